Source: an optimization exercise on an open RTL-to-GDS flow (aim: small area). Production flows keep margins and buffers that such runs may drop.
At most, simulation tests tie the RTL to the original design; equivalence was not proved.
Order is by start time. A run may have started before the one above it ended, and the first run may already hold edits.
The series may have gaps, and a smaller design here may also do less where the tests do not look.
For runs 1 to 3, 6 and 7, only the layout was checked, not whether the RTL still works.
Power is estimated from default activity; no workload was simulated.

==> design/flow/design.v <==
`default_nettype none
module prt_scaler_krnl_mac
(
    input wire  [7:0] S0_IN, input wire [7:0] S1_IN, input wire [7:0] S2_IN, input wire [7:0] S3_IN,
    input wire  [7:0] C0_IN, input wire [7:0] C1_IN, input wire [7:0] C2_IN, input wire [7:0] C3_IN,
    output wire [15:0] CS_OUT
);
wire t_w1 = ~(S0_IN[0] & C0_IN[0]);
wire t_w2 = ~(S0_IN[0] & C0_IN[1]);
wire t_w3 = ~(S0_IN[0] & C0_IN[2]);
wire t_w4 = ~(S0_IN[0] & C0_IN[3]);
wire t_w5 = ~(S0_IN[0] & C0_IN[4]);
wire t_w6 = ~(S0_IN[0] & C0_IN[5]);
wire t_w7 = ~(S0_IN[0] & C0_IN[6]);
wire t_w8 = ~(S0_IN[0] & C0_IN[7]);
wire t_w9 = ~(S0_IN[1] & C0_IN[0]);
wire t_w10 = ~(S0_IN[1] & C0_IN[1]);
wire t_w11 = ~(S0_IN[1] & C0_IN[2]);
wire t_w12 = ~(S0_IN[1] & C0_IN[3]);
wire t_w13 = ~(S0_IN[1] & C0_IN[4]);
wire t_w14 = ~(S0_IN[1] & C0_IN[5]);
wire t_w15 = ~(S0_IN[1] & C0_IN[6]);
wire t_w16 = ~(S0_IN[1] & C0_IN[7]);
wire t_w17 = ~(S0_IN[2] & C0_IN[0]);
wire t_w18 = ~(S0_IN[2] & C0_IN[1]);
wire t_w19 = ~(S0_IN[2] & C0_IN[2]);
wire t_w20 = ~(S0_IN[2] & C0_IN[3]);
wire t_w21 = ~(S0_IN[2] & C0_IN[4]);
wire t_w22 = ~(S0_IN[2] & C0_IN[5]);
wire t_w23 = ~(S0_IN[2] & C0_IN[6]);
wire t_w24 = ~(S0_IN[2] & C0_IN[7]);
wire t_w25 = ~(S0_IN[3] & C0_IN[0]);
wire t_w26 = ~(S0_IN[3] & C0_IN[1]);
wire t_w27 = ~(S0_IN[3] & C0_IN[2]);
wire t_w28 = ~(S0_IN[3] & C0_IN[3]);
wire t_w29 = ~(S0_IN[3] & C0_IN[4]);
wire t_w30 = ~(S0_IN[3] & C0_IN[5]);
wire t_w31 = ~(S0_IN[3] & C0_IN[6]);
wire t_w32 = ~(S0_IN[3] & C0_IN[7]);
wire t_w33 = ~(S0_IN[4] & C0_IN[0]);
wire t_w34 = ~(S0_IN[4] & C0_IN[1]);
wire t_w35 = ~(S0_IN[4] & C0_IN[2]);
wire t_w36 = ~(S0_IN[4] & C0_IN[3]);
wire t_w37 = ~(S0_IN[4] & C0_IN[4]);
wire t_w38 = ~(S0_IN[4] & C0_IN[5]);
wire t_w39 = ~(S0_IN[4] & C0_IN[6]);
wire t_w40 = ~(S0_IN[4] & C0_IN[7]);
wire t_w41 = ~(S0_IN[5] & C0_IN[0]);
wire t_w42 = ~(S0_IN[5] & C0_IN[1]);
wire t_w43 = ~(S0_IN[5] & C0_IN[2]);
wire t_w44 = ~(S0_IN[5] & C0_IN[3]);
wire t_w45 = ~(S0_IN[5] & C0_IN[4]);
wire t_w46 = ~(S0_IN[5] & C0_IN[5]);
wire t_w47 = ~(S0_IN[5] & C0_IN[6]);
wire t_w48 = ~(S0_IN[5] & C0_IN[7]);
wire t_w49 = ~(S0_IN[6] & C0_IN[0]);
wire t_w50 = ~(S0_IN[6] & C0_IN[1]);
wire t_w51 = ~(S0_IN[6] & C0_IN[2]);
wire t_w52 = ~(S0_IN[6] & C0_IN[3]);
wire t_w53 = ~(S0_IN[6] & C0_IN[4]);
wire t_w54 = ~(S0_IN[6] & C0_IN[5]);
wire t_w55 = ~(S0_IN[6] & C0_IN[6]);
wire t_w56 = ~(S0_IN[6] & C0_IN[7]);
wire t_w57 = ~(S0_IN[7] & C0_IN[0]);
wire t_w58 = ~(S0_IN[7] & C0_IN[1]);
wire t_w59 = ~(S0_IN[7] & C0_IN[2]);
wire t_w60 = ~(S0_IN[7] & C0_IN[3]);
wire t_w61 = ~(S0_IN[7] & C0_IN[4]);
wire t_w62 = ~(S0_IN[7] & C0_IN[5]);
wire t_w63 = ~(S0_IN[7] & C0_IN[6]);
wire t_w64 = ~(S0_IN[7] & C0_IN[7]);
wire t_w65 = t_w2|t_w9;
wire t_w66, t_w67; prt_scaler_fa t_fa1 (.a(t_w10), .b(t_w17), .c(t_w3), .s(t_w66), .co(t_w67));
wire t_w68 = t_w65|t_w66;
wire t_w69, t_w70; prt_scaler_fa t_fa2 (.a(t_w11), .b(t_w18), .c(t_w25), .s(t_w69), .co(t_w70));
wire t_w71, t_w72; prt_scaler_fa t_fa3 (.a(t_w4), .b(t_w67), .c(t_w69), .s(t_w71), .co(t_w72));
wire t_w73 = t_w68|t_w71;
wire t_w74, t_w75; prt_scaler_fa t_fa4 (.a(t_w12), .b(t_w19), .c(t_w26), .s(t_w74), .co(t_w75));
wire t_w76, t_w77; prt_scaler_fa t_fa5 (.a(t_w33), .b(t_w5), .c(t_w70), .s(t_w76), .co(t_w77));
wire t_w78, t_w79; prt_scaler_fa t_fa6 (.a(t_w74), .b(t_w72), .c(t_w76), .s(t_w78), .co(t_w79));
wire t_w80 = t_w73|t_w78;
wire t_w81, t_w82; prt_scaler_fa t_fa7 (.a(t_w13), .b(t_w20), .c(t_w27), .s(t_w81), .co(t_w82));
wire t_w83, t_w84; prt_scaler_fa t_fa8 (.a(t_w34), .b(t_w41), .c(t_w6), .s(t_w83), .co(t_w84));
wire t_w85, t_w86; prt_scaler_fa t_fa9 (.a(t_w75), .b(t_w81), .c(t_w83), .s(t_w85), .co(t_w86));
wire t_w87, t_w88; prt_scaler_fa t_fa10 (.a(t_w77), .b(t_w85), .c(t_w79), .s(t_w87), .co(t_w88));
wire t_w89 = t_w80|t_w87;
wire t_w90, t_w91; prt_scaler_fa t_fa11 (.a(t_w14), .b(t_w21), .c(t_w28), .s(t_w90), .co(t_w91));
wire t_w92, t_w93; prt_scaler_fa t_fa12 (.a(t_w35), .b(t_w42), .c(t_w49), .s(t_w92), .co(t_w93));
wire t_w94, t_w95; prt_scaler_fa t_fa13 (.a(t_w7), .b(t_w82), .c(t_w84), .s(t_w94), .co(t_w95));
wire t_w96, t_w97; prt_scaler_fa t_fa14 (.a(t_w90), .b(t_w92), .c(t_w86), .s(t_w96), .co(t_w97));
wire t_w98, t_w99; prt_scaler_fa t_fa15 (.a(t_w94), .b(t_w96), .c(t_w88), .s(t_w98), .co(t_w99));
wire t_w100 = t_w89|t_w98;
wire t_w101, t_w102; prt_scaler_fa t_fa16 (.a(t_w15), .b(t_w22), .c(t_w29), .s(t_w101), .co(t_w102));
wire t_w103, t_w104; prt_scaler_fa t_fa17 (.a(t_w36), .b(t_w43), .c(t_w50), .s(t_w103), .co(t_w104));
wire t_w105, t_w106; prt_scaler_fa t_fa18 (.a(t_w57), .b(t_w8), .c(t_w101), .s(t_w105), .co(t_w106));
wire t_w107, t_w108; prt_scaler_fa t_fa19 (.a(t_w103), .b(t_w91), .c(t_w93), .s(t_w107), .co(t_w108));
wire t_w109, t_w110; prt_scaler_fa t_fa20 (.a(t_w105), .b(t_w107), .c(t_w95), .s(t_w109), .co(t_w110));
wire t_w111, t_w112; prt_scaler_fa t_fa21 (.a(t_w109), .b(t_w97), .c(t_w99), .s(t_w111), .co(t_w112));
wire t_w113 = t_w100|t_w111;
wire t_w114 = ~(S1_IN[0] & C1_IN[0]);
wire t_w115 = ~(S1_IN[0] & C1_IN[1]);
wire t_w116 = ~(S1_IN[0] & C1_IN[2]);
wire t_w117 = ~(S1_IN[0] & C1_IN[3]);
wire t_w118 = ~(S1_IN[0] & C1_IN[4]);
wire t_w119 = ~(S1_IN[0] & C1_IN[5]);
wire t_w120 = ~(S1_IN[0] & C1_IN[6]);
wire t_w121 = ~(S1_IN[0] & C1_IN[7]);
wire t_w122 = ~(S1_IN[1] & C1_IN[0]);
wire t_w123 = ~(S1_IN[1] & C1_IN[1]);
wire t_w124 = ~(S1_IN[1] & C1_IN[2]);
wire t_w125 = ~(S1_IN[1] & C1_IN[3]);
wire t_w126 = ~(S1_IN[1] & C1_IN[4]);
wire t_w127 = ~(S1_IN[1] & C1_IN[5]);
wire t_w128 = ~(S1_IN[1] & C1_IN[6]);
wire t_w129 = ~(S1_IN[1] & C1_IN[7]);
wire t_w130 = ~(S1_IN[2] & C1_IN[0]);
wire t_w131 = ~(S1_IN[2] & C1_IN[1]);
wire t_w132 = ~(S1_IN[2] & C1_IN[2]);
wire t_w133 = ~(S1_IN[2] & C1_IN[3]);
wire t_w134 = ~(S1_IN[2] & C1_IN[4]);
wire t_w135 = ~(S1_IN[2] & C1_IN[5]);
wire t_w136 = ~(S1_IN[2] & C1_IN[6]);
wire t_w137 = ~(S1_IN[2] & C1_IN[7]);
wire t_w138 = ~(S1_IN[3] & C1_IN[0]);
wire t_w139 = ~(S1_IN[3] & C1_IN[1]);
wire t_w140 = ~(S1_IN[3] & C1_IN[2]);
wire t_w141 = ~(S1_IN[3] & C1_IN[3]);
wire t_w142 = ~(S1_IN[3] & C1_IN[4]);
wire t_w143 = ~(S1_IN[3] & C1_IN[5]);
wire t_w144 = ~(S1_IN[3] & C1_IN[6]);
wire t_w145 = ~(S1_IN[3] & C1_IN[7]);
wire t_w146 = ~(S1_IN[4] & C1_IN[0]);
wire t_w147 = ~(S1_IN[4] & C1_IN[1]);
wire t_w148 = ~(S1_IN[4] & C1_IN[2]);
wire t_w149 = ~(S1_IN[4] & C1_IN[3]);
wire t_w150 = ~(S1_IN[4] & C1_IN[4]);
wire t_w151 = ~(S1_IN[4] & C1_IN[5]);
wire t_w152 = ~(S1_IN[4] & C1_IN[6]);
wire t_w153 = ~(S1_IN[4] & C1_IN[7]);
wire t_w154 = ~(S1_IN[5] & C1_IN[0]);
wire t_w155 = ~(S1_IN[5] & C1_IN[1]);
wire t_w156 = ~(S1_IN[5] & C1_IN[2]);
wire t_w157 = ~(S1_IN[5] & C1_IN[3]);
wire t_w158 = ~(S1_IN[5] & C1_IN[4]);
wire t_w159 = ~(S1_IN[5] & C1_IN[5]);
wire t_w160 = ~(S1_IN[5] & C1_IN[6]);
wire t_w161 = ~(S1_IN[5] & C1_IN[7]);
wire t_w162 = ~(S1_IN[6] & C1_IN[0]);
wire t_w163 = ~(S1_IN[6] & C1_IN[1]);
wire t_w164 = ~(S1_IN[6] & C1_IN[2]);
wire t_w165 = ~(S1_IN[6] & C1_IN[3]);
wire t_w166 = ~(S1_IN[6] & C1_IN[4]);
wire t_w167 = ~(S1_IN[6] & C1_IN[5]);
wire t_w168 = ~(S1_IN[6] & C1_IN[6]);
wire t_w169 = ~(S1_IN[6] & C1_IN[7]);
wire t_w170 = ~(S1_IN[7] & C1_IN[0]);
wire t_w171 = ~(S1_IN[7] & C1_IN[1]);
wire t_w172 = ~(S1_IN[7] & C1_IN[2]);
wire t_w173 = ~(S1_IN[7] & C1_IN[3]);
wire t_w174 = ~(S1_IN[7] & C1_IN[4]);
wire t_w175 = ~(S1_IN[7] & C1_IN[5]);
wire t_w176 = ~(S1_IN[7] & C1_IN[6]);
wire t_w177 = ~(S1_IN[7] & C1_IN[7]);
wire t_w178 = t_w115|t_w122;
wire t_w179, t_w180; prt_scaler_fa t_fa22 (.a(t_w116), .b(t_w123), .c(t_w130), .s(t_w179), .co(t_w180));
wire t_w181 = t_w178|t_w179;
wire t_w182, t_w183; prt_scaler_fa t_fa23 (.a(t_w117), .b(t_w124), .c(t_w131), .s(t_w182), .co(t_w183));
wire t_w184, t_w185; prt_scaler_fa t_fa24 (.a(t_w138), .b(t_w180), .c(t_w182), .s(t_w184), .co(t_w185));
wire t_w186 = t_w181|t_w184;
wire t_w187, t_w188; prt_scaler_fa t_fa25 (.a(t_w118), .b(t_w125), .c(t_w132), .s(t_w187), .co(t_w188));
wire t_w189, t_w190; prt_scaler_fa t_fa26 (.a(t_w139), .b(t_w146), .c(t_w183), .s(t_w189), .co(t_w190));
wire t_w191, t_w192; prt_scaler_fa t_fa27 (.a(t_w187), .b(t_w185), .c(t_w189), .s(t_w191), .co(t_w192));
wire t_w193 = t_w186|t_w191;
wire t_w194, t_w195; prt_scaler_fa t_fa28 (.a(t_w119), .b(t_w126), .c(t_w133), .s(t_w194), .co(t_w195));
wire t_w196, t_w197; prt_scaler_fa t_fa29 (.a(t_w140), .b(t_w147), .c(t_w154), .s(t_w196), .co(t_w197));
wire t_w198, t_w199; prt_scaler_fa t_fa30 (.a(t_w188), .b(t_w194), .c(t_w196), .s(t_w198), .co(t_w199));
wire t_w200, t_w201; prt_scaler_fa t_fa31 (.a(t_w190), .b(t_w198), .c(t_w192), .s(t_w200), .co(t_w201));
wire t_w202 = t_w193|t_w200;
wire t_w203, t_w204; prt_scaler_fa t_fa32 (.a(t_w120), .b(t_w127), .c(t_w134), .s(t_w203), .co(t_w204));
wire t_w205, t_w206; prt_scaler_fa t_fa33 (.a(t_w141), .b(t_w148), .c(t_w155), .s(t_w205), .co(t_w206));
wire t_w207, t_w208; prt_scaler_fa t_fa34 (.a(t_w162), .b(t_w195), .c(t_w197), .s(t_w207), .co(t_w208));
wire t_w209, t_w210; prt_scaler_fa t_fa35 (.a(t_w203), .b(t_w205), .c(t_w199), .s(t_w209), .co(t_w210));
wire t_w211, t_w212; prt_scaler_fa t_fa36 (.a(t_w207), .b(t_w209), .c(t_w201), .s(t_w211), .co(t_w212));
wire t_w213 = t_w202|t_w211;
wire t_w214, t_w215; prt_scaler_fa t_fa37 (.a(t_w121), .b(t_w128), .c(t_w135), .s(t_w214), .co(t_w215));
wire t_w216, t_w217; prt_scaler_fa t_fa38 (.a(t_w142), .b(t_w149), .c(t_w156), .s(t_w216), .co(t_w217));
wire t_w218, t_w219; prt_scaler_fa t_fa39 (.a(t_w163), .b(t_w170), .c(t_w204), .s(t_w218), .co(t_w219));
wire t_w220, t_w221; prt_scaler_fa t_fa40 (.a(t_w206), .b(t_w214), .c(t_w216), .s(t_w220), .co(t_w221));
wire t_w222, t_w223; prt_scaler_fa t_fa41 (.a(t_w208), .b(t_w218), .c(t_w220), .s(t_w222), .co(t_w223));
wire t_w224, t_w225; prt_scaler_fa t_fa42 (.a(t_w210), .b(t_w222), .c(t_w212), .s(t_w224), .co(t_w225));
wire t_w226 = t_w213|t_w224;
wire t_w227 = ~(S2_IN[0] & C2_IN[0]);
wire t_w228 = ~(S2_IN[0] & C2_IN[1]);
wire t_w229 = ~(S2_IN[0] & C2_IN[2]);
wire t_w230 = ~(S2_IN[0] & C2_IN[3]);
wire t_w231 = ~(S2_IN[0] & C2_IN[4]);
wire t_w232 = ~(S2_IN[0] & C2_IN[5]);
wire t_w233 = ~(S2_IN[0] & C2_IN[6]);
wire t_w234 = ~(S2_IN[0] & C2_IN[7]);
wire t_w235 = ~(S2_IN[1] & C2_IN[0]);
wire t_w236 = ~(S2_IN[1] & C2_IN[1]);
wire t_w237 = ~(S2_IN[1] & C2_IN[2]);
wire t_w238 = ~(S2_IN[1] & C2_IN[3]);
wire t_w239 = ~(S2_IN[1] & C2_IN[4]);
wire t_w240 = ~(S2_IN[1] & C2_IN[5]);
wire t_w241 = ~(S2_IN[1] & C2_IN[6]);
wire t_w242 = ~(S2_IN[1] & C2_IN[7]);
wire t_w243 = ~(S2_IN[2] & C2_IN[0]);
wire t_w244 = ~(S2_IN[2] & C2_IN[1]);
wire t_w245 = ~(S2_IN[2] & C2_IN[2]);
wire t_w246 = ~(S2_IN[2] & C2_IN[3]);
wire t_w247 = ~(S2_IN[2] & C2_IN[4]);
wire t_w248 = ~(S2_IN[2] & C2_IN[5]);
wire t_w249 = ~(S2_IN[2] & C2_IN[6]);
wire t_w250 = ~(S2_IN[2] & C2_IN[7]);
wire t_w251 = ~(S2_IN[3] & C2_IN[0]);
wire t_w252 = ~(S2_IN[3] & C2_IN[1]);
wire t_w253 = ~(S2_IN[3] & C2_IN[2]);
wire t_w254 = ~(S2_IN[3] & C2_IN[3]);
wire t_w255 = ~(S2_IN[3] & C2_IN[4]);
wire t_w256 = ~(S2_IN[3] & C2_IN[5]);
wire t_w257 = ~(S2_IN[3] & C2_IN[6]);
wire t_w258 = ~(S2_IN[3] & C2_IN[7]);
wire t_w259 = ~(S2_IN[4] & C2_IN[0]);
wire t_w260 = ~(S2_IN[4] & C2_IN[1]);
wire t_w261 = ~(S2_IN[4] & C2_IN[2]);
wire t_w262 = ~(S2_IN[4] & C2_IN[3]);
wire t_w263 = ~(S2_IN[4] & C2_IN[4]);
wire t_w264 = ~(S2_IN[4] & C2_IN[5]);
wire t_w265 = ~(S2_IN[4] & C2_IN[6]);
wire t_w266 = ~(S2_IN[4] & C2_IN[7]);
wire t_w267 = ~(S2_IN[5] & C2_IN[0]);
wire t_w268 = ~(S2_IN[5] & C2_IN[1]);
wire t_w269 = ~(S2_IN[5] & C2_IN[2]);
wire t_w270 = ~(S2_IN[5] & C2_IN[3]);
wire t_w271 = ~(S2_IN[5] & C2_IN[4]);
wire t_w272 = ~(S2_IN[5] & C2_IN[5]);
wire t_w273 = ~(S2_IN[5] & C2_IN[6]);
wire t_w274 = ~(S2_IN[5] & C2_IN[7]);
wire t_w275 = ~(S2_IN[6] & C2_IN[0]);
wire t_w276 = ~(S2_IN[6] & C2_IN[1]);
wire t_w277 = ~(S2_IN[6] & C2_IN[2]);
wire t_w278 = ~(S2_IN[6] & C2_IN[3]);
wire t_w279 = ~(S2_IN[6] & C2_IN[4]);
wire t_w280 = ~(S2_IN[6] & C2_IN[5]);
wire t_w281 = ~(S2_IN[6] & C2_IN[6]);
wire t_w282 = ~(S2_IN[6] & C2_IN[7]);
wire t_w283 = ~(S2_IN[7] & C2_IN[0]);
wire t_w284 = ~(S2_IN[7] & C2_IN[1]);
wire t_w285 = ~(S2_IN[7] & C2_IN[2]);
wire t_w286 = ~(S2_IN[7] & C2_IN[3]);
wire t_w287 = ~(S2_IN[7] & C2_IN[4]);
wire t_w288 = ~(S2_IN[7] & C2_IN[5]);
wire t_w289 = ~(S2_IN[7] & C2_IN[6]);
wire t_w290 = ~(S2_IN[7] & C2_IN[7]);
wire t_w291 = t_w228|t_w235;
wire t_w292, t_w293; prt_scaler_fa t_fa43 (.a(t_w229), .b(t_w236), .c(t_w243), .s(t_w292), .co(t_w293));
wire t_w294 = t_w291|t_w292;
wire t_w295, t_w296; prt_scaler_fa t_fa44 (.a(t_w230), .b(t_w237), .c(t_w244), .s(t_w295), .co(t_w296));
wire t_w297, t_w298; prt_scaler_fa t_fa45 (.a(t_w251), .b(t_w293), .c(t_w295), .s(t_w297), .co(t_w298));
wire t_w299 = t_w294|t_w297;
wire t_w300, t_w301; prt_scaler_fa t_fa46 (.a(t_w231), .b(t_w238), .c(t_w245), .s(t_w300), .co(t_w301));
wire t_w302, t_w303; prt_scaler_fa t_fa47 (.a(t_w252), .b(t_w259), .c(t_w296), .s(t_w302), .co(t_w303));
wire t_w304, t_w305; prt_scaler_fa t_fa48 (.a(t_w300), .b(t_w298), .c(t_w302), .s(t_w304), .co(t_w305));
wire t_w306 = t_w299|t_w304;
wire t_w307, t_w308; prt_scaler_fa t_fa49 (.a(t_w232), .b(t_w239), .c(t_w246), .s(t_w307), .co(t_w308));
wire t_w309, t_w310; prt_scaler_fa t_fa50 (.a(t_w253), .b(t_w260), .c(t_w267), .s(t_w309), .co(t_w310));
wire t_w311, t_w312; prt_scaler_fa t_fa51 (.a(t_w301), .b(t_w307), .c(t_w309), .s(t_w311), .co(t_w312));
wire t_w313, t_w314; prt_scaler_fa t_fa52 (.a(t_w303), .b(t_w311), .c(t_w305), .s(t_w313), .co(t_w314));
wire t_w315 = t_w306|t_w313;
wire t_w316, t_w317; prt_scaler_fa t_fa53 (.a(t_w233), .b(t_w240), .c(t_w247), .s(t_w316), .co(t_w317));
wire t_w318, t_w319; prt_scaler_fa t_fa54 (.a(t_w254), .b(t_w261), .c(t_w268), .s(t_w318), .co(t_w319));
wire t_w320, t_w321; prt_scaler_fa t_fa55 (.a(t_w275), .b(t_w308), .c(t_w310), .s(t_w320), .co(t_w321));
wire t_w322, t_w323; prt_scaler_fa t_fa56 (.a(t_w316), .b(t_w318), .c(t_w312), .s(t_w322), .co(t_w323));
wire t_w324, t_w325; prt_scaler_fa t_fa57 (.a(t_w320), .b(t_w322), .c(t_w314), .s(t_w324), .co(t_w325));
wire t_w326 = t_w315|t_w324;
wire t_w327, t_w328; prt_scaler_fa t_fa58 (.a(t_w234), .b(t_w241), .c(t_w248), .s(t_w327), .co(t_w328));
wire t_w329, t_w330; prt_scaler_fa t_fa59 (.a(t_w255), .b(t_w262), .c(t_w269), .s(t_w329), .co(t_w330));
wire t_w331, t_w332; prt_scaler_fa t_fa60 (.a(t_w276), .b(t_w283), .c(t_w317), .s(t_w331), .co(t_w332));
wire t_w333, t_w334; prt_scaler_fa t_fa61 (.a(t_w319), .b(t_w327), .c(t_w329), .s(t_w333), .co(t_w334));
wire t_w335, t_w336; prt_scaler_fa t_fa62 (.a(t_w321), .b(t_w331), .c(t_w333), .s(t_w335), .co(t_w336));
wire t_w337, t_w338; prt_scaler_fa t_fa63 (.a(t_w323), .b(t_w335), .c(t_w325), .s(t_w337), .co(t_w338));
wire t_w339 = t_w326|t_w337;
wire t_w340 = ~(S3_IN[0] & C3_IN[0]);
wire t_w341 = ~(S3_IN[0] & C3_IN[1]);
wire t_w342 = ~(S3_IN[0] & C3_IN[2]);
wire t_w343 = ~(S3_IN[0] & C3_IN[3]);
wire t_w344 = ~(S3_IN[0] & C3_IN[4]);
wire t_w345 = ~(S3_IN[0] & C3_IN[5]);
wire t_w346 = ~(S3_IN[0] & C3_IN[6]);
wire t_w347 = ~(S3_IN[0] & C3_IN[7]);
wire t_w348 = ~(S3_IN[1] & C3_IN[0]);
wire t_w349 = ~(S3_IN[1] & C3_IN[1]);
wire t_w350 = ~(S3_IN[1] & C3_IN[2]);
wire t_w351 = ~(S3_IN[1] & C3_IN[3]);
wire t_w352 = ~(S3_IN[1] & C3_IN[4]);
wire t_w353 = ~(S3_IN[1] & C3_IN[5]);
wire t_w354 = ~(S3_IN[1] & C3_IN[6]);
wire t_w355 = ~(S3_IN[1] & C3_IN[7]);
wire t_w356 = ~(S3_IN[2] & C3_IN[0]);
wire t_w357 = ~(S3_IN[2] & C3_IN[1]);
wire t_w358 = ~(S3_IN[2] & C3_IN[2]);
wire t_w359 = ~(S3_IN[2] & C3_IN[3]);
wire t_w360 = ~(S3_IN[2] & C3_IN[4]);
wire t_w361 = ~(S3_IN[2] & C3_IN[5]);
wire t_w362 = ~(S3_IN[2] & C3_IN[6]);
wire t_w363 = ~(S3_IN[2] & C3_IN[7]);
wire t_w364 = ~(S3_IN[3] & C3_IN[0]);
wire t_w365 = ~(S3_IN[3] & C3_IN[1]);
wire t_w366 = ~(S3_IN[3] & C3_IN[2]);
wire t_w367 = ~(S3_IN[3] & C3_IN[3]);
wire t_w368 = ~(S3_IN[3] & C3_IN[4]);
wire t_w369 = ~(S3_IN[3] & C3_IN[5]);
wire t_w370 = ~(S3_IN[3] & C3_IN[6]);
wire t_w371 = ~(S3_IN[3] & C3_IN[7]);
wire t_w372 = ~(S3_IN[4] & C3_IN[0]);
wire t_w373 = ~(S3_IN[4] & C3_IN[1]);
wire t_w374 = ~(S3_IN[4] & C3_IN[2]);
wire t_w375 = ~(S3_IN[4] & C3_IN[3]);
wire t_w376 = ~(S3_IN[4] & C3_IN[4]);
wire t_w377 = ~(S3_IN[4] & C3_IN[5]);
wire t_w378 = ~(S3_IN[4] & C3_IN[6]);
wire t_w379 = ~(S3_IN[4] & C3_IN[7]);
wire t_w380 = ~(S3_IN[5] & C3_IN[0]);
wire t_w381 = ~(S3_IN[5] & C3_IN[1]);
wire t_w382 = ~(S3_IN[5] & C3_IN[2]);
wire t_w383 = ~(S3_IN[5] & C3_IN[3]);
wire t_w384 = ~(S3_IN[5] & C3_IN[4]);
wire t_w385 = ~(S3_IN[5] & C3_IN[5]);
wire t_w386 = ~(S3_IN[5] & C3_IN[6]);
wire t_w387 = ~(S3_IN[5] & C3_IN[7]);
wire t_w388 = ~(S3_IN[6] & C3_IN[0]);
wire t_w389 = ~(S3_IN[6] & C3_IN[1]);
wire t_w390 = ~(S3_IN[6] & C3_IN[2]);
wire t_w391 = ~(S3_IN[6] & C3_IN[3]);
wire t_w392 = ~(S3_IN[6] & C3_IN[4]);
wire t_w393 = ~(S3_IN[6] & C3_IN[5]);
wire t_w394 = ~(S3_IN[6] & C3_IN[6]);
wire t_w395 = ~(S3_IN[6] & C3_IN[7]);
wire t_w396 = ~(S3_IN[7] & C3_IN[0]);
wire t_w397 = ~(S3_IN[7] & C3_IN[1]);
wire t_w398 = ~(S3_IN[7] & C3_IN[2]);
wire t_w399 = ~(S3_IN[7] & C3_IN[3]);
wire t_w400 = ~(S3_IN[7] & C3_IN[4]);
wire t_w401 = ~(S3_IN[7] & C3_IN[5]);
wire t_w402 = ~(S3_IN[7] & C3_IN[6]);
wire t_w403 = ~(S3_IN[7] & C3_IN[7]);
wire t_w404 = t_w341|t_w348;
wire t_w405, t_w406; prt_scaler_fa t_fa64 (.a(t_w342), .b(t_w349), .c(t_w356), .s(t_w405), .co(t_w406));
wire t_w407 = t_w404|t_w405;
wire t_w408, t_w409; prt_scaler_fa t_fa65 (.a(t_w343), .b(t_w350), .c(t_w357), .s(t_w408), .co(t_w409));
wire t_w410, t_w411; prt_scaler_fa t_fa66 (.a(t_w364), .b(t_w406), .c(t_w408), .s(t_w410), .co(t_w411));
wire t_w412 = t_w407|t_w410;
wire t_w413, t_w414; prt_scaler_fa t_fa67 (.a(t_w344), .b(t_w351), .c(t_w358), .s(t_w413), .co(t_w414));
wire t_w415, t_w416; prt_scaler_fa t_fa68 (.a(t_w365), .b(t_w372), .c(t_w409), .s(t_w415), .co(t_w416));
wire t_w417, t_w418; prt_scaler_fa t_fa69 (.a(t_w413), .b(t_w411), .c(t_w415), .s(t_w417), .co(t_w418));
wire t_w419 = t_w412|t_w417;
wire t_w420, t_w421; prt_scaler_fa t_fa70 (.a(t_w345), .b(t_w352), .c(t_w359), .s(t_w420), .co(t_w421));
wire t_w422, t_w423; prt_scaler_fa t_fa71 (.a(t_w366), .b(t_w373), .c(t_w380), .s(t_w422), .co(t_w423));
wire t_w424, t_w425; prt_scaler_fa t_fa72 (.a(t_w414), .b(t_w420), .c(t_w422), .s(t_w424), .co(t_w425));
wire t_w426, t_w427; prt_scaler_fa t_fa73 (.a(t_w416), .b(t_w424), .c(t_w418), .s(t_w426), .co(t_w427));
wire t_w428 = t_w419|t_w426;
wire t_w429, t_w430; prt_scaler_fa t_fa74 (.a(t_w346), .b(t_w353), .c(t_w360), .s(t_w429), .co(t_w430));
wire t_w431, t_w432; prt_scaler_fa t_fa75 (.a(t_w367), .b(t_w374), .c(t_w381), .s(t_w431), .co(t_w432));
wire t_w433, t_w434; prt_scaler_fa t_fa76 (.a(t_w388), .b(t_w421), .c(t_w423), .s(t_w433), .co(t_w434));
wire t_w435, t_w436; prt_scaler_fa t_fa77 (.a(t_w429), .b(t_w431), .c(t_w425), .s(t_w435), .co(t_w436));
wire t_w437, t_w438; prt_scaler_fa t_fa78 (.a(t_w433), .b(t_w435), .c(t_w427), .s(t_w437), .co(t_w438));
wire t_w439 = t_w428|t_w437;
wire t_w440, t_w441; prt_scaler_fa t_fa79 (.a(t_w347), .b(t_w354), .c(t_w361), .s(t_w440), .co(t_w441));
wire t_w442, t_w443; prt_scaler_fa t_fa80 (.a(t_w368), .b(t_w375), .c(t_w382), .s(t_w442), .co(t_w443));
wire t_w444, t_w445; prt_scaler_fa t_fa81 (.a(t_w389), .b(t_w396), .c(t_w430), .s(t_w444), .co(t_w445));
wire t_w446, t_w447; prt_scaler_fa t_fa82 (.a(t_w432), .b(t_w440), .c(t_w442), .s(t_w446), .co(t_w447));
wire t_w448, t_w449; prt_scaler_fa t_fa83 (.a(t_w434), .b(t_w444), .c(t_w446), .s(t_w448), .co(t_w449));
wire t_w450, t_w451; prt_scaler_fa t_fa84 (.a(t_w436), .b(t_w448), .c(t_w438), .s(t_w450), .co(t_w451));
wire t_w452 = t_w439|t_w450;
wire t_w453, t_w454; prt_scaler_fa t_fa85 (.a(t_w129), .b(t_w136), .c(t_w143), .s(t_w453), .co(t_w454));
wire t_w455, t_w456; prt_scaler_fa t_fa86 (.a(t_w150), .b(t_w157), .c(t_w16), .s(t_w455), .co(t_w456));
wire t_w457, t_w458; prt_scaler_fa t_fa87 (.a(t_w164), .b(t_w171), .c(t_w23), .s(t_w457), .co(t_w458));
wire t_w459, t_w460; prt_scaler_fa t_fa88 (.a(t_w242), .b(t_w249), .c(t_w256), .s(t_w459), .co(t_w460));
wire t_w461, t_w462; prt_scaler_fa t_fa89 (.a(t_w263), .b(t_w270), .c(t_w277), .s(t_w461), .co(t_w462));
wire t_w463, t_w464; prt_scaler_fa t_fa90 (.a(t_w284), .b(t_w30), .c(t_w355), .s(t_w463), .co(t_w464));
wire t_w465, t_w466; prt_scaler_fa t_fa91 (.a(t_w362), .b(t_w369), .c(t_w37), .s(t_w465), .co(t_w466));
wire t_w467, t_w468; prt_scaler_fa t_fa92 (.a(t_w376), .b(t_w383), .c(t_w390), .s(t_w467), .co(t_w468));
wire t_w469, t_w470; prt_scaler_fa t_fa93 (.a(t_w397), .b(t_w44), .c(t_w51), .s(t_w469), .co(t_w470));
wire t_w471, t_w472; prt_scaler_fa t_fa94 (.a(t_w58), .b(t_w102), .c(t_w104), .s(t_w471), .co(t_w472));
wire t_w473, t_w474; prt_scaler_fa t_fa95 (.a(t_w215), .b(t_w217), .c(t_w328), .s(t_w473), .co(t_w474));
wire t_w475, t_w476; prt_scaler_fa t_fa96 (.a(t_w330), .b(t_w441), .c(t_w443), .s(t_w475), .co(t_w476));
wire t_w477, t_w478; prt_scaler_fa t_fa97 (.a(t_w453), .b(t_w455), .c(t_w457), .s(t_w477), .co(t_w478));
wire t_w479, t_w480; prt_scaler_fa t_fa98 (.a(t_w459), .b(t_w461), .c(t_w463), .s(t_w479), .co(t_w480));
wire t_w481, t_w482; prt_scaler_fa t_fa99 (.a(t_w465), .b(t_w467), .c(t_w469), .s(t_w481), .co(t_w482));
wire t_w483, t_w484; prt_scaler_fa t_fa100 (.a(t_w106), .b(t_w108), .c(t_w219), .s(t_w483), .co(t_w484));
wire t_w485, t_w486; prt_scaler_fa t_fa101 (.a(t_w221), .b(t_w332), .c(t_w334), .s(t_w485), .co(t_w486));
wire t_w487, t_w488; prt_scaler_fa t_fa102 (.a(t_w445), .b(t_w447), .c(t_w471), .s(t_w487), .co(t_w488));
wire t_w489, t_w490; prt_scaler_fa t_fa103 (.a(t_w473), .b(t_w475), .c(t_w477), .s(t_w489), .co(t_w490));
wire t_w491, t_w492; prt_scaler_fa t_fa104 (.a(t_w479), .b(t_w481), .c(t_w110), .s(t_w491), .co(t_w492));
wire t_w493, t_w494; prt_scaler_fa t_fa105 (.a(t_w223), .b(t_w336), .c(t_w449), .s(t_w493), .co(t_w494));
wire t_w495, t_w496; prt_scaler_fa t_fa106 (.a(t_w483), .b(t_w485), .c(t_w487), .s(t_w495), .co(t_w496));
wire t_w497, t_w498; prt_scaler_fa t_fa107 (.a(t_w489), .b(t_w491), .c(t_w493), .s(t_w497), .co(t_w498));
wire t_w499, t_w500; prt_scaler_fa t_fa108 (.a(t_w495), .b(t_w497), .c(t_w112), .s(t_w499), .co(t_w500));
wire t_w501, t_w502; prt_scaler_fa t_fa109 (.a(t_w225), .b(t_w338), .c(t_w451), .s(t_w501), .co(t_w502));
wire t_w503, t_w504; prt_scaler_fa t_fa110 (.a(t_w113), .b(t_w226), .c(t_w339), .s(t_w503), .co(t_w504));
wire t_w505, t_w506; prt_scaler_fa t_fa111 (.a(t_w452), .b(t_w499), .c(t_w501), .s(t_w505), .co(t_w506));
wire t_w507, t_w508; prt_scaler_fa t_fa112 (.a(t_w137), .b(t_w144), .c(t_w151), .s(t_w507), .co(t_w508));
wire t_w509, t_w510; prt_scaler_fa t_fa113 (.a(t_w158), .b(t_w165), .c(t_w172), .s(t_w509), .co(t_w510));
wire t_w511, t_w512; prt_scaler_fa t_fa114 (.a(t_w24), .b(t_w250), .c(t_w257), .s(t_w511), .co(t_w512));
wire t_w513, t_w514; prt_scaler_fa t_fa115 (.a(t_w264), .b(t_w271), .c(t_w278), .s(t_w513), .co(t_w514));
wire t_w515, t_w516; prt_scaler_fa t_fa116 (.a(t_w285), .b(t_w31), .c(t_w363), .s(t_w515), .co(t_w516));
wire t_w517, t_w518; prt_scaler_fa t_fa117 (.a(t_w370), .b(t_w377), .c(t_w38), .s(t_w517), .co(t_w518));
wire t_w519, t_w520; prt_scaler_fa t_fa118 (.a(t_w384), .b(t_w391), .c(t_w398), .s(t_w519), .co(t_w520));
wire t_w521, t_w522; prt_scaler_fa t_fa119 (.a(t_w45), .b(t_w52), .c(t_w59), .s(t_w521), .co(t_w522));
wire t_w523, t_w524; prt_scaler_fa t_fa120 (.a(t_w454), .b(t_w456), .c(t_w458), .s(t_w523), .co(t_w524));
wire t_w525, t_w526; prt_scaler_fa t_fa121 (.a(t_w460), .b(t_w462), .c(t_w464), .s(t_w525), .co(t_w526));
wire t_w527, t_w528; prt_scaler_fa t_fa122 (.a(t_w466), .b(t_w468), .c(t_w470), .s(t_w527), .co(t_w528));
wire t_w529, t_w530; prt_scaler_fa t_fa123 (.a(t_w507), .b(t_w509), .c(t_w511), .s(t_w529), .co(t_w530));
wire t_w531, t_w532; prt_scaler_fa t_fa124 (.a(t_w513), .b(t_w515), .c(t_w517), .s(t_w531), .co(t_w532));
wire t_w533, t_w534; prt_scaler_fa t_fa125 (.a(t_w519), .b(t_w521), .c(t_w472), .s(t_w533), .co(t_w534));
wire t_w535, t_w536; prt_scaler_fa t_fa126 (.a(t_w474), .b(t_w476), .c(t_w478), .s(t_w535), .co(t_w536));
wire t_w537, t_w538; prt_scaler_fa t_fa127 (.a(t_w480), .b(t_w482), .c(t_w523), .s(t_w537), .co(t_w538));
wire t_w539, t_w540; prt_scaler_fa t_fa128 (.a(t_w525), .b(t_w527), .c(t_w529), .s(t_w539), .co(t_w540));
wire t_w541, t_w542; prt_scaler_fa t_fa129 (.a(t_w531), .b(t_w484), .c(t_w486), .s(t_w541), .co(t_w542));
wire t_w543, t_w544; prt_scaler_fa t_fa130 (.a(t_w488), .b(t_w490), .c(t_w533), .s(t_w543), .co(t_w544));
wire t_w545, t_w546; prt_scaler_fa t_fa131 (.a(t_w535), .b(t_w537), .c(t_w539), .s(t_w545), .co(t_w546));
wire t_w547, t_w548; prt_scaler_fa t_fa132 (.a(t_w492), .b(t_w494), .c(t_w496), .s(t_w547), .co(t_w548));
wire t_w549, t_w550; prt_scaler_fa t_fa133 (.a(t_w541), .b(t_w543), .c(t_w545), .s(t_w549), .co(t_w550));
wire t_w551, t_w552; prt_scaler_fa t_fa134 (.a(t_w498), .b(t_w547), .c(t_w549), .s(t_w551), .co(t_w552));
wire t_w553, t_w554; prt_scaler_fa t_fa135 (.a(t_w551), .b(t_w500), .c(t_w502), .s(t_w553), .co(t_w554));
wire t_w555, t_w556; prt_scaler_fa t_fa136 (.a(t_w504), .b(t_w506), .c(t_w553), .s(t_w555), .co(t_w556));
wire t_w557, t_w558; prt_scaler_fa t_fa137 (.a(t_w145), .b(t_w152), .c(t_w159), .s(t_w557), .co(t_w558));
wire t_w559, t_w560; prt_scaler_fa t_fa138 (.a(t_w166), .b(t_w173), .c(t_w258), .s(t_w559), .co(t_w560));
wire t_w561, t_w562; prt_scaler_fa t_fa139 (.a(t_w265), .b(t_w272), .c(t_w279), .s(t_w561), .co(t_w562));
wire t_w563, t_w564; prt_scaler_fa t_fa140 (.a(t_w286), .b(t_w32), .c(t_w371), .s(t_w563), .co(t_w564));
wire t_w565, t_w566; prt_scaler_fa t_fa141 (.a(t_w378), .b(t_w385), .c(t_w39), .s(t_w565), .co(t_w566));
wire t_w567, t_w568; prt_scaler_fa t_fa142 (.a(t_w392), .b(t_w399), .c(t_w46), .s(t_w567), .co(t_w568));
wire t_w569, t_w570; prt_scaler_fa t_fa143 (.a(t_w53), .b(t_w60), .c(t_w508), .s(t_w569), .co(t_w570));
wire t_w571, t_w572; prt_scaler_fa t_fa144 (.a(t_w510), .b(t_w512), .c(t_w514), .s(t_w571), .co(t_w572));
wire t_w573, t_w574; prt_scaler_fa t_fa145 (.a(t_w516), .b(t_w518), .c(t_w520), .s(t_w573), .co(t_w574));
wire t_w575, t_w576; prt_scaler_fa t_fa146 (.a(t_w522), .b(t_w557), .c(t_w559), .s(t_w575), .co(t_w576));
wire t_w577, t_w578; prt_scaler_fa t_fa147 (.a(t_w561), .b(t_w563), .c(t_w565), .s(t_w577), .co(t_w578));
wire t_w579, t_w580; prt_scaler_fa t_fa148 (.a(t_w567), .b(t_w524), .c(t_w526), .s(t_w579), .co(t_w580));
wire t_w581, t_w582; prt_scaler_fa t_fa149 (.a(t_w528), .b(t_w530), .c(t_w532), .s(t_w581), .co(t_w582));
wire t_w583, t_w584; prt_scaler_fa t_fa150 (.a(t_w569), .b(t_w571), .c(t_w573), .s(t_w583), .co(t_w584));
wire t_w585, t_w586; prt_scaler_fa t_fa151 (.a(t_w575), .b(t_w577), .c(t_w534), .s(t_w585), .co(t_w586));
wire t_w587, t_w588; prt_scaler_fa t_fa152 (.a(t_w536), .b(t_w538), .c(t_w540), .s(t_w587), .co(t_w588));
wire t_w589, t_w590; prt_scaler_fa t_fa153 (.a(t_w579), .b(t_w581), .c(t_w583), .s(t_w589), .co(t_w590));
wire t_w591, t_w592; prt_scaler_fa t_fa154 (.a(t_w542), .b(t_w544), .c(t_w546), .s(t_w591), .co(t_w592));
wire t_w593, t_w594; prt_scaler_fa t_fa155 (.a(t_w585), .b(t_w587), .c(t_w589), .s(t_w593), .co(t_w594));
wire t_w595, t_w596; prt_scaler_fa t_fa156 (.a(t_w548), .b(t_w550), .c(t_w591), .s(t_w595), .co(t_w596));
wire t_w597, t_w598; prt_scaler_fa t_fa157 (.a(t_w593), .b(t_w552), .c(t_w595), .s(t_w597), .co(t_w598));
wire t_w599, t_w600; prt_scaler_fa t_fa158 (.a(t_w597), .b(t_w554), .c(t_w556), .s(t_w599), .co(t_w600));
wire t_w601, t_w602; prt_scaler_fa t_fa159 (.a(t_w153), .b(t_w160), .c(t_w167), .s(t_w601), .co(t_w602));
wire t_w603, t_w604; prt_scaler_fa t_fa160 (.a(t_w174), .b(t_w266), .c(t_w273), .s(t_w603), .co(t_w604));
wire t_w605, t_w606; prt_scaler_fa t_fa161 (.a(t_w280), .b(t_w287), .c(t_w379), .s(t_w605), .co(t_w606));
wire t_w607, t_w608; prt_scaler_fa t_fa162 (.a(t_w386), .b(t_w393), .c(t_w40), .s(t_w607), .co(t_w608));
wire t_w609, t_w610; prt_scaler_fa t_fa163 (.a(t_w400), .b(t_w47), .c(t_w54), .s(t_w609), .co(t_w610));
wire t_w611, t_w612; prt_scaler_fa t_fa164 (.a(t_w61), .b(t_w558), .c(t_w560), .s(t_w611), .co(t_w612));
wire t_w613, t_w614; prt_scaler_fa t_fa165 (.a(t_w562), .b(t_w564), .c(t_w566), .s(t_w613), .co(t_w614));
wire t_w615, t_w616; prt_scaler_fa t_fa166 (.a(t_w568), .b(t_w601), .c(t_w603), .s(t_w615), .co(t_w616));
wire t_w617, t_w618; prt_scaler_fa t_fa167 (.a(t_w605), .b(t_w607), .c(t_w609), .s(t_w617), .co(t_w618));
wire t_w619, t_w620; prt_scaler_fa t_fa168 (.a(t_w570), .b(t_w572), .c(t_w574), .s(t_w619), .co(t_w620));
wire t_w621, t_w622; prt_scaler_fa t_fa169 (.a(t_w576), .b(t_w578), .c(t_w611), .s(t_w621), .co(t_w622));
wire t_w623, t_w624; prt_scaler_fa t_fa170 (.a(t_w613), .b(t_w615), .c(t_w617), .s(t_w623), .co(t_w624));
wire t_w625, t_w626; prt_scaler_fa t_fa171 (.a(t_w580), .b(t_w582), .c(t_w584), .s(t_w625), .co(t_w626));
wire t_w627, t_w628; prt_scaler_fa t_fa172 (.a(t_w619), .b(t_w621), .c(t_w623), .s(t_w627), .co(t_w628));
wire t_w629, t_w630; prt_scaler_fa t_fa173 (.a(t_w586), .b(t_w588), .c(t_w590), .s(t_w629), .co(t_w630));
wire t_w631, t_w632; prt_scaler_fa t_fa174 (.a(t_w625), .b(t_w627), .c(t_w592), .s(t_w631), .co(t_w632));
wire t_w633, t_w634; prt_scaler_fa t_fa175 (.a(t_w594), .b(t_w629), .c(t_w596), .s(t_w633), .co(t_w634));
wire t_w635, t_w636; prt_scaler_fa t_fa176 (.a(t_w631), .b(t_w598), .c(t_w633), .s(t_w635), .co(t_w636));
wire t_w637, t_w638; prt_scaler_fa t_fa177 (.a(t_w161), .b(t_w168), .c(t_w175), .s(t_w637), .co(t_w638));
wire t_w639, t_w640; prt_scaler_fa t_fa178 (.a(t_w274), .b(t_w281), .c(t_w288), .s(t_w639), .co(t_w640));
wire t_w641, t_w642; prt_scaler_fa t_fa179 (.a(t_w387), .b(t_w394), .c(t_w401), .s(t_w641), .co(t_w642));
wire t_w643, t_w644; prt_scaler_fa t_fa180 (.a(t_w48), .b(t_w55), .c(t_w62), .s(t_w643), .co(t_w644));
wire t_w645, t_w646; prt_scaler_fa t_fa181 (.a(t_w602), .b(t_w604), .c(t_w606), .s(t_w645), .co(t_w646));
wire t_w647, t_w648; prt_scaler_fa t_fa182 (.a(t_w608), .b(t_w610), .c(t_w637), .s(t_w647), .co(t_w648));
wire t_w649, t_w650; prt_scaler_fa t_fa183 (.a(t_w639), .b(t_w641), .c(t_w643), .s(t_w649), .co(t_w650));
wire t_w651, t_w652; prt_scaler_fa t_fa184 (.a(t_w612), .b(t_w614), .c(t_w616), .s(t_w651), .co(t_w652));
wire t_w653, t_w654; prt_scaler_fa t_fa185 (.a(t_w618), .b(t_w645), .c(t_w647), .s(t_w653), .co(t_w654));
wire t_w655, t_w656; prt_scaler_fa t_fa186 (.a(t_w649), .b(t_w620), .c(t_w622), .s(t_w655), .co(t_w656));
wire t_w657, t_w658; prt_scaler_fa t_fa187 (.a(t_w624), .b(t_w651), .c(t_w653), .s(t_w657), .co(t_w658));
wire t_w659, t_w660; prt_scaler_fa t_fa188 (.a(t_w626), .b(t_w628), .c(t_w655), .s(t_w659), .co(t_w660));
wire t_w661, t_w662; prt_scaler_fa t_fa189 (.a(t_w657), .b(t_w630), .c(t_w659), .s(t_w661), .co(t_w662));
wire t_w663, t_w664; prt_scaler_fa t_fa190 (.a(t_w632), .b(t_w661), .c(t_w634), .s(t_w663), .co(t_w664));
wire t_w665, t_w666; prt_scaler_fa t_fa191 (.a(t_w169), .b(t_w176), .c(t_w282), .s(t_w665), .co(t_w666));
wire t_w667, t_w668; prt_scaler_fa t_fa192 (.a(t_w289), .b(t_w395), .c(t_w402), .s(t_w667), .co(t_w668));
wire t_w669, t_w670; prt_scaler_fa t_fa193 (.a(t_w56), .b(t_w63), .c(t_w638), .s(t_w669), .co(t_w670));
wire t_w671, t_w672; prt_scaler_fa t_fa194 (.a(t_w640), .b(t_w642), .c(t_w644), .s(t_w671), .co(t_w672));
wire t_w673, t_w674; prt_scaler_fa t_fa195 (.a(t_w665), .b(t_w667), .c(t_w646), .s(t_w673), .co(t_w674));
wire t_w675, t_w676; prt_scaler_fa t_fa196 (.a(t_w648), .b(t_w650), .c(t_w669), .s(t_w675), .co(t_w676));
wire t_w677, t_w678; prt_scaler_fa t_fa197 (.a(t_w671), .b(t_w652), .c(t_w654), .s(t_w677), .co(t_w678));
wire t_w679, t_w680; prt_scaler_fa t_fa198 (.a(t_w673), .b(t_w675), .c(t_w656), .s(t_w679), .co(t_w680));
wire t_w681, t_w682; prt_scaler_fa t_fa199 (.a(t_w658), .b(t_w677), .c(t_w660), .s(t_w681), .co(t_w682));
wire t_w683, t_w684; prt_scaler_fa t_fa200 (.a(t_w679), .b(t_w662), .c(t_w681), .s(t_w683), .co(t_w684));
wire t_w685, t_w686; prt_scaler_fa t_fa201 (.a(t_w177), .b(t_w290), .c(t_w403), .s(t_w685), .co(t_w686));
wire t_w687, t_w688; prt_scaler_fa t_fa202 (.a(t_w64), .b(t_w666), .c(t_w668), .s(t_w687), .co(t_w688));
wire t_w689, t_w690; prt_scaler_fa t_fa203 (.a(t_w685), .b(t_w670), .c(t_w672), .s(t_w689), .co(t_w690));
wire t_w691, t_w692; prt_scaler_fa t_fa204 (.a(t_w687), .b(t_w674), .c(t_w676), .s(t_w691), .co(t_w692));
wire t_w693, t_w694; prt_scaler_fa t_fa205 (.a(t_w689), .b(t_w678), .c(t_w691), .s(t_w693), .co(t_w694));
wire t_w695, t_w696; prt_scaler_fa t_fa206 (.a(t_w680), .b(t_w693), .c(t_w682), .s(t_w695), .co(t_w696));
wire t_w697, t_w698; prt_scaler_fa t_fa207 (.a(t_w686), .b(t_w688), .c(t_w690), .s(t_w697), .co(t_w698));
wire t_w699, t_w700; prt_scaler_fa t_fa208 (.a(t_w692), .b(t_w697), .c(t_w694), .s(t_w699), .co(t_w700));
assign CS_OUT = {t_w700, t_w698, t_w696, t_w699, t_w695, t_w684, t_w664, t_w683, t_w663, t_w636, t_w600, t_w635, t_w599, t_w555, t_w505, t_w503};
endmodule
module prt_scaler_fa(input wire a, input wire b, input wire c, output wire s, output wire co);
assign s = a ^ b ^ c;
assign co = (a & b) | (a & c) | (b & c);
endmodule
`default_nettype wire
`default_nettype none
module prt_scaler_engine
#(
    parameter                               P_PPC = 4,           
    parameter                               P_BPC = 8            
)
(
    input wire                              RST_IN,
    input wire                              CLK_IN,
    input wire                              CTL_RUN_IN,
    input wire                              CTL_FS_IN,
    input wire [3:0]                        CTL_MODE_IN,
    input wire [15:0]                       CTL_HWIDTH_IN,
    input wire [15:0]                       CTL_VHEIGHT_IN,
    input wire                              LBF_RDY_IN,
    input wire                              SLW_RDY_IN,
    output wire                             SLW_LRST_OUT,
    output wire                             SLW_LNXT_OUT,
    output wire [1:0]                       SLW_STEP_OUT,
    input wire [(3*5*P_BPC)-1:0]            SLW_DAT0_IN,
    input wire [(3*5*P_BPC)-1:0]            SLW_DAT1_IN,
    output wire [(3*P_PPC*P_BPC)-1:0]       VID_DAT_OUT,
    output wire                             VID_DE_OUT
);
localparam [2:0] SM_IDLE = 3'd0, SM_S0 = 3'd1, SM_S1 = 3'd2, SM_S2 = 3'd3,
                 SM_S3 = 3'd4, SM_S4 = 3'd5, SM_S5 = 3'd6;
logic        clk_ctl_run;
logic        clk_ctl_fs;
logic [3:0]  clk_ctl_mode;
logic [1:0]  clk_agnt_ratio;
logic        clk_lbf_rdy;
logic        clk_slw_rdy;
logic        clk_slw_run;
logic        clk_slw_run_del;
logic [15:0] clk_agnt_hcnt;
logic [15:0] clk_agnt_vcnt;
logic        clk_agnt_hlast;
logic        clk_agnt_vlast;
logic [2:0]  clk_agnt_blk_idx;
logic [2:0]  clk_agnt_row_idx;
logic        clk_slw_lnxt_pre;
logic [3:0]  clk_agnt_cnt;
logic [2:0]  clk_agnt_sm_cur;
logic [1:0]  clk_slw_step;
logic [6:0]  clk_krnl_de;
logic [4:0]  clk_vid_de;
logic [2:0]  agnt_sm_nxt;
logic        slw_run_set;
logic        slw_lrst;
logic        slw_lnxt;
logic        agnt_cnt_ld;
wire         agnt_cnt_end = (clk_agnt_cnt == 4'd0);
wire         mode5 = (clk_ctl_mode == 4'd5);
wire         mode6 = (clk_ctl_mode == 4'd6);
wire         mode7 = (clk_ctl_mode == 4'd7);
wire         mode8 = (clk_ctl_mode == 4'd8);
    always_ff @ (posedge RST_IN, posedge CLK_IN)
    begin
        if (RST_IN)
            clk_ctl_run <= 0;
        else
            clk_ctl_run <= CTL_RUN_IN;
    end
    always_ff @ (posedge CLK_IN)
    begin
        clk_ctl_fs   <= CTL_FS_IN;
        clk_ctl_mode <= CTL_MODE_IN;
        clk_lbf_rdy  <= LBF_RDY_IN;
        clk_slw_rdy  <= SLW_RDY_IN;
    end
    always_ff @ (posedge CLK_IN)
    begin
        case (clk_ctl_mode)
            4'd6 : clk_agnt_ratio <= 2'd1;
            4'd7 : clk_agnt_ratio <= 2'd2;
            4'd8 : clk_agnt_ratio <= 2'd3;
            default : clk_agnt_ratio <= 2'd0;
        endcase
    end
    always_ff @ (posedge CLK_IN)
    begin
        if (clk_ctl_run)
        begin
            if (clk_ctl_fs || clk_agnt_hlast)
                clk_slw_run <= 0;
            else if (slw_run_set)
                clk_slw_run <= 1;
            clk_slw_run_del <= clk_slw_run;
        end
        else
        begin
            clk_slw_run <= 0;
            clk_slw_run_del <= 0;
        end
    end
wire [15:0] agnt_hcnt_nxt = clk_slw_run ? (clk_agnt_hcnt + 16'd1) : 16'd0;
wire [15:0] agnt_vcnt_nxt = !clk_ctl_run ? 16'd0 :
                            clk_ctl_fs ? 16'd0 :
                            slw_lrst ? (clk_agnt_vcnt + 16'd1) : clk_agnt_vcnt;
    always_ff @ (posedge CLK_IN)
    begin
        clk_agnt_hcnt  <= agnt_hcnt_nxt;
        clk_agnt_vcnt  <= agnt_vcnt_nxt;
        clk_agnt_hlast <= ({16'd0, agnt_hcnt_nxt} == ({18'd0, CTL_HWIDTH_IN[15:2]} - 32'd1));
        clk_agnt_vlast <= ({16'd0, agnt_vcnt_nxt} == ({16'd0, CTL_VHEIGHT_IN} - 32'd1));
    end
    always_ff @ (posedge CLK_IN)
    begin
        if (clk_slw_run)
        begin
            if (clk_ctl_fs || slw_lrst)
                clk_agnt_blk_idx <= 0;
            else if (mode5 && (clk_agnt_blk_idx == 3'd3))
                clk_agnt_blk_idx <= 3'd1;
            else if (mode6 && (clk_agnt_blk_idx == 3'd2))
                clk_agnt_blk_idx <= 3'd1;
            else if (mode7 && (clk_agnt_blk_idx == 3'd3))
                clk_agnt_blk_idx <= 3'd1;
            else if (mode8 && (clk_agnt_blk_idx == 3'd2))
                clk_agnt_blk_idx <= 3'd1;
            else
                clk_agnt_blk_idx <= clk_agnt_blk_idx + 3'd1;
        end
        else
            clk_agnt_blk_idx <= 0;
    end
    always_ff @ (posedge CLK_IN)
    begin
        if (clk_ctl_run)
        begin
            if (clk_ctl_fs)
                clk_agnt_row_idx <= 0;
            else if (slw_lrst)
            begin
                if (mode5 && (clk_agnt_row_idx == 3'd3))
                    clk_agnt_row_idx <= 3'd1;
                else if (mode6 && (clk_agnt_row_idx == 3'd2))
                    clk_agnt_row_idx <= 3'd1;
                else if (mode7 && (clk_agnt_row_idx == 3'd3))
                    clk_agnt_row_idx <= 3'd1;
                else if (mode8 && (clk_agnt_row_idx == 3'd4))
                    clk_agnt_row_idx <= 3'd1;
                else
                    clk_agnt_row_idx <= clk_agnt_row_idx + 3'd1;
            end
        end
        else
            clk_agnt_row_idx <= 0;
    end
    always_ff @ (posedge CLK_IN)
    begin
        clk_slw_lnxt_pre <=
            (mode5 && ((clk_agnt_row_idx == 3'd1) || (clk_agnt_row_idx == 3'd3))) ||
            (mode6 && (clk_agnt_row_idx == 3'd2)) ||
            (mode7 && (clk_agnt_row_idx == 3'd3)) ||
            (mode8 && ((clk_agnt_row_idx == 3'd1) || (clk_agnt_row_idx == 3'd2) || (clk_agnt_row_idx == 3'd4)));
    end
    always_ff @ (posedge CLK_IN)
    begin
        if (agnt_cnt_ld)
            clk_agnt_cnt <= 4'hf;
        else if (!agnt_cnt_end)
            clk_agnt_cnt <= clk_agnt_cnt - 4'd1;
    end
    always_ff @ (posedge CLK_IN)
    begin
        if (clk_ctl_run && !clk_ctl_fs)
            clk_agnt_sm_cur <= agnt_sm_nxt;
        else
            clk_agnt_sm_cur <= SM_IDLE;
    end
    always_comb
    begin
        slw_run_set = 0;
        slw_lrst = 0;
        slw_lnxt = 0;
        agnt_cnt_ld = 0;
        agnt_sm_nxt = clk_agnt_sm_cur;
        case (clk_agnt_sm_cur)
            SM_IDLE :
                if (clk_lbf_rdy && clk_slw_rdy)
                begin
                    slw_run_set = 1;
                    agnt_sm_nxt = SM_S0;
                end
            SM_S0 :
                if (clk_agnt_hlast)
                begin
                    if (clk_agnt_vlast)
                        agnt_sm_nxt = SM_S5;
                    else
                    begin
                        agnt_cnt_ld = 1;
                        agnt_sm_nxt = SM_S1;
                    end
                end
            SM_S1 :
                if (agnt_cnt_end)
                begin
                    slw_lnxt = clk_slw_lnxt_pre;
                    agnt_cnt_ld = 1;
                    agnt_sm_nxt = SM_S2;
                end
            SM_S2 :
                if (agnt_cnt_end)
                begin
                    agnt_cnt_ld = 1;
                    agnt_sm_nxt = SM_S3;
                end
            SM_S3 :
                if (agnt_cnt_end)
                begin
                    slw_lrst = 1;
                    agnt_cnt_ld = 1;
                    agnt_sm_nxt = SM_S4;
                end
            SM_S4 :
                if (agnt_cnt_end)
                    agnt_sm_nxt = SM_IDLE;
            SM_S5 : ;
            default :
                agnt_sm_nxt = SM_IDLE;
        endcase
    end
    always_ff @ (posedge CLK_IN)
    begin
        clk_slw_step <= 2'd0;
        if (mode5)
        begin
            case (clk_agnt_blk_idx)
                3'd0 : clk_slw_step <= 2'd2;
                3'd1 : clk_slw_step <= 2'd3;
                3'd2 : clk_slw_step <= 2'd2;
                3'd3 : clk_slw_step <= 2'd3;
                default : ;
            endcase
        end
        else if (mode6)
        begin
            case (clk_agnt_blk_idx)
                3'd0 : clk_slw_step <= 2'd1;
                3'd1 : clk_slw_step <= 2'd2;
                3'd2 : clk_slw_step <= 2'd2;
                default : ;
            endcase
        end
        else if (mode7)
        begin
            case (clk_agnt_blk_idx)
                3'd0 : clk_slw_step <= 2'd1;
                3'd1 : clk_slw_step <= 2'd1;
                3'd2 : clk_slw_step <= 2'd1;
                3'd3 : clk_slw_step <= 2'd2;
                default : ;
            endcase
        end
        else if (mode8)
        begin
            case (clk_agnt_blk_idx)
                3'd0 : clk_slw_step <= 2'd2;
                3'd1 : clk_slw_step <= 2'd3;
                3'd2 : clk_slw_step <= 2'd3;
                default : ;
            endcase
        end
    end
    always_ff @ (posedge CLK_IN)
    begin
        if (clk_ctl_run)
            clk_krnl_de <= {clk_krnl_de[5:0], clk_slw_run};
        else
            clk_krnl_de <= 0;
        clk_vid_de <= {clk_vid_de[3:0], clk_krnl_de[6]};
    end
    assign SLW_LRST_OUT = slw_lrst;
    assign SLW_LNXT_OUT = slw_lnxt;
    assign SLW_STEP_OUT = clk_slw_run_del ? clk_slw_step : 2'd0;
    assign VID_DE_OUT   = clk_vid_de[4];
logic [7:0] clk_lut_sel [1:8];
    always_ff @ (posedge CLK_IN)
    begin
        clk_lut_sel[1] <= {clk_agnt_ratio, clk_agnt_row_idx, clk_agnt_blk_idx};
        for (int i = 2; i <= 8; i++)
            clk_lut_sel[i] <= clk_lut_sel[i-1];
    end
logic [7:0] dec_c00;
logic [7:0] dec_c01;
logic [7:0] dec_c02;
logic [7:0] dec_c03;
logic [7:0] dec_c10;
logic [0:0] dec_m10;
logic [7:0] dec_c11;
logic [7:0] dec_c12;
logic [0:0] dec_m12;
logic [7:0] dec_c13;
logic [7:0] dec_c20;
logic [0:0] dec_m20;
logic [7:0] dec_c21;
logic [0:0] dec_m21;
logic [7:0] dec_c22;
logic [0:0] dec_m22;
logic [7:0] dec_c23;
logic [0:0] dec_m23;
logic [7:0] dec_c30;
logic [1:0] dec_m30;
logic [7:0] dec_c31;
logic [0:0] dec_m31;
logic [7:0] dec_c32;
logic [1:0] dec_m32;
logic [7:0] dec_c33;
logic [0:0] dec_m33;
logic [7:0] clk_c00;
logic [7:0] clk_c01;
logic [7:0] clk_c02;
logic [7:0] clk_c03;
logic [7:0] clk_c10;
logic [0:0] clk_m10;
logic [7:0] clk_c11;
logic [7:0] clk_c12;
logic [0:0] clk_m12;
logic [7:0] clk_c13;
logic [7:0] clk_c20;
logic [0:0] clk_m20;
logic [7:0] clk_c21;
logic [0:0] clk_m21;
logic [7:0] clk_c22;
logic [0:0] clk_m22;
logic [7:0] clk_c23;
logic [0:0] clk_m23;
logic [7:0] clk_c30;
logic [1:0] clk_m30;
logic [7:0] clk_c31;
logic [0:0] clk_m31;
logic [7:0] clk_c32;
logic [1:0] clk_m32;
logic [7:0] clk_c33;
logic [0:0] clk_m33;
wire [9:0] dec_idx = {clk_lut_sel[8], clk_lut_sel[6][7:6]};
    always_comb
    begin
        dec_c00 = 8'd0;
        case (dec_idx)
            10'd0 : dec_c00 = 8'd255;
            10'd1 : dec_c00 = 8'd114;
            10'd2 : dec_c00 = 8'd255;
            10'd3 : dec_c00 = 8'd255;
            10'd4 : dec_c00 = 8'd128;
            10'd5 : dec_c00 = 8'd64;
            10'd6 : dec_c00 = 8'd201;
            10'd7 : dec_c00 = 8'd77;
            10'd8 : dec_c00 = 8'd237;
            10'd10 : dec_c00 = 8'd194;
            10'd11 : dec_c00 = 8'd140;
            10'd12 : dec_c00 = 8'd18;
            10'd14 : dec_c00 = 8'd61;
            10'd15 : dec_c00 = 8'd115;
            10'd32 : dec_c00 = 8'd128;
            10'd33 : dec_c00 = 8'd64;
            10'd34 : dec_c00 = 8'd201;
            10'd35 : dec_c00 = 8'd77;
            10'd36 : dec_c00 = 8'd64;
            10'd38 : dec_c00 = 8'd219;
            10'd39 : dec_c00 = 8'd209;
            10'd40 : dec_c00 = 8'd97;
            10'd42 : dec_c00 = 8'd59;
            10'd43 : dec_c00 = 8'd112;
            10'd44 : dec_c00 = 8'd31;
            10'd46 : dec_c00 = 8'd23;
            10'd47 : dec_c00 = 8'd48;
            10'd64 : dec_c00 = 8'd237;
            10'd66 : dec_c00 = 8'd194;
            10'd67 : dec_c00 = 8'd140;
            10'd68 : dec_c00 = 8'd97;
            10'd70 : dec_c00 = 8'd59;
            10'd71 : dec_c00 = 8'd112;
            10'd72 : dec_c00 = 8'd122;
            10'd75 : dec_c00 = 8'd79;
            10'd76 : dec_c00 = 8'd63;
            10'd79 : dec_c00 = 8'd77;
            10'd96 : dec_c00 = 8'd18;
            10'd98 : dec_c00 = 8'd61;
            10'd99 : dec_c00 = 8'd115;
            10'd100 : dec_c00 = 8'd31;
            10'd102 : dec_c00 = 8'd23;
            10'd103 : dec_c00 = 8'd48;
            10'd104 : dec_c00 = 8'd63;
            10'd107 : dec_c00 = 8'd13;
            10'd108 : dec_c00 = 8'd7;
            10'd111 : dec_c00 = 8'd117;
            10'd256 : dec_c00 = 8'd255;
            10'd257 : dec_c00 = 8'd114;
            10'd258 : dec_c00 = 8'd255;
            10'd259 : dec_c00 = 8'd255;
            10'd260 : dec_c00 = 8'd128;
            10'd261 : dec_c00 = 8'd64;
            10'd262 : dec_c00 = 8'd201;
            10'd263 : dec_c00 = 8'd77;
            10'd264 : dec_c00 = 8'd128;
            10'd265 : dec_c00 = 8'd64;
            10'd266 : dec_c00 = 8'd201;
            10'd267 : dec_c00 = 8'd77;
            10'd288 : dec_c00 = 8'd255;
            10'd289 : dec_c00 = 8'd114;
            10'd290 : dec_c00 = 8'd255;
            10'd291 : dec_c00 = 8'd255;
            10'd292 : dec_c00 = 8'd128;
            10'd293 : dec_c00 = 8'd64;
            10'd294 : dec_c00 = 8'd201;
            10'd295 : dec_c00 = 8'd77;
            10'd296 : dec_c00 = 8'd128;
            10'd297 : dec_c00 = 8'd64;
            10'd298 : dec_c00 = 8'd201;
            10'd299 : dec_c00 = 8'd77;
            10'd320 : dec_c00 = 8'd128;
            10'd321 : dec_c00 = 8'd64;
            10'd322 : dec_c00 = 8'd201;
            10'd323 : dec_c00 = 8'd77;
            10'd324 : dec_c00 = 8'd127;
            10'd325 : dec_c00 = 8'd13;
            10'd326 : dec_c00 = 8'd51;
            10'd327 : dec_c00 = 8'd178;
            10'd328 : dec_c00 = 8'd127;
            10'd329 : dec_c00 = 8'd13;
            10'd330 : dec_c00 = 8'd51;
            10'd331 : dec_c00 = 8'd178;
            10'd512 : dec_c00 = 8'd255;
            10'd513 : dec_c00 = 8'd114;
            10'd514 : dec_c00 = 8'd255;
            10'd515 : dec_c00 = 8'd255;
            10'd516 : dec_c00 = 8'd255;
            10'd517 : dec_c00 = 8'd114;
            10'd518 : dec_c00 = 8'd255;
            10'd519 : dec_c00 = 8'd255;
            10'd520 : dec_c00 = 8'd128;
            10'd521 : dec_c00 = 8'd64;
            10'd522 : dec_c00 = 8'd201;
            10'd523 : dec_c00 = 8'd77;
            10'd524 : dec_c00 = 8'd127;
            10'd525 : dec_c00 = 8'd13;
            10'd526 : dec_c00 = 8'd51;
            10'd527 : dec_c00 = 8'd178;
            10'd544 : dec_c00 = 8'd255;
            10'd545 : dec_c00 = 8'd114;
            10'd546 : dec_c00 = 8'd255;
            10'd547 : dec_c00 = 8'd255;
            10'd548 : dec_c00 = 8'd255;
            10'd549 : dec_c00 = 8'd114;
            10'd550 : dec_c00 = 8'd255;
            10'd551 : dec_c00 = 8'd255;
            10'd552 : dec_c00 = 8'd128;
            10'd553 : dec_c00 = 8'd64;
            10'd554 : dec_c00 = 8'd201;
            10'd555 : dec_c00 = 8'd77;
            10'd556 : dec_c00 = 8'd127;
            10'd557 : dec_c00 = 8'd13;
            10'd558 : dec_c00 = 8'd51;
            10'd559 : dec_c00 = 8'd178;
            10'd576 : dec_c00 = 8'd237;
            10'd578 : dec_c00 = 8'd194;
            10'd579 : dec_c00 = 8'd140;
            10'd580 : dec_c00 = 8'd64;
            10'd582 : dec_c00 = 8'd219;
            10'd583 : dec_c00 = 8'd209;
            10'd584 : dec_c00 = 8'd64;
            10'd586 : dec_c00 = 8'd104;
            10'd587 : dec_c00 = 8'd11;
            10'd588 : dec_c00 = 8'd63;
            10'd590 : dec_c00 = 8'd69;
            10'd591 : dec_c00 = 8'd66;
            10'd608 : dec_c00 = 8'd18;
            10'd610 : dec_c00 = 8'd61;
            10'd611 : dec_c00 = 8'd115;
            10'd612 : dec_c00 = 8'd64;
            10'd614 : dec_c00 = 8'd36;
            10'd615 : dec_c00 = 8'd46;
            10'd616 : dec_c00 = 8'd97;
            10'd618 : dec_c00 = 8'd59;
            10'd619 : dec_c00 = 8'd112;
            10'd620 : dec_c00 = 8'd31;
            10'd622 : dec_c00 = 8'd23;
            10'd623 : dec_c00 = 8'd48;
            10'd768 : dec_c00 = 8'd255;
            10'd769 : dec_c00 = 8'd114;
            10'd770 : dec_c00 = 8'd255;
            10'd771 : dec_c00 = 8'd255;
            10'd800 : dec_c00 = 8'd128;
            10'd801 : dec_c00 = 8'd64;
            10'd802 : dec_c00 = 8'd201;
            10'd803 : dec_c00 = 8'd77;
            10'd807 : dec_c00 = 8'd8;
            10'd811 : dec_c00 = 8'd8;
            10'd835 : dec_c00 = 8'd148;
            10'd839 : dec_c00 = 8'd28;
            10'd843 : dec_c00 = 8'd28;
            10'd867 : dec_c00 = 8'd240;
            10'd871 : dec_c00 = 8'd56;
            10'd875 : dec_c00 = 8'd56;
            10'd899 : dec_c00 = 8'd3;
            10'd903 : dec_c00 = 8'd4;
            10'd907 : dec_c00 = 8'd4;
            default : ;
        endcase
    end
    always_comb
    begin
        dec_c01 = 8'd0;
        case (dec_idx)
            10'd4 : dec_c01 = 8'd127;
            10'd5 : dec_c01 = 8'd13;
            10'd6 : dec_c01 = 8'd51;
            10'd7 : dec_c01 = 8'd178;
            10'd8 : dec_c01 = 8'd18;
            10'd10 : dec_c01 = 8'd61;
            10'd11 : dec_c01 = 8'd115;
            10'd12 : dec_c01 = 8'd237;
            10'd14 : dec_c01 = 8'd194;
            10'd15 : dec_c01 = 8'd140;
            10'd36 : dec_c01 = 8'd64;
            10'd38 : dec_c01 = 8'd36;
            10'd39 : dec_c01 = 8'd46;
            10'd40 : dec_c01 = 8'd31;
            10'd42 : dec_c01 = 8'd23;
            10'd43 : dec_c01 = 8'd48;
            10'd44 : dec_c01 = 8'd97;
            10'd46 : dec_c01 = 8'd59;
            10'd47 : dec_c01 = 8'd112;
            10'd68 : dec_c01 = 8'd97;
            10'd71 : dec_c01 = 8'd36;
            10'd72 : dec_c01 = 8'd63;
            10'd75 : dec_c01 = 8'd77;
            10'd76 : dec_c01 = 8'd122;
            10'd79 : dec_c01 = 8'd79;
            10'd100 : dec_c01 = 8'd30;
            10'd103 : dec_c01 = 8'd92;
            10'd104 : dec_c01 = 8'd7;
            10'd107 : dec_c01 = 8'd117;
            10'd108 : dec_c01 = 8'd63;
            10'd111 : dec_c01 = 8'd13;
            10'd260 : dec_c01 = 8'd255;
            10'd261 : dec_c01 = 8'd114;
            10'd262 : dec_c01 = 8'd255;
            10'd263 : dec_c01 = 8'd255;
            10'd264 : dec_c01 = 8'd255;
            10'd265 : dec_c01 = 8'd114;
            10'd266 : dec_c01 = 8'd255;
            10'd267 : dec_c01 = 8'd255;
            10'd292 : dec_c01 = 8'd255;
            10'd293 : dec_c01 = 8'd114;
            10'd294 : dec_c01 = 8'd255;
            10'd295 : dec_c01 = 8'd255;
            10'd296 : dec_c01 = 8'd255;
            10'd297 : dec_c01 = 8'd114;
            10'd298 : dec_c01 = 8'd255;
            10'd299 : dec_c01 = 8'd255;
            10'd324 : dec_c01 = 8'd128;
            10'd325 : dec_c01 = 8'd64;
            10'd326 : dec_c01 = 8'd201;
            10'd327 : dec_c01 = 8'd77;
            10'd328 : dec_c01 = 8'd128;
            10'd329 : dec_c01 = 8'd64;
            10'd330 : dec_c01 = 8'd201;
            10'd331 : dec_c01 = 8'd77;
            10'd520 : dec_c01 = 8'd127;
            10'd521 : dec_c01 = 8'd13;
            10'd522 : dec_c01 = 8'd51;
            10'd523 : dec_c01 = 8'd178;
            10'd524 : dec_c01 = 8'd128;
            10'd525 : dec_c01 = 8'd64;
            10'd526 : dec_c01 = 8'd201;
            10'd527 : dec_c01 = 8'd77;
            10'd552 : dec_c01 = 8'd127;
            10'd553 : dec_c01 = 8'd13;
            10'd554 : dec_c01 = 8'd51;
            10'd555 : dec_c01 = 8'd178;
            10'd556 : dec_c01 = 8'd128;
            10'd557 : dec_c01 = 8'd64;
            10'd558 : dec_c01 = 8'd201;
            10'd559 : dec_c01 = 8'd77;
            10'd584 : dec_c01 = 8'd63;
            10'd586 : dec_c01 = 8'd69;
            10'd587 : dec_c01 = 8'd66;
            10'd588 : dec_c01 = 8'd64;
            10'd590 : dec_c01 = 8'd104;
            10'd591 : dec_c01 = 8'd11;
            10'd616 : dec_c01 = 8'd31;
            10'd618 : dec_c01 = 8'd23;
            10'd619 : dec_c01 = 8'd48;
            10'd620 : dec_c01 = 8'd97;
            10'd622 : dec_c01 = 8'd59;
            10'd623 : dec_c01 = 8'd112;
            10'd772 : dec_c01 = 8'd255;
            10'd773 : dec_c01 = 8'd114;
            10'd774 : dec_c01 = 8'd255;
            10'd775 : dec_c01 = 8'd255;
            10'd776 : dec_c01 = 8'd255;
            10'd777 : dec_c01 = 8'd114;
            10'd778 : dec_c01 = 8'd255;
            10'd779 : dec_c01 = 8'd255;
            10'd807 : dec_c01 = 8'd87;
            10'd811 : dec_c01 = 8'd87;
            10'd839 : dec_c01 = 8'd107;
            10'd843 : dec_c01 = 8'd107;
            10'd871 : dec_c01 = 8'd122;
            10'd875 : dec_c01 = 8'd122;
            10'd903 : dec_c01 = 8'd63;
            10'd907 : dec_c01 = 8'd63;
            default : ;
        endcase
    end
    always_comb
    begin
        dec_c02 = 8'd0;
        case (dec_idx)
            10'd32 : dec_c02 = 8'd127;
            10'd33 : dec_c02 = 8'd13;
            10'd34 : dec_c02 = 8'd51;
            10'd35 : dec_c02 = 8'd178;
            10'd36 : dec_c02 = 8'd64;
            10'd38 : dec_c02 = 8'd104;
            10'd39 : dec_c02 = 8'd11;
            10'd40 : dec_c02 = 8'd97;
            10'd43 : dec_c02 = 8'd36;
            10'd44 : dec_c02 = 8'd30;
            10'd47 : dec_c02 = 8'd92;
            10'd64 : dec_c02 = 8'd18;
            10'd66 : dec_c02 = 8'd61;
            10'd67 : dec_c02 = 8'd115;
            10'd68 : dec_c02 = 8'd31;
            10'd70 : dec_c02 = 8'd23;
            10'd71 : dec_c02 = 8'd48;
            10'd72 : dec_c02 = 8'd63;
            10'd75 : dec_c02 = 8'd13;
            10'd76 : dec_c02 = 8'd7;
            10'd79 : dec_c02 = 8'd117;
            10'd96 : dec_c02 = 8'd237;
            10'd98 : dec_c02 = 8'd194;
            10'd99 : dec_c02 = 8'd140;
            10'd100 : dec_c02 = 8'd97;
            10'd102 : dec_c02 = 8'd59;
            10'd103 : dec_c02 = 8'd112;
            10'd104 : dec_c02 = 8'd122;
            10'd107 : dec_c02 = 8'd79;
            10'd108 : dec_c02 = 8'd63;
            10'd111 : dec_c02 = 8'd77;
            10'd288 : dec_c02 = 8'd128;
            10'd289 : dec_c02 = 8'd64;
            10'd290 : dec_c02 = 8'd201;
            10'd291 : dec_c02 = 8'd77;
            10'd292 : dec_c02 = 8'd127;
            10'd293 : dec_c02 = 8'd13;
            10'd294 : dec_c02 = 8'd51;
            10'd295 : dec_c02 = 8'd178;
            10'd296 : dec_c02 = 8'd127;
            10'd297 : dec_c02 = 8'd13;
            10'd298 : dec_c02 = 8'd51;
            10'd299 : dec_c02 = 8'd178;
            10'd320 : dec_c02 = 8'd255;
            10'd321 : dec_c02 = 8'd114;
            10'd322 : dec_c02 = 8'd255;
            10'd323 : dec_c02 = 8'd255;
            10'd324 : dec_c02 = 8'd128;
            10'd325 : dec_c02 = 8'd64;
            10'd326 : dec_c02 = 8'd201;
            10'd327 : dec_c02 = 8'd77;
            10'd328 : dec_c02 = 8'd128;
            10'd329 : dec_c02 = 8'd64;
            10'd330 : dec_c02 = 8'd201;
            10'd331 : dec_c02 = 8'd77;
            10'd576 : dec_c02 = 8'd18;
            10'd578 : dec_c02 = 8'd61;
            10'd579 : dec_c02 = 8'd115;
            10'd580 : dec_c02 = 8'd64;
            10'd582 : dec_c02 = 8'd36;
            10'd583 : dec_c02 = 8'd46;
            10'd584 : dec_c02 = 8'd97;
            10'd586 : dec_c02 = 8'd59;
            10'd587 : dec_c02 = 8'd112;
            10'd588 : dec_c02 = 8'd31;
            10'd590 : dec_c02 = 8'd23;
            10'd591 : dec_c02 = 8'd48;
            10'd608 : dec_c02 = 8'd237;
            10'd610 : dec_c02 = 8'd194;
            10'd611 : dec_c02 = 8'd140;
            10'd612 : dec_c02 = 8'd64;
            10'd614 : dec_c02 = 8'd219;
            10'd615 : dec_c02 = 8'd209;
            10'd616 : dec_c02 = 8'd64;
            10'd618 : dec_c02 = 8'd104;
            10'd619 : dec_c02 = 8'd11;
            10'd620 : dec_c02 = 8'd63;
            10'd622 : dec_c02 = 8'd69;
            10'd623 : dec_c02 = 8'd66;
            10'd800 : dec_c02 = 8'd127;
            10'd801 : dec_c02 = 8'd13;
            10'd802 : dec_c02 = 8'd51;
            10'd803 : dec_c02 = 8'd178;
            10'd807 : dec_c02 = 8'd40;
            10'd811 : dec_c02 = 8'd40;
            10'd835 : dec_c02 = 8'd107;
            10'd839 : dec_c02 = 8'd20;
            10'd843 : dec_c02 = 8'd20;
            10'd867 : dec_c02 = 8'd15;
            10'd871 : dec_c02 = 8'd6;
            10'd875 : dec_c02 = 8'd6;
            10'd899 : dec_c02 = 8'd252;
            10'd903 : dec_c02 = 8'd63;
            10'd907 : dec_c02 = 8'd63;
            default : ;
        endcase
    end
    always_comb
    begin
        dec_c03 = 8'd0;
        case (dec_idx)
            10'd36 : dec_c03 = 8'd63;
            10'd38 : dec_c03 = 8'd69;
            10'd39 : dec_c03 = 8'd66;
            10'd40 : dec_c03 = 8'd30;
            10'd43 : dec_c03 = 8'd92;
            10'd44 : dec_c03 = 8'd97;
            10'd47 : dec_c03 = 8'd36;
            10'd68 : dec_c03 = 8'd30;
            10'd71 : dec_c03 = 8'd92;
            10'd72 : dec_c03 = 8'd7;
            10'd75 : dec_c03 = 8'd117;
            10'd76 : dec_c03 = 8'd63;
            10'd79 : dec_c03 = 8'd13;
            10'd100 : dec_c03 = 8'd97;
            10'd103 : dec_c03 = 8'd36;
            10'd104 : dec_c03 = 8'd63;
            10'd107 : dec_c03 = 8'd77;
            10'd108 : dec_c03 = 8'd122;
            10'd111 : dec_c03 = 8'd79;
            10'd292 : dec_c03 = 8'd128;
            10'd293 : dec_c03 = 8'd64;
            10'd294 : dec_c03 = 8'd201;
            10'd295 : dec_c03 = 8'd77;
            10'd296 : dec_c03 = 8'd128;
            10'd297 : dec_c03 = 8'd64;
            10'd298 : dec_c03 = 8'd201;
            10'd299 : dec_c03 = 8'd77;
            10'd324 : dec_c03 = 8'd255;
            10'd325 : dec_c03 = 8'd114;
            10'd326 : dec_c03 = 8'd255;
            10'd327 : dec_c03 = 8'd255;
            10'd328 : dec_c03 = 8'd255;
            10'd329 : dec_c03 = 8'd114;
            10'd330 : dec_c03 = 8'd255;
            10'd331 : dec_c03 = 8'd255;
            10'd584 : dec_c03 = 8'd31;
            10'd586 : dec_c03 = 8'd23;
            10'd587 : dec_c03 = 8'd48;
            10'd588 : dec_c03 = 8'd97;
            10'd590 : dec_c03 = 8'd59;
            10'd591 : dec_c03 = 8'd112;
            10'd616 : dec_c03 = 8'd63;
            10'd618 : dec_c03 = 8'd69;
            10'd619 : dec_c03 = 8'd66;
            10'd620 : dec_c03 = 8'd64;
            10'd622 : dec_c03 = 8'd104;
            10'd623 : dec_c03 = 8'd11;
            10'd807 : dec_c03 = 8'd120;
            10'd811 : dec_c03 = 8'd120;
            10'd839 : dec_c03 = 8'd100;
            10'd843 : dec_c03 = 8'd100;
            10'd871 : dec_c03 = 8'd71;
            10'd875 : dec_c03 = 8'd71;
            10'd903 : dec_c03 = 8'd125;
            10'd907 : dec_c03 = 8'd125;
            default : ;
        endcase
    end
    always_comb
    begin
        dec_c10 = 8'd0;
        dec_m10 = 1'd0;
        case (dec_idx)
            10'd0 : dec_c10 = 8'd128;
            10'd1 : dec_c10 = 8'd64;
            10'd2 : dec_c10 = 8'd201;
            10'd3 : dec_c10 = 8'd77;
            10'd4 : begin dec_c10 = 8'd18; dec_m10 = 1'd1; end
            10'd6 : begin dec_c10 = 8'd61; dec_m10 = 1'd1; end
            10'd7 : begin dec_c10 = 8'd115; dec_m10 = 1'd1; end
            10'd8 : dec_c10 = 8'd18;
            10'd10 : dec_c10 = 8'd61;
            10'd11 : dec_c10 = 8'd115;
            10'd12 : begin dec_c10 = 8'd127; dec_m10 = 1'd1; end
            10'd13 : begin dec_c10 = 8'd13; dec_m10 = 1'd1; end
            10'd14 : begin dec_c10 = 8'd51; dec_m10 = 1'd1; end
            10'd15 : begin dec_c10 = 8'd178; dec_m10 = 1'd1; end
            10'd32 : dec_c10 = 8'd64;
            10'd34 : dec_c10 = 8'd219;
            10'd35 : dec_c10 = 8'd209;
            10'd36 : begin dec_c10 = 8'd31; dec_m10 = 1'd1; end
            10'd38 : begin dec_c10 = 8'd23; dec_m10 = 1'd1; end
            10'd39 : begin dec_c10 = 8'd48; dec_m10 = 1'd1; end
            10'd40 : dec_c10 = 8'd31;
            10'd42 : dec_c10 = 8'd23;
            10'd43 : dec_c10 = 8'd48;
            10'd44 : begin dec_c10 = 8'd64; dec_m10 = 1'd1; end
            10'd46 : begin dec_c10 = 8'd36; dec_m10 = 1'd1; end
            10'd47 : begin dec_c10 = 8'd46; dec_m10 = 1'd1; end
            10'd64 : dec_c10 = 8'd97;
            10'd66 : dec_c10 = 8'd59;
            10'd67 : dec_c10 = 8'd112;
            10'd68 : begin dec_c10 = 8'd63; dec_m10 = 1'd1; end
            10'd71 : begin dec_c10 = 8'd77; dec_m10 = 1'd1; end
            10'd72 : dec_c10 = 8'd63;
            10'd75 : dec_c10 = 8'd77;
            10'd76 : begin dec_c10 = 8'd97; dec_m10 = 1'd1; end
            10'd79 : begin dec_c10 = 8'd36; dec_m10 = 1'd1; end
            10'd96 : dec_c10 = 8'd31;
            10'd98 : dec_c10 = 8'd23;
            10'd99 : dec_c10 = 8'd48;
            10'd100 : begin dec_c10 = 8'd7; dec_m10 = 1'd1; end
            10'd103 : begin dec_c10 = 8'd117; dec_m10 = 1'd1; end
            10'd104 : dec_c10 = 8'd7;
            10'd107 : dec_c10 = 8'd117;
            10'd108 : begin dec_c10 = 8'd30; dec_m10 = 1'd1; end
            10'd111 : begin dec_c10 = 8'd92; dec_m10 = 1'd1; end
            10'd256 : dec_c10 = 8'd255;
            10'd257 : dec_c10 = 8'd114;
            10'd258 : dec_c10 = 8'd255;
            10'd259 : dec_c10 = 8'd255;
            10'd260 : begin dec_c10 = 8'd128; dec_m10 = 1'd1; end
            10'd261 : begin dec_c10 = 8'd64; dec_m10 = 1'd1; end
            10'd262 : begin dec_c10 = 8'd201; dec_m10 = 1'd1; end
            10'd263 : begin dec_c10 = 8'd77; dec_m10 = 1'd1; end
            10'd264 : begin dec_c10 = 8'd128; dec_m10 = 1'd1; end
            10'd265 : begin dec_c10 = 8'd64; dec_m10 = 1'd1; end
            10'd266 : begin dec_c10 = 8'd201; dec_m10 = 1'd1; end
            10'd267 : begin dec_c10 = 8'd77; dec_m10 = 1'd1; end
            10'd288 : dec_c10 = 8'd255;
            10'd289 : dec_c10 = 8'd114;
            10'd290 : dec_c10 = 8'd255;
            10'd291 : dec_c10 = 8'd255;
            10'd292 : begin dec_c10 = 8'd128; dec_m10 = 1'd1; end
            10'd293 : begin dec_c10 = 8'd64; dec_m10 = 1'd1; end
            10'd294 : begin dec_c10 = 8'd201; dec_m10 = 1'd1; end
            10'd295 : begin dec_c10 = 8'd77; dec_m10 = 1'd1; end
            10'd296 : begin dec_c10 = 8'd128; dec_m10 = 1'd1; end
            10'd297 : begin dec_c10 = 8'd64; dec_m10 = 1'd1; end
            10'd298 : begin dec_c10 = 8'd201; dec_m10 = 1'd1; end
            10'd299 : begin dec_c10 = 8'd77; dec_m10 = 1'd1; end
            10'd320 : dec_c10 = 8'd128;
            10'd321 : dec_c10 = 8'd64;
            10'd322 : dec_c10 = 8'd201;
            10'd323 : dec_c10 = 8'd77;
            10'd324 : begin dec_c10 = 8'd127; dec_m10 = 1'd1; end
            10'd325 : begin dec_c10 = 8'd13; dec_m10 = 1'd1; end
            10'd326 : begin dec_c10 = 8'd51; dec_m10 = 1'd1; end
            10'd327 : begin dec_c10 = 8'd178; dec_m10 = 1'd1; end
            10'd328 : begin dec_c10 = 8'd127; dec_m10 = 1'd1; end
            10'd329 : begin dec_c10 = 8'd13; dec_m10 = 1'd1; end
            10'd330 : begin dec_c10 = 8'd51; dec_m10 = 1'd1; end
            10'd331 : begin dec_c10 = 8'd178; dec_m10 = 1'd1; end
            10'd512 : dec_c10 = 8'd255;
            10'd513 : dec_c10 = 8'd114;
            10'd514 : dec_c10 = 8'd255;
            10'd515 : dec_c10 = 8'd255;
            10'd516 : dec_c10 = 8'd128;
            10'd517 : dec_c10 = 8'd64;
            10'd518 : dec_c10 = 8'd201;
            10'd519 : dec_c10 = 8'd77;
            10'd520 : dec_c10 = 8'd127;
            10'd521 : dec_c10 = 8'd13;
            10'd522 : dec_c10 = 8'd51;
            10'd523 : dec_c10 = 8'd178;
            10'd544 : dec_c10 = 8'd255;
            10'd545 : dec_c10 = 8'd114;
            10'd546 : dec_c10 = 8'd255;
            10'd547 : dec_c10 = 8'd255;
            10'd548 : dec_c10 = 8'd128;
            10'd549 : dec_c10 = 8'd64;
            10'd550 : dec_c10 = 8'd201;
            10'd551 : dec_c10 = 8'd77;
            10'd552 : dec_c10 = 8'd127;
            10'd553 : dec_c10 = 8'd13;
            10'd554 : dec_c10 = 8'd51;
            10'd555 : dec_c10 = 8'd178;
            10'd576 : dec_c10 = 8'd64;
            10'd578 : dec_c10 = 8'd219;
            10'd579 : dec_c10 = 8'd209;
            10'd580 : dec_c10 = 8'd64;
            10'd582 : dec_c10 = 8'd104;
            10'd583 : dec_c10 = 8'd11;
            10'd584 : dec_c10 = 8'd63;
            10'd586 : dec_c10 = 8'd69;
            10'd587 : dec_c10 = 8'd66;
            10'd608 : dec_c10 = 8'd64;
            10'd610 : dec_c10 = 8'd36;
            10'd611 : dec_c10 = 8'd46;
            10'd612 : dec_c10 = 8'd97;
            10'd614 : dec_c10 = 8'd59;
            10'd615 : dec_c10 = 8'd112;
            10'd616 : dec_c10 = 8'd31;
            10'd618 : dec_c10 = 8'd23;
            10'd619 : dec_c10 = 8'd48;
            10'd768 : dec_c10 = 8'd128;
            10'd769 : dec_c10 = 8'd64;
            10'd770 : dec_c10 = 8'd201;
            10'd771 : dec_c10 = 8'd77;
            10'd772 : begin dec_c10 = 8'd127; dec_m10 = 1'd1; end
            10'd773 : begin dec_c10 = 8'd13; dec_m10 = 1'd1; end
            10'd774 : begin dec_c10 = 8'd51; dec_m10 = 1'd1; end
            10'd775 : begin dec_c10 = 8'd178; dec_m10 = 1'd1; end
            10'd776 : begin dec_c10 = 8'd127; dec_m10 = 1'd1; end
            10'd777 : begin dec_c10 = 8'd13; dec_m10 = 1'd1; end
            10'd778 : begin dec_c10 = 8'd51; dec_m10 = 1'd1; end
            10'd779 : begin dec_c10 = 8'd178; dec_m10 = 1'd1; end
            10'd800 : dec_c10 = 8'd64;
            10'd802 : dec_c10 = 8'd104;
            10'd803 : dec_c10 = 8'd11;
            10'd804 : begin dec_c10 = 8'd63; dec_m10 = 1'd1; end
            10'd806 : begin dec_c10 = 8'd69; dec_m10 = 1'd1; end
            10'd807 : begin dec_c10 = 8'd66; dec_m10 = 1'd1; end
            10'd808 : begin dec_c10 = 8'd63; dec_m10 = 1'd1; end
            10'd810 : begin dec_c10 = 8'd69; dec_m10 = 1'd1; end
            10'd811 : begin dec_c10 = 8'd66; dec_m10 = 1'd1; end
            10'd835 : dec_c10 = 8'd38;
            10'd839 : begin dec_c10 = 8'd84; dec_m10 = 1'd1; end
            10'd843 : begin dec_c10 = 8'd84; dec_m10 = 1'd1; end
            10'd867 : dec_c10 = 8'd79;
            10'd871 : begin dec_c10 = 8'd115; dec_m10 = 1'd1; end
            10'd875 : begin dec_c10 = 8'd115; dec_m10 = 1'd1; end
            10'd899 : dec_c10 = 8'd8;
            10'd903 : begin dec_c10 = 8'd40; dec_m10 = 1'd1; end
            10'd907 : begin dec_c10 = 8'd40; dec_m10 = 1'd1; end
            default : ;
        endcase
    end
    always_comb
    begin
        dec_c11 = 8'd0;
        case (dec_idx)
            10'd0 : dec_c11 = 8'd127;
            10'd1 : dec_c11 = 8'd13;
            10'd2 : dec_c11 = 8'd51;
            10'd3 : dec_c11 = 8'd178;
            10'd4 : dec_c11 = 8'd237;
            10'd6 : dec_c11 = 8'd194;
            10'd7 : dec_c11 = 8'd140;
            10'd8 : dec_c11 = 8'd237;
            10'd10 : dec_c11 = 8'd194;
            10'd11 : dec_c11 = 8'd140;
            10'd12 : dec_c11 = 8'd128;
            10'd13 : dec_c11 = 8'd64;
            10'd14 : dec_c11 = 8'd201;
            10'd15 : dec_c11 = 8'd77;
            10'd32 : dec_c11 = 8'd64;
            10'd34 : dec_c11 = 8'd36;
            10'd35 : dec_c11 = 8'd46;
            10'd36 : dec_c11 = 8'd97;
            10'd38 : dec_c11 = 8'd59;
            10'd39 : dec_c11 = 8'd112;
            10'd40 : dec_c11 = 8'd97;
            10'd42 : dec_c11 = 8'd59;
            10'd43 : dec_c11 = 8'd112;
            10'd44 : dec_c11 = 8'd64;
            10'd46 : dec_c11 = 8'd219;
            10'd47 : dec_c11 = 8'd209;
            10'd64 : dec_c11 = 8'd97;
            10'd67 : dec_c11 = 8'd36;
            10'd68 : dec_c11 = 8'd122;
            10'd71 : dec_c11 = 8'd79;
            10'd72 : dec_c11 = 8'd122;
            10'd75 : dec_c11 = 8'd79;
            10'd76 : dec_c11 = 8'd97;
            10'd78 : dec_c11 = 8'd59;
            10'd79 : dec_c11 = 8'd112;
            10'd96 : dec_c11 = 8'd30;
            10'd99 : dec_c11 = 8'd92;
            10'd100 : dec_c11 = 8'd63;
            10'd103 : dec_c11 = 8'd77;
            10'd104 : dec_c11 = 8'd63;
            10'd107 : dec_c11 = 8'd13;
            10'd108 : dec_c11 = 8'd31;
            10'd110 : dec_c11 = 8'd23;
            10'd111 : dec_c11 = 8'd48;
            10'd256 : dec_c11 = 8'd128;
            10'd257 : dec_c11 = 8'd64;
            10'd258 : dec_c11 = 8'd201;
            10'd259 : dec_c11 = 8'd77;
            10'd260 : dec_c11 = 8'd255;
            10'd261 : dec_c11 = 8'd114;
            10'd262 : dec_c11 = 8'd255;
            10'd263 : dec_c11 = 8'd255;
            10'd264 : dec_c11 = 8'd255;
            10'd265 : dec_c11 = 8'd114;
            10'd266 : dec_c11 = 8'd255;
            10'd267 : dec_c11 = 8'd255;
            10'd288 : dec_c11 = 8'd128;
            10'd289 : dec_c11 = 8'd64;
            10'd290 : dec_c11 = 8'd201;
            10'd291 : dec_c11 = 8'd77;
            10'd292 : dec_c11 = 8'd255;
            10'd293 : dec_c11 = 8'd114;
            10'd294 : dec_c11 = 8'd255;
            10'd295 : dec_c11 = 8'd255;
            10'd296 : dec_c11 = 8'd255;
            10'd297 : dec_c11 = 8'd114;
            10'd298 : dec_c11 = 8'd255;
            10'd299 : dec_c11 = 8'd255;
            10'd320 : dec_c11 = 8'd127;
            10'd321 : dec_c11 = 8'd13;
            10'd322 : dec_c11 = 8'd51;
            10'd323 : dec_c11 = 8'd178;
            10'd324 : dec_c11 = 8'd128;
            10'd325 : dec_c11 = 8'd64;
            10'd326 : dec_c11 = 8'd201;
            10'd327 : dec_c11 = 8'd77;
            10'd328 : dec_c11 = 8'd128;
            10'd329 : dec_c11 = 8'd64;
            10'd330 : dec_c11 = 8'd201;
            10'd331 : dec_c11 = 8'd77;
            10'd516 : dec_c11 = 8'd127;
            10'd517 : dec_c11 = 8'd13;
            10'd518 : dec_c11 = 8'd51;
            10'd519 : dec_c11 = 8'd178;
            10'd520 : dec_c11 = 8'd128;
            10'd521 : dec_c11 = 8'd64;
            10'd522 : dec_c11 = 8'd201;
            10'd523 : dec_c11 = 8'd77;
            10'd524 : dec_c11 = 8'd255;
            10'd525 : dec_c11 = 8'd114;
            10'd526 : dec_c11 = 8'd255;
            10'd527 : dec_c11 = 8'd255;
            10'd548 : dec_c11 = 8'd127;
            10'd549 : dec_c11 = 8'd13;
            10'd550 : dec_c11 = 8'd51;
            10'd551 : dec_c11 = 8'd178;
            10'd552 : dec_c11 = 8'd128;
            10'd553 : dec_c11 = 8'd64;
            10'd554 : dec_c11 = 8'd201;
            10'd555 : dec_c11 = 8'd77;
            10'd556 : dec_c11 = 8'd255;
            10'd557 : dec_c11 = 8'd114;
            10'd558 : dec_c11 = 8'd255;
            10'd559 : dec_c11 = 8'd255;
            10'd580 : dec_c11 = 8'd63;
            10'd582 : dec_c11 = 8'd69;
            10'd583 : dec_c11 = 8'd66;
            10'd584 : dec_c11 = 8'd64;
            10'd586 : dec_c11 = 8'd104;
            10'd587 : dec_c11 = 8'd11;
            10'd588 : dec_c11 = 8'd64;
            10'd590 : dec_c11 = 8'd219;
            10'd591 : dec_c11 = 8'd209;
            10'd612 : dec_c11 = 8'd31;
            10'd614 : dec_c11 = 8'd23;
            10'd615 : dec_c11 = 8'd48;
            10'd616 : dec_c11 = 8'd97;
            10'd618 : dec_c11 = 8'd59;
            10'd619 : dec_c11 = 8'd112;
            10'd620 : dec_c11 = 8'd64;
            10'd622 : dec_c11 = 8'd36;
            10'd623 : dec_c11 = 8'd46;
            10'd768 : dec_c11 = 8'd127;
            10'd769 : dec_c11 = 8'd13;
            10'd770 : dec_c11 = 8'd51;
            10'd771 : dec_c11 = 8'd178;
            10'd772 : dec_c11 = 8'd128;
            10'd773 : dec_c11 = 8'd64;
            10'd774 : dec_c11 = 8'd201;
            10'd775 : dec_c11 = 8'd77;
            10'd776 : dec_c11 = 8'd128;
            10'd777 : dec_c11 = 8'd64;
            10'd778 : dec_c11 = 8'd201;
            10'd779 : dec_c11 = 8'd77;
            10'd800 : dec_c11 = 8'd63;
            10'd802 : dec_c11 = 8'd69;
            10'd803 : dec_c11 = 8'd66;
            10'd804 : dec_c11 = 8'd64;
            10'd806 : dec_c11 = 8'd104;
            10'd807 : dec_c11 = 8'd11;
            10'd808 : dec_c11 = 8'd64;
            10'd810 : dec_c11 = 8'd104;
            10'd811 : dec_c11 = 8'd11;
            10'd835 : dec_c11 = 8'd84;
            10'd839 : dec_c11 = 8'd38;
            10'd843 : dec_c11 = 8'd38;
            10'd867 : dec_c11 = 8'd115;
            10'd871 : dec_c11 = 8'd79;
            10'd875 : dec_c11 = 8'd79;
            10'd899 : dec_c11 = 8'd40;
            10'd903 : dec_c11 = 8'd8;
            10'd907 : dec_c11 = 8'd8;
            default : ;
        endcase
    end
    always_comb
    begin
        dec_c12 = 8'd0;
        dec_m12 = 1'd0;
        case (dec_idx)
            10'd32 : dec_c12 = 8'd64;
            10'd34 : dec_c12 = 8'd104;
            10'd35 : dec_c12 = 8'd11;
            10'd36 : begin dec_c12 = 8'd30; dec_m12 = 1'd1; end
            10'd39 : begin dec_c12 = 8'd92; dec_m12 = 1'd1; end
            10'd40 : dec_c12 = 8'd30;
            10'd43 : dec_c12 = 8'd92;
            10'd44 : begin dec_c12 = 8'd63; dec_m12 = 1'd1; end
            10'd46 : begin dec_c12 = 8'd69; dec_m12 = 1'd1; end
            10'd47 : begin dec_c12 = 8'd66; dec_m12 = 1'd1; end
            10'd64 : dec_c12 = 8'd31;
            10'd66 : dec_c12 = 8'd23;
            10'd67 : dec_c12 = 8'd48;
            10'd68 : begin dec_c12 = 8'd7; dec_m12 = 1'd1; end
            10'd71 : begin dec_c12 = 8'd117; dec_m12 = 1'd1; end
            10'd72 : dec_c12 = 8'd7;
            10'd75 : dec_c12 = 8'd117;
            10'd76 : begin dec_c12 = 8'd30; dec_m12 = 1'd1; end
            10'd79 : begin dec_c12 = 8'd92; dec_m12 = 1'd1; end
            10'd96 : dec_c12 = 8'd97;
            10'd98 : dec_c12 = 8'd59;
            10'd99 : dec_c12 = 8'd112;
            10'd100 : begin dec_c12 = 8'd63; dec_m12 = 1'd1; end
            10'd103 : begin dec_c12 = 8'd13; dec_m12 = 1'd1; end
            10'd104 : dec_c12 = 8'd63;
            10'd107 : dec_c12 = 8'd77;
            10'd108 : begin dec_c12 = 8'd97; dec_m12 = 1'd1; end
            10'd111 : begin dec_c12 = 8'd36; dec_m12 = 1'd1; end
            10'd288 : dec_c12 = 8'd128;
            10'd289 : dec_c12 = 8'd64;
            10'd290 : dec_c12 = 8'd201;
            10'd291 : dec_c12 = 8'd77;
            10'd292 : begin dec_c12 = 8'd127; dec_m12 = 1'd1; end
            10'd293 : begin dec_c12 = 8'd13; dec_m12 = 1'd1; end
            10'd294 : begin dec_c12 = 8'd51; dec_m12 = 1'd1; end
            10'd295 : begin dec_c12 = 8'd178; dec_m12 = 1'd1; end
            10'd296 : begin dec_c12 = 8'd127; dec_m12 = 1'd1; end
            10'd297 : begin dec_c12 = 8'd13; dec_m12 = 1'd1; end
            10'd298 : begin dec_c12 = 8'd51; dec_m12 = 1'd1; end
            10'd299 : begin dec_c12 = 8'd178; dec_m12 = 1'd1; end
            10'd320 : dec_c12 = 8'd255;
            10'd321 : dec_c12 = 8'd114;
            10'd322 : dec_c12 = 8'd255;
            10'd323 : dec_c12 = 8'd255;
            10'd324 : begin dec_c12 = 8'd128; dec_m12 = 1'd1; end
            10'd325 : begin dec_c12 = 8'd64; dec_m12 = 1'd1; end
            10'd326 : begin dec_c12 = 8'd201; dec_m12 = 1'd1; end
            10'd327 : begin dec_c12 = 8'd77; dec_m12 = 1'd1; end
            10'd328 : begin dec_c12 = 8'd128; dec_m12 = 1'd1; end
            10'd329 : begin dec_c12 = 8'd64; dec_m12 = 1'd1; end
            10'd330 : begin dec_c12 = 8'd201; dec_m12 = 1'd1; end
            10'd331 : begin dec_c12 = 8'd77; dec_m12 = 1'd1; end
            10'd576 : dec_c12 = 8'd64;
            10'd578 : dec_c12 = 8'd36;
            10'd579 : dec_c12 = 8'd46;
            10'd580 : dec_c12 = 8'd97;
            10'd582 : dec_c12 = 8'd59;
            10'd583 : dec_c12 = 8'd112;
            10'd584 : dec_c12 = 8'd31;
            10'd586 : dec_c12 = 8'd23;
            10'd587 : dec_c12 = 8'd48;
            10'd608 : dec_c12 = 8'd64;
            10'd610 : dec_c12 = 8'd219;
            10'd611 : dec_c12 = 8'd209;
            10'd612 : dec_c12 = 8'd64;
            10'd614 : dec_c12 = 8'd104;
            10'd615 : dec_c12 = 8'd11;
            10'd616 : dec_c12 = 8'd63;
            10'd618 : dec_c12 = 8'd69;
            10'd619 : dec_c12 = 8'd66;
            10'd800 : dec_c12 = 8'd63;
            10'd802 : dec_c12 = 8'd69;
            10'd803 : dec_c12 = 8'd66;
            10'd804 : begin dec_c12 = 8'd97; dec_m12 = 1'd1; end
            10'd806 : begin dec_c12 = 8'd59; dec_m12 = 1'd1; end
            10'd807 : begin dec_c12 = 8'd112; dec_m12 = 1'd1; end
            10'd808 : begin dec_c12 = 8'd97; dec_m12 = 1'd1; end
            10'd810 : begin dec_c12 = 8'd59; dec_m12 = 1'd1; end
            10'd811 : begin dec_c12 = 8'd112; dec_m12 = 1'd1; end
            10'd835 : dec_c12 = 8'd51;
            10'd839 : begin dec_c12 = 8'd82; dec_m12 = 1'd1; end
            10'd843 : begin dec_c12 = 8'd82; dec_m12 = 1'd1; end
            10'd867 : dec_c12 = 8'd13;
            10'd871 : begin dec_c12 = 8'd48; dec_m12 = 1'd1; end
            10'd875 : begin dec_c12 = 8'd48; dec_m12 = 1'd1; end
            10'd899 : dec_c12 = 8'd87;
            10'd903 : begin dec_c12 = 8'd120; dec_m12 = 1'd1; end
            10'd907 : begin dec_c12 = 8'd120; dec_m12 = 1'd1; end
            default : ;
        endcase
    end
    always_comb
    begin
        dec_c13 = 8'd0;
        case (dec_idx)
            10'd32 : dec_c13 = 8'd63;
            10'd34 : dec_c13 = 8'd69;
            10'd35 : dec_c13 = 8'd66;
            10'd36 : dec_c13 = 8'd97;
            10'd39 : dec_c13 = 8'd36;
            10'd40 : dec_c13 = 8'd97;
            10'd43 : dec_c13 = 8'd36;
            10'd44 : dec_c13 = 8'd64;
            10'd46 : dec_c13 = 8'd104;
            10'd47 : dec_c13 = 8'd11;
            10'd64 : dec_c13 = 8'd30;
            10'd67 : dec_c13 = 8'd92;
            10'd68 : dec_c13 = 8'd63;
            10'd71 : dec_c13 = 8'd13;
            10'd72 : dec_c13 = 8'd63;
            10'd75 : dec_c13 = 8'd13;
            10'd76 : dec_c13 = 8'd31;
            10'd78 : dec_c13 = 8'd23;
            10'd79 : dec_c13 = 8'd48;
            10'd96 : dec_c13 = 8'd97;
            10'd99 : dec_c13 = 8'd36;
            10'd100 : dec_c13 = 8'd122;
            10'd103 : dec_c13 = 8'd79;
            10'd104 : dec_c13 = 8'd122;
            10'd107 : dec_c13 = 8'd79;
            10'd108 : dec_c13 = 8'd97;
            10'd110 : dec_c13 = 8'd59;
            10'd111 : dec_c13 = 8'd112;
            10'd288 : dec_c13 = 8'd127;
            10'd289 : dec_c13 = 8'd13;
            10'd290 : dec_c13 = 8'd51;
            10'd291 : dec_c13 = 8'd178;
            10'd292 : dec_c13 = 8'd128;
            10'd293 : dec_c13 = 8'd64;
            10'd294 : dec_c13 = 8'd201;
            10'd295 : dec_c13 = 8'd77;
            10'd296 : dec_c13 = 8'd128;
            10'd297 : dec_c13 = 8'd64;
            10'd298 : dec_c13 = 8'd201;
            10'd299 : dec_c13 = 8'd77;
            10'd320 : dec_c13 = 8'd128;
            10'd321 : dec_c13 = 8'd64;
            10'd322 : dec_c13 = 8'd201;
            10'd323 : dec_c13 = 8'd77;
            10'd324 : dec_c13 = 8'd255;
            10'd325 : dec_c13 = 8'd114;
            10'd326 : dec_c13 = 8'd255;
            10'd327 : dec_c13 = 8'd255;
            10'd328 : dec_c13 = 8'd255;
            10'd329 : dec_c13 = 8'd114;
            10'd330 : dec_c13 = 8'd255;
            10'd331 : dec_c13 = 8'd255;
            10'd580 : dec_c13 = 8'd31;
            10'd582 : dec_c13 = 8'd23;
            10'd583 : dec_c13 = 8'd48;
            10'd584 : dec_c13 = 8'd97;
            10'd586 : dec_c13 = 8'd59;
            10'd587 : dec_c13 = 8'd112;
            10'd588 : dec_c13 = 8'd64;
            10'd590 : dec_c13 = 8'd36;
            10'd591 : dec_c13 = 8'd46;
            10'd612 : dec_c13 = 8'd63;
            10'd614 : dec_c13 = 8'd69;
            10'd615 : dec_c13 = 8'd66;
            10'd616 : dec_c13 = 8'd64;
            10'd618 : dec_c13 = 8'd104;
            10'd619 : dec_c13 = 8'd11;
            10'd620 : dec_c13 = 8'd64;
            10'd622 : dec_c13 = 8'd219;
            10'd623 : dec_c13 = 8'd209;
            10'd800 : dec_c13 = 8'd97;
            10'd802 : dec_c13 = 8'd59;
            10'd803 : dec_c13 = 8'd112;
            10'd804 : dec_c13 = 8'd63;
            10'd806 : dec_c13 = 8'd69;
            10'd807 : dec_c13 = 8'd66;
            10'd808 : dec_c13 = 8'd63;
            10'd810 : dec_c13 = 8'd69;
            10'd811 : dec_c13 = 8'd66;
            10'd835 : dec_c13 = 8'd82;
            10'd839 : dec_c13 = 8'd51;
            10'd843 : dec_c13 = 8'd51;
            10'd867 : dec_c13 = 8'd48;
            10'd871 : dec_c13 = 8'd13;
            10'd875 : dec_c13 = 8'd13;
            10'd899 : dec_c13 = 8'd120;
            10'd903 : dec_c13 = 8'd87;
            10'd907 : dec_c13 = 8'd87;
            default : ;
        endcase
    end
    always_comb
    begin
        dec_c20 = 8'd0;
        dec_m20 = 1'd0;
        case (dec_idx)
            10'd0 : begin dec_c20 = 8'd18; dec_m20 = 1'd1; end
            10'd2 : begin dec_c20 = 8'd61; dec_m20 = 1'd1; end
            10'd3 : begin dec_c20 = 8'd115; dec_m20 = 1'd1; end
            10'd4 : begin dec_c20 = 8'd237; dec_m20 = 1'd1; end
            10'd6 : begin dec_c20 = 8'd194; dec_m20 = 1'd1; end
            10'd7 : begin dec_c20 = 8'd140; dec_m20 = 1'd1; end
            10'd8 : begin dec_c20 = 8'd127; dec_m20 = 1'd1; end
            10'd9 : begin dec_c20 = 8'd13; dec_m20 = 1'd1; end
            10'd10 : begin dec_c20 = 8'd51; dec_m20 = 1'd1; end
            10'd11 : begin dec_c20 = 8'd178; dec_m20 = 1'd1; end
            10'd12 : begin dec_c20 = 8'd237; dec_m20 = 1'd1; end
            10'd14 : begin dec_c20 = 8'd194; dec_m20 = 1'd1; end
            10'd15 : begin dec_c20 = 8'd140; dec_m20 = 1'd1; end
            10'd32 : begin dec_c20 = 8'd31; dec_m20 = 1'd1; end
            10'd34 : begin dec_c20 = 8'd23; dec_m20 = 1'd1; end
            10'd35 : begin dec_c20 = 8'd48; dec_m20 = 1'd1; end
            10'd36 : begin dec_c20 = 8'd97; dec_m20 = 1'd1; end
            10'd38 : begin dec_c20 = 8'd59; dec_m20 = 1'd1; end
            10'd39 : begin dec_c20 = 8'd112; dec_m20 = 1'd1; end
            10'd40 : begin dec_c20 = 8'd64; dec_m20 = 1'd1; end
            10'd42 : begin dec_c20 = 8'd36; dec_m20 = 1'd1; end
            10'd43 : begin dec_c20 = 8'd46; dec_m20 = 1'd1; end
            10'd44 : begin dec_c20 = 8'd97; dec_m20 = 1'd1; end
            10'd46 : begin dec_c20 = 8'd59; dec_m20 = 1'd1; end
            10'd47 : begin dec_c20 = 8'd112; dec_m20 = 1'd1; end
            10'd64 : begin dec_c20 = 8'd63; dec_m20 = 1'd1; end
            10'd67 : begin dec_c20 = 8'd77; dec_m20 = 1'd1; end
            10'd68 : begin dec_c20 = 8'd122; dec_m20 = 1'd1; end
            10'd71 : begin dec_c20 = 8'd79; dec_m20 = 1'd1; end
            10'd72 : begin dec_c20 = 8'd97; dec_m20 = 1'd1; end
            10'd75 : begin dec_c20 = 8'd36; dec_m20 = 1'd1; end
            10'd76 : begin dec_c20 = 8'd122; dec_m20 = 1'd1; end
            10'd79 : begin dec_c20 = 8'd79; dec_m20 = 1'd1; end
            10'd96 : begin dec_c20 = 8'd7; dec_m20 = 1'd1; end
            10'd99 : begin dec_c20 = 8'd117; dec_m20 = 1'd1; end
            10'd100 : begin dec_c20 = 8'd63; dec_m20 = 1'd1; end
            10'd103 : begin dec_c20 = 8'd13; dec_m20 = 1'd1; end
            10'd104 : begin dec_c20 = 8'd30; dec_m20 = 1'd1; end
            10'd107 : begin dec_c20 = 8'd92; dec_m20 = 1'd1; end
            10'd108 : begin dec_c20 = 8'd63; dec_m20 = 1'd1; end
            10'd111 : begin dec_c20 = 8'd13; dec_m20 = 1'd1; end
            10'd256 : dec_c20 = 8'd128;
            10'd257 : dec_c20 = 8'd64;
            10'd258 : dec_c20 = 8'd201;
            10'd259 : dec_c20 = 8'd77;
            10'd260 : begin dec_c20 = 8'd255; dec_m20 = 1'd1; end
            10'd261 : begin dec_c20 = 8'd114; dec_m20 = 1'd1; end
            10'd262 : begin dec_c20 = 8'd255; dec_m20 = 1'd1; end
            10'd263 : begin dec_c20 = 8'd255; dec_m20 = 1'd1; end
            10'd264 : begin dec_c20 = 8'd255; dec_m20 = 1'd1; end
            10'd265 : begin dec_c20 = 8'd114; dec_m20 = 1'd1; end
            10'd266 : begin dec_c20 = 8'd255; dec_m20 = 1'd1; end
            10'd267 : begin dec_c20 = 8'd255; dec_m20 = 1'd1; end
            10'd288 : dec_c20 = 8'd128;
            10'd289 : dec_c20 = 8'd64;
            10'd290 : dec_c20 = 8'd201;
            10'd291 : dec_c20 = 8'd77;
            10'd292 : begin dec_c20 = 8'd255; dec_m20 = 1'd1; end
            10'd293 : begin dec_c20 = 8'd114; dec_m20 = 1'd1; end
            10'd294 : begin dec_c20 = 8'd255; dec_m20 = 1'd1; end
            10'd295 : begin dec_c20 = 8'd255; dec_m20 = 1'd1; end
            10'd296 : begin dec_c20 = 8'd255; dec_m20 = 1'd1; end
            10'd297 : begin dec_c20 = 8'd114; dec_m20 = 1'd1; end
            10'd298 : begin dec_c20 = 8'd255; dec_m20 = 1'd1; end
            10'd299 : begin dec_c20 = 8'd255; dec_m20 = 1'd1; end
            10'd320 : dec_c20 = 8'd127;
            10'd321 : dec_c20 = 8'd13;
            10'd322 : dec_c20 = 8'd51;
            10'd323 : dec_c20 = 8'd178;
            10'd324 : begin dec_c20 = 8'd128; dec_m20 = 1'd1; end
            10'd325 : begin dec_c20 = 8'd64; dec_m20 = 1'd1; end
            10'd326 : begin dec_c20 = 8'd201; dec_m20 = 1'd1; end
            10'd327 : begin dec_c20 = 8'd77; dec_m20 = 1'd1; end
            10'd328 : begin dec_c20 = 8'd128; dec_m20 = 1'd1; end
            10'd329 : begin dec_c20 = 8'd64; dec_m20 = 1'd1; end
            10'd330 : begin dec_c20 = 8'd201; dec_m20 = 1'd1; end
            10'd331 : begin dec_c20 = 8'd77; dec_m20 = 1'd1; end
            10'd512 : dec_c20 = 8'd128;
            10'd513 : dec_c20 = 8'd64;
            10'd514 : dec_c20 = 8'd201;
            10'd515 : dec_c20 = 8'd77;
            10'd516 : dec_c20 = 8'd127;
            10'd517 : dec_c20 = 8'd13;
            10'd518 : dec_c20 = 8'd51;
            10'd519 : dec_c20 = 8'd178;
            10'd524 : begin dec_c20 = 8'd127; dec_m20 = 1'd1; end
            10'd525 : begin dec_c20 = 8'd13; dec_m20 = 1'd1; end
            10'd526 : begin dec_c20 = 8'd51; dec_m20 = 1'd1; end
            10'd527 : begin dec_c20 = 8'd178; dec_m20 = 1'd1; end
            10'd544 : dec_c20 = 8'd128;
            10'd545 : dec_c20 = 8'd64;
            10'd546 : dec_c20 = 8'd201;
            10'd547 : dec_c20 = 8'd77;
            10'd548 : dec_c20 = 8'd127;
            10'd549 : dec_c20 = 8'd13;
            10'd550 : dec_c20 = 8'd51;
            10'd551 : dec_c20 = 8'd178;
            10'd556 : begin dec_c20 = 8'd127; dec_m20 = 1'd1; end
            10'd557 : begin dec_c20 = 8'd13; dec_m20 = 1'd1; end
            10'd558 : begin dec_c20 = 8'd51; dec_m20 = 1'd1; end
            10'd559 : begin dec_c20 = 8'd178; dec_m20 = 1'd1; end
            10'd576 : dec_c20 = 8'd64;
            10'd578 : dec_c20 = 8'd104;
            10'd579 : dec_c20 = 8'd11;
            10'd580 : dec_c20 = 8'd63;
            10'd582 : dec_c20 = 8'd69;
            10'd583 : dec_c20 = 8'd66;
            10'd588 : begin dec_c20 = 8'd63; dec_m20 = 1'd1; end
            10'd590 : begin dec_c20 = 8'd69; dec_m20 = 1'd1; end
            10'd591 : begin dec_c20 = 8'd66; dec_m20 = 1'd1; end
            10'd608 : dec_c20 = 8'd63;
            10'd610 : dec_c20 = 8'd69;
            10'd611 : dec_c20 = 8'd66;
            10'd612 : dec_c20 = 8'd31;
            10'd614 : dec_c20 = 8'd23;
            10'd615 : dec_c20 = 8'd48;
            10'd620 : begin dec_c20 = 8'd31; dec_m20 = 1'd1; end
            10'd622 : begin dec_c20 = 8'd23; dec_m20 = 1'd1; end
            10'd623 : begin dec_c20 = 8'd48; dec_m20 = 1'd1; end
            10'd768 : begin dec_c20 = 8'd237; dec_m20 = 1'd1; end
            10'd770 : begin dec_c20 = 8'd194; dec_m20 = 1'd1; end
            10'd771 : begin dec_c20 = 8'd140; dec_m20 = 1'd1; end
            10'd772 : begin dec_c20 = 8'd127; dec_m20 = 1'd1; end
            10'd773 : begin dec_c20 = 8'd13; dec_m20 = 1'd1; end
            10'd774 : begin dec_c20 = 8'd51; dec_m20 = 1'd1; end
            10'd775 : begin dec_c20 = 8'd178; dec_m20 = 1'd1; end
            10'd776 : begin dec_c20 = 8'd127; dec_m20 = 1'd1; end
            10'd777 : begin dec_c20 = 8'd13; dec_m20 = 1'd1; end
            10'd778 : begin dec_c20 = 8'd51; dec_m20 = 1'd1; end
            10'd779 : begin dec_c20 = 8'd178; dec_m20 = 1'd1; end
            10'd800 : begin dec_c20 = 8'd97; dec_m20 = 1'd1; end
            10'd803 : begin dec_c20 = 8'd36; dec_m20 = 1'd1; end
            10'd804 : begin dec_c20 = 8'd31; dec_m20 = 1'd1; end
            10'd806 : begin dec_c20 = 8'd23; dec_m20 = 1'd1; end
            10'd807 : begin dec_c20 = 8'd48; dec_m20 = 1'd1; end
            10'd808 : begin dec_c20 = 8'd31; dec_m20 = 1'd1; end
            10'd810 : begin dec_c20 = 8'd23; dec_m20 = 1'd1; end
            10'd811 : begin dec_c20 = 8'd48; dec_m20 = 1'd1; end
            10'd835 : begin dec_c20 = 8'd61; dec_m20 = 1'd1; end
            10'd839 : begin dec_c20 = 8'd84; dec_m20 = 1'd1; end
            10'd843 : begin dec_c20 = 8'd84; dec_m20 = 1'd1; end
            10'd867 : begin dec_c20 = 8'd92; dec_m20 = 1'd1; end
            10'd871 : begin dec_c20 = 8'd102; dec_m20 = 1'd1; end
            10'd875 : begin dec_c20 = 8'd102; dec_m20 = 1'd1; end
            10'd899 : begin dec_c20 = 8'd20; dec_m20 = 1'd1; end
            10'd903 : begin dec_c20 = 8'd28; dec_m20 = 1'd1; end
            10'd907 : begin dec_c20 = 8'd28; dec_m20 = 1'd1; end
            default : ;
        endcase
    end
    always_comb
    begin
        dec_c21 = 8'd0;
        dec_m21 = 1'd0;
        case (dec_idx)
            10'd0 : dec_c21 = 8'd237;
            10'd2 : dec_c21 = 8'd194;
            10'd3 : dec_c21 = 8'd140;
            10'd4 : dec_c21 = 8'd18;
            10'd6 : dec_c21 = 8'd61;
            10'd7 : dec_c21 = 8'd115;
            10'd8 : dec_c21 = 8'd128;
            10'd9 : dec_c21 = 8'd64;
            10'd10 : dec_c21 = 8'd201;
            10'd11 : dec_c21 = 8'd77;
            10'd12 : begin dec_c21 = 8'd18; dec_m21 = 1'd1; end
            10'd14 : begin dec_c21 = 8'd61; dec_m21 = 1'd1; end
            10'd15 : begin dec_c21 = 8'd115; dec_m21 = 1'd1; end
            10'd32 : dec_c21 = 8'd97;
            10'd34 : dec_c21 = 8'd59;
            10'd35 : dec_c21 = 8'd112;
            10'd36 : dec_c21 = 8'd31;
            10'd38 : dec_c21 = 8'd23;
            10'd39 : dec_c21 = 8'd48;
            10'd40 : dec_c21 = 8'd64;
            10'd42 : dec_c21 = 8'd219;
            10'd43 : dec_c21 = 8'd209;
            10'd44 : begin dec_c21 = 8'd31; dec_m21 = 1'd1; end
            10'd46 : begin dec_c21 = 8'd23; dec_m21 = 1'd1; end
            10'd47 : begin dec_c21 = 8'd48; dec_m21 = 1'd1; end
            10'd64 : dec_c21 = 8'd122;
            10'd67 : dec_c21 = 8'd79;
            10'd68 : dec_c21 = 8'd63;
            10'd71 : dec_c21 = 8'd77;
            10'd72 : dec_c21 = 8'd97;
            10'd74 : dec_c21 = 8'd59;
            10'd75 : dec_c21 = 8'd112;
            10'd76 : begin dec_c21 = 8'd63; dec_m21 = 1'd1; end
            10'd79 : begin dec_c21 = 8'd77; dec_m21 = 1'd1; end
            10'd96 : dec_c21 = 8'd63;
            10'd99 : dec_c21 = 8'd13;
            10'd100 : dec_c21 = 8'd7;
            10'd103 : dec_c21 = 8'd117;
            10'd104 : dec_c21 = 8'd31;
            10'd106 : dec_c21 = 8'd23;
            10'd107 : dec_c21 = 8'd48;
            10'd108 : begin dec_c21 = 8'd7; dec_m21 = 1'd1; end
            10'd111 : begin dec_c21 = 8'd117; dec_m21 = 1'd1; end
            10'd256 : dec_c21 = 8'd255;
            10'd257 : dec_c21 = 8'd114;
            10'd258 : dec_c21 = 8'd255;
            10'd259 : dec_c21 = 8'd255;
            10'd260 : dec_c21 = 8'd128;
            10'd261 : dec_c21 = 8'd64;
            10'd262 : dec_c21 = 8'd201;
            10'd263 : dec_c21 = 8'd77;
            10'd264 : dec_c21 = 8'd128;
            10'd265 : dec_c21 = 8'd64;
            10'd266 : dec_c21 = 8'd201;
            10'd267 : dec_c21 = 8'd77;
            10'd288 : dec_c21 = 8'd255;
            10'd289 : dec_c21 = 8'd114;
            10'd290 : dec_c21 = 8'd255;
            10'd291 : dec_c21 = 8'd255;
            10'd292 : dec_c21 = 8'd128;
            10'd293 : dec_c21 = 8'd64;
            10'd294 : dec_c21 = 8'd201;
            10'd295 : dec_c21 = 8'd77;
            10'd296 : dec_c21 = 8'd128;
            10'd297 : dec_c21 = 8'd64;
            10'd298 : dec_c21 = 8'd201;
            10'd299 : dec_c21 = 8'd77;
            10'd320 : dec_c21 = 8'd128;
            10'd321 : dec_c21 = 8'd64;
            10'd322 : dec_c21 = 8'd201;
            10'd323 : dec_c21 = 8'd77;
            10'd324 : dec_c21 = 8'd127;
            10'd325 : dec_c21 = 8'd13;
            10'd326 : dec_c21 = 8'd51;
            10'd327 : dec_c21 = 8'd178;
            10'd328 : dec_c21 = 8'd127;
            10'd329 : dec_c21 = 8'd13;
            10'd330 : dec_c21 = 8'd51;
            10'd331 : dec_c21 = 8'd178;
            10'd512 : dec_c21 = 8'd127;
            10'd513 : dec_c21 = 8'd13;
            10'd514 : dec_c21 = 8'd51;
            10'd515 : dec_c21 = 8'd178;
            10'd516 : dec_c21 = 8'd128;
            10'd517 : dec_c21 = 8'd64;
            10'd518 : dec_c21 = 8'd201;
            10'd519 : dec_c21 = 8'd77;
            10'd520 : dec_c21 = 8'd255;
            10'd521 : dec_c21 = 8'd114;
            10'd522 : dec_c21 = 8'd255;
            10'd523 : dec_c21 = 8'd255;
            10'd524 : dec_c21 = 8'd128;
            10'd525 : dec_c21 = 8'd64;
            10'd526 : dec_c21 = 8'd201;
            10'd527 : dec_c21 = 8'd77;
            10'd544 : dec_c21 = 8'd127;
            10'd545 : dec_c21 = 8'd13;
            10'd546 : dec_c21 = 8'd51;
            10'd547 : dec_c21 = 8'd178;
            10'd548 : dec_c21 = 8'd128;
            10'd549 : dec_c21 = 8'd64;
            10'd550 : dec_c21 = 8'd201;
            10'd551 : dec_c21 = 8'd77;
            10'd552 : dec_c21 = 8'd255;
            10'd553 : dec_c21 = 8'd114;
            10'd554 : dec_c21 = 8'd255;
            10'd555 : dec_c21 = 8'd255;
            10'd556 : dec_c21 = 8'd128;
            10'd557 : dec_c21 = 8'd64;
            10'd558 : dec_c21 = 8'd201;
            10'd559 : dec_c21 = 8'd77;
            10'd576 : dec_c21 = 8'd63;
            10'd578 : dec_c21 = 8'd69;
            10'd579 : dec_c21 = 8'd66;
            10'd580 : dec_c21 = 8'd64;
            10'd582 : dec_c21 = 8'd104;
            10'd583 : dec_c21 = 8'd11;
            10'd584 : dec_c21 = 8'd64;
            10'd586 : dec_c21 = 8'd219;
            10'd587 : dec_c21 = 8'd209;
            10'd588 : dec_c21 = 8'd64;
            10'd590 : dec_c21 = 8'd104;
            10'd591 : dec_c21 = 8'd11;
            10'd608 : dec_c21 = 8'd31;
            10'd610 : dec_c21 = 8'd23;
            10'd611 : dec_c21 = 8'd48;
            10'd612 : dec_c21 = 8'd97;
            10'd614 : dec_c21 = 8'd59;
            10'd615 : dec_c21 = 8'd112;
            10'd616 : dec_c21 = 8'd64;
            10'd618 : dec_c21 = 8'd36;
            10'd619 : dec_c21 = 8'd46;
            10'd620 : dec_c21 = 8'd97;
            10'd622 : dec_c21 = 8'd59;
            10'd623 : dec_c21 = 8'd112;
            10'd768 : dec_c21 = 8'd127;
            10'd769 : dec_c21 = 8'd13;
            10'd770 : dec_c21 = 8'd51;
            10'd771 : dec_c21 = 8'd178;
            10'd772 : begin dec_c21 = 8'd237; dec_m21 = 1'd1; end
            10'd774 : begin dec_c21 = 8'd194; dec_m21 = 1'd1; end
            10'd775 : begin dec_c21 = 8'd140; dec_m21 = 1'd1; end
            10'd776 : begin dec_c21 = 8'd237; dec_m21 = 1'd1; end
            10'd778 : begin dec_c21 = 8'd194; dec_m21 = 1'd1; end
            10'd779 : begin dec_c21 = 8'd140; dec_m21 = 1'd1; end
            10'd800 : dec_c21 = 8'd31;
            10'd802 : dec_c21 = 8'd23;
            10'd803 : dec_c21 = 8'd48;
            10'd804 : begin dec_c21 = 8'd97; dec_m21 = 1'd1; end
            10'd807 : begin dec_c21 = 8'd36; dec_m21 = 1'd1; end
            10'd808 : begin dec_c21 = 8'd97; dec_m21 = 1'd1; end
            10'd811 : begin dec_c21 = 8'd36; dec_m21 = 1'd1; end
            10'd835 : dec_c21 = 8'd84;
            10'd839 : begin dec_c21 = 8'd61; dec_m21 = 1'd1; end
            10'd843 : begin dec_c21 = 8'd61; dec_m21 = 1'd1; end
            10'd867 : dec_c21 = 8'd102;
            10'd871 : begin dec_c21 = 8'd92; dec_m21 = 1'd1; end
            10'd875 : begin dec_c21 = 8'd92; dec_m21 = 1'd1; end
            10'd899 : dec_c21 = 8'd28;
            10'd903 : begin dec_c21 = 8'd20; dec_m21 = 1'd1; end
            10'd907 : begin dec_c21 = 8'd20; dec_m21 = 1'd1; end
            default : ;
        endcase
    end
    always_comb
    begin
        dec_c22 = 8'd0;
        dec_m22 = 1'd0;
        case (dec_idx)
            10'd32 : begin dec_c22 = 8'd30; dec_m22 = 1'd1; end
            10'd35 : begin dec_c22 = 8'd92; dec_m22 = 1'd1; end
            10'd36 : begin dec_c22 = 8'd97; dec_m22 = 1'd1; end
            10'd39 : begin dec_c22 = 8'd36; dec_m22 = 1'd1; end
            10'd40 : begin dec_c22 = 8'd63; dec_m22 = 1'd1; end
            10'd42 : begin dec_c22 = 8'd69; dec_m22 = 1'd1; end
            10'd43 : begin dec_c22 = 8'd66; dec_m22 = 1'd1; end
            10'd44 : begin dec_c22 = 8'd97; dec_m22 = 1'd1; end
            10'd47 : begin dec_c22 = 8'd36; dec_m22 = 1'd1; end
            10'd64 : begin dec_c22 = 8'd7; dec_m22 = 1'd1; end
            10'd67 : begin dec_c22 = 8'd117; dec_m22 = 1'd1; end
            10'd68 : begin dec_c22 = 8'd63; dec_m22 = 1'd1; end
            10'd71 : begin dec_c22 = 8'd13; dec_m22 = 1'd1; end
            10'd72 : begin dec_c22 = 8'd30; dec_m22 = 1'd1; end
            10'd75 : begin dec_c22 = 8'd92; dec_m22 = 1'd1; end
            10'd76 : begin dec_c22 = 8'd63; dec_m22 = 1'd1; end
            10'd79 : begin dec_c22 = 8'd13; dec_m22 = 1'd1; end
            10'd96 : begin dec_c22 = 8'd63; dec_m22 = 1'd1; end
            10'd99 : begin dec_c22 = 8'd77; dec_m22 = 1'd1; end
            10'd100 : begin dec_c22 = 8'd122; dec_m22 = 1'd1; end
            10'd103 : begin dec_c22 = 8'd79; dec_m22 = 1'd1; end
            10'd104 : begin dec_c22 = 8'd97; dec_m22 = 1'd1; end
            10'd107 : begin dec_c22 = 8'd36; dec_m22 = 1'd1; end
            10'd108 : begin dec_c22 = 8'd122; dec_m22 = 1'd1; end
            10'd111 : begin dec_c22 = 8'd79; dec_m22 = 1'd1; end
            10'd288 : dec_c22 = 8'd127;
            10'd289 : dec_c22 = 8'd13;
            10'd290 : dec_c22 = 8'd51;
            10'd291 : dec_c22 = 8'd178;
            10'd292 : begin dec_c22 = 8'd128; dec_m22 = 1'd1; end
            10'd293 : begin dec_c22 = 8'd64; dec_m22 = 1'd1; end
            10'd294 : begin dec_c22 = 8'd201; dec_m22 = 1'd1; end
            10'd295 : begin dec_c22 = 8'd77; dec_m22 = 1'd1; end
            10'd296 : begin dec_c22 = 8'd128; dec_m22 = 1'd1; end
            10'd297 : begin dec_c22 = 8'd64; dec_m22 = 1'd1; end
            10'd298 : begin dec_c22 = 8'd201; dec_m22 = 1'd1; end
            10'd299 : begin dec_c22 = 8'd77; dec_m22 = 1'd1; end
            10'd320 : dec_c22 = 8'd128;
            10'd321 : dec_c22 = 8'd64;
            10'd322 : dec_c22 = 8'd201;
            10'd323 : dec_c22 = 8'd77;
            10'd324 : begin dec_c22 = 8'd255; dec_m22 = 1'd1; end
            10'd325 : begin dec_c22 = 8'd114; dec_m22 = 1'd1; end
            10'd326 : begin dec_c22 = 8'd255; dec_m22 = 1'd1; end
            10'd327 : begin dec_c22 = 8'd255; dec_m22 = 1'd1; end
            10'd328 : begin dec_c22 = 8'd255; dec_m22 = 1'd1; end
            10'd329 : begin dec_c22 = 8'd114; dec_m22 = 1'd1; end
            10'd330 : begin dec_c22 = 8'd255; dec_m22 = 1'd1; end
            10'd331 : begin dec_c22 = 8'd255; dec_m22 = 1'd1; end
            10'd576 : dec_c22 = 8'd97;
            10'd578 : dec_c22 = 8'd59;
            10'd579 : dec_c22 = 8'd112;
            10'd580 : dec_c22 = 8'd31;
            10'd582 : dec_c22 = 8'd23;
            10'd583 : dec_c22 = 8'd48;
            10'd588 : begin dec_c22 = 8'd31; dec_m22 = 1'd1; end
            10'd590 : begin dec_c22 = 8'd23; dec_m22 = 1'd1; end
            10'd591 : begin dec_c22 = 8'd48; dec_m22 = 1'd1; end
            10'd608 : dec_c22 = 8'd64;
            10'd610 : dec_c22 = 8'd104;
            10'd611 : dec_c22 = 8'd11;
            10'd612 : dec_c22 = 8'd63;
            10'd614 : dec_c22 = 8'd69;
            10'd615 : dec_c22 = 8'd66;
            10'd620 : begin dec_c22 = 8'd63; dec_m22 = 1'd1; end
            10'd622 : begin dec_c22 = 8'd69; dec_m22 = 1'd1; end
            10'd623 : begin dec_c22 = 8'd66; dec_m22 = 1'd1; end
            10'd800 : begin dec_c22 = 8'd122; dec_m22 = 1'd1; end
            10'd803 : begin dec_c22 = 8'd79; dec_m22 = 1'd1; end
            10'd804 : begin dec_c22 = 8'd30; dec_m22 = 1'd1; end
            10'd807 : begin dec_c22 = 8'd92; dec_m22 = 1'd1; end
            10'd808 : begin dec_c22 = 8'd30; dec_m22 = 1'd1; end
            10'd811 : begin dec_c22 = 8'd92; dec_m22 = 1'd1; end
            10'd835 : begin dec_c22 = 8'd49; dec_m22 = 1'd1; end
            10'd839 : begin dec_c22 = 8'd61; dec_m22 = 1'd1; end
            10'd843 : begin dec_c22 = 8'd61; dec_m22 = 1'd1; end
            10'd867 : begin dec_c22 = 8'd25; dec_m22 = 1'd1; end
            10'd871 : begin dec_c22 = 8'd36; dec_m22 = 1'd1; end
            10'd875 : begin dec_c22 = 8'd36; dec_m22 = 1'd1; end
            10'd899 : begin dec_c22 = 8'd100; dec_m22 = 1'd1; end
            10'd903 : begin dec_c22 = 8'd107; dec_m22 = 1'd1; end
            10'd907 : begin dec_c22 = 8'd107; dec_m22 = 1'd1; end
            default : ;
        endcase
    end
    always_comb
    begin
        dec_c23 = 8'd0;
        dec_m23 = 1'd0;
        case (dec_idx)
            10'd32 : dec_c23 = 8'd97;
            10'd35 : dec_c23 = 8'd36;
            10'd36 : dec_c23 = 8'd30;
            10'd39 : dec_c23 = 8'd92;
            10'd40 : dec_c23 = 8'd64;
            10'd42 : dec_c23 = 8'd104;
            10'd43 : dec_c23 = 8'd11;
            10'd44 : begin dec_c23 = 8'd30; dec_m23 = 1'd1; end
            10'd47 : begin dec_c23 = 8'd92; dec_m23 = 1'd1; end
            10'd64 : dec_c23 = 8'd63;
            10'd67 : dec_c23 = 8'd13;
            10'd68 : dec_c23 = 8'd7;
            10'd71 : dec_c23 = 8'd117;
            10'd72 : dec_c23 = 8'd31;
            10'd74 : dec_c23 = 8'd23;
            10'd75 : dec_c23 = 8'd48;
            10'd76 : begin dec_c23 = 8'd7; dec_m23 = 1'd1; end
            10'd79 : begin dec_c23 = 8'd117; dec_m23 = 1'd1; end
            10'd96 : dec_c23 = 8'd122;
            10'd99 : dec_c23 = 8'd79;
            10'd100 : dec_c23 = 8'd63;
            10'd103 : dec_c23 = 8'd77;
            10'd104 : dec_c23 = 8'd97;
            10'd106 : dec_c23 = 8'd59;
            10'd107 : dec_c23 = 8'd112;
            10'd108 : begin dec_c23 = 8'd63; dec_m23 = 1'd1; end
            10'd111 : begin dec_c23 = 8'd77; dec_m23 = 1'd1; end
            10'd288 : dec_c23 = 8'd128;
            10'd289 : dec_c23 = 8'd64;
            10'd290 : dec_c23 = 8'd201;
            10'd291 : dec_c23 = 8'd77;
            10'd292 : dec_c23 = 8'd127;
            10'd293 : dec_c23 = 8'd13;
            10'd294 : dec_c23 = 8'd51;
            10'd295 : dec_c23 = 8'd178;
            10'd296 : dec_c23 = 8'd127;
            10'd297 : dec_c23 = 8'd13;
            10'd298 : dec_c23 = 8'd51;
            10'd299 : dec_c23 = 8'd178;
            10'd320 : dec_c23 = 8'd255;
            10'd321 : dec_c23 = 8'd114;
            10'd322 : dec_c23 = 8'd255;
            10'd323 : dec_c23 = 8'd255;
            10'd324 : dec_c23 = 8'd128;
            10'd325 : dec_c23 = 8'd64;
            10'd326 : dec_c23 = 8'd201;
            10'd327 : dec_c23 = 8'd77;
            10'd328 : dec_c23 = 8'd128;
            10'd329 : dec_c23 = 8'd64;
            10'd330 : dec_c23 = 8'd201;
            10'd331 : dec_c23 = 8'd77;
            10'd576 : dec_c23 = 8'd31;
            10'd578 : dec_c23 = 8'd23;
            10'd579 : dec_c23 = 8'd48;
            10'd580 : dec_c23 = 8'd97;
            10'd582 : dec_c23 = 8'd59;
            10'd583 : dec_c23 = 8'd112;
            10'd584 : dec_c23 = 8'd64;
            10'd586 : dec_c23 = 8'd36;
            10'd587 : dec_c23 = 8'd46;
            10'd588 : dec_c23 = 8'd97;
            10'd590 : dec_c23 = 8'd59;
            10'd591 : dec_c23 = 8'd112;
            10'd608 : dec_c23 = 8'd97;
            10'd610 : dec_c23 = 8'd59;
            10'd611 : dec_c23 = 8'd112;
            10'd612 : dec_c23 = 8'd64;
            10'd614 : dec_c23 = 8'd104;
            10'd615 : dec_c23 = 8'd11;
            10'd616 : dec_c23 = 8'd64;
            10'd618 : dec_c23 = 8'd219;
            10'd619 : dec_c23 = 8'd209;
            10'd620 : dec_c23 = 8'd64;
            10'd622 : dec_c23 = 8'd104;
            10'd623 : dec_c23 = 8'd11;
            10'd800 : dec_c23 = 8'd30;
            10'd803 : dec_c23 = 8'd92;
            10'd804 : begin dec_c23 = 8'd122; dec_m23 = 1'd1; end
            10'd807 : begin dec_c23 = 8'd79; dec_m23 = 1'd1; end
            10'd808 : begin dec_c23 = 8'd122; dec_m23 = 1'd1; end
            10'd811 : begin dec_c23 = 8'd79; dec_m23 = 1'd1; end
            10'd835 : dec_c23 = 8'd61;
            10'd839 : begin dec_c23 = 8'd49; dec_m23 = 1'd1; end
            10'd843 : begin dec_c23 = 8'd49; dec_m23 = 1'd1; end
            10'd867 : dec_c23 = 8'd36;
            10'd871 : begin dec_c23 = 8'd25; dec_m23 = 1'd1; end
            10'd875 : begin dec_c23 = 8'd25; dec_m23 = 1'd1; end
            10'd899 : dec_c23 = 8'd107;
            10'd903 : begin dec_c23 = 8'd100; dec_m23 = 1'd1; end
            10'd907 : begin dec_c23 = 8'd100; dec_m23 = 1'd1; end
            default : ;
        endcase
    end
    always_comb
    begin
        dec_c30 = 8'd0;
        dec_m30 = 2'd0;
        case (dec_idx)
            10'd0 : begin dec_c30 = 8'd237; dec_m30 = 2'd1; end
            10'd2 : begin dec_c30 = 8'd194; dec_m30 = 2'd1; end
            10'd3 : begin dec_c30 = 8'd140; dec_m30 = 2'd1; end
            10'd4 : begin dec_c30 = 8'd128; dec_m30 = 2'd1; end
            10'd5 : begin dec_c30 = 8'd64; dec_m30 = 2'd1; end
            10'd6 : begin dec_c30 = 8'd201; dec_m30 = 2'd1; end
            10'd7 : begin dec_c30 = 8'd77; dec_m30 = 2'd1; end
            10'd8 : begin dec_c30 = 8'd237; dec_m30 = 2'd1; end
            10'd10 : begin dec_c30 = 8'd194; dec_m30 = 2'd1; end
            10'd11 : begin dec_c30 = 8'd140; dec_m30 = 2'd1; end
            10'd12 : begin dec_c30 = 8'd18; dec_m30 = 2'd1; end
            10'd14 : begin dec_c30 = 8'd61; dec_m30 = 2'd1; end
            10'd15 : begin dec_c30 = 8'd115; dec_m30 = 2'd1; end
            10'd32 : begin dec_c30 = 8'd97; dec_m30 = 2'd1; end
            10'd34 : begin dec_c30 = 8'd59; dec_m30 = 2'd1; end
            10'd35 : begin dec_c30 = 8'd112; dec_m30 = 2'd1; end
            10'd36 : begin dec_c30 = 8'd64; dec_m30 = 2'd1; end
            10'd38 : begin dec_c30 = 8'd219; dec_m30 = 2'd1; end
            10'd39 : begin dec_c30 = 8'd209; dec_m30 = 2'd1; end
            10'd40 : begin dec_c30 = 8'd97; dec_m30 = 2'd1; end
            10'd42 : begin dec_c30 = 8'd59; dec_m30 = 2'd1; end
            10'd43 : begin dec_c30 = 8'd112; dec_m30 = 2'd1; end
            10'd44 : begin dec_c30 = 8'd31; dec_m30 = 2'd1; end
            10'd46 : begin dec_c30 = 8'd23; dec_m30 = 2'd1; end
            10'd47 : begin dec_c30 = 8'd48; dec_m30 = 2'd1; end
            10'd64 : begin dec_c30 = 8'd122; dec_m30 = 2'd1; end
            10'd67 : begin dec_c30 = 8'd79; dec_m30 = 2'd1; end
            10'd68 : begin dec_c30 = 8'd97; dec_m30 = 2'd1; end
            10'd70 : begin dec_c30 = 8'd59; dec_m30 = 2'd1; end
            10'd71 : begin dec_c30 = 8'd112; dec_m30 = 2'd1; end
            10'd72 : begin dec_c30 = 8'd122; dec_m30 = 2'd1; end
            10'd75 : begin dec_c30 = 8'd79; dec_m30 = 2'd1; end
            10'd76 : begin dec_c30 = 8'd63; dec_m30 = 2'd1; end
            10'd79 : begin dec_c30 = 8'd77; dec_m30 = 2'd1; end
            10'd96 : begin dec_c30 = 8'd63; dec_m30 = 2'd1; end
            10'd99 : begin dec_c30 = 8'd13; dec_m30 = 2'd1; end
            10'd100 : begin dec_c30 = 8'd31; dec_m30 = 2'd1; end
            10'd102 : begin dec_c30 = 8'd23; dec_m30 = 2'd1; end
            10'd103 : begin dec_c30 = 8'd48; dec_m30 = 2'd1; end
            10'd104 : begin dec_c30 = 8'd63; dec_m30 = 2'd1; end
            10'd107 : begin dec_c30 = 8'd13; dec_m30 = 2'd1; end
            10'd108 : begin dec_c30 = 8'd7; dec_m30 = 2'd1; end
            10'd111 : begin dec_c30 = 8'd117; dec_m30 = 2'd1; end
            10'd256 : begin dec_c30 = 8'd128; dec_m30 = 2'd1; end
            10'd257 : begin dec_c30 = 8'd64; dec_m30 = 2'd1; end
            10'd258 : begin dec_c30 = 8'd201; dec_m30 = 2'd1; end
            10'd259 : begin dec_c30 = 8'd77; dec_m30 = 2'd1; end
            10'd260 : begin dec_c30 = 8'd255; dec_m30 = 2'd1; end
            10'd261 : begin dec_c30 = 8'd114; dec_m30 = 2'd1; end
            10'd262 : begin dec_c30 = 8'd255; dec_m30 = 2'd1; end
            10'd263 : begin dec_c30 = 8'd255; dec_m30 = 2'd1; end
            10'd264 : begin dec_c30 = 8'd255; dec_m30 = 2'd1; end
            10'd265 : begin dec_c30 = 8'd114; dec_m30 = 2'd1; end
            10'd266 : begin dec_c30 = 8'd255; dec_m30 = 2'd1; end
            10'd267 : begin dec_c30 = 8'd255; dec_m30 = 2'd1; end
            10'd288 : begin dec_c30 = 8'd128; dec_m30 = 2'd1; end
            10'd289 : begin dec_c30 = 8'd64; dec_m30 = 2'd1; end
            10'd290 : begin dec_c30 = 8'd201; dec_m30 = 2'd1; end
            10'd291 : begin dec_c30 = 8'd77; dec_m30 = 2'd1; end
            10'd292 : begin dec_c30 = 8'd255; dec_m30 = 2'd1; end
            10'd293 : begin dec_c30 = 8'd114; dec_m30 = 2'd1; end
            10'd294 : begin dec_c30 = 8'd255; dec_m30 = 2'd1; end
            10'd295 : begin dec_c30 = 8'd255; dec_m30 = 2'd1; end
            10'd296 : begin dec_c30 = 8'd255; dec_m30 = 2'd1; end
            10'd297 : begin dec_c30 = 8'd114; dec_m30 = 2'd1; end
            10'd298 : begin dec_c30 = 8'd255; dec_m30 = 2'd1; end
            10'd299 : begin dec_c30 = 8'd255; dec_m30 = 2'd1; end
            10'd320 : begin dec_c30 = 8'd127; dec_m30 = 2'd1; end
            10'd321 : begin dec_c30 = 8'd13; dec_m30 = 2'd1; end
            10'd322 : begin dec_c30 = 8'd51; dec_m30 = 2'd1; end
            10'd323 : begin dec_c30 = 8'd178; dec_m30 = 2'd1; end
            10'd324 : begin dec_c30 = 8'd128; dec_m30 = 2'd1; end
            10'd325 : begin dec_c30 = 8'd64; dec_m30 = 2'd1; end
            10'd326 : begin dec_c30 = 8'd201; dec_m30 = 2'd1; end
            10'd327 : begin dec_c30 = 8'd77; dec_m30 = 2'd1; end
            10'd328 : begin dec_c30 = 8'd128; dec_m30 = 2'd1; end
            10'd329 : begin dec_c30 = 8'd64; dec_m30 = 2'd1; end
            10'd330 : begin dec_c30 = 8'd201; dec_m30 = 2'd1; end
            10'd331 : begin dec_c30 = 8'd77; dec_m30 = 2'd1; end
            10'd512 : dec_c30 = 8'd127;
            10'd513 : dec_c30 = 8'd13;
            10'd514 : dec_c30 = 8'd51;
            10'd515 : dec_c30 = 8'd178;
            10'd520 : begin dec_c30 = 8'd127; dec_m30 = 2'd1; end
            10'd521 : begin dec_c30 = 8'd13; dec_m30 = 2'd1; end
            10'd522 : begin dec_c30 = 8'd51; dec_m30 = 2'd1; end
            10'd523 : begin dec_c30 = 8'd178; dec_m30 = 2'd1; end
            10'd524 : begin dec_c30 = 8'd128; dec_m30 = 2'd1; end
            10'd525 : begin dec_c30 = 8'd64; dec_m30 = 2'd1; end
            10'd526 : begin dec_c30 = 8'd201; dec_m30 = 2'd1; end
            10'd527 : begin dec_c30 = 8'd77; dec_m30 = 2'd1; end
            10'd544 : dec_c30 = 8'd127;
            10'd545 : dec_c30 = 8'd13;
            10'd546 : dec_c30 = 8'd51;
            10'd547 : dec_c30 = 8'd178;
            10'd552 : begin dec_c30 = 8'd127; dec_m30 = 2'd1; end
            10'd553 : begin dec_c30 = 8'd13; dec_m30 = 2'd1; end
            10'd554 : begin dec_c30 = 8'd51; dec_m30 = 2'd1; end
            10'd555 : begin dec_c30 = 8'd178; dec_m30 = 2'd1; end
            10'd556 : begin dec_c30 = 8'd128; dec_m30 = 2'd1; end
            10'd557 : begin dec_c30 = 8'd64; dec_m30 = 2'd1; end
            10'd558 : begin dec_c30 = 8'd201; dec_m30 = 2'd1; end
            10'd559 : begin dec_c30 = 8'd77; dec_m30 = 2'd1; end
            10'd576 : dec_c30 = 8'd63;
            10'd578 : dec_c30 = 8'd69;
            10'd579 : dec_c30 = 8'd66;
            10'd584 : begin dec_c30 = 8'd63; dec_m30 = 2'd1; end
            10'd586 : begin dec_c30 = 8'd69; dec_m30 = 2'd1; end
            10'd587 : begin dec_c30 = 8'd66; dec_m30 = 2'd1; end
            10'd588 : begin dec_c30 = 8'd64; dec_m30 = 2'd1; end
            10'd590 : begin dec_c30 = 8'd104; dec_m30 = 2'd1; end
            10'd591 : begin dec_c30 = 8'd11; dec_m30 = 2'd1; end
            10'd608 : dec_c30 = 8'd31;
            10'd610 : dec_c30 = 8'd23;
            10'd611 : dec_c30 = 8'd48;
            10'd616 : begin dec_c30 = 8'd31; dec_m30 = 2'd1; end
            10'd618 : begin dec_c30 = 8'd23; dec_m30 = 2'd1; end
            10'd619 : begin dec_c30 = 8'd48; dec_m30 = 2'd1; end
            10'd620 : begin dec_c30 = 8'd97; dec_m30 = 2'd1; end
            10'd622 : begin dec_c30 = 8'd59; dec_m30 = 2'd1; end
            10'd623 : begin dec_c30 = 8'd112; dec_m30 = 2'd1; end
            10'd768 : begin dec_c30 = 8'd64; dec_m30 = 2'd1; end
            10'd770 : begin dec_c30 = 8'd219; dec_m30 = 2'd1; end
            10'd771 : begin dec_c30 = 8'd209; dec_m30 = 2'd1; end
            10'd772 : begin dec_c30 = 8'd64; dec_m30 = 2'd2; end
            10'd774 : begin dec_c30 = 8'd36; dec_m30 = 2'd2; end
            10'd775 : begin dec_c30 = 8'd46; dec_m30 = 2'd2; end
            10'd776 : begin dec_c30 = 8'd64; dec_m30 = 2'd2; end
            10'd778 : begin dec_c30 = 8'd36; dec_m30 = 2'd2; end
            10'd779 : begin dec_c30 = 8'd46; dec_m30 = 2'd2; end
            10'd800 : begin dec_c30 = 8'd63; dec_m30 = 2'd1; end
            10'd803 : begin dec_c30 = 8'd77; dec_m30 = 2'd1; end
            10'd804 : begin dec_c30 = 8'd63; dec_m30 = 2'd2; end
            10'd807 : begin dec_c30 = 8'd13; dec_m30 = 2'd2; end
            10'd808 : begin dec_c30 = 8'd63; dec_m30 = 2'd2; end
            10'd811 : begin dec_c30 = 8'd13; dec_m30 = 2'd2; end
            10'd835 : begin dec_c30 = 8'd102; dec_m30 = 2'd1; end
            10'd839 : begin dec_c30 = 8'd36; dec_m30 = 2'd2; end
            10'd843 : begin dec_c30 = 8'd36; dec_m30 = 2'd2; end
            10'd867 : begin dec_c30 = 8'd122; dec_m30 = 2'd1; end
            10'd871 : begin dec_c30 = 8'd63; dec_m30 = 2'd2; end
            10'd875 : begin dec_c30 = 8'd63; dec_m30 = 2'd2; end
            10'd899 : begin dec_c30 = 8'd56; dec_m30 = 2'd1; end
            10'd903 : begin dec_c30 = 8'd5; dec_m30 = 2'd2; end
            10'd907 : begin dec_c30 = 8'd5; dec_m30 = 2'd2; end
            default : ;
        endcase
    end
    always_comb
    begin
        dec_c31 = 8'd0;
        dec_m31 = 1'd0;
        case (dec_idx)
            10'd0 : dec_c31 = 8'd18;
            10'd2 : dec_c31 = 8'd61;
            10'd3 : dec_c31 = 8'd115;
            10'd4 : begin dec_c31 = 8'd127; dec_m31 = 1'd1; end
            10'd5 : begin dec_c31 = 8'd13; dec_m31 = 1'd1; end
            10'd6 : begin dec_c31 = 8'd51; dec_m31 = 1'd1; end
            10'd7 : begin dec_c31 = 8'd178; dec_m31 = 1'd1; end
            10'd8 : begin dec_c31 = 8'd18; dec_m31 = 1'd1; end
            10'd10 : begin dec_c31 = 8'd61; dec_m31 = 1'd1; end
            10'd11 : begin dec_c31 = 8'd115; dec_m31 = 1'd1; end
            10'd12 : begin dec_c31 = 8'd237; dec_m31 = 1'd1; end
            10'd14 : begin dec_c31 = 8'd194; dec_m31 = 1'd1; end
            10'd15 : begin dec_c31 = 8'd140; dec_m31 = 1'd1; end
            10'd32 : dec_c31 = 8'd31;
            10'd34 : dec_c31 = 8'd23;
            10'd35 : dec_c31 = 8'd48;
            10'd36 : begin dec_c31 = 8'd64; dec_m31 = 1'd1; end
            10'd38 : begin dec_c31 = 8'd36; dec_m31 = 1'd1; end
            10'd39 : begin dec_c31 = 8'd46; dec_m31 = 1'd1; end
            10'd40 : begin dec_c31 = 8'd31; dec_m31 = 1'd1; end
            10'd42 : begin dec_c31 = 8'd23; dec_m31 = 1'd1; end
            10'd43 : begin dec_c31 = 8'd48; dec_m31 = 1'd1; end
            10'd44 : begin dec_c31 = 8'd97; dec_m31 = 1'd1; end
            10'd46 : begin dec_c31 = 8'd59; dec_m31 = 1'd1; end
            10'd47 : begin dec_c31 = 8'd112; dec_m31 = 1'd1; end
            10'd64 : dec_c31 = 8'd63;
            10'd67 : dec_c31 = 8'd77;
            10'd68 : begin dec_c31 = 8'd97; dec_m31 = 1'd1; end
            10'd71 : begin dec_c31 = 8'd36; dec_m31 = 1'd1; end
            10'd72 : begin dec_c31 = 8'd63; dec_m31 = 1'd1; end
            10'd75 : begin dec_c31 = 8'd77; dec_m31 = 1'd1; end
            10'd76 : begin dec_c31 = 8'd122; dec_m31 = 1'd1; end
            10'd79 : begin dec_c31 = 8'd79; dec_m31 = 1'd1; end
            10'd96 : dec_c31 = 8'd7;
            10'd99 : dec_c31 = 8'd117;
            10'd100 : begin dec_c31 = 8'd30; dec_m31 = 1'd1; end
            10'd103 : begin dec_c31 = 8'd92; dec_m31 = 1'd1; end
            10'd104 : begin dec_c31 = 8'd7; dec_m31 = 1'd1; end
            10'd107 : begin dec_c31 = 8'd117; dec_m31 = 1'd1; end
            10'd108 : begin dec_c31 = 8'd63; dec_m31 = 1'd1; end
            10'd111 : begin dec_c31 = 8'd13; dec_m31 = 1'd1; end
            10'd256 : dec_c31 = 8'd255;
            10'd257 : dec_c31 = 8'd114;
            10'd258 : dec_c31 = 8'd255;
            10'd259 : dec_c31 = 8'd255;
            10'd260 : begin dec_c31 = 8'd128; dec_m31 = 1'd1; end
            10'd261 : begin dec_c31 = 8'd64; dec_m31 = 1'd1; end
            10'd262 : begin dec_c31 = 8'd201; dec_m31 = 1'd1; end
            10'd263 : begin dec_c31 = 8'd77; dec_m31 = 1'd1; end
            10'd264 : begin dec_c31 = 8'd128; dec_m31 = 1'd1; end
            10'd265 : begin dec_c31 = 8'd64; dec_m31 = 1'd1; end
            10'd266 : begin dec_c31 = 8'd201; dec_m31 = 1'd1; end
            10'd267 : begin dec_c31 = 8'd77; dec_m31 = 1'd1; end
            10'd288 : dec_c31 = 8'd255;
            10'd289 : dec_c31 = 8'd114;
            10'd290 : dec_c31 = 8'd255;
            10'd291 : dec_c31 = 8'd255;
            10'd292 : begin dec_c31 = 8'd128; dec_m31 = 1'd1; end
            10'd293 : begin dec_c31 = 8'd64; dec_m31 = 1'd1; end
            10'd294 : begin dec_c31 = 8'd201; dec_m31 = 1'd1; end
            10'd295 : begin dec_c31 = 8'd77; dec_m31 = 1'd1; end
            10'd296 : begin dec_c31 = 8'd128; dec_m31 = 1'd1; end
            10'd297 : begin dec_c31 = 8'd64; dec_m31 = 1'd1; end
            10'd298 : begin dec_c31 = 8'd201; dec_m31 = 1'd1; end
            10'd299 : begin dec_c31 = 8'd77; dec_m31 = 1'd1; end
            10'd320 : dec_c31 = 8'd128;
            10'd321 : dec_c31 = 8'd64;
            10'd322 : dec_c31 = 8'd201;
            10'd323 : dec_c31 = 8'd77;
            10'd324 : begin dec_c31 = 8'd127; dec_m31 = 1'd1; end
            10'd325 : begin dec_c31 = 8'd13; dec_m31 = 1'd1; end
            10'd326 : begin dec_c31 = 8'd51; dec_m31 = 1'd1; end
            10'd327 : begin dec_c31 = 8'd178; dec_m31 = 1'd1; end
            10'd328 : begin dec_c31 = 8'd127; dec_m31 = 1'd1; end
            10'd329 : begin dec_c31 = 8'd13; dec_m31 = 1'd1; end
            10'd330 : begin dec_c31 = 8'd51; dec_m31 = 1'd1; end
            10'd331 : begin dec_c31 = 8'd178; dec_m31 = 1'd1; end
            10'd512 : dec_c31 = 8'd128;
            10'd513 : dec_c31 = 8'd64;
            10'd514 : dec_c31 = 8'd201;
            10'd515 : dec_c31 = 8'd77;
            10'd516 : dec_c31 = 8'd255;
            10'd517 : dec_c31 = 8'd114;
            10'd518 : dec_c31 = 8'd255;
            10'd519 : dec_c31 = 8'd255;
            10'd520 : dec_c31 = 8'd128;
            10'd521 : dec_c31 = 8'd64;
            10'd522 : dec_c31 = 8'd201;
            10'd523 : dec_c31 = 8'd77;
            10'd524 : dec_c31 = 8'd127;
            10'd525 : dec_c31 = 8'd13;
            10'd526 : dec_c31 = 8'd51;
            10'd527 : dec_c31 = 8'd178;
            10'd544 : dec_c31 = 8'd128;
            10'd545 : dec_c31 = 8'd64;
            10'd546 : dec_c31 = 8'd201;
            10'd547 : dec_c31 = 8'd77;
            10'd548 : dec_c31 = 8'd255;
            10'd549 : dec_c31 = 8'd114;
            10'd550 : dec_c31 = 8'd255;
            10'd551 : dec_c31 = 8'd255;
            10'd552 : dec_c31 = 8'd128;
            10'd553 : dec_c31 = 8'd64;
            10'd554 : dec_c31 = 8'd201;
            10'd555 : dec_c31 = 8'd77;
            10'd556 : dec_c31 = 8'd127;
            10'd557 : dec_c31 = 8'd13;
            10'd558 : dec_c31 = 8'd51;
            10'd559 : dec_c31 = 8'd178;
            10'd576 : dec_c31 = 8'd64;
            10'd578 : dec_c31 = 8'd104;
            10'd579 : dec_c31 = 8'd11;
            10'd580 : dec_c31 = 8'd64;
            10'd582 : dec_c31 = 8'd219;
            10'd583 : dec_c31 = 8'd209;
            10'd584 : dec_c31 = 8'd64;
            10'd586 : dec_c31 = 8'd104;
            10'd587 : dec_c31 = 8'd11;
            10'd588 : dec_c31 = 8'd63;
            10'd590 : dec_c31 = 8'd69;
            10'd591 : dec_c31 = 8'd66;
            10'd608 : dec_c31 = 8'd97;
            10'd610 : dec_c31 = 8'd59;
            10'd611 : dec_c31 = 8'd112;
            10'd612 : dec_c31 = 8'd64;
            10'd614 : dec_c31 = 8'd36;
            10'd615 : dec_c31 = 8'd46;
            10'd616 : dec_c31 = 8'd97;
            10'd618 : dec_c31 = 8'd59;
            10'd619 : dec_c31 = 8'd112;
            10'd620 : dec_c31 = 8'd31;
            10'd622 : dec_c31 = 8'd23;
            10'd623 : dec_c31 = 8'd48;
            10'd768 : begin dec_c31 = 8'd64; dec_m31 = 1'd1; end
            10'd770 : begin dec_c31 = 8'd36; dec_m31 = 1'd1; end
            10'd771 : begin dec_c31 = 8'd46; dec_m31 = 1'd1; end
            10'd772 : begin dec_c31 = 8'd64; dec_m31 = 1'd1; end
            10'd774 : begin dec_c31 = 8'd219; dec_m31 = 1'd1; end
            10'd775 : begin dec_c31 = 8'd209; dec_m31 = 1'd1; end
            10'd776 : begin dec_c31 = 8'd64; dec_m31 = 1'd1; end
            10'd778 : begin dec_c31 = 8'd219; dec_m31 = 1'd1; end
            10'd779 : begin dec_c31 = 8'd209; dec_m31 = 1'd1; end
            10'd800 : begin dec_c31 = 8'd63; dec_m31 = 1'd1; end
            10'd803 : begin dec_c31 = 8'd13; dec_m31 = 1'd1; end
            10'd804 : begin dec_c31 = 8'd63; dec_m31 = 1'd1; end
            10'd807 : begin dec_c31 = 8'd77; dec_m31 = 1'd1; end
            10'd808 : begin dec_c31 = 8'd63; dec_m31 = 1'd1; end
            10'd811 : begin dec_c31 = 8'd77; dec_m31 = 1'd1; end
            10'd835 : begin dec_c31 = 8'd36; dec_m31 = 1'd1; end
            10'd839 : begin dec_c31 = 8'd102; dec_m31 = 1'd1; end
            10'd843 : begin dec_c31 = 8'd102; dec_m31 = 1'd1; end
            10'd867 : begin dec_c31 = 8'd63; dec_m31 = 1'd1; end
            10'd871 : begin dec_c31 = 8'd122; dec_m31 = 1'd1; end
            10'd875 : begin dec_c31 = 8'd122; dec_m31 = 1'd1; end
            10'd899 : begin dec_c31 = 8'd5; dec_m31 = 1'd1; end
            10'd903 : begin dec_c31 = 8'd56; dec_m31 = 1'd1; end
            10'd907 : begin dec_c31 = 8'd56; dec_m31 = 1'd1; end
            default : ;
        endcase
    end
    always_comb
    begin
        dec_c32 = 8'd0;
        dec_m32 = 2'd0;
        case (dec_idx)
            10'd32 : begin dec_c32 = 8'd97; dec_m32 = 2'd1; end
            10'd35 : begin dec_c32 = 8'd36; dec_m32 = 2'd1; end
            10'd36 : begin dec_c32 = 8'd64; dec_m32 = 2'd1; end
            10'd38 : begin dec_c32 = 8'd104; dec_m32 = 2'd1; end
            10'd39 : begin dec_c32 = 8'd11; dec_m32 = 2'd1; end
            10'd40 : begin dec_c32 = 8'd97; dec_m32 = 2'd1; end
            10'd43 : begin dec_c32 = 8'd36; dec_m32 = 2'd1; end
            10'd44 : begin dec_c32 = 8'd30; dec_m32 = 2'd1; end
            10'd47 : begin dec_c32 = 8'd92; dec_m32 = 2'd1; end
            10'd64 : begin dec_c32 = 8'd63; dec_m32 = 2'd1; end
            10'd67 : begin dec_c32 = 8'd13; dec_m32 = 2'd1; end
            10'd68 : begin dec_c32 = 8'd31; dec_m32 = 2'd1; end
            10'd70 : begin dec_c32 = 8'd23; dec_m32 = 2'd1; end
            10'd71 : begin dec_c32 = 8'd48; dec_m32 = 2'd1; end
            10'd72 : begin dec_c32 = 8'd63; dec_m32 = 2'd1; end
            10'd75 : begin dec_c32 = 8'd13; dec_m32 = 2'd1; end
            10'd76 : begin dec_c32 = 8'd7; dec_m32 = 2'd1; end
            10'd79 : begin dec_c32 = 8'd117; dec_m32 = 2'd1; end
            10'd96 : begin dec_c32 = 8'd122; dec_m32 = 2'd1; end
            10'd99 : begin dec_c32 = 8'd79; dec_m32 = 2'd1; end
            10'd100 : begin dec_c32 = 8'd97; dec_m32 = 2'd1; end
            10'd102 : begin dec_c32 = 8'd59; dec_m32 = 2'd1; end
            10'd103 : begin dec_c32 = 8'd112; dec_m32 = 2'd1; end
            10'd104 : begin dec_c32 = 8'd122; dec_m32 = 2'd1; end
            10'd107 : begin dec_c32 = 8'd79; dec_m32 = 2'd1; end
            10'd108 : begin dec_c32 = 8'd63; dec_m32 = 2'd1; end
            10'd111 : begin dec_c32 = 8'd77; dec_m32 = 2'd1; end
            10'd288 : begin dec_c32 = 8'd127; dec_m32 = 2'd1; end
            10'd289 : begin dec_c32 = 8'd13; dec_m32 = 2'd1; end
            10'd290 : begin dec_c32 = 8'd51; dec_m32 = 2'd1; end
            10'd291 : begin dec_c32 = 8'd178; dec_m32 = 2'd1; end
            10'd292 : begin dec_c32 = 8'd128; dec_m32 = 2'd1; end
            10'd293 : begin dec_c32 = 8'd64; dec_m32 = 2'd1; end
            10'd294 : begin dec_c32 = 8'd201; dec_m32 = 2'd1; end
            10'd295 : begin dec_c32 = 8'd77; dec_m32 = 2'd1; end
            10'd296 : begin dec_c32 = 8'd128; dec_m32 = 2'd1; end
            10'd297 : begin dec_c32 = 8'd64; dec_m32 = 2'd1; end
            10'd298 : begin dec_c32 = 8'd201; dec_m32 = 2'd1; end
            10'd299 : begin dec_c32 = 8'd77; dec_m32 = 2'd1; end
            10'd320 : begin dec_c32 = 8'd128; dec_m32 = 2'd1; end
            10'd321 : begin dec_c32 = 8'd64; dec_m32 = 2'd1; end
            10'd322 : begin dec_c32 = 8'd201; dec_m32 = 2'd1; end
            10'd323 : begin dec_c32 = 8'd77; dec_m32 = 2'd1; end
            10'd324 : begin dec_c32 = 8'd255; dec_m32 = 2'd1; end
            10'd325 : begin dec_c32 = 8'd114; dec_m32 = 2'd1; end
            10'd326 : begin dec_c32 = 8'd255; dec_m32 = 2'd1; end
            10'd327 : begin dec_c32 = 8'd255; dec_m32 = 2'd1; end
            10'd328 : begin dec_c32 = 8'd255; dec_m32 = 2'd1; end
            10'd329 : begin dec_c32 = 8'd114; dec_m32 = 2'd1; end
            10'd330 : begin dec_c32 = 8'd255; dec_m32 = 2'd1; end
            10'd331 : begin dec_c32 = 8'd255; dec_m32 = 2'd1; end
            10'd576 : dec_c32 = 8'd31;
            10'd578 : dec_c32 = 8'd23;
            10'd579 : dec_c32 = 8'd48;
            10'd584 : begin dec_c32 = 8'd31; dec_m32 = 2'd1; end
            10'd586 : begin dec_c32 = 8'd23; dec_m32 = 2'd1; end
            10'd587 : begin dec_c32 = 8'd48; dec_m32 = 2'd1; end
            10'd588 : begin dec_c32 = 8'd97; dec_m32 = 2'd1; end
            10'd590 : begin dec_c32 = 8'd59; dec_m32 = 2'd1; end
            10'd591 : begin dec_c32 = 8'd112; dec_m32 = 2'd1; end
            10'd608 : dec_c32 = 8'd63;
            10'd610 : dec_c32 = 8'd69;
            10'd611 : dec_c32 = 8'd66;
            10'd616 : begin dec_c32 = 8'd63; dec_m32 = 2'd1; end
            10'd618 : begin dec_c32 = 8'd69; dec_m32 = 2'd1; end
            10'd619 : begin dec_c32 = 8'd66; dec_m32 = 2'd1; end
            10'd620 : begin dec_c32 = 8'd64; dec_m32 = 2'd1; end
            10'd622 : begin dec_c32 = 8'd104; dec_m32 = 2'd1; end
            10'd623 : begin dec_c32 = 8'd11; dec_m32 = 2'd1; end
            10'd800 : begin dec_c32 = 8'd7; dec_m32 = 2'd1; end
            10'd803 : begin dec_c32 = 8'd117; dec_m32 = 2'd1; end
            10'd807 : begin dec_c32 = 8'd48; dec_m32 = 2'd2; end
            10'd811 : begin dec_c32 = 8'd48; dec_m32 = 2'd2; end
            10'd835 : begin dec_c32 = 8'd92; dec_m32 = 2'd1; end
            10'd839 : begin dec_c32 = 8'd25; dec_m32 = 2'd2; end
            10'd843 : begin dec_c32 = 8'd25; dec_m32 = 2'd2; end
            10'd867 : begin dec_c32 = 8'd63; dec_m32 = 2'd1; end
            10'd871 : begin dec_c32 = 8'd7; dec_m32 = 2'd2; end
            10'd875 : begin dec_c32 = 8'd7; dec_m32 = 2'd2; end
            10'd899 : begin dec_c32 = 8'd122; dec_m32 = 2'd1; end
            10'd903 : begin dec_c32 = 8'd72; dec_m32 = 2'd2; end
            10'd907 : begin dec_c32 = 8'd72; dec_m32 = 2'd2; end
            default : ;
        endcase
    end
    always_comb
    begin
        dec_c33 = 8'd0;
        dec_m33 = 1'd0;
        case (dec_idx)
            10'd32 : dec_c33 = 8'd30;
            10'd35 : dec_c33 = 8'd92;
            10'd36 : begin dec_c33 = 8'd63; dec_m33 = 1'd1; end
            10'd38 : begin dec_c33 = 8'd69; dec_m33 = 1'd1; end
            10'd39 : begin dec_c33 = 8'd66; dec_m33 = 1'd1; end
            10'd40 : begin dec_c33 = 8'd30; dec_m33 = 1'd1; end
            10'd43 : begin dec_c33 = 8'd92; dec_m33 = 1'd1; end
            10'd44 : begin dec_c33 = 8'd97; dec_m33 = 1'd1; end
            10'd47 : begin dec_c33 = 8'd36; dec_m33 = 1'd1; end
            10'd64 : dec_c33 = 8'd7;
            10'd67 : dec_c33 = 8'd117;
            10'd68 : begin dec_c33 = 8'd30; dec_m33 = 1'd1; end
            10'd71 : begin dec_c33 = 8'd92; dec_m33 = 1'd1; end
            10'd72 : begin dec_c33 = 8'd7; dec_m33 = 1'd1; end
            10'd75 : begin dec_c33 = 8'd117; dec_m33 = 1'd1; end
            10'd76 : begin dec_c33 = 8'd63; dec_m33 = 1'd1; end
            10'd79 : begin dec_c33 = 8'd13; dec_m33 = 1'd1; end
            10'd96 : dec_c33 = 8'd63;
            10'd99 : dec_c33 = 8'd77;
            10'd100 : begin dec_c33 = 8'd97; dec_m33 = 1'd1; end
            10'd103 : begin dec_c33 = 8'd36; dec_m33 = 1'd1; end
            10'd104 : begin dec_c33 = 8'd63; dec_m33 = 1'd1; end
            10'd107 : begin dec_c33 = 8'd77; dec_m33 = 1'd1; end
            10'd108 : begin dec_c33 = 8'd122; dec_m33 = 1'd1; end
            10'd111 : begin dec_c33 = 8'd79; dec_m33 = 1'd1; end
            10'd288 : dec_c33 = 8'd128;
            10'd289 : dec_c33 = 8'd64;
            10'd290 : dec_c33 = 8'd201;
            10'd291 : dec_c33 = 8'd77;
            10'd292 : begin dec_c33 = 8'd127; dec_m33 = 1'd1; end
            10'd293 : begin dec_c33 = 8'd13; dec_m33 = 1'd1; end
            10'd294 : begin dec_c33 = 8'd51; dec_m33 = 1'd1; end
            10'd295 : begin dec_c33 = 8'd178; dec_m33 = 1'd1; end
            10'd296 : begin dec_c33 = 8'd127; dec_m33 = 1'd1; end
            10'd297 : begin dec_c33 = 8'd13; dec_m33 = 1'd1; end
            10'd298 : begin dec_c33 = 8'd51; dec_m33 = 1'd1; end
            10'd299 : begin dec_c33 = 8'd178; dec_m33 = 1'd1; end
            10'd320 : dec_c33 = 8'd255;
            10'd321 : dec_c33 = 8'd114;
            10'd322 : dec_c33 = 8'd255;
            10'd323 : dec_c33 = 8'd255;
            10'd324 : begin dec_c33 = 8'd128; dec_m33 = 1'd1; end
            10'd325 : begin dec_c33 = 8'd64; dec_m33 = 1'd1; end
            10'd326 : begin dec_c33 = 8'd201; dec_m33 = 1'd1; end
            10'd327 : begin dec_c33 = 8'd77; dec_m33 = 1'd1; end
            10'd328 : begin dec_c33 = 8'd128; dec_m33 = 1'd1; end
            10'd329 : begin dec_c33 = 8'd64; dec_m33 = 1'd1; end
            10'd330 : begin dec_c33 = 8'd201; dec_m33 = 1'd1; end
            10'd331 : begin dec_c33 = 8'd77; dec_m33 = 1'd1; end
            10'd576 : dec_c33 = 8'd97;
            10'd578 : dec_c33 = 8'd59;
            10'd579 : dec_c33 = 8'd112;
            10'd580 : dec_c33 = 8'd64;
            10'd582 : dec_c33 = 8'd36;
            10'd583 : dec_c33 = 8'd46;
            10'd584 : dec_c33 = 8'd97;
            10'd586 : dec_c33 = 8'd59;
            10'd587 : dec_c33 = 8'd112;
            10'd588 : dec_c33 = 8'd31;
            10'd590 : dec_c33 = 8'd23;
            10'd591 : dec_c33 = 8'd48;
            10'd608 : dec_c33 = 8'd64;
            10'd610 : dec_c33 = 8'd104;
            10'd611 : dec_c33 = 8'd11;
            10'd612 : dec_c33 = 8'd64;
            10'd614 : dec_c33 = 8'd219;
            10'd615 : dec_c33 = 8'd209;
            10'd616 : dec_c33 = 8'd64;
            10'd618 : dec_c33 = 8'd104;
            10'd619 : dec_c33 = 8'd11;
            10'd620 : dec_c33 = 8'd63;
            10'd622 : dec_c33 = 8'd69;
            10'd623 : dec_c33 = 8'd66;
            10'd803 : begin dec_c33 = 8'd48; dec_m33 = 1'd1; end
            10'd804 : begin dec_c33 = 8'd7; dec_m33 = 1'd1; end
            10'd807 : begin dec_c33 = 8'd117; dec_m33 = 1'd1; end
            10'd808 : begin dec_c33 = 8'd7; dec_m33 = 1'd1; end
            10'd811 : begin dec_c33 = 8'd117; dec_m33 = 1'd1; end
            10'd835 : begin dec_c33 = 8'd25; dec_m33 = 1'd1; end
            10'd839 : begin dec_c33 = 8'd92; dec_m33 = 1'd1; end
            10'd843 : begin dec_c33 = 8'd92; dec_m33 = 1'd1; end
            10'd867 : begin dec_c33 = 8'd7; dec_m33 = 1'd1; end
            10'd871 : begin dec_c33 = 8'd63; dec_m33 = 1'd1; end
            10'd875 : begin dec_c33 = 8'd63; dec_m33 = 1'd1; end
            10'd899 : begin dec_c33 = 8'd72; dec_m33 = 1'd1; end
            10'd903 : begin dec_c33 = 8'd122; dec_m33 = 1'd1; end
            10'd907 : begin dec_c33 = 8'd122; dec_m33 = 1'd1; end
            default : ;
        endcase
    end
    always_ff @ (posedge CLK_IN)
    begin
        clk_c00 <= dec_c00;
        clk_c01 <= dec_c01;
        clk_c02 <= dec_c02;
        clk_c03 <= dec_c03;
        clk_c10 <= dec_c10;
        clk_m10 <= dec_m10;
        clk_c11 <= dec_c11;
        clk_c12 <= dec_c12;
        clk_m12 <= dec_m12;
        clk_c13 <= dec_c13;
        clk_c20 <= dec_c20;
        clk_m20 <= dec_m20;
        clk_c21 <= dec_c21;
        clk_m21 <= dec_m21;
        clk_c22 <= dec_c22;
        clk_m22 <= dec_m22;
        clk_c23 <= dec_c23;
        clk_m23 <= dec_m23;
        clk_c30 <= dec_c30;
        clk_m30 <= dec_m30;
        clk_c31 <= dec_c31;
        clk_m31 <= dec_m31;
        clk_c32 <= dec_c32;
        clk_m32 <= dec_m32;
        clk_c33 <= dec_c33;
        clk_m33 <= dec_m33;
    end
logic [119:0] clk_slw_dat0;
logic [119:0] clk_slw_dat1;
    always_ff @ (posedge CLK_IN)
    begin
        clk_slw_dat0 <= SLW_DAT0_IN;
        clk_slw_dat1 <= SLW_DAT1_IN;
    end
wire [7:0] k00_s0 = clk_slw_dat0[0 +: 8];
wire [7:0] k00_s1 = clk_slw_dat0[8 +: 8];
wire [7:0] k00_s2 = clk_slw_dat1[0 +: 8];
wire [7:0] k00_s3 = clk_slw_dat1[8 +: 8];
wire [15:0] k00_cs;
prt_scaler_krnl_mac MAC_k00 (.S0_IN(k00_s0), .S1_IN(k00_s1), .S2_IN(k00_s2), .S3_IN(k00_s3), .C0_IN(clk_c00), .C1_IN(clk_c01), .C2_IN(clk_c02), .C3_IN(clk_c03), .CS_OUT(k00_cs));
logic [15:0] clk_k00_cs;
always_ff @ (posedge CLK_IN) clk_k00_cs <= k00_cs;
wire [9:0] k00_sa = ({9'd0, ~clk_k00_cs[0]} << 0) | ({9'd0, ~clk_k00_cs[2]} << 1) | ({9'd0, ~clk_k00_cs[3]} << 2) | ({9'd0, ~clk_k00_cs[4]} << 3) | ({9'd0, ~clk_k00_cs[6]} << 4) | ({9'd0, ~clk_k00_cs[8]} << 5) | ({9'd0, ~clk_k00_cs[10]} << 6) | ({9'd0, ~clk_k00_cs[12]} << 7) | ({9'd0, ~clk_k00_cs[14]} << 8);
wire [9:0] k00_sb = ({9'd0, ~clk_k00_cs[1]} << 0) | ({9'd0, ~clk_k00_cs[5]} << 3) | ({9'd0, ~clk_k00_cs[7]} << 4) | ({9'd0, ~clk_k00_cs[9]} << 5) | ({9'd0, ~clk_k00_cs[11]} << 6) | ({9'd0, ~clk_k00_cs[13]} << 7) | ({9'd0, ~clk_k00_cs[15]} << 8);
wire [9:0] k00_sum = k00_sa + k00_sb;
logic [7:0] clk_k00_p [0:2];
always_ff @ (posedge CLK_IN) begin clk_k00_p[0] <= (k00_sum[9] | k00_sum[8]) ? 8'hff : k00_sum[7:0]; clk_k00_p[1] <= clk_k00_p[0]; clk_k00_p[2] <= clk_k00_p[1]; end
wire [7:0] k01_s0 = clk_m10[0] ? clk_slw_dat0[16 +: 8] : clk_slw_dat0[0 +: 8];
wire [7:0] k01_s1 = clk_slw_dat0[8 +: 8];
wire [7:0] k01_s2 = clk_m12[0] ? clk_slw_dat1[16 +: 8] : clk_slw_dat1[0 +: 8];
wire [7:0] k01_s3 = clk_slw_dat1[8 +: 8];
wire [15:0] k01_cs;
prt_scaler_krnl_mac MAC_k01 (.S0_IN(k01_s0), .S1_IN(k01_s1), .S2_IN(k01_s2), .S3_IN(k01_s3), .C0_IN(clk_c10), .C1_IN(clk_c11), .C2_IN(clk_c12), .C3_IN(clk_c13), .CS_OUT(k01_cs));
logic [15:0] clk_k01_cs;
always_ff @ (posedge CLK_IN) clk_k01_cs <= k01_cs;
wire [9:0] k01_sa = ({9'd0, ~clk_k01_cs[0]} << 0) | ({9'd0, ~clk_k01_cs[2]} << 1) | ({9'd0, ~clk_k01_cs[3]} << 2) | ({9'd0, ~clk_k01_cs[4]} << 3) | ({9'd0, ~clk_k01_cs[6]} << 4) | ({9'd0, ~clk_k01_cs[8]} << 5) | ({9'd0, ~clk_k01_cs[10]} << 6) | ({9'd0, ~clk_k01_cs[12]} << 7) | ({9'd0, ~clk_k01_cs[14]} << 8);
wire [9:0] k01_sb = ({9'd0, ~clk_k01_cs[1]} << 0) | ({9'd0, ~clk_k01_cs[5]} << 3) | ({9'd0, ~clk_k01_cs[7]} << 4) | ({9'd0, ~clk_k01_cs[9]} << 5) | ({9'd0, ~clk_k01_cs[11]} << 6) | ({9'd0, ~clk_k01_cs[13]} << 7) | ({9'd0, ~clk_k01_cs[15]} << 8);
wire [9:0] k01_sum = k01_sa + k01_sb;
logic [7:0] clk_k01_p [0:2];
always_ff @ (posedge CLK_IN) begin clk_k01_p[0] <= (k01_sum[9] | k01_sum[8]) ? 8'hff : k01_sum[7:0]; clk_k01_p[1] <= clk_k01_p[0]; clk_k01_p[2] <= clk_k01_p[1]; end
wire [7:0] k02_s0 = clk_m20[0] ? clk_slw_dat0[16 +: 8] : clk_slw_dat0[0 +: 8];
wire [7:0] k02_s1 = clk_m21[0] ? clk_slw_dat0[24 +: 8] : clk_slw_dat0[8 +: 8];
wire [7:0] k02_s2 = clk_m22[0] ? clk_slw_dat1[16 +: 8] : clk_slw_dat1[0 +: 8];
wire [7:0] k02_s3 = clk_m23[0] ? clk_slw_dat1[24 +: 8] : clk_slw_dat1[8 +: 8];
wire [15:0] k02_cs;
prt_scaler_krnl_mac MAC_k02 (.S0_IN(k02_s0), .S1_IN(k02_s1), .S2_IN(k02_s2), .S3_IN(k02_s3), .C0_IN(clk_c20), .C1_IN(clk_c21), .C2_IN(clk_c22), .C3_IN(clk_c23), .CS_OUT(k02_cs));
logic [15:0] clk_k02_cs;
always_ff @ (posedge CLK_IN) clk_k02_cs <= k02_cs;
wire [9:0] k02_sa = ({9'd0, ~clk_k02_cs[0]} << 0) | ({9'd0, ~clk_k02_cs[2]} << 1) | ({9'd0, ~clk_k02_cs[3]} << 2) | ({9'd0, ~clk_k02_cs[4]} << 3) | ({9'd0, ~clk_k02_cs[6]} << 4) | ({9'd0, ~clk_k02_cs[8]} << 5) | ({9'd0, ~clk_k02_cs[10]} << 6) | ({9'd0, ~clk_k02_cs[12]} << 7) | ({9'd0, ~clk_k02_cs[14]} << 8);
wire [9:0] k02_sb = ({9'd0, ~clk_k02_cs[1]} << 0) | ({9'd0, ~clk_k02_cs[5]} << 3) | ({9'd0, ~clk_k02_cs[7]} << 4) | ({9'd0, ~clk_k02_cs[9]} << 5) | ({9'd0, ~clk_k02_cs[11]} << 6) | ({9'd0, ~clk_k02_cs[13]} << 7) | ({9'd0, ~clk_k02_cs[15]} << 8);
wire [9:0] k02_sum = k02_sa + k02_sb;
logic [7:0] clk_k02_p [0:2];
always_ff @ (posedge CLK_IN) begin clk_k02_p[0] <= (k02_sum[9] | k02_sum[8]) ? 8'hff : k02_sum[7:0]; clk_k02_p[1] <= clk_k02_p[0]; clk_k02_p[2] <= clk_k02_p[1]; end
wire [7:0] k03_s0 = clk_m30[1] ? clk_slw_dat0[32 +: 8] : clk_m30[0] ? clk_slw_dat0[16 +: 8] : clk_slw_dat0[0 +: 8];
wire [7:0] k03_s1 = clk_m31[0] ? clk_slw_dat0[24 +: 8] : clk_slw_dat0[8 +: 8];
wire [7:0] k03_s2 = clk_m32[1] ? clk_slw_dat1[32 +: 8] : clk_m32[0] ? clk_slw_dat1[16 +: 8] : clk_slw_dat1[0 +: 8];
wire [7:0] k03_s3 = clk_m33[0] ? clk_slw_dat1[24 +: 8] : clk_slw_dat1[8 +: 8];
wire [15:0] k03_cs;
prt_scaler_krnl_mac MAC_k03 (.S0_IN(k03_s0), .S1_IN(k03_s1), .S2_IN(k03_s2), .S3_IN(k03_s3), .C0_IN(clk_c30), .C1_IN(clk_c31), .C2_IN(clk_c32), .C3_IN(clk_c33), .CS_OUT(k03_cs));
logic [15:0] clk_k03_cs;
always_ff @ (posedge CLK_IN) clk_k03_cs <= k03_cs;
wire [9:0] k03_sa = ({9'd0, ~clk_k03_cs[0]} << 0) | ({9'd0, ~clk_k03_cs[2]} << 1) | ({9'd0, ~clk_k03_cs[3]} << 2) | ({9'd0, ~clk_k03_cs[4]} << 3) | ({9'd0, ~clk_k03_cs[6]} << 4) | ({9'd0, ~clk_k03_cs[8]} << 5) | ({9'd0, ~clk_k03_cs[10]} << 6) | ({9'd0, ~clk_k03_cs[12]} << 7) | ({9'd0, ~clk_k03_cs[14]} << 8);
wire [9:0] k03_sb = ({9'd0, ~clk_k03_cs[1]} << 0) | ({9'd0, ~clk_k03_cs[5]} << 3) | ({9'd0, ~clk_k03_cs[7]} << 4) | ({9'd0, ~clk_k03_cs[9]} << 5) | ({9'd0, ~clk_k03_cs[11]} << 6) | ({9'd0, ~clk_k03_cs[13]} << 7) | ({9'd0, ~clk_k03_cs[15]} << 8);
wire [9:0] k03_sum = k03_sa + k03_sb;
logic [7:0] clk_k03_p [0:2];
always_ff @ (posedge CLK_IN) begin clk_k03_p[0] <= (k03_sum[9] | k03_sum[8]) ? 8'hff : k03_sum[7:0]; clk_k03_p[1] <= clk_k03_p[0]; clk_k03_p[2] <= clk_k03_p[1]; end
wire [7:0] k10_s0 = clk_slw_dat0[40 +: 8];
wire [7:0] k10_s1 = clk_slw_dat0[48 +: 8];
wire [7:0] k10_s2 = clk_slw_dat1[40 +: 8];
wire [7:0] k10_s3 = clk_slw_dat1[48 +: 8];
wire [15:0] k10_cs;
prt_scaler_krnl_mac MAC_k10 (.S0_IN(k10_s0), .S1_IN(k10_s1), .S2_IN(k10_s2), .S3_IN(k10_s3), .C0_IN(clk_c00), .C1_IN(clk_c01), .C2_IN(clk_c02), .C3_IN(clk_c03), .CS_OUT(k10_cs));
logic [15:0] clk_k10_cs;
always_ff @ (posedge CLK_IN) clk_k10_cs <= k10_cs;
wire [9:0] k10_sa = ({9'd0, ~clk_k10_cs[0]} << 0) | ({9'd0, ~clk_k10_cs[2]} << 1) | ({9'd0, ~clk_k10_cs[3]} << 2) | ({9'd0, ~clk_k10_cs[4]} << 3) | ({9'd0, ~clk_k10_cs[6]} << 4) | ({9'd0, ~clk_k10_cs[8]} << 5) | ({9'd0, ~clk_k10_cs[10]} << 6) | ({9'd0, ~clk_k10_cs[12]} << 7) | ({9'd0, ~clk_k10_cs[14]} << 8);
wire [9:0] k10_sb = ({9'd0, ~clk_k10_cs[1]} << 0) | ({9'd0, ~clk_k10_cs[5]} << 3) | ({9'd0, ~clk_k10_cs[7]} << 4) | ({9'd0, ~clk_k10_cs[9]} << 5) | ({9'd0, ~clk_k10_cs[11]} << 6) | ({9'd0, ~clk_k10_cs[13]} << 7) | ({9'd0, ~clk_k10_cs[15]} << 8);
wire [9:0] k10_sum = k10_sa + k10_sb;
logic [7:0] clk_k10_p [0:2];
always_ff @ (posedge CLK_IN) begin clk_k10_p[0] <= (k10_sum[9] | k10_sum[8]) ? 8'hff : k10_sum[7:0]; clk_k10_p[1] <= clk_k10_p[0]; clk_k10_p[2] <= clk_k10_p[1]; end
wire [7:0] k11_s0 = clk_m10[0] ? clk_slw_dat0[56 +: 8] : clk_slw_dat0[40 +: 8];
wire [7:0] k11_s1 = clk_slw_dat0[48 +: 8];
wire [7:0] k11_s2 = clk_m12[0] ? clk_slw_dat1[56 +: 8] : clk_slw_dat1[40 +: 8];
wire [7:0] k11_s3 = clk_slw_dat1[48 +: 8];
wire [15:0] k11_cs;
prt_scaler_krnl_mac MAC_k11 (.S0_IN(k11_s0), .S1_IN(k11_s1), .S2_IN(k11_s2), .S3_IN(k11_s3), .C0_IN(clk_c10), .C1_IN(clk_c11), .C2_IN(clk_c12), .C3_IN(clk_c13), .CS_OUT(k11_cs));
logic [15:0] clk_k11_cs;
always_ff @ (posedge CLK_IN) clk_k11_cs <= k11_cs;
wire [9:0] k11_sa = ({9'd0, ~clk_k11_cs[0]} << 0) | ({9'd0, ~clk_k11_cs[2]} << 1) | ({9'd0, ~clk_k11_cs[3]} << 2) | ({9'd0, ~clk_k11_cs[4]} << 3) | ({9'd0, ~clk_k11_cs[6]} << 4) | ({9'd0, ~clk_k11_cs[8]} << 5) | ({9'd0, ~clk_k11_cs[10]} << 6) | ({9'd0, ~clk_k11_cs[12]} << 7) | ({9'd0, ~clk_k11_cs[14]} << 8);
wire [9:0] k11_sb = ({9'd0, ~clk_k11_cs[1]} << 0) | ({9'd0, ~clk_k11_cs[5]} << 3) | ({9'd0, ~clk_k11_cs[7]} << 4) | ({9'd0, ~clk_k11_cs[9]} << 5) | ({9'd0, ~clk_k11_cs[11]} << 6) | ({9'd0, ~clk_k11_cs[13]} << 7) | ({9'd0, ~clk_k11_cs[15]} << 8);
wire [9:0] k11_sum = k11_sa + k11_sb;
logic [7:0] clk_k11_p [0:2];
always_ff @ (posedge CLK_IN) begin clk_k11_p[0] <= (k11_sum[9] | k11_sum[8]) ? 8'hff : k11_sum[7:0]; clk_k11_p[1] <= clk_k11_p[0]; clk_k11_p[2] <= clk_k11_p[1]; end
wire [7:0] k12_s0 = clk_m20[0] ? clk_slw_dat0[56 +: 8] : clk_slw_dat0[40 +: 8];
wire [7:0] k12_s1 = clk_m21[0] ? clk_slw_dat0[64 +: 8] : clk_slw_dat0[48 +: 8];
wire [7:0] k12_s2 = clk_m22[0] ? clk_slw_dat1[56 +: 8] : clk_slw_dat1[40 +: 8];
wire [7:0] k12_s3 = clk_m23[0] ? clk_slw_dat1[64 +: 8] : clk_slw_dat1[48 +: 8];
wire [15:0] k12_cs;
prt_scaler_krnl_mac MAC_k12 (.S0_IN(k12_s0), .S1_IN(k12_s1), .S2_IN(k12_s2), .S3_IN(k12_s3), .C0_IN(clk_c20), .C1_IN(clk_c21), .C2_IN(clk_c22), .C3_IN(clk_c23), .CS_OUT(k12_cs));
logic [15:0] clk_k12_cs;
always_ff @ (posedge CLK_IN) clk_k12_cs <= k12_cs;
wire [9:0] k12_sa = ({9'd0, ~clk_k12_cs[0]} << 0) | ({9'd0, ~clk_k12_cs[2]} << 1) | ({9'd0, ~clk_k12_cs[3]} << 2) | ({9'd0, ~clk_k12_cs[4]} << 3) | ({9'd0, ~clk_k12_cs[6]} << 4) | ({9'd0, ~clk_k12_cs[8]} << 5) | ({9'd0, ~clk_k12_cs[10]} << 6) | ({9'd0, ~clk_k12_cs[12]} << 7) | ({9'd0, ~clk_k12_cs[14]} << 8);
wire [9:0] k12_sb = ({9'd0, ~clk_k12_cs[1]} << 0) | ({9'd0, ~clk_k12_cs[5]} << 3) | ({9'd0, ~clk_k12_cs[7]} << 4) | ({9'd0, ~clk_k12_cs[9]} << 5) | ({9'd0, ~clk_k12_cs[11]} << 6) | ({9'd0, ~clk_k12_cs[13]} << 7) | ({9'd0, ~clk_k12_cs[15]} << 8);
wire [9:0] k12_sum = k12_sa + k12_sb;
logic [7:0] clk_k12_p [0:2];
always_ff @ (posedge CLK_IN) begin clk_k12_p[0] <= (k12_sum[9] | k12_sum[8]) ? 8'hff : k12_sum[7:0]; clk_k12_p[1] <= clk_k12_p[0]; clk_k12_p[2] <= clk_k12_p[1]; end
wire [7:0] k13_s0 = clk_m30[1] ? clk_slw_dat0[72 +: 8] : clk_m30[0] ? clk_slw_dat0[56 +: 8] : clk_slw_dat0[40 +: 8];
wire [7:0] k13_s1 = clk_m31[0] ? clk_slw_dat0[64 +: 8] : clk_slw_dat0[48 +: 8];
wire [7:0] k13_s2 = clk_m32[1] ? clk_slw_dat1[72 +: 8] : clk_m32[0] ? clk_slw_dat1[56 +: 8] : clk_slw_dat1[40 +: 8];
wire [7:0] k13_s3 = clk_m33[0] ? clk_slw_dat1[64 +: 8] : clk_slw_dat1[48 +: 8];
wire [15:0] k13_cs;
prt_scaler_krnl_mac MAC_k13 (.S0_IN(k13_s0), .S1_IN(k13_s1), .S2_IN(k13_s2), .S3_IN(k13_s3), .C0_IN(clk_c30), .C1_IN(clk_c31), .C2_IN(clk_c32), .C3_IN(clk_c33), .CS_OUT(k13_cs));
logic [15:0] clk_k13_cs;
always_ff @ (posedge CLK_IN) clk_k13_cs <= k13_cs;
wire [9:0] k13_sa = ({9'd0, ~clk_k13_cs[0]} << 0) | ({9'd0, ~clk_k13_cs[2]} << 1) | ({9'd0, ~clk_k13_cs[3]} << 2) | ({9'd0, ~clk_k13_cs[4]} << 3) | ({9'd0, ~clk_k13_cs[6]} << 4) | ({9'd0, ~clk_k13_cs[8]} << 5) | ({9'd0, ~clk_k13_cs[10]} << 6) | ({9'd0, ~clk_k13_cs[12]} << 7) | ({9'd0, ~clk_k13_cs[14]} << 8);
wire [9:0] k13_sb = ({9'd0, ~clk_k13_cs[1]} << 0) | ({9'd0, ~clk_k13_cs[5]} << 3) | ({9'd0, ~clk_k13_cs[7]} << 4) | ({9'd0, ~clk_k13_cs[9]} << 5) | ({9'd0, ~clk_k13_cs[11]} << 6) | ({9'd0, ~clk_k13_cs[13]} << 7) | ({9'd0, ~clk_k13_cs[15]} << 8);
wire [9:0] k13_sum = k13_sa + k13_sb;
logic [7:0] clk_k13_p [0:2];
always_ff @ (posedge CLK_IN) begin clk_k13_p[0] <= (k13_sum[9] | k13_sum[8]) ? 8'hff : k13_sum[7:0]; clk_k13_p[1] <= clk_k13_p[0]; clk_k13_p[2] <= clk_k13_p[1]; end
wire [7:0] k20_s0 = clk_slw_dat0[80 +: 8];
wire [7:0] k20_s1 = clk_slw_dat0[88 +: 8];
wire [7:0] k20_s2 = clk_slw_dat1[80 +: 8];
wire [7:0] k20_s3 = clk_slw_dat1[88 +: 8];
wire [15:0] k20_cs;
prt_scaler_krnl_mac MAC_k20 (.S0_IN(k20_s0), .S1_IN(k20_s1), .S2_IN(k20_s2), .S3_IN(k20_s3), .C0_IN(clk_c00), .C1_IN(clk_c01), .C2_IN(clk_c02), .C3_IN(clk_c03), .CS_OUT(k20_cs));
logic [15:0] clk_k20_cs;
always_ff @ (posedge CLK_IN) clk_k20_cs <= k20_cs;
wire [9:0] k20_sa = ({9'd0, ~clk_k20_cs[0]} << 0) | ({9'd0, ~clk_k20_cs[2]} << 1) | ({9'd0, ~clk_k20_cs[3]} << 2) | ({9'd0, ~clk_k20_cs[4]} << 3) | ({9'd0, ~clk_k20_cs[6]} << 4) | ({9'd0, ~clk_k20_cs[8]} << 5) | ({9'd0, ~clk_k20_cs[10]} << 6) | ({9'd0, ~clk_k20_cs[12]} << 7) | ({9'd0, ~clk_k20_cs[14]} << 8);
wire [9:0] k20_sb = ({9'd0, ~clk_k20_cs[1]} << 0) | ({9'd0, ~clk_k20_cs[5]} << 3) | ({9'd0, ~clk_k20_cs[7]} << 4) | ({9'd0, ~clk_k20_cs[9]} << 5) | ({9'd0, ~clk_k20_cs[11]} << 6) | ({9'd0, ~clk_k20_cs[13]} << 7) | ({9'd0, ~clk_k20_cs[15]} << 8);
wire [9:0] k20_sum = k20_sa + k20_sb;
logic [7:0] clk_k20_p [0:2];
always_ff @ (posedge CLK_IN) begin clk_k20_p[0] <= (k20_sum[9] | k20_sum[8]) ? 8'hff : k20_sum[7:0]; clk_k20_p[1] <= clk_k20_p[0]; clk_k20_p[2] <= clk_k20_p[1]; end
wire [7:0] k21_s0 = clk_m10[0] ? clk_slw_dat0[96 +: 8] : clk_slw_dat0[80 +: 8];
wire [7:0] k21_s1 = clk_slw_dat0[88 +: 8];
wire [7:0] k21_s2 = clk_m12[0] ? clk_slw_dat1[96 +: 8] : clk_slw_dat1[80 +: 8];
wire [7:0] k21_s3 = clk_slw_dat1[88 +: 8];
wire [15:0] k21_cs;
prt_scaler_krnl_mac MAC_k21 (.S0_IN(k21_s0), .S1_IN(k21_s1), .S2_IN(k21_s2), .S3_IN(k21_s3), .C0_IN(clk_c10), .C1_IN(clk_c11), .C2_IN(clk_c12), .C3_IN(clk_c13), .CS_OUT(k21_cs));
logic [15:0] clk_k21_cs;
always_ff @ (posedge CLK_IN) clk_k21_cs <= k21_cs;
wire [9:0] k21_sa = ({9'd0, ~clk_k21_cs[0]} << 0) | ({9'd0, ~clk_k21_cs[2]} << 1) | ({9'd0, ~clk_k21_cs[3]} << 2) | ({9'd0, ~clk_k21_cs[4]} << 3) | ({9'd0, ~clk_k21_cs[6]} << 4) | ({9'd0, ~clk_k21_cs[8]} << 5) | ({9'd0, ~clk_k21_cs[10]} << 6) | ({9'd0, ~clk_k21_cs[12]} << 7) | ({9'd0, ~clk_k21_cs[14]} << 8);
wire [9:0] k21_sb = ({9'd0, ~clk_k21_cs[1]} << 0) | ({9'd0, ~clk_k21_cs[5]} << 3) | ({9'd0, ~clk_k21_cs[7]} << 4) | ({9'd0, ~clk_k21_cs[9]} << 5) | ({9'd0, ~clk_k21_cs[11]} << 6) | ({9'd0, ~clk_k21_cs[13]} << 7) | ({9'd0, ~clk_k21_cs[15]} << 8);
wire [9:0] k21_sum = k21_sa + k21_sb;
logic [7:0] clk_k21_p [0:2];
always_ff @ (posedge CLK_IN) begin clk_k21_p[0] <= (k21_sum[9] | k21_sum[8]) ? 8'hff : k21_sum[7:0]; clk_k21_p[1] <= clk_k21_p[0]; clk_k21_p[2] <= clk_k21_p[1]; end
wire [7:0] k22_s0 = clk_m20[0] ? clk_slw_dat0[96 +: 8] : clk_slw_dat0[80 +: 8];
wire [7:0] k22_s1 = clk_m21[0] ? clk_slw_dat0[104 +: 8] : clk_slw_dat0[88 +: 8];
wire [7:0] k22_s2 = clk_m22[0] ? clk_slw_dat1[96 +: 8] : clk_slw_dat1[80 +: 8];
wire [7:0] k22_s3 = clk_m23[0] ? clk_slw_dat1[104 +: 8] : clk_slw_dat1[88 +: 8];
wire [15:0] k22_cs;
prt_scaler_krnl_mac MAC_k22 (.S0_IN(k22_s0), .S1_IN(k22_s1), .S2_IN(k22_s2), .S3_IN(k22_s3), .C0_IN(clk_c20), .C1_IN(clk_c21), .C2_IN(clk_c22), .C3_IN(clk_c23), .CS_OUT(k22_cs));
logic [15:0] clk_k22_cs;
always_ff @ (posedge CLK_IN) clk_k22_cs <= k22_cs;
wire [9:0] k22_sa = ({9'd0, ~clk_k22_cs[0]} << 0) | ({9'd0, ~clk_k22_cs[2]} << 1) | ({9'd0, ~clk_k22_cs[3]} << 2) | ({9'd0, ~clk_k22_cs[4]} << 3) | ({9'd0, ~clk_k22_cs[6]} << 4) | ({9'd0, ~clk_k22_cs[8]} << 5) | ({9'd0, ~clk_k22_cs[10]} << 6) | ({9'd0, ~clk_k22_cs[12]} << 7) | ({9'd0, ~clk_k22_cs[14]} << 8);
wire [9:0] k22_sb = ({9'd0, ~clk_k22_cs[1]} << 0) | ({9'd0, ~clk_k22_cs[5]} << 3) | ({9'd0, ~clk_k22_cs[7]} << 4) | ({9'd0, ~clk_k22_cs[9]} << 5) | ({9'd0, ~clk_k22_cs[11]} << 6) | ({9'd0, ~clk_k22_cs[13]} << 7) | ({9'd0, ~clk_k22_cs[15]} << 8);
wire [9:0] k22_sum = k22_sa + k22_sb;
logic [7:0] clk_k22_p [0:2];
always_ff @ (posedge CLK_IN) begin clk_k22_p[0] <= (k22_sum[9] | k22_sum[8]) ? 8'hff : k22_sum[7:0]; clk_k22_p[1] <= clk_k22_p[0]; clk_k22_p[2] <= clk_k22_p[1]; end
wire [7:0] k23_s0 = clk_m30[1] ? clk_slw_dat0[112 +: 8] : clk_m30[0] ? clk_slw_dat0[96 +: 8] : clk_slw_dat0[80 +: 8];
wire [7:0] k23_s1 = clk_m31[0] ? clk_slw_dat0[104 +: 8] : clk_slw_dat0[88 +: 8];
wire [7:0] k23_s2 = clk_m32[1] ? clk_slw_dat1[112 +: 8] : clk_m32[0] ? clk_slw_dat1[96 +: 8] : clk_slw_dat1[80 +: 8];
wire [7:0] k23_s3 = clk_m33[0] ? clk_slw_dat1[104 +: 8] : clk_slw_dat1[88 +: 8];
wire [15:0] k23_cs;
prt_scaler_krnl_mac MAC_k23 (.S0_IN(k23_s0), .S1_IN(k23_s1), .S2_IN(k23_s2), .S3_IN(k23_s3), .C0_IN(clk_c30), .C1_IN(clk_c31), .C2_IN(clk_c32), .C3_IN(clk_c33), .CS_OUT(k23_cs));
logic [15:0] clk_k23_cs;
always_ff @ (posedge CLK_IN) clk_k23_cs <= k23_cs;
wire [9:0] k23_sa = ({9'd0, ~clk_k23_cs[0]} << 0) | ({9'd0, ~clk_k23_cs[2]} << 1) | ({9'd0, ~clk_k23_cs[3]} << 2) | ({9'd0, ~clk_k23_cs[4]} << 3) | ({9'd0, ~clk_k23_cs[6]} << 4) | ({9'd0, ~clk_k23_cs[8]} << 5) | ({9'd0, ~clk_k23_cs[10]} << 6) | ({9'd0, ~clk_k23_cs[12]} << 7) | ({9'd0, ~clk_k23_cs[14]} << 8);
wire [9:0] k23_sb = ({9'd0, ~clk_k23_cs[1]} << 0) | ({9'd0, ~clk_k23_cs[5]} << 3) | ({9'd0, ~clk_k23_cs[7]} << 4) | ({9'd0, ~clk_k23_cs[9]} << 5) | ({9'd0, ~clk_k23_cs[11]} << 6) | ({9'd0, ~clk_k23_cs[13]} << 7) | ({9'd0, ~clk_k23_cs[15]} << 8);
wire [9:0] k23_sum = k23_sa + k23_sb;
logic [7:0] clk_k23_p [0:2];
always_ff @ (posedge CLK_IN) begin clk_k23_p[0] <= (k23_sum[9] | k23_sum[8]) ? 8'hff : k23_sum[7:0]; clk_k23_p[1] <= clk_k23_p[0]; clk_k23_p[2] <= clk_k23_p[1]; end
assign VID_DAT_OUT = {clk_k23_p[2], clk_k22_p[2], clk_k21_p[2], clk_k20_p[2], clk_k13_p[2], clk_k12_p[2], clk_k11_p[2], clk_k10_p[2], clk_k03_p[2], clk_k02_p[2], clk_k01_p[2], clk_k00_p[2]};
endmodule
`default_nettype wire
==> design/flow/run.sh <==
#!/bin/bash
# synth_recipe.tcl (not shown) runs the flow's synth.tcl, then flattens the netlist and writes it again
# the make line also repeats each setting of config.mk as NAME=value (left out here)
make -C /OpenROAD-flow-scripts/flow DESIGN_CONFIG=/design/flow/config.mk WORK_HOME=/design/flow/orfs CLKGATE_MAP_FILE= SYNTH_SCRIPT=/design/flow/synth_recipe.tcl finish
==> design/flow/config.mk <==
export PLATFORM = sky130hd
export DESIGN_NAME = prt_scaler_engine
export DESIGN_NICKNAME = prt_scaler_engine
export VERILOG_FILES = /design/flow/design.v
export SDC_FILE = /design/flow/constraint.sdc
export NUM_CORES = 8
export LEC_CHECK = 0
export CAP_MARGIN = 40
export CORE_MARGIN = 2
export CORE_UTILIZATION = 30
export PLACE_DENSITY = 0.4
export SLEW_MARGIN = 40
export SYNTH_HIERARCHICAL = 1
export SYNTH_MEMORY_MAX_BITS = 65536
==> design/flow/constraint.sdc <==
create_clock -name core_clock -period 5.0 [get_ports {CLK_IN}]
set_input_delay 1.0000 -clock core_clock [delete_from_list [all_inputs] [get_ports {CLK_IN}]]
set_output_delay 1.0000 -clock core_clock [all_outputs]
set_load 0.01 [all_outputs]
==> qor.yml, run 1 <==
most-common-layout-cells: "nand2_1 (3210), fa_1 (2025), buf_4 (1463)"
grt.total_usage: 0.3328
relSlewSlack: 0.3437
cpPeakStageDelay_ps: 550
ios: 383
crit_top_cell: "fa_1"
syn_inst: 10380
ff2ff_setup_slack_ps: -690
grt_max_degree: 30
die_h_microns: 593.7
grt_pass1_vias: 95730
worstPathArrival_ps: 6520
insertion_delay_ps: 940
synth_top_area_frac: 0.4789
yosysUniqueCellTypes: 87
multi_input_area_sq_um: 81420
path_clk_slew_ps: 60
synth_nets: 13270
rsz0062_at_grt: "yes"
wire_per_inst_microns: 35.60
via_per_inst: 5.300
drive_gt1_frac: 0.2727
p_comb_frac: 0.562
grt_pass1_wl_mm: 803.9
timing.fmax_mhz: 175.8
vias: 87610
finish.instance_area_sq_um: 136700
dp_hpwl_mm: 490.4
postSynth.asyncResetShare: 0.001003
fillers: 33860
critPathLaunchType: "flip-flop"
ys_warn_count: 20
p_int_mw: 28.35
core_sq_um: 346200
min_path_type: "primary input to asynchronous set/reset pin"
synthFlopType: "dfxtp_1"
buffer_ports.inserted: 380
r2r-start: "clk_m30[0]"
dp.cells: 16120
finalNonFillerCells: 16530
avgSynthCellArea_sq_um: 10.06
gp_congestion: 1.059
fin_ws_ps: -689.9
die_x_microns: 593.7
reg2reg_depth: 15
crit_family: "adder cells"
cp.required_ps: 5830
finalCriticalPeriod_ps: 5690
antenna_found_initial: 60
place_area_sq_um: 128300
crit_type: "flip-flop to flip-flop"
layout_commonest_cell: "nand2_1"
maxCapViolCount: 0
ant_nets: 0
die_area_sq_um: 352500
start_util: 0.3014
cts_root_buf: "clkbuf_16"
report.final.hold_viol_count: 0
rows: 216
drc_errors: 0
fin_worst_skew_ps: 75.45
tritoncts: "built"
fin_util: 0.3947
cp_slowest_cell: "fa_1"
synth_sequential_area_ratio: 0.1913
fin_crit_sh: 1.138
status: "complete, but fails checks"
ys_ff_latch: 997
r2r_end: "clk_k23_cs[3]"
swShare: 0.4025
area_growth_pct: 30.97
so_faults: "setup timing"
pwr-share-clk: 0.201
crit_buf_inv: 3
power.net_switching_mw: 19.10
clockBufferDepth: 4
fin_nets: 14690
drt_first_pass_iters: 6
setup_viol_count_final: 42
seq_area_sq_um: 20150
grt_overflow: 0
end_kind: "flip-flop"
p_leak_nw: 45.24
synth.area.top_cells: "fa_1 (48%), dfxtp_1 (19%), nand2_1 (12%)"
cts_buffers: 124
pre_cts_ws_ps: -901.0
synth_edf_count: 0
cts_max_level: 3
crit_fanout: 8
power.density_nw_per_um2: 347.2
irDropWorstVdd_uv: 567.8
path_cells: "buf_12 > buf_6 > mux2i_1 > o21ai_2 > buf_6 > nand2_4 > fa_1 > fa_1 > fa_1 > fa_1 > fa_2 > fa_2 > fa_1 > fa_2 > fa_2"
seq_power_share: 0.236
synth_area_sq_um: 104300
tightest_slew_ps: 980.9
drt-total-wl_mm: 588.5
final_max_slew_viol_count: 0
synth_top_area_cell: "fa_1"
clkSinkCount: 997
drt_iter0_markers: 8432
-- Yosys stat by module, one instance, submodules excluded --
module	times used	flip-flops and latches	area (sq um)
prt_scaler_engine	1	997	37670
prt_scaler_krnl_mac	12	0	1391
prt_scaler_fa	2496	0	20.02
-- power by group through the flow --
stage                     combinational, mW  clock, mW  sequential (mW)
after floorplan                        21.8          0             11.2
after global placement                 26.0          0             11.4
after detailed placement               26.0          0             11.4
after CTS                              26.8       9.84             11.3
after global routing                   30.0       10.1             11.4
final                                  26.7       9.56             11.2
-- layout make-up --
cell class | instances | share of cell area
diodes | 44 | 0.0008057
flip-flops and latches | 997 | 0.1474
clock inverters | 70 | 0.006217
multi-input cells | 8102 | 0.5958
clock buffers | 161 | 0.02534
inverters | 251 | 0.006894
repair buffers | 2325 | 0.1756
well taps | 4578 | 0.04192
-- metal layers --
layer / track usage / vias up / wire length [microns]
met5: 0 / - / 149
met4: 0.2237 / 22 / 49240
met3: 0.06836 / 1314 / 43300
met2: 0.5102 / 4455 / 258300
met1: 0.4239 / 46240 / 237500
li1: - / 35570 / -
-- cells in the mapped netlist, types with 13 or more instances --
cell type  number
a22oi_1        13
buf_1          15
ha_1          113
a31oi_1        13
nor4bb_1       16
buf_4         196
inv_1         251
mux2i_1        49
a21oi_1       134
or3_1          27
dfxtp_1       996
and3_1         40
xor2_1         45
or4_1          35
clkbuf_1      794
nor4b_2        96
o2111ai_1      23
nor2_1        301
nand2b_1       65
o21ai_0       236
mux2_2        192
nand2_1      3328
nor4_1         88
fa_1         2496
a211oi_1       23
nor3_1        125
buf_2          19
o21a_1         26
o211ai_1       13
nand4_1       175
xnor2_1        51
o22ai_1        34
nand3_1       138
and2_1         22
-- worst max-delay path by stage --
stage	to	start	cells after the start
finish	clk_k23_cs[3]	clk_m30[0]	15
global route	clk_k13_cs[3]	clk_m32[0]	16
CTS	clk_k23_cs[3]	clk_m32[0]	15
detailed placement	clk_k03_cs[3]	clk_m32[0]	15
global placement	clk_k03_cs[3]	clk_m32[0]	15
floorplan	clk_k23_cs[3]	clk_m31	15
-- through the flow --
| stage | hold slack [ps] | setup TNS [ps] | power [mW] |
|---|---|---|---|
| 4_1_cts | 184.5 | -14730 | 47.88 |
| 6_report | 220.9 | -14630 | 47.45 |
| 2_1_floorplan | 309.6 | -6593 | 33.03 |
| 3_3_place_gp | 309.9 | -31150 | 37.35 |
| 5_1_grt | 199.5 | -18590 | 51.53 |
| 3_5_place_dp | 312.1 | -30550 | 37.40 |
-- logic make-up after synthesis --
logic type	count (synthesis)	share of synthesized area
flip-flops	997	0.1913
AO/OA/AOI/OAI	594	0.03446
buffers and inverters	1277	0.05336
AND/OR/NAND/NOR	4561	0.1946
multiplexers	241	0.02542
adder cells (fa/ha/maj)	2609	0.4925
XOR/XNOR	97	0.008322
-- registers in the layout, summed over array words and instances (netlist names), 24 cells and up --
register	cells
clk_lut_sel	64
clk_k10_p	24
clk_k22_p	24
clk_slw_dat0	120
clk_k21_p	24
clk_k23_p	24
clk_k00_p	24
clk_k01_p	24
clk_k12_p	24
clk_k20_p	24
clk_k02_p	24
clk_k03_p	24
clk_slw_dat1	120
clk_k11_p	24
clk_k13_p	24
-- what timing repair did --
action	CTS	global route
setup buffers	73	50
gates cloned	10	4
pin swaps	87	131
endpoints found under the setup margin	96	83
hold buffers	0	0
gates resized for setup	485	329
==> run 2: too many edits to list; what changed since run 1 <==
design/flow/design.v: 2998 -> 3012 lines; modules unchanged: 1
  prt_scaler_krnl_mac: edited, 500 -> 474 lines, not shown
  prt_scaler_engine: edited, 2490 -> 2530 lines, shown in part
==> module prt_scaler_engine, changes in run 2, first 79 of 380 lines <==
@@ -289,24 +289,54 @@
 logic [7:0] dec_c10;
 logic [0:0] dec_m10;
+logic [0:0] clk_m10_0;
+logic [0:0] clk_m10_1;
+logic [0:0] clk_m10_2;
 logic [7:0] dec_c11;
 logic [7:0] dec_c12;
 logic [0:0] dec_m12;
+logic [0:0] clk_m12_0;
+logic [0:0] clk_m12_1;
+logic [0:0] clk_m12_2;
 logic [7:0] dec_c13;
 logic [7:0] dec_c20;
 logic [0:0] dec_m20;
+logic [0:0] clk_m20_0;
+logic [0:0] clk_m20_1;
+logic [0:0] clk_m20_2;
 logic [7:0] dec_c21;
 logic [0:0] dec_m21;
+logic [0:0] clk_m21_0;
+logic [0:0] clk_m21_1;
+logic [0:0] clk_m21_2;
 logic [7:0] dec_c22;
 logic [0:0] dec_m22;
+logic [0:0] clk_m22_0;
+logic [0:0] clk_m22_1;
+logic [0:0] clk_m22_2;
 logic [7:0] dec_c23;
 logic [0:0] dec_m23;
+logic [0:0] clk_m23_0;
+logic [0:0] clk_m23_1;
+logic [0:0] clk_m23_2;
 logic [7:0] dec_c30;
 logic [1:0] dec_m30;
+logic [1:0] clk_m30_0;
+logic [1:0] clk_m30_1;
+logic [1:0] clk_m30_2;
 logic [7:0] dec_c31;
 logic [0:0] dec_m31;
+logic [0:0] clk_m31_0;
+logic [0:0] clk_m31_1;
+logic [0:0] clk_m31_2;
 logic [7:0] dec_c32;
 logic [1:0] dec_m32;
+logic [1:0] clk_m32_0;
+logic [1:0] clk_m32_1;
+logic [1:0] clk_m32_2;
 logic [7:0] dec_c33;
 logic [0:0] dec_m33;
+logic [0:0] clk_m33_0;
+logic [0:0] clk_m33_1;
+logic [0:0] clk_m33_2;
 logic [7:0] clk_c00;
 logic [7:0] clk_c01;
@@ -314,25 +344,15 @@
 logic [7:0] clk_c03;
 logic [7:0] clk_c10;
-logic [0:0] clk_m10;
 logic [7:0] clk_c11;
 logic [7:0] clk_c12;
-logic [0:0] clk_m12;
 logic [7:0] clk_c13;
 logic [7:0] clk_c20;
-logic [0:0] clk_m20;
 logic [7:0] clk_c21;
-logic [0:0] clk_m21;
 logic [7:0] clk_c22;
-logic [0:0] clk_m22;
 logic [7:0] clk_c23;
-logic [0:0] clk_m23;
 logic [7:0] clk_c30;
-logic [1:0] clk_m30;
 logic [7:0] clk_c31;
-logic [0:0] clk_m31;
 logic [7:0] clk_c32;
-logic [1:0] clk_m32;
 logic [7:0] clk_c33;
-logic [0:0] clk_m33;
==> run 2 against run 1 <==
Compared with the run above: the layout still fails its checks (setup timing); clock power rose by 9.8%; clock skew up 13 ps; sequential share of layout area increased by 1.3 points; non-clock buffer count fell by 640; die area rose by 5.5%; fmax up 13%; utilization shrank 2.9 points; cell count is 1.0% higher; count of clock-buffer cells in the layout is 17 higher; register-to-register slack gained 650 ps; setup slack improved by 650 ps; power shrank 2.3%; critical endpoint is now clk_k23_cs[7]; largest power group unchanged.
==> qor.yml, run 2 <==
status: "complete, but fails checks"
so_faults: "setup timing"
path_cells: "buf_16 > buf_6 > mux2i_1 > buf_4 > o21ai_1 > buf_4 > buf_4 > nand2_2 > fa_1 > fa_1 > fa_1 > fa_1 > fa_1 > fa_2 > inv_2 > ha_4 > inv_1"
ff2ff_setup_slack_ps: -40  # +650 ps
p_leak_nw: 44.91  # -0.74%
synth_sequential_area_ratio: 0.1944  # +0.003092
drive_gt1_frac: 0.1762  # -0.09652
synthFlopType: "dfxtp_1"
synth.most_common_cell: "nand2_1"
fin_ws_ps: -35.15  # +654.8 ps
crit_top_cell: "fa_1"
gp_congestion: 1.048  # -1.0%
cts_max_level: 4  # +1
finish.instance_area_sq_um: 133700  # -2.2%
wire_per_inst_microns: 33.83  # -5.0%
timing.fmax_mhz: 198.6  # +13%
finalCriticalPeriod_ps: 5035  # -654.8 ps
grt_max_degree: 31  # +3.3%
ys_warn_count: 20  # unchanged
swShare: 0.4020  # -0.0005045
power.net_switching_mw: 18.64  # -2.4%
place_area_sq_um: 127500  # -0.62%
antenna_found_initial: 65  # +8.3%
synth_area_sq_um: 110100  # +5.5%
grt_pass1_vias: 96440  # +0.75%
final_max_slew_viol_count: 0  # unchanged
p_int_mw: 27.74  # -2.2%
start_util: 0.3012  # about the same
tritoncts: "built"
critPathCapture: "clk_k23_cs[7]"
rsz0062_at_grt: "yes"
via_per_inst: 5.302  # about the same
critPathLaunchType: "flip-flop"
yosysUniqueCellTypes: 89  # +2.3%
area_growth_pct: 21.41
die_x_microns: 609.8  # +2.7%
buffer_ports.inserted: 380  # unchanged
relSlewSlack: 0.3657  # +0.02207
rows: 222  # +2.8%
setup_viol_count_final: 4  # -90%
maxCapViolCount: 0  # unchanged
synth_nets: 14090  # +6.2%
report.final.hold_viol_count: 0  # unchanged
crit_fanout: 5  # -3
synth_common_cells: "nand2_1 (3330), fa_1 (2472), dfxtp_1 (1068), clkbuf_1 (765), inv_1 (419)"
finalNonFillerCells: 16700  # +1.0%
drt_iter0_markers: 8533  # +1.2%
largestRegisters: "clk_slw_dat0 x120, clk_slw_dat1 x120, clk_lut_sel x64"
layout_commonest_cell: "nand2_1"
irDropWorstVdd_uv: 323.5  # -43%
path_clk_slew_ps: 60  # about the same
clockBufferDepth: 4  # unchanged
cp_slowest_cell: "fa_2"
worstPathArrival_ps: 5810  # -710 ps
reg2reg_depth: 17  # +2
postSynth.asyncResetShare: 0.0009355  # -0.00006756
die_h_microns: 609.8  # +2.7%
synth_edf_count: 0  # unchanged
pwr-share-clk: 0.227  # +0.026
tns_ps: -64.41  # +14570 ps
fin_worst_skew_ps: 88.93  # +13.49 ps
grt_overflow: 0  # unchanged
fin_hold_ws_ps: 259.9  # +38.97 ps
drt_first_pass_iters: 7  # +1
end_kind: "flip-flop"
fin_nets: 14820  # +0.87%
drt-total-wl_mm: 564.9  # -4.0%
cts_buffers: 143  # +15%
crit_type: "flip-flop to flip-flop"
cp.required_ps: 5770  # -60 ps
r2r-start: "clk_m32_0[0]"
fillers: 36480  # +7.7%
synth.area.top_cells: "fa_1 (45%), dfxtp_1 (19%), nand2_1 (11%)"
power.density_nw_per_um2: 347.0  # about the same
most-common-layout-cells: "nand2_1 (3312), fa_1 (2367), dfxtp_1 (1052)"
p_comb_frac: 0.520  # -0.042
synth_top_area_cell: "fa_1"
ant_nets: 0  # unchanged
r2r_end: "clk_k23_cs[7]"
grt_pass1_wl_mm: 783.2  # -2.6%
avgSynthCellArea_sq_um: 9.988  # -0.67%
ios: 383  # unchanged
syn_inst: 11020  # +6.2%
multi_input_area_sq_um: 82920  # +1.9%
die_area_sq_um: 371800  # +5.5%
tightest_slew_ps: 947.9  # -32.99 ps
insertion_delay_ps: 920  # -20 ps
dp.cells: 16380  # +1.6%
cts_root_buf: "clkbuf_16"
drc_errors: 0  # unchanged
grt.total_usage: 0.3036  # -0.02925
crit_start: "clk_m32_0[0]"
cpPeakStageDelay_ps: 560  # about the same
clkSinkCount: 1069  # +7.2%
core_sq_um: 365500  # +5.6%
dp_hpwl_mm: 466.5  # -4.9%
synth_top_area_frac: 0.4495  # -0.02939
ys_ff_latch: 1069  # +7.2%
seq_power_share: 0.252  # +0.016
fin_crit_sh: 1.007  # -0.1310
seq_area_sq_um: 21440  # +6.4%
min_path_type: "primary input to asynchronous set/reset pin"
vias: 88540  # +1.1%
==> run 2: Yosys stat by module, one instance, submodules excluded <==
module               times used  flip-flops and latches  cell area (sq um)  cells
prt_scaler_fa              2424                       0              20.02      1
prt_scaler_krnl_mac          12                       0               1491    344
prt_scaler_engine             1                    1069              43670   4470
==> run 2: logic make-up (layout without fill, tap and decap cells) <==
kind of cell / count (synthesis) / count (layout) / synth area share
AO/OA/AOI/OAI: 657 / 657 / 0.03745
XOR/XNOR: 121 / 121 / 0.009626
adder cells (fa/ha/maj): 2788 / 2788 / 0.4854
buffers and inverters: 1522 / 2356 / 0.06171
flip-flops: 1069 / 1069 / 0.1944
multiplexers: 249 / 249 / 0.02483
other: 0 / 28 / 0
AND/OR/NAND/NOR: 4616 / 4616 / 0.1865
==> run 2: how the worst min path moves through the flow <==
stage | slack (ps) | to
finish | 260 | clk_ctl_run
floorplan | 310 | clk_k00_p[1][0]
global placement | 310 | clk_k11_p[1][4]
detailed placement | 310 | clk_k03_p[1][2]
global route | 220 | clk_ctl_run
CTS | 190 | clk_ctl_run
==> run 2: layer usage <==
metal | vias up | part of all wire | track usage
met5 | - | 0.00022 | 0
li1 | 36120 | - | -
met3 | 1073 | 0.083 | 0.06569
met1 | 46950 | 0.42 | 0.4032
met4 | 20 | 0.070 | 0.1739
met2 | 4374 | 0.43 | 0.4569
==> run 2: worst max-delay path, delay by kind of cell, from the launching register on <==
kind | cells | cell delay, ps
fa+ha+maj | 7 | 3250
buf+inv | 7 | 890
flops | 1 | 470
mux | 1 | 180
compound gates | 1 | 70
simple gates | 1 | 70
==> run 2: through the flow <==
stage / power (mW) / setup slack (ps) / util
3_3_place_gp: 35.75 / -886.8 / 0.3486
6_report: 46.38 / -35.15 / 0.3657
4_1_cts: 47.04 / -60.30 / 0.3632
2_1_floorplan: 31.36 / 36.93 / -
5_1_grt: 50.62 / -100.1 / 0.3655
3_5_place_dp: 35.77 / -602.8 / 0.3489
==> run 2: timing repair <==
| action | in CTS | in global routing |
|---|---|---|
| hold buffers | 0 | 0 |
| gates resized for setup | 105 | 176 |
| cloned | 4 | 2 |
| buffers inserted | 12 | 25 |
| setup endpoints to repair | 47 | 48 |
| pin swaps | 6 | 46 |
==> run 2: layout make-up <==
| type | count | share of cell area |
|---|---|---|
| Timing Repair Buffer | 1685 | 0.1265 |
| Clock inverter | 73 | 0.006450 |
| Antenna cell | 28 | 0.0005242 |
| Sequential cell | 1069 | 0.1604 |
| Tap cell | 4816 | 0.04508 |
| Multi-Input combinational cell | 8431 | 0.6204 |
| Clock buffer | 178 | 0.02882 |
| Inverter | 420 | 0.01179 |
==> run 2: power groups by stage <==
stage	combinational, mW	clock, mW	sequential (mW)
2_1_floorplan	19.6	0	11.8
3_3_place_gp	23.9	0	11.9
3_5_place_dp	23.9	0	11.9
4_1_cts	24.3	10.9	11.8
5_1_grt	27.5	11.3	11.9
6_report	24.1	10.5	11.7
==> run 3: changes to the inputs <==
--- a/design/flow/config.mk
+++ b/design/flow/config.mk
@@ -6,9 +6,9 @@
 export NUM_CORES = 8
 export LEC_CHECK = 0
-export CAP_MARGIN = 40
+export CAP_MARGIN = 20
 export CORE_MARGIN = 2
-export CORE_UTILIZATION = 30
-export PLACE_DENSITY = 0.4
-export SLEW_MARGIN = 40
+export CORE_UTILIZATION = 50
+export PLACE_DENSITY = 0.6
+export SLEW_MARGIN = 20
 export SYNTH_HIERARCHICAL = 1
 export SYNTH_MEMORY_MAX_BITS = 65536
==> run 3 against run 2 <==
Compared with the run above: the layout still fails its checks (setup timing); global-route usage grew 14 points; die area down 40%; synthesized cell count unchanged; clock skew is 22 ps lower; area after synthesis is the same; critical path depth down 9; combinational power is 3% lower; wire length down 14%; worst hold slack better by 47 ps; first-iteration DRC count increased by 25%; sequential power about the same; critical path type unchanged; critical endpoint is now clk_c10[0]; largest cell class unchanged.
==> qor.yml, run 3 <==
layout_commonest_cell: "nand2_1"
irDropWorstVdd_uv: 440.8  # +36%
p_total_mw: 44.17  # -4.8%
setup_viol_count_final: 1  # -3
die_h_microns: 473.2  # -22%
fin_ws_ps: -29.87  # +5.284 ps
report.final.hold_viol_count: 0  # unchanged
maxCapViolCount: 0  # unchanged
synth_top_area_frac: 0.4495  # unchanged
ys_ff_latch: 1069  # unchanged
syn_inst: 11020  # unchanged
grt.total_usage: 0.4394  # +0.1359
so_faults: "setup timing"
r2r-start: "clk_lut_sel[8][5]"
synth.most_common_cell: "nand2_1"
fin_worst_skew_ps: 67.32  # -21.61 ps
synthFlopType: "dfxtp_1"
clkSinkCount: 1069  # unchanged
fillers: 18840  # -48%
synth_top_area_cell: "fa_1"
vias: 89890  # +1.5%
avgSynthCellArea_sq_um: 9.988  # unchanged
drive_gt1_frac: 0.1387  # -0.03754
dp_hpwl_mm: 391.1  # -16%
grt_max_degree: 31  # unchanged
postSynth.asyncResetShare: 0.0009355  # unchanged
via_per_inst: 6.258  # +18%
fin_crit_sh: 1.006  # -0.001057
drt-total-wl_mm: 486.5  # -14%
final_max_slew_viol_count: 0  # unchanged
grt_pass1_vias: 96200  # -0.25%
place_area_sq_um: 121300  # -4.9%
grt_overflow: 0  # unchanged
crit_type: "flip-flop to flip-flop"
finish.instance_area_sq_um: 126000  # -5.7%
status: "complete, but fails checks"
die_area_sq_um: 224000  # -40%
end_kind: "flip-flop"
fin_util: 0.5745  # +0.2088
clockBufferDepth: 3  # -1
yosysUniqueCellTypes: 89  # unchanged
crit_fanout: 17  # +12
gp_congestion: 1.216  # +16%
path_clk_slew_ps: 80  # +20 ps
core_sq_um: 219300  # -40%
synth_common_cells: "nand2_1 (3330), fa_1 (2472), dfxtp_1 (1068), clkbuf_1 (765), inv_1 (419)"
tns_ps: -29.87  # +34.55 ps
crit_start: "clk_lut_sel[8][5]"
drt_iter0_markers: 10700  # +25%
antenna_found_initial: 40  # -38%
cts_root_buf: "clkbuf_16"
tritoncts: "built"
timing.fmax_mhz: 198.8  # +0.10%
cts_hold_buf: 0  # unchanged
cp.required_ps: 5640  # -130 ps
grt_pass1_wl_mm: 690.4  # -12%
relSlewSlack: 0.09421  # -0.2715
power.density_nw_per_um2: 350.6  # +1.0%
buffer_ports.inserted: 380  # unchanged
ys_warn_count: 20  # unchanged
worstPathArrival_ps: 5670  # -140 ps
ant_nets: 0  # unchanged
most-common-layout-cells: "nand2_1 (3327), fa_1 (2437), dfxtp_1 (1058)"
synth_area_sq_um: 110100  # unchanged
finalCriticalPeriod_ps: 5030  # -5.284 ps
wire_per_inst_microns: 33.87  # +0.13%
area_growth_pct: 14.43
min_path_type: "flip-flop to flip-flop"
insertion_delay_ps: 850  # -70 ps
ios: 383  # unchanged
rows: 172  # -23%
drt_first_pass_iters: 10  # +3
rsz0062_at_grt: "yes"
synth.area.top_cells: "fa_1 (45%), dfxtp_1 (19%), nand2_1 (11%)"
synth_nets: 14090  # unchanged
synth_sequential_area_ratio: 0.1944  # unchanged
fin_nets: 14440  # -2.6%
die_x_microns: 473.2  # -22%
critPathLaunchType: "flip-flop"
largestRegisters: "clk_slw_dat0 x120, clk_slw_dat1 x120, clk_lut_sel x64"
pre_cts_ws_ps: -494.6  # +108.2 ps
cts_max_level: 3  # -1
worstHoldStart: "clk_k21_p[0][7]"
tightest_slew_ps: 1354  # +405.8 ps
fin_hold_ws_ps: 307.0  # +47.07 ps
p_leak_nw: 42.24  # -5.9%
drc_errors: 0  # unchanged
cts_buffers: 118  # -17%
start_util: 0.5020  # +0.2009
synth_edf_count: 0  # unchanged
finalNonFillerCells: 14370  # -14%
dp.cells: 14110  # -14%
## run 3: timing repair
item	in CTS	in global routing
hold endpoints to repair	0	0
gates resized for setup	17	107
endpoints found under the setup margin	23	37
gates cloned	0	1
setup buffers	5	9
pin swaps	1	5
## run 3: kinds of logic after synthesis
group | synth area share
flip-flops | 0.1944
adder cells (fa/ha/maj) | 0.4854
XOR/XNOR | 0.009626
AO/OA/AOI/OAI | 0.03745
AND/OR/NAND/NOR | 0.1865
multiplexers | 0.02483
buffers and inverters | 0.06171
## run 3: per-layer routing
| layer | GRT usage | vias to the layer above | wire, microns | share of wire |
|---|---|---|---|---|
| li1 | - | 35350 | - | - |
| met1 | 0.5426 | 45710 | 172000 | 0.35 |
| met2 | 0.6231 | 6896 | 198700 | 0.41 |
| met3 | 0.1798 | 1896 | 68850 | 0.14 |
| met4 | 0.3111 | 40 | 46390 | 0.095 |
| met5 | 0 | - | 574 | 0.0012 |
## run 3: where the power goes
group	internal, mW	switching [mW]	total (mW)
Combinational	10.4	13.0	23.4
Sequential	10.9	0.712	11.6
Clock	5.09	4.05	9.15
Total	26.4	17.8	44.2
## run 3: worst paths after layout
path | to | slack [ps] | depth (start not counted)
max | clk_c10[0] | -30 | 8
min | clk_k21_p[1][7] | 310 | 0
max reg2reg | clk_c10[0] | -30 | 8
min reg2reg | clk_k21_p[1][7] | 310 | 0
max in group asynchronous | clk_ctl_run | 4580 | 2
min in group asynchronous | clk_ctl_run | 330 | 2
## run 3: layout make-up
class / count / area [sq um] / area share
Antenna cell: 20 / 50.05 / 0.0003973
Clock buffer: 145 / 3224 / 0.02559
Clock inverter: 77 / 897.1 / 0.007121
Inverter: 420 / 1577 / 0.01251
Multi-Input combinational cell: 8431 / 82350 / 0.6537
Sequential cell: 1069 / 21420 / 0.1700
Tap cell: 2871 / 3592 / 0.02851
Timing Repair Buffer: 1332 / 12870 / 0.1021
## run 3: critical path, cell delays in order (launching register included)
cell      delay [ps]
dfxtp_1          820
or3_1            580
nor2_1           350
a22oi_1          970
nand3_1          210
a311oi_2         530
nand3_1          200
or4_1            570
or4_1            620
## run 3: Yosys stat by module (local to each module, per instance)
module               area (sq um)  cells  copies in the design
prt_scaler_fa               20.02      1                  2424
prt_scaler_krnl_mac          1491    344                    12
prt_scaler_engine           43670   4470                     1
==> run 4: too many edits to list; what changed since run 3 <==
design/flow/design.v: 3012 -> 4694 lines; modules unchanged: 2
  prt_scaler_coef: new, 3324 lines, shown in part
  prt_scaler_krnl: new, 37 lines
  prt_scaler_engine: edited, 2530 -> 847 lines, not shown
  code outside the modules changed too, not shown
==> module prt_scaler_coef as of run 4, first 115 of 3324 lines <==
module prt_scaler_coef(SEL_IN, COEF_OUT);
  input [9:0] SEL_IN;
  wire [9:0] SEL_IN;
  output [127:0] COEF_OUT;
  wire [127:0] COEF_OUT;
  wire _0000_;
  wire _0001_;
  wire _0002_;
  wire _0003_;
  wire _0004_;
  wire _0005_;
  wire _0006_;
  wire _0007_;
  wire _0008_;
  wire _0009_;
  wire _0010_;
  wire _0011_;
  wire _0012_;
  wire _0013_;
  wire _0014_;
  wire _0015_;
  wire _0016_;
  wire _0017_;
  wire _0018_;
  wire _0019_;
  wire _0020_;
  wire _0021_;
  wire _0022_;
  wire _0023_;
  wire _0024_;
  wire _0025_;
  wire _0026_;
  wire _0027_;
  wire _0028_;
  wire _0029_;
  wire _0030_;
  wire _0031_;
  wire _0032_;
  wire _0033_;
  wire _0034_;
  wire _0035_;
  wire _0036_;
  wire _0037_;
  wire _0038_;
  wire _0039_;
  wire _0040_;
  wire _0041_;
  wire _0042_;
  wire _0043_;
  wire _0044_;
  wire _0045_;
  wire _0046_;
  wire _0047_;
  wire _0048_;
  wire _0049_;
  wire _0050_;
  wire _0051_;
  wire _0052_;
  wire _0053_;
  wire _0054_;
  wire _0055_;
  wire _0056_;
  wire _0057_;
  wire _0058_;
  wire _0059_;
  wire _0060_;
  wire _0061_;
  wire _0062_;
  wire _0063_;
  wire _0064_;
  wire _0065_;
  wire _0066_;
  wire _0067_;
  wire _0068_;
  wire _0069_;
  wire _0070_;
  wire _0071_;
  wire _0072_;
  wire _0073_;
  wire _0074_;
  wire _0075_;
  wire _0076_;
  wire _0077_;
  wire _0078_;
  wire _0079_;
  wire _0080_;
  wire _0081_;
  wire _0082_;
  wire _0083_;
  wire _0084_;
  wire _0085_;
  wire _0086_;
  wire _0087_;
  wire _0088_;
  wire _0089_;
  wire _0090_;
  wire _0091_;
  wire _0092_;
  wire _0093_;
  wire _0094_;
  wire _0095_;
  wire _0096_;
  wire _0097_;
  wire _0098_;
  wire _0099_;
  wire _0100_;
  wire _0101_;
  wire _0102_;
  wire _0103_;
  wire _0104_;
  wire _0105_;
  wire _0106_;
  wire _0107_;
  wire _0108_;
  wire _0109_;
==> module prt_scaler_krnl as of run 4 <==
module prt_scaler_krnl
(
    input wire  [21:0] CS_IN,
    output wire [7:0] PIX_OUT
);
wire a_w1, a_w2; prt_scaler_fa a_fa1 (.a(CS_IN[0]), .b(CS_IN[1]), .c(CS_IN[18]), .s(a_w1), .co(a_w2));
wire a_w3, a_w4; prt_scaler_fa a_fa2 (.a(CS_IN[19]), .b(CS_IN[20]), .c(CS_IN[21]), .s(a_w3), .co(a_w4));
wire a_w5 = ~(a_w1 ^ a_w3);
wire a_w6 = a_w1 | a_w3;
wire a_w7, a_w8; prt_scaler_fa a_fa3 (.a(CS_IN[2]), .b(CS_IN[3]), .c(a_w2), .s(a_w7), .co(a_w8));
wire a_w9, a_w10; prt_scaler_fa a_fa4 (.a(a_w4), .b(a_w6), .c(a_w7), .s(a_w9), .co(a_w10));
wire a_w11, a_w12; prt_scaler_fa a_fa5 (.a(CS_IN[4]), .b(CS_IN[5]), .c(a_w8), .s(a_w11), .co(a_w12));
wire a_w13 = ~(a_w10 ^ a_w11);
wire a_w14 = a_w10 | a_w11;
wire a_w15, a_w16; prt_scaler_fa a_fa6 (.a(CS_IN[6]), .b(CS_IN[7]), .c(a_w12), .s(a_w15), .co(a_w16));
wire a_w17 = ~(a_w14 ^ a_w15);
wire a_w18 = a_w14 | a_w15;
wire a_w19, a_w20; prt_scaler_fa a_fa7 (.a(CS_IN[8]), .b(CS_IN[9]), .c(a_w16), .s(a_w19), .co(a_w20));
wire a_w21 = ~(a_w18 ^ a_w19);
wire a_w22 = a_w18 | a_w19;
wire a_w23, a_w24; prt_scaler_fa a_fa8 (.a(CS_IN[10]), .b(CS_IN[11]), .c(a_w20), .s(a_w23), .co(a_w24));
wire a_w25 = ~(a_w22 ^ a_w23);
wire a_w26 = a_w22 | a_w23;
wire a_w27, a_w28; prt_scaler_fa a_fa9 (.a(CS_IN[12]), .b(CS_IN[13]), .c(a_w24), .s(a_w27), .co(a_w28));
wire a_w29 = ~(a_w26 ^ a_w27);
wire a_w30 = a_w26 | a_w27;
wire a_w31, a_w32; prt_scaler_fa a_fa10 (.a(CS_IN[14]), .b(CS_IN[15]), .c(a_w28), .s(a_w31), .co(a_w32));
wire a_w33 = ~(a_w30 ^ a_w31);
wire a_w34 = a_w30 | a_w31;
wire a_w35, a_w36; prt_scaler_fa a_fa11 (.a(CS_IN[16]), .b(CS_IN[17]), .c(a_w32), .s(a_w35), .co(a_w36));
wire a_w37 = ~(a_w34 ^ a_w35);
wire a_w38 = a_w34 | a_w35;
wire a_w39 = ~(a_w36 ^ a_w38);
wire a_w40 = a_w36 | a_w38;
wire [9:0] nsum = {a_w39, a_w37, a_w33, a_w29, a_w25, a_w21, a_w17, a_w13, a_w9, a_w5};
assign PIX_OUT = ~(nsum[7:0] & {8{nsum[9] & nsum[8]}});
endmodule
--- a/design/flow/config.mk
+++ b/design/flow/config.mk
@@ -9,4 +9,5 @@
 export CORE_MARGIN = 2
 export CORE_UTILIZATION = 50
+export GPL_TIMING_DRIVEN = 0
 export PLACE_DENSITY = 0.6
 export SLEW_MARGIN = 20
==> run 4 against run 3 <==
Compared with the run above: the layout still fails its checks (setup timing); wire length grew 3.1%; cell count is 3.9% lower; critical path depth stayed put; first-iteration DRC count down 7.2%; global-route usage increased by 2.7 points; worst hold slack got worse by 25 ps; sequential power is 6% higher; sequential share of layout area is 0.66 points higher; power grew 8.3%; clock power is 2% lower; largest power group unchanged.
==> qor.yml, run 4 <==
path_depth: 8  # unchanged
timing.fmax_mhz: 191.2  # -3.8%
hold_depth: 0  # unchanged
p_leak_nw: 38.11  # -9.8%
ant_nets: 0  # unchanged
cts_max_level: 3  # unchanged
buffer_ports.inserted: 378  # -0.53%
crit_buf_inv: 5  # +5
yosysUniqueCellTypes: 88  # -1.1%
largest_reg_flops: 128
drt_iter0_markers: 9936  # -7.2%
avgSynthCellArea_sq_um: 10.40  # +4.1%
grt_overflow: 0  # unchanged
fin_ws_ps: -231.3  # -201.4 ps
min_path_type: "flip-flop to flip-flop"
worstHoldEndpoint: "clk_k01_p[2][0]"
report.final.hold_viol_count: 0  # unchanged
grt.total_usage: 0.4661  # +0.02666
grt_max_degree: 22  # -29%
drt-total-wl_mm: 501.8  # +3.1%
synthFlopType: "dfxtp_1"
r2r_end: "clk_coef[53]"
seq_area_sq_um: 21640  # +1.0%
grt_pass1_wl_mm: 695.7  # +0.77%
ff2ff_setup_slack_ps: -230  # -200 ps
antenna_found_initial: 90  # +130%
layout_commonest_cell: "nand2_1"
ys_ff_latch: 1069  # unchanged
cp.required_ps: 5630  # about the same
maxCapViolCount: 0  # unchanged
r2r-start: "clk_lut_sel[8][1]"
synth_top_area_frac: 0.4803  # +0.03084
finalCriticalPeriod_ps: 5231  # +201.4 ps
finalNonFillerCells: 13800  # -3.9%
relSlewSlack: 0.1330  # +0.03875
postSynth.asyncResetShare: 0.0009355  # unchanged
multi_input_area_sq_um: 81020  # -1.6%
crit_fanout: 10  # -7
power.density_nw_per_um2: 390.4  # +11%
fillers: 17450  # -7.4%
synth.area.top_cells: "fa_1 (48%), dfxtp_1 (20%), nand2_1 (11%)"
end_kind: "flip-flop"
grt_pass1_vias: 92720  # -3.6%
largest_register: "clk_coef"
start_util: 0.5028  # +0.0007443
path_cells: "clkbuf_2 > clkbuf_1 > buf_6 > clkbuf_1 > clkbuf_1 > o22ai_1 > a211oi_1 > nand4_1"
worstHoldStart: "clk_k01_p[1][0]"
tritoncts: "built"
core_sq_um: 211900  # -3.4%
via_per_inst: 6.251  # -0.11%
synth_nets: 13230  # -6.1%
ios: 383  # unchanged
drive_gt1_frac: 0.1635  # +0.02483
rows: 169  # -1.7%
area_growth_pct: 15.00
synth_sequential_area_ratio: 0.2009  # +0.006511
synth_top_area_cell: "fa_1"
drt_first_pass_iters: 12  # +2
crit_family: "buffers and inverters"
insertion_delay_ps: 850  # about the same
dp_hpwl_mm: 407.9  # +4.3%
fin_crit_sh: 1.046  # +0.04028
synth_common_cells: "nand2_1 (3201), fa_1 (2556), dfxtp_1 (1068), clkbuf_1 (809), inv_1 (270)"
worstPathArrival_ps: 5870  # +200 ps
critPathLaunchType: "flip-flop"
drc_errors: 0  # unchanged
pre_cts_ws_ps: -2056  # -1561 ps
clockBufferDepth: 3  # unchanged
dp.cells: 13480  # -4.4%
crit_type: "flip-flop to flip-flop"
status: "complete, but fails checks"
crit_top_cell: "clkbuf_1"
irDropWorstVdd_uv: 602.1  # +37%
synth_edf_count: 0  # unchanged
p_total_mw: 47.82  # +8.3%
clkSinkCount: 1069  # unchanged
cts_root_buf: "clkbuf_16"
cpPeakStageDelay_ps: 930  # -40 ps
fin_util: 0.5782  # +0.003718
tightest_slew_ps: 1287  # -66.73 ps
reg2reg_depth: 8  # unchanged
fin_worst_skew_ps: 58.90  # -8.420 ps
vias: 86270  # -4.0%
so_faults: "setup timing"
gp_congestion: 1.128  # -7.2%
largestRegisters: "clk_coef x128, clk_slw_dat0 x96, clk_slw_dat1 x96"
final_max_slew_viol_count: 0  # unchanged
cp_slowest_cell: "clkbuf_1"
cts_buffers: 115  # -2.5%
ys_warn_count: 20  # unchanged
setup_viol_count_final: 39  # +38
syn_inst: 10240  # -7.1%
die_area_sq_um: 216800  # -3.2%
cts_hold_buf: 0  # unchanged
path_clk_slew_ps: 60  # -20 ps
rsz0062_at_grt: "yes"
fin_nets: 13750  # -4.8%
synth_area_sq_um: 106500  # -3.2%
die_x_microns: 465.6  # -1.6%
most-common-layout-cells: "nand2_1 (3150), fa_1 (2359), dfxtp_1 (939)"
die_h_microns: 465.6  # -1.6%
synth.most_common_cell: "nand2_1"
wire_per_inst_microns: 36.36  # +7.4%
[run 4: cell types whose count changed after synthesis, sizes merged, moves of 67 or more]
cell and change:
fa +84, ha -164, inv -149, nand2 -129, nor2 -145, nor4 -67
o21ai -93, or3 +78
[run 4: through the flow]
stage | area (sq um) | hold WS, ps | setup TNS (ps)
3_3_place_gp | 113900 | 309.6 | -508150
5_1_grt | 122400 | 290.4 | -778.4
2_1_floorplan | 106500 | 309.6 | 0
6_report | 122500 | 282.3 | -2688
4_1_cts | 120900 | 260.6 | -131.1
3_5_place_dp | 114700 | 312.1 | -321600
[run 4: worst max-delay path by stage]
stage / from / to / slack (ps)
after floorplan: clk_m12 / clk_k01_cs[9] / 50
after global placement: clk_lut_sel[6][6] / clk_coef[22] / -4050
after detailed placement: clk_lut_sel[6][7] / clk_coef[22] / -2060
after CTS: clk_m23 / clk_k02_cs[5] / -70
after global routing: clk_m20 / clk_k02_cs[5] / -100
final: clk_lut_sel[8][1] / clk_coef[53] / -230
[run 4: area by class of cell]
cell class / instances / share of cell area
Sequential cell: 1069 / 0.1766
Inverter: 273 / 0.008457
Clock inverter: 59 / 0.005791
Tap cell: 2821 / 0.02881
Antenna cell: 117 / 0.002390
Multi-Input combinational cell: 7798 / 0.6614
Clock buffer: 158 / 0.02661
Buffer: 923 / 0.04239
Timing Repair Buffer: 583 / 0.04750
[run 4: what timing repair did]
item | 4_1_cts | 5_1_grt
gates resized for setup | 551 | 550
cloned | 5 | 4
setup endpoints to repair | 417 | 198
setup buffers | 116 | 40
pin swaps | 25 | 65
[run 4: modules after synthesis (local to each module, per instance)]
module,flops+latches,cells inside
prt_scaler_coef,0,1274
prt_scaler_engine,1069,1950
prt_scaler_fa,0,1
prt_scaler_krnl,0,28
prt_scaler_krnl_mac,0,344
[run 4: report_power, final]
| part | switching, mW | internal (mW) |
|---|---|---|
| Combinational | 12.8 | 13.7 |
| Clock | 4.02 | 4.99 |
| Sequential | 1.34 | 11.0 |
[run 4: cell families (layout without fill, tap and decap cells)]
logic type,Yosys count,count (layout),share of synthesized area
AOI/OAI and AO/OA,514,514,0.03131
adders and majority gates,2708,2708,0.4982
and+or+nand+nor,4248,4248,0.1789
buffers and inverters,1377,1996,0.05821
muxes,262,262,0.02699
other,0,117,0
xor gates and xnor gates,66,66,0.005426
DFF,1069,1069,0.2009
[run 4: routing by layer]
| layer | GRT usage | up-vias | share of wire |
|---|---|---|---|
| met2 | 0.6706 | 6571 | 0.42 |
| met3 | 0.1762 | 1802 | 0.13 |
| met1 | 0.5637 | 44630 | 0.35 |
| li1 | - | 33240 | - |
| met5 | 0 | - | 0.00089 |
| met4 | 0.3648 | 32 | 0.099 |
==> run 5: changes to the inputs <==
--- a/design/flow/config.mk
+++ b/design/flow/config.mk
@@ -9,5 +9,4 @@
 export CORE_MARGIN = 2
 export CORE_UTILIZATION = 50
-export GPL_TIMING_DRIVEN = 0
 export PLACE_DENSITY = 0.6
 export SLEW_MARGIN = 20
==> run 5 against run 4 <==
Compared with the run above: now clean on timing, DRC and antenna; sequential power about the same; critical endpoint is now clk_k02_cs[9]; synthesized cell count unchanged; critical path depth up 2; flip-flop and latch count unchanged; setup slack better by 270 ps; largest power group unchanged; combinational power down about 20%; cell area down 1.4%; die area unchanged.
==> qor.yml, run 5 <==
status: "finished clean"
insertion_delay_ps: 830  # -20 ps
layout_commonest_cell: "nand2_1"
fin_worst_skew_ps: 75.34  # +16.44 ps
setup_viol_count_final: 0  # -100%
via_per_inst: 6.190  # -0.97%
cts_max_level: 3  # unchanged
grt_pass1_vias: 90090  # -2.8%
irDropWorstVdd_uv: 589.0  # -2.2%
synth_adder_area_share: 0.4982  # unchanged
crit_top_cell: "fa_1"
path_cells: "mux2_2 > nand2_1 > fa_1 > fa_1 > fa_1 > fa_1 > fa_1 > fa_1 > fa_1 > fa_1"
crit_start: "clk_slw_dat0[29]"
finalCriticalPeriod_ps: 4960  # -270.8 ps
largest_register: "clk_coef"
synth.most_common_cell: "nand2_1"
die_x_microns: 465.6  # unchanged
start_util: 0.5028  # unchanged
largestRegisters: "clk_coef x128, clk_slw_dat0 x96, clk_slw_dat1 x96"
reg2reg_depth: 10  # +2
seq_area_sq_um: 21430  # -0.95%
critPathLaunchType: "flip-flop"
multi_input_area_sq_um: 79500  # -1.9%
drc_errors: 0  # unchanged
ys_ff_latch: 1069  # unchanged
grt_max_degree: 55  # +150%
timing.fmax_mhz: 201.6  # +5.5%
most-common-layout-cells: "nand2_1 (3201), fa_1 (2533), dfxtp_1 (1050)"
core_sq_um: 211900  # unchanged
die_h_microns: 465.6  # unchanged
r2r-start: "clk_slw_dat0[29]"
crit_fanout: 5  # -5
dp.cells: 13090  # -2.9%
pre_cts_ws_ps: -143.0  # +1913 ps
clkSinkCount: 1069  # unchanged
synth.area.top_cells: "fa_1 (48%), dfxtp_1 (20%), nand2_1 (11%)"
power.density_nw_per_um2: 349.9  # -10%
maxCapViolCount: 0  # unchanged
largest_reg_flops: 128  # unchanged
place_area_sq_um: 115900  # +1.1%
end_kind: "flip-flop"
tns_ps: 0  # +2688 ps
ys_warn_count: 20  # unchanged
synth_edf_count: 0  # unchanged
report.final.hold_viol_count: 0  # unchanged
yosys.area_share.simple: 0.1789  # unchanged
cts_hold_buf: 0  # unchanged
hold_depth: 0  # unchanged
worstPathArrival_ps: 5600  # -270 ps
relSlewSlack: 0.1232  # -0.009750
fin_ws_ps: 39.55  # +270.8 ps
cpPeakStageDelay_ps: 610  # -320 ps
wire_per_inst_microns: 34.51  # -5.1%
finish.instance_area_sq_um: 120800  # -1.4%
synth_compound_area_frac: 0.03131  # unchanged
p_leak_nw: 37.78  # -0.86%
synth_nets: 13230  # unchanged
cts_buffers: 114  # -0.87%
grt_pass1_wl_mm: 655.3  # -5.8%
area_growth_pct: 13.39
clockBufferDepth: 3  # unchanged
avgSynthCellArea_sq_um: 10.40  # unchanged
tritoncts: "built"
synth_common_cells: "nand2_1 (3201), fa_1 (2556), dfxtp_1 (1068), clkbuf_1 (809), inv_1 (270)"
final_max_slew_viol_count: 0  # unchanged
cp.required_ps: 5640  # about the same
fin_crit_sh: 0.9921  # -0.05416
min_path_type: "flip-flop to flip-flop"
drive_gt1_frac: 0.1303  # -0.03323
path_clk_slew_ps: 70  # about the same
cts_root_buf: "clkbuf_16"
synth_top_area_frac: 0.4803  # unchanged
fin_nets: 13380  # -2.7%
crit_type: "flip-flop to flip-flop"
synth_top_area_cell: "fa_1"
rows: 169  # unchanged
syn_inst: 10240  # unchanged
grt.total_usage: 0.4335  # -0.03262
antenna_found_initial: 74  # -18%
cts_setup_buffers: 0  # -100%
worstHoldStart: "clk_k11_p[1][7]"
synthFlopType: "dfxtp_1"
ios: 383  # unchanged
synth_xor_area_frac: 0.005426  # unchanged
drt_first_pass_iters: 8  # -4
finalNonFillerCells: 13380  # -3.0%
drt-total-wl_mm: 461.9  # -8.0%
grt_overflow: 0  # unchanged
cp_slowest_cell: "dfxtp_1"
fillers: 18140  # +3.9%
yosysUniqueCellTypes: 88  # unchanged
gp_congestion: 1.104  # -2.1%
fin_util: 0.5701  # -0.008067
vias: 82850  # -4.0%
synth_sequential_area_ratio: 0.2009  # unchanged
drt_iter0_markers: 9996  # +0.60%
synth_area_sq_um: 106500  # unchanged
rsz0062_at_grt: "yes"
postSynth.asyncResetShare: 0.0009355  # unchanged
ant_nets: 0  # unchanged
dp_hpwl_mm: 369.2  # -9.5%
die_area_sq_um: 216800  # unchanged
tightest_slew_ps: 1279  # -8.352 ps
synth_top_family_by_area: "adder cells"
muxShareOfSynthArea: 0.02699  # unchanged
buffer_ports.inserted: 380  # +0.53%
-- run 5: cells by family (layout without fill, tap and decap cells) --
logic type / after synthesis / count (layout)
AND/OR/NAND/NOR: 4248 / 4248
XOR/XNOR: 66 / 66
multiplexers: 262 / 262
flip-flops: 1069 / 1069
buffers and inverters: 1377 / 1620
AO/OA/AOI/OAI: 514 / 514
adder cells (fa/ha/maj): 2708 / 2708
other: 0 / 75
-- run 5: metal layers --
metal,track usage,part of all wire,vias to the layer above
met5,0.004172,0.00072,-
li1,-,-,32390
met4,0.3326,0.098,34
met1,0.5387,0.36,42650
met2,0.6054,0.41,6215
met3,0.1700,0.14,1560
-- run 5: power breakdown --
| part | internal [mW] | switching, mW |
|---|---|---|
| logic | 9.55 | 11.5 |
| registers | 11.0 | 1.06 |
| clock network | 5.22 | 3.97 |
| total | 25.7 | 16.5 |
-- run 5: timing repair --
item / in CTS / in global routing
hold endpoints to repair: 0 / 0
setup endpoints to repair: 48 / 122
cloned: 0 / 2
pin swaps: 0 / 1
resized for setup: 15 / 95
-- run 5: per-stage QoR --
stage               total power, mW  hold slack [ps]
finish                        42.27            304.0
floorplan                     30.16            309.6
CTS                           42.47            267.7
global route                  45.89            293.4
detailed placement            33.10            312.1
global placement              32.48            309.8
-- run 5: final cells by class --
type,count,share of cell area
inverter,273,0.008483
clock inverter,70,0.008142
tap,2821,0.02922
sequential,1069,0.1774
clock buffer,142,0.02598
multi-input combinational,7798,0.6582
timing repair buffer,1135,0.09102
antenna,75,0.001554
-- run 5: worst max-delay path, delay by kind of cell, from the launching register on --
| family | cells | cell delay [ps] |
|---|---|---|
| flops | 1 | 610 |
| mux | 1 | 460 |
| fa+ha+maj | 8 | 3560 |
| simple gates | 1 | 120 |
-- run 5: worst paths after layout --
path / endpoint / slack [ps]
max: clk_k02_cs[9] / 40
min: clk_k11_p[2][7] / 300
max reg2reg: clk_k02_cs[9] / 40
min reg2reg: clk_k11_p[2][7] / 300
max in group asynchronous: clk_ctl_run / 4580
min in group asynchronous: clk_ctl_run / 330
-- run 5: modules after synthesis, one instance, submodules excluded --
module / cells / times used
prt_scaler_krnl_mac: 344 / 12
prt_scaler_engine: 1950 / 1
prt_scaler_krnl: 28 / 12
prt_scaler_coef: 1274 / 1
prt_scaler_fa: 1 / 2556
==> run 6: changes to the inputs <==
--- a/design/flow/design.v
+++ b/design/flow/design.v
@@ -3330,5 +3330,5 @@
     input wire  [7:0] S0_IN, input wire [7:0] S1_IN, input wire [7:0] S2_IN, input wire [7:0] S3_IN,
     input wire  [7:0] C0_IN, input wire [7:0] C1_IN, input wire [7:0] C2_IN, input wire [7:0] C3_IN,
-    output wire [21:0] CS_OUT
+    output wire [17:0] CS_OUT
 );
 wire t_w1 = ~(S0_IN[0] & C0_IN[0]);
@@ -3701,102 +3701,106 @@
 wire t_w475, t_w476; prt_scaler_fa t_fa108 (.a(t_w471), .b(t_w473), .c(t_w106), .s(t_w475), .co(t_w476));
 wire t_w477, t_w478; prt_scaler_fa t_fa109 (.a(t_w213), .b(t_w320), .c(t_w427), .s(t_w477), .co(t_w478));
-wire t_w479, t_w480; prt_scaler_fa t_fa110 (.a(t_w131), .b(t_w138), .c(t_w145), .s(t_w479), .co(t_w480));
-wire t_w481, t_w482; prt_scaler_fa t_fa111 (.a(t_w152), .b(t_w159), .c(t_w166), .s(t_w481), .co(t_w482));
-wire t_w483, t_w484; prt_scaler_fa t_fa112 (.a(t_w238), .b(t_w24), .c(t_w245), .s(t_w483), .co(t_w484));
-wire t_w485, t_w486; prt_scaler_fa t_fa113 (.a(t_w252), .b(t_w259), .c(t_w266), .s(t_w485), .co(t_w486));
-wire t_w487, t_w488; prt_scaler_fa t_fa114 (.a(t_w273), .b(t_w31), .c(t_w345), .s(t_w487), .co(t_w488));
-wire t_w489, t_w490; prt_scaler_fa t_fa115 (.a(t_w352), .b(t_w359), .c(t_w366), .s(t_w489), .co(t_w490));
-wire t_w491, t_w492; prt_scaler_fa t_fa116 (.a(t_w373), .b(t_w38), .c(t_w380), .s(t_w491), .co(t_w492));
-wire t_w493, t_w494; prt_scaler_fa t_fa117 (.a(t_w45), .b(t_w52), .c(t_w59), .s(t_w493), .co(t_w494));
-wire t_w495, t_w496; prt_scaler_fa t_fa118 (.a(t_w430), .b(t_w432), .c(t_w434), .s(t_w495), .co(t_w496));
-wire t_w497, t_w498; prt_scaler_fa t_fa119 (.a(t_w436), .b(t_w438), .c(t_w440), .s(t_w497), .co(t_w498));
-wire t_w499, t_w500; prt_scaler_fa t_fa120 (.a(t_w442), .b(t_w444), .c(t_w446), .s(t_w499), .co(t_w500));
-wire t_w501, t_w502; prt_scaler_fa t_fa121 (.a(t_w479), .b(t_w481), .c(t_w483), .s(t_w501), .co(t_w502));
-wire t_w503, t_w504; prt_scaler_fa t_fa122 (.a(t_w485), .b(t_w487), .c(t_w489), .s(t_w503), .co(t_w504));
-wire t_w505, t_w506; prt_scaler_fa t_fa123 (.a(t_w491), .b(t_w493), .c(t_w448), .s(t_w505), .co(t_w506));
-wire t_w507, t_w508; prt_scaler_fa t_fa124 (.a(t_w450), .b(t_w452), .c(t_w454), .s(t_w507), .co(t_w508));
-wire t_w509, t_w510; prt_scaler_fa t_fa125 (.a(t_w456), .b(t_w458), .c(t_w495), .s(t_w509), .co(t_w510));
-wire t_w511, t_w512; prt_scaler_fa t_fa126 (.a(t_w497), .b(t_w499), .c(t_w501), .s(t_w511), .co(t_w512));
-wire t_w513, t_w514; prt_scaler_fa t_fa127 (.a(t_w503), .b(t_w460), .c(t_w505), .s(t_w513), .co(t_w514));
-wire t_w515, t_w516; prt_scaler_fa t_fa128 (.a(t_w462), .b(t_w464), .c(t_w507), .s(t_w515), .co(t_w516));
-wire t_w517, t_w518; prt_scaler_fa t_fa129 (.a(t_w466), .b(t_w509), .c(t_w511), .s(t_w517), .co(t_w518));
-wire t_w519, t_w520; prt_scaler_fa t_fa130 (.a(t_w468), .b(t_w513), .c(t_w470), .s(t_w519), .co(t_w520));
-wire t_w521, t_w522; prt_scaler_fa t_fa131 (.a(t_w472), .b(t_w515), .c(t_w517), .s(t_w521), .co(t_w522));
-wire t_w523, t_w524; prt_scaler_fa t_fa132 (.a(t_w519), .b(t_w474), .c(t_w521), .s(t_w523), .co(t_w524));
-wire t_w525 = ~(t_w523 ^ t_w476);
-wire t_w526 = t_w523 | t_w476;
-wire t_w527, t_w528; prt_scaler_fa t_fa133 (.a(t_w139), .b(t_w146), .c(t_w153), .s(t_w527), .co(t_w528));
-wire t_w529, t_w530; prt_scaler_fa t_fa134 (.a(t_w160), .b(t_w167), .c(t_w246), .s(t_w529), .co(t_w530));
-wire t_w531, t_w532; prt_scaler_fa t_fa135 (.a(t_w253), .b(t_w260), .c(t_w267), .s(t_w531), .co(t_w532));
-wire t_w533, t_w534; prt_scaler_fa t_fa136 (.a(t_w274), .b(t_w32), .c(t_w353), .s(t_w533), .co(t_w534));
-wire t_w535, t_w536; prt_scaler_fa t_fa137 (.a(t_w360), .b(t_w367), .c(t_w374), .s(t_w535), .co(t_w536));
-wire t_w537, t_w538; prt_scaler_fa t_fa138 (.a(t_w381), .b(t_w39), .c(t_w46), .s(t_w537), .co(t_w538));
-wire t_w539, t_w540; prt_scaler_fa t_fa139 (.a(t_w53), .b(t_w60), .c(t_w480), .s(t_w539), .co(t_w540));
-wire t_w541, t_w542; prt_scaler_fa t_fa140 (.a(t_w482), .b(t_w484), .c(t_w486), .s(t_w541), .co(t_w542));
-wire t_w543, t_w544; prt_scaler_fa t_fa141 (.a(t_w488), .b(t_w490), .c(t_w492), .s(t_w543), .co(t_w544));
-wire t_w545, t_w546; prt_scaler_fa t_fa142 (.a(t_w494), .b(t_w527), .c(t_w529), .s(t_w545), .co(t_w546));
-wire t_w547, t_w548; prt_scaler_fa t_fa143 (.a(t_w531), .b(t_w533), .c(t_w535), .s(t_w547), .co(t_w548));
-wire t_w549, t_w550; prt_scaler_fa t_fa144 (.a(t_w537), .b(t_w496), .c(t_w498), .s(t_w549), .co(t_w550));
-wire t_w551, t_w552; prt_scaler_fa t_fa145 (.a(t_w500), .b(t_w539), .c(t_w502), .s(t_w551), .co(t_w552));
-wire t_w553, t_w554; prt_scaler_fa t_fa146 (.a(t_w504), .b(t_w541), .c(t_w543), .s(t_w553), .co(t_w554));
-wire t_w555, t_w556; prt_scaler_fa t_fa147 (.a(t_w545), .b(t_w547), .c(t_w506), .s(t_w555), .co(t_w556));
-wire t_w557, t_w558; prt_scaler_fa t_fa148 (.a(t_w508), .b(t_w510), .c(t_w549), .s(t_w557), .co(t_w558));
-wire t_w559, t_w560; prt_scaler_fa t_fa149 (.a(t_w551), .b(t_w512), .c(t_w553), .s(t_w559), .co(t_w560));
-wire t_w561, t_w562; prt_scaler_fa t_fa150 (.a(t_w514), .b(t_w555), .c(t_w516), .s(t_w561), .co(t_w562));
-wire t_w563, t_w564; prt_scaler_fa t_fa151 (.a(t_w557), .b(t_w518), .c(t_w559), .s(t_w563), .co(t_w564));
-wire t_w565, t_w566; prt_scaler_fa t_fa152 (.a(t_w561), .b(t_w520), .c(t_w522), .s(t_w565), .co(t_w566));
-wire t_w567, t_w568; prt_scaler_fa t_fa153 (.a(t_w563), .b(t_w524), .c(t_w565), .s(t_w567), .co(t_w568));
-wire t_w569, t_w570; prt_scaler_fa t_fa154 (.a(t_w147), .b(t_w154), .c(t_w161), .s(t_w569), .co(t_w570));
-wire t_w571, t_w572; prt_scaler_fa t_fa155 (.a(t_w168), .b(t_w254), .c(t_w261), .s(t_w571), .co(t_w572));
-wire t_w573, t_w574; prt_scaler_fa t_fa156 (.a(t_w268), .b(t_w275), .c(t_w361), .s(t_w573), .co(t_w574));
-wire t_w575, t_w576; prt_scaler_fa t_fa157 (.a(t_w368), .b(t_w375), .c(t_w382), .s(t_w575), .co(t_w576));
-wire t_w577, t_w578; prt_scaler_fa t_fa158 (.a(t_w40), .b(t_w47), .c(t_w54), .s(t_w577), .co(t_w578));
-wire t_w579, t_w580; prt_scaler_fa t_fa159 (.a(t_w61), .b(t_w528), .c(t_w530), .s(t_w579), .co(t_w580));
-wire t_w581, t_w582; prt_scaler_fa t_fa160 (.a(t_w532), .b(t_w534), .c(t_w536), .s(t_w581), .co(t_w582));
-wire t_w583, t_w584; prt_scaler_fa t_fa161 (.a(t_w538), .b(t_w569), .c(t_w571), .s(t_w583), .co(t_w584));
-wire t_w585, t_w586; prt_scaler_fa t_fa162 (.a(t_w573), .b(t_w575), .c(t_w577), .s(t_w585), .co(t_w586));
-wire t_w587, t_w588; prt_scaler_fa t_fa163 (.a(t_w540), .b(t_w542), .c(t_w544), .s(t_w587), .co(t_w588));
-wire t_w589, t_w590; prt_scaler_fa t_fa164 (.a(t_w546), .b(t_w548), .c(t_w579), .s(t_w589), .co(t_w590));
-wire t_w591, t_w592; prt_scaler_fa t_fa165 (.a(t_w581), .b(t_w583), .c(t_w585), .s(t_w591), .co(t_w592));
-wire t_w593, t_w594; prt_scaler_fa t_fa166 (.a(t_w550), .b(t_w552), .c(t_w554), .s(t_w593), .co(t_w594));
-wire t_w595, t_w596; prt_scaler_fa t_fa167 (.a(t_w587), .b(t_w589), .c(t_w591), .s(t_w595), .co(t_w596));
-wire t_w597, t_w598; prt_scaler_fa t_fa168 (.a(t_w556), .b(t_w558), .c(t_w560), .s(t_w597), .co(t_w598));
-wire t_w599, t_w600; prt_scaler_fa t_fa169 (.a(t_w593), .b(t_w595), .c(t_w562), .s(t_w599), .co(t_w600));
-wire t_w601, t_w602; prt_scaler_fa t_fa170 (.a(t_w597), .b(t_w564), .c(t_w599), .s(t_w601), .co(t_w602));
-wire t_w603 = ~(t_w566 ^ t_w601);
-wire t_w604 = t_w566 | t_w601;
-wire t_w605, t_w606; prt_scaler_fa t_fa171 (.a(t_w155), .b(t_w162), .c(t_w169), .s(t_w605), .co(t_w606));
-wire t_w607, t_w608; prt_scaler_fa t_fa172 (.a(t_w262), .b(t_w269), .c(t_w276), .s(t_w607), .co(t_w608));
-wire t_w609, t_w610; prt_scaler_fa t_fa173 (.a(t_w369), .b(t_w376), .c(t_w383), .s(t_w609), .co(t_w610));
-wire t_w611, t_w612; prt_scaler_fa t_fa174 (.a(t_w48), .b(t_w55), .c(t_w62), .s(t_w611), .co(t_w612));
-wire t_w613, t_w614; prt_scaler_fa t_fa175 (.a(t_w570), .b(t_w572), .c(t_w574), .s(t_w613), .co(t_w614));
-wire t_w615, t_w616; prt_scaler_fa t_fa176 (.a(t_w576), .b(t_w578), .c(t_w605), .s(t_w615), .co(t_w616));
-wire t_w617, t_w618; prt_scaler_fa t_fa177 (.a(t_w607), .b(t_w609), .c(t_w611), .s(t_w617), .co(t_w618));
-wire t_w619, t_w620; prt_scaler_fa t_fa178 (.a(t_w580), .b(t_w582), .c(t_w584), .s(t_w619), .co(t_w620));
-wire t_w621, t_w622; prt_scaler_fa t_fa179 (.a(t_w586), .b(t_w613), .c(t_w615), .s(t_w621), .co(t_w622));
-wire t_w623, t_w624; prt_scaler_fa t_fa180 (.a(t_w617), .b(t_w588), .c(t_w590), .s(t_w623), .co(t_w624));
-wire t_w625, t_w626; prt_scaler_fa t_fa181 (.a(t_w619), .b(t_w592), .c(t_w621), .s(t_w625), .co(t_w626));
-wire t_w627, t_w628; prt_scaler_fa t_fa182 (.a(t_w594), .b(t_w623), .c(t_w596), .s(t_w627), .co(t_w628));
-wire t_w629, t_w630; prt_scaler_fa t_fa183 (.a(t_w625), .b(t_w598), .c(t_w627), .s(t_w629), .co(t_w630));
-wire t_w631, t_w632; prt_scaler_fa t_fa184 (.a(t_w600), .b(t_w629), .c(t_w602), .s(t_w631), .co(t_w632));
-wire t_w633, t_w634; prt_scaler_fa t_fa185 (.a(t_w163), .b(t_w170), .c(t_w270), .s(t_w633), .co(t_w634));
-wire t_w635, t_w636; prt_scaler_fa t_fa186 (.a(t_w277), .b(t_w377), .c(t_w384), .s(t_w635), .co(t_w636));
-wire t_w637, t_w638; prt_scaler_fa t_fa187 (.a(t_w56), .b(t_w63), .c(t_w606), .s(t_w637), .co(t_w638));
-wire t_w639, t_w640; prt_scaler_fa t_fa188 (.a(t_w608), .b(t_w610), .c(t_w612), .s(t_w639), .co(t_w640));
-wire t_w641, t_w642; prt_scaler_fa t_fa189 (.a(t_w633), .b(t_w635), .c(t_w614), .s(t_w641), .co(t_w642));
-wire t_w643, t_w644; prt_scaler_fa t_fa190 (.a(t_w637), .b(t_w616), .c(t_w618), .s(t_w643), .co(t_w644));
-wire t_w645, t_w646; prt_scaler_fa t_fa191 (.a(t_w639), .b(t_w641), .c(t_w620), .s(t_w645), .co(t_w646));
-wire t_w647, t_w648; prt_scaler_fa t_fa192 (.a(t_w622), .b(t_w643), .c(t_w624), .s(t_w647), .co(t_w648));
-wire t_w649, t_w650; prt_scaler_fa t_fa193 (.a(t_w645), .b(t_w626), .c(t_w647), .s(t_w649), .co(t_w650));
-wire t_w651, t_w652; prt_scaler_fa t_fa194 (.a(t_w628), .b(t_w649), .c(t_w630), .s(t_w651), .co(t_w652));
-wire t_w653, t_w654; prt_scaler_fa t_fa195 (.a(t_w171), .b(t_w278), .c(t_w385), .s(t_w653), .co(t_w654));
-wire t_w655, t_w656; prt_scaler_fa t_fa196 (.a(t_w64), .b(t_w634), .c(t_w636), .s(t_w655), .co(t_w656));
-wire t_w657, t_w658; prt_scaler_fa t_fa197 (.a(t_w653), .b(t_w638), .c(t_w640), .s(t_w657), .co(t_w658));
-wire t_w659, t_w660; prt_scaler_fa t_fa198 (.a(t_w655), .b(t_w642), .c(t_w644), .s(t_w659), .co(t_w660));
-wire t_w661, t_w662; prt_scaler_fa t_fa199 (.a(t_w657), .b(t_w646), .c(t_w659), .s(t_w661), .co(t_w662));
-wire t_w663, t_w664; prt_scaler_fa t_fa200 (.a(t_w648), .b(t_w661), .c(t_w650), .s(t_w663), .co(t_w664));
-wire t_w665, t_w666; prt_scaler_fa t_fa201 (.a(t_w654), .b(t_w656), .c(t_w658), .s(t_w665), .co(t_w666));
-wire t_w667, t_w668; prt_scaler_fa t_fa202 (.a(t_w665), .b(t_w660), .c(t_w662), .s(t_w667), .co(t_w668));
-assign CS_OUT = {t_w428, t_w321, t_w214, t_w107, t_w668, t_w666, t_w664, t_w667, t_w652, t_w663, t_w632, t_w651, t_w631, t_w604, t_w603, t_w568, t_w567, t_w526, t_w525, t_w478, t_w477, t_w475};
+wire t_w479, t_w480; prt_scaler_fa t_fa110 (.a(t_w475), .b(t_w477), .c(t_w107), .s(t_w479), .co(t_w480));
+wire t_w481, t_w482; prt_scaler_fa t_fa111 (.a(t_w214), .b(t_w321), .c(t_w428), .s(t_w481), .co(t_w482));
+wire t_w483, t_w484; prt_scaler_fa t_fa112 (.a(t_w131), .b(t_w138), .c(t_w145), .s(t_w483), .co(t_w484));
+wire t_w485, t_w486; prt_scaler_fa t_fa113 (.a(t_w152), .b(t_w159), .c(t_w166), .s(t_w485), .co(t_w486));
+wire t_w487, t_w488; prt_scaler_fa t_fa114 (.a(t_w238), .b(t_w24), .c(t_w245), .s(t_w487), .co(t_w488));
+wire t_w489, t_w490; prt_scaler_fa t_fa115 (.a(t_w252), .b(t_w259), .c(t_w266), .s(t_w489), .co(t_w490));
+wire t_w491, t_w492; prt_scaler_fa t_fa116 (.a(t_w273), .b(t_w31), .c(t_w345), .s(t_w491), .co(t_w492));
+wire t_w493, t_w494; prt_scaler_fa t_fa117 (.a(t_w352), .b(t_w359), .c(t_w366), .s(t_w493), .co(t_w494));
+wire t_w495, t_w496; prt_scaler_fa t_fa118 (.a(t_w373), .b(t_w38), .c(t_w380), .s(t_w495), .co(t_w496));
+wire t_w497, t_w498; prt_scaler_fa t_fa119 (.a(t_w45), .b(t_w52), .c(t_w59), .s(t_w497), .co(t_w498));
+wire t_w499, t_w500; prt_scaler_fa t_fa120 (.a(t_w430), .b(t_w432), .c(t_w434), .s(t_w499), .co(t_w500));
+wire t_w501, t_w502; prt_scaler_fa t_fa121 (.a(t_w436), .b(t_w438), .c(t_w440), .s(t_w501), .co(t_w502));
+wire t_w503, t_w504; prt_scaler_fa t_fa122 (.a(t_w442), .b(t_w444), .c(t_w446), .s(t_w503), .co(t_w504));
+wire t_w505, t_w506; prt_scaler_fa t_fa123 (.a(t_w483), .b(t_w485), .c(t_w487), .s(t_w505), .co(t_w506));
+wire t_w507, t_w508; prt_scaler_fa t_fa124 (.a(t_w489), .b(t_w491), .c(t_w493), .s(t_w507), .co(t_w508));
+wire t_w509, t_w510; prt_scaler_fa t_fa125 (.a(t_w495), .b(t_w497), .c(t_w448), .s(t_w509), .co(t_w510));
+wire t_w511, t_w512; prt_scaler_fa t_fa126 (.a(t_w450), .b(t_w452), .c(t_w454), .s(t_w511), .co(t_w512));
+wire t_w513, t_w514; prt_scaler_fa t_fa127 (.a(t_w456), .b(t_w458), .c(t_w499), .s(t_w513), .co(t_w514));
+wire t_w515, t_w516; prt_scaler_fa t_fa128 (.a(t_w501), .b(t_w503), .c(t_w505), .s(t_w515), .co(t_w516));
+wire t_w517, t_w518; prt_scaler_fa t_fa129 (.a(t_w507), .b(t_w460), .c(t_w509), .s(t_w517), .co(t_w518));
+wire t_w519, t_w520; prt_scaler_fa t_fa130 (.a(t_w462), .b(t_w464), .c(t_w511), .s(t_w519), .co(t_w520));
+wire t_w521, t_w522; prt_scaler_fa t_fa131 (.a(t_w466), .b(t_w513), .c(t_w515), .s(t_w521), .co(t_w522));
+wire t_w523, t_w524; prt_scaler_fa t_fa132 (.a(t_w468), .b(t_w517), .c(t_w470), .s(t_w523), .co(t_w524));
+wire t_w525, t_w526; prt_scaler_fa t_fa133 (.a(t_w472), .b(t_w519), .c(t_w521), .s(t_w525), .co(t_w526));
+wire t_w527, t_w528; prt_scaler_fa t_fa134 (.a(t_w523), .b(t_w474), .c(t_w525), .s(t_w527), .co(t_w528));
+wire t_w529, t_w530; prt_scaler_fa t_fa135 (.a(t_w527), .b(t_w476), .c(t_w478), .s(t_w529), .co(t_w530));
+wire t_w531 = ~(t_w529 ^ t_w480);
+wire t_w532 = t_w529 | t_w480;
+wire t_w533, t_w534; prt_scaler_fa t_fa136 (.a(t_w139), .b(t_w146), .c(t_w153), .s(t_w533), .co(t_w534));
+wire t_w535, t_w536; prt_scaler_fa t_fa137 (.a(t_w160), .b(t_w167), .c(t_w246), .s(t_w535), .co(t_w536));
+wire t_w537, t_w538; prt_scaler_fa t_fa138 (.a(t_w253), .b(t_w260), .c(t_w267), .s(t_w537), .co(t_w538));
+wire t_w539, t_w540; prt_scaler_fa t_fa139 (.a(t_w274), .b(t_w32), .c(t_w353), .s(t_w539), .co(t_w540));
+wire t_w541, t_w542; prt_scaler_fa t_fa140 (.a(t_w360), .b(t_w367), .c(t_w374), .s(t_w541), .co(t_w542));
+wire t_w543, t_w544; prt_scaler_fa t_fa141 (.a(t_w381), .b(t_w39), .c(t_w46), .s(t_w543), .co(t_w544));
+wire t_w545, t_w546; prt_scaler_fa t_fa142 (.a(t_w53), .b(t_w60), .c(t_w484), .s(t_w545), .co(t_w546));
+wire t_w547, t_w548; prt_scaler_fa t_fa143 (.a(t_w486), .b(t_w488), .c(t_w490), .s(t_w547), .co(t_w548));
+wire t_w549, t_w550; prt_scaler_fa t_fa144 (.a(t_w492), .b(t_w494), .c(t_w496), .s(t_w549), .co(t_w550));
+wire t_w551, t_w552; prt_scaler_fa t_fa145 (.a(t_w498), .b(t_w533), .c(t_w535), .s(t_w551), .co(t_w552));
+wire t_w553, t_w554; prt_scaler_fa t_fa146 (.a(t_w537), .b(t_w539), .c(t_w541), .s(t_w553), .co(t_w554));
+wire t_w555, t_w556; prt_scaler_fa t_fa147 (.a(t_w543), .b(t_w500), .c(t_w502), .s(t_w555), .co(t_w556));
+wire t_w557, t_w558; prt_scaler_fa t_fa148 (.a(t_w504), .b(t_w545), .c(t_w506), .s(t_w557), .co(t_w558));
+wire t_w559, t_w560; prt_scaler_fa t_fa149 (.a(t_w508), .b(t_w547), .c(t_w549), .s(t_w559), .co(t_w560));
+wire t_w561, t_w562; prt_scaler_fa t_fa150 (.a(t_w551), .b(t_w553), .c(t_w510), .s(t_w561), .co(t_w562));
+wire t_w563, t_w564; prt_scaler_fa t_fa151 (.a(t_w512), .b(t_w514), .c(t_w555), .s(t_w563), .co(t_w564));
+wire t_w565, t_w566; prt_scaler_fa t_fa152 (.a(t_w557), .b(t_w516), .c(t_w559), .s(t_w565), .co(t_w566));
+wire t_w567, t_w568; prt_scaler_fa t_fa153 (.a(t_w518), .b(t_w561), .c(t_w520), .s(t_w567), .co(t_w568));
+wire t_w569, t_w570; prt_scaler_fa t_fa154 (.a(t_w563), .b(t_w522), .c(t_w565), .s(t_w569), .co(t_w570));
+wire t_w571, t_w572; prt_scaler_fa t_fa155 (.a(t_w567), .b(t_w524), .c(t_w526), .s(t_w571), .co(t_w572));
+wire t_w573, t_w574; prt_scaler_fa t_fa156 (.a(t_w569), .b(t_w528), .c(t_w571), .s(t_w573), .co(t_w574));
+wire t_w575 = ~(t_w573 ^ t_w530);
+wire t_w576 = t_w573 | t_w530;
+wire t_w577, t_w578; prt_scaler_fa t_fa157 (.a(t_w147), .b(t_w154), .c(t_w161), .s(t_w577), .co(t_w578));
+wire t_w579, t_w580; prt_scaler_fa t_fa158 (.a(t_w168), .b(t_w254), .c(t_w261), .s(t_w579), .co(t_w580));
+wire t_w581, t_w582; prt_scaler_fa t_fa159 (.a(t_w268), .b(t_w275), .c(t_w361), .s(t_w581), .co(t_w582));
+wire t_w583, t_w584; prt_scaler_fa t_fa160 (.a(t_w368), .b(t_w375), .c(t_w382), .s(t_w583), .co(t_w584));
+wire t_w585, t_w586; prt_scaler_fa t_fa161 (.a(t_w40), .b(t_w47), .c(t_w54), .s(t_w585), .co(t_w586));
+wire t_w587, t_w588; prt_scaler_fa t_fa162 (.a(t_w61), .b(t_w534), .c(t_w536), .s(t_w587), .co(t_w588));
+wire t_w589, t_w590; prt_scaler_fa t_fa163 (.a(t_w538), .b(t_w540), .c(t_w542), .s(t_w589), .co(t_w590));
+wire t_w591, t_w592; prt_scaler_fa t_fa164 (.a(t_w544), .b(t_w577), .c(t_w579), .s(t_w591), .co(t_w592));
+wire t_w593, t_w594; prt_scaler_fa t_fa165 (.a(t_w581), .b(t_w583), .c(t_w585), .s(t_w593), .co(t_w594));
+wire t_w595, t_w596; prt_scaler_fa t_fa166 (.a(t_w546), .b(t_w548), .c(t_w550), .s(t_w595), .co(t_w596));
+wire t_w597, t_w598; prt_scaler_fa t_fa167 (.a(t_w552), .b(t_w554), .c(t_w587), .s(t_w597), .co(t_w598));
+wire t_w599, t_w600; prt_scaler_fa t_fa168 (.a(t_w589), .b(t_w591), .c(t_w593), .s(t_w599), .co(t_w600));
+wire t_w601, t_w602; prt_scaler_fa t_fa169 (.a(t_w556), .b(t_w558), .c(t_w560), .s(t_w601), .co(t_w602));
+wire t_w603, t_w604; prt_scaler_fa t_fa170 (.a(t_w595), .b(t_w597), .c(t_w599), .s(t_w603), .co(t_w604));
+wire t_w605, t_w606; prt_scaler_fa t_fa171 (.a(t_w562), .b(t_w564), .c(t_w566), .s(t_w605), .co(t_w606));
+wire t_w607, t_w608; prt_scaler_fa t_fa172 (.a(t_w601), .b(t_w603), .c(t_w568), .s(t_w607), .co(t_w608));
+wire t_w609, t_w610; prt_scaler_fa t_fa173 (.a(t_w605), .b(t_w570), .c(t_w607), .s(t_w609), .co(t_w610));
+wire t_w611, t_w612; prt_scaler_fa t_fa174 (.a(t_w572), .b(t_w609), .c(t_w574), .s(t_w611), .co(t_w612));
+wire t_w613, t_w614; prt_scaler_fa t_fa175 (.a(t_w155), .b(t_w162), .c(t_w169), .s(t_w613), .co(t_w614));
+wire t_w615, t_w616; prt_scaler_fa t_fa176 (.a(t_w262), .b(t_w269), .c(t_w276), .s(t_w615), .co(t_w616));
+wire t_w617, t_w618; prt_scaler_fa t_fa177 (.a(t_w369), .b(t_w376), .c(t_w383), .s(t_w617), .co(t_w618));
+wire t_w619, t_w620; prt_scaler_fa t_fa178 (.a(t_w48), .b(t_w55), .c(t_w62), .s(t_w619), .co(t_w620));
+wire t_w621, t_w622; prt_scaler_fa t_fa179 (.a(t_w578), .b(t_w580), .c(t_w582), .s(t_w621), .co(t_w622));
+wire t_w623, t_w624; prt_scaler_fa t_fa180 (.a(t_w584), .b(t_w586), .c(t_w613), .s(t_w623), .co(t_w624));
+wire t_w625, t_w626; prt_scaler_fa t_fa181 (.a(t_w615), .b(t_w617), .c(t_w619), .s(t_w625), .co(t_w626));
+wire t_w627, t_w628; prt_scaler_fa t_fa182 (.a(t_w588), .b(t_w590), .c(t_w592), .s(t_w627), .co(t_w628));
+wire t_w629, t_w630; prt_scaler_fa t_fa183 (.a(t_w594), .b(t_w621), .c(t_w623), .s(t_w629), .co(t_w630));
+wire t_w631, t_w632; prt_scaler_fa t_fa184 (.a(t_w625), .b(t_w596), .c(t_w598), .s(t_w631), .co(t_w632));
+wire t_w633, t_w634; prt_scaler_fa t_fa185 (.a(t_w627), .b(t_w600), .c(t_w629), .s(t_w633), .co(t_w634));
+wire t_w635, t_w636; prt_scaler_fa t_fa186 (.a(t_w602), .b(t_w631), .c(t_w604), .s(t_w635), .co(t_w636));
+wire t_w637, t_w638; prt_scaler_fa t_fa187 (.a(t_w633), .b(t_w606), .c(t_w635), .s(t_w637), .co(t_w638));
+wire t_w639, t_w640; prt_scaler_fa t_fa188 (.a(t_w608), .b(t_w637), .c(t_w610), .s(t_w639), .co(t_w640));
+wire t_w641, t_w642; prt_scaler_fa t_fa189 (.a(t_w163), .b(t_w170), .c(t_w270), .s(t_w641), .co(t_w642));
+wire t_w643, t_w644; prt_scaler_fa t_fa190 (.a(t_w277), .b(t_w377), .c(t_w384), .s(t_w643), .co(t_w644));
+wire t_w645, t_w646; prt_scaler_fa t_fa191 (.a(t_w56), .b(t_w63), .c(t_w614), .s(t_w645), .co(t_w646));
+wire t_w647, t_w648; prt_scaler_fa t_fa192 (.a(t_w616), .b(t_w618), .c(t_w620), .s(t_w647), .co(t_w648));
+wire t_w649, t_w650; prt_scaler_fa t_fa193 (.a(t_w641), .b(t_w643), .c(t_w622), .s(t_w649), .co(t_w650));
+wire t_w651, t_w652; prt_scaler_fa t_fa194 (.a(t_w645), .b(t_w624), .c(t_w626), .s(t_w651), .co(t_w652));
+wire t_w653, t_w654; prt_scaler_fa t_fa195 (.a(t_w647), .b(t_w649), .c(t_w628), .s(t_w653), .co(t_w654));
+wire t_w655, t_w656; prt_scaler_fa t_fa196 (.a(t_w630), .b(t_w651), .c(t_w632), .s(t_w655), .co(t_w656));
+wire t_w657, t_w658; prt_scaler_fa t_fa197 (.a(t_w653), .b(t_w634), .c(t_w655), .s(t_w657), .co(t_w658));
+wire t_w659, t_w660; prt_scaler_fa t_fa198 (.a(t_w636), .b(t_w657), .c(t_w638), .s(t_w659), .co(t_w660));
+wire t_w661, t_w662; prt_scaler_fa t_fa199 (.a(t_w171), .b(t_w278), .c(t_w385), .s(t_w661), .co(t_w662));
+wire t_w663, t_w664; prt_scaler_fa t_fa200 (.a(t_w64), .b(t_w642), .c(t_w644), .s(t_w663), .co(t_w664));
+wire t_w665, t_w666; prt_scaler_fa t_fa201 (.a(t_w661), .b(t_w646), .c(t_w648), .s(t_w665), .co(t_w666));
+wire t_w667, t_w668; prt_scaler_fa t_fa202 (.a(t_w663), .b(t_w650), .c(t_w652), .s(t_w667), .co(t_w668));
+wire t_w669, t_w670; prt_scaler_fa t_fa203 (.a(t_w665), .b(t_w654), .c(t_w667), .s(t_w669), .co(t_w670));
+wire t_w671, t_w672; prt_scaler_fa t_fa204 (.a(t_w656), .b(t_w669), .c(t_w658), .s(t_w671), .co(t_w672));
+wire t_w673, t_w674; prt_scaler_fa t_fa205 (.a(t_w662), .b(t_w664), .c(t_w666), .s(t_w673), .co(t_w674));
+wire t_w675, t_w676; prt_scaler_fa t_fa206 (.a(t_w673), .b(t_w668), .c(t_w670), .s(t_w675), .co(t_w676));
+assign CS_OUT = {t_w676, t_w674, t_w672, t_w675, t_w660, t_w671, t_w640, t_w659, t_w612, t_w639, t_w576, t_w611, t_w532, t_w575, t_w531, t_w482, t_w481, t_w479};
 endmodule
 module prt_scaler_fa(input wire a, input wire b, input wire c, output wire s, output wire co);
@@ -3808,37 +3812,18 @@
 module prt_scaler_krnl
 (
-    input wire  [21:0] CS_IN,
+    input wire  [17:0] CS_IN,
     output wire [7:0] PIX_OUT
 );
-wire a_w1, a_w2; prt_scaler_fa a_fa1 (.a(CS_IN[0]), .b(CS_IN[1]), .c(CS_IN[18]), .s(a_w1), .co(a_w2));
-wire a_w3, a_w4; prt_scaler_fa a_fa2 (.a(CS_IN[19]), .b(CS_IN[20]), .c(CS_IN[21]), .s(a_w3), .co(a_w4));
-wire a_w5 = ~(a_w1 ^ a_w3);
-wire a_w6 = a_w1 | a_w3;
-wire a_w7, a_w8; prt_scaler_fa a_fa3 (.a(CS_IN[2]), .b(CS_IN[3]), .c(a_w2), .s(a_w7), .co(a_w8));
-wire a_w9, a_w10; prt_scaler_fa a_fa4 (.a(a_w4), .b(a_w6), .c(a_w7), .s(a_w9), .co(a_w10));
-wire a_w11, a_w12; prt_scaler_fa a_fa5 (.a(CS_IN[4]), .b(CS_IN[5]), .c(a_w8), .s(a_w11), .co(a_w12));
-wire a_w13 = ~(a_w10 ^ a_w11);
-wire a_w14 = a_w10 | a_w11;
-wire a_w15, a_w16; prt_scaler_fa a_fa6 (.a(CS_IN[6]), .b(CS_IN[7]), .c(a_w12), .s(a_w15), .co(a_w16));
-wire a_w17 = ~(a_w14 ^ a_w15);
-wire a_w18 = a_w14 | a_w15;
-wire a_w19, a_w20; prt_scaler_fa a_fa7 (.a(CS_IN[8]), .b(CS_IN[9]), .c(a_w16), .s(a_w19), .co(a_w20));
-wire a_w21 = ~(a_w18 ^ a_w19);
-wire a_w22 = a_w18 | a_w19;
-wire a_w23, a_w24; prt_scaler_fa a_fa8 (.a(CS_IN[10]), .b(CS_IN[11]), .c(a_w20), .s(a_w23), .co(a_w24));
-wire a_w25 = ~(a_w22 ^ a_w23);
-wire a_w26 = a_w22 | a_w23;
-wire a_w27, a_w28; prt_scaler_fa a_fa9 (.a(CS_IN[12]), .b(CS_IN[13]), .c(a_w24), .s(a_w27), .co(a_w28));
-wire a_w29 = ~(a_w26 ^ a_w27);
-wire a_w30 = a_w26 | a_w27;
-wire a_w31, a_w32; prt_scaler_fa a_fa10 (.a(CS_IN[14]), .b(CS_IN[15]), .c(a_w28), .s(a_w31), .co(a_w32));
-wire a_w33 = ~(a_w30 ^ a_w31);
-wire a_w34 = a_w30 | a_w31;
-wire a_w35, a_w36; prt_scaler_fa a_fa11 (.a(CS_IN[16]), .b(CS_IN[17]), .c(a_w32), .s(a_w35), .co(a_w36));
-wire a_w37 = ~(a_w34 ^ a_w35);
-wire a_w38 = a_w34 | a_w35;
-wire a_w39 = ~(a_w36 ^ a_w38);
-wire a_w40 = a_w36 | a_w38;
-wire [9:0] nsum = {a_w39, a_w37, a_w33, a_w29, a_w25, a_w21, a_w17, a_w13, a_w9, a_w5};
+wire a_w1 = ~(CS_IN[0] ^ CS_IN[1]);
+wire a_w2 = CS_IN[0] | CS_IN[1];
+wire a_w3, a_w4; prt_scaler_fa a_fa1 (.a(CS_IN[2]), .b(CS_IN[3]), .c(a_w2), .s(a_w3), .co(a_w4));
+wire a_w5, a_w6; prt_scaler_fa a_fa2 (.a(CS_IN[4]), .b(CS_IN[5]), .c(a_w4), .s(a_w5), .co(a_w6));
+wire a_w7, a_w8; prt_scaler_fa a_fa3 (.a(CS_IN[6]), .b(CS_IN[7]), .c(a_w6), .s(a_w7), .co(a_w8));
+wire a_w9, a_w10; prt_scaler_fa a_fa4 (.a(CS_IN[8]), .b(CS_IN[9]), .c(a_w8), .s(a_w9), .co(a_w10));
+wire a_w11, a_w12; prt_scaler_fa a_fa5 (.a(CS_IN[10]), .b(CS_IN[11]), .c(a_w10), .s(a_w11), .co(a_w12));
+wire a_w13, a_w14; prt_scaler_fa a_fa6 (.a(CS_IN[12]), .b(CS_IN[13]), .c(a_w12), .s(a_w13), .co(a_w14));
+wire a_w15, a_w16; prt_scaler_fa a_fa7 (.a(CS_IN[14]), .b(CS_IN[15]), .c(a_w14), .s(a_w15), .co(a_w16));
+wire a_w17, a_w18; prt_scaler_fa a_fa8 (.a(CS_IN[16]), .b(CS_IN[17]), .c(a_w16), .s(a_w17), .co(a_w18));
+wire [9:0] nsum = {a_w18, a_w17, a_w15, a_w13, a_w11, a_w9, a_w7, a_w5, a_w3, a_w1};
 assign PIX_OUT = ~(nsum[7:0] & {8{nsum[9] & nsum[8]}});
 endmodule
@@ -4134,5 +4119,5 @@
     begin
         dec_m10 = 1'd0;
-        case (clk_lut_sel[8])
+        case (clk_lut_sel[7])
             8'd1 : dec_m10 = 1'd1;
             8'd3 : dec_m10 = 1'd1;
@@ -4168,5 +4153,5 @@
     begin
         dec_m12 = 1'd0;
-        case (clk_lut_sel[8])
+        case (clk_lut_sel[7])
             8'd9 : dec_m12 = 1'd1;
             8'd11 : dec_m12 = 1'd1;
@@ -4196,5 +4181,5 @@
     begin
         dec_m20 = 1'd0;
-        case (clk_lut_sel[8])
+        case (clk_lut_sel[7])
             8'd0 : dec_m20 = 1'd1;
             8'd1 : dec_m20 = 1'd1;
@@ -4247,5 +4232,5 @@
     begin
         dec_m21 = 1'd0;
-        case (clk_lut_sel[8])
+        case (clk_lut_sel[7])
             8'd3 : dec_m21 = 1'd1;
             8'd11 : dec_m21 = 1'd1;
@@ -4271,5 +4256,5 @@
     begin
         dec_m22 = 1'd0;
-        case (clk_lut_sel[8])
+        case (clk_lut_sel[7])
             8'd8 : dec_m22 = 1'd1;
             8'd9 : dec_m22 = 1'd1;
@@ -4311,5 +4296,5 @@
     begin
         dec_m23 = 1'd0;
-        case (clk_lut_sel[8])
+        case (clk_lut_sel[7])
             8'd11 : dec_m23 = 1'd1;
             8'd19 : dec_m23 = 1'd1;
@@ -4390,5 +4375,5 @@
     begin
         dec_m31 = 1'd0;
-        case (clk_lut_sel[8])
+        case (clk_lut_sel[7])
             8'd1 : dec_m31 = 1'd1;
             8'd2 : dec_m31 = 1'd1;
@@ -4477,5 +4462,5 @@
     begin
         dec_m33 = 1'd0;
-        case (clk_lut_sel[8])
+        case (clk_lut_sel[7])
             8'd9 : dec_m33 = 1'd1;
             8'd10 : dec_m33 = 1'd1;
@@ -4534,15 +4519,31 @@
         clk_slw_dat1 <= SLW_DAT1_IN;
     end
+logic [7:0] clk_pm10_0;
+always_ff @ (posedge CLK_IN) clk_pm10_0 <= clk_m10[0] ? SLW_DAT0_IN[16 +: 8] : SLW_DAT0_IN[0 +: 8];
+logic [7:0] clk_pm12_0;
+always_ff @ (posedge CLK_IN) clk_pm12_0 <= clk_m12[0] ? SLW_DAT1_IN[16 +: 8] : SLW_DAT1_IN[0 +: 8];
+logic [7:0] clk_pm20_0;
+always_ff @ (posedge CLK_IN) clk_pm20_0 <= clk_m20[0] ? SLW_DAT0_IN[16 +: 8] : SLW_DAT0_IN[0 +: 8];
+logic [7:0] clk_pm21_0;
+always_ff @ (posedge CLK_IN) clk_pm21_0 <= clk_m21[0] ? SLW_DAT0_IN[24 +: 8] : SLW_DAT0_IN[8 +: 8];
+logic [7:0] clk_pm22_0;
+always_ff @ (posedge CLK_IN) clk_pm22_0 <= clk_m22[0] ? SLW_DAT1_IN[16 +: 8] : SLW_DAT1_IN[0 +: 8];
+logic [7:0] clk_pm23_0;
+always_ff @ (posedge CLK_IN) clk_pm23_0 <= clk_m23[0] ? SLW_DAT1_IN[24 +: 8] : SLW_DAT1_IN[8 +: 8];
 logic [7:0] clk_pm30_0;
 always_ff @ (posedge CLK_IN) clk_pm30_0 <= clk_m30[1] ? SLW_DAT0_IN[32 +: 8] : clk_m30[0] ? SLW_DAT0_IN[16 +: 8] : SLW_DAT0_IN[0 +: 8];
+logic [7:0] clk_pm31_0;
+always_ff @ (posedge CLK_IN) clk_pm31_0 <= clk_m31[0] ? SLW_DAT0_IN[24 +: 8] : SLW_DAT0_IN[8 +: 8];
 logic [7:0] clk_pm32_0;
 always_ff @ (posedge CLK_IN) clk_pm32_0 <= clk_m32[1] ? SLW_DAT1_IN[32 +: 8] : clk_m32[0] ? SLW_DAT1_IN[16 +: 8] : SLW_DAT1_IN[0 +: 8];
+logic [7:0] clk_pm33_0;
+always_ff @ (posedge CLK_IN) clk_pm33_0 <= clk_m33[0] ? SLW_DAT1_IN[24 +: 8] : SLW_DAT1_IN[8 +: 8];
 wire [7:0] k00_s0 = clk_slw_dat0[0 +: 8];
 wire [7:0] k00_s1 = clk_slw_dat0[8 +: 8];
 wire [7:0] k00_s2 = clk_slw_dat1[0 +: 8];
 wire [7:0] k00_s3 = clk_slw_dat1[8 +: 8];
-wire [21:0] k00_cs;
+wire [17:0] k00_cs;
 prt_scaler_krnl_mac MAC_k00 (.S0_IN(k00_s0), .S1_IN(k00_s1), .S2_IN(k00_s2), .S3_IN(k00_s3), .C0_IN(clk_c00), .C1_IN(clk_c01), .C2_IN(clk_c02), .C3_IN(clk_c03), .CS_OUT(k00_cs));
-logic [21:0] clk_k00_cs;
+logic [17:0] clk_k00_cs;
 always_ff @ (posedge CLK_IN) clk_k00_cs <= k00_cs;
 wire [7:0] k00_pix;
@@ -4550,11 +4551,11 @@
 logic [7:0] clk_k00_p [0:2];
 always_ff @ (posedge CLK_IN) begin clk_k00_p[0] <= k00_pix; clk_k00_p[1] <= clk_k00_p[0]; clk_k00_p[2] <= clk_k00_p[1]; end
-wire [7:0] k01_s0 = clk_m10[0] ? clk_slw_dat0[16 +: 8] : clk_slw_dat0[0 +: 8];
+wire [7:0] k01_s0 = clk_pm10_0;
 wire [7:0] k01_s1 = clk_slw_dat0[8 +: 8];
-wire [7:0] k01_s2 = clk_m12[0] ? clk_slw_dat1[16 +: 8] : clk_slw_dat1[0 +: 8];
+wire [7:0] k01_s2 = clk_pm12_0;
 wire [7:0] k01_s3 = clk_slw_dat1[8 +: 8];
-wire [21:0] k01_cs;
+wire [17:0] k01_cs;
 prt_scaler_krnl_mac MAC_k01 (.S0_IN(k01_s0), .S1_IN(k01_s1), .S2_IN(k01_s2), .S3_IN(k01_s3), .C0_IN(clk_c10), .C1_IN(clk_c11), .C2_IN(clk_c12), .C3_IN(clk_c13), .CS_OUT(k01_cs));
-logic [21:0] clk_k01_cs;
+logic [17:0] clk_k01_cs;
 always_ff @ (posedge CLK_IN) clk_k01_cs <= k01_cs;
 wire [7:0] k01_pix;
@@ -4562,11 +4563,11 @@
 logic [7:0] clk_k01_p [0:2];
 always_ff @ (posedge CLK_IN) begin clk_k01_p[0] <= k01_pix; clk_k01_p[1] <= clk_k01_p[0]; clk_k01_p[2] <= clk_k01_p[1]; end
-wire [7:0] k02_s0 = clk_m20[0] ? clk_slw_dat0[16 +: 8] : clk_slw_dat0[0 +: 8];
-wire [7:0] k02_s1 = clk_m21[0] ? clk_slw_dat0[24 +: 8] : clk_slw_dat0[8 +: 8];
-wire [7:0] k02_s2 = clk_m22[0] ? clk_slw_dat1[16 +: 8] : clk_slw_dat1[0 +: 8];
-wire [7:0] k02_s3 = clk_m23[0] ? clk_slw_dat1[24 +: 8] : clk_slw_dat1[8 +: 8];
-wire [21:0] k02_cs;
+wire [7:0] k02_s0 = clk_pm20_0;
+wire [7:0] k02_s1 = clk_pm21_0;
+wire [7:0] k02_s2 = clk_pm22_0;
+wire [7:0] k02_s3 = clk_pm23_0;
+wire [17:0] k02_cs;
 prt_scaler_krnl_mac MAC_k02 (.S0_IN(k02_s0), .S1_IN(k02_s1), .S2_IN(k02_s2), .S3_IN(k02_s3), .C0_IN(clk_c20), .C1_IN(clk_c21), .C2_IN(clk_c22), .C3_IN(clk_c23), .CS_OUT(k02_cs));
-logic [21:0] clk_k02_cs;
+logic [17:0] clk_k02_cs;
 always_ff @ (posedge CLK_IN) clk_k02_cs <= k02_cs;
 wire [7:0] k02_pix;
@@ -4575,10 +4576,10 @@
 always_ff @ (posedge CLK_IN) begin clk_k02_p[0] <= k02_pix; clk_k02_p[1] <= clk_k02_p[0]; clk_k02_p[2] <= clk_k02_p[1]; end
 wire [7:0] k03_s0 = clk_pm30_0;
-wire [7:0] k03_s1 = clk_m31[0] ? clk_slw_dat0[24 +: 8] : clk_slw_dat0[8 +: 8];
+wire [7:0] k03_s1 = clk_pm31_0;
 wire [7:0] k03_s2 = clk_pm32_0;
-wire [7:0] k03_s3 = clk_m33[0] ? clk_slw_dat1[24 +: 8] : clk_slw_dat1[8 +: 8];
-wire [21:0] k03_cs;
+wire [7:0] k03_s3 = clk_pm33_0;
+wire [17:0] k03_cs;
 prt_scaler_krnl_mac MAC_k03 (.S0_IN(k03_s0), .S1_IN(k03_s1), .S2_IN(k03_s2), .S3_IN(k03_s3), .C0_IN(clk_c30), .C1_IN(clk_c31), .C2_IN(clk_c32), .C3_IN(clk_c33), .CS_OUT(k03_cs));
-logic [21:0] clk_k03_cs;
+logic [17:0] clk_k03_cs;
 always_ff @ (posedge CLK_IN) clk_k03_cs <= k03_cs;
 wire [7:0] k03_pix;
@@ -4586,15 +4587,31 @@
 logic [7:0] clk_k03_p [0:2];
 always_ff @ (posedge CLK_IN) begin clk_k03_p[0] <= k03_pix; clk_k03_p[1] <= clk_k03_p[0]; clk_k03_p[2] <= clk_k03_p[1]; end
+logic [7:0] clk_pm10_1;
+always_ff @ (posedge CLK_IN) clk_pm10_1 <= clk_m10[0] ? SLW_DAT0_IN[56 +: 8] : SLW_DAT0_IN[40 +: 8];
+logic [7:0] clk_pm12_1;
+always_ff @ (posedge CLK_IN) clk_pm12_1 <= clk_m12[0] ? SLW_DAT1_IN[56 +: 8] : SLW_DAT1_IN[40 +: 8];
+logic [7:0] clk_pm20_1;
+always_ff @ (posedge CLK_IN) clk_pm20_1 <= clk_m20[0] ? SLW_DAT0_IN[56 +: 8] : SLW_DAT0_IN[40 +: 8];
+logic [7:0] clk_pm21_1;
+always_ff @ (posedge CLK_IN) clk_pm21_1 <= clk_m21[0] ? SLW_DAT0_IN[64 +: 8] : SLW_DAT0_IN[48 +: 8];
+logic [7:0] clk_pm22_1;
+always_ff @ (posedge CLK_IN) clk_pm22_1 <= clk_m22[0] ? SLW_DAT1_IN[56 +: 8] : SLW_DAT1_IN[40 +: 8];
+logic [7:0] clk_pm23_1;
+always_ff @ (posedge CLK_IN) clk_pm23_1 <= clk_m23[0] ? SLW_DAT1_IN[64 +: 8] : SLW_DAT1_IN[48 +: 8];
 logic [7:0] clk_pm30_1;
 always_ff @ (posedge CLK_IN) clk_pm30_1 <= clk_m30[1] ? SLW_DAT0_IN[72 +: 8] : clk_m30[0] ? SLW_DAT0_IN[56 +: 8] : SLW_DAT0_IN[40 +: 8];
+logic [7:0] clk_pm31_1;
+always_ff @ (posedge CLK_IN) clk_pm31_1 <= clk_m31[0] ? SLW_DAT0_IN[64 +: 8] : SLW_DAT0_IN[48 +: 8];
 logic [7:0] clk_pm32_1;
 always_ff @ (posedge CLK_IN) clk_pm32_1 <= clk_m32[1] ? SLW_DAT1_IN[72 +: 8] : clk_m32[0] ? SLW_DAT1_IN[56 +: 8] : SLW_DAT1_IN[40 +: 8];
+logic [7:0] clk_pm33_1;
+always_ff @ (posedge CLK_IN) clk_pm33_1 <= clk_m33[0] ? SLW_DAT1_IN[64 +: 8] : SLW_DAT1_IN[48 +: 8];
 wire [7:0] k10_s0 = clk_slw_dat0[40 +: 8];
 wire [7:0] k10_s1 = clk_slw_dat0[48 +: 8];
 wire [7:0] k10_s2 = clk_slw_dat1[40 +: 8];
 wire [7:0] k10_s3 = clk_slw_dat1[48 +: 8];
-wire [21:0] k10_cs;
+wire [17:0] k10_cs;
 prt_scaler_krnl_mac MAC_k10 (.S0_IN(k10_s0), .S1_IN(k10_s1), .S2_IN(k10_s2), .S3_IN(k10_s3), .C0_IN(clk_c00), .C1_IN(clk_c01), .C2_IN(clk_c02), .C3_IN(clk_c03), .CS_OUT(k10_cs));
-logic [21:0] clk_k10_cs;
+logic [17:0] clk_k10_cs;
 always_ff @ (posedge CLK_IN) clk_k10_cs <= k10_cs;
 wire [7:0] k10_pix;
@@ -4602,11 +4619,11 @@
 logic [7:0] clk_k10_p [0:2];
 always_ff @ (posedge CLK_IN) begin clk_k10_p[0] <= k10_pix; clk_k10_p[1] <= clk_k10_p[0]; clk_k10_p[2] <= clk_k10_p[1]; end
-wire [7:0] k11_s0 = clk_m10[0] ? clk_slw_dat0[56 +: 8] : clk_slw_dat0[40 +: 8];
+wire [7:0] k11_s0 = clk_pm10_1;
 wire [7:0] k11_s1 = clk_slw_dat0[48 +: 8];
-wire [7:0] k11_s2 = clk_m12[0] ? clk_slw_dat1[56 +: 8] : clk_slw_dat1[40 +: 8];
+wire [7:0] k11_s2 = clk_pm12_1;
 wire [7:0] k11_s3 = clk_slw_dat1[48 +: 8];
-wire [21:0] k11_cs;
+wire [17:0] k11_cs;
 prt_scaler_krnl_mac MAC_k11 (.S0_IN(k11_s0), .S1_IN(k11_s1), .S2_IN(k11_s2), .S3_IN(k11_s3), .C0_IN(clk_c10), .C1_IN(clk_c11), .C2_IN(clk_c12), .C3_IN(clk_c13), .CS_OUT(k11_cs));
-logic [21:0] clk_k11_cs;
+logic [17:0] clk_k11_cs;
 always_ff @ (posedge CLK_IN) clk_k11_cs <= k11_cs;
 wire [7:0] k11_pix;
@@ -4614,11 +4631,11 @@
 logic [7:0] clk_k11_p [0:2];
 always_ff @ (posedge CLK_IN) begin clk_k11_p[0] <= k11_pix; clk_k11_p[1] <= clk_k11_p[0]; clk_k11_p[2] <= clk_k11_p[1]; end
-wire [7:0] k12_s0 = clk_m20[0] ? clk_slw_dat0[56 +: 8] : clk_slw_dat0[40 +: 8];
-wire [7:0] k12_s1 = clk_m21[0] ? clk_slw_dat0[64 +: 8] : clk_slw_dat0[48 +: 8];
-wire [7:0] k12_s2 = clk_m22[0] ? clk_slw_dat1[56 +: 8] : clk_slw_dat1[40 +: 8];
-wire [7:0] k12_s3 = clk_m23[0] ? clk_slw_dat1[64 +: 8] : clk_slw_dat1[48 +: 8];
-wire [21:0] k12_cs;
+wire [7:0] k12_s0 = clk_pm20_1;
+wire [7:0] k12_s1 = clk_pm21_1;
+wire [7:0] k12_s2 = clk_pm22_1;
+wire [7:0] k12_s3 = clk_pm23_1;
+wire [17:0] k12_cs;
 prt_scaler_krnl_mac MAC_k12 (.S0_IN(k12_s0), .S1_IN(k12_s1), .S2_IN(k12_s2), .S3_IN(k12_s3), .C0_IN(clk_c20), .C1_IN(clk_c21), .C2_IN(clk_c22), .C3_IN(clk_c23), .CS_OUT(k12_cs));
-logic [21:0] clk_k12_cs;
+logic [17:0] clk_k12_cs;
 always_ff @ (posedge CLK_IN) clk_k12_cs <= k12_cs;
 wire [7:0] k12_pix;
@@ -4627,10 +4644,10 @@
 always_ff @ (posedge CLK_IN) begin clk_k12_p[0] <= k12_pix; clk_k12_p[1] <= clk_k12_p[0]; clk_k12_p[2] <= clk_k12_p[1]; end
 wire [7:0] k13_s0 = clk_pm30_1;
-wire [7:0] k13_s1 = clk_m31[0] ? clk_slw_dat0[64 +: 8] : clk_slw_dat0[48 +: 8];
+wire [7:0] k13_s1 = clk_pm31_1;
 wire [7:0] k13_s2 = clk_pm32_1;
-wire [7:0] k13_s3 = clk_m33[0] ? clk_slw_dat1[64 +: 8] : clk_slw_dat1[48 +: 8];
-wire [21:0] k13_cs;
+wire [7:0] k13_s3 = clk_pm33_1;
+wire [17:0] k13_cs;
 prt_scaler_krnl_mac MAC_k13 (.S0_IN(k13_s0), .S1_IN(k13_s1), .S2_IN(k13_s2), .S3_IN(k13_s3), .C0_IN(clk_c30), .C1_IN(clk_c31), .C2_IN(clk_c32), .C3_IN(clk_c33), .CS_OUT(k13_cs));
-logic [21:0] clk_k13_cs;
+logic [17:0] clk_k13_cs;
 always_ff @ (posedge CLK_IN) clk_k13_cs <= k13_cs;
 wire [7:0] k13_pix;
@@ -4638,15 +4655,31 @@
 logic [7:0] clk_k13_p [0:2];
 always_ff @ (posedge CLK_IN) begin clk_k13_p[0] <= k13_pix; clk_k13_p[1] <= clk_k13_p[0]; clk_k13_p[2] <= clk_k13_p[1]; end
+logic [7:0] clk_pm10_2;
+always_ff @ (posedge CLK_IN) clk_pm10_2 <= clk_m10[0] ? SLW_DAT0_IN[96 +: 8] : SLW_DAT0_IN[80 +: 8];
+logic [7:0] clk_pm12_2;
+always_ff @ (posedge CLK_IN) clk_pm12_2 <= clk_m12[0] ? SLW_DAT1_IN[96 +: 8] : SLW_DAT1_IN[80 +: 8];
+logic [7:0] clk_pm20_2;
+always_ff @ (posedge CLK_IN) clk_pm20_2 <= clk_m20[0] ? SLW_DAT0_IN[96 +: 8] : SLW_DAT0_IN[80 +: 8];
+logic [7:0] clk_pm21_2;
+always_ff @ (posedge CLK_IN) clk_pm21_2 <= clk_m21[0] ? SLW_DAT0_IN[104 +: 8] : SLW_DAT0_IN[88 +: 8];
+logic [7:0] clk_pm22_2;
+always_ff @ (posedge CLK_IN) clk_pm22_2 <= clk_m22[0] ? SLW_DAT1_IN[96 +: 8] : SLW_DAT1_IN[80 +: 8];
+logic [7:0] clk_pm23_2;
+always_ff @ (posedge CLK_IN) clk_pm23_2 <= clk_m23[0] ? SLW_DAT1_IN[104 +: 8] : SLW_DAT1_IN[88 +: 8];
 logic [7:0] clk_pm30_2;
 always_ff @ (posedge CLK_IN) clk_pm30_2 <= clk_m30[1] ? SLW_DAT0_IN[112 +: 8] : clk_m30[0] ? SLW_DAT0_IN[96 +: 8] : SLW_DAT0_IN[80 +: 8];
+logic [7:0] clk_pm31_2;
+always_ff @ (posedge CLK_IN) clk_pm31_2 <= clk_m31[0] ? SLW_DAT0_IN[104 +: 8] : SLW_DAT0_IN[88 +: 8];
 logic [7:0] clk_pm32_2;
 always_ff @ (posedge CLK_IN) clk_pm32_2 <= clk_m32[1] ? SLW_DAT1_IN[112 +: 8] : clk_m32[0] ? SLW_DAT1_IN[96 +: 8] : SLW_DAT1_IN[80 +: 8];
+logic [7:0] clk_pm33_2;
+always_ff @ (posedge CLK_IN) clk_pm33_2 <= clk_m33[0] ? SLW_DAT1_IN[104 +: 8] : SLW_DAT1_IN[88 +: 8];
 wire [7:0] k20_s0 = clk_slw_dat0[80 +: 8];
 wire [7:0] k20_s1 = clk_slw_dat0[88 +: 8];
 wire [7:0] k20_s2 = clk_slw_dat1[80 +: 8];
 wire [7:0] k20_s3 = clk_slw_dat1[88 +: 8];
-wire [21:0] k20_cs;
+wire [17:0] k20_cs;
 prt_scaler_krnl_mac MAC_k20 (.S0_IN(k20_s0), .S1_IN(k20_s1), .S2_IN(k20_s2), .S3_IN(k20_s3), .C0_IN(clk_c00), .C1_IN(clk_c01), .C2_IN(clk_c02), .C3_IN(clk_c03), .CS_OUT(k20_cs));
-logic [21:0] clk_k20_cs;
+logic [17:0] clk_k20_cs;
 always_ff @ (posedge CLK_IN) clk_k20_cs <= k20_cs;
 wire [7:0] k20_pix;
@@ -4654,11 +4687,11 @@
 logic [7:0] clk_k20_p [0:2];
 always_ff @ (posedge CLK_IN) begin clk_k20_p[0] <= k20_pix; clk_k20_p[1] <= clk_k20_p[0]; clk_k20_p[2] <= clk_k20_p[1]; end
-wire [7:0] k21_s0 = clk_m10[0] ? clk_slw_dat0[96 +: 8] : clk_slw_dat0[80 +: 8];
+wire [7:0] k21_s0 = clk_pm10_2;
 wire [7:0] k21_s1 = clk_slw_dat0[88 +: 8];
-wire [7:0] k21_s2 = clk_m12[0] ? clk_slw_dat1[96 +: 8] : clk_slw_dat1[80 +: 8];
+wire [7:0] k21_s2 = clk_pm12_2;
 wire [7:0] k21_s3 = clk_slw_dat1[88 +: 8];
-wire [21:0] k21_cs;
+wire [17:0] k21_cs;
 prt_scaler_krnl_mac MAC_k21 (.S0_IN(k21_s0), .S1_IN(k21_s1), .S2_IN(k21_s2), .S3_IN(k21_s3), .C0_IN(clk_c10), .C1_IN(clk_c11), .C2_IN(clk_c12), .C3_IN(clk_c13), .CS_OUT(k21_cs));
-logic [21:0] clk_k21_cs;
+logic [17:0] clk_k21_cs;
 always_ff @ (posedge CLK_IN) clk_k21_cs <= k21_cs;
 wire [7:0] k21_pix;
@@ -4666,11 +4699,11 @@
 logic [7:0] clk_k21_p [0:2];
 always_ff @ (posedge CLK_IN) begin clk_k21_p[0] <= k21_pix; clk_k21_p[1] <= clk_k21_p[0]; clk_k21_p[2] <= clk_k21_p[1]; end
-wire [7:0] k22_s0 = clk_m20[0] ? clk_slw_dat0[96 +: 8] : clk_slw_dat0[80 +: 8];
-wire [7:0] k22_s1 = clk_m21[0] ? clk_slw_dat0[104 +: 8] : clk_slw_dat0[88 +: 8];
-wire [7:0] k22_s2 = clk_m22[0] ? clk_slw_dat1[96 +: 8] : clk_slw_dat1[80 +: 8];
-wire [7:0] k22_s3 = clk_m23[0] ? clk_slw_dat1[104 +: 8] : clk_slw_dat1[88 +: 8];
-wire [21:0] k22_cs;
+wire [7:0] k22_s0 = clk_pm20_2;
+wire [7:0] k22_s1 = clk_pm21_2;
+wire [7:0] k22_s2 = clk_pm22_2;
+wire [7:0] k22_s3 = clk_pm23_2;
+wire [17:0] k22_cs;
 prt_scaler_krnl_mac MAC_k22 (.S0_IN(k22_s0), .S1_IN(k22_s1), .S2_IN(k22_s2), .S3_IN(k22_s3), .C0_IN(clk_c20), .C1_IN(clk_c21), .C2_IN(clk_c22), .C3_IN(clk_c23), .CS_OUT(k22_cs));
-logic [21:0] clk_k22_cs;
+logic [17:0] clk_k22_cs;
 always_ff @ (posedge CLK_IN) clk_k22_cs <= k22_cs;
 wire [7:0] k22_pix;
@@ -4679,10 +4712,10 @@
 always_ff @ (posedge CLK_IN) begin clk_k22_p[0] <= k22_pix; clk_k22_p[1] <= clk_k22_p[0]; clk_k22_p[2] <= clk_k22_p[1]; end
 wire [7:0] k23_s0 = clk_pm30_2;
-wire [7:0] k23_s1 = clk_m31[0] ? clk_slw_dat0[104 +: 8] : clk_slw_dat0[88 +: 8];
+wire [7:0] k23_s1 = clk_pm31_2;
 wire [7:0] k23_s2 = clk_pm32_2;
-wire [7:0] k23_s3 = clk_m33[0] ? clk_slw_dat1[104 +: 8] : clk_slw_dat1[88 +: 8];
-wire [21:0] k23_cs;
+wire [7:0] k23_s3 = clk_pm33_2;
+wire [17:0] k23_cs;
 prt_scaler_krnl_mac MAC_k23 (.S0_IN(k23_s0), .S1_IN(k23_s1), .S2_IN(k23_s2), .S3_IN(k23_s3), .C0_IN(clk_c30), .C1_IN(clk_c31), .C2_IN(clk_c32), .C3_IN(clk_c33), .CS_OUT(k23_cs));
-logic [21:0] clk_k23_cs;
+logic [17:0] clk_k23_cs;
 always_ff @ (posedge CLK_IN) clk_k23_cs <= k23_cs;
 wire [7:0] k23_pix;
==> run 6 against run 5 <==
Compared with the run above: the layout now fails its checks (capacitance limit, slew limit); flip-flop and latch count is 48 higher; non-clock buffer count fell by 51; clock skew is 17 ps lower; worst hold slack better by 16 ps; critical path depth up 1; die area shrank 0.78%; largest cell class unchanged; largest power group unchanged.
==> qor.yml, run 6 <==
cp.required_ps: 5710  # +70 ps
grt.total_usage: 0.4251  # -0.008391
grt_pass1_vias: 88380  # -1.9%
gp_congestion: 1.112  # +0.72%
p_total_mw: 45.22  # +7.0%
synth_sequential_area_ratio: 0.2116  # +0.01069
synth.most_common_cell: "nand2_1"
fin_nets: 13110  # -2.0%
final_max_slew_viol_count: 3  # +3
crit_type: "flip-flop to flip-flop"
fin_crit_sh: 0.9727  # -0.01936
status: "complete, but fails checks"
drt-total-wl_mm: 449.9  # -2.6%
worstPathArrival_ps: 5580  # -20 ps
layout_commonest_cell: "nand2_1"
path_depth: 11  # +1
setup_viol_count_final: 0  # unchanged
fin_hold_ws_ps: 320.3  # +16.31 ps
cts_buffers: 120  # +5.3%
tns_ps: 0  # unchanged
largestRegisters: "clk_coef x128, clk_lut_sel x64"
tightest_slew_ps: 2108  # +829.5 ps
synth_nets: 12990  # -1.9%
crit_buf_inv: 2  # +2
drive_gt1_frac: 0.1242  # -0.006058
antenna_found_initial: 65  # -12%
insertion_delay_ps: 830  # about the same
vias: 81470  # -1.7%
avgSynthCellArea_sq_um: 10.50  # +0.96%
yosysUniqueCellTypes: 89  # +1.1%
finalNonFillerCells: 13160  # -1.7%
fin_worst_skew_ps: 58.25  # -17.09 ps
die_x_microns: 463.8  # -0.39%
core_sq_um: 209800  # -0.99%
path_cells: "nand2_1 > fa_1 > fa_1 > fa_1 > fa_1 > fa_1 > fa_1 > fa_1 > inv_1 > ha_1 > inv_1"
tritoncts: "built"
path_clk_slew_ps: 70  # about the same
p_leak_nw: 36.41  # -3.6%
maxCapViolCount: 1  # +1
end_kind: "flip-flop"
buffer_ports.inserted: 380  # unchanged
synth_top_area_cell: "fa_1"
power.density_nw_per_um2: 377.3  # +7.8%
ant_nets: 0  # unchanged
drc_errors: 0  # unchanged
cts_hold_buf: 0  # unchanged
post_cts_resized: 0  # -15
die_h_microns: 463.8  # -0.39%
crit_top_cell: "fa_1"
hold_depth: 0  # unchanged
min_path_type: "flip-flop to flip-flop"
fin_util: 0.5713  # +0.001201
largest_register: "clk_coef"
grt_max_degree: 49  # -11%
dp_hpwl_mm: 358.7  # -2.8%
timing.fmax_mhz: 205.6  # +2.0%
largest_reg_flops: 128  # unchanged
cts_setup_buffers: 0  # unchanged
ys_warn_count: 20  # unchanged
clkSinkCount: 1117  # +4.5%
synthFlopType: "dfxtp_1"
synth.area.top_cells: "fa_1 (49%), dfxtp_1 (21%), nand2_1 (11%)"
cts_max_level: 3  # unchanged
area_growth_pct: 13.40  # about the same
fin_ws_ps: 136.3  # +96.78 ps
finish.instance_area_sq_um: 119900  # -0.78%
drt_iter0_markers: 9442  # -5.5%
ios: 383  # unchanged
synth_common_cells: "nand2_1 (3187), fa_1 (2568), dfxtp_1 (1116), clkbuf_1 (809), buf_4 (218)"
cts_root_buf: "clkbuf_16"
relSlewSlack: -0.4456  # -0.5688
start_util: 0.5038  # +0.001024
irDropWorstVdd_uv: 473.9  # -20%
ys_ff_latch: 1117  # +4.5%
dp.cells: 12870  # -1.7%
synth_top_area_frac: 0.4864  # +0.006083
reg2reg_depth: 11  # +1
finalCriticalPeriod_ps: 4864  # -96.78 ps
grt_overflow: 0  # unchanged
die_area_sq_um: 215100  # -0.78%
drt_first_pass_iters: 7  # -1
pre_cts_ws_ps: 205.3  # +348.3 ps
rsz0062_at_grt: "no"
critPathLaunchType: "flip-flop"
cpPeakStageDelay_ps: 630  # +20 ps
report.final.hold_viol_count: 0  # unchanged
so_faults: "capacitance limit, slew limit"
syn_inst: 10070  # -1.7%
postSynth.asyncResetShare: 0.0008953  # -0.00004020
cp_slowest_cell: "fa_1"
crit_fanout: 8  # +3
wire_per_inst_microns: 34.19  # -0.93%
most-common-layout-cells: "nand2_1 (3187), fa_1 (2568), dfxtp_1 (1102)"
place_area_sq_um: 115300  # -0.50%
rows: 168  # -0.59%
synth_edf_count: 0  # unchanged
synth_area_sq_um: 105700  # -0.79%
grt_pass1_wl_mm: 643.0  # -1.9%
via_per_inst: 6.192  # about the same
clockBufferDepth: 3  # unchanged
crit_family: "adder cells"
fillers: 17870  # -1.5%
==> run 6: final cells by class <==
class / instances / area, sq um / share of cell area
multi-input cells: 7691 / 77840 / 0.6494
repair buffers: 1084 / 10950 / 0.09137
diodes: 63 / 157.7 / 0.001315
well taps: 2805 / 3510 / 0.02928
flip-flops and latches: 1117 / 22390 / 0.1868
clock buffers: 143 / 3233 / 0.02698
clock inverters: 80 / 1120 / 0.009343
inverters: 175 / 656.9 / 0.005481
==> run 6: power by group <==
group / switching (mW) / internal (mW) / total (mW)
sequential: 1.17 / 11.4 / 12.6
combinational: 12.5 / 10.3 / 22.8
clock: 4.08 / 5.75 / 9.83
total: 17.7 / 27.5 / 45.2
==> run 6: worst register-to-register path, stage by stage (launching register included) <==
cell and delay, ps:
dfxtp_1 600, nand2_1 150, fa_1 630, fa_1 490
fa_1 520, fa_1 450, fa_1 550, fa_1 450
fa_1 540, inv_1 60, ha_1 270, inv_1 40
==> run 6: Yosys stat by module, one instance, submodules excluded <==
module / cells inside / flip-flops and latches / area (sq um)
prt_scaler_krnl: 14 / 0 / 76.32
prt_scaler_fa: 1 / 0 / 20.02
prt_scaler_engine: 1977 / 1117 / 28630
prt_scaler_krnl_mac: 340 / 0 / 1461
prt_scaler_coef: 1274 / 0 / 7197
==> run 6: worst paths after layout <==
path	slack, ps	start	to
worst max register to register	140	clk_pm10_2[2]	clk_k21_cs[3]
max in group asynchronous	4550	RST_IN	clk_ctl_run
min in group asynchronous	360	RST_IN	clk_ctl_run
worst max-delay path	140	clk_pm10_2[2]	clk_k21_cs[3]
worst min register to register	320	clk_k20_p[1][2]	clk_k20_p[2][2]
worst min-delay path	320	clk_k20_p[1][2]	clk_k20_p[2][2]
==> run 6: kinds of logic (layout without fill, tap and decap cells) <==
kind of cell / after synthesis / after routing / share of synthesized area
buf+inv: 1259 / 1482 / 0.05306
other cells: 0 / 63 / 0
mux: 252 / 252 / 0.02622
simple gates: 4234 / 4234 / 0.1785
fa+ha+maj: 2637 / 2637 / 0.4946
compound gates: 500 / 500 / 0.03021
xor+xnor: 68 / 68 / 0.005777
flops: 1117 / 1117 / 0.2116
==> run 6: metal layers <==
metal  routed length [microns]  GRT usage
met4                     39550     0.2980
met5                       287          0
met3                     57570     0.1453
met2                    188700     0.6058
met1                    163700     0.5438
==> run 7: changes to the inputs <==
--- a/design/flow/config.mk
+++ b/design/flow/config.mk
@@ -9,4 +9,5 @@
 export CORE_MARGIN = 2
 export CORE_UTILIZATION = 50
+export CTS_BUF_LIST = sky130_fd_sc_hd__clkbuf_4 sky130_fd_sc_hd__clkbuf_8
 export PLACE_DENSITY = 0.6
 export SLEW_MARGIN = 20
==> run 7 against run 6 <==
Compared with the run above: the run now finishes clean; cell count increased by 1.1%; via count rose by 0.44%; critical path depth increased by 2; flip-flop and latch count unchanged; die area unchanged; cell area rose by 0.35%.
==> qor.yml, run 7 <==
crit_fanout: 24  # +16
crit_type: "flip-flop to flip-flop"
synth_nets: 12990  # unchanged
p_leak_nw: 36.75  # +0.94%
cts_buffers: 189  # +57%
syn_inst: 10070  # unchanged
place_area_sq_um: 115300  # unchanged
report.final.hold_viol_count: 0  # unchanged
synth_xor_area_frac: 0.005777  # unchanged
largestRegisters: "clk_coef x128, clk_lut_sel x64"
drt_first_pass_iters: 6  # -1
irDropWorstVdd_uv: 523.2  # +10%
finalCriticalPeriod_ps: 4835  # -28.71 ps
tns_ps: 0  # unchanged
die_x_microns: 463.8  # unchanged
worstPathArrival_ps: 5730  # +150 ps
fin_hold_ws_ps: 155.1  # -165.2 ps
synth_area_sq_um: 105700  # unchanged
fin_ws_ps: 165.0  # +28.71 ps
wire_per_inst_microns: 33.85  # -1.0%
grt_max_degree: 49  # unchanged
cts_hold_buf: 0  # unchanged
critPathLaunchType: "flip-flop"
die_area_sq_um: 215100  # unchanged
timing.fmax_mhz: 206.8  # +0.59%
finalNonFillerCells: 13310  # +1.1%
end_kind: "flip-flop"
area_growth_pct: 13.80
setup_viol_count_final: 0  # unchanged
cts_max_level: 4  # +1
synth_adder_area_share: 0.4946  # unchanged
die_h_microns: 463.8  # unchanged
largest_reg_flops: 128  # unchanged
synth_sequential_area_ratio: 0.2116  # unchanged
antenna_found_initial: 63  # -3.1%
drt-total-wl_mm: 450.4  # +0.11%
most-common-layout-cells: "nand2_1 (3187), fa_1 (2568), dfxtp_1 (1102)"
muxShareOfSynthArea: 0.02622  # unchanged
final_max_slew_viol_count: 0  # -3
p_total_mw: 45.51  # +0.65%
grt_pass1_vias: 89110  # +0.82%
ios: 383  # unchanged
insertion_delay_ps: 1030  # +200 ps
avgSynthCellArea_sq_um: 10.50  # unchanged
ys_ff_latch: 1117  # unchanged
dp_hpwl_mm: 358.7  # unchanged
post_cts_resized: 0  # unchanged
synth.area.top_cells: "fa_1 (49%), dfxtp_1 (21%), nand2_1 (11%)"
start_util: 0.5038  # unchanged
buffer_ports.inserted: 380  # unchanged
rows: 168  # unchanged
yosys.area_share.simple: 0.1785  # unchanged
vias: 81830  # +0.44%
tritoncts: "built"
min_path_type: "primary input to asynchronous set/reset pin"
clkSinkCount: 1117  # unchanged
fin_nets: 13180  # +0.53%
clockBufferDepth: 3  # unchanged
path_clk_slew_ps: 60  # about the same
rsz0062_at_grt: "no"
synth_edf_count: 0  # unchanged
tightest_slew_ps: 1345  # -763.6 ps
synth_common_cells: "nand2_1 (3187), fa_1 (2568), dfxtp_1 (1116), clkbuf_1 (809), buf_4 (218)"
pre_cts_ws_ps: 205.3  # unchanged
postSynth.asyncResetShare: 0.0008953  # unchanged
cts_setup_buffers: 0  # unchanged
relSlewSlack: 0.07799  # +0.5236
ys_warn_count: 20  # unchanged
synth_compound_area_frac: 0.03021  # unchanged
synth_top_area_frac: 0.4864  # unchanged
drive_gt1_frac: 0.1361  # +0.01190
status: "finished clean"
yosysUniqueCellTypes: 89  # unchanged
core_sq_um: 209800  # unchanged
gp_congestion: 1.112  # unchanged
drc_errors: 0  # unchanged
synth_top_area_cell: "fa_1"
ant_nets: 0  # unchanged
fin_util: 0.5733  # +0.001998
largest_register: "clk_coef"
grt.total_usage: 0.4258  # +0.0007355
power.density_nw_per_um2: 378.4  # +0.30%
synth_top_family_by_area: "adder cells"
drt_iter0_markers: 9320  # -1.3%
fin_worst_skew_ps: 86.46  # +28.21 ps
cts_root_buf: "clkbuf_8"
dp.cells: 12870  # unchanged
via_per_inst: 6.150  # -0.67%
layout_commonest_cell: "nand2_1"
finish.instance_area_sq_um: 120300  # +0.35%
cp.required_ps: 5890  # +180 ps
fin_crit_sh: 0.9670  # -0.005742
synthFlopType: "dfxtp_1"
maxCapViolCount: 0  # -1
synth.most_common_cell: "nand2_1"
grt_pass1_wl_mm: 643.6  # about the same
grt_overflow: 0  # unchanged
-- run 7: cell types whose count changed in the layout (fill, tap and decap cells not counted), sizes merged --
cell / change
inv: -2
clkinvlp: -6
clkbuf: +129
clkinv: +2
bufinv: +6
diode: +18
-- run 7: area by class of cell --
class / instances / area (sq um)
fill: 17900 / 89510
multi-input combinational: 7691 / 77830
sequential: 1117 / 22390
timing repair buffer: 1084 / 10950
tap: 2805 / 3510
clock buffer: 272 / 3456
clock inverter: 80 / 1275
inverter: 175 / 656.9
antenna: 81 / 202.7
-- run 7: power by group --
| group | total, mW | switching [mW] | internal (mW) |
|---|---|---|---|
| Clock | 10.2 | 4.20 | 5.95 |
| Sequential | 12.6 | 1.17 | 11.4 |
| Combinational | 22.8 | 12.5 | 10.3 |
| Total | 45.5 | 17.8 | 27.7 |
-- run 7: cell families after synthesis --
group | Yosys count
flip-flops | 1117
AO/OA/AOI/OAI | 500
adder cells (fa/ha/maj) | 2637
AND/OR/NAND/NOR | 4234
XOR/XNOR | 68
buffers and inverters | 1259
multiplexers | 252
-- run 7: per-layer routing --
layer  vias to the layer above  GRT usage  share of wire
met5                         -          0        0.00050
li1                      32020          -              -
met1                     42510     0.5427           0.37
met4                        36     0.2914          0.085
met2                      5877     0.6089           0.42
met3                      1392     0.1501           0.12
-- run 7: Yosys stat by module, one instance, submodules excluded --
module               flip-flops and latches  cells inside  area [sq um]  times used
prt_scaler_krnl_mac                       0           340          1461          12
prt_scaler_coef                           0          1274          7197           1
prt_scaler_engine                      1117          1977         28630           1
prt_scaler_fa                             0             1         20.02        2568
prt_scaler_krnl                           0            14         76.32          12
-- run 7: path summary, 6_finish.rpt --
| path | endpoint | from | slack [ps] | cells after the start |
|---|---|---|---|---|
| max | clk_k01_cs[3] | clk_coef[51] | 170 | 13 |
| min | clk_ctl_run | RST_IN | 160 | 2 |
| max reg2reg | clk_k01_cs[3] | clk_coef[51] | 170 | 13 |
| min reg2reg | clk_lut_sel[2][0] | clk_lut_sel[1][0] | 280 | 0 |
| max in group asynchronous | clk_ctl_run | RST_IN | 4750 | 2 |
| min in group core_clock | clk_lut_sel[2][0] | clk_lut_sel[1][0] | 280 | 0 |
-- run 7: critical path, stage by stage, from the launching register on --
cell     delay [ps]
dfxtp_1         360
buf_12          230
nand2_1         110
fa_1            470
fa_1            480
fa_1            440
fa_1            400
fa_1            400
fa_1            480
fa_1            480
fa_1            490
inv_1            40
ha_1            260
inv_1            40
==> run 8: changes to the inputs <==
--- a/design/flow/design.v
+++ b/design/flow/design.v
@@ -3824,7 +3824,7 @@
 wire a_w13, a_w14; prt_scaler_fa a_fa6 (.a(CS_IN[12]), .b(CS_IN[13]), .c(a_w12), .s(a_w13), .co(a_w14));
 wire a_w15, a_w16; prt_scaler_fa a_fa7 (.a(CS_IN[14]), .b(CS_IN[15]), .c(a_w14), .s(a_w15), .co(a_w16));
-wire a_w17, a_w18; prt_scaler_fa a_fa8 (.a(CS_IN[16]), .b(CS_IN[17]), .c(a_w16), .s(a_w17), .co(a_w18));
-wire [9:0] nsum = {a_w18, a_w17, a_w15, a_w13, a_w11, a_w9, a_w7, a_w5, a_w3, a_w1};
-assign PIX_OUT = ~(nsum[7:0] & {8{nsum[9] & nsum[8]}});
+wire [7:0] nsum = {a_w15, a_w13, a_w11, a_w9, a_w7, a_w5, a_w3, a_w1};
+wire nover = CS_IN[16] & CS_IN[17] & a_w16;
+assign PIX_OUT = ~(nsum & {8{nover}});
 endmodule
 `default_nettype wire
==> design/flow/config.mk (replaced) <==
export PLATFORM = sky130hd
export DESIGN_NAME = prt_scaler_engine
export DESIGN_NICKNAME = prt_scaler_engine
export VERILOG_FILES = /design/flow/design.v
export SDC_FILE = /design/flow/constraint.sdc
export NUM_CORES = 8
export LEC_CHECK = 0
export CAP_MARGIN = 30
export CORE_MARGIN = 2
export CORE_UTILIZATION = 60
export PLACE_DENSITY = 0.7
export SLEW_MARGIN = 30
export SYNTH_HIERARCHICAL = 1
export SYNTH_MEMORY_MAX_BITS = 65536
==> run 8 against run 7 <==
Compared with the run above: clock skew shrank 9.8 ps; still clean on timing, DRC and antenna; cell area fell by 1.7%; non-clock buffer count down 86; fmax down 1.5%; worst hold slack better by 110 ps; synthesized cell count did not move; cell count decreased by 4.9%; clock power shrank 9%; first-iteration DRC count is 21% higher; die area down 17%; area after synthesis barely moved.
==> qor.yml, run 8 <==
status: "finished clean"
cts_max_level: 3  # -1
core_sq_um: 174400  # -17%
syn_inst: 10070  # unchanged
dp_hpwl_mm: 340.2  # -5.2%
grt_max_degree: 49  # unchanged
reg2reg_depth: 11  # -2
synth_nets: 12970  # -0.092%
vias: 84450  # +3.2%
irDropWorstVdd_uv: 387.6  # -26%
worstPathArrival_ps: 5580  # -150 ps
r2r_end: "clk_k02_cs[3]"
fin_worst_skew_ps: 76.70  # -9.755 ps
clockBufferDepth: 3  # unchanged
final_max_slew_viol_count: 0  # unchanged
critPathCapture: "clk_k02_cs[3]"
largest_reg_flops: 128  # unchanged
ys_warn_count: 20  # unchanged
avgSynthCellArea_sq_um: 10.49  # about the same
seq_power_share: 0.281  # +0.004
ios: 383  # unchanged
power.net_switching_mw: 17.92  # +0.55%
synth.most_common_cell: "nand2_1"
setup_viol_count_final: 0  # unchanged
clkSinkCount: 1117  # unchanged
cp.required_ps: 5670  # -220 ps
synth_area_sq_um: 105600  # about the same
antenna_found_initial: 72  # +14%
min_path_type: "flip-flop to flip-flop"
largest_register: "clk_coef"
relSlewSlack: 0.2212  # +0.1432
report.final.hold_viol_count: 0  # unchanged
drc_errors: 0  # unchanged
gp_congestion: 1.146  # +3.1%
path_clk_slew_ps: 70  # about the same
area_growth_pct: 11.95
cts_setup_buffers: 0  # unchanged
drt_first_pass_iters: 10  # +4
crit_start: "clk_pm22_0[5]"
tritoncts: "built"
layout_commonest_cell: "nand2_1"
largestRegisters: "clk_coef x128, clk_lut_sel x64"
synth.area.top_cells: "fa_1 (48%), dfxtp_1 (21%), nand2_1 (11%)"
synth_sequential_area_ratio: 0.2117  # about the same
critPathLaunchType: "flip-flop"
fin_crit_sh: 0.9813  # +0.01434
p_leak_nw: 35.77  # -2.7%
die_area_sq_um: 179400  # -17%
ys_ff_latch: 1117  # unchanged
tightest_slew_ps: 1159  # -185.3 ps
insertion_delay_ps: 830  # -200 ps
grt_pass1_vias: 91380  # +2.5%
crit_fanout: 8  # -67%
synthFlopType: "dfxtp_1"
maxCapViolCount: 0  # unchanged
drt-total-wl_mm: 438.5  # -2.6%
p_int_mw: 27.05  # -2.3%
postSynth.asyncResetShare: 0.0008953  # unchanged
rows: 153  # -8.9%
grt_overflow: 0  # unchanged
synth_top_area_cell: "fa_1"
power.density_nw_per_um2: 380.3  # +0.51%
synth_top_area_frac: 0.4844  # -0.001998
dp.cells: 12290  # -4.5%
drive_gt1_frac: 0.1155  # -0.02057
ant_nets: 0  # unchanged
die_h_microns: 423.6  # -8.7%
grt.total_usage: 0.4981  # +0.07235
via_per_inst: 6.676  # +8.5%
yosysUniqueCellTypes: 89  # unchanged
timing.fmax_mhz: 203.8  # -1.5%
pwr-share-clk: 0.206  # -0.017
buffer_ports.inserted: 380  # unchanged
die_x_microns: 423.6  # -8.7%
cts_root_buf: "clkbuf_16"
p_comb_frac: 0.513  # +0.013
end_kind: "flip-flop"
ff2ff_setup_slack_ps: 90  # -70 ps
synth_common_cells: "nand2_1 (3187), fa_1 (2556), dfxtp_1 (1116), clkbuf_1 (809), buf_4 (218)"
crit_type: "flip-flop to flip-flop"
start_util: 0.6057  # +0.1019
finalCriticalPeriod_ps: 4907  # +71.71 ps
tns_ps: 0  # unchanged
finalNonFillerCells: 12650  # -4.9%
cts_hold_buf: 0  # unchanged
post_cts_resized: 0  # unchanged
most-common-layout-cells: "nand2_1 (3187), fa_1 (2556), dfxtp_1 (1106)"
cts_buffers: 117  # -38%
swShare: 0.3986  # +0.006881
fin_nets: 13000  # -1.4%
r2r-start: "clk_pm22_0[5]"
synth_edf_count: 0  # unchanged
grt_pass1_wl_mm: 630.1  # -2.1%
wire_per_inst_microns: 34.67  # +2.4%
drt_iter0_markers: 11270  # +21%
## run 8: cell types whose count changed after synthesis, sizes merged
cell / previous run / this run
clkbuf: 821 / 833
nand4: 131 / 215
nand3: 205 / 121
nand3b: 23 / 11
fa: 2568 / 2556
nand4b: 20 / 32
## run 8: logic make-up after synthesis
family / Yosys count / share of synthesized area
and+or+nand+nor: 4234 / 0.1797
adders and majority gates: 2625 / 0.4926
buffers and inverters: 1271 / 0.05366
DFF: 1117 / 0.2117
AOI/OAI and AO/OA: 500 / 0.03023
muxes: 252 / 0.02624
xor gates and xnor gates: 68 / 0.005780
## run 8: through the flow
stage	power (mW)	util	setup slack (ps)	cell area, sq um	hold WS, ps
finish	44.97	0.6780	93.34	118200	268.1
CTS	45.03	0.6760	171.9	117900	274.6
detailed placement	35.48	0.6526	197.4	113800	312.1
global route	48.58	0.6774	-0.6350	118100	301.6
global placement	34.61	0.6523	233.9	113800	309.7
floorplan	33.56	-	387.8	105600	309.6
## run 8: modules after synthesis (local to each module, per instance)
module | times used | flops+latches | cells inside
prt_scaler_engine | 1 | 1117 | 1977
prt_scaler_fa | 2556 | 0 | 1
prt_scaler_krnl_mac | 12 | 0 | 340
prt_scaler_coef | 1 | 0 | 1274
prt_scaler_krnl | 12 | 0 | 15
## run 8: layout make-up
cell class	instances	area, sq um
Antenna cell	136	340.3
Clock buffer	152	3291
Clock inverter	67	783.3
Fill cell	12770	56150
Inverter	175	656.9
Multi-Input combinational cell	7679	77700
Sequential cell	1117	22390
Tap cell	2325	2909
Timing Repair Buffer	998	10180
## run 8: critical path, cell delays in order (launching register included)
cell and delay (ps):
dfxtp_1 750, nand2_1 170, fa_1 540, fa_1 450
fa_1 580, fa_1 430, fa_1 520, fa_1 440
fa_1 550, inv_1 50, ha_1 280, inv_1 40
## run 8: how the worst min path moves through the flow
stage                          startpoint               to  slack (ps)  cells past startpoint
after global placement    clk_k12_p[0][6]  clk_k12_p[1][6]         310                      0
after global routing      clk_k03_p[1][6]  clk_k03_p[2][6]         300                      0
after CTS                 clk_k03_p[1][6]  clk_k03_p[2][6]         270                      0
after floorplan           clk_k00_p[0][0]  clk_k00_p[1][0]         310                      0
after detailed placement  clk_k02_p[1][4]  clk_k02_p[2][4]         310                      0
final                     clk_k03_p[1][6]  clk_k03_p[2][6]         270                      0
## run 8: power by group through the flow
stage / logic (mW) / registers, mW / clock network (mW)
global placement: 21.9 / 12.7 / 0
global route: 26.1 / 12.8 / 9.67
CTS: 23.1 / 12.6 / 9.31
detailed placement: 22.7 / 12.8 / 0
finish: 23.1 / 12.6 / 9.24
floorplan: 21.1 / 12.4 / 0
## run 8: layer usage
metal | vias up | global-route usage | share of wire
met4 | 34 | 0.4199 | 0.11
met2 | 7816 | 0.6835 | 0.41
met3 | 2357 | 0.2216 | 0.16
met5 | - | 0.001344 | 0.00059
li1 | 31760 | - | -
met1 | 42480 | 0.5996 | 0.33
==> run 9: changes to the inputs <==
--- a/design/flow/config.mk
+++ b/design/flow/config.mk
@@ -8,6 +8,8 @@
 export CAP_MARGIN = 30
 export CORE_MARGIN = 2
-export CORE_UTILIZATION = 60
-export PLACE_DENSITY = 0.7
+export CORE_UTILIZATION = 50
+export CTS_CLUSTER_DIAMETER = 80
+export CTS_CLUSTER_SIZE = 20
+export PLACE_DENSITY = 0.6
 export SLEW_MARGIN = 30
 export SYNTH_HIERARCHICAL = 1
==> run 9 against run 8 <==
Compared with the run above: area after synthesis is the same; global-route usage shrank 7.8 points; utilization shrank 11 points; critical endpoint is now clk_k10_cs[3]; wire length grew 1.6%; worst hold slack gained 28 ps; clock skew shrank 23 ps; register-to-register slack gained 60 ps; synthesized cell count is the same; via count shrank 3.6%; die area grew 20%; sequential power is essentially flat; power shrank 4.3%.
==> qor.yml, run 9 <==
fin_nets: 13080  # +0.63%
area_growth_pct: 12.28
grt_overflow: 0  # unchanged
cp.required_ps: 5680  # about the same
synth_top_area_cell: "fa_1"
avgSynthCellArea_sq_um: 10.49  # unchanged
via_per_inst: 6.201  # -7.1%
setup_viol_count_final: 0  # unchanged
gp_congestion: 1.101  # -3.9%
ant_nets: 0  # unchanged
finish.instance_area_sq_um: 118600  # +0.30%
post_cts_resized: 0  # unchanged
dp.cells: 12890  # +4.8%
p_total_mw: 43.03  # -4.3%
ios: 383  # unchanged
final_max_slew_viol_count: 0  # unchanged
cts_root_buf: "clkbuf_16"
timing.fmax_mhz: 206.2  # +1.2%
report.final.hold_viol_count: 0  # unchanged
drive_gt1_frac: 0.1204  # +0.004863
synth_sequential_area_ratio: 0.2117  # unchanged
grt_pass1_vias: 87430  # -4.3%
p_leak_nw: 35.78  # about the same
die_x_microns: 463.6  # +9.5%
synthFlopType: "dfxtp_1"
synth_top_area_frac: 0.4844  # unchanged
start_util: 0.5035  # -0.1022
synth.area.top_cells: "fa_1 (48%), dfxtp_1 (21%), nand2_1 (11%)"
cpPeakStageDelay_ps: 660  # -90 ps
most-common-layout-cells: "nand2_1 (3187), fa_1 (2556), dfxtp_1 (1103)"
worstPathArrival_ps: 5530  # -50 ps
layout_commonest_cell: "nand2_1"
fin_crit_sh: 0.9701  # -0.01126
ys_warn_count: 20  # unchanged
grt_max_degree: 49  # unchanged
place_area_sq_um: 115400  # +1.4%
crit_fanout: 9  # +1
fin_worst_skew_ps: 53.31  # -23.39 ps
relSlewSlack: 0.2565  # +0.03532
tns_ps: 0  # unchanged
maxCapViolCount: 0  # unchanged
swShare: 0.4065  # +0.007953
cts_max_level: 3  # unchanged
grt.total_usage: 0.4204  # -0.07774
cts_setup_buffers: 0  # unchanged
path_clk_slew_ps: 80  # about the same
path_cells: "buf_4 > nand2_1 > fa_1 > fa_1 > fa_1 > fa_1 > fa_1 > fa_1 > fa_1 > inv_1 > ha_1 > inv_1"
clkSinkCount: 1117  # unchanged
vias: 81400  # -3.6%
insertion_delay_ps: 780  # -50 ps
fillers: 18260  # +43%
drt-total-wl_mm: 445.6  # +1.6%
tritoncts: "built"
yosysUniqueCellTypes: 89  # unchanged
cts_buffers: 86  # -26%
largest_register: "clk_coef"
cp_slowest_cell: "dfxtp_1"
ys_ff_latch: 1117  # unchanged
tightest_slew_ps: 1100  # -59.55 ps
synth_common_cells: "nand2_1 (3187), fa_1 (2556), dfxtp_1 (1116), clkbuf_1 (809), buf_4 (218)"
clockBufferDepth: 3  # unchanged
grt_pass1_wl_mm: 636.3  # +0.98%
pwr-share-clk: 0.176  # -0.030
drt_first_pass_iters: 6  # -4
synth_area_sq_um: 105600  # unchanged
status: "finished clean"
dp_hpwl_mm: 357.5  # +5.1%
synth.most_common_cell: "nand2_1"
wire_per_inst_microns: 33.94  # -2.1%
synth_nets: 12970  # unchanged
drt_iter0_markers: 9727  # -14%
seq_power_share: 0.291  # +0.010
p_comb_frac: 0.533  # +0.020
postSynth.asyncResetShare: 0.0008953  # unchanged
die_h_microns: 463.6  # +9.5%
syn_inst: 10070  # unchanged
min_path_type: "flip-flop to flip-flop"
rsz0062_at_grt: "no"
finalNonFillerCells: 13130  # +3.8%
end_kind: "flip-flop"
finalCriticalPeriod_ps: 4850  # -56.29 ps
largest_reg_flops: 128  # unchanged
critPathLaunchType: "flip-flop"
crit_type: "flip-flop to flip-flop"
irDropWorstVdd_uv: 424.5  # +9.5%
power.net_switching_mw: 17.49  # -2.4%
buffer_ports.inserted: 380  # unchanged
antenna_found_initial: 63  # -13%
power.density_nw_per_um2: 362.8  # -4.6%
cts_hold_buf: 0  # unchanged
rows: 168  # +9.8%
fin_hold_ws_ps: 296.0  # +27.93 ps
p_int_mw: 25.54  # -5.6%
crit_top_cell: "fa_1"
largestRegisters: "clk_coef x128, clk_lut_sel x64"
synth_edf_count: 0  # unchanged
core_sq_um: 209800  # +20%
drc_errors: 0  # unchanged
die_area_sq_um: 214900  # +20%
-- run 9: cell types whose count changed in the layout (fill, tap and decap cells not counted), sizes merged --
| cell | delta |
|---|---|
| buf | +113 |
| bufinv | -4 |
| clkbuf | -57 |
| clkinv | -17 |
| clkinvlp | -5 |
| diode | -38 |
| inv | +7 |
-- run 9: area by class of cell --
cell class                      count  area (sq um)  share of cell area
Clock inverter                     48         676.9            0.005707
Sequential cell                  1117         22390              0.1888
Antenna cell                       98         245.2            0.002068
Clock buffer                       95          2281             0.01923
Inverter                          175         656.9            0.005539
Tap cell                         2805          3510             0.02959
Timing Repair Buffer             1111         11120             0.09375
Multi-Input combinational cell   7679         77720              0.6553
-- run 9: per-module statistics from Yosys (local to each module, per instance) --
| module | cell area, sq um | copies in the design |
|---|---|---|
| prt_scaler_krnl | 91.34 | 12 |
| prt_scaler_fa | 20.02 | 2556 |
| prt_scaler_krnl_mac | 1461 | 12 |
| prt_scaler_engine | 28630 | 1 |
| prt_scaler_coef | 7197 | 1 |
-- run 9: per-layer routing --
layer	vias up	global-route usage	wire length (microns)
li1	31860	-	-
met1	42180	0.5484	163800
met2	5910	0.5936	186700
met3	1425	0.1259	55430
met4	30	0.3105	39410
met5	-	0.001560	220
-- run 9: worst max-delay path, delay by kind of cell (launching register included) --
| kind | cells | cell delay, ps |
|---|---|---|
| fa+ha+maj | 8 | 3680 |
| buf+inv | 3 | 320 |
| flops | 1 | 660 |
| simple gates | 1 | 80 |
-- run 9: logic make-up (layout without fill, tap and decap cells) --
logic type                 Yosys count  count (layout)  share of synthesized area
AOI/OAI and AO/OA                  500             500                    0.03023
buffers and inverters             1271            1429                    0.05366
adders and majority gates         2625            2625                     0.4926
and+or+nand+nor                   4234            4234                     0.1797
DFF                               1117            1117                     0.2117
xor gates and xnor gates            68              68                   0.005780
muxes                              252             252                    0.02624
other                                0              98                          0
-- run 9: path summary, 6_finish.rpt --
kind                                     endpoint               from  cells past startpoint  slack, ps
worst min register to register  clk_lut_sel[4][1]  clk_lut_sel[3][1]                      0        300
worst max register to register      clk_k10_cs[3]   clk_slw_dat0[53]                     12        150
max in group asynchronous             clk_ctl_run             RST_IN                      2       4530
min in group asynchronous             clk_ctl_run             RST_IN                      2        390
worst min-delay path            clk_lut_sel[4][1]  clk_lut_sel[3][1]                      0        300
worst max-delay path                clk_k10_cs[3]   clk_slw_dat0[53]                     12        150
-- run 9: power groups by stage --
stage               logic [mW]  registers [mW]  clock network [mW]
floorplan                 21.1            12.4                   0
global placement          22.8            12.7                   0
detailed placement        23.1            12.7                   0
CTS                       23.3            12.5                7.74
global route              26.4            12.7                8.05
finish                    22.9            12.5                7.58
-- run 9: through the flow --
stage,util,worst slack [ps]
after floorplan,-,387.8
after global placement,0.5497,184.8
after detailed placement,0.5501,182.2
after CTS,0.5642,185.0
after global routing,0.5649,4.261
final,0.5653,149.6
==> run 10: changes to the inputs <==
--- a/design/flow/config.mk
+++ b/design/flow/config.mk
@@ -8,8 +8,8 @@
 export CAP_MARGIN = 30
 export CORE_MARGIN = 2
-export CORE_UTILIZATION = 50
-export CTS_CLUSTER_DIAMETER = 80
-export CTS_CLUSTER_SIZE = 20
-export PLACE_DENSITY = 0.6
+export CORE_UTILIZATION = 60
+export CTS_CLUSTER_DIAMETER = 90
+export CTS_CLUSTER_SIZE = 24
+export PLACE_DENSITY = 0.7
 export SLEW_MARGIN = 30
 export SYNTH_HIERARCHICAL = 1
==> run 10 against run 9 <==
Compared with the run above: flip-flop and latch count unchanged; largest power group unchanged; critical endpoint is now clk_k02_cs[3]; wire length down 2.6%; global-route usage up 7.2 points; cell area down 1.7%; still clean; count of clock-buffer cells in the layout down 15; combinational power about the same; power down 2.1%; die area down 17%; setup slack worse by 80 ps; sequential power about the same.
==> qor.yml, run 10 <==
ios: 383  # unchanged
synth.most_common_cell: "nand2_1"
synthFlopType: "dfxtp_1"
syn_inst: 10070  # unchanged
rows: 153  # -8.9%
finalNonFillerCells: 12530  # -4.6%
gp_congestion: 1.146  # +4.1%
drc_errors: 0  # unchanged
fin_nets: 12950  # -0.97%
pre_cts_ws_ps: 197.4  # +15.14 ps
crit_fanout: 8  # -1
largest_register: "clk_coef"
antenna_found_initial: 67  # +6.3%
min_path_type: "flip-flop to flip-flop"
synth.area.top_cells: "fa_1 (48%), dfxtp_1 (21%), nand2_1 (11%)"
end_kind: "flip-flop"
synth_edf_count: 0  # unchanged
synth_top_area_cell: "fa_1"
grt_pass1_wl_mm: 621.7  # -2.3%
synth_top_area_frac: 0.4844  # unchanged
cp.required_ps: 5660  # -20 ps
final_max_slew_viol_count: 0  # unchanged
finish.instance_area_sq_um: 116600  # -1.7%
clockBufferDepth: 3  # unchanged
area_growth_pct: 10.36
rsz0062_at_grt: "no"
cts_hold_buf: 0  # unchanged
drt_first_pass_iters: 11  # +5
power.density_nw_per_um2: 361.5  # -0.35%
place_area_sq_um: 113800  # -1.4%
vias: 83670  # +2.8%
fin_hold_ws_ps: 292.1  # -3.948 ps
dp.cells: 12290  # -4.6%
largest_reg_flops: 128  # unchanged
relSlewSlack: 0.1410  # -0.1156
grt_max_degree: 49  # unchanged
die_area_sq_um: 179400  # -17%
core_sq_um: 174400  # -17%
ys_warn_count: 20  # unchanged
start_util: 0.6057  # +0.1022
die_x_microns: 423.6  # -8.6%
grt_pass1_vias: 89890  # +2.8%
cts_root_buf: "clkbuf_16"
fin_worst_skew_ps: 67.22  # +13.91 ps
cts_max_level: 3  # unchanged
tightest_slew_ps: 1256  # +156.4 ps
worstPathArrival_ps: 5590  # +60 ps
synth_nets: 12970  # unchanged
grt.total_usage: 0.4921  # +0.07171
drt_iter0_markers: 11060  # +14%
dp_hpwl_mm: 340.2  # -4.8%
die_h_microns: 423.6  # -8.6%
cts_setup_buffers: 0  # unchanged
tns_ps: 0  # unchanged
crit_type: "flip-flop to flip-flop"
synth_common_cells: "nand2_1 (3187), fa_1 (2556), dfxtp_1 (1116), clkbuf_1 (809), buf_4 (218)"
tritoncts: "built"
layout_commonest_cell: "nand2_1"
drt-total-wl_mm: 434.2  # -2.6%
p_total_mw: 42.15  # -2.1%
report.final.hold_viol_count: 0  # unchanged
setup_viol_count_final: 0  # unchanged
fillers: 13030  # -29%
critPathLaunchType: "flip-flop"
largestRegisters: "clk_coef x128, clk_lut_sel x64"
fin_crit_sh: 0.9860  # +0.01593
status: "finished clean"
ys_ff_latch: 1117  # unchanged
p_leak_nw: 34.97  # -2.3%
wire_per_inst_microns: 34.66  # +2.1%
drive_gt1_frac: 0.1075  # -0.01290
postSynth.asyncResetShare: 0.0008953  # unchanged
irDropWorstVdd_uv: 423.9  # -0.16%
insertion_delay_ps: 800  # +20 ps
cts_buffers: 72  # -16%
timing.fmax_mhz: 202.8  # -1.6%
ant_nets: 0  # unchanged
avgSynthCellArea_sq_um: 10.49  # unchanged
grt_overflow: 0  # unchanged
via_per_inst: 6.678  # +7.7%
fin_util: 0.6684  # +0.1031
maxCapViolCount: 0  # unchanged
clkSinkCount: 1117  # unchanged
fin_ws_ps: 69.98  # -79.65 ps
path_clk_slew_ps: 90  # about the same
synth_sequential_area_ratio: 0.2117  # unchanged
buffer_ports.inserted: 380  # unchanged
synth_area_sq_um: 105600  # unchanged
finalCriticalPeriod_ps: 4930  # +79.65 ps
most-common-layout-cells: "nand2_1 (3187), fa_1 (2556), dfxtp_1 (1105)"
yosysUniqueCellTypes: 89  # unchanged
-- run 10: cell counts after synthesis --
No cell type changed its count.
-- run 10: Yosys stat by module (local to each module, per instance) --
module | area, sq um | flip-flops and latches | copies in the design | cells inside
prt_scaler_coef | 7197 | 0 | 1 | 1274
prt_scaler_engine | 28630 | 1117 | 1 | 1977
prt_scaler_fa | 20.02 | 0 | 2556 | 1
prt_scaler_krnl | 91.34 | 0 | 12 | 15
prt_scaler_krnl_mac | 1461 | 0 | 12 | 340
-- run 10: cell families after synthesis --
kind of cell,count (synthesis),share of synthesized area
and+or+nand+nor,4234,0.1797
adders and majority gates,2625,0.4926
buffers and inverters,1271,0.05366
DFF,1117,0.2117
AOI/OAI and AO/OA,500,0.03023
muxes,252,0.02624
xor gates and xnor gates,68,0.005780
-- run 10: worst max-delay path, cell delays in order, from the launching register on --
cell     delay (ps)
dfxtp_1         760
nand2_1         170
fa_1            540
fa_1            460
fa_1            580
fa_1            430
fa_1            520
fa_1            440
fa_1            550
inv_1            50
ha_1            270
inv_1            40
-- run 10: final timing paths --
path | from | endpoint | slack (ps) | cells past startpoint
max in group asynchronous | RST_IN | clk_ctl_run | 4530 | 2
max | clk_pm22_0[4] | clk_k02_cs[3] | 70 | 11
min in group asynchronous | RST_IN | clk_ctl_run | 390 | 2
min reg2reg | clk_k11_p[1][7] | clk_k11_p[2][7] | 290 | 0
min | clk_k11_p[1][7] | clk_k11_p[2][7] | 290 | 0
max reg2reg | clk_pm22_0[4] | clk_k02_cs[3] | 70 | 11
-- run 10: final cells by class --
type,instances,area (sq um),share of cell area
inverters,175,656.9,0.005635
clock buffers,80,1884,0.01616
multi-input cells,7679,77700,0.6666
diodes,118,295.3,0.002533
repair buffers,998,10180,0.08733
clock inverters,36,554.3,0.004755
well taps,2325,2909,0.02495
flip-flops and latches,1117,22390,0.1921
-- run 10: report_power, final --
group	switching (mW)	leakage [nW]	internal, mW
registers	1.20	9.32	11.4
logic	12.5	24.5	10.4
clock network	3.72	1.18	2.93
total	17.4	35.0	24.7
-- run 10: timing repair --
action                                  4_1_cts  5_1_grt
endpoints found under the setup margin        0        1
gates resized for setup                       0        1
hold endpoints to repair                      0        0
-- run 10: metal layers --
metal	vias up	GRT usage	wire [microns]
met1	42110	0.6012	142000
li1	31570	-	-
met2	7735	0.6760	177400
met5	-	0.001075	253
met3	2213	0.2135	68770
met4	36	0.4014	45840
==> run 11: changes to the inputs <==
==> design/flow/flow/run.sh (new file) <==
#!/bin/bash
# The standard layout, with every input and output port buffered by the smallest plain
# buffer (sky130_fd_sc_hd__buf_1) instead of the delay buffer buffer_ports picks by default.
set -euo pipefail
export BUFFER_PORTS_ARGS="-buffer_cell sky130_fd_sc_hd__buf_1"
bash standard.sh > standard.log 2>&1
==> design/flow/standard.sh (new file) <==
#!/bin/bash
# synth_recipe.tcl (not shown) runs the flow's synth.tcl, then flattens the netlist and writes it again
# the make line also repeats each setting of config.mk as NAME=value (left out here)
make -C /OpenROAD-flow-scripts/flow DESIGN_CONFIG=/design/flow/config.mk WORK_HOME=/design/flow/orfs CLKGATE_MAP_FILE= SYNTH_SCRIPT=/design/flow/synth_recipe.tcl "${@:-finish}"
--- a/design/flow/config.mk
+++ b/design/flow/config.mk
@@ -8,8 +8,8 @@
 export CAP_MARGIN = 30
 export CORE_MARGIN = 2
-export CORE_UTILIZATION = 60
-export CTS_CLUSTER_DIAMETER = 90
-export CTS_CLUSTER_SIZE = 24
-export PLACE_DENSITY = 0.7
+export CORE_UTILIZATION = 50
+export CTS_CLUSTER_DIAMETER = 80
+export CTS_CLUSTER_SIZE = 20
+export PLACE_DENSITY = 0.6
 export SLEW_MARGIN = 30
 export SYNTH_HIERARCHICAL = 1
removed: design/flow/run.sh
==> run 11 against run 10 <==
Compared with the run above: still clean; combinational power is 4% lower; setup slack better by 100 ps; first-iteration DRC count is 13% lower; area after synthesis stayed put; count of clock-buffer cells in the layout is 17 higher; fmax is 2.1% higher; largest cell class unchanged.
==> qor.yml, run 11 <==
postSynth.asyncResetShare: 0.0008953  # unchanged
crit_type: "flip-flop to flip-flop"
die_area_sq_um: 214900  # +20%
timing.fmax_mhz: 207.1  # +2.1%
p_total_mw: 42.39  # +0.59%
fillers: 18410  # +41%
dp_hpwl_mm: 359.7  # +5.7%
cts_setup_buffers: 0  # unchanged
cts_buffers: 90  # +25%
fin_nets: 13010  # +0.43%
synth_top_area_cell: "fa_1"
fin_worst_skew_ps: 46.52  # -20.70 ps
report.final.hold_viol_count: 0  # unchanged
path_depth: 11  # unchanged
drive_gt1_frac: 0.1149  # +0.007387
gp_congestion: 1.089  # -5.0%
largestRegisters: "clk_coef x128, clk_lut_sel x64"
ys_warn_count: 20  # unchanged
layout_commonest_cell: "nand2_1"
end_kind: "flip-flop"
irDropWorstVdd_uv: 568.5  # +34%
grt_max_degree: 49  # unchanged
maxCapViolCount: 0  # unchanged
start_util: 0.5035  # -0.1022
area_growth_pct: 9.692
vias: 81270  # -2.9%
synthFlopType: "dfxtp_1"
synth_top_area_frac: 0.4844  # unchanged
setup_viol_count_final: 0  # unchanged
synth_area_sq_um: 105600  # unchanged
final_max_slew_viol_count: 0  # unchanged
avgSynthCellArea_sq_um: 10.49  # unchanged
power.density_nw_per_um2: 365.9  # +1.2%
place_area_sq_um: 112400  # -1.2%
crit_start: "clk_slw_dat0[54]"
cpPeakStageDelay_ps: 750  # about the same
syn_inst: 10070  # unchanged
via_per_inst: 6.213  # -7.0%
fin_util: 0.5523  # -0.1161
crit_top_cell: "fa_1"
grt.total_usage: 0.4240  # -0.06808
largest_reg_flops: 128  # unchanged
clockBufferDepth: 3  # unchanged
cp_slowest_cell: "dfxtp_1"
core_sq_um: 209800  # +20%
ff2ff_setup_slack_ps: 170  # +100 ps
rows: 168  # +9.8%
wire_per_inst_microns: 34.36  # -0.88%
tritoncts: "built"
worstPathArrival_ps: 5520  # -70 ps
dp.cells: 12810  # +4.2%
rsz0062_at_grt: "no"
r2r_end: "clk_k10_cs[3]"
tns_ps: 0  # unchanged
die_x_microns: 463.6  # +9.5%
tightest_slew_ps: 1170  # -86.34 ps
largest_register: "clk_coef"
grt_overflow: 0  # unchanged
drt_iter0_markers: 9600  # -13%
cts_hold_buf: 1  # +1
critPathCapture: "clk_k10_cs[3]"
grt_pass1_wl_mm: 640.0  # +2.9%
cts_max_level: 3  # unchanged
multi_input_area_sq_um: 77740  # about the same
finalNonFillerCells: 13080  # +4.4%
critPathLaunchType: "flip-flop"
r2r-start: "clk_slw_dat0[54]"
seq_area_sq_um: 22390  # unchanged
insertion_delay_ps: 810  # about the same
antenna_found_initial: 76  # +13%
relSlewSlack: 0.2202  # +0.07921
crit_buf_inv: 2  # unchanged
status: "finished clean"
crit_family: "adder cells"
drt_first_pass_iters: 6  # -5
ant_nets: 0  # unchanged
synth_nets: 12970  # unchanged
ios: 383  # unchanged
finish.instance_area_sq_um: 115900  # -0.61%
ys_ff_latch: 1117  # unchanged
post_cts_resized: 0  # unchanged
path_cells: "nand2_1 > fa_1 > fa_1 > fa_1 > fa_1 > fa_1 > fa_1 > fa_1 > inv_1 > ha_1 > inv_1"
synth_sequential_area_ratio: 0.2117  # unchanged
min_path_type: "primary input to flip-flop"
synth_common_cells: "nand2_1 (3187), fa_1 (2556), dfxtp_1 (1116), clkbuf_1 (809), buf_4 (218)"
synth.most_common_cell: "nand2_1"
yosysUniqueCellTypes: 89  # unchanged
grt_pass1_vias: 87680  # -2.5%
p_leak_nw: 34.44  # -1.5%
most-common-layout-cells: "nand2_1 (3187), fa_1 (2556), dfxtp_1 (1103)"
clkSinkCount: 1117  # unchanged
drt-total-wl_mm: 449.3  # +3.5%
crit_fanout: 9  # +1
cts_root_buf: "clkbuf_16"
synth.area.top_cells: "fa_1 (48%), dfxtp_1 (21%), nand2_1 (11%)"
synth_edf_count: 0  # unchanged
fin_crit_sh: 0.9657  # -0.02033
path_clk_slew_ps: 80  # about the same
buffer_ports.inserted: 380  # unchanged
drc_errors: 0  # unchanged
cp.required_ps: 5690  # +30 ps
die_h_microns: 463.6  # +9.5%
finalCriticalPeriod_ps: 4828  # -101.6 ps
reg2reg_depth: 11  # unchanged
## run 11: cell counts after synthesis
Identical to the previous run, type by type.
## run 11: how the worst min path moves through the flow
stage	startpoint	to	slack, ps	cells past startpoint
4_1_cts	CTL_FS_IN	clk_ctl_fs	240	1
2_1_floorplan	clk_k00_p[0][0]	clk_k00_p[1][0]	310	0
3_5_place_dp	clk_lut_sel[5][6]	clk_lut_sel[6][6]	310	0
3_3_place_gp	clk_k23_p[1][4]	clk_k23_p[2][4]	310	0
6_report	CTL_FS_IN	clk_ctl_fs	300	1
5_1_grt	CTL_RUN_IN	clk_ctl_run	300	1
## run 11: cell type report
cell class | instances | share of cell area
tap | 2805 | 0.03029
multi-input combinational | 7679 | 0.6709
inverter | 175 | 0.005669
clock buffer | 97 | 0.02002
clock inverter | 55 | 0.006900
timing repair buffer | 1036 | 0.07049
antenna | 115 | 0.002484
sequential | 1117 | 0.1932
## run 11: logic make-up after synthesis
| kind of cell | count (synthesis) | synth area share |
|---|---|---|
| AND/OR/NAND/NOR | 4234 | 0.1797 |
| XOR/XNOR | 68 | 0.005780 |
| adder cells (fa/ha/maj) | 2625 | 0.4926 |
| flip-flops | 1117 | 0.2117 |
| multiplexers | 252 | 0.02624 |
| AO/OA/AOI/OAI | 500 | 0.03023 |
| buffers and inverters | 1271 | 0.05366 |
## run 11: where the power goes
part / switching, mW / leakage, nW / internal (mW)
sequential: 1.14 / 9.32 / 11.4
combinational: 12.4 / 23.6 / 9.66
clock: 4.05 / 1.52 / 3.75
## run 11: Yosys stat by module (local to each module, per instance)
module / flip-flops and latches / cells / cell area, sq um / times used
prt_scaler_coef: 0 / 1274 / 7197 / 1
prt_scaler_engine: 1117 / 1977 / 28630 / 1
prt_scaler_fa: 0 / 1 / 20.02 / 2556
prt_scaler_krnl: 0 / 15 / 91.34 / 12
prt_scaler_krnl_mac: 0 / 340 / 1461 / 12
## run 11: per-layer routing
layer,global-route usage,vias up,part of all wire
li1,-,31710,-
met2,0.6032,5934,0.42
met3,0.1406,1318,0.13
met4,0.2909,34,0.084
met1,0.5492,42270,0.37
met5,0,-,0.00049
## run 11: stage by stage
step | hold slack (ps) | worst slack [ps]
global route | 295.2 | 74.43
detailed placement | 312.0 | 224.1
CTS | 239.8 | 226.0
floorplan | 309.6 | 387.8
global placement | 309.6 | 243.9
finish | 305.0 | 171.6
==> run 12: changes to the inputs <==
--- a/design/flow/config.mk
+++ b/design/flow/config.mk
@@ -8,8 +8,8 @@
 export CAP_MARGIN = 30
 export CORE_MARGIN = 2
-export CORE_UTILIZATION = 50
-export CTS_CLUSTER_DIAMETER = 80
-export CTS_CLUSTER_SIZE = 20
-export PLACE_DENSITY = 0.6
+export CORE_UTILIZATION = 60
+export CTS_CLUSTER_DIAMETER = 90
+export CTS_CLUSTER_SIZE = 24
+export PLACE_DENSITY = 0.7
 export SLEW_MARGIN = 30
 export SYNTH_HIERARCHICAL = 1
==> run 12 against run 11 <==
Compared with the run above: still clean; synthesized cell count stayed put; critical path depth did not move; area after synthesis unchanged; critical path type unchanged; highest routed layer unchanged.
==> qor.yml, run 12 <==
ys_ff_latch: 1117  # unchanged
crit_type: "flip-flop to flip-flop"
dp_hpwl_mm: 347.0  # -3.5%
core_sq_um: 174400  # -17%
cts_buffers: 70  # -22%
timing.fmax_mhz: 203.4  # -1.8%
most-common-layout-cells: "nand2_1 (3187), fa_1 (2551), dfxtp_1 (1102)"
critPathLaunchType: "flip-flop"
drive_gt1_frac: 0.1167  # +0.001872
grt_max_degree: 49  # unchanged
maxCapViolCount: 0  # unchanged
postSynth.asyncResetShare: 0.0008953  # unchanged
p_leak_nw: 34.37  # -0.20%
cpPeakStageDelay_ps: 590  # -160 ps
synth_nets: 12970  # unchanged
largest_register: "clk_coef"
grt_overflow: 0  # unchanged
grt_pass1_wl_mm: 634.2  # -0.91%
fin_hold_ws_ps: 47.81  # -257.1 ps
relSlewSlack: 0.1692  # -0.05101
crit_fanout: 8  # -1
synth_top_area_cell: "fa_1"
irDropWorstVdd_uv: 392.1  # -31%
crit_buf_inv: 2  # unchanged
ys_warn_count: 20  # unchanged
start_util: 0.6057  # +0.1022
rows: 153  # -8.9%
cts_hold_buf: 0  # -1
drt-total-wl_mm: 440.7  # -1.9%
synth_top_area_frac: 0.4844  # unchanged
setup_viol_count_final: 0  # unchanged
fillers: 13190  # -28%
drc_errors: 0  # unchanged
die_h_microns: 423.6  # -8.6%
clockBufferDepth: 3  # unchanged
post_cts_resized: 0  # unchanged
report.final.hold_viol_count: 0  # unchanged
end_kind: "flip-flop"
tritoncts: "built"
finalCriticalPeriod_ps: 4917  # +88.56 ps
power.density_nw_per_um2: 364.7  # -0.34%
die_x_microns: 423.6  # -8.6%
worstPathArrival_ps: 5570  # +50 ps
r2r-start: "clk_pm31_1[2]"
fin_nets: 13040  # +0.28%
cts_root_buf: "clkbuf_16"
min_path_type: "primary input to asynchronous set/reset pin"
path_clk_slew_ps: 100  # +20 ps
cts_setup_buffers: 0  # unchanged
path_cells: "nand2_1 > fa_1 > fa_1 > fa_1 > fa_1 > fa_1 > fa_1 > fa_1 > inv_1 > ha_1 > inv_1"
tightest_slew_ps: 1212  # +41.85 ps
antenna_found_initial: 85  # +12%
gp_congestion: 1.126  # +3.4%
cp.required_ps: 5650  # -40 ps
largestRegisters: "clk_coef x128, clk_lut_sel x64"
fin_worst_skew_ps: 45.51  # -1.015 ps
largest_reg_flops: 128  # unchanged
buffer_ports.inserted: 380  # unchanged
grt_pass1_vias: 91500  # +4.4%
synth.area.top_cells: "fa_1 (48%), dfxtp_1 (21%), nand2_1 (11%)"
synth.most_common_cell: "nand2_1"
drt_first_pass_iters: 8  # +2
grt.total_usage: 0.5015  # +0.07748
area_growth_pct: 8.759
crit_family: "adder cells"
drt_iter0_markers: 11470  # +19%
rsz0062_at_grt: "no"
wire_per_inst_microns: 34.92  # +1.6%
cp_slowest_cell: "dfxtp_1"
synth_edf_count: 0  # unchanged
cts_max_level: 3  # unchanged
ios: 383  # unchanged
tns_ps: 0  # unchanged
fin_crit_sh: 0.9834  # +0.01771
synth_sequential_area_ratio: 0.2117  # unchanged
synthFlopType: "dfxtp_1"
ant_nets: 0  # unchanged
clkSinkCount: 1117  # unchanged
synth_common_cells: "nand2_1 (3187), fa_1 (2556), dfxtp_1 (1116), clkbuf_1 (809), buf_4 (218)"
layout_commonest_cell: "nand2_1"
crit_start: "clk_pm31_1[2]"
avgSynthCellArea_sq_um: 10.49  # unchanged
via_per_inst: 6.684  # +7.6%
die_area_sq_um: 179400  # -17%
status: "finished clean"
crit_top_cell: "fa_1"
insertion_delay_ps: 780  # -30 ps
synth_area_sq_um: 105600  # unchanged
final_max_slew_viol_count: 0  # unchanged
vias: 84350  # +3.8%
syn_inst: 10070  # unchanged
yosysUniqueCellTypes: 89  # unchanged
## run 12: routing by layer
| layer | up-vias | global-route usage | part of all wire |
|---|---|---|---|
| met5 | - | 0.007258 | 0.00062 |
| met4 | 36 | 0.4109 | 0.11 |
| met3 | 2290 | 0.2043 | 0.15 |
| met2 | 7662 | 0.6967 | 0.41 |
| met1 | 42610 | 0.6134 | 0.33 |
| li1 | 31750 | - | - |
## run 12: Yosys stat by module, one instance, submodules excluded
module	copies in the design	cells	area, sq um
prt_scaler_coef	1	1274	7197
prt_scaler_fa	2556	1	20.02
prt_scaler_engine	1	1977	28630
prt_scaler_krnl	12	15	91.34
prt_scaler_krnl_mac	12	340	1461
## run 12: cells by family (layout without fill, tap and decap cells)
logic type	count (synthesis)	in the layout	share of synthesized area
AND/OR/NAND/NOR	4234	4234	0.1797
adder cells (fa/ha/maj)	2625	2625	0.4926
buffers and inverters	1271	1380	0.05366
flip-flops	1117	1117	0.2117
AO/OA/AOI/OAI	500	500	0.03023
multiplexers	252	252	0.02624
XOR/XNOR	68	68	0.005780
other	0	119	0
## run 12: report_power, final
part / switching, mW / internal (mW) / leakage [nW] / total (mW)
registers: 1.21 / 11.4 / 9.32 / 12.6
logic: 12.8 / 9.90 / 23.9 / 22.7
clock network: 3.66 / 2.91 / 1.15 / 6.57
## run 12: worst register-to-register path, delay by kind of cell, from the launching register on
family | cells | cell delay, ps
adders and majority gates | 8 | 3910
and+or+nand+nor | 1 | 180
buffers and inverters | 2 | 110
DFF | 1 | 590
## run 12: per-stage QoR
stage,util,power [mW],std cells,area (sq um),setup slack [ps]
after floorplan,-,33.56,10070,105600,387.8
after global placement,0.6429,33.88,12390,112100,45.61
after detailed placement,0.6432,35.02,12390,112200,153.9
after CTS,0.6568,41.91,12500,114500,70.30
after global routing,0.6581,45.48,12570,114800,11.45
final,0.6587,41.89,12620,114900,83.05
## run 12: cell type report
class	instances	area, sq um	area share
Inverter	175	656.9	0.005718
Clock inverter	36	555.5	0.004836
Multi-Input combinational cell	7679	77730	0.6766
Clock buffer	76	1814	0.01579
Timing Repair Buffer	1093	8518	0.07415
Sequential cell	1117	22400	0.1950
Antenna cell	119	297.8	0.002592
Tap cell	2325	2909	0.02532
## run 12: final timing paths
| path | endpoint | slack, ps | cells past startpoint |
|---|---|---|---|
| worst max register to register | clk_k13_cs[3] | 80 | 11 |
| min in group core_clock | clk_k12_p[2][7] | 310 | 0 |
| max in group asynchronous | clk_ctl_run | 4860 | 2 |
| worst min-delay path | clk_ctl_run | 50 | 2 |
| worst min register to register | clk_k12_p[2][7] | 310 | 0 |
| worst max-delay path | clk_k13_cs[3] | 80 | 11 |
==> run 13: changes to the inputs <==
==> design/flow/flow/run.sh (replaced) <==
#!/bin/bash
# The standard layout, with every input and output port buffered by the smallest plain
# buffer (sky130_fd_sc_hd__buf_1) instead of the delay buffer buffer_ports picks by default,
# and ORFS's power recovery (downsizing of gates with positive slack) after global routing.
set -euo pipefail
export BUFFER_PORTS_ARGS="-buffer_cell sky130_fd_sc_hd__buf_1"
export RECOVER_POWER=100
bash standard.sh > standard.log 2>&1
--- a/design/flow/config.mk
+++ b/design/flow/config.mk
@@ -8,8 +8,8 @@
 export CAP_MARGIN = 30
 export CORE_MARGIN = 2
-export CORE_UTILIZATION = 60
-export CTS_CLUSTER_DIAMETER = 90
-export CTS_CLUSTER_SIZE = 24
-export PLACE_DENSITY = 0.7
+export CORE_UTILIZATION = 50
+export CTS_CLUSTER_DIAMETER = 80
+export CTS_CLUSTER_SIZE = 20
+export PLACE_DENSITY = 0.6
 export SLEW_MARGIN = 30
 export SYNTH_HIERARCHICAL = 1
==> run 13 against run 12 <==
Compared with the run above: the layout now fails its checks (capacitance limit, slew limit, setup timing); clock power increased by 19%; critical path depth unchanged; utilization decreased by 11 points; cell area increased by 0.58%; flip-flop and latch count unchanged; combinational power decreased by 4%; power increased by 0.83%; largest cell class unchanged.
==> qor.yml, run 13 <==
start_util: 0.5035  # -0.1022
yosysUniqueCellTypes: 89  # unchanged
clockBufferDepth: 3  # unchanged
post_cts_resized: 0  # unchanged
synth.area.top_cells: "fa_1 (48%), dfxtp_1 (21%), nand2_1 (11%)"
grt_max_degree: 49  # unchanged
synth.most_common_cell: "nand2_1"
synth_adder_area_share: 0.4926  # unchanged
pwr-share-clk: 0.184  # +0.027
largestRegisters: "clk_coef x128, clk_lut_sel x64"
ys_ff_latch: 1117  # unchanged
die_area_sq_um: 214900  # +20%
multi_input_area_sq_um: 77590  # -0.19%
core_sq_um: 209800  # +20%
dp_hpwl_mm: 359.7  # +3.7%
synth_nets: 12970  # unchanged
ios: 383  # unchanged
tritoncts: "built"
most-common-layout-cells: "nand2_1 (3187), fa_1 (2556), dfxtp_1 (1111)"
synth_compound_area_frac: 0.03023  # unchanged
r2r-start: "clk_lut_sel[6][7]"
cp.required_ps: 5690  # +40 ps
so_faults: "capacitance limit, slew limit, setup timing"
largest_reg_flops: 128  # unchanged
ff2ff_setup_slack_ps: -60  # -140 ps
place_area_sq_um: 112400  # +0.23%
grt_pass1_wl_mm: 640.0  # +0.92%
layout_commonest_cell: "nand2_1"
worstHoldEndpoint: "clk_ctl_fs"
worstHoldStart: "CTL_FS_IN"
hold_depth: 1
fin_crit_sh: 1.011  # +0.02806
cts_max_level: 3  # unchanged
grt_pass1_vias: 87680  # -4.2%
antenna_found_initial: 88  # +3.5%
setup_viol_count_final: 1  # +1
power.density_nw_per_um2: 365.6  # +0.25%
final_max_slew_viol_count: 262  # +262
synth_top_family_by_area: "adder cells"
power.net_switching_mw: 17.50  # -0.94%
fin_ws_ps: -57.24  # -140.3 ps
finish.instance_area_sq_um: 115500  # +0.58%
fin_nets: 13010  # -0.28%
r2r_end: "clk_coef[1]"
synth_edf_count: 0  # unchanged
timing.fmax_mhz: 197.7  # -2.8%
gp_congestion: 1.089  # -3.3%
synth_top_area_frac: 0.4844  # unchanged
crit_type: "flip-flop to flip-flop"
drive_gt1_frac: 0.09391  # -0.02284
seq_power_share: 0.297  # -0.004
drt_iter0_markers: 9414  # -18%
yosys.area_share.simple: 0.1797  # unchanged
insertion_delay_ps: 800  # +20 ps
via_per_inst: 6.214  # -7.0%
seq_area_sq_um: 22370  # -0.11%
rsz0062_at_grt: "no"
cts_root_buf: "clkbuf_16"
p_leak_nw: 34.28  # -0.27%
status: "complete, but fails checks"
path_clk_slew_ps: 80  # -20 ps
synth_top_area_cell: "fa_1"
fin_util: 0.5508  # -0.1080
synth_common_cells: "nand2_1 (3187), fa_1 (2556), dfxtp_1 (1116), clkbuf_1 (809), buf_4 (218)"
swShare: 0.4144  # -0.007402
p_int_mw: 24.74  # +2.1%
ys_warn_count: 20  # unchanged
vias: 81380  # -3.5%
report.final.hold_viol_count: 0  # unchanged
rows: 168  # +9.8%
fin_worst_skew_ps: 45.38  # -0.1320 ps
fillers: 18490  # +40%
reg2reg_depth: 11  # unchanged
worstPathArrival_ps: 5750  # +180 ps
muxShareOfSynthArea: 0.02624  # unchanged
postSynth.asyncResetShare: 0.0008953  # unchanged
tightest_slew_ps: 3449  # +2237 ps
synth_area_sq_um: 105600  # unchanged
buffer_ports.inserted: 380  # unchanged
wire_per_inst_microns: 34.34  # -1.7%
maxCapViolCount: 11  # +11
largest_register: "clk_coef"
synth_sequential_area_ratio: 0.2117  # unchanged
die_x_microns: 463.6  # +9.5%
cts_buffers: 90  # +29%
avgSynthCellArea_sq_um: 10.49  # unchanged
end_kind: "flip-flop"
grt.total_usage: 0.4240  # -0.07748
min_path_type: "primary input to flip-flop"
synth_xor_area_frac: 0.005781  # unchanged
relSlewSlack: -1.299  # -1.468
grt_overflow: 0  # unchanged
die_h_microns: 463.6  # +9.5%
drt-total-wl_mm: 449.7  # +2.0%
irDropWorstVdd_uv: 568.6  # +45%
critPathLaunchType: "flip-flop"
synthFlopType: "dfxtp_1"
clkSinkCount: 1117  # unchanged
ant_nets: 0  # unchanged
p_comb_frac: 0.519  # -0.023
finalCriticalPeriod_ps: 5057  # +140.3 ps
drc_errors: 0  # unchanged
crit_fanout: 27  # +19
drt_first_pass_iters: 6  # -2
syn_inst: 10070  # unchanged
area_growth_pct: 9.387
[run 13: cell counts after synthesis]
No cell type changed its count.
[run 13: worst max-delay path by stage]
stage	from	endpoint	slack (ps)	cells after the start
2_1_floorplan	clk_coef[23]	clk_k00_cs[3]	390	13
3_3_place_gp	clk_slw_dat0[54]	clk_k10_cs[3]	240	11
3_5_place_dp	clk_slw_dat0[54]	clk_k11_cs[3]	220	11
4_1_cts	clk_slw_dat0[54]	clk_k10_cs[3]	230	11
5_1_grt	clk_lut_sel[6][7]	clk_coef[1]	60	11
6_report	clk_lut_sel[6][7]	clk_coef[1]	-60	11
[run 13: timing repair]
| action | in CTS | in global routing |
|---|---|---|
| endpoints found under the setup margin | 0 | 0 |
| endpoints found under the hold margin | 1 | 0 |
| hold buffers | 1 | 0 |
| buffers inserted | 0 | 0 |
[run 13: power by group through the flow]
stage | logic, mW | clock network (mW) | registers (mW)
after global placement | 21.9 | 0 | 12.7
final | 21.9 | 7.79 | 12.6
after CTS | 22.4 | 7.95 | 12.6
after global routing | 25.3 | 8.27 | 12.8
after detailed placement | 22.2 | 0 | 12.7
after floorplan | 21.1 | 0 | 12.4
[run 13: cell type report]
class / instances / share of cell area
clock buffers: 97 / 0.02008
well taps: 2805 / 0.03038
repair buffers: 1036 / 0.06897
multi-input cells: 7679 / 0.6715
flip-flops and latches: 1117 / 0.1936
diodes: 132 / 0.002859
inverters: 175 / 0.005685
clock inverters: 55 / 0.006920
[run 13: metrics by stage]
| step | hold WS [ps] | TNS (ps) | std cells | power [mW] | setup WS [ps] |
|---|---|---|---|---|---|
| after floorplan | 309.6 | 0 | 10070 | 33.56 | 387.8 |
| after global placement | 309.6 | 0 | 12810 | 34.59 | 243.9 |
| after detailed placement | 312.0 | 0 | 12810 | 34.99 | 224.1 |
| after CTS | 239.8 | 0 | 12960 | 42.90 | 226.0 |
| after global routing | 294.3 | 0 | 13060 | 46.32 | 55.72 |
| final | 304.0 | -57.24 | 13100 | 42.24 | -57.24 |
[run 13: critical path: stages (launching register included)]
cell	delay, ps
dfxtp_1	770
clkinv_1	200
clkbuf_1	770
buf_4	380
a211oi_1	100
buf_4	220
nand2_1	280
o221ai_1	290
nor4b_1	930
mux2i_1	420
nand4_1	340
clkbuf_4	250
[run 13: cell families after synthesis]
kind of cell	after synthesis
adders and majority gates	2625
buffers and inverters	1271
xor gates and xnor gates	68
AOI/OAI and AO/OA	500
muxes	252
and+or+nand+nor	4234
DFF	1117
[run 13: Yosys stat by module, one instance, submodules excluded]
module               cell area [sq um]  cells inside  flops+latches
prt_scaler_krnl                  91.34            15              0
prt_scaler_engine                28630          1977           1117
prt_scaler_krnl_mac               1461           340              0
prt_scaler_fa                    20.02             1              0
prt_scaler_coef                   7197          1274              0
[run 13: routing by layer]
| metal | vias to the layer above | wire length [microns] | track usage |
|---|---|---|---|
| met3 | 1388 | 56270 | 0.1406 |
| met5 | - | 264 | 0 |
| li1 | 31750 | - | - |
| met4 | 38 | 39310 | 0.2909 |
| met2 | 5869 | 187600 | 0.6032 |
| met1 | 42340 | 166200 | 0.5492 |
==> run 14: changes to the inputs <==
==> design/flow/flow/run.sh (replaced) <==
#!/bin/bash
# The standard layout, with every input and output port buffered by the smallest plain
# buffer (sky130_fd_sc_hd__buf_1) instead of the delay buffer buffer_ports picks by default.
set -euo pipefail
export BUFFER_PORTS_ARGS="-buffer_cell sky130_fd_sc_hd__buf_1"
bash standard.sh > standard.log 2>&1
==> design/flow/config.mk (replaced) <==
export PLATFORM = sky130hd
export DESIGN_NAME = prt_scaler_engine
export DESIGN_NICKNAME = prt_scaler_engine
export VERILOG_FILES = /design/flow/design.v
export SDC_FILE = /design/flow/constraint.sdc
export NUM_CORES = 8
export LEC_CHECK = 0
export CAP_MARGIN = 25
export CORE_MARGIN = 2
export CORE_UTILIZATION = 60
export CTS_CLUSTER_DIAMETER = 110
export CTS_CLUSTER_SIZE = 28
export PLACE_DENSITY = 0.7
export SLEW_MARGIN = 25
export SYNTH_HIERARCHICAL = 1
export SYNTH_MEMORY_MAX_BITS = 65536
==> run 14 against run 13 <==
Compared with the run above: now clean on timing, DRC and antenna; count of clock-buffer cells in the layout decreased by 41; clock power decreased by about 30%; non-clock buffer count increased by 58; sequential power about the same; wire length decreased by 2.4%; clock skew increased by 28 ps; via count increased by 3.2%; combinational power increased by 3%; fmax increased by 3.8%; cell count decreased by 3.8%; critical path depth unchanged; critical endpoint is now clk_k12_cs[3]; largest power group unchanged.
==> qor.yml, run 14 <==
status: "finished clean"
final_max_slew_viol_count: 0  # -100%
finish.instance_area_sq_um: 114200  # -1.2%
crit_buf_inv: 2  # -3
via_per_inst: 6.663  # +7.2%
drc_errors: 0  # unchanged
vias: 83970  # +3.2%
core_sq_um: 174400  # -17%
ios: 383  # unchanged
cts_buffers: 52  # -42%
drt_iter0_markers: 11380  # +21%
grt_overflow: 0  # unchanged
postSynth.asyncResetShare: 0.0008953  # unchanged
relSlewSlack: 0.1238  # +1.423
tightest_slew_ps: 1278  # -2171 ps
crit_fanout: 8  # -70%
fillers: 13300  # -28%
grt_pass1_vias: 90960  # +3.7%
gp_congestion: 1.126  # +3.4%
synth_top_family_by_area: "adder cells"
min_path_type: "primary input to asynchronous set/reset pin"
synth_xor_area_frac: 0.005781  # unchanged
synth_edf_count: 0  # unchanged
report.final.hold_viol_count: 0  # unchanged
fin_nets: 13030  # +0.15%
synth_top_area_frac: 0.4844  # unchanged
buffer_ports.inserted: 380  # unchanged
drt_first_pass_iters: 10  # +4
drive_gt1_frac: 0.1129  # +0.01899
synth_common_cells: "nand2_1 (3187), fa_1 (2556), dfxtp_1 (1116), clkbuf_1 (809), buf_4 (218)"
maxCapViolCount: 0  # -11
synth.area.top_cells: "fa_1 (48%), dfxtp_1 (21%), nand2_1 (11%)"
worstPathArrival_ps: 5540  # -210 ps
rsz0062_at_grt: "no"
cp_slowest_cell: "dfxtp_1"
die_area_sq_um: 179400  # -17%
drt-total-wl_mm: 438.7  # -2.4%
critPathLaunchType: "flip-flop"
muxShareOfSynthArea: 0.02624  # unchanged
cts_root_buf: "clkbuf_16"
rows: 153  # -8.9%
synth_sequential_area_ratio: 0.2117  # unchanged
antenna_found_initial: 83  # -5.7%
fin_worst_skew_ps: 73.46  # +28.08 ps
area_growth_pct: 8.103
clockBufferDepth: 3  # unchanged
synth_area_sq_um: 105600  # unchanged
largest_reg_flops: 128  # unchanged
crit_top_cell: "fa_1"
crit_family: "adder cells"
dp_hpwl_mm: 347.3  # -3.5%
multi_input_area_sq_um: 77710  # +0.15%
finalCriticalPeriod_ps: 4871  # -186.2 ps
ys_warn_count: 20  # unchanged
power.density_nw_per_um2: 355.5  # -2.8%
start_util: 0.6057  # +0.1022
path_cells: "nand2_1 > fa_1 > fa_1 > fa_1 > fa_1 > fa_1 > fa_1 > fa_1 > inv_1 > ha_1 > inv_1"
timing.fmax_mhz: 205.3  # +3.8%
wire_per_inst_microns: 34.82  # +1.4%
synth_nets: 12970  # unchanged
cp.required_ps: 5670  # -20 ps
p_leak_nw: 34.03  # -0.73%
largestRegisters: "clk_coef x128, clk_lut_sel x64"
syn_inst: 10070  # unchanged
end_kind: "flip-flop"
irDropWorstVdd_uv: 412.0  # -28%
cts_hold_buf: 0  # -1
yosys.area_share.simple: 0.1797  # unchanged
path_clk_slew_ps: 120  # +40 ps
grt_max_degree: 49  # unchanged
layout_commonest_cell: "nand2_1"
most-common-layout-cells: "nand2_1 (3187), fa_1 (2556), dfxtp_1 (1104)"
crit_type: "flip-flop to flip-flop"
tns_ps: 0  # +57.24 ps
place_area_sq_um: 112200  # -0.24%
seq_area_sq_um: 22390  # about the same
die_h_microns: 423.6  # -8.6%
ys_ff_latch: 1117  # unchanged
avgSynthCellArea_sq_um: 10.49  # unchanged
clkSinkCount: 1117  # unchanged
synth_top_area_cell: "fa_1"
p_total_mw: 40.59  # -3.9%
cts_max_level: 2  # -1
fin_ws_ps: 128.9  # +186.2 ps
die_x_microns: 423.6  # -8.6%
grt.total_usage: 0.4982  # +0.07412
tritoncts: "built"
fin_util: 0.6548  # +0.1040
synthFlopType: "dfxtp_1"
cpPeakStageDelay_ps: 650  # -280 ps
ant_nets: 0  # unchanged
synth_compound_area_frac: 0.03023  # unchanged
synth_adder_area_share: 0.4926  # unchanged
yosysUniqueCellTypes: 89  # unchanged
path_depth: 11  # unchanged
synth.most_common_cell: "nand2_1"
setup_viol_count_final: 0  # -1
fin_crit_sh: 0.9742  # -0.03723
pre_cts_ws_ps: 159.9  # -64.22 ps
largest_register: "clk_coef"
reg2reg_depth: 11  # unchanged
insertion_delay_ps: 810  # about the same
grt_pass1_wl_mm: 630.3  # -1.5%
## run 14: final timing paths
path                                  from  slack, ps              end
max reg2reg                  clk_pm23_1[2]        130    clk_k12_cs[3]
min                                 RST_IN         50      clk_ctl_run
max                          clk_pm23_1[2]        130    clk_k12_cs[3]
min in group core_clock    clk_k20_p[1][2]        320  clk_k20_p[2][2]
max in group asynchronous           RST_IN       4860      clk_ctl_run
min reg2reg                clk_k20_p[1][2]        320  clk_k20_p[2][2]
## run 14: kinds of logic after synthesis
| family | count (synthesis) |
|---|---|
| and+or+nand+nor | 4234 |
| xor gates and xnor gates | 68 |
| DFF | 1117 |
| buffers and inverters | 1271 |
| AOI/OAI and AO/OA | 500 |
| adders and majority gates | 2625 |
| muxes | 252 |
## run 14: per-module statistics from Yosys (local to each module, per instance)
| module | copies in the design | flip-flops and latches |
|---|---|---|
| prt_scaler_coef | 1 | 0 |
| prt_scaler_engine | 1 | 1117 |
| prt_scaler_fa | 2556 | 0 |
| prt_scaler_krnl | 12 | 0 |
| prt_scaler_krnl_mac | 12 | 0 |
## run 14: timing repair
item | 4_1_cts | 5_1_grt
setup buffers | 0 | 0
resized for setup | 0 | 1
endpoints found under the hold margin | 0 | 0
endpoints found under the setup margin | 0 | 2
## run 14: power breakdown
group	switching (mW)	leakage, nW	internal, mW	total (mW)
combinational	12.7	23.9	9.84	22.6
clock	3.28	0.802	2.14	5.42
sequential	1.20	9.32	11.4	12.6
total	17.2	34.0	23.4	40.6
## run 14: stage by stage
stage          hold WS, ps  instances
6_report             48.92      12600
2_1_floorplan        309.6      10070
3_3_place_gp         309.5      12390
5_1_grt              43.14      12550
3_5_place_dp         312.1      12390
4_1_cts              6.584      12470
## run 14: final cells by class
cell class | count | area share
Multi-Input combinational cell | 7679 | 0.6805
Sequential cell | 1117 | 0.1961
Timing Repair Buffer | 1094 | 0.07478
Tap cell | 2325 | 0.02548
Clock buffer | 56 | 0.01180
Inverter | 175 | 0.005753
Antenna cell | 134 | 0.002937
Clock inverter | 21 | 0.002663
## run 14: layer usage
metal | routed length [microns] | GRT usage | vias to the layer above
met1 | 145900 | 0.6058 | 42540
met5 | 240 | 0.006183 | -
met3 | 65170 | 0.2054 | 2166
met4 | 46020 | 0.4059 | 34
met2 | 181500 | 0.6951 | 7517
li1 | - | - | 31710
==> run 15: changes to the inputs <==
--- a/design/flow/config.mk
+++ b/design/flow/config.mk
@@ -8,8 +8,8 @@
 export CAP_MARGIN = 25
 export CORE_MARGIN = 2
-export CORE_UTILIZATION = 60
-export CTS_CLUSTER_DIAMETER = 110
-export CTS_CLUSTER_SIZE = 28
-export PLACE_DENSITY = 0.7
+export CORE_UTILIZATION = 65
+export CTS_CLUSTER_DIAMETER = 100
+export CTS_CLUSTER_SIZE = 26
+export PLACE_DENSITY = 0.75
 export SLEW_MARGIN = 25
 export SYNTH_HIERARCHICAL = 1
==> run 15 against run 14 <==
Compared with the run above: now fails the layout checks on setup timing; synthesized cell count unchanged; cell count decreased by 2.4%; flip-flop and latch count unchanged; critical path depth unchanged; combinational power increased by 5%; register-to-register slack got worse by 150 ps; non-clock buffer count decreased by 106; sequential share of layout area increased by 0.18 points; sequential power about the same; utilization increased by 4.9 points; power increased by 3.9%.
==> qor.yml, run 15 <==
muxShareOfSynthArea: 0.02624  # unchanged
synth_area_sq_um: 105600  # unchanged
final_max_slew_viol_count: 0  # unchanged
drt-total-wl_mm: 471.6  # +7.5%
start_util: 0.6563  # +0.05066
path_clk_slew_ps: 100  # -20 ps
so_faults: "setup timing"
fin_nets: 12920  # -0.79%
layout_commonest_cell: "nand2_1"
drt_first_pass_iters: 11  # +1
synth_sequential_area_ratio: 0.2117  # unchanged
p_total_mw: 42.20  # +3.9%
synth_top_area_frac: 0.4844  # unchanged
multi_input_area_sq_um: 77690  # about the same
antenna_found_initial: 93  # +12%
crit_fanout: 8  # unchanged
synth_adder_area_share: 0.4926  # unchanged
clockBufferDepth: 3  # unchanged
core_sq_um: 160900  # -7.7%
post_cts_resized: 0  # unchanged
ant_nets: 0  # unchanged
synth.most_common_cell: "nand2_1"
clkSinkCount: 1117  # unchanged
grt_pass1_wl_mm: 670.0  # +6.3%
timing.fmax_mhz: 199.2  # -3.0%
dp_hpwl_mm: 357.7  # +3.0%
grt_overflow: 0  # unchanged
drive_gt1_frac: 0.1046  # -0.008294
wl_met2_mm: 186.7  # +2.9%
die_area_sq_um: 165700  # -7.6%
fin_crit_sh: 1.004  # +0.02969
finish.instance_area_sq_um: 113200  # -0.83%
syn_inst: 10070  # unchanged
yosys.area_share.simple: 0.1797  # unchanged
ys_warn_count: 20  # unchanged
most-common-layout-cells: "nand2_1 (3187), fa_1 (2552), dfxtp_1 (1095)"
cts_root_buf: "clkbuf_16"
largestRegisters: "clk_coef x128, clk_lut_sel x64"
fin_ws_ps: -19.49  # -148.4 ps
postSynth.asyncResetShare: 0.0008953  # unchanged
grt_pass1_vias: 95890  # +5.4%
tritoncts: "built"
cp.required_ps: 5720  # +50 ps
synth_xor_area_frac: 0.005781  # unchanged
synth_nets: 12970  # unchanged
tightest_slew_ps: 1234  # -43.29 ps
crit_start: "clk_pm31_1[2]"
reg2reg_depth: 11  # unchanged
r2r-start: "clk_pm31_1[2]"
relSlewSlack: 0.1535  # +0.02969
area_growth_pct: 7.209
rows: 147  # -3.9%
drc_errors: 0  # unchanged
largest_register: "clk_coef"
power.density_nw_per_um2: 372.6  # +4.8%
top_layer_used: "met5"
synth.area.top_cells: "fa_1 (48%), dfxtp_1 (21%), nand2_1 (11%)"
critPathCapture: "clk_k13_cs[3]"
finalNonFillerCells: 12300  # -2.4%
setup_viol_count_final: 1  # +1
die_x_microns: 407.1  # -3.9%
vias: 88270  # +5.1%
grt_max_degree: 49  # unchanged
wl_met3_mm: 81.77  # +25%
fillers: 10710  # -20%
cts_max_level: 2  # unchanged
fin_hold_ws_ps: 45.26  # -3.660 ps
dp.cells: 12120  # -2.2%
via_per_inst: 7.176  # +7.7%
wire_per_inst_microns: 38.34  # +10%
place_area_sq_um: 111200  # -0.87%
synth_top_area_cell: "fa_1"
status: "complete, but fails checks"
ys_ff_latch: 1117  # unchanged
rsz0062_at_grt: "yes"
p_leak_nw: 33.55  # -1.4%
cts_buffers: 55  # +5.8%
irDropWorstVdd_uv: 556.0  # +35%
fin_worst_skew_ps: 69.27  # -4.191 ps
report.final.hold_viol_count: 0  # unchanged
largest_reg_flops: 128  # unchanged
synth_edf_count: 0  # unchanged
min_path_type: "primary input to asynchronous set/reset pin"
grt.total_usage: 0.5767  # +0.07853
die_h_microns: 407.1  # -3.9%
critPathLaunchType: "flip-flop"
seq_area_sq_um: 22400  # about the same
ios: 383  # unchanged
insertion_delay_ps: 830  # +20 ps
worstPathArrival_ps: 5740  # +200 ps
end_kind: "flip-flop"
yosysUniqueCellTypes: 89  # unchanged
drt_iter0_markers: 14020  # +23%
crit_type: "flip-flop to flip-flop"
gp_congestion: 1.142  # +1.4%
synth_compound_area_frac: 0.03023  # unchanged
finalCriticalPeriod_ps: 5019  # +148.4 ps
avgSynthCellArea_sq_um: 10.49  # unchanged
met1_length_mm: 142.4  # -2.3%
maxCapViolCount: 0  # unchanged
ff2ff_setup_slack_ps: -20  # -150 ps
synthFlopType: "dfxtp_1"
cts_hold_buf: 0  # unchanged
r2r_end: "clk_k13_cs[3]"
cts_setup_buffers: 0  # unchanged
fin_util: 0.7037  # +0.04889
synth_common_cells: "nand2_1 (3187), fa_1 (2556), dfxtp_1 (1116), clkbuf_1 (809), buf_4 (218)"
buffer_ports.inserted: 380  # unchanged
synth_top_family_by_area: "adder cells"
[run 15: cell counts after synthesis]
Identical to the previous run, type by type.
[run 15: how the worst min path moves through the flow]
stage	slack [ps]	startpoint	to
floorplan	310	clk_k00_p[0][0]	clk_k00_p[1][0]
detailed placement	310	clk_k11_p[0][3]	clk_k11_p[1][3]
global route	30	RST_IN	clk_ctl_run
CTS	30	RST_IN	clk_ctl_run
finish	50	RST_IN	clk_ctl_run
global placement	310	clk_vid_de[3]	clk_vid_de[4]
[run 15: layout make-up]
class | count | area share
Timing Repair Buffer | 988 | 0.06874
Multi-Input combinational cell | 7679 | 0.6861
Inverter | 175 | 0.005801
Sequential cell | 1117 | 0.1978
Tap cell | 2160 | 0.02387
Clock buffer | 62 | 0.01266
Clock inverter | 17 | 0.002762
Antenna cell | 103 | 0.002276
[run 15: worst max-delay path: stages (launching register included)]
cell and delay, ps:
dfxtp_1 570, nand2_1 150, fa_1 470, fa_1 690, fa_1 520, fa_1 500, fa_1 530, fa_1 440
fa_1 580, inv_1 90, ha_1 320, inv_1 50
[run 15: through the flow]
stage	setup TNS, ps	setup WS, ps
3_5_place_dp	0	137.0
3_3_place_gp	0	286.8
4_1_cts	0	54.58
5_1_grt	-39.52	-39.52
2_1_floorplan	0	387.8
6_report	-19.49	-19.49
[run 15: logic make-up after synthesis]
kind of cell | count (synthesis)
buffers and inverters | 1271
xor gates and xnor gates | 68
muxes | 252
adders and majority gates | 2625
AOI/OAI and AO/OA | 500
DFF | 1117
and+or+nand+nor | 4234
[run 15: layer usage]
layer	vias up	GRT usage
li1	31460	-
met1	43230	0.6532
met2	9793	0.7735
met3	3731	0.3074
met4	50	0.5358
met5	-	0.02586
[run 15: power by group]
group,total (mW),internal (mW),switching (mW)
clock,5.62,2.25,3.37
combinational,23.8,10.2,13.7
sequential,12.8,11.4,1.34
total,42.2,23.8,18.4
[run 15: Yosys stat by module, one instance, submodules excluded]
module,flip-flops and latches,cells inside,cell area [sq um]
prt_scaler_coef,0,1274,7197
prt_scaler_krnl_mac,0,340,1461
prt_scaler_fa,0,1,20.02
prt_scaler_krnl,0,15,91.34
prt_scaler_engine,1117,1977,28630

[afterwards: timing with drivers on the ports]
How much do the figures lean on ideal ports? The routed layouts below were timed once more, with nothing changed but the port constraints.
Step 1 assumes that a clkbuf_16 drives the clock port and a buf_2 every other input.
Step 2 moves the port delays by t, midway between the first and last clock arrival at a register: inputs arrive t later, outputs are due t later. That takes back most of the time a late clock gives input paths.
Three values: ideal ports, drivers, drivers and shift; two values: the first two.
run	shift t [ns]	setup WS [ns]	worst hold slack (ns)	latest minus earliest clock arrival (ns)
run 1	1.015	-0.690 / -0.690 / -0.690	0.221 / 0.135 / 0.298	0.080 / 0.080
run 2	0.990	-0.035 / -0.035 / -0.035	0.260 / 0.174 / 0.312	0.093 / 0.093
run 3	0.926	-0.030 / -0.030 / -0.030	0.307 / 0.248 / 0.307	0.070 / 0.070
run 4	0.919	-0.231 / -0.231 / -0.231	0.282 / 0.230 / 0.282	0.064 / 0.064
run 5	0.895	0.040 / 0.040 / 0.040	0.304 / 0.255 / 0.304	0.079 / 0.079
run 6	0.898	0.136 / 0.136 / 0.136	0.320 / 0.283 / 0.320	0.060 / 0.060
run 7	1.075	0.165 / 0.165 / 0.165	0.155 / 0.097 / 0.283	0.095 / 0.095
run 8	0.894	0.093 / 0.093 / 0.093	0.268 / 0.263 / 0.268	0.086 / 0.086
run 9	0.853	0.150 / 0.150 / 0.150	0.296 / 0.296 / 0.296	0.061 / 0.061
run 10	0.867	0.070 / 0.070 / 0.070	0.292 / 0.292 / 0.292	0.073 / 0.073
run 11	0.889	0.172 / 0.172 / 0.172	0.305 / 0.224 / 0.321	0.053 / 0.053
run 12	0.847	0.083 / 0.083 / 0.083	0.048 / -0.025 / 0.309	0.062 / 0.063
run 13	0.881	-0.057 / -0.057 / -0.057	0.304 / 0.226 / 0.316	0.049 / 0.049
run 14	0.863	0.129 / 0.129 / 0.129	0.049 / -0.029 / 0.319	0.086 / 0.085
run 15	0.887	-0.019 / -0.019 / -0.019	0.045 / -0.025 / 0.318	0.074 / 0.074
